What follows belongs to an exercise in optimizing a design on an open flow for small area and a short achievable clock period; a production flow would make more cautious choices.
In this exercise RTL edits were held to simulation tests only and were not proved equivalent to the original.
The runs stand in the order in which they began. Some may have run side by side, so a run need not build on the results above it, and the first need not be the original design.
Not every run is shown, and edits may drop behaviour that the tests do not exercise.
Power and IR drop assume default switching activity.

==> design.v <==
module Compare_and_Swap #(
    parameter BIT_WIDTH = 8
    )
(
    input  [BIT_WIDTH-1:0] a,
    input  [BIT_WIDTH-1:0] b,
    output [BIT_WIDTH-1:0] big,
    output [BIT_WIDTH-1:0] sme
 );
wire [7:0] g0 = b & ~a;
wire [7:0] l0 = a & ~b;
wire [3:0] g1, l1;
wire [1:0] g2, l2;
genvar k;
generate
  for (k = 0; k < 4; k = k + 1) begin : t1
    assign g1[k] = g0[2*k+1] | (~l0[2*k+1] & g0[2*k]);
    assign l1[k] = l0[2*k+1] | (~g0[2*k+1] & l0[2*k]);
  end
  for (k = 0; k < 2; k = k + 1) begin : t2
    assign g2[k] = g1[2*k+1] | (~l1[2*k+1] & g1[2*k]);
    assign l2[k] = l1[2*k+1] | (~g1[2*k+1] & l1[2*k]);
  end
endgenerate
wire a_lt_b = g2[1] | (~l2[1] & g2[0]);
assign big = a_lt_b ? b : a;
assign sme = a_lt_b ? a : b;
endmodule
module OE_Sort #(
    parameter BIT_WIDTH = 8,
    parameter N = 16
    )
(
    input clk,
    input rst,
    input in_valid,
    input [BIT_WIDTH*N-1:0] list,
    output out_valid,
    output [BIT_WIDTH*N-1:0] sorted_list
    );
reg [3:0] valid_pipe;
always @(posedge clk)
    if (rst) valid_pipe <= 4'b0;
    else valid_pipe <= {valid_pipe[2:0], in_valid};
assign out_valid = valid_pipe[3];
wire [7:0] l1_0, l1_13;
Compare_and_Swap #(.BIT_WIDTH(8)) cs_1_0_13 (.a(list[7:0]), .b(list[111:104]), .big(l1_0), .sme(l1_13));
wire [7:0] l1_1, l1_12;
Compare_and_Swap #(.BIT_WIDTH(8)) cs_1_1_12 (.a(list[15:8]), .b(list[103:96]), .big(l1_1), .sme(l1_12));
wire [7:0] l1_2, l1_15;
Compare_and_Swap #(.BIT_WIDTH(8)) cs_1_2_15 (.a(list[23:16]), .b(list[127:120]), .big(l1_2), .sme(l1_15));
wire [7:0] l1_3, l1_14;
Compare_and_Swap #(.BIT_WIDTH(8)) cs_1_3_14 (.a(list[31:24]), .b(list[119:112]), .big(l1_3), .sme(l1_14));
wire [7:0] l1_4, l1_8;
Compare_and_Swap #(.BIT_WIDTH(8)) cs_1_4_8 (.a(list[39:32]), .b(list[71:64]), .big(l1_4), .sme(l1_8));
wire [7:0] l1_5, l1_6;
Compare_and_Swap #(.BIT_WIDTH(8)) cs_1_5_6 (.a(list[47:40]), .b(list[55:48]), .big(l1_5), .sme(l1_6));
wire [7:0] l1_7, l1_11;
Compare_and_Swap #(.BIT_WIDTH(8)) cs_1_7_11 (.a(list[63:56]), .b(list[95:88]), .big(l1_7), .sme(l1_11));
wire [7:0] l1_9, l1_10;
Compare_and_Swap #(.BIT_WIDTH(8)) cs_1_9_10 (.a(list[79:72]), .b(list[87:80]), .big(l1_9), .sme(l1_10));
wire [7:0] l2_0, l2_5;
Compare_and_Swap #(.BIT_WIDTH(8)) cs_2_0_5 (.a(l1_0), .b(l1_5), .big(l2_0), .sme(l2_5));
wire [7:0] l2_1, l2_7;
Compare_and_Swap #(.BIT_WIDTH(8)) cs_2_1_7 (.a(l1_1), .b(l1_7), .big(l2_1), .sme(l2_7));
wire [7:0] l2_2, l2_9;
Compare_and_Swap #(.BIT_WIDTH(8)) cs_2_2_9 (.a(l1_2), .b(l1_9), .big(l2_2), .sme(l2_9));
wire [7:0] l2_3, l2_4;
Compare_and_Swap #(.BIT_WIDTH(8)) cs_2_3_4 (.a(l1_3), .b(l1_4), .big(l2_3), .sme(l2_4));
wire [7:0] l2_6, l2_13;
Compare_and_Swap #(.BIT_WIDTH(8)) cs_2_6_13 (.a(l1_6), .b(l1_13), .big(l2_6), .sme(l2_13));
wire [7:0] l2_8, l2_14;
Compare_and_Swap #(.BIT_WIDTH(8)) cs_2_8_14 (.a(l1_8), .b(l1_14), .big(l2_8), .sme(l2_14));
wire [7:0] l2_10, l2_15;
Compare_and_Swap #(.BIT_WIDTH(8)) cs_2_10_15 (.a(l1_10), .b(l1_15), .big(l2_10), .sme(l2_15));
wire [7:0] l2_11, l2_12;
Compare_and_Swap #(.BIT_WIDTH(8)) cs_2_11_12 (.a(l1_11), .b(l1_12), .big(l2_11), .sme(l2_12));
reg [7:0] r2_0;
always @(posedge clk) r2_0 <= l2_0;
reg [7:0] r2_1;
always @(posedge clk) r2_1 <= l2_1;
reg [7:0] r2_2;
always @(posedge clk) r2_2 <= l2_2;
reg [7:0] r2_3;
always @(posedge clk) r2_3 <= l2_3;
reg [7:0] r2_4;
always @(posedge clk) r2_4 <= l2_4;
reg [7:0] r2_5;
always @(posedge clk) r2_5 <= l2_5;
reg [7:0] r2_6;
always @(posedge clk) r2_6 <= l2_6;
reg [7:0] r2_7;
always @(posedge clk) r2_7 <= l2_7;
reg [7:0] r2_8;
always @(posedge clk) r2_8 <= l2_8;
reg [7:0] r2_9;
always @(posedge clk) r2_9 <= l2_9;
reg [7:0] r2_10;
always @(posedge clk) r2_10 <= l2_10;
reg [7:0] r2_11;
always @(posedge clk) r2_11 <= l2_11;
reg [7:0] r2_12;
always @(posedge clk) r2_12 <= l2_12;
reg [7:0] r2_13;
always @(posedge clk) r2_13 <= l2_13;
reg [7:0] r2_14;
always @(posedge clk) r2_14 <= l2_14;
reg [7:0] r2_15;
always @(posedge clk) r2_15 <= l2_15;
wire [7:0] l3_0, l3_1;
Compare_and_Swap #(.BIT_WIDTH(8)) cs_3_0_1 (.a(r2_0), .b(r2_1), .big(l3_0), .sme(l3_1));
wire [7:0] l3_2, l3_3;
Compare_and_Swap #(.BIT_WIDTH(8)) cs_3_2_3 (.a(r2_2), .b(r2_3), .big(l3_2), .sme(l3_3));
wire [7:0] l3_4, l3_5;
Compare_and_Swap #(.BIT_WIDTH(8)) cs_3_4_5 (.a(r2_4), .b(r2_5), .big(l3_4), .sme(l3_5));
wire [7:0] l3_6, l3_8;
Compare_and_Swap #(.BIT_WIDTH(8)) cs_3_6_8 (.a(r2_6), .b(r2_8), .big(l3_6), .sme(l3_8));
wire [7:0] l3_7, l3_9;
Compare_and_Swap #(.BIT_WIDTH(8)) cs_3_7_9 (.a(r2_7), .b(r2_9), .big(l3_7), .sme(l3_9));
wire [7:0] l3_10, l3_11;
Compare_and_Swap #(.BIT_WIDTH(8)) cs_3_10_11 (.a(r2_10), .b(r2_11), .big(l3_10), .sme(l3_11));
wire [7:0] l3_12, l3_13;
Compare_and_Swap #(.BIT_WIDTH(8)) cs_3_12_13 (.a(r2_12), .b(r2_13), .big(l3_12), .sme(l3_13));
wire [7:0] l3_14, l3_15;
Compare_and_Swap #(.BIT_WIDTH(8)) cs_3_14_15 (.a(r2_14), .b(r2_15), .big(l3_14), .sme(l3_15));
wire [7:0] l4_0, l4_2;
Compare_and_Swap #(.BIT_WIDTH(8)) cs_4_0_2 (.a(l3_0), .b(l3_2), .big(l4_0), .sme(l4_2));
wire [7:0] l4_1, l4_3;
Compare_and_Swap #(.BIT_WIDTH(8)) cs_4_1_3 (.a(l3_1), .b(l3_3), .big(l4_1), .sme(l4_3));
wire [7:0] l4_4, l4_10;
Compare_and_Swap #(.BIT_WIDTH(8)) cs_4_4_10 (.a(l3_4), .b(l3_10), .big(l4_4), .sme(l4_10));
wire [7:0] l4_5, l4_11;
Compare_and_Swap #(.BIT_WIDTH(8)) cs_4_5_11 (.a(l3_5), .b(l3_11), .big(l4_5), .sme(l4_11));
wire [7:0] l4_6, l4_7;
Compare_and_Swap #(.BIT_WIDTH(8)) cs_4_6_7 (.a(l3_6), .b(l3_7), .big(l4_6), .sme(l4_7));
wire [7:0] l4_8, l4_9;
Compare_and_Swap #(.BIT_WIDTH(8)) cs_4_8_9 (.a(l3_8), .b(l3_9), .big(l4_8), .sme(l4_9));
wire [7:0] l4_12, l4_14;
Compare_and_Swap #(.BIT_WIDTH(8)) cs_4_12_14 (.a(l3_12), .b(l3_14), .big(l4_12), .sme(l4_14));
wire [7:0] l4_13, l4_15;
Compare_and_Swap #(.BIT_WIDTH(8)) cs_4_13_15 (.a(l3_13), .b(l3_15), .big(l4_13), .sme(l4_15));
reg [7:0] r4_0;
always @(posedge clk) r4_0 <= l4_0;
reg [7:0] r4_1;
always @(posedge clk) r4_1 <= l4_1;
reg [7:0] r4_2;
always @(posedge clk) r4_2 <= l4_2;
reg [7:0] r4_3;
always @(posedge clk) r4_3 <= l4_3;
reg [7:0] r4_4;
always @(posedge clk) r4_4 <= l4_4;
reg [7:0] r4_5;
always @(posedge clk) r4_5 <= l4_5;
reg [7:0] r4_6;
always @(posedge clk) r4_6 <= l4_6;
reg [7:0] r4_7;
always @(posedge clk) r4_7 <= l4_7;
reg [7:0] r4_8;
always @(posedge clk) r4_8 <= l4_8;
reg [7:0] r4_9;
always @(posedge clk) r4_9 <= l4_9;
reg [7:0] r4_10;
always @(posedge clk) r4_10 <= l4_10;
reg [7:0] r4_11;
always @(posedge clk) r4_11 <= l4_11;
reg [7:0] r4_12;
always @(posedge clk) r4_12 <= l4_12;
reg [7:0] r4_13;
always @(posedge clk) r4_13 <= l4_13;
reg [7:0] r4_14;
always @(posedge clk) r4_14 <= l4_14;
reg [7:0] r4_15;
always @(posedge clk) r4_15 <= l4_15;
wire [7:0] l5_1, l5_2;
Compare_and_Swap #(.BIT_WIDTH(8)) cs_5_1_2 (.a(r4_1), .b(r4_2), .big(l5_1), .sme(l5_2));
wire [7:0] l5_3, l5_12;
Compare_and_Swap #(.BIT_WIDTH(8)) cs_5_3_12 (.a(r4_3), .b(r4_12), .big(l5_3), .sme(l5_12));
wire [7:0] l5_4, l5_6;
Compare_and_Swap #(.BIT_WIDTH(8)) cs_5_4_6 (.a(r4_4), .b(r4_6), .big(l5_4), .sme(l5_6));
wire [7:0] l5_5, l5_7;
Compare_and_Swap #(.BIT_WIDTH(8)) cs_5_5_7 (.a(r4_5), .b(r4_7), .big(l5_5), .sme(l5_7));
wire [7:0] l5_8, l5_10;
Compare_and_Swap #(.BIT_WIDTH(8)) cs_5_8_10 (.a(r4_8), .b(r4_10), .big(l5_8), .sme(l5_10));
wire [7:0] l5_9, l5_11;
Compare_and_Swap #(.BIT_WIDTH(8)) cs_5_9_11 (.a(r4_9), .b(r4_11), .big(l5_9), .sme(l5_11));
wire [7:0] l5_13, l5_14;
Compare_and_Swap #(.BIT_WIDTH(8)) cs_5_13_14 (.a(r4_13), .b(r4_14), .big(l5_13), .sme(l5_14));
wire [7:0] l6_1, l6_4;
Compare_and_Swap #(.BIT_WIDTH(8)) cs_6_1_4 (.a(l5_1), .b(l5_4), .big(l6_1), .sme(l6_4));
wire [7:0] l6_2, l6_6;
Compare_and_Swap #(.BIT_WIDTH(8)) cs_6_2_6 (.a(l5_2), .b(l5_6), .big(l6_2), .sme(l6_6));
wire [7:0] l6_5, l6_8;
Compare_and_Swap #(.BIT_WIDTH(8)) cs_6_5_8 (.a(l5_5), .b(l5_8), .big(l6_5), .sme(l6_8));
wire [7:0] l6_7, l6_10;
Compare_and_Swap #(.BIT_WIDTH(8)) cs_6_7_10 (.a(l5_7), .b(l5_10), .big(l6_7), .sme(l6_10));
wire [7:0] l6_9, l6_13;
Compare_and_Swap #(.BIT_WIDTH(8)) cs_6_9_13 (.a(l5_9), .b(l5_13), .big(l6_9), .sme(l6_13));
wire [7:0] l6_11, l6_14;
Compare_and_Swap #(.BIT_WIDTH(8)) cs_6_11_14 (.a(l5_11), .b(l5_14), .big(l6_11), .sme(l6_14));
reg [7:0] r6_0;
always @(posedge clk) r6_0 <= r4_0;
reg [7:0] r6_1;
always @(posedge clk) r6_1 <= l6_1;
reg [7:0] r6_2;
always @(posedge clk) r6_2 <= l6_2;
reg [7:0] r6_3;
always @(posedge clk) r6_3 <= l5_3;
reg [7:0] r6_4;
always @(posedge clk) r6_4 <= l6_4;
reg [7:0] r6_5;
always @(posedge clk) r6_5 <= l6_5;
reg [7:0] r6_6;
always @(posedge clk) r6_6 <= l6_6;
reg [7:0] r6_7;
always @(posedge clk) r6_7 <= l6_7;
reg [7:0] r6_8;
always @(posedge clk) r6_8 <= l6_8;
reg [7:0] r6_9;
always @(posedge clk) r6_9 <= l6_9;
reg [7:0] r6_10;
always @(posedge clk) r6_10 <= l6_10;
reg [7:0] r6_11;
always @(posedge clk) r6_11 <= l6_11;
reg [7:0] r6_12;
always @(posedge clk) r6_12 <= l5_12;
reg [7:0] r6_13;
always @(posedge clk) r6_13 <= l6_13;
reg [7:0] r6_14;
always @(posedge clk) r6_14 <= l6_14;
reg [7:0] r6_15;
always @(posedge clk) r6_15 <= r4_15;
wire [7:0] l7_2, l7_4;
Compare_and_Swap #(.BIT_WIDTH(8)) cs_7_2_4 (.a(r6_2), .b(r6_4), .big(l7_2), .sme(l7_4));
wire [7:0] l7_3, l7_6;
Compare_and_Swap #(.BIT_WIDTH(8)) cs_7_3_6 (.a(r6_3), .b(r6_6), .big(l7_3), .sme(l7_6));
wire [7:0] l7_9, l7_12;
Compare_and_Swap #(.BIT_WIDTH(8)) cs_7_9_12 (.a(r6_9), .b(r6_12), .big(l7_9), .sme(l7_12));
wire [7:0] l7_11, l7_13;
Compare_and_Swap #(.BIT_WIDTH(8)) cs_7_11_13 (.a(r6_11), .b(r6_13), .big(l7_11), .sme(l7_13));
wire [7:0] l8_3, l8_5;
Compare_and_Swap #(.BIT_WIDTH(8)) cs_8_3_5 (.a(l7_3), .b(r6_5), .big(l8_3), .sme(l8_5));
wire [7:0] l8_6, l8_8;
Compare_and_Swap #(.BIT_WIDTH(8)) cs_8_6_8 (.a(l7_6), .b(r6_8), .big(l8_6), .sme(l8_8));
wire [7:0] l8_7, l8_9;
Compare_and_Swap #(.BIT_WIDTH(8)) cs_8_7_9 (.a(r6_7), .b(l7_9), .big(l8_7), .sme(l8_9));
wire [7:0] l8_10, l8_12;
Compare_and_Swap #(.BIT_WIDTH(8)) cs_8_10_12 (.a(r6_10), .b(l7_12), .big(l8_10), .sme(l8_12));
reg [7:0] r8_0;
always @(posedge clk) r8_0 <= r6_0;
reg [7:0] r8_1;
always @(posedge clk) r8_1 <= r6_1;
reg [7:0] r8_2;
always @(posedge clk) r8_2 <= l7_2;
reg [7:0] r8_3;
always @(posedge clk) r8_3 <= l8_3;
reg [7:0] r8_4;
always @(posedge clk) r8_4 <= l7_4;
reg [7:0] r8_5;
always @(posedge clk) r8_5 <= l8_5;
reg [7:0] r8_6;
always @(posedge clk) r8_6 <= l8_6;
reg [7:0] r8_7;
always @(posedge clk) r8_7 <= l8_7;
reg [7:0] r8_8;
always @(posedge clk) r8_8 <= l8_8;
reg [7:0] r8_9;
always @(posedge clk) r8_9 <= l8_9;
reg [7:0] r8_10;
always @(posedge clk) r8_10 <= l8_10;
reg [7:0] r8_11;
always @(posedge clk) r8_11 <= l7_11;
reg [7:0] r8_12;
always @(posedge clk) r8_12 <= l8_12;
reg [7:0] r8_13;
always @(posedge clk) r8_13 <= l7_13;
reg [7:0] r8_14;
always @(posedge clk) r8_14 <= r6_14;
reg [7:0] r8_15;
always @(posedge clk) r8_15 <= r6_15;
wire [7:0] l9_3, l9_4;
Compare_and_Swap #(.BIT_WIDTH(8)) cs_9_3_4 (.a(r8_3), .b(r8_4), .big(l9_3), .sme(l9_4));
wire [7:0] l9_5, l9_6;
Compare_and_Swap #(.BIT_WIDTH(8)) cs_9_5_6 (.a(r8_5), .b(r8_6), .big(l9_5), .sme(l9_6));
wire [7:0] l9_7, l9_8;
Compare_and_Swap #(.BIT_WIDTH(8)) cs_9_7_8 (.a(r8_7), .b(r8_8), .big(l9_7), .sme(l9_8));
wire [7:0] l9_9, l9_10;
Compare_and_Swap #(.BIT_WIDTH(8)) cs_9_9_10 (.a(r8_9), .b(r8_10), .big(l9_9), .sme(l9_10));
wire [7:0] l9_11, l9_12;
Compare_and_Swap #(.BIT_WIDTH(8)) cs_9_11_12 (.a(r8_11), .b(r8_12), .big(l9_11), .sme(l9_12));
wire [7:0] l10_6, l10_7;
Compare_and_Swap #(.BIT_WIDTH(8)) cs_10_6_7 (.a(l9_6), .b(l9_7), .big(l10_6), .sme(l10_7));
wire [7:0] l10_8, l10_9;
Compare_and_Swap #(.BIT_WIDTH(8)) cs_10_8_9 (.a(l9_8), .b(l9_9), .big(l10_8), .sme(l10_9));
assign sorted_list[7:0] = r8_0;
assign sorted_list[15:8] = r8_1;
assign sorted_list[23:16] = r8_2;
assign sorted_list[31:24] = l9_3;
assign sorted_list[39:32] = l9_4;
assign sorted_list[47:40] = l9_5;
assign sorted_list[55:48] = l10_6;
assign sorted_list[63:56] = l10_7;
assign sorted_list[71:64] = l10_8;
assign sorted_list[79:72] = l10_9;
assign sorted_list[87:80] = l9_10;
assign sorted_list[95:88] = l9_11;
assign sorted_list[103:96] = l9_12;
assign sorted_list[111:104] = r8_13;
assign sorted_list[119:112] = r8_14;
assign sorted_list[127:120] = r8_15;
endmodule
==> run.sh <==
#!/bin/bash
# synth_recipe.tcl (not shown) runs the flow's synth.tcl, then flattens the netlist and writes it again
# the make line also repeats each setting of config.mk as NAME=value (left out here)
make -C /OpenROAD-flow-scripts/flow DESIGN_CONFIG=/design/flow/config.mk WORK_HOME=/design/flow/orfs CLKGATE_MAP_FILE= SYNTH_SCRIPT=/design/flow/synth_recipe.tcl finish
==> config.mk <==
export PLATFORM = sky130hd
export DESIGN_NAME = OE_Sort
export DESIGN_NICKNAME = OE_Sort
export VERILOG_FILES = /design/flow/design.v
export SDC_FILE = /design/flow/constraint.sdc
export NUM_CORES = 4
export LEC_CHECK = 0
export ABC_AREA = 1
export CAP_MARGIN = 20
export CORE_MARGIN = 2
export CORE_UTILIZATION = 40
export SLEW_MARGIN = 20
==> constraint.sdc <==
create_clock -name core_clock -period 2.5 [get_ports {clk}]
set_input_delay 0.5000 -clock core_clock [delete_from_list [all_inputs] [get_ports {clk}]]
set_output_delay 0.5000 -clock core_clock [all_outputs]
set_load 0.01 [all_outputs]
==> impl_metrics.csv, run 1 <==
group,metric,value,unit
flow_run,maxCapViolations,0,
floorplan,io-pin-count,260,
finish,final_cell_mix,"nand2_1 (2644), nand3_1 (888), inv_1 (767)",
finish,drive_gt1_frac,0.227,
sta,skew,0.0249,ns
critical_path,worst_r2r_path_depth,17,
floorplan,core_area,85500,um2
hold_path,hold_depth,0,
clock_tree,clockBufferDepth,3,
sta,setup_slack,-0.878,ns
clock_tree,htreeDepth,2,
critical_path,crit_type,"flop to output port",
floorplan,die_h,298,um
synth,ys_warn_count,1,
critical_path,startpoint_type,"flop",
routing,drt_pass1_iterations,6,
finish,finalNetCount,7215,
hold_path,min_path_type,"flop to flop",
clock_tree,cts_buffers,53,
synth,synth-seq-cells,516,
floorplan,dieArea,89000,um2
sta,fin_crit_sh,1.35,
finish,syn2layout_area_growth,37.8,%
synth,syn_nets,6261,
critical_path,critPathMaxFanout,8,
sta,setup_violations,77,
synth,synth_area,34600,um2
sta,drv_slew,0,
status,so.violations,"setup timing",
finish,mostFrequentLayoutCell,"nand2_1",
clock_tree,cts_tree,"done",
place,dp_hpwl,88500,um
sta,period_minus_slack,3.38,ns
global_routing,first_global_vias,35700,
sta,max_slew_margin,0.535,
clock_tree,clkTransAtPathRegs,0.06,ns
place,numPortBuffers,259,
routing,viasPerCell,4.79,
hold_path,hold-path-endpoint,"r8_15[4]$_DFF_P_",
routing,wire_per_inst,13.5,um
critical_path,ff2ff_setup_slack,0.14,ns
clock_tree,cts_sinks,516,
sta,worst_hold_slack,0.325,ns
synth,ys_seq_area_frac,0.298,
critical_path,reg2reg_from,"r2_6[7]$_DFF_P_",
clock_tree,hold_buffers,0,
finish,num_antenna_cells,0,
routing,wirelength,112000,um
sta,rsz0062_at_grt,"yes",
global_routing,grt-ovfl-total,0,
clock_tree,ctsRootBufferMaster,"clkbuf_16",
routing,drc_errors,0,
critical_path,cp.arrival,2.88,ns
sta,hold_viol,0,
status,status,"finished with violations",
sta,tightest_slew,0.695,ns
hold_path,min_from,"r6_15[4]$_DFF_P_",
floorplan,fp.dieW,298,um
sta,fmax,0.296,GHz
critical_path,timing.rr.end,"r4_9[4]$_DFF_P_",
synth,syn_avg_cell_area,5.65,um2
routing,first_iter_violations,2677,
floorplan,start_util,0.405,
synth,ys_types,37,
global_routing,grt_max_degree,26,
floorplan,num_rows,107,
critical_path,worst_ep_required_time,2.00,ns
global_routing,grt_pass1_wl,176000,um
synth,synth_cells,6130,
clock_tree,insertion_delay,0.61,ns
critical_path,cp-end-kind,"output port",
place,gp_congestion,0.968,
global_routing,antenna_found_initial,0,
global_routing,grt_usage,0.238,
routing,vias,39600,
routing,ant_nets,0,
==> cells by family after synthesis <==
family,after synthesis,synth area share
multiplexers,3,0.000867
flip-flops,516,0.298
AO/OA/AOI/OAI,456,0.0729
AND/OR/NAND/NOR,4110,0.498
buffers and inverters,1045,0.130
==> synthesized netlist by cell type <==
cell type,count,area share
nor2_1,195,0.021
o21a_4,2,0.00087
o21ai_0,191,0.028
o2111ai_1,5,0.0013
inv_1,798,0.086
nand4_1,48,0.0087
a21oi_2,4,0.0010
o21a_2,6,0.0015
mux2i_1,3,0.00087
or2_1,9,0.0016
nand2_2,66,0.012
dfxtp_1,516,0.30
o21a_1,27,0.0059
nand2_1,2818,0.31
buf_2,123,0.018
a21oi_1,106,0.015
nor2_4,6,0.0019
nand3_4,1,0.00051
inv_2,25,0.0027
a21boi_0,1,0.00022
nand3_1,913,0.13
o21ai_2,9,0.0023
o211ai_1,14,0.0030
buf_4,49,0.011
nor2_8,2,0.0012
nand2_4,27,0.0088
clkbuf_1,16,0.0017
nand3b_1,3,0.00065
buf_6,34,0.011
nor3_1,4,0.00058
nand2_8,1,0.00058
o22ai_1,5,0.00090
nor2_2,15,0.0027
o21ai_1,73,0.011
and2_1,2,0.00036
o31ai_1,4,0.00087
a31oi_1,9,0.0016
==> timing repair <==
item,in CTS,in global routing
setup endpoints to repair,86,494
cloned,11,15
pin swaps,52,119
buffers inserted,48,55
gates resized for setup,569,498
==> layout make-up <==
class / count / area (um2)
Fill cell: 8391 / 37800
Multi-Input combinational cell: 4582 / 21600
Sequential cell: 516 / 10500
Timing Repair Buffer: 1108 / 9430
Inverter: 823 / 3100
Clock buffer: 73 / 1460
Tap cell: 1144 / 1430
Clock inverter: 27 / 308
==> through the flow <==
stage / cells / setup WS, ns / cell area [um2] / TNS, ns / utilization
2_1_floorplan: 6130 / 0.0237 / 34600 / 0 / -
3_3_place_gp: 8053 / -0.553 / 43100 / -74.82 / 0.504
3_5_place_dp: 8053 / -0.621 / 43100 / -79.42 / 0.504
4_1_cts: 8211 / -0.817 / 45600 / -31.94 / 0.533
5_1_grt: 8273 / -1.06 / 47800 / -46.14 / 0.558
6_report: 8273 / -0.878 / 47800 / -35.05 / 0.558
==> critical path: stages, from the launching register on <==
cell and delay, ns:
dfxtp_2 0.33, inv_2 0.06, nand2_2 0.06, nand2_2 0.08, nand2_4 0.07, a21oi_4 0.22, nand2_8 0.12, buf_8 0.17
nand3_4 0.07, nand4_1 0.22, nand2_4 0.16, buf_4 0.12, o21a_4 0.14, buf_12 0.12, nand2_8 0.08, nand2_2 0.07
nand2_1 0.04, buf_2 0.13
==> metal layers <==
metal	part of all wire	GRT usage	up-vias
li1	-	-	21000
met1	0.44	0.298	17600
met2	0.48	0.426	864
met3	0.036	0.0211	189
met4	0.036	0.0803	0
met5	0	0	-
==> how the worst max path moves through the flow <==
| stage | start | endpoint | cells after the start |
|---|---|---|---|
| floorplan | r8_7[7]$_DFF_P_ | sorted_list[70] | 20 |
| global placement | r8_9[7]$_DFF_P_ | sorted_list[71] | 18 |
| detailed placement | r8_7[7]$_DFF_P_ | sorted_list[55] | 18 |
| CTS | r8_7[7]$_DFF_P_ | sorted_list[55] | 20 |
| global route | r8_7[7]$_DFF_P_ | sorted_list[54] | 19 |
| finish | r8_7[7]$_DFF_P_ | sorted_list[48] | 17 |
Power of run 1 is left out: the tool's default activity adds up to more than one toggle a clock period on the data nets, which glitch-free logic cannot reach.
==> inputs of run 2 (changes only) <==
==> design.v (replaced) <==
module Compare_and_Swap #(
    parameter BIT_WIDTH = 8
    )
(
    input  [BIT_WIDTH-1:0] a,
    input  [BIT_WIDTH-1:0] b,
    output [BIT_WIDTH-1:0] big,
    output [BIT_WIDTH-1:0] sme
 );
wire [7:0] g0 = b & ~a;
wire [7:0] l0 = a & ~b;
wire [3:0] g1, l1;
wire [1:0] g2, l2;
genvar k;
generate
  for (k = 0; k < 4; k = k + 1) begin : t1
    assign g1[k] = g0[2*k+1] | (~l0[2*k+1] & g0[2*k]);
    assign l1[k] = l0[2*k+1] | (~g0[2*k+1] & l0[2*k]);
  end
  for (k = 0; k < 2; k = k + 1) begin : t2
    assign g2[k] = g1[2*k+1] | (~l1[2*k+1] & g1[2*k]);
    assign l2[k] = l1[2*k+1] | (~g1[2*k+1] & l1[2*k]);
  end
endgenerate
wire a_lt_b = g2[1] | (~l2[1] & g2[0]);
assign big = a_lt_b ? b : a;
assign sme = a_lt_b ? a : b;
endmodule
module OE_Sort #(
    parameter BIT_WIDTH = 8,
    parameter N = 16
    )
(
    input clk,
    input rst,
    input in_valid,
    input [BIT_WIDTH*N-1:0] list,
    output out_valid,
    output [BIT_WIDTH*N-1:0] sorted_list
    );
reg [4:0] valid_pipe;
always @(posedge clk)
    if (rst) valid_pipe <= 5'b0;
    else valid_pipe <= {valid_pipe[3:0], in_valid};
assign out_valid = valid_pipe[4];
wire [7:0] l1_0, l1_13;
Compare_and_Swap #(.BIT_WIDTH(8)) cs_1_0_13 (.a(list[7:0]), .b(list[111:104]), .big(l1_0), .sme(l1_13));
wire [7:0] l1_1, l1_12;
Compare_and_Swap #(.BIT_WIDTH(8)) cs_1_1_12 (.a(list[15:8]), .b(list[103:96]), .big(l1_1), .sme(l1_12));
wire [7:0] l1_2, l1_15;
Compare_and_Swap #(.BIT_WIDTH(8)) cs_1_2_15 (.a(list[23:16]), .b(list[127:120]), .big(l1_2), .sme(l1_15));
wire [7:0] l1_3, l1_14;
Compare_and_Swap #(.BIT_WIDTH(8)) cs_1_3_14 (.a(list[31:24]), .b(list[119:112]), .big(l1_3), .sme(l1_14));
wire [7:0] l1_4, l1_8;
Compare_and_Swap #(.BIT_WIDTH(8)) cs_1_4_8 (.a(list[39:32]), .b(list[71:64]), .big(l1_4), .sme(l1_8));
wire [7:0] l1_5, l1_6;
Compare_and_Swap #(.BIT_WIDTH(8)) cs_1_5_6 (.a(list[47:40]), .b(list[55:48]), .big(l1_5), .sme(l1_6));
wire [7:0] l1_7, l1_11;
Compare_and_Swap #(.BIT_WIDTH(8)) cs_1_7_11 (.a(list[63:56]), .b(list[95:88]), .big(l1_7), .sme(l1_11));
wire [7:0] l1_9, l1_10;
Compare_and_Swap #(.BIT_WIDTH(8)) cs_1_9_10 (.a(list[79:72]), .b(list[87:80]), .big(l1_9), .sme(l1_10));
reg [7:0] r1_0;
always @(posedge clk) r1_0 <= l1_0;
reg [7:0] r1_1;
always @(posedge clk) r1_1 <= l1_1;
reg [7:0] r1_2;
always @(posedge clk) r1_2 <= l1_2;
reg [7:0] r1_3;
always @(posedge clk) r1_3 <= l1_3;
reg [7:0] r1_4;
always @(posedge clk) r1_4 <= l1_4;
reg [7:0] r1_5;
always @(posedge clk) r1_5 <= l1_5;
reg [7:0] r1_6;
always @(posedge clk) r1_6 <= l1_6;
reg [7:0] r1_7;
always @(posedge clk) r1_7 <= l1_7;
reg [7:0] r1_8;
always @(posedge clk) r1_8 <= l1_8;
reg [7:0] r1_9;
always @(posedge clk) r1_9 <= l1_9;
reg [7:0] r1_10;
always @(posedge clk) r1_10 <= l1_10;
reg [7:0] r1_11;
always @(posedge clk) r1_11 <= l1_11;
reg [7:0] r1_12;
always @(posedge clk) r1_12 <= l1_12;
reg [7:0] r1_13;
always @(posedge clk) r1_13 <= l1_13;
reg [7:0] r1_14;
always @(posedge clk) r1_14 <= l1_14;
reg [7:0] r1_15;
always @(posedge clk) r1_15 <= l1_15;
wire [7:0] l2_0, l2_5;
Compare_and_Swap #(.BIT_WIDTH(8)) cs_2_0_5 (.a(r1_0), .b(r1_5), .big(l2_0), .sme(l2_5));
wire [7:0] l2_1, l2_7;
Compare_and_Swap #(.BIT_WIDTH(8)) cs_2_1_7 (.a(r1_1), .b(r1_7), .big(l2_1), .sme(l2_7));
wire [7:0] l2_2, l2_9;
Compare_and_Swap #(.BIT_WIDTH(8)) cs_2_2_9 (.a(r1_2), .b(r1_9), .big(l2_2), .sme(l2_9));
wire [7:0] l2_3, l2_4;
Compare_and_Swap #(.BIT_WIDTH(8)) cs_2_3_4 (.a(r1_3), .b(r1_4), .big(l2_3), .sme(l2_4));
wire [7:0] l2_6, l2_13;
Compare_and_Swap #(.BIT_WIDTH(8)) cs_2_6_13 (.a(r1_6), .b(r1_13), .big(l2_6), .sme(l2_13));
wire [7:0] l2_8, l2_14;
Compare_and_Swap #(.BIT_WIDTH(8)) cs_2_8_14 (.a(r1_8), .b(r1_14), .big(l2_8), .sme(l2_14));
wire [7:0] l2_10, l2_15;
Compare_and_Swap #(.BIT_WIDTH(8)) cs_2_10_15 (.a(r1_10), .b(r1_15), .big(l2_10), .sme(l2_15));
wire [7:0] l2_11, l2_12;
Compare_and_Swap #(.BIT_WIDTH(8)) cs_2_11_12 (.a(r1_11), .b(r1_12), .big(l2_11), .sme(l2_12));
wire [7:0] l3_0, l3_1;
Compare_and_Swap #(.BIT_WIDTH(8)) cs_3_0_1 (.a(l2_0), .b(l2_1), .big(l3_0), .sme(l3_1));
wire [7:0] l3_2, l3_3;
Compare_and_Swap #(.BIT_WIDTH(8)) cs_3_2_3 (.a(l2_2), .b(l2_3), .big(l3_2), .sme(l3_3));
wire [7:0] l3_4, l3_5;
Compare_and_Swap #(.BIT_WIDTH(8)) cs_3_4_5 (.a(l2_4), .b(l2_5), .big(l3_4), .sme(l3_5));
wire [7:0] l3_6, l3_8;
Compare_and_Swap #(.BIT_WIDTH(8)) cs_3_6_8 (.a(l2_6), .b(l2_8), .big(l3_6), .sme(l3_8));
wire [7:0] l3_7, l3_9;
Compare_and_Swap #(.BIT_WIDTH(8)) cs_3_7_9 (.a(l2_7), .b(l2_9), .big(l3_7), .sme(l3_9));
wire [7:0] l3_10, l3_11;
Compare_and_Swap #(.BIT_WIDTH(8)) cs_3_10_11 (.a(l2_10), .b(l2_11), .big(l3_10), .sme(l3_11));
wire [7:0] l3_12, l3_13;
Compare_and_Swap #(.BIT_WIDTH(8)) cs_3_12_13 (.a(l2_12), .b(l2_13), .big(l3_12), .sme(l3_13));
wire [7:0] l3_14, l3_15;
Compare_and_Swap #(.BIT_WIDTH(8)) cs_3_14_15 (.a(l2_14), .b(l2_15), .big(l3_14), .sme(l3_15));
reg [7:0] r3_0;
always @(posedge clk) r3_0 <= l3_0;
reg [7:0] r3_1;
always @(posedge clk) r3_1 <= l3_1;
reg [7:0] r3_2;
always @(posedge clk) r3_2 <= l3_2;
reg [7:0] r3_3;
always @(posedge clk) r3_3 <= l3_3;
reg [7:0] r3_4;
always @(posedge clk) r3_4 <= l3_4;
reg [7:0] r3_5;
always @(posedge clk) r3_5 <= l3_5;
reg [7:0] r3_6;
always @(posedge clk) r3_6 <= l3_6;
reg [7:0] r3_7;
always @(posedge clk) r3_7 <= l3_7;
reg [7:0] r3_8;
always @(posedge clk) r3_8 <= l3_8;
reg [7:0] r3_9;
always @(posedge clk) r3_9 <= l3_9;
reg [7:0] r3_10;
always @(posedge clk) r3_10 <= l3_10;
reg [7:0] r3_11;
always @(posedge clk) r3_11 <= l3_11;
reg [7:0] r3_12;
always @(posedge clk) r3_12 <= l3_12;
reg [7:0] r3_13;
always @(posedge clk) r3_13 <= l3_13;
reg [7:0] r3_14;
always @(posedge clk) r3_14 <= l3_14;
reg [7:0] r3_15;
always @(posedge clk) r3_15 <= l3_15;
wire [7:0] l4_0, l4_2;
Compare_and_Swap #(.BIT_WIDTH(8)) cs_4_0_2 (.a(r3_0), .b(r3_2), .big(l4_0), .sme(l4_2));
wire [7:0] l4_1, l4_3;
Compare_and_Swap #(.BIT_WIDTH(8)) cs_4_1_3 (.a(r3_1), .b(r3_3), .big(l4_1), .sme(l4_3));
wire [7:0] l4_4, l4_10;
Compare_and_Swap #(.BIT_WIDTH(8)) cs_4_4_10 (.a(r3_4), .b(r3_10), .big(l4_4), .sme(l4_10));
wire [7:0] l4_5, l4_11;
Compare_and_Swap #(.BIT_WIDTH(8)) cs_4_5_11 (.a(r3_5), .b(r3_11), .big(l4_5), .sme(l4_11));
wire [7:0] l4_6, l4_7;
Compare_and_Swap #(.BIT_WIDTH(8)) cs_4_6_7 (.a(r3_6), .b(r3_7), .big(l4_6), .sme(l4_7));
wire [7:0] l4_8, l4_9;
Compare_and_Swap #(.BIT_WIDTH(8)) cs_4_8_9 (.a(r3_8), .b(r3_9), .big(l4_8), .sme(l4_9));
wire [7:0] l4_12, l4_14;
Compare_and_Swap #(.BIT_WIDTH(8)) cs_4_12_14 (.a(r3_12), .b(r3_14), .big(l4_12), .sme(l4_14));
wire [7:0] l4_13, l4_15;
Compare_and_Swap #(.BIT_WIDTH(8)) cs_4_13_15 (.a(r3_13), .b(r3_15), .big(l4_13), .sme(l4_15));
wire [7:0] l5_1, l5_2;
Compare_and_Swap #(.BIT_WIDTH(8)) cs_5_1_2 (.a(l4_1), .b(l4_2), .big(l5_1), .sme(l5_2));
wire [7:0] l5_3, l5_12;
Compare_and_Swap #(.BIT_WIDTH(8)) cs_5_3_12 (.a(l4_3), .b(l4_12), .big(l5_3), .sme(l5_12));
wire [7:0] l5_4, l5_6;
Compare_and_Swap #(.BIT_WIDTH(8)) cs_5_4_6 (.a(l4_4), .b(l4_6), .big(l5_4), .sme(l5_6));
wire [7:0] l5_5, l5_7;
Compare_and_Swap #(.BIT_WIDTH(8)) cs_5_5_7 (.a(l4_5), .b(l4_7), .big(l5_5), .sme(l5_7));
wire [7:0] l5_8, l5_10;
Compare_and_Swap #(.BIT_WIDTH(8)) cs_5_8_10 (.a(l4_8), .b(l4_10), .big(l5_8), .sme(l5_10));
wire [7:0] l5_9, l5_11;
Compare_and_Swap #(.BIT_WIDTH(8)) cs_5_9_11 (.a(l4_9), .b(l4_11), .big(l5_9), .sme(l5_11));
wire [7:0] l5_13, l5_14;
Compare_and_Swap #(.BIT_WIDTH(8)) cs_5_13_14 (.a(l4_13), .b(l4_14), .big(l5_13), .sme(l5_14));
reg [7:0] r5_0;
always @(posedge clk) r5_0 <= l4_0;
reg [7:0] r5_1;
always @(posedge clk) r5_1 <= l5_1;
reg [7:0] r5_2;
always @(posedge clk) r5_2 <= l5_2;
reg [7:0] r5_3;
always @(posedge clk) r5_3 <= l5_3;
reg [7:0] r5_4;
always @(posedge clk) r5_4 <= l5_4;
reg [7:0] r5_5;
always @(posedge clk) r5_5 <= l5_5;
reg [7:0] r5_6;
always @(posedge clk) r5_6 <= l5_6;
reg [7:0] r5_7;
always @(posedge clk) r5_7 <= l5_7;
reg [7:0] r5_8;
always @(posedge clk) r5_8 <= l5_8;
reg [7:0] r5_9;
always @(posedge clk) r5_9 <= l5_9;
reg [7:0] r5_10;
always @(posedge clk) r5_10 <= l5_10;
reg [7:0] r5_11;
always @(posedge clk) r5_11 <= l5_11;
reg [7:0] r5_12;
always @(posedge clk) r5_12 <= l5_12;
reg [7:0] r5_13;
always @(posedge clk) r5_13 <= l5_13;
reg [7:0] r5_14;
always @(posedge clk) r5_14 <= l5_14;
reg [7:0] r5_15;
always @(posedge clk) r5_15 <= l4_15;
wire [7:0] l6_1, l6_4;
Compare_and_Swap #(.BIT_WIDTH(8)) cs_6_1_4 (.a(r5_1), .b(r5_4), .big(l6_1), .sme(l6_4));
wire [7:0] l6_2, l6_6;
Compare_and_Swap #(.BIT_WIDTH(8)) cs_6_2_6 (.a(r5_2), .b(r5_6), .big(l6_2), .sme(l6_6));
wire [7:0] l6_5, l6_8;
Compare_and_Swap #(.BIT_WIDTH(8)) cs_6_5_8 (.a(r5_5), .b(r5_8), .big(l6_5), .sme(l6_8));
wire [7:0] l6_7, l6_10;
Compare_and_Swap #(.BIT_WIDTH(8)) cs_6_7_10 (.a(r5_7), .b(r5_10), .big(l6_7), .sme(l6_10));
wire [7:0] l6_9, l6_13;
Compare_and_Swap #(.BIT_WIDTH(8)) cs_6_9_13 (.a(r5_9), .b(r5_13), .big(l6_9), .sme(l6_13));
wire [7:0] l6_11, l6_14;
Compare_and_Swap #(.BIT_WIDTH(8)) cs_6_11_14 (.a(r5_11), .b(r5_14), .big(l6_11), .sme(l6_14));
wire [7:0] l7_2, l7_4;
Compare_and_Swap #(.BIT_WIDTH(8)) cs_7_2_4 (.a(l6_2), .b(l6_4), .big(l7_2), .sme(l7_4));
wire [7:0] l7_3, l7_6;
Compare_and_Swap #(.BIT_WIDTH(8)) cs_7_3_6 (.a(r5_3), .b(l6_6), .big(l7_3), .sme(l7_6));
wire [7:0] l7_9, l7_12;
Compare_and_Swap #(.BIT_WIDTH(8)) cs_7_9_12 (.a(l6_9), .b(r5_12), .big(l7_9), .sme(l7_12));
wire [7:0] l7_11, l7_13;
Compare_and_Swap #(.BIT_WIDTH(8)) cs_7_11_13 (.a(l6_11), .b(l6_13), .big(l7_11), .sme(l7_13));
reg [7:0] r7_0;
always @(posedge clk) r7_0 <= r5_0;
reg [7:0] r7_1;
always @(posedge clk) r7_1 <= l6_1;
reg [7:0] r7_2;
always @(posedge clk) r7_2 <= l7_2;
reg [7:0] r7_3;
always @(posedge clk) r7_3 <= l7_3;
reg [7:0] r7_4;
always @(posedge clk) r7_4 <= l7_4;
reg [7:0] r7_5;
always @(posedge clk) r7_5 <= l6_5;
reg [7:0] r7_6;
always @(posedge clk) r7_6 <= l7_6;
reg [7:0] r7_7;
always @(posedge clk) r7_7 <= l6_7;
reg [7:0] r7_8;
always @(posedge clk) r7_8 <= l6_8;
reg [7:0] r7_9;
always @(posedge clk) r7_9 <= l7_9;
reg [7:0] r7_10;
always @(posedge clk) r7_10 <= l6_10;
reg [7:0] r7_11;
always @(posedge clk) r7_11 <= l7_11;
reg [7:0] r7_12;
always @(posedge clk) r7_12 <= l7_12;
reg [7:0] r7_13;
always @(posedge clk) r7_13 <= l7_13;
reg [7:0] r7_14;
always @(posedge clk) r7_14 <= l6_14;
reg [7:0] r7_15;
always @(posedge clk) r7_15 <= r5_15;
wire [7:0] l8_3, l8_5;
Compare_and_Swap #(.BIT_WIDTH(8)) cs_8_3_5 (.a(r7_3), .b(r7_5), .big(l8_3), .sme(l8_5));
wire [7:0] l8_6, l8_8;
Compare_and_Swap #(.BIT_WIDTH(8)) cs_8_6_8 (.a(r7_6), .b(r7_8), .big(l8_6), .sme(l8_8));
wire [7:0] l8_7, l8_9;
Compare_and_Swap #(.BIT_WIDTH(8)) cs_8_7_9 (.a(r7_7), .b(r7_9), .big(l8_7), .sme(l8_9));
wire [7:0] l8_10, l8_12;
Compare_and_Swap #(.BIT_WIDTH(8)) cs_8_10_12 (.a(r7_10), .b(r7_12), .big(l8_10), .sme(l8_12));
wire [7:0] l9_3, l9_4;
Compare_and_Swap #(.BIT_WIDTH(8)) cs_9_3_4 (.a(l8_3), .b(r7_4), .big(l9_3), .sme(l9_4));
wire [7:0] l9_5, l9_6;
Compare_and_Swap #(.BIT_WIDTH(8)) cs_9_5_6 (.a(l8_5), .b(l8_6), .big(l9_5), .sme(l9_6));
wire [7:0] l9_7, l9_8;
Compare_and_Swap #(.BIT_WIDTH(8)) cs_9_7_8 (.a(l8_7), .b(l8_8), .big(l9_7), .sme(l9_8));
wire [7:0] l9_9, l9_10;
Compare_and_Swap #(.BIT_WIDTH(8)) cs_9_9_10 (.a(l8_9), .b(l8_10), .big(l9_9), .sme(l9_10));
wire [7:0] l9_11, l9_12;
Compare_and_Swap #(.BIT_WIDTH(8)) cs_9_11_12 (.a(r7_11), .b(l8_12), .big(l9_11), .sme(l9_12));
reg [7:0] r9_0;
always @(posedge clk) r9_0 <= r7_0;
reg [7:0] r9_1;
always @(posedge clk) r9_1 <= r7_1;
reg [7:0] r9_2;
always @(posedge clk) r9_2 <= r7_2;
reg [7:0] r9_3;
always @(posedge clk) r9_3 <= l9_3;
reg [7:0] r9_4;
always @(posedge clk) r9_4 <= l9_4;
reg [7:0] r9_5;
always @(posedge clk) r9_5 <= l9_5;
reg [7:0] r9_6;
always @(posedge clk) r9_6 <= l9_6;
reg [7:0] r9_7;
always @(posedge clk) r9_7 <= l9_7;
reg [7:0] r9_8;
always @(posedge clk) r9_8 <= l9_8;
reg [7:0] r9_9;
always @(posedge clk) r9_9 <= l9_9;
reg [7:0] r9_10;
always @(posedge clk) r9_10 <= l9_10;
reg [7:0] r9_11;
always @(posedge clk) r9_11 <= l9_11;
reg [7:0] r9_12;
always @(posedge clk) r9_12 <= l9_12;
reg [7:0] r9_13;
always @(posedge clk) r9_13 <= r7_13;
reg [7:0] r9_14;
always @(posedge clk) r9_14 <= r7_14;
reg [7:0] r9_15;
always @(posedge clk) r9_15 <= r7_15;
wire [7:0] l10_6, l10_7;
Compare_and_Swap #(.BIT_WIDTH(8)) cs_10_6_7 (.a(r9_6), .b(r9_7), .big(l10_6), .sme(l10_7));
wire [7:0] l10_8, l10_9;
Compare_and_Swap #(.BIT_WIDTH(8)) cs_10_8_9 (.a(r9_8), .b(r9_9), .big(l10_8), .sme(l10_9));
assign sorted_list[7:0] = r9_0;
assign sorted_list[15:8] = r9_1;
assign sorted_list[23:16] = r9_2;
assign sorted_list[31:24] = r9_3;
assign sorted_list[39:32] = r9_4;
assign sorted_list[47:40] = r9_5;
assign sorted_list[55:48] = l10_6;
assign sorted_list[63:56] = l10_7;
assign sorted_list[71:64] = l10_8;
assign sorted_list[79:72] = l10_9;
assign sorted_list[87:80] = r9_10;
assign sorted_list[95:88] = r9_11;
assign sorted_list[103:96] = r9_12;
assign sorted_list[111:104] = r9_13;
assign sorted_list[119:112] = r9_14;
assign sorted_list[127:120] = r9_15;
endmodule
==> run 2 against run 1 <==
The layout still fails its checks (setup timing). Critical path depth down 5. Synthesized cell count down 1.8%. Sequential share of layout area is 6.2 points higher. Sequential cell count up 129. Core utilization is 4.6 points lower. Clock-buffer cell count grew 16. Via count is 5.6% lower. Largest cell class unchanged. Highest routed layer unchanged.
==> impl_metrics.csv, run 2 <==
group,metric,value,unit
hold_path,hold-path-endpoint,"r9_14[5]$_DFF_P_",
sta,period_minus_slack,2.86,ns
clock_tree,ctsRootBufferMaster,"clkbuf_16",
critical_path,startpoint_type,"flop",
global_routing,grt_pass1_wl,171000,um
synth,synth_area,36600,um2
sta,hold_viol,0,
critical_path,worst_ep_required_time,2.00,ns
clock_tree,clockBufferDepth,3,
place,dp_hpwl,86800,um
floorplan,dieArea,93900,um2
critical_path,worst_r2r_path_depth,18,
floorplan,fp.dieW,306,um
finish,num_antenna_cells,0,
sta,rsz0062_at_grt,"yes",
clock_tree,cts_tree,"done",
synth,synth-seq-cells,645,
finish,syn2layout_area_growth,26.3,%
synth,ys_seq_area_frac,0.353,
floorplan,start_util,0.405,
critical_path,critical-path-top-delay-family,"buffers and inverters",
synth,ys_types,43,
sta,drv_slew,0,
finish,finalNetCount,6682,
synth,synthTopCellsByArea,"dfxtp_1 (35%), nand2_1 (26%), nand3_1 (11%)",
synth,syn_avg_cell_area,6.08,um2
clock_tree,insertion_delay,0.64,ns
sta,setup_violations,26,
sta,skew,0.0280,ns
sta,fmax,0.349,GHz
synth,ys_warn_count,1,
clock_tree,clkTransAtPathRegs,0.06,ns
routing,wire_per_inst,14.0,um
synth,yosysMostFrequentCell,"nand2_1",
routing,wirelength,109000,um
synth,syn_nets,6149,
routing,drc_errors,0,
place,numPortBuffers,259,
global_routing,antenna_found_initial,0,
critical_path,cp_slowest_cell,"dfxtp_1",
critical_path,crit_path_max_incr_delay,0.37,ns
critical_path,cp-end-kind,"output port",
place,gp_congestion,0.918,
floorplan,core_area,90300,um2
status,status,"finished with violations",
finish,design_area,46200,um2
place,dpl-instance-area,41500,um2
synth,synth.top_cell.area_share,0.353,
routing,ant_nets,0,
finish,mostFrequentLayoutCell,"nand2_1",
critical_path,timing.rr.end,"r3_7[3]$_DFF_P_",
hold_path,min_from,"r7_14[5]$_DFF_P_",
clock_tree,hold_buffers,0,
critical_path,reg2reg_from,"r1_7[7]$_DFF_P_",
synth,synth_edf_count,0,
clock_tree,cts_sinks,645,
routing,first_iter_violations,2370,
routing,viasPerCell,4.80,
critical_path,critPathMaxFanout,6,
sta,fin_crit_sh,1.15,
sta,max_slew_margin,0.581,
sta,tightest_slew,0.625,ns
clock_tree,htreeDepth,3,
critical_path,crit_path_cell_trace,"inv_1, o211ai_1, o2111ai_1, o211ai_1, nand2_1, o211ai_1, buf_4, buf_6, buf_6, nand2_2, o21ai_1, buf_2",
hold_path,min_path_type,"flop to flop",
synth,synth_cells,6018,
critical_path,critPathMostFrequentCell,"o211ai_1",
synth,synth_top_flop_cell,"dfxtp_1",
critical_path,cp.arrival,2.36,ns
sta,setup_slack,-0.364,ns
synth,yosys.area.top_type,"dfxtp_1",
finish,final_cell_mix,"nand2_1 (2475), inv_1 (804), nand3_1 (777)",
synth,synthTopCellsByCount,"nand2_1 (2570), inv_1 (819), nand3_1 (789)",
critical_path,ff2ff_setup_slack,0.06,ns
hold_path,hold_depth,0,
global_routing,grt_max_degree,29,
sta,worst_hold_slack,0.317,ns
global_routing,first_global_vias,33100,
critical_path,crit_buf_inv,5,
status,so.violations,"setup timing",
clock_tree,cts_buffers,72,
routing,vias,37400,
finish,final.fill_count,9182,
floorplan,die_h,306,um
floorplan,io-pin-count,260,
flow_run,maxCapViolations,0,
finish,drive_gt1_frac,0.150,
routing,drt_pass1_iterations,6,
synth,ys_async_sr_fraction,0,
place,dp_slack,-0.0484,ns
global_routing,grt_usage,0.225,
critical_path,crit_type,"flop to output port",
floorplan,num_rows,110,
global_routing,grt-ovfl-total,0,
run 2: worst max path at each step:
stage                          from                to  slack, ns  cells past startpoint
CTS                 r9_9[5]$_DFF_P_   sorted_list[65]      -0.32                     11
global placement           list[23]  r1_15[5]$_DFF_P_      -0.11                     10
floorplan           r3_6[5]$_DFF_P_   r5_4[2]$_DFF_P_       0.49                     16
finish              r9_9[2]$_DFF_P_   sorted_list[74]      -0.36                     12
detailed placement         list[23]  r1_15[5]$_DFF_P_      -0.05                     10
global route        r9_9[2]$_DFF_P_   sorted_list[74]      -0.52                     12
run 2: layer usage:
layer | part of all wire | track usage | vias up
met5 | 0 | 0 | -
met4 | 0.036 | 0.0869 | 0
met2 | 0.48 | 0.390 | 887
met1 | 0.44 | 0.284 | 16500
met3 | 0.044 | 0.0260 | 145
li1 | - | - | 19800
run 2: final cells by class:
| class | count | area (um2) | area share |
|---|---|---|---|
| clock buffers | 89 | 2010 | 0.0435 |
| inverters | 843 | 3170 | 0.0687 |
| well taps | 1176 | 1470 | 0.0318 |
| flip-flops and latches | 645 | 13000 | 0.281 |
| multi-input cells | 4340 | 20300 | 0.439 |
| clock inverters | 43 | 504 | 0.0109 |
| repair buffers | 649 | 5770 | 0.125 |
run 2: metrics by stage:
step	utilization	cells	setup TNS [ns]
floorplan	-	6018	0
global placement	0.460	7537	-0.145
detailed placement	0.460	7537	-0.121
CTS	0.490	7691	-5.43
global route	0.512	7785	-9.86
finish	0.512	7785	-5.05
run 2: cell families after synthesis:
family,after synthesis,synth area share
simple gates,3747,0.433
mux,5,0.00137
buf+inv,1048,0.125
flops,645,0.353
compound gates,573,0.0871
run 2: timing repair:
action,CTS,global route
cloned,3,16
buffers inserted,19,79
setup endpoints to repair,30,414
pin swaps,9,80
gates resized for setup,209,344
Power of run 2 is left out for the same reason.
==> inputs of run 3 (changes only) <==
==> design.v (replaced) <==
module Compare_and_Swap #(
    parameter BIT_WIDTH = 8
    )
(
    input  [BIT_WIDTH-1:0] a,
    input  [BIT_WIDTH-1:0] b,
    output a_lt_b
 );
wire [7:0] g0 = b & ~a;
wire [7:0] l0 = a & ~b;
wire [3:0] g1, l1;
wire [1:0] g2, l2;
genvar k;
generate
  for (k = 0; k < 4; k = k + 1) begin : t1
    assign g1[k] = g0[2*k+1] | (~l0[2*k+1] & g0[2*k]);
    assign l1[k] = l0[2*k+1] | (~g0[2*k+1] & l0[2*k]);
  end
  for (k = 0; k < 2; k = k + 1) begin : t2
    assign g2[k] = g1[2*k+1] | (~l1[2*k+1] & g1[2*k]);
    assign l2[k] = l1[2*k+1] | (~g1[2*k+1] & l1[2*k]);
  end
endgenerate
assign a_lt_b = g2[1] | (~l2[1] & g2[0]);
endmodule
module OE_Sort #(
    parameter BIT_WIDTH = 8,
    parameter N = 16
    )
(
    input clk,
    input rst,
    input in_valid,
    input [BIT_WIDTH*N-1:0] list,
    output out_valid,
    output [BIT_WIDTH*N-1:0] sorted_list
    );
reg [9:0] valid_pipe;
always @(posedge clk)
    if (rst) valid_pipe <= 10'b0;
    else valid_pipe <= {valid_pipe[8:0], in_valid};
assign out_valid = valid_pipe[9];
wire lt_0_0_13;
Compare_and_Swap #(.BIT_WIDTH(8)) cmp_0 (.a(list[7:0]), .b(list[111:104]), .a_lt_b(lt_0_0_13));
wire [7:0] x0_0 = lt_0_0_13 ? list[111:104] : list[7:0];
wire [7:0] x0_13 = lt_0_0_13 ? list[7:0] : list[111:104];
wire lt_1_1_12;
Compare_and_Swap #(.BIT_WIDTH(8)) cmp_1 (.a(list[15:8]), .b(list[103:96]), .a_lt_b(lt_1_1_12));
wire [7:0] x1_1 = lt_1_1_12 ? list[103:96] : list[15:8];
wire [7:0] x1_12 = lt_1_1_12 ? list[15:8] : list[103:96];
wire lt_2_2_15;
Compare_and_Swap #(.BIT_WIDTH(8)) cmp_2 (.a(list[23:16]), .b(list[127:120]), .a_lt_b(lt_2_2_15));
wire [7:0] x2_2 = lt_2_2_15 ? list[127:120] : list[23:16];
wire [7:0] x2_15 = lt_2_2_15 ? list[23:16] : list[127:120];
wire lt_3_3_14;
Compare_and_Swap #(.BIT_WIDTH(8)) cmp_3 (.a(list[31:24]), .b(list[119:112]), .a_lt_b(lt_3_3_14));
wire [7:0] x3_3 = lt_3_3_14 ? list[119:112] : list[31:24];
wire [7:0] x3_14 = lt_3_3_14 ? list[31:24] : list[119:112];
wire lt_4_4_8;
Compare_and_Swap #(.BIT_WIDTH(8)) cmp_4 (.a(list[39:32]), .b(list[71:64]), .a_lt_b(lt_4_4_8));
wire [7:0] x4_4 = lt_4_4_8 ? list[71:64] : list[39:32];
wire [7:0] x4_8 = lt_4_4_8 ? list[39:32] : list[71:64];
wire lt_5_5_6;
Compare_and_Swap #(.BIT_WIDTH(8)) cmp_5 (.a(list[47:40]), .b(list[55:48]), .a_lt_b(lt_5_5_6));
wire [7:0] x5_5 = lt_5_5_6 ? list[55:48] : list[47:40];
wire [7:0] x5_6 = lt_5_5_6 ? list[47:40] : list[55:48];
wire lt_6_7_11;
Compare_and_Swap #(.BIT_WIDTH(8)) cmp_6 (.a(list[63:56]), .b(list[95:88]), .a_lt_b(lt_6_7_11));
wire [7:0] x6_7 = lt_6_7_11 ? list[95:88] : list[63:56];
wire [7:0] x6_11 = lt_6_7_11 ? list[63:56] : list[95:88];
wire lt_7_9_10;
Compare_and_Swap #(.BIT_WIDTH(8)) cmp_7 (.a(list[79:72]), .b(list[87:80]), .a_lt_b(lt_7_9_10));
wire [7:0] x7_9 = lt_7_9_10 ? list[87:80] : list[79:72];
wire [7:0] x7_10 = lt_7_9_10 ? list[79:72] : list[87:80];
reg [7:0] q0_s1;
always @(posedge clk) q0_s1 <= x0_0;
reg [7:0] q5_s1;
always @(posedge clk) q5_s1 <= x5_5;
wire lt_8_0_5;
Compare_and_Swap #(.BIT_WIDTH(8)) cmp_8 (.a(q0_s1), .b(q5_s1), .a_lt_b(lt_8_0_5));
wire [7:0] x8_0 = lt_8_0_5 ? q5_s1 : q0_s1;
wire [7:0] x8_5 = lt_8_0_5 ? q0_s1 : q5_s1;
reg [7:0] q1_s1;
always @(posedge clk) q1_s1 <= x1_1;
reg [7:0] q7_s1;
always @(posedge clk) q7_s1 <= x6_7;
wire lt_9_1_7;
Compare_and_Swap #(.BIT_WIDTH(8)) cmp_9 (.a(q1_s1), .b(q7_s1), .a_lt_b(lt_9_1_7));
wire [7:0] x9_1 = lt_9_1_7 ? q7_s1 : q1_s1;
wire [7:0] x9_7 = lt_9_1_7 ? q1_s1 : q7_s1;
reg [7:0] q2_s1;
always @(posedge clk) q2_s1 <= x2_2;
reg [7:0] q9_s1;
always @(posedge clk) q9_s1 <= x7_9;
wire lt_10_2_9;
Compare_and_Swap #(.BIT_WIDTH(8)) cmp_10 (.a(q2_s1), .b(q9_s1), .a_lt_b(lt_10_2_9));
wire [7:0] x10_2 = lt_10_2_9 ? q9_s1 : q2_s1;
wire [7:0] x10_9 = lt_10_2_9 ? q2_s1 : q9_s1;
reg [7:0] q3_s1;
always @(posedge clk) q3_s1 <= x3_3;
reg [7:0] q4_s1;
always @(posedge clk) q4_s1 <= x4_4;
wire lt_11_3_4;
Compare_and_Swap #(.BIT_WIDTH(8)) cmp_11 (.a(q3_s1), .b(q4_s1), .a_lt_b(lt_11_3_4));
wire [7:0] x11_3 = lt_11_3_4 ? q4_s1 : q3_s1;
wire [7:0] x11_4 = lt_11_3_4 ? q3_s1 : q4_s1;
reg [7:0] q6_s1;
always @(posedge clk) q6_s1 <= x5_6;
reg [7:0] q13_s1;
always @(posedge clk) q13_s1 <= x0_13;
wire lt_12_6_13;
Compare_and_Swap #(.BIT_WIDTH(8)) cmp_12 (.a(q6_s1), .b(q13_s1), .a_lt_b(lt_12_6_13));
wire [7:0] x12_6 = lt_12_6_13 ? q13_s1 : q6_s1;
wire [7:0] x12_13 = lt_12_6_13 ? q6_s1 : q13_s1;
reg [7:0] q8_s1;
always @(posedge clk) q8_s1 <= x4_8;
reg [7:0] q14_s1;
always @(posedge clk) q14_s1 <= x3_14;
wire lt_13_8_14;
Compare_and_Swap #(.BIT_WIDTH(8)) cmp_13 (.a(q8_s1), .b(q14_s1), .a_lt_b(lt_13_8_14));
wire [7:0] x13_8 = lt_13_8_14 ? q14_s1 : q8_s1;
wire [7:0] x13_14 = lt_13_8_14 ? q8_s1 : q14_s1;
reg [7:0] q10_s1;
always @(posedge clk) q10_s1 <= x7_10;
reg [7:0] q15_s1;
always @(posedge clk) q15_s1 <= x2_15;
wire lt_14_10_15;
Compare_and_Swap #(.BIT_WIDTH(8)) cmp_14 (.a(q10_s1), .b(q15_s1), .a_lt_b(lt_14_10_15));
wire [7:0] x14_10 = lt_14_10_15 ? q15_s1 : q10_s1;
wire [7:0] x14_15 = lt_14_10_15 ? q10_s1 : q15_s1;
reg [7:0] q11_s1;
always @(posedge clk) q11_s1 <= x6_11;
reg [7:0] q12_s1;
always @(posedge clk) q12_s1 <= x1_12;
wire lt_15_11_12;
Compare_and_Swap #(.BIT_WIDTH(8)) cmp_15 (.a(q11_s1), .b(q12_s1), .a_lt_b(lt_15_11_12));
wire [7:0] x15_11 = lt_15_11_12 ? q12_s1 : q11_s1;
wire [7:0] x15_12 = lt_15_11_12 ? q11_s1 : q12_s1;
reg [7:0] q0_s2;
always @(posedge clk) q0_s2 <= x8_0;
reg [7:0] q1_s2;
always @(posedge clk) q1_s2 <= x9_1;
wire lt_16_0_1;
Compare_and_Swap #(.BIT_WIDTH(8)) cmp_16 (.a(q0_s2), .b(q1_s2), .a_lt_b(lt_16_0_1));
wire [7:0] x16_0 = lt_16_0_1 ? q1_s2 : q0_s2;
wire [7:0] x16_1 = lt_16_0_1 ? q0_s2 : q1_s2;
reg [7:0] q2_s2;
always @(posedge clk) q2_s2 <= x10_2;
reg [7:0] q3_s2;
always @(posedge clk) q3_s2 <= x11_3;
wire lt_17_2_3;
Compare_and_Swap #(.BIT_WIDTH(8)) cmp_17 (.a(q2_s2), .b(q3_s2), .a_lt_b(lt_17_2_3));
wire [7:0] x17_2 = lt_17_2_3 ? q3_s2 : q2_s2;
wire [7:0] x17_3 = lt_17_2_3 ? q2_s2 : q3_s2;
reg [7:0] q4_s2;
always @(posedge clk) q4_s2 <= x11_4;
reg [7:0] q5_s2;
always @(posedge clk) q5_s2 <= x8_5;
wire lt_18_4_5;
Compare_and_Swap #(.BIT_WIDTH(8)) cmp_18 (.a(q4_s2), .b(q5_s2), .a_lt_b(lt_18_4_5));
wire [7:0] x18_4 = lt_18_4_5 ? q5_s2 : q4_s2;
wire [7:0] x18_5 = lt_18_4_5 ? q4_s2 : q5_s2;
reg [7:0] q6_s2;
always @(posedge clk) q6_s2 <= x12_6;
reg [7:0] q8_s2;
always @(posedge clk) q8_s2 <= x13_8;
wire lt_19_6_8;
Compare_and_Swap #(.BIT_WIDTH(8)) cmp_19 (.a(q6_s2), .b(q8_s2), .a_lt_b(lt_19_6_8));
wire [7:0] x19_6 = lt_19_6_8 ? q8_s2 : q6_s2;
wire [7:0] x19_8 = lt_19_6_8 ? q6_s2 : q8_s2;
reg [7:0] q7_s2;
always @(posedge clk) q7_s2 <= x9_7;
reg [7:0] q9_s2;
always @(posedge clk) q9_s2 <= x10_9;
wire lt_20_7_9;
Compare_and_Swap #(.BIT_WIDTH(8)) cmp_20 (.a(q7_s2), .b(q9_s2), .a_lt_b(lt_20_7_9));
wire [7:0] x20_7 = lt_20_7_9 ? q9_s2 : q7_s2;
wire [7:0] x20_9 = lt_20_7_9 ? q7_s2 : q9_s2;
reg [7:0] q10_s2;
always @(posedge clk) q10_s2 <= x14_10;
reg [7:0] q11_s2;
always @(posedge clk) q11_s2 <= x15_11;
wire lt_21_10_11;
Compare_and_Swap #(.BIT_WIDTH(8)) cmp_21 (.a(q10_s2), .b(q11_s2), .a_lt_b(lt_21_10_11));
wire [7:0] x21_10 = lt_21_10_11 ? q11_s2 : q10_s2;
wire [7:0] x21_11 = lt_21_10_11 ? q10_s2 : q11_s2;
reg [7:0] q12_s2;
always @(posedge clk) q12_s2 <= x15_12;
reg [7:0] q13_s2;
always @(posedge clk) q13_s2 <= x12_13;
wire lt_22_12_13;
Compare_and_Swap #(.BIT_WIDTH(8)) cmp_22 (.a(q12_s2), .b(q13_s2), .a_lt_b(lt_22_12_13));
wire [7:0] x22_12 = lt_22_12_13 ? q13_s2 : q12_s2;
wire [7:0] x22_13 = lt_22_12_13 ? q12_s2 : q13_s2;
reg [7:0] q14_s2;
always @(posedge clk) q14_s2 <= x13_14;
reg [7:0] q15_s2;
always @(posedge clk) q15_s2 <= x14_15;
wire lt_23_14_15;
Compare_and_Swap #(.BIT_WIDTH(8)) cmp_23 (.a(q14_s2), .b(q15_s2), .a_lt_b(lt_23_14_15));
wire [7:0] x23_14 = lt_23_14_15 ? q15_s2 : q14_s2;
wire [7:0] x23_15 = lt_23_14_15 ? q14_s2 : q15_s2;
reg [7:0] q0_s3;
always @(posedge clk) q0_s3 <= x16_0;
reg [7:0] q2_s3;
always @(posedge clk) q2_s3 <= x17_2;
wire lt_24_0_2;
Compare_and_Swap #(.BIT_WIDTH(8)) cmp_24 (.a(q0_s3), .b(q2_s3), .a_lt_b(lt_24_0_2));
wire [7:0] x24_0 = lt_24_0_2 ? q2_s3 : q0_s3;
wire [7:0] x24_2 = lt_24_0_2 ? q0_s3 : q2_s3;
reg [7:0] q1_s3;
always @(posedge clk) q1_s3 <= x16_1;
reg [7:0] q3_s3;
always @(posedge clk) q3_s3 <= x17_3;
wire lt_25_1_3;
Compare_and_Swap #(.BIT_WIDTH(8)) cmp_25 (.a(q1_s3), .b(q3_s3), .a_lt_b(lt_25_1_3));
wire [7:0] x25_1 = lt_25_1_3 ? q3_s3 : q1_s3;
wire [7:0] x25_3 = lt_25_1_3 ? q1_s3 : q3_s3;
reg [7:0] q4_s3;
always @(posedge clk) q4_s3 <= x18_4;
reg [7:0] q10_s3;
always @(posedge clk) q10_s3 <= x21_10;
wire lt_26_4_10;
Compare_and_Swap #(.BIT_WIDTH(8)) cmp_26 (.a(q4_s3), .b(q10_s3), .a_lt_b(lt_26_4_10));
wire [7:0] x26_4 = lt_26_4_10 ? q10_s3 : q4_s3;
wire [7:0] x26_10 = lt_26_4_10 ? q4_s3 : q10_s3;
reg [7:0] q5_s3;
always @(posedge clk) q5_s3 <= x18_5;
reg [7:0] q11_s3;
always @(posedge clk) q11_s3 <= x21_11;
wire lt_27_5_11;
Compare_and_Swap #(.BIT_WIDTH(8)) cmp_27 (.a(q5_s3), .b(q11_s3), .a_lt_b(lt_27_5_11));
wire [7:0] x27_5 = lt_27_5_11 ? q11_s3 : q5_s3;
wire [7:0] x27_11 = lt_27_5_11 ? q5_s3 : q11_s3;
reg [7:0] q6_s3;
always @(posedge clk) q6_s3 <= x19_6;
reg [7:0] q7_s3;
always @(posedge clk) q7_s3 <= x20_7;
wire lt_28_6_7;
Compare_and_Swap #(.BIT_WIDTH(8)) cmp_28 (.a(q6_s3), .b(q7_s3), .a_lt_b(lt_28_6_7));
wire [7:0] x28_6 = lt_28_6_7 ? q7_s3 : q6_s3;
wire [7:0] x28_7 = lt_28_6_7 ? q6_s3 : q7_s3;
reg [7:0] q8_s3;
always @(posedge clk) q8_s3 <= x19_8;
reg [7:0] q9_s3;
always @(posedge clk) q9_s3 <= x20_9;
wire lt_29_8_9;
Compare_and_Swap #(.BIT_WIDTH(8)) cmp_29 (.a(q8_s3), .b(q9_s3), .a_lt_b(lt_29_8_9));
wire [7:0] x29_8 = lt_29_8_9 ? q9_s3 : q8_s3;
wire [7:0] x29_9 = lt_29_8_9 ? q8_s3 : q9_s3;
reg [7:0] q12_s3;
always @(posedge clk) q12_s3 <= x22_12;
reg [7:0] q14_s3;
always @(posedge clk) q14_s3 <= x23_14;
wire lt_30_12_14;
Compare_and_Swap #(.BIT_WIDTH(8)) cmp_30 (.a(q12_s3), .b(q14_s3), .a_lt_b(lt_30_12_14));
wire [7:0] x30_12 = lt_30_12_14 ? q14_s3 : q12_s3;
wire [7:0] x30_14 = lt_30_12_14 ? q12_s3 : q14_s3;
reg [7:0] q13_s3;
always @(posedge clk) q13_s3 <= x22_13;
reg [7:0] q15_s3;
always @(posedge clk) q15_s3 <= x23_15;
wire lt_31_13_15;
Compare_and_Swap #(.BIT_WIDTH(8)) cmp_31 (.a(q13_s3), .b(q15_s3), .a_lt_b(lt_31_13_15));
wire [7:0] x31_13 = lt_31_13_15 ? q15_s3 : q13_s3;
wire [7:0] x31_15 = lt_31_13_15 ? q13_s3 : q15_s3;
reg [7:0] q1_s4;
always @(posedge clk) q1_s4 <= x25_1;
reg [7:0] q2_s4;
always @(posedge clk) q2_s4 <= x24_2;
wire lt_32_1_2;
Compare_and_Swap #(.BIT_WIDTH(8)) cmp_32 (.a(q1_s4), .b(q2_s4), .a_lt_b(lt_32_1_2));
wire [7:0] x32_1 = lt_32_1_2 ? q2_s4 : q1_s4;
wire [7:0] x32_2 = lt_32_1_2 ? q1_s4 : q2_s4;
reg [7:0] q3_s4;
always @(posedge clk) q3_s4 <= x25_3;
reg [7:0] q12_s4;
always @(posedge clk) q12_s4 <= x30_12;
wire lt_33_3_12;
Compare_and_Swap #(.BIT_WIDTH(8)) cmp_33 (.a(q3_s4), .b(q12_s4), .a_lt_b(lt_33_3_12));
wire [7:0] x33_3 = lt_33_3_12 ? q12_s4 : q3_s4;
wire [7:0] x33_12 = lt_33_3_12 ? q3_s4 : q12_s4;
reg [7:0] q4_s4;
always @(posedge clk) q4_s4 <= x26_4;
reg [7:0] q6_s4;
always @(posedge clk) q6_s4 <= x28_6;
wire lt_34_4_6;
Compare_and_Swap #(.BIT_WIDTH(8)) cmp_34 (.a(q4_s4), .b(q6_s4), .a_lt_b(lt_34_4_6));
wire [7:0] x34_4 = lt_34_4_6 ? q6_s4 : q4_s4;
wire [7:0] x34_6 = lt_34_4_6 ? q4_s4 : q6_s4;
reg [7:0] q5_s4;
always @(posedge clk) q5_s4 <= x27_5;
reg [7:0] q7_s4;
always @(posedge clk) q7_s4 <= x28_7;
wire lt_35_5_7;
Compare_and_Swap #(.BIT_WIDTH(8)) cmp_35 (.a(q5_s4), .b(q7_s4), .a_lt_b(lt_35_5_7));
wire [7:0] x35_5 = lt_35_5_7 ? q7_s4 : q5_s4;
wire [7:0] x35_7 = lt_35_5_7 ? q5_s4 : q7_s4;
reg [7:0] q8_s4;
always @(posedge clk) q8_s4 <= x29_8;
reg [7:0] q10_s4;
always @(posedge clk) q10_s4 <= x26_10;
wire lt_36_8_10;
Compare_and_Swap #(.BIT_WIDTH(8)) cmp_36 (.a(q8_s4), .b(q10_s4), .a_lt_b(lt_36_8_10));
wire [7:0] x36_8 = lt_36_8_10 ? q10_s4 : q8_s4;
wire [7:0] x36_10 = lt_36_8_10 ? q8_s4 : q10_s4;
reg [7:0] q9_s4;
always @(posedge clk) q9_s4 <= x29_9;
reg [7:0] q11_s4;
always @(posedge clk) q11_s4 <= x27_11;
wire lt_37_9_11;
Compare_and_Swap #(.BIT_WIDTH(8)) cmp_37 (.a(q9_s4), .b(q11_s4), .a_lt_b(lt_37_9_11));
wire [7:0] x37_9 = lt_37_9_11 ? q11_s4 : q9_s4;
wire [7:0] x37_11 = lt_37_9_11 ? q9_s4 : q11_s4;
reg [7:0] q13_s4;
always @(posedge clk) q13_s4 <= x31_13;
reg [7:0] q14_s4;
always @(posedge clk) q14_s4 <= x30_14;
wire lt_38_13_14;
Compare_and_Swap #(.BIT_WIDTH(8)) cmp_38 (.a(q13_s4), .b(q14_s4), .a_lt_b(lt_38_13_14));
wire [7:0] x38_13 = lt_38_13_14 ? q14_s4 : q13_s4;
wire [7:0] x38_14 = lt_38_13_14 ? q13_s4 : q14_s4;
reg [7:0] q1_s5;
always @(posedge clk) q1_s5 <= x32_1;
reg [7:0] q4_s5;
always @(posedge clk) q4_s5 <= x34_4;
wire lt_39_1_4;
Compare_and_Swap #(.BIT_WIDTH(8)) cmp_39 (.a(q1_s5), .b(q4_s5), .a_lt_b(lt_39_1_4));
wire [7:0] x39_1 = lt_39_1_4 ? q4_s5 : q1_s5;
wire [7:0] x39_4 = lt_39_1_4 ? q1_s5 : q4_s5;
reg [7:0] q2_s5;
always @(posedge clk) q2_s5 <= x32_2;
reg [7:0] q6_s5;
always @(posedge clk) q6_s5 <= x34_6;
wire lt_40_2_6;
Compare_and_Swap #(.BIT_WIDTH(8)) cmp_40 (.a(q2_s5), .b(q6_s5), .a_lt_b(lt_40_2_6));
wire [7:0] x40_2 = lt_40_2_6 ? q6_s5 : q2_s5;
wire [7:0] x40_6 = lt_40_2_6 ? q2_s5 : q6_s5;
reg [7:0] q5_s5;
always @(posedge clk) q5_s5 <= x35_5;
reg [7:0] q8_s5;
always @(posedge clk) q8_s5 <= x36_8;
wire lt_41_5_8;
Compare_and_Swap #(.BIT_WIDTH(8)) cmp_41 (.a(q5_s5), .b(q8_s5), .a_lt_b(lt_41_5_8));
wire [7:0] x41_5 = lt_41_5_8 ? q8_s5 : q5_s5;
wire [7:0] x41_8 = lt_41_5_8 ? q5_s5 : q8_s5;
reg [7:0] q7_s5;
always @(posedge clk) q7_s5 <= x35_7;
reg [7:0] q10_s5;
always @(posedge clk) q10_s5 <= x36_10;
wire lt_42_7_10;
Compare_and_Swap #(.BIT_WIDTH(8)) cmp_42 (.a(q7_s5), .b(q10_s5), .a_lt_b(lt_42_7_10));
wire [7:0] x42_7 = lt_42_7_10 ? q10_s5 : q7_s5;
wire [7:0] x42_10 = lt_42_7_10 ? q7_s5 : q10_s5;
reg [7:0] q9_s5;
always @(posedge clk) q9_s5 <= x37_9;
reg [7:0] q13_s5;
always @(posedge clk) q13_s5 <= x38_13;
wire lt_43_9_13;
Compare_and_Swap #(.BIT_WIDTH(8)) cmp_43 (.a(q9_s5), .b(q13_s5), .a_lt_b(lt_43_9_13));
wire [7:0] x43_9 = lt_43_9_13 ? q13_s5 : q9_s5;
wire [7:0] x43_13 = lt_43_9_13 ? q9_s5 : q13_s5;
reg [7:0] q11_s5;
always @(posedge clk) q11_s5 <= x37_11;
reg [7:0] q14_s5;
always @(posedge clk) q14_s5 <= x38_14;
wire lt_44_11_14;
Compare_and_Swap #(.BIT_WIDTH(8)) cmp_44 (.a(q11_s5), .b(q14_s5), .a_lt_b(lt_44_11_14));
wire [7:0] x44_11 = lt_44_11_14 ? q14_s5 : q11_s5;
wire [7:0] x44_14 = lt_44_11_14 ? q11_s5 : q14_s5;
reg [7:0] q2_s6;
always @(posedge clk) q2_s6 <= x40_2;
reg [7:0] q4_s6;
always @(posedge clk) q4_s6 <= x39_4;
wire lt_45_2_4;
Compare_and_Swap #(.BIT_WIDTH(8)) cmp_45 (.a(q2_s6), .b(q4_s6), .a_lt_b(lt_45_2_4));
wire [7:0] x45_2 = lt_45_2_4 ? q4_s6 : q2_s6;
wire [7:0] x45_4 = lt_45_2_4 ? q2_s6 : q4_s6;
reg [7:0] q3_s5;
always @(posedge clk) q3_s5 <= x33_3;
reg [7:0] q3_s6;
always @(posedge clk) q3_s6 <= q3_s5;
reg [7:0] q6_s6;
always @(posedge clk) q6_s6 <= x40_6;
wire lt_46_3_6;
Compare_and_Swap #(.BIT_WIDTH(8)) cmp_46 (.a(q3_s6), .b(q6_s6), .a_lt_b(lt_46_3_6));
wire [7:0] x46_3 = lt_46_3_6 ? q6_s6 : q3_s6;
wire [7:0] x46_6 = lt_46_3_6 ? q3_s6 : q6_s6;
reg [7:0] q9_s6;
always @(posedge clk) q9_s6 <= x43_9;
reg [7:0] q12_s5;
always @(posedge clk) q12_s5 <= x33_12;
reg [7:0] q12_s6;
always @(posedge clk) q12_s6 <= q12_s5;
wire lt_47_9_12;
Compare_and_Swap #(.BIT_WIDTH(8)) cmp_47 (.a(q9_s6), .b(q12_s6), .a_lt_b(lt_47_9_12));
wire [7:0] x47_9 = lt_47_9_12 ? q12_s6 : q9_s6;
wire [7:0] x47_12 = lt_47_9_12 ? q9_s6 : q12_s6;
reg [7:0] q11_s6;
always @(posedge clk) q11_s6 <= x44_11;
reg [7:0] q13_s6;
always @(posedge clk) q13_s6 <= x43_13;
wire lt_48_11_13;
Compare_and_Swap #(.BIT_WIDTH(8)) cmp_48 (.a(q11_s6), .b(q13_s6), .a_lt_b(lt_48_11_13));
wire [7:0] x48_11 = lt_48_11_13 ? q13_s6 : q11_s6;
wire [7:0] x48_13 = lt_48_11_13 ? q11_s6 : q13_s6;
reg [7:0] q3_s7;
always @(posedge clk) q3_s7 <= x46_3;
reg [7:0] q5_s6;
always @(posedge clk) q5_s6 <= x41_5;
reg [7:0] q5_s7;
always @(posedge clk) q5_s7 <= q5_s6;
wire lt_49_3_5;
Compare_and_Swap #(.BIT_WIDTH(8)) cmp_49 (.a(q3_s7), .b(q5_s7), .a_lt_b(lt_49_3_5));
wire [7:0] x49_3 = lt_49_3_5 ? q5_s7 : q3_s7;
wire [7:0] x49_5 = lt_49_3_5 ? q3_s7 : q5_s7;
reg [7:0] q6_s7;
always @(posedge clk) q6_s7 <= x46_6;
reg [7:0] q8_s6;
always @(posedge clk) q8_s6 <= x41_8;
reg [7:0] q8_s7;
always @(posedge clk) q8_s7 <= q8_s6;
wire lt_50_6_8;
Compare_and_Swap #(.BIT_WIDTH(8)) cmp_50 (.a(q6_s7), .b(q8_s7), .a_lt_b(lt_50_6_8));
wire [7:0] x50_6 = lt_50_6_8 ? q8_s7 : q6_s7;
wire [7:0] x50_8 = lt_50_6_8 ? q6_s7 : q8_s7;
reg [7:0] q7_s6;
always @(posedge clk) q7_s6 <= x42_7;
reg [7:0] q7_s7;
always @(posedge clk) q7_s7 <= q7_s6;
reg [7:0] q9_s7;
always @(posedge clk) q9_s7 <= x47_9;
wire lt_51_7_9;
Compare_and_Swap #(.BIT_WIDTH(8)) cmp_51 (.a(q7_s7), .b(q9_s7), .a_lt_b(lt_51_7_9));
wire [7:0] x51_7 = lt_51_7_9 ? q9_s7 : q7_s7;
wire [7:0] x51_9 = lt_51_7_9 ? q7_s7 : q9_s7;
reg [7:0] q10_s6;
always @(posedge clk) q10_s6 <= x42_10;
reg [7:0] q10_s7;
always @(posedge clk) q10_s7 <= q10_s6;
reg [7:0] q12_s7;
always @(posedge clk) q12_s7 <= x47_12;
wire lt_52_10_12;
Compare_and_Swap #(.BIT_WIDTH(8)) cmp_52 (.a(q10_s7), .b(q12_s7), .a_lt_b(lt_52_10_12));
wire [7:0] x52_10 = lt_52_10_12 ? q12_s7 : q10_s7;
wire [7:0] x52_12 = lt_52_10_12 ? q10_s7 : q12_s7;
reg [7:0] q3_s8;
always @(posedge clk) q3_s8 <= x49_3;
reg [7:0] q4_s7;
always @(posedge clk) q4_s7 <= x45_4;
reg [7:0] q4_s8;
always @(posedge clk) q4_s8 <= q4_s7;
wire lt_53_3_4;
Compare_and_Swap #(.BIT_WIDTH(8)) cmp_53 (.a(q3_s8), .b(q4_s8), .a_lt_b(lt_53_3_4));
wire [7:0] x53_3 = lt_53_3_4 ? q4_s8 : q3_s8;
wire [7:0] x53_4 = lt_53_3_4 ? q3_s8 : q4_s8;
reg [7:0] q5_s8;
always @(posedge clk) q5_s8 <= x49_5;
reg [7:0] q6_s8;
always @(posedge clk) q6_s8 <= x50_6;
wire lt_54_5_6;
Compare_and_Swap #(.BIT_WIDTH(8)) cmp_54 (.a(q5_s8), .b(q6_s8), .a_lt_b(lt_54_5_6));
wire [7:0] x54_5 = lt_54_5_6 ? q6_s8 : q5_s8;
wire [7:0] x54_6 = lt_54_5_6 ? q5_s8 : q6_s8;
reg [7:0] q7_s8;
always @(posedge clk) q7_s8 <= x51_7;
reg [7:0] q8_s8;
always @(posedge clk) q8_s8 <= x50_8;
wire lt_55_7_8;
Compare_and_Swap #(.BIT_WIDTH(8)) cmp_55 (.a(q7_s8), .b(q8_s8), .a_lt_b(lt_55_7_8));
wire [7:0] x55_7 = lt_55_7_8 ? q8_s8 : q7_s8;
wire [7:0] x55_8 = lt_55_7_8 ? q7_s8 : q8_s8;
reg [7:0] q9_s8;
always @(posedge clk) q9_s8 <= x51_9;
reg [7:0] q10_s8;
always @(posedge clk) q10_s8 <= x52_10;
wire lt_56_9_10;
Compare_and_Swap #(.BIT_WIDTH(8)) cmp_56 (.a(q9_s8), .b(q10_s8), .a_lt_b(lt_56_9_10));
wire [7:0] x56_9 = lt_56_9_10 ? q10_s8 : q9_s8;
wire [7:0] x56_10 = lt_56_9_10 ? q9_s8 : q10_s8;
reg [7:0] q11_s7;
always @(posedge clk) q11_s7 <= x48_11;
reg [7:0] q11_s8;
always @(posedge clk) q11_s8 <= q11_s7;
reg [7:0] q12_s8;
always @(posedge clk) q12_s8 <= x52_12;
wire lt_57_11_12;
Compare_and_Swap #(.BIT_WIDTH(8)) cmp_57 (.a(q11_s8), .b(q12_s8), .a_lt_b(lt_57_11_12));
wire [7:0] x57_11 = lt_57_11_12 ? q12_s8 : q11_s8;
wire [7:0] x57_12 = lt_57_11_12 ? q11_s8 : q12_s8;
reg [7:0] q6_s9;
always @(posedge clk) q6_s9 <= x54_6;
reg [7:0] q7_s9;
always @(posedge clk) q7_s9 <= x55_7;
wire lt_58_6_7;
Compare_and_Swap #(.BIT_WIDTH(8)) cmp_58 (.a(q6_s9), .b(q7_s9), .a_lt_b(lt_58_6_7));
wire [7:0] x58_6 = lt_58_6_7 ? q7_s9 : q6_s9;
wire [7:0] x58_7 = lt_58_6_7 ? q6_s9 : q7_s9;
reg [7:0] q8_s9;
always @(posedge clk) q8_s9 <= x55_8;
reg [7:0] q9_s9;
always @(posedge clk) q9_s9 <= x56_9;
wire lt_59_8_9;
Compare_and_Swap #(.BIT_WIDTH(8)) cmp_59 (.a(q8_s9), .b(q9_s9), .a_lt_b(lt_59_8_9));
wire [7:0] x59_8 = lt_59_8_9 ? q9_s9 : q8_s9;
wire [7:0] x59_9 = lt_59_8_9 ? q8_s9 : q9_s9;
reg [7:0] q0_s4;
always @(posedge clk) q0_s4 <= x24_0;
reg [7:0] q0_s5;
always @(posedge clk) q0_s5 <= q0_s4;
reg [7:0] q0_s6;
always @(posedge clk) q0_s6 <= q0_s5;
reg [7:0] q0_s7;
always @(posedge clk) q0_s7 <= q0_s6;
reg [7:0] q0_s8;
always @(posedge clk) q0_s8 <= q0_s7;
reg [7:0] q0_s9;
always @(posedge clk) q0_s9 <= q0_s8;
reg [7:0] q0_s10;
always @(posedge clk) q0_s10 <= q0_s9;
assign sorted_list[7:0] = q0_s10;
reg [7:0] q1_s6;
always @(posedge clk) q1_s6 <= x39_1;
reg [7:0] q1_s7;
always @(posedge clk) q1_s7 <= q1_s6;
reg [7:0] q1_s8;
always @(posedge clk) q1_s8 <= q1_s7;
reg [7:0] q1_s9;
always @(posedge clk) q1_s9 <= q1_s8;
reg [7:0] q1_s10;
always @(posedge clk) q1_s10 <= q1_s9;
assign sorted_list[15:8] = q1_s10;
reg [7:0] q2_s7;
always @(posedge clk) q2_s7 <= x45_2;
reg [7:0] q2_s8;
always @(posedge clk) q2_s8 <= q2_s7;
reg [7:0] q2_s9;
always @(posedge clk) q2_s9 <= q2_s8;
reg [7:0] q2_s10;
always @(posedge clk) q2_s10 <= q2_s9;
assign sorted_list[23:16] = q2_s10;
reg [7:0] q3_s9;
always @(posedge clk) q3_s9 <= x53_3;
reg [7:0] q3_s10;
always @(posedge clk) q3_s10 <= q3_s9;
assign sorted_list[31:24] = q3_s10;
reg [7:0] q4_s9;
always @(posedge clk) q4_s9 <= x53_4;
reg [7:0] q4_s10;
always @(posedge clk) q4_s10 <= q4_s9;
assign sorted_list[39:32] = q4_s10;
reg [7:0] q5_s9;
always @(posedge clk) q5_s9 <= x54_5;
reg [7:0] q5_s10;
always @(posedge clk) q5_s10 <= q5_s9;
assign sorted_list[47:40] = q5_s10;
reg [7:0] q6_s10;
always @(posedge clk) q6_s10 <= x58_6;
assign sorted_list[55:48] = q6_s10;
reg [7:0] q7_s10;
always @(posedge clk) q7_s10 <= x58_7;
assign sorted_list[63:56] = q7_s10;
reg [7:0] q8_s10;
always @(posedge clk) q8_s10 <= x59_8;
assign sorted_list[71:64] = q8_s10;
reg [7:0] q9_s10;
always @(posedge clk) q9_s10 <= x59_9;
assign sorted_list[79:72] = q9_s10;
reg [7:0] q10_s9;
always @(posedge clk) q10_s9 <= x56_10;
reg [7:0] q10_s10;
always @(posedge clk) q10_s10 <= q10_s9;
assign sorted_list[87:80] = q10_s10;
reg [7:0] q11_s9;
always @(posedge clk) q11_s9 <= x57_11;
reg [7:0] q11_s10;
always @(posedge clk) q11_s10 <= q11_s9;
assign sorted_list[95:88] = q11_s10;
reg [7:0] q12_s9;
always @(posedge clk) q12_s9 <= x57_12;
reg [7:0] q12_s10;
always @(posedge clk) q12_s10 <= q12_s9;
assign sorted_list[103:96] = q12_s10;
reg [7:0] q13_s7;
always @(posedge clk) q13_s7 <= x48_13;
reg [7:0] q13_s8;
always @(posedge clk) q13_s8 <= q13_s7;
reg [7:0] q13_s9;
always @(posedge clk) q13_s9 <= q13_s8;
reg [7:0] q13_s10;
always @(posedge clk) q13_s10 <= q13_s9;
assign sorted_list[111:104] = q13_s10;
reg [7:0] q14_s6;
always @(posedge clk) q14_s6 <= x44_14;
reg [7:0] q14_s7;
always @(posedge clk) q14_s7 <= q14_s6;
reg [7:0] q14_s8;
always @(posedge clk) q14_s8 <= q14_s7;
reg [7:0] q14_s9;
always @(posedge clk) q14_s9 <= q14_s8;
reg [7:0] q14_s10;
always @(posedge clk) q14_s10 <= q14_s9;
assign sorted_list[119:112] = q14_s10;
reg [7:0] q15_s4;
always @(posedge clk) q15_s4 <= x31_15;
reg [7:0] q15_s5;
always @(posedge clk) q15_s5 <= q15_s4;
reg [7:0] q15_s6;
always @(posedge clk) q15_s6 <= q15_s5;
reg [7:0] q15_s7;
always @(posedge clk) q15_s7 <= q15_s6;
reg [7:0] q15_s8;
always @(posedge clk) q15_s8 <= q15_s7;
reg [7:0] q15_s9;
always @(posedge clk) q15_s9 <= q15_s8;
reg [7:0] q15_s10;
always @(posedge clk) q15_s10 <= q15_s9;
assign sorted_list[127:120] = q15_s10;
endmodule
--- a/config.mk
+++ b/config.mk
@@ -9,4 +9,4 @@
 export CAP_MARGIN = 20
 export CORE_MARGIN = 2
-export CORE_UTILIZATION = 40
+export CORE_UTILIZATION = 55
 export SLEW_MARGIN = 20
==> run 3 against run 2 <==
Now clean on timing, DRC and antenna. Critical endpoint is now sorted_list[49]. Worst setup slack improved by 0.77 ns. Sequential share of layout area increased by 17 points. Highest routed layer unchanged. Routed wire length increased by 3.6%. First-iteration DRC count increased by 11%. Global-route usage increased by 1.2 points.
==> impl_metrics.csv, run 3 <==
group,metric,value,unit
status,status,"finished clean",
floorplan,die_h,309,um
synth,ys_warn_count,1,
hold_path,hold_depth,3,
sta,setup_violations,0,
finish,drive_gt1_frac,0.0558,
floorplan,io-pin-count,260,
sta,tightest_slew,0.380,ns
routing,drc_errors,0,
critical_path,cp.arrival,1.60,ns
synth,synth_top_family_by_area,"simple AND/OR/NAND/NOR gates",
place,dp_hpwl,85400,um
synth,synth_top_flop_cell,"dfxtp_1",
routing,wl_met2,52500,um
synth,synth.mux.area_fraction,0,
synth,synth_xor_area_frac,0,
routing,ant_nets,0,
critical_path,crit_path_cell_trace,"clkdlybuf4s50_1",
synth,synth-seq-cells,1290,
critical_path,crit_type,"flop to output port",
routing,first_iter_violations,2623,
routing,routed.top_layer,"met4",
finish,finalNetCount,7298,
sta,skew,0.0237,ns
floorplan,core_area,92100,um2
clock_tree,clockBufferDepth,3,
clock_tree,cts_setup_buffers,0,
floorplan,fp.dieW,309,um
floorplan,dieArea,95700,um2
critical_path,cp_slowest_cell,"clkdlybuf4s50_1",
global_routing,grt_pass1_wl,183000,um
critical_path,worst_ep_required_time,2.00,ns
critical_path,critical-path-top-delay-family,"buffers and inverters",
sta,period_minus_slack,2.10,ns
routing,met1_length,51200,um
clock_tree,cts_buffers,131,
place,numPortBuffers,259,
floorplan,num_rows,111,
synth,synth_area,51300,um2
critical_path,crit_path_max_incr_delay,0.58,ns
critical_path,startpoint_type,"flop",
synth,synth_cells,7011,
global_routing,grt-ovfl-total,0,
synth,synthAdderAreaFrac,0,
place,dp_slack,0.337,ns
synth,synth.top_cell.area_share,0.504,
critical_path,critPathMaxFanout,1,
clock_tree,insertion_delay,0.74,ns
finish,largest_register,"valid_pipe",
clock_tree,clkTransAtPathRegs,0.06,ns
sta,hold_viol,0,
sta,drv_slew,0,
synth,ys_types,14,
sta,fin_setup_tns,0,ns
global_routing,grt_max_degree,18,
finish,mostFrequentLayoutCell,"nand2_1",
routing,drt_pass1_iterations,8,
synth,syn_avg_cell_area,7.31,um2
synth,synth_compound_area_frac,0.0278,
routing,wirelength,113000,um
critical_path,cp-end-kind,"output port",
sta,rsz0062_at_grt,"no",
clock_tree,htreeDepth,4,
synth,yosys.area.top_type,"dfxtp_1",
synth,synthTopCellsByCount,"nand2_1 (3120), dfxtp_1 (1290), nand3_1 (1080)",
synth,synth-simple-area-share,0.371,
global_routing,first_global_vias,36400,
routing,viasPerCell,4.85,
critical_path,worstSetupPathDepth,1,
finish,final_cell_mix,"nand2_1 (3120), dfxtp_1 (1290), nand3_1 (1080)",
finish,syn2layout_area_growth,12.8,%
clock_tree,cts.repair.resized,0,
finish,largest_reg_flops,10,
synth,ys_async_sr_fraction,0,
synth,ys_seq_area_frac,0.504,
clock_tree,cts_sinks,1290,
critical_path,crit_buf_inv,1,
sta,fmax,0.477,GHz
synth,syn_nets,7142,
hold_path,min_path_type,"input port to flop",
global_routing,grt_usage,0.236,
synth,synthTopCellsByArea,"dfxtp_1 (50%), nand2_1 (23%), nand3_1 (11%)",
sta,setup_slack,0.404,ns
routing,wire_per_inst,13.3,um
clock_tree,hold_buffers,0,
routing,met3_length,4740,um
synth,synth_edf_count,0,
floorplan,start_util,0.557,
sta,max_slew_margin,0.746,
flow_run,maxCapViolations,0,
critical_path,worst_r2r_path_depth,8,
clock_tree,cts_tree,"done",
global_routing,antenna_found_initial,1,
synth,yosysMostFrequentCell,"nand2_1",
place,gp_congestion,0.882,
clock_tree,ctsRootBufferMaster,"clkbuf_16",
routing,vias,41300,
sta,fin_crit_sh,0.839,
run 3: routing by layer:
layer	track usage	up-vias
li1	-	22000
met1	0.302	18200
met2	0.398	922
met3	0.0348	209
met4	0.100	0
met5	0	-
run 3: final timing paths:
check	from	to	slack, ns
min reg2reg	q15_s6[0]$_DFF_P_	q15_s7[0]$_DFF_P_	0.31
min	in_valid	valid_pipe[0]$_SDFF_PP0_	0.29
max reg2reg	q1_s1[5]$_DFF_P_	q1_s2[5]$_DFF_P_	0.66
max	q6_s10[1]$_DFF_P_	sorted_list[49]	0.40
run 3: cell families after synthesis:
family,count (synthesis)
compound gates,240
buf+inv,971
flops,1290
simple gates,4510
run 3: area by class of cell:
type                       instances  area, um2
inverter                         730       2740
fill                            8182      34200
multi-input combinational       4750      20500
clock buffer                     168       3680
sequential                      1290      25800
tap                             1243       1560
timing repair buffer             264       2630
antenna                            7       17.5
clock inverter                    68        933
run 3: per-stage QoR:
stage	std cells	area [um2]	hold WS (ns)	utilization
after floorplan	7011	51300	0.310	-
after global placement	8277	53200	0.309	0.578
after detailed placement	8277	53200	0.312	0.578
after CTS	8513	57800	0.239	0.628
after global routing	8514	57800	0.264	0.628
final	8520	57800	0.293	0.628
Power of run 3 is not shown: the default activity estimate is doubtful for this run.
==> inputs of run 4 (changes only) <==
==> design.v (replaced) <==
module Compare_and_Swap #(
    parameter BIT_WIDTH = 8
    )
(
    input  [BIT_WIDTH-1:0] a,
    input  [BIT_WIDTH-1:0] b,
    output a_lt_b
 );
wire [7:0] g0 = b & ~a;
wire [7:0] l0 = a & ~b;
wire [3:0] g1, l1;
wire [1:0] g2, l2;
genvar k;
generate
  for (k = 0; k < 4; k = k + 1) begin : t1
    assign g1[k] = g0[2*k+1] | (~l0[2*k+1] & g0[2*k]);
    assign l1[k] = l0[2*k+1] | (~g0[2*k+1] & l0[2*k]);
  end
  for (k = 0; k < 2; k = k + 1) begin : t2
    assign g2[k] = g1[2*k+1] | (~l1[2*k+1] & g1[2*k]);
    assign l2[k] = l1[2*k+1] | (~g1[2*k+1] & l1[2*k]);
  end
endgenerate
assign a_lt_b = g2[1] | (~l2[1] & g2[0]);
endmodule
module OE_Sort #(
    parameter BIT_WIDTH = 8,
    parameter N = 16
    )
(
    input clk,
    input rst,
    input in_valid,
    input [BIT_WIDTH*N-1:0] list,
    output out_valid,
    output [BIT_WIDTH*N-1:0] sorted_list
    );
reg [5:0] valid_pipe;
always @(posedge clk)
    if (rst) valid_pipe <= 6'b0;
    else valid_pipe <= {valid_pipe[4:0], in_valid};
assign out_valid = valid_pipe[5];
wire lt_0_0_13;
Compare_and_Swap #(.BIT_WIDTH(8)) cmp_0 (.a(list[7:0]), .b(list[111:104]), .a_lt_b(lt_0_0_13));
wire [7:0] x0_0 = lt_0_0_13 ? list[111:104] : list[7:0];
wire [7:0] x0_13 = lt_0_0_13 ? list[7:0] : list[111:104];
wire lt_1_1_12;
Compare_and_Swap #(.BIT_WIDTH(8)) cmp_1 (.a(list[15:8]), .b(list[103:96]), .a_lt_b(lt_1_1_12));
wire [7:0] x1_1 = lt_1_1_12 ? list[103:96] : list[15:8];
wire [7:0] x1_12 = lt_1_1_12 ? list[15:8] : list[103:96];
wire lt_2_2_15;
Compare_and_Swap #(.BIT_WIDTH(8)) cmp_2 (.a(list[23:16]), .b(list[127:120]), .a_lt_b(lt_2_2_15));
wire [7:0] x2_2 = lt_2_2_15 ? list[127:120] : list[23:16];
wire [7:0] x2_15 = lt_2_2_15 ? list[23:16] : list[127:120];
wire lt_3_3_14;
Compare_and_Swap #(.BIT_WIDTH(8)) cmp_3 (.a(list[31:24]), .b(list[119:112]), .a_lt_b(lt_3_3_14));
wire [7:0] x3_3 = lt_3_3_14 ? list[119:112] : list[31:24];
wire [7:0] x3_14 = lt_3_3_14 ? list[31:24] : list[119:112];
wire lt_4_4_8;
Compare_and_Swap #(.BIT_WIDTH(8)) cmp_4 (.a(list[39:32]), .b(list[71:64]), .a_lt_b(lt_4_4_8));
wire [7:0] x4_4 = lt_4_4_8 ? list[71:64] : list[39:32];
wire [7:0] x4_8 = lt_4_4_8 ? list[39:32] : list[71:64];
wire lt_5_5_6;
Compare_and_Swap #(.BIT_WIDTH(8)) cmp_5 (.a(list[47:40]), .b(list[55:48]), .a_lt_b(lt_5_5_6));
wire [7:0] x5_5 = lt_5_5_6 ? list[55:48] : list[47:40];
wire [7:0] x5_6 = lt_5_5_6 ? list[47:40] : list[55:48];
wire lt_6_7_11;
Compare_and_Swap #(.BIT_WIDTH(8)) cmp_6 (.a(list[63:56]), .b(list[95:88]), .a_lt_b(lt_6_7_11));
wire [7:0] x6_7 = lt_6_7_11 ? list[95:88] : list[63:56];
wire [7:0] x6_11 = lt_6_7_11 ? list[63:56] : list[95:88];
wire lt_7_9_10;
Compare_and_Swap #(.BIT_WIDTH(8)) cmp_7 (.a(list[79:72]), .b(list[87:80]), .a_lt_b(lt_7_9_10));
wire [7:0] x7_9 = lt_7_9_10 ? list[87:80] : list[79:72];
wire [7:0] x7_10 = lt_7_9_10 ? list[79:72] : list[87:80];
wire lt_8_0_5;
Compare_and_Swap #(.BIT_WIDTH(8)) cmp_8 (.a(x0_0), .b(x5_5), .a_lt_b(lt_8_0_5));
wire [7:0] x8_0 = lt_8_0_5 ? x5_5 : x0_0;
wire [7:0] x8_5 = lt_8_0_5 ? x0_0 : x5_5;
wire lt_9_1_7;
Compare_and_Swap #(.BIT_WIDTH(8)) cmp_9 (.a(x1_1), .b(x6_7), .a_lt_b(lt_9_1_7));
wire [7:0] x9_1 = lt_9_1_7 ? x6_7 : x1_1;
wire [7:0] x9_7 = lt_9_1_7 ? x1_1 : x6_7;
wire lt_10_2_9;
Compare_and_Swap #(.BIT_WIDTH(8)) cmp_10 (.a(x2_2), .b(x7_9), .a_lt_b(lt_10_2_9));
wire [7:0] x10_2 = lt_10_2_9 ? x7_9 : x2_2;
wire [7:0] x10_9 = lt_10_2_9 ? x2_2 : x7_9;
wire lt_11_3_4;
Compare_and_Swap #(.BIT_WIDTH(8)) cmp_11 (.a(x3_3), .b(x4_4), .a_lt_b(lt_11_3_4));
wire [7:0] x11_3 = lt_11_3_4 ? x4_4 : x3_3;
wire [7:0] x11_4 = lt_11_3_4 ? x3_3 : x4_4;
wire lt_12_6_13;
Compare_and_Swap #(.BIT_WIDTH(8)) cmp_12 (.a(x5_6), .b(x0_13), .a_lt_b(lt_12_6_13));
wire [7:0] x12_6 = lt_12_6_13 ? x0_13 : x5_6;
wire [7:0] x12_13 = lt_12_6_13 ? x5_6 : x0_13;
wire lt_13_8_14;
Compare_and_Swap #(.BIT_WIDTH(8)) cmp_13 (.a(x4_8), .b(x3_14), .a_lt_b(lt_13_8_14));
wire [7:0] x13_8 = lt_13_8_14 ? x3_14 : x4_8;
wire [7:0] x13_14 = lt_13_8_14 ? x4_8 : x3_14;
wire lt_14_10_15;
Compare_and_Swap #(.BIT_WIDTH(8)) cmp_14 (.a(x7_10), .b(x2_15), .a_lt_b(lt_14_10_15));
wire [7:0] x14_10 = lt_14_10_15 ? x2_15 : x7_10;
wire [7:0] x14_15 = lt_14_10_15 ? x7_10 : x2_15;
wire lt_15_11_12;
Compare_and_Swap #(.BIT_WIDTH(8)) cmp_15 (.a(x6_11), .b(x1_12), .a_lt_b(lt_15_11_12));
wire [7:0] x15_11 = lt_15_11_12 ? x1_12 : x6_11;
wire [7:0] x15_12 = lt_15_11_12 ? x6_11 : x1_12;
reg [7:0] q0_s1;
always @(posedge clk) q0_s1 <= x8_0;
reg [7:0] q1_s1;
always @(posedge clk) q1_s1 <= x9_1;
wire lt_16_0_1;
Compare_and_Swap #(.BIT_WIDTH(8)) cmp_16 (.a(q0_s1), .b(q1_s1), .a_lt_b(lt_16_0_1));
wire [7:0] x16_0 = lt_16_0_1 ? q1_s1 : q0_s1;
wire [7:0] x16_1 = lt_16_0_1 ? q0_s1 : q1_s1;
reg [7:0] q2_s1;
always @(posedge clk) q2_s1 <= x10_2;
reg [7:0] q3_s1;
always @(posedge clk) q3_s1 <= x11_3;
wire lt_17_2_3;
Compare_and_Swap #(.BIT_WIDTH(8)) cmp_17 (.a(q2_s1), .b(q3_s1), .a_lt_b(lt_17_2_3));
wire [7:0] x17_2 = lt_17_2_3 ? q3_s1 : q2_s1;
wire [7:0] x17_3 = lt_17_2_3 ? q2_s1 : q3_s1;
reg [7:0] q4_s1;
always @(posedge clk) q4_s1 <= x11_4;
reg [7:0] q5_s1;
always @(posedge clk) q5_s1 <= x8_5;
wire lt_18_4_5;
Compare_and_Swap #(.BIT_WIDTH(8)) cmp_18 (.a(q4_s1), .b(q5_s1), .a_lt_b(lt_18_4_5));
wire [7:0] x18_4 = lt_18_4_5 ? q5_s1 : q4_s1;
wire [7:0] x18_5 = lt_18_4_5 ? q4_s1 : q5_s1;
reg [7:0] q6_s1;
always @(posedge clk) q6_s1 <= x12_6;
reg [7:0] q8_s1;
always @(posedge clk) q8_s1 <= x13_8;
wire lt_19_6_8;
Compare_and_Swap #(.BIT_WIDTH(8)) cmp_19 (.a(q6_s1), .b(q8_s1), .a_lt_b(lt_19_6_8));
wire [7:0] x19_6 = lt_19_6_8 ? q8_s1 : q6_s1;
wire [7:0] x19_8 = lt_19_6_8 ? q6_s1 : q8_s1;
reg [7:0] q7_s1;
always @(posedge clk) q7_s1 <= x9_7;
reg [7:0] q9_s1;
always @(posedge clk) q9_s1 <= x10_9;
wire lt_20_7_9;
Compare_and_Swap #(.BIT_WIDTH(8)) cmp_20 (.a(q7_s1), .b(q9_s1), .a_lt_b(lt_20_7_9));
wire [7:0] x20_7 = lt_20_7_9 ? q9_s1 : q7_s1;
wire [7:0] x20_9 = lt_20_7_9 ? q7_s1 : q9_s1;
reg [7:0] q10_s1;
always @(posedge clk) q10_s1 <= x14_10;
reg [7:0] q11_s1;
always @(posedge clk) q11_s1 <= x15_11;
wire lt_21_10_11;
Compare_and_Swap #(.BIT_WIDTH(8)) cmp_21 (.a(q10_s1), .b(q11_s1), .a_lt_b(lt_21_10_11));
wire [7:0] x21_10 = lt_21_10_11 ? q11_s1 : q10_s1;
wire [7:0] x21_11 = lt_21_10_11 ? q10_s1 : q11_s1;
reg [7:0] q12_s1;
always @(posedge clk) q12_s1 <= x15_12;
reg [7:0] q13_s1;
always @(posedge clk) q13_s1 <= x12_13;
wire lt_22_12_13;
Compare_and_Swap #(.BIT_WIDTH(8)) cmp_22 (.a(q12_s1), .b(q13_s1), .a_lt_b(lt_22_12_13));
wire [7:0] x22_12 = lt_22_12_13 ? q13_s1 : q12_s1;
wire [7:0] x22_13 = lt_22_12_13 ? q12_s1 : q13_s1;
reg [7:0] q14_s1;
always @(posedge clk) q14_s1 <= x13_14;
reg [7:0] q15_s1;
always @(posedge clk) q15_s1 <= x14_15;
wire lt_23_14_15;
Compare_and_Swap #(.BIT_WIDTH(8)) cmp_23 (.a(q14_s1), .b(q15_s1), .a_lt_b(lt_23_14_15));
wire [7:0] x23_14 = lt_23_14_15 ? q15_s1 : q14_s1;
wire [7:0] x23_15 = lt_23_14_15 ? q14_s1 : q15_s1;
wire lt_24_0_2;
Compare_and_Swap #(.BIT_WIDTH(8)) cmp_24 (.a(x16_0), .b(x17_2), .a_lt_b(lt_24_0_2));
reg [7:0] q0_s2;
always @(posedge clk) q0_s2 <= x16_0;
reg [7:0] q2_s2;
always @(posedge clk) q2_s2 <= x17_2;
reg lt_24_0_2_s2;
always @(posedge clk) lt_24_0_2_s2 <= lt_24_0_2;
wire [7:0] x24_0 = lt_24_0_2_s2 ? q2_s2 : q0_s2;
wire [7:0] x24_2 = lt_24_0_2_s2 ? q0_s2 : q2_s2;
wire lt_25_1_3;
Compare_and_Swap #(.BIT_WIDTH(8)) cmp_25 (.a(x16_1), .b(x17_3), .a_lt_b(lt_25_1_3));
reg [7:0] q1_s2;
always @(posedge clk) q1_s2 <= x16_1;
reg [7:0] q3_s2;
always @(posedge clk) q3_s2 <= x17_3;
reg lt_25_1_3_s2;
always @(posedge clk) lt_25_1_3_s2 <= lt_25_1_3;
wire [7:0] x25_1 = lt_25_1_3_s2 ? q3_s2 : q1_s2;
wire [7:0] x25_3 = lt_25_1_3_s2 ? q1_s2 : q3_s2;
wire lt_26_4_10;
Compare_and_Swap #(.BIT_WIDTH(8)) cmp_26 (.a(x18_4), .b(x21_10), .a_lt_b(lt_26_4_10));
reg [7:0] q4_s2;
always @(posedge clk) q4_s2 <= x18_4;
reg [7:0] q10_s2;
always @(posedge clk) q10_s2 <= x21_10;
reg lt_26_4_10_s2;
always @(posedge clk) lt_26_4_10_s2 <= lt_26_4_10;
wire [7:0] x26_4 = lt_26_4_10_s2 ? q10_s2 : q4_s2;
wire [7:0] x26_10 = lt_26_4_10_s2 ? q4_s2 : q10_s2;
wire lt_27_5_11;
Compare_and_Swap #(.BIT_WIDTH(8)) cmp_27 (.a(x18_5), .b(x21_11), .a_lt_b(lt_27_5_11));
reg [7:0] q5_s2;
always @(posedge clk) q5_s2 <= x18_5;
reg [7:0] q11_s2;
always @(posedge clk) q11_s2 <= x21_11;
reg lt_27_5_11_s2;
always @(posedge clk) lt_27_5_11_s2 <= lt_27_5_11;
wire [7:0] x27_5 = lt_27_5_11_s2 ? q11_s2 : q5_s2;
wire [7:0] x27_11 = lt_27_5_11_s2 ? q5_s2 : q11_s2;
wire lt_28_6_7;
Compare_and_Swap #(.BIT_WIDTH(8)) cmp_28 (.a(x19_6), .b(x20_7), .a_lt_b(lt_28_6_7));
reg [7:0] q6_s2;
always @(posedge clk) q6_s2 <= x19_6;
reg [7:0] q7_s2;
always @(posedge clk) q7_s2 <= x20_7;
reg lt_28_6_7_s2;
always @(posedge clk) lt_28_6_7_s2 <= lt_28_6_7;
wire [7:0] x28_6 = lt_28_6_7_s2 ? q7_s2 : q6_s2;
wire [7:0] x28_7 = lt_28_6_7_s2 ? q6_s2 : q7_s2;
wire lt_29_8_9;
Compare_and_Swap #(.BIT_WIDTH(8)) cmp_29 (.a(x19_8), .b(x20_9), .a_lt_b(lt_29_8_9));
reg [7:0] q8_s2;
always @(posedge clk) q8_s2 <= x19_8;
reg [7:0] q9_s2;
always @(posedge clk) q9_s2 <= x20_9;
reg lt_29_8_9_s2;
always @(posedge clk) lt_29_8_9_s2 <= lt_29_8_9;
wire [7:0] x29_8 = lt_29_8_9_s2 ? q9_s2 : q8_s2;
wire [7:0] x29_9 = lt_29_8_9_s2 ? q8_s2 : q9_s2;
wire lt_30_12_14;
Compare_and_Swap #(.BIT_WIDTH(8)) cmp_30 (.a(x22_12), .b(x23_14), .a_lt_b(lt_30_12_14));
reg [7:0] q12_s2;
always @(posedge clk) q12_s2 <= x22_12;
reg [7:0] q14_s2;
always @(posedge clk) q14_s2 <= x23_14;
reg lt_30_12_14_s2;
always @(posedge clk) lt_30_12_14_s2 <= lt_30_12_14;
wire [7:0] x30_12 = lt_30_12_14_s2 ? q14_s2 : q12_s2;
wire [7:0] x30_14 = lt_30_12_14_s2 ? q12_s2 : q14_s2;
wire lt_31_13_15;
Compare_and_Swap #(.BIT_WIDTH(8)) cmp_31 (.a(x22_13), .b(x23_15), .a_lt_b(lt_31_13_15));
reg [7:0] q13_s2;
always @(posedge clk) q13_s2 <= x22_13;
reg [7:0] q15_s2;
always @(posedge clk) q15_s2 <= x23_15;
reg lt_31_13_15_s2;
always @(posedge clk) lt_31_13_15_s2 <= lt_31_13_15;
wire [7:0] x31_13 = lt_31_13_15_s2 ? q15_s2 : q13_s2;
wire [7:0] x31_15 = lt_31_13_15_s2 ? q13_s2 : q15_s2;
wire lt_32_1_2;
Compare_and_Swap #(.BIT_WIDTH(8)) cmp_32 (.a(x25_1), .b(x24_2), .a_lt_b(lt_32_1_2));
wire [7:0] x32_1 = lt_32_1_2 ? x24_2 : x25_1;
wire [7:0] x32_2 = lt_32_1_2 ? x25_1 : x24_2;
wire lt_33_3_12;
Compare_and_Swap #(.BIT_WIDTH(8)) cmp_33 (.a(x25_3), .b(x30_12), .a_lt_b(lt_33_3_12));
wire [7:0] x33_3 = lt_33_3_12 ? x30_12 : x25_3;
wire [7:0] x33_12 = lt_33_3_12 ? x25_3 : x30_12;
wire lt_34_4_6;
Compare_and_Swap #(.BIT_WIDTH(8)) cmp_34 (.a(x26_4), .b(x28_6), .a_lt_b(lt_34_4_6));
wire [7:0] x34_4 = lt_34_4_6 ? x28_6 : x26_4;
wire [7:0] x34_6 = lt_34_4_6 ? x26_4 : x28_6;
wire lt_35_5_7;
Compare_and_Swap #(.BIT_WIDTH(8)) cmp_35 (.a(x27_5), .b(x28_7), .a_lt_b(lt_35_5_7));
wire [7:0] x35_5 = lt_35_5_7 ? x28_7 : x27_5;
wire [7:0] x35_7 = lt_35_5_7 ? x27_5 : x28_7;
wire lt_36_8_10;
Compare_and_Swap #(.BIT_WIDTH(8)) cmp_36 (.a(x29_8), .b(x26_10), .a_lt_b(lt_36_8_10));
wire [7:0] x36_8 = lt_36_8_10 ? x26_10 : x29_8;
wire [7:0] x36_10 = lt_36_8_10 ? x29_8 : x26_10;
wire lt_37_9_11;
Compare_and_Swap #(.BIT_WIDTH(8)) cmp_37 (.a(x29_9), .b(x27_11), .a_lt_b(lt_37_9_11));
wire [7:0] x37_9 = lt_37_9_11 ? x27_11 : x29_9;
wire [7:0] x37_11 = lt_37_9_11 ? x29_9 : x27_11;
wire lt_38_13_14;
Compare_and_Swap #(.BIT_WIDTH(8)) cmp_38 (.a(x31_13), .b(x30_14), .a_lt_b(lt_38_13_14));
wire [7:0] x38_13 = lt_38_13_14 ? x30_14 : x31_13;
wire [7:0] x38_14 = lt_38_13_14 ? x31_13 : x30_14;
reg [7:0] q1_s3;
always @(posedge clk) q1_s3 <= x32_1;
reg [7:0] q4_s3;
always @(posedge clk) q4_s3 <= x34_4;
wire lt_39_1_4;
Compare_and_Swap #(.BIT_WIDTH(8)) cmp_39 (.a(q1_s3), .b(q4_s3), .a_lt_b(lt_39_1_4));
wire [7:0] x39_1 = lt_39_1_4 ? q4_s3 : q1_s3;
wire [7:0] x39_4 = lt_39_1_4 ? q1_s3 : q4_s3;
reg [7:0] q2_s3;
always @(posedge clk) q2_s3 <= x32_2;
reg [7:0] q6_s3;
always @(posedge clk) q6_s3 <= x34_6;
wire lt_40_2_6;
Compare_and_Swap #(.BIT_WIDTH(8)) cmp_40 (.a(q2_s3), .b(q6_s3), .a_lt_b(lt_40_2_6));
wire [7:0] x40_2 = lt_40_2_6 ? q6_s3 : q2_s3;
wire [7:0] x40_6 = lt_40_2_6 ? q2_s3 : q6_s3;
reg [7:0] q5_s3;
always @(posedge clk) q5_s3 <= x35_5;
reg [7:0] q8_s3;
always @(posedge clk) q8_s3 <= x36_8;
wire lt_41_5_8;
Compare_and_Swap #(.BIT_WIDTH(8)) cmp_41 (.a(q5_s3), .b(q8_s3), .a_lt_b(lt_41_5_8));
wire [7:0] x41_5 = lt_41_5_8 ? q8_s3 : q5_s3;
wire [7:0] x41_8 = lt_41_5_8 ? q5_s3 : q8_s3;
reg [7:0] q7_s3;
always @(posedge clk) q7_s3 <= x35_7;
reg [7:0] q10_s3;
always @(posedge clk) q10_s3 <= x36_10;
wire lt_42_7_10;
Compare_and_Swap #(.BIT_WIDTH(8)) cmp_42 (.a(q7_s3), .b(q10_s3), .a_lt_b(lt_42_7_10));
wire [7:0] x42_7 = lt_42_7_10 ? q10_s3 : q7_s3;
wire [7:0] x42_10 = lt_42_7_10 ? q7_s3 : q10_s3;
reg [7:0] q9_s3;
always @(posedge clk) q9_s3 <= x37_9;
reg [7:0] q13_s3;
always @(posedge clk) q13_s3 <= x38_13;
wire lt_43_9_13;
Compare_and_Swap #(.BIT_WIDTH(8)) cmp_43 (.a(q9_s3), .b(q13_s3), .a_lt_b(lt_43_9_13));
wire [7:0] x43_9 = lt_43_9_13 ? q13_s3 : q9_s3;
wire [7:0] x43_13 = lt_43_9_13 ? q9_s3 : q13_s3;
reg [7:0] q11_s3;
always @(posedge clk) q11_s3 <= x37_11;
reg [7:0] q14_s3;
always @(posedge clk) q14_s3 <= x38_14;
wire lt_44_11_14;
Compare_and_Swap #(.BIT_WIDTH(8)) cmp_44 (.a(q11_s3), .b(q14_s3), .a_lt_b(lt_44_11_14));
wire [7:0] x44_11 = lt_44_11_14 ? q14_s3 : q11_s3;
wire [7:0] x44_14 = lt_44_11_14 ? q11_s3 : q14_s3;
wire lt_45_2_4;
Compare_and_Swap #(.BIT_WIDTH(8)) cmp_45 (.a(x40_2), .b(x39_4), .a_lt_b(lt_45_2_4));
reg [7:0] q2_s4;
always @(posedge clk) q2_s4 <= x40_2;
reg [7:0] q4_s4;
always @(posedge clk) q4_s4 <= x39_4;
reg lt_45_2_4_s4;
always @(posedge clk) lt_45_2_4_s4 <= lt_45_2_4;
wire [7:0] x45_2 = lt_45_2_4_s4 ? q4_s4 : q2_s4;
wire [7:0] x45_4 = lt_45_2_4_s4 ? q2_s4 : q4_s4;
reg [7:0] q3_s3;
always @(posedge clk) q3_s3 <= x33_3;
wire lt_46_3_6;
Compare_and_Swap #(.BIT_WIDTH(8)) cmp_46 (.a(q3_s3), .b(x40_6), .a_lt_b(lt_46_3_6));
reg [7:0] q3_s4;
always @(posedge clk) q3_s4 <= q3_s3;
reg [7:0] q6_s4;
always @(posedge clk) q6_s4 <= x40_6;
reg lt_46_3_6_s4;
always @(posedge clk) lt_46_3_6_s4 <= lt_46_3_6;
wire [7:0] x46_3 = lt_46_3_6_s4 ? q6_s4 : q3_s4;
wire [7:0] x46_6 = lt_46_3_6_s4 ? q3_s4 : q6_s4;
reg [7:0] q12_s3;
always @(posedge clk) q12_s3 <= x33_12;
wire lt_47_9_12;
Compare_and_Swap #(.BIT_WIDTH(8)) cmp_47 (.a(x43_9), .b(q12_s3), .a_lt_b(lt_47_9_12));
reg [7:0] q9_s4;
always @(posedge clk) q9_s4 <= x43_9;
reg [7:0] q12_s4;
always @(posedge clk) q12_s4 <= q12_s3;
reg lt_47_9_12_s4;
always @(posedge clk) lt_47_9_12_s4 <= lt_47_9_12;
wire [7:0] x47_9 = lt_47_9_12_s4 ? q12_s4 : q9_s4;
wire [7:0] x47_12 = lt_47_9_12_s4 ? q9_s4 : q12_s4;
wire lt_48_11_13;
Compare_and_Swap #(.BIT_WIDTH(8)) cmp_48 (.a(x44_11), .b(x43_13), .a_lt_b(lt_48_11_13));
reg [7:0] q11_s4;
always @(posedge clk) q11_s4 <= x44_11;
reg [7:0] q13_s4;
always @(posedge clk) q13_s4 <= x43_13;
reg lt_48_11_13_s4;
always @(posedge clk) lt_48_11_13_s4 <= lt_48_11_13;
wire [7:0] x48_11 = lt_48_11_13_s4 ? q13_s4 : q11_s4;
wire [7:0] x48_13 = lt_48_11_13_s4 ? q11_s4 : q13_s4;
reg [7:0] q5_s4;
always @(posedge clk) q5_s4 <= x41_5;
wire lt_49_3_5;
Compare_and_Swap #(.BIT_WIDTH(8)) cmp_49 (.a(x46_3), .b(q5_s4), .a_lt_b(lt_49_3_5));
wire [7:0] x49_3 = lt_49_3_5 ? q5_s4 : x46_3;
wire [7:0] x49_5 = lt_49_3_5 ? x46_3 : q5_s4;
reg [7:0] q8_s4;
always @(posedge clk) q8_s4 <= x41_8;
wire lt_50_6_8;
Compare_and_Swap #(.BIT_WIDTH(8)) cmp_50 (.a(x46_6), .b(q8_s4), .a_lt_b(lt_50_6_8));
wire [7:0] x50_6 = lt_50_6_8 ? q8_s4 : x46_6;
wire [7:0] x50_8 = lt_50_6_8 ? x46_6 : q8_s4;
reg [7:0] q7_s4;
always @(posedge clk) q7_s4 <= x42_7;
wire lt_51_7_9;
Compare_and_Swap #(.BIT_WIDTH(8)) cmp_51 (.a(q7_s4), .b(x47_9), .a_lt_b(lt_51_7_9));
wire [7:0] x51_7 = lt_51_7_9 ? x47_9 : q7_s4;
wire [7:0] x51_9 = lt_51_7_9 ? q7_s4 : x47_9;
reg [7:0] q10_s4;
always @(posedge clk) q10_s4 <= x42_10;
wire lt_52_10_12;
Compare_and_Swap #(.BIT_WIDTH(8)) cmp_52 (.a(q10_s4), .b(x47_12), .a_lt_b(lt_52_10_12));
wire [7:0] x52_10 = lt_52_10_12 ? x47_12 : q10_s4;
wire [7:0] x52_12 = lt_52_10_12 ? q10_s4 : x47_12;
reg [7:0] q3_s5;
always @(posedge clk) q3_s5 <= x49_3;
reg [7:0] q4_s5;
always @(posedge clk) q4_s5 <= x45_4;
wire lt_53_3_4;
Compare_and_Swap #(.BIT_WIDTH(8)) cmp_53 (.a(q3_s5), .b(q4_s5), .a_lt_b(lt_53_3_4));
wire [7:0] x53_3 = lt_53_3_4 ? q4_s5 : q3_s5;
wire [7:0] x53_4 = lt_53_3_4 ? q3_s5 : q4_s5;
reg [7:0] q5_s5;
always @(posedge clk) q5_s5 <= x49_5;
reg [7:0] q6_s5;
always @(posedge clk) q6_s5 <= x50_6;
wire lt_54_5_6;
Compare_and_Swap #(.BIT_WIDTH(8)) cmp_54 (.a(q5_s5), .b(q6_s5), .a_lt_b(lt_54_5_6));
wire [7:0] x54_5 = lt_54_5_6 ? q6_s5 : q5_s5;
wire [7:0] x54_6 = lt_54_5_6 ? q5_s5 : q6_s5;
reg [7:0] q7_s5;
always @(posedge clk) q7_s5 <= x51_7;
reg [7:0] q8_s5;
always @(posedge clk) q8_s5 <= x50_8;
wire lt_55_7_8;
Compare_and_Swap #(.BIT_WIDTH(8)) cmp_55 (.a(q7_s5), .b(q8_s5), .a_lt_b(lt_55_7_8));
wire [7:0] x55_7 = lt_55_7_8 ? q8_s5 : q7_s5;
wire [7:0] x55_8 = lt_55_7_8 ? q7_s5 : q8_s5;
reg [7:0] q9_s5;
always @(posedge clk) q9_s5 <= x51_9;
reg [7:0] q10_s5;
always @(posedge clk) q10_s5 <= x52_10;
wire lt_56_9_10;
Compare_and_Swap #(.BIT_WIDTH(8)) cmp_56 (.a(q9_s5), .b(q10_s5), .a_lt_b(lt_56_9_10));
wire [7:0] x56_9 = lt_56_9_10 ? q10_s5 : q9_s5;
wire [7:0] x56_10 = lt_56_9_10 ? q9_s5 : q10_s5;
reg [7:0] q11_s5;
always @(posedge clk) q11_s5 <= x48_11;
reg [7:0] q12_s5;
always @(posedge clk) q12_s5 <= x52_12;
wire lt_57_11_12;
Compare_and_Swap #(.BIT_WIDTH(8)) cmp_57 (.a(q11_s5), .b(q12_s5), .a_lt_b(lt_57_11_12));
wire [7:0] x57_11 = lt_57_11_12 ? q12_s5 : q11_s5;
wire [7:0] x57_12 = lt_57_11_12 ? q11_s5 : q12_s5;
wire lt_58_6_7;
Compare_and_Swap #(.BIT_WIDTH(8)) cmp_58 (.a(x54_6), .b(x55_7), .a_lt_b(lt_58_6_7));
reg [7:0] q6_s6;
always @(posedge clk) q6_s6 <= x54_6;
reg [7:0] q7_s6;
always @(posedge clk) q7_s6 <= x55_7;
reg lt_58_6_7_s6;
always @(posedge clk) lt_58_6_7_s6 <= lt_58_6_7;
wire [7:0] x58_6 = lt_58_6_7_s6 ? q7_s6 : q6_s6;
wire [7:0] x58_7 = lt_58_6_7_s6 ? q6_s6 : q7_s6;
wire lt_59_8_9;
Compare_and_Swap #(.BIT_WIDTH(8)) cmp_59 (.a(x55_8), .b(x56_9), .a_lt_b(lt_59_8_9));
reg [7:0] q8_s6;
always @(posedge clk) q8_s6 <= x55_8;
reg [7:0] q9_s6;
always @(posedge clk) q9_s6 <= x56_9;
reg lt_59_8_9_s6;
always @(posedge clk) lt_59_8_9_s6 <= lt_59_8_9;
wire [7:0] x59_8 = lt_59_8_9_s6 ? q9_s6 : q8_s6;
wire [7:0] x59_9 = lt_59_8_9_s6 ? q8_s6 : q9_s6;
reg [7:0] q0_s3;
always @(posedge clk) q0_s3 <= x24_0;
reg [7:0] q0_s4;
always @(posedge clk) q0_s4 <= q0_s3;
reg [7:0] q0_s5;
always @(posedge clk) q0_s5 <= q0_s4;
reg [7:0] q0_s6;
always @(posedge clk) q0_s6 <= q0_s5;
assign sorted_list[7:0] = q0_s6;
reg [7:0] q1_s4;
always @(posedge clk) q1_s4 <= x39_1;
reg [7:0] q1_s5;
always @(posedge clk) q1_s5 <= q1_s4;
reg [7:0] q1_s6;
always @(posedge clk) q1_s6 <= q1_s5;
assign sorted_list[15:8] = q1_s6;
reg [7:0] q2_s5;
always @(posedge clk) q2_s5 <= x45_2;
reg [7:0] q2_s6;
always @(posedge clk) q2_s6 <= q2_s5;
assign sorted_list[23:16] = q2_s6;
reg [7:0] q3_s6;
always @(posedge clk) q3_s6 <= x53_3;
assign sorted_list[31:24] = q3_s6;
reg [7:0] q4_s6;
always @(posedge clk) q4_s6 <= x53_4;
assign sorted_list[39:32] = q4_s6;
reg [7:0] q5_s6;
always @(posedge clk) q5_s6 <= x54_5;
assign sorted_list[47:40] = q5_s6;
assign sorted_list[55:48] = x58_6;
assign sorted_list[63:56] = x58_7;
assign sorted_list[71:64] = x59_8;
assign sorted_list[79:72] = x59_9;
reg [7:0] q10_s6;
always @(posedge clk) q10_s6 <= x56_10;
assign sorted_list[87:80] = q10_s6;
reg [7:0] q11_s6;
always @(posedge clk) q11_s6 <= x57_11;
assign sorted_list[95:88] = q11_s6;
reg [7:0] q12_s6;
always @(posedge clk) q12_s6 <= x57_12;
assign sorted_list[103:96] = q12_s6;
reg [7:0] q13_s5;
always @(posedge clk) q13_s5 <= x48_13;
reg [7:0] q13_s6;
always @(posedge clk) q13_s6 <= q13_s5;
assign sorted_list[111:104] = q13_s6;
reg [7:0] q14_s4;
always @(posedge clk) q14_s4 <= x44_14;
reg [7:0] q14_s5;
always @(posedge clk) q14_s5 <= q14_s4;
reg [7:0] q14_s6;
always @(posedge clk) q14_s6 <= q14_s5;
assign sorted_list[119:112] = q14_s6;
reg [7:0] q15_s3;
always @(posedge clk) q15_s3 <= x31_15;
reg [7:0] q15_s4;
always @(posedge clk) q15_s4 <= q15_s3;
reg [7:0] q15_s5;
always @(posedge clk) q15_s5 <= q15_s4;
reg [7:0] q15_s6;
always @(posedge clk) q15_s6 <= q15_s5;
assign sorted_list[127:120] = q15_s6;
endmodule
==> run 4 against run 3 <==
Critical path depth increased by 3. First-iteration DRC count decreased by 11%. Core utilization increased by 6.5 points. Hold slack improved by 0.024 ns.
==> impl_metrics.csv, run 4 <==
group,metric,value,unit
status,status,"finished clean",
critical_path,timing.rr.end,"lt_28_6_7_s2$_DFF_P_",
sta,hold_viol,0,
critical_path,crit_path_cell_trace,"buf_6, nor2_1, a21oi_1, clkdlybuf4s50_1",
global_routing,grt_max_degree,33,
routing,wire_per_inst,13.1,um
global_routing,grt_pass1_wl,152000,um
floorplan,core_area,67000,um2
sta,setup_slack,0.123,ns
synth,synth-seq-cells,788,
floorplan,dieArea,69700,um2
routing,ant_nets,0,
synth,synth_area,37200,um2
finish,num_antenna_cells,0,
finish,finalNetCount,6503,
sta,rsz0062_at_grt,"yes",
floorplan,io-pin-count,260,
critical_path,cp-end-kind,"output port",
synth,synthTopCellsByCount,"nand2_1 (1944), inv_1 (879), dfxtp_1 (788)",
floorplan,fp.dieW,264,um
synth,synth.top_cell.area_share,0.424,
critical_path,startpoint_type,"flop",
synth,synthTopCellsByArea,"dfxtp_1 (42%), nand2_1 (20%), inv_1 (8.9%)",
synth,yosys.area.top_type,"dfxtp_1",
clock_tree,ctsRootBufferMaster,"clkbuf_16",
routing,wirelength,95500,um
routing,first_iter_violations,2323,
critical_path,ff2ff_setup_slack,0.20,ns
sta,skew,0.0215,ns
global_routing,first_global_vias,30900,
floorplan,num_rows,95,
routing,vias,35500,
clock_tree,clkTransAtPathRegs,0.07,ns
clock_tree,clockBufferDepth,3,
place,gp_congestion,0.987,
finish,drive_gt1_frac,0.115,
clock_tree,cts_sinks,788,
synth,synth_cells,5720,
synth,ys_types,47,
clock_tree,cts_tree,"done",
synth,ys_warn_count,1,
critical_path,crit_path_max_incr_delay,0.55,ns
routing,drc_errors,0,
finish,final_cell_mix,"nand2_1 (1934), inv_1 (879), dfxtp_1 (783)",
finish,mostFrequentLayoutCell,"nand2_1",
hold_path,min_from,"q1_s4[7]$_DFF_P_",
critical_path,critPathMaxFanout,32,
sta,drv_slew,0,
place,dp_hpwl,77100,um
sta,tightest_slew,0.877,ns
synth,yosysMostFrequentCell,"nand2_1",
place,numPortBuffers,259,
hold_path,hold-path-endpoint,"q1_s5[7]$_DFF_P_",
global_routing,grt_usage,0.267,
global_routing,grt-ovfl-total,0,
sta,period_minus_slack,2.38,ns
sta,max_slew_margin,0.414,
critical_path,worst_ep_required_time,2.00,ns
synth,syn_avg_cell_area,6.50,um2
sta,setup_violations,0,
floorplan,start_util,0.554,
routing,viasPerCell,4.87,
sta,fmax,0.421,GHz
place,dp_slack,-0.480,ns
clock_tree,hold_buffers,0,
critical_path,reg2reg_from,"q7_s1[7]$_DFF_P_",
synth,ys_seq_area_frac,0.424,
clock_tree,cts_buffers,74,
finish,final_util,0.693,
hold_path,hold_depth,0,
critical_path,crit_type,"flop to output port",
flow_run,maxCapViolations,0,
critical_path,worst_r2r_path_depth,15,
global_routing,antenna_found_initial,0,
synth,syn_nets,5851,
hold_path,min_path_type,"flop to flop",
routing,drt_pass1_iterations,7,
sta,fin_crit_sh,0.951,
critical_path,cp_slowest_cell,"clkdlybuf4s50_1",
clock_tree,insertion_delay,0.62,ns
sta,fin_setup_tns,0,ns
synth,synth_edf_count,0,
synth,ys_async_sr_fraction,0,
finish,syn2layout_area_growth,25.0,%
clock_tree,htreeDepth,3,
critical_path,cp.arrival,1.88,ns
floorplan,die_h,264,um
synth,synth_top_flop_cell,"dfxtp_1",
[run 4: how the worst max path moves through the flow]
stage          cells after the start                 start                      to  slack (ns)
3_5_place_dp                      17             list[103]       q12_s1[1]$_DFF_P_       -0.48
2_1_floorplan                     18              list[23]       q15_s1[2]$_DFF_P_        0.33
5_1_grt                           14     q11_s3[7]$_DFF_P_  lt_48_11_13_s4$_DFF_P_       -0.07
3_3_place_gp                      19              list[19]        q2_s1[1]$_DFF_P_       -0.43
4_1_cts                            4  lt_59_8_9_s6$_DFF_P_         sorted_list[78]        0.04
6_report                           4  lt_59_8_9_s6$_DFF_P_         sorted_list[78]        0.12
[run 4: metrics by stage]
step / hold WS (ns) / cell area, um2 / instances
after floorplan: 0.310 / 37200 / 5720
after global placement: 0.310 / 43700 / 7162
after detailed placement: 0.312 / 43700 / 7162
after CTS: 0.319 / 46300 / 7296
after global routing: 0.324 / 46500 / 7303
final: 0.317 / 46500 / 7303
[run 4: cells by family after synthesis]
group,after synthesis,share of synthesized area
simple gates,2879,0.315
buf+inv,1080,0.118
compound gates,968,0.141
fa+ha+maj,2,0.000539
mux,3,0.000808
flops,788,0.424
[run 4: critical path, delay by kind of cell, from the launching register on]
kind	cells	cell delay, ns
compound gates	1	0.13
buf+inv	2	0.75
simple gates	1	0.06
flops	1	0.32
[run 4: cell type report]
class                      count  area [um2]
fill                        5946       20600
multi-input combinational   3854       17100
sequential                   788       15800
timing repair buffer         762        6540
inverter                     892        3350
clock buffer                  92        2010
tap                          873        1090
clock inverter                42         554
[run 4: metal layers]
metal	global-route usage	wire, um	up-vias
met5	0	0	-
met2	0.456	44500	843
met3	0.0259	3730	201
met4	0.129	4480	0
met1	0.338	42900	15300
li1	-	-	19200
[run 4: what timing repair did]
action,CTS,global route
setup endpoints to repair,0,135
resized for setup,0,54
buffers inserted,0,5
Power of run 4 is not shown: the default activity estimate is doubtful for this run.
==> inputs of run 5 (changes only) <==
==> design.v: back to that of run 3 <==
--- a/config.mk
+++ b/config.mk
@@ -10,3 +10,4 @@
 export CORE_MARGIN = 2
 export CORE_UTILIZATION = 55
+export SETUP_SLACK_MARGIN = 0.8
 export SLEW_MARGIN = 20
==> run 5 against run 4 <==
Still clean. First-iteration DRC count is 13% higher. Core utilization is 6.5 points lower. Critical path depth is 3 lower. Non-clock buffer count is 490 lower. Worst setup slack better by 0.71 ns. Hold slack worse by 0.022 ns. Via count is 16% higher. Routed wire length is 19% higher. Die area is 37% higher. Sequential share of layout area is 11 points higher. Critical path type unchanged. Highest routed layer unchanged.
==> impl_metrics.csv, run 5 <==
group,metric,value,unit
routing,viasPerCell,4.85,
sta,fmax,0.599,GHz
clock_tree,hold_buffers,0,
sta,hold_viol,0,
clock_tree,cts_buffers,131,
clock_tree,cts_sinks,1290,
synth,ys_async_sr_fraction,0,
finish,finalNetCount,7306,
synth,synth.top_cell.area_share,0.504,
routing,first_iter_violations,2631,
global_routing,grt-ovfl-total,0,
floorplan,io-pin-count,260,
sta,fin_crit_sh,0.667,
sta,setup_violations,0,
synth,synth-seq-cells,1290,
routing,ant_nets,0,
place,dp_slack,0.337,ns
routing,wirelength,114000,um
critical_path,critical-path-top-delay-family,"flip-flops",
synth,synth_cells,7011,
sta,drv_slew,0,
place,dp_hpwl,85400,um
sta,tightest_slew,0.367,ns
critical_path,cp-end-kind,"output port",
synth,yosys.area.top_type,"dfxtp_1",
routing,drc_errors,0,
routing,drt_pass1_iterations,8,
finish,largest_register,"valid_pipe",
clock_tree,ctsRootBufferMaster,"clkbuf_16",
synth,synthTopCellsByCount,"nand2_1 (3120), dfxtp_1 (1290), nand3_1 (1080)",
finish,mostFrequentLayoutCell,"nand2_1",
synth,synth_area,51300,um2
synth,ys_warn_count,1,
critical_path,crit_type,"flop to output port",
clock_tree,insertion_delay,0.74,ns
clock_tree,clkTransAtPathRegs,0.06,ns
critical_path,startpoint_type,"flop",
place,gp_congestion,0.882,
critical_path,worst_ep_required_time,2.00,ns
place,place_inst,8277,
floorplan,num_rows,111,
critical_path,cp.arrival,1.17,ns
place,numPortBuffers,259,
floorplan,start_util,0.557,
synth,syn_nets,7142,
global_routing,grt_max_degree,18,
hold_path,min_path_type,"input port to flop",
finish,final-instance-count-excl-fill,8524,
sta,setup_slack,0.832,ns
global_routing,grt_usage,0.236,
synth,ys_seq_area_frac,0.504,
routing,vias,41300,
clock_tree,clockBufferDepth,3,
synth,syn_avg_cell_area,7.31,um2
floorplan,fp.dieW,309,um
floorplan,core_area,92100,um2
global_routing,grt_pass1_wl,183000,um
synth,ys_types,14,
critical_path,crit_path_max_incr_delay,0.33,ns
sta,skew,0.0231,ns
synth,synth_top_flop_cell,"dfxtp_1",
synth,synth_edf_count,0,
finish,final_util,0.628,
global_routing,antenna_found_initial,1,
critical_path,cp_slowest_cell,"dfxtp_2",
routing,wire_per_inst,13.3,um
critical_path,critPathMaxFanout,1,
floorplan,die_h,309,um
flow_run,maxCapViolations,0,
finish,largest_reg_flops,10,
floorplan,dieArea,95700,um2
status,status,"finished clean",
synth,synthTopCellsByArea,"dfxtp_1 (50%), nand2_1 (23%), nand3_1 (11%)",
sta,period_minus_slack,1.67,ns
synth,yosysMostFrequentCell,"nand2_1",
clock_tree,cts_tree,"done",
sta,fin_setup_tns,0,ns
sta,max_slew_margin,0.755,
sta,rsz0062_at_grt,"yes",
critical_path,crit_path_cell_trace,"buf_6",
finish,syn2layout_area_growth,12.8,%
finish,drive_gt1_frac,0.0837,
global_routing,first_global_vias,36400,
critical_path,crit_buf_inv,1,
clock_tree,htreeDepth,4,
finish,final_cell_mix,"nand2_1 (3109), dfxtp_1 (1237), nand3_1 (1080)",
run 5: cell count changes after synthesis, moves of 79 or more:
cell / change
o21ai_0: -425
nand2_1: +1176
a21oi_1: -134
nor2_1: -257
buf_6: +96
buf_4: +100
nand3_1: +653
inv_1: -149
clkbuf_1: -79
dfxtp_1: +502
run 5: cells by family after synthesis:
kind of cell	count (synthesis)	synth area share
DFF	1290	0.504
and+or+nand+nor	4510	0.371
buffers and inverters	971	0.0974
AOI/OAI and AO/OA	240	0.0278
run 5: per-stage QoR:
stage / instance area (um2) / hold WS [ns]
3_5_place_dp: 53200 / 0.312
2_1_floorplan: 51300 / 0.310
4_1_cts: 57400 / 0.239
3_3_place_gp: 53200 / 0.309
5_1_grt: 57800 / 0.264
6_report: 57800 / 0.295
run 5: what timing repair did:
item	4_1_cts	5_1_grt
setup buffers	2	6
setup endpoints to repair	152	225
pin swaps	1	1
hold endpoints to repair	0	0
gates resized for setup	565	99
run 5: per-layer routing:
metal,global-route usage,vias up,share of wire
met2,0.398,894,0.47
li1,-,22000,-
met4,0.103,0,0.038
met3,0.0348,204,0.043
met1,0.302,18200,0.45
met5,0,-,0
run 5: path summary, 6_finish.rpt:
| kind | endpoint | start | depth (start not counted) | slack, ns |
|---|---|---|---|---|
| hold / removal | valid_pipe[0]$_SDFF_PP0_ | in_valid | 3 | 0.29 |
| setup reg to reg | q13_s2[4]$_DFF_P_ | q13_s1[6]$_DFF_P_ | 8 | 0.89 |
| setup / recovery | sorted_list[4] | q0_s10[4]$_DFF_P_ | 1 | 0.83 |
| hold reg to reg | q15_s7[0]$_DFF_P_ | q15_s6[0]$_DFF_P_ | 0 | 0.31 |
run 5: final cells by class:
| cell class | count | area, um2 |
|---|---|---|
| clock buffer | 168 | 3680 |
| inverter | 730 | 2740 |
| tap | 1243 | 1560 |
| fill | 8190 | 34200 |
| sequential | 1290 | 25900 |
| clock inverter | 68 | 933 |
| timing repair buffer | 272 | 2310 |
| antenna | 3 | 7.51 |
| multi-input combinational | 4750 | 20700 |
Power of run 5 is not shown: the default activity estimate is doubtful for this run.
==> inputs of run 6 (changes only) <==
==> design.v: back to that of run 4 <==
==> flow/run.sh (new file) <==
#!/bin/bash
# The standard layout (standard.sh, ORFS from synthesis to finish), except that
# buffer_ports gives every input and output port a sky130_fd_sc_hd__buf_2 instead of the
# delay buffer (clkdlybuf4s50_1) it picks by default. Each ORFS step keeps its own log under
# orfs/logs/; make's full output goes to standard.log here.
set -euo pipefail
export BUFFER_PORTS_ARGS="-buffer_cell sky130_fd_sc_hd__buf_2"
bash standard.sh finish > standard.log 2>&1
==> standard.sh (new file) <==
#!/bin/bash
# synth_recipe.tcl (not shown) runs the flow's synth.tcl, then flattens the netlist and writes it again
# the make line also repeats each setting of config.mk as NAME=value (left out here)
make -C /OpenROAD-flow-scripts/flow DESIGN_CONFIG=/design/flow/config.mk WORK_HOME=/design/flow/orfs CLKGATE_MAP_FILE= SYNTH_SCRIPT=/design/flow/synth_recipe.tcl "${@:-finish}"
--- a/config.mk
+++ b/config.mk
@@ -10,4 +10,3 @@
 export CORE_MARGIN = 2
 export CORE_UTILIZATION = 55
-export SETUP_SLACK_MARGIN = 0.8
 export SLEW_MARGIN = 20
removed: run.sh
==> run 6 against run 5 <==
Core utilization grew 3.2 points. Worst setup slack lost 0.67 ns. Register-to-register slack lost 0.73 ns. Largest cell class is now multi-input gates. Still clean on timing, DRC and antenna. Hold slack lost 0.20 ns. Via count shrank 15%. Sequential share of layout area shrank 9.1 points. Area after synthesis shrank 28%. Sequential cell count shrank 502. Die area shrank 27%. Routed wire length shrank 16%. Fmax shrank 29%. Non-clock buffer count grew 349.
==> impl_metrics.csv, run 6 <==
group,metric,value,unit
synth,yosysMostFrequentCell,"nand2_1",
clock_tree,clockBufferDepth,3,
synth,synth_cells,5720,
sta,period_minus_slack,2.34,ns
clock_tree,hold_buffers,0,
synth,ys_warn_count,1,
finish,mostFrequentLayoutCell,"nand2_1",
routing,drc_errors,0,
floorplan,fp.dieW,264,um
synth,ys_async_sr_fraction,0,
finish,num_antenna_cells,0,
critical_path,cp-end-kind,"flop",
global_routing,first_global_vias,30800,
place,place_inst,7026,
synth,synth.top_cell.area_share,0.424,
routing,viasPerCell,4.90,
floorplan,num_rows,95,
synth,ys_seq_area_frac,0.424,
routing,wirelength,95100,um
floorplan,core_area,67000,um2
sta,drv_slew,0,
routing,first_iter_violations,2583,
finish,multi_input_area,17000,um2
sta,setup_violations,0,
clock_tree,insertion_delay,0.62,ns
synth,synth_edf_count,0,
sta,max_slew_margin,0.362,
global_routing,grt_max_degree,33,
synth,yosys.area.top_type,"dfxtp_1",
synth,synth_top_flop_cell,"dfxtp_1",
synth,syn_avg_cell_area,6.50,um2
clock_tree,htreeDepth,3,
critical_path,worst_ep_required_time,3.00,ns
synth,synthTopCellsByArea,"dfxtp_1 (42%), nand2_1 (20%), inv_1 (8.9%)",
sta,hold_viol,0,
finish,final.fill_count,6092,
clock_tree,ctsRootBufferMaster,"clkbuf_16",
floorplan,dieArea,69700,um2
synth,ys_types,47,
sta,skew,0.0186,ns
global_routing,grt-ovfl-total,0,
clock_tree,clkTransAtPathRegs,0.06,ns
place,dp_hpwl,76800,um
synth,syn_nets,5851,
clock_tree,cts_tree,"done",
clock_tree,cts_buffers,78,
critical_path,ff2ff_setup_slack,0.16,ns
critical_path,crit_path_max_incr_delay,0.33,ns
critical_path,cp_slowest_cell,"dfxtp_1",
critical_path,crit_type,"flop to flop",
global_routing,grt_usage,0.267,
flow_run,maxCapViolations,0,
finish,syn2layout_area_growth,19.0,%
finish,final_cell_mix,"nand2_1 (1941), inv_1 (877), dfxtp_1 (780)",
global_routing,grt_pass1_wl,153000,um
finish,drive_gt1_frac,0.135,
synth,synth-seq-cells,788,
sta,setup_slack,0.160,ns
routing,drt_pass1_iterations,6,
finish,finalNetCount,6364,
hold_path,min_path_type,"input port to flop",
place,numPortBuffers,259,
synth,synth_area,37200,um2
place,gp_congestion,0.970,
clock_tree,cts.repair.resized,0,
global_routing,antenna_found_initial,0,
routing,ant_nets,0,
finish,regArea,15800,um2
routing,wire_per_inst,13.3,um
place,dp_slack,-0.0575,ns
synth,synthTopCellsByCount,"nand2_1 (1944), inv_1 (879), dfxtp_1 (788)",
critical_path,critPathMaxFanout,32,
clock_tree,cts_setup_buffers,0,
critical_path,critPathMostFrequentCell,"o21ai_0",
finish,final-instance-count-excl-fill,7167,
sta,fmax,0.427,GHz
critical_path,crit_path_cell_trace,"buf_12, o21ai_0, inv_1, o22ai_1, o21ai_0, a211oi_1, o21ai_0, nand2_1, clkinv_1, o21ai_0",
floorplan,io-pin-count,260,
critical_path,cp.arrival,2.84,ns
critical_path,startpoint_type,"flop",
status,status,"finished clean",
floorplan,start_util,0.554,
sta,tightest_slew,0.952,ns
sta,fin_crit_sh,0.936,
routing,vias,35100,
floorplan,die_h,264,um
clock_tree,cts_sinks,788,
-- run 6: cell count changes in the layout (fill, tap and decap cells not counted), moves of 67 or more --
cell	delta
clkdlybuf4s50_1	-130
o21ai_1	+67
inv_1	+147
dfxtp_1	-457
o21ai_0	+414
buf_2	+172
nand2_1	-1168
a21oi_1	+134
nand3_1	-653
buf_4	+326
nor2_1	+257
-- run 6: final cells by class --
cell class | instances | area share
clock buffer | 102 | 0.0487
clock inverter | 39 | 0.0119
inverter | 892 | 0.0757
multi-input combinational | 3852 | 0.385
sequential | 788 | 0.357
tap | 873 | 0.0247
timing repair buffer | 621 | 0.0973
-- run 6: final timing paths --
| check | from | to | cells past startpoint |
|---|---|---|---|
| setup / recovery | lt_29_8_9_s2$_DFF_P_ | q10_s3[3]$_DFF_P_ | 10 |
| hold reg to reg | q0_s5[6]$_DFF_P_ | q0_s6[6]$_DFF_P_ | 0 |
| setup reg to reg | lt_29_8_9_s2$_DFF_P_ | q10_s3[3]$_DFF_P_ | 10 |
| hold / removal | in_valid | valid_pipe[0]$_SDFF_PP0_ | 3 |
-- run 6: cell families after synthesis --
| group | count (synthesis) | synth area share |
|---|---|---|
| simple gates | 2879 | 0.315 |
| buf+inv | 1080 | 0.118 |
| compound gates | 968 | 0.141 |
| flops | 788 | 0.424 |
| mux | 3 | 0.000808 |
| fa+ha+maj | 2 | 0.000539 |
-- run 6: critical path: cells and delay by family (launching register included) --
family	cells	cell delay [ns]
compound gates	6	1.18
buf+inv	3	0.51
flops	1	0.33
simple gates	1	0.20
-- run 6: per-stage QoR --
step	util	instance area [um2]	TNS, ns	hold slack, ns
global placement	0.619	41500	-0.919	0.310
floorplan	-	37200	0	0.310
detailed placement	0.619	41500	-0.998	0.312
global route	0.660	44200	-0.00371	0.0962
finish	0.660	44200	0	0.0948
CTS	0.659	44200	0	0.0577
-- run 6: metal layers --
layer	track usage	vias up	part of all wire
li1	-	18900	-
met1	0.338	15300	0.45
met2	0.469	781	0.48
met3	0.0337	143	0.041
met4	0.0920	0	0.031
met5	0	-	0
Power of run 6 is not shown: the default activity estimate is doubtful for this run.
==> inputs of run 7 (changes only) <==
==> design.v: back to that of run 3 <==
--- a/config.mk
+++ b/config.mk
@@ -10,3 +10,6 @@
 export CORE_MARGIN = 2
 export CORE_UTILIZATION = 55
+export CTS_CLUSTER_DIAMETER = 80
+export CTS_CLUSTER_SIZE = 30
+export SETUP_SLACK_MARGIN = 0.8
 export SLEW_MARGIN = 20
==> run 7 against run 6 <==
Register-to-register slack better by 0.75 ns. Fmax rose by 41%. Still clean on timing, DRC and antenna. Critical path depth is 9 lower. Critical path type is now flop to output port.
==> impl_metrics.csv, run 7 <==
group,metric,value,unit
synth,synth_area,51300,um2
floorplan,io-pin-count,260,
clock_tree,cts_buffers,53,
place,dp_slack,0.682,ns
critical_path,crit_path_max_incr_delay,0.35,ns
routing,vias,40300,
synth,ys_types,14,
synth,syn_nets,7142,
routing,first_iter_violations,2641,
synth,syn_avg_cell_area,7.31,um2
synth,ys_warn_count,1,
place,dpl-instance-area,51900,um2
clock_tree,insertion_delay,0.69,ns
sta,tightest_slew,0.394,ns
sta,skew,0.0300,ns
place,gp_congestion,0.877,
sta,hold_viol,0,
routing,viasPerCell,4.82,
sta,setup_violations,0,
critical_path,cp_slowest_cell,"dfxtp_2",
synth,synth_top_flop_cell,"dfxtp_1",
routing,wirelength,113000,um
routing,ant_nets,0,
clock_tree,clockBufferDepth,3,
place,dp_hpwl,85900,um
critical_path,critical-path-top-delay-family,"flip-flops",
flow_run,maxCapViolations,0,
critical_path,cp.arrival,1.15,ns
synth,synth-seq-cells,1290,
synth,yosys.area.top_type,"dfxtp_1",
sta,fin_setup_tns,0,ns
global_routing,grt_max_degree,31,
place,numPortBuffers,259,
sta,rsz0062_at_grt,"yes",
finish,largest_reg_flops,10,
finish,final.fill_count,8533,
finish,syn2layout_area_growth,6.21,%
critical_path,worst_ep_required_time,2.00,ns
synth,synthTopCellsByCount,"nand2_1 (3120), dfxtp_1 (1290), nand3_1 (1080)",
synth,ys_async_sr_fraction,0,
routing,wire_per_inst,13.5,um
floorplan,dieArea,95700,um2
finish,drive_gt1_frac,0.0816,
finish,design_area,54500,um2
hold_path,min_path_type,"input port to flop",
global_routing,antenna_found_initial,0,
clock_tree,cts_tree,"done",
sta,fmax,0.604,GHz
global_routing,grt_usage,0.235,
floorplan,die_h,309,um
floorplan,num_rows,111,
synth,synth_edf_count,0,
global_routing,grt_pass1_wl,183000,um
critical_path,crit_path_cell_trace,"buf_6",
synth,yosysMostFrequentCell,"nand2_1",
clock_tree,cts_sinks,1290,
critical_path,critPathMaxFanout,1,
finish,num_antenna_cells,0,
synth,ys_seq_area_frac,0.504,
synth,synth.top_cell.area_share,0.504,
sta,setup_slack,0.845,ns
critical_path,cp-end-kind,"output port",
floorplan,start_util,0.557,
sta,fin_crit_sh,0.662,
clock_tree,clkTransAtPathRegs,0.10,ns
finish,final_util,0.591,
finish,mostFrequentLayoutCell,"nand2_1",
critical_path,crit_type,"flop to output port",
sta,drv_slew,0,
synth,synth_cells,7011,
global_routing,first_global_vias,35200,
floorplan,core_area,92100,um2
finish,largest_register,"valid_pipe",
global_routing,grt-ovfl-total,0,
finish,final_cell_mix,"nand2_1 (3120), dfxtp_1 (1223), nand3_1 (1080)",
routing,drc_errors,0,
sta,period_minus_slack,1.65,ns
status,status,"finished clean",
finish,finalNetCount,7239,
critical_path,crit_buf_inv,1,
clock_tree,htreeDepth,2,
critical_path,startpoint_type,"flop",
sta,max_slew_margin,0.737,
clock_tree,ctsRootBufferMaster,"clkbuf_16",
routing,drt_pass1_iterations,7,
synth,synthTopCellsByArea,"dfxtp_1 (50%), nand2_1 (23%), nand3_1 (11%)",
floorplan,fp.dieW,309,um
-- run 7: cell types whose count changed in the layout (fill, tap and decap cells not counted), moves of 69 or more --
cell	before	now
a21oi_1	192	60
buf_4	339	2
dfxtp_1	780	1223
inv_1	877	730
nand2_1	1941	3120
nand2_4	14	83
nand3_1	427	1080
nor2_1	387	130
o21ai_0	534	120
-- run 7: logic make-up (layout without fill, tap and decap cells) --
kind of cell,after synthesis,after routing,share of synthesized area
simple gates,4510,4510,0.371
flops,1290,1290,0.504
buf+inv,971,1090,0.0974
compound gates,240,240,0.0278
-- run 7: metal layers --
| layer | track usage | wire, um |
|---|---|---|
| met3 | 0.0262 | 3880 |
| met1 | 0.314 | 52400 |
| met5 | 0 | 0 |
| met4 | 0.0733 | 3680 |
| met2 | 0.399 | 52900 |
-- run 7: metrics by stage --
stage | std cells | hold WS (ns)
finish | 8373 | 0.0446
global route | 8373 | 0.0206
CTS | 8373 | 0.0000916
detailed placement | 8272 | 0.312
global placement | 8272 | 0.310
floorplan | 7011 | 0.310
-- run 7: path summary, 6_finish.rpt --
path | startpoint | endpoint | slack (ns) | depth (start not counted)
setup / recovery | q6_s10[1]$_DFF_P_ | sorted_list[49] | 0.85 | 1
hold / removal | list[21] | q15_s1[5]$_DFF_P_ | 0.04 | 3
setup reg to reg | q4_s1[7]$_DFF_P_ | q3_s2[1]$_DFF_P_ | 0.91 | 8
hold reg to reg | q0_s7[0]$_DFF_P_ | q0_s8[0]$_DFF_P_ | 0.33 | 0
-- run 7: final cells by class --
cell class / instances / area [um2] / area share
Tap cell: 1243 / 1560 / 0.0286
Clock inverter: 19 / 298 / 0.00547
Timing Repair Buffer: 283 / 1790 / 0.0328
Clock buffer: 58 / 1380 / 0.0253
Multi-Input combinational cell: 4750 / 20800 / 0.382
Sequential cell: 1290 / 25900 / 0.476
Inverter: 730 / 2740 / 0.0503
-- run 7: worst reg2reg max path: stages (launching register included) --
cell and delay, ns:
dfxtp_1 0.46, nand2_1 0.10, nand2_1 0.07, nand2_1 0.07, a21oi_1 0.24, nand2_4 0.18
nand2_4 0.19, nand2_1 0.07, nand2_1 0.15
-- run 7: timing repair --
item	4_1_cts	5_1_grt
pin swaps	1	1
hold buffers	22	0
endpoints found under the hold margin	22	0
gates resized for setup	22	145
endpoints found under the setup margin	47	269
setup buffers	2	0
Power of run 7 is not shown: the default activity estimate is doubtful for this run.
==> inputs of run 8 (changes only) <==
--- a/design.v
+++ b/design.v
@@ -7,20 +7,16 @@
     output a_lt_b
  );
-wire [7:0] g0 = b & ~a;
-wire [7:0] l0 = a & ~b;
-wire [3:0] g1, l1;
-wire [1:0] g2, l2;
+wire [7:0] G = b & ~a;
+wire [7:0] P = b | ~a;
+wire [3:0] g2, p2;
+wire [4:0] c;
+assign c[0] = 1'b0;
 genvar k;
-generate
-  for (k = 0; k < 4; k = k + 1) begin : t1
-    assign g1[k] = g0[2*k+1] | (~l0[2*k+1] & g0[2*k]);
-    assign l1[k] = l0[2*k+1] | (~g0[2*k+1] & l0[2*k]);
-  end
-  for (k = 0; k < 2; k = k + 1) begin : t2
-    assign g2[k] = g1[2*k+1] | (~l1[2*k+1] & g1[2*k]);
-    assign l2[k] = l1[2*k+1] | (~g1[2*k+1] & l1[2*k]);
-  end
-endgenerate
-assign a_lt_b = g2[1] | (~l2[1] & g2[0]);
+generate for (k = 0; k < 4; k = k + 1) begin : t
+  assign g2[k] = G[2*k+1] | (P[2*k+1] & G[2*k]);
+  assign p2[k] = P[2*k+1] & P[2*k];
+  assign c[k+1] = g2[k] | (p2[k] & c[k]);
+end endgenerate
+assign a_lt_b = c[4];
 endmodule
 module OE_Sort #(
==> run 8 against run 7 <==
Still clean. Core utilization rose by 1.0 points. Largest cell class unchanged. Critical path type unchanged. First-iteration DRC count down 12%. Sequential share of layout area rose by 2.7 points.
==> impl_metrics.csv, run 8 <==
group,metric,value,unit
finish,final.fill_count,7892,
global_routing,grt_max_degree,31,
critical_path,critical-path-top-delay-family,"flip-flops",
synth,ys_types,18,
floorplan,die_h,298,um
clock_tree,cts_buffers,52,
finish,final_util,0.602,
global_routing,met1_usage,0.294,
routing,vias,36200,
global_routing,antenna_found_initial,1,
finish,final_cell_mix,"nand2_1 (2280), dfxtp_1 (1276), inv_1 (850)",
floorplan,dieArea,88900,um2
synth,synth_edf_count,0,
critical_path,startpoint_type,"flop",
power_and_ir_drop,total_leakage_power,0.0271,uW
critical_path,crit_path_cell_trace,"buf_2",
floorplan,start_util,0.557,
floorplan,num_rows,107,
clock_tree,insertion_delay,0.65,ns
place,gp_congestion,0.919,
global_routing,grt_use_met3,0.0214,
routing,first_iter_violations,2323,
finish,design_area,51400,um2
power_and_ir_drop,irDropWorstVdd,726,uV
place,dpl-instance-area,49400,um2
clock_tree,hold_buffers,0,
hold_path,min_from,"in_valid",
finish,largest_register,"valid_pipe",
place,dp_hpwl,80400,um
finish,mostFrequentLayoutCell,"nand2_1",
routing,ant_nets,0,
critical_path,crit_buf_inv,1,
global_routing,gr-usage-met2,0.398,
synth,synth-seq-cells,1290,
clock_tree,clockBufferDepth,3,
synth,synthTopCellsByArea,"dfxtp_1 (54%), nand2_1 (18%), nand3_1 (8.8%)",
synth,synth_area,47600,um2
synth,ys_warn_count,1,
synth,ys_async_sr_fraction,0,
synth,synth_cells,6171,
sta,fmax,0.607,GHz
sta,hold_viol,0,
synth,synth_top_flop_cell,"dfxtp_1",
critical_path,crit_path_max_incr_delay,0.36,ns
global_routing,grt_busiest_layer,"met2",
global_routing,grt-ovfl-total,0,
finish,finalNetCount,6493,
global_routing,grt_pass1_wl,165000,um
synth,yosys.area.top_type,"dfxtp_1",
critical_path,worst_ep_required_time,2.00,ns
sta,drv_slew,0,
critical_path,reg2reg_from,"q14_s1[7]$_DFF_P_",
critical_path,cp-end-kind,"output port",
sta,fin_crit_sh,0.659,
clock_tree,htreeDepth,2,
floorplan,fp.dieW,298,um
synth,synthTopCellsByCount,"nand2_1 (2280), dfxtp_1 (1290), inv_1 (850)",
power_and_ir_drop,powerDensity,1350,nW/um2
sta,rsz0062_at_grt,"no",
synth,syn_nets,6302,
critical_path,critical_path.startpoint,"q2_s10[6]$_DFF_P_",
sta,setup_violations,0,
floorplan,io-pin-count,260,
sta,period_minus_slack,1.65,ns
synth,ys_seq_area_frac,0.543,
sta,tightest_slew,0.636,ns
clock_tree,cts_tree,"done",
finish,drive_gt1_frac,0.111,
critical_path,cp_slowest_cell,"dfxtp_1",
routing,wire_per_inst,13.7,um
global_routing,grt_usage,0.226,
hold_path,min_path_type,"input port to flop",
critical_path,cp.arrival,1.15,ns
synth,syn_avg_cell_area,7.71,um2
floorplan,core_area,85400,um2
routing,viasPerCell,4.80,
critical_path,critPathMaxFanout,1,
routing,drt_pass1_iterations,7,
sta,skew,0.0228,ns
synth,synth.top_cell.area_share,0.543,
sta,fin_setup_tns,0,ns
sta,worst_hold_slack,0.0482,ns
critical_path,crit_type,"flop to output port",
flow_run,maxCapViolations,0,
synth,yosysMostFrequentCell,"nand2_1",
finish,syn2layout_area_growth,7.98,%
routing,drc_errors,0,
clock_tree,ctsRootBufferMaster,"clkbuf_16",
power_and_ir_drop,total_power,69600,uW
routing,wirelength,103000,um
sta,max_slew_margin,0.576,
status,status,"finished clean",
finish,largest_reg_flops,10,
clock_tree,cts_sinks,1290,
clock_tree,clkTransAtPathRegs,0.10,ns
place,numPortBuffers,259,
global_routing,first_global_vias,31700,
[run 8: path summary, 6_finish.rpt]
kind,to,slack (ns),depth (start not counted)
worst min-delay path,valid_pipe[0]$_SDFF_PP0_,0.05,3
worst max register to register,q14_s2[2]$_DFF_P_,0.87,6
worst max-delay path,sorted_list[22],0.85,1
worst min register to register,q13_s10[7]$_DFF_P_,0.33,0
[run 8: cells by family after synthesis]
logic type,synth area share
buffers and inverters,0.0939
AO/OA/AOI/OAI,0.0520
flip-flops,0.543
AND/OR/NAND/NOR,0.311
[run 8: routing by layer]
| layer | part of all wire | wire [um] |
|---|---|---|
| met1 | 0.45 | 46700 |
| met2 | 0.49 | 50100 |
| met3 | 0.031 | 3240 |
| met4 | 0.029 | 3020 |
| met5 | 0 | 0 |
[run 8: final cells by class]
type	instances	area (um2)	area share
Multi-Input combinational cell	3851	17600	0.342
Clock buffer	58	1400	0.0272
Inverter	850	3190	0.0621
Clock inverter	16	191	0.00372
Antenna cell	2	5.00	0.0000974
Sequential cell	1290	25800	0.503
Timing Repair Buffer	317	1740	0.0339
Tap cell	1144	1430	0.0278
[run 8: timing repair]
| action | in CTS | in global routing |
|---|---|---|
| cloned | 0 | 1 |
| setup buffers | 0 | 5 |
| resized for setup | 2 | 69 |
| pin swaps | 0 | 2 |
| endpoints found under the setup margin | 6 | 383 |
[run 8: metrics by stage]
stage / cells / worst slack (ns)
CTS: 7520 / 0.802
global placement: 7446 / 0.624
floorplan: 6171 / 1.12
detailed placement: 7446 / 0.583
finish: 7528 / 0.853
global route: 7527 / 0.781
[run 8: power by group]
group          switching [uW]  internal (uW)
clock                    6040           4220
sequential               5830          28300
combinational           16500           8800
total                   28300          41300
==> inputs of run 9 (changes only) <==
==> flow/run.sh (replaced) <==
#!/bin/bash
# The standard layout (standard.sh, ORFS from synthesis to finish), except that
# buffer_ports gives every input and output port a sky130_fd_sc_hd__buf_1 instead of the
# delay buffer (clkdlybuf4s50_1) it picks by default. Each ORFS step keeps its own log under
# orfs/logs/; make's full output goes to standard.log here.
set -euo pipefail
export BUFFER_PORTS_ARGS="-buffer_cell sky130_fd_sc_hd__buf_1"
bash standard.sh finish > standard.log 2>&1
--- a/config.mk
+++ b/config.mk
@@ -9,5 +9,5 @@
 export CAP_MARGIN = 20
 export CORE_MARGIN = 2
-export CORE_UTILIZATION = 55
+export CORE_UTILIZATION = 65
 export CTS_CLUSTER_DIAMETER = 80
 export CTS_CLUSTER_SIZE = 30
==> run 9 against run 8 <==
Still clean. Combinational power is 2% lower. Die area is 15% lower. Via count is 1.2% higher. Hold slack better by 0.0033 ns. Routed wire length is 3.6% lower. Clock skew is 0.0035 ns lower. Non-clock buffer count is 5 lower. Critical path type unchanged. Largest cell class unchanged.
==> impl_metrics.csv, run 9 <==
group,metric,value,unit
status,status,"finished clean",
finish,finalNetCount,6489,
critical_path,worst_ep_required_time,2.00,ns
sta,tightest_slew,0.627,ns
finish,final_cell_mix,"nand2_1 (2280), dfxtp_1 (1279), inv_1 (850)",
sta,hold_viol,0,
clock_tree,clkTransAtPathRegs,0.10,ns
power_and_ir_drop,irDropWorstVdd,980,uV
place,gp_congestion,0.947,
critical_path,crit_path_cell_trace,"buf_1",
synth,syn_avg_cell_area,7.71,um2
critical_path,crit_type,"flop to output port",
critical_path,cp_slowest_cell,"dfxtp_1",
finish,design_area,50700,um2
clock_tree,insertion_delay,0.65,ns
global_routing,antenna_found_initial,0,
global_routing,met1_usage,0.329,
critical_path,cp-end-kind,"output port",
critical_path,timing.rr.end,"q5_s3[0]$_DFF_P_",
global_routing,grt_usage,0.257,
floorplan,die_h,275,um
synth,yosysMostFrequentCell,"nand2_1",
synth,synthTopCellsByCount,"nand2_1 (2280), dfxtp_1 (1290), inv_1 (850)",
place,numPortBuffers,259,
critical_path,crit_path_max_incr_delay,0.35,ns
global_routing,first_global_vias,31400,
synth,synthTopCellsByArea,"dfxtp_1 (54%), nand2_1 (18%), nand3_1 (8.8%)",
routing,wirelength,99300,um
synth,synth_edf_count,0,
critical_path,reg2reg_from,"q4_s2[7]$_DFF_P_",
critical_path,crit_buf_inv,1,
routing,drt_pass1_iterations,6,
floorplan,num_rows,99,
synth,yosys.area.top_type,"dfxtp_1",
finish,largest_reg_flops,10,
sta,max_slew_margin,0.582,
clock_tree,ctsRootBufferMaster,"clkbuf_16",
clock_tree,hold_buffers,0,
synth,ys_types,18,
routing,viasPerCell,4.99,
sta,rsz0062_at_grt,"no",
place,dpl-instance-area,48900,um2
power_and_ir_drop,powerDensity,1360,nW/um2
floorplan,fp.dieW,275,um
clock_tree,cts_sinks,1290,
critical_path,critPathMaxFanout,1,
power_and_ir_drop,total_leakage_power,0.0262,uW
routing,wire_per_inst,13.5,um
finish,drive_gt1_frac,0.0697,
critical_path,critical-path-top-delay-family,"flip-flops",
routing,first_iter_violations,2359,
critical_path,worst_r2r_path_depth,7,
synth,syn_nets,6302,
synth,ys_async_sr_fraction,0,
synth,synth_cells,6171,
finish,largest_register,"valid_pipe",
finish,final-instance-count-excl-fill,7332,
place,place_inst,7257,
clock_tree,htreeDepth,2,
finish,final_util,0.697,
routing,vias,36600,
sta,fin_setup_tns,0,ns
floorplan,io-pin-count,260,
sta,period_minus_slack,1.63,ns
routing,drc_errors,0,
sta,skew,0.0193,ns
sta,fin_crit_sh,0.653,
floorplan,dieArea,75400,um2
clock_tree,clockBufferDepth,3,
hold_path,hold_depth,3,
sta,drv_slew,0,
sta,fmax,0.613,GHz
global_routing,gr-usage-met2,0.451,
clock_tree,cts_tree,"done",
floorplan,start_util,0.655,
flow_run,maxCapViolations,0,
hold_path,min_from,"in_valid",
sta,worst_hold_slack,0.0516,ns
routing,ant_nets,0,
global_routing,grt_use_met3,0.0248,
synth,synth_top_flop_cell,"dfxtp_1",
finish,mostFrequentLayoutCell,"nand2_1",
finish,syn2layout_area_growth,6.48,%
hold_path,min_path_type,"input port to flop",
sta,setup_violations,0,
floorplan,core_area,72700,um2
synth,synth.top_cell.area_share,0.543,
critical_path,startpoint_type,"flop",
hold_path,hold-path-endpoint,"valid_pipe[0]$_SDFF_PP0_",
synth,synth-seq-cells,1290,
clock_tree,cts_buffers,50,
synth,ys_warn_count,1,
global_routing,grt_max_degree,31,
synth,synth_area,47600,um2
global_routing,grt_busiest_layer,"met2",
place,dp_hpwl,76600,um
critical_path,cp.arrival,1.13,ns
synth,ys_seq_area_frac,0.543,
critical_path,ff2ff_setup_slack,0.87,ns
global_routing,grt_pass1_wl,157000,um
global_routing,grt-ovfl-total,0,
run 9: cell counts after synthesis:
Identical to the previous run, type by type.
run 9: kinds of logic after synthesis:
family	share of synthesized area
flops	0.543
buf+inv	0.0939
simple gates	0.311
compound gates	0.0520
run 9: how the worst max path moves through the flow:
stage,slack (ns),end,start,depth (start not counted)
2_1_floorplan,1.12,q0_s1[4]$_DFF_P_,list[7],7
3_3_place_gp,0.64,q6_s1[6]$_DFF_P_,list[47],8
3_5_place_dp,0.56,q10_s1[0]$_DFF_P_,list[79],8
4_1_cts,0.80,sorted_list[96],q12_s10[0]$_DFF_P_,1
5_1_grt,0.79,q5_s6[0]$_DFF_P_,q5_s5[3]$_DFF_P_,11
6_report,0.87,sorted_list[15],q1_s10[7]$_DFF_P_,1
run 9: report_power, final:
part           switching (uW)  internal, uW  total, uW
Sequential               5810         28300      34100
Combinational           16400          8500      24900
Clock                    5850          3930       9780
run 9: layout make-up:
| type | count | area (um2) |
|---|---|---|
| sequential | 1290 | 25800 |
| fill | 6095 | 22000 |
| multi-input combinational | 3854 | 17600 |
| inverter | 850 | 3190 |
| timing repair buffer | 312 | 1380 |
| clock buffer | 54 | 1310 |
| tap | 959 | 1200 |
| clock inverter | 12 | 131 |
| antenna | 1 | 2.50 |
run 9: worst reg2reg max path, delay by kind of cell, from the launching register on:
family / cells / cell delay, ns
compound gates: 1 / 0.36
flops: 1 / 0.35
buf+inv: 1 / 0.11
simple gates: 5 / 0.70
run 9: metal layers:
metal / routed length (um) / vias to the layer above / share of wire
met5: 0 / - / 0
met4: 3830 / 0 / 0.039
met3: 3750 / 161 / 0.038
met2: 48200 / 770 / 0.49
met1: 43600 / 16300 / 0.44
li1: - / 19400 / -
run 9: what timing repair did:
action / in CTS / in global routing
gates cloned: 0 / 4
setup endpoints to repair: 8 / 380
hold endpoints to repair: 0 / 0
pin swaps: 0 / 5
gates resized for setup: 6 / 74
buffers inserted: 0 / 4
run 9: through the flow:
| step | setup WS (ns) | total power, uW |
|---|---|---|
| floorplan | 1.12 | 52900 |
| global placement | 0.640 | 58100 |
| detailed placement | 0.561 | 58700 |
| CTS | 0.801 | 68300 |
| global route | 0.793 | 74300 |
| finish | 0.868 | 68800 |
==> inputs of run 10 (changes only) <==
==> run.sh (new file) <==
#!/bin/bash
# synth_recipe.tcl (not shown) runs the flow's synth.tcl, then flattens the netlist and writes it again
# the make line also repeats each setting of config.mk as NAME=value (left out here)
make -C /OpenROAD-flow-scripts/flow DESIGN_CONFIG=/design/flow/config.mk WORK_HOME=/design/flow/orfs CLKGATE_MAP_FILE= SYNTH_SCRIPT=/design/flow/synth_recipe.tcl finish
removed: flow/run.sh
removed: standard.sh
==> run 10 against run 9 <==
Still clean. Via count is 1.1% higher. Core utilization is 1.5 points higher. Clock skew is 0.0051 ns higher. Register-to-register slack worse by 0.05 ns. Die area stayed put. First-iteration DRC count is 8.7% higher. Global-route usage is 0.93 points higher. Cell count is 0.20% higher. Largest cell class unchanged.
==> impl_metrics.csv, run 10 <==
group,metric,value,unit
synth,yosys.area.top_type,"dfxtp_1",
synth,synth_top_flop_cell,"dfxtp_1",
floorplan,core_area,72700,um2
global_routing,first_global_vias,32500,
synth,synth-seq-cells,1290,
finish,design_area,51700,um2
clock_tree,clkTransAtPathRegs,0.11,ns
critical_path,cp_slowest_cell,"a211oi_1",
synth,synth.top_cell.area_share,0.543,
routing,drc_errors,0,
floorplan,num_rows,99,
place,dpl-instance-area,50600,um2
synth,ys_seq_area_frac,0.543,
sta,period_minus_slack,1.68,ns
routing,first_iter_violations,2565,
power_and_ir_drop,intPower,40900,uW
routing,wire_per_inst,13.9,um
sta,fin_setup_tns,0,ns
power_and_ir_drop,power_frac_comb,0.368,
power_and_ir_drop,power.switching,28400,uW
sta,tightest_slew,0.478,ns
clock_tree,cts_sinks,1290,
global_routing,grt_usage,0.266,
status,status,"finished clean",
synth,synthTopCellsByArea,"dfxtp_1 (54%), nand2_1 (18%), nand3_1 (8.8%)",
critical_path,crit_path_max_incr_delay,0.44,ns
clock_tree,insertion_delay,0.65,ns
clock_tree,clockBufferDepth,3,
place,dp_hpwl,78000,um
flow_run,maxCapViolations,0,
finish,final.fill_count,5952,
critical_path,worst_ep_required_time,3.07,ns
critical_path,crit_path_cell_trace,"inv_1, nor2_2, a211oi_1, nand2_4, nand2_4, nand2_1, nand2_1",
finish,mostFrequentLayoutCell,"nand2_1",
power_and_ir_drop,powerDensity,1340,nW/um2
routing,wl_met2,49400,um
finish,largest_register,"valid_pipe",
critical_path,critical-path-top-delay-family,"simple AND/OR/NAND/NOR gates",
sta,drv_slew,0,
routing,wirelength,102000,um
routing,drt_pass1_iterations,6,
finish,final_cell_mix,"nand2_1 (2280), dfxtp_1 (1265), inv_1 (850)",
synth,ys_warn_count,1,
finish,syn2layout_area_growth,8.70,%
synth,ys_async_sr_fraction,0,
power_and_ir_drop,total_leakage_power,0.0271,uW
sta,fin_crit_sh,0.672,
routing,met3_length,4380,um
finish,largest_reg_flops,10,
global_routing,grt-ovfl-total,0,
clock_tree,cts_buffers,50,
floorplan,die_h,275,um
clock_tree,cts_tree,"done",
floorplan,start_util,0.655,
sta,setup_violations,0,
finish,drive_gt1_frac,0.0928,
synth,ys_types,18,
critical_path,critPathMaxFanout,15,
synth,syn_nets,6302,
critical_path,crit_buf_inv,1,
hold_path,min_path_type,"flop to flop",
critical_path,startpoint_type,"flop",
sta,fmax,0.595,GHz
synth,synth_area,47600,um2
critical_path,cp.arrival,2.25,ns
critical_path,crit_type,"flop to flop",
clock_tree,htreeDepth,2,
power_and_ir_drop,clkPwrFrac,0.140,
global_routing,grt_pass1_wl,163000,um
power_and_ir_drop,total_power,69300,uW
synth,syn_avg_cell_area,7.71,um2
floorplan,dieArea,75400,um2
routing,met1_length,44000,um
floorplan,io-pin-count,260,
global_routing,grt_max_degree,31,
routing,ant_nets,0,
place,gp_congestion,0.953,
power_and_ir_drop,irDropWorstVdd,930,uV
clock_tree,hold_buffers,0,
sta,max_slew_margin,0.680,
critical_path,cp-end-kind,"flop",
sta,skew,0.0244,ns
routing,vias,37000,
power_and_ir_drop,seq_power_share,0.492,
place,numPortBuffers,259,
synth,yosysMostFrequentCell,"nand2_1",
routing,routed.top_layer,"met4",
floorplan,fp.dieW,275,um
finish,finalNetCount,6506,
power_and_ir_drop,p_sw_frac,0.409,
synth,synthTopCellsByCount,"nand2_1 (2280), dfxtp_1 (1290), inv_1 (850)",
sta,hold_viol,0,
synth,synth_cells,6171,
global_routing,antenna_found_initial,1,
routing,viasPerCell,5.03,
finish,multi_input_area,17600,um2
finish,regArea,25900,um2
sta,rsz0062_at_grt,"no",
synth,synth_edf_count,0,
clock_tree,ctsRootBufferMaster,"clkbuf_16",
run 10: changes by cell type in the layout (fill, tap and decap cells not counted), moves of 2 or more:
cell             delta
buf_1             -248
clkbuf_2            -7
nand2_4             -3
dfxtp_2            +14
buf_4              +16
clkinv_2            +2
nand2_2             +3
dfxtp_1            -14
clkdlybuf4s50_1   +130
clkinvlp_4          -2
buf_2             +126
run 10: power by group through the flow:
| stage | combinational [uW] | sequential [uW] | clock [uW] |
|---|---|---|---|
| after floorplan | 20400 | 32500 | 0 |
| after global placement | 24800 | 34300 | 0 |
| after CTS | 24800 | 34000 | 9930 |
| after detailed placement | 25300 | 34500 | 0 |
| after global routing | 29300 | 34900 | 10700 |
| final | 25500 | 34100 | 9700 |
run 10: what timing repair did:
action / in CTS / in global routing
gates resized for setup: 514 / 82
buffers inserted: 0 / 11
cloned: 0 / 4
pin swaps: 0 / 5
endpoints found under the setup margin: 151 / 390
run 10: area by class of cell:
cell class / instances / area share
clock inverters: 11 / 0.00206
inverters: 850 / 0.0617
multi-input cells: 3854 / 0.340
flip-flops and latches: 1290 / 0.500
clock buffers: 53 / 0.0252
repair buffers: 329 / 0.0477
diodes: 1 / 0.0000484
well taps: 959 / 0.0232
run 10: path summary, 6_finish.rpt:
path | depth (start not counted) | slack [ns] | to | from
hold / removal | 0 | 0.32 | q1_s9[7]$_DFF_P_ | q1_s8[7]$_DFF_P_
setup / recovery | 7 | 0.82 | q3_s3[5]$_DFF_P_ | q2_s2[7]$_DFF_P_
hold reg to reg | 0 | 0.32 | q1_s9[7]$_DFF_P_ | q1_s8[7]$_DFF_P_
setup reg to reg | 7 | 0.82 | q3_s3[5]$_DFF_P_ | q2_s2[7]$_DFF_P_
run 10: cells by family after synthesis:
logic type / Yosys count / share of synthesized area
DFF: 1290 / 0.543
AOI/OAI and AO/OA: 360 / 0.0520
and+or+nand+nor: 3490 / 0.311
buffers and inverters: 1031 / 0.0939
run 10: routing by layer:
metal  vias to the layer above  global-route usage
met2                       950               0.465
li1                      19400                   -
met1                     16400               0.338
met3                       202              0.0243
met5                         -                   0
met4                         0               0.113
run 10: metrics by stage:
stage,hold slack (ns),utilization,cells,setup slack [ns]
final,0.316,0.712,7347,0.819
after global placement,0.310,0.695,7267,0.121
after CTS,0.308,0.708,7331,0.719
after detailed placement,0.312,0.695,7267,0.122
after global routing,0.328,0.712,7347,0.727
after floorplan,0.310,-,6171,1.12
==> inputs of run 11 (changes only) <==
==> design.v (replaced) <==
module Compare_and_Swap #(
    parameter BIT_WIDTH = 8
    )
(
    input  [BIT_WIDTH-1:0] a,
    input  [BIT_WIDTH-1:0] b,
    output a_lt_b
 );
wire [7:0] G = b & ~a;
wire [7:0] P = b | ~a;
wire [3:0] g2, p2;
wire [4:0] c;
assign c[0] = 1'b0;
genvar k;
generate for (k = 0; k < 4; k = k + 1) begin : t
  assign g2[k] = G[2*k+1] | (P[2*k+1] & G[2*k]);
  assign p2[k] = P[2*k+1] & P[2*k];
  assign c[k+1] = g2[k] | (p2[k] & c[k]);
end endgenerate
assign a_lt_b = c[4];
endmodule
module OE_Sort #(
    parameter BIT_WIDTH = 8,
    parameter N = 16
    )
(
    input clk,
    input rst,
    input in_valid,
    input [BIT_WIDTH*N-1:0] list,
    output out_valid,
    output [BIT_WIDTH*N-1:0] sorted_list
    );
reg [8:0] valid_pipe;
always @(posedge clk)
    if (rst) valid_pipe <= 9'b0;
    else valid_pipe <= {valid_pipe[7:0], in_valid};
assign out_valid = valid_pipe[8];
wire lt_0_0_13;
Compare_and_Swap #(.BIT_WIDTH(8)) cmp_0 (.a(list[7:0]), .b(list[111:104]), .a_lt_b(lt_0_0_13));
wire [7:0] x0_0 = lt_0_0_13 ? list[111:104] : list[7:0];
wire [7:0] x0_13 = lt_0_0_13 ? list[7:0] : list[111:104];
wire lt_1_1_12;
Compare_and_Swap #(.BIT_WIDTH(8)) cmp_1 (.a(list[15:8]), .b(list[103:96]), .a_lt_b(lt_1_1_12));
wire [7:0] x1_1 = lt_1_1_12 ? list[103:96] : list[15:8];
wire [7:0] x1_12 = lt_1_1_12 ? list[15:8] : list[103:96];
wire lt_2_2_15;
Compare_and_Swap #(.BIT_WIDTH(8)) cmp_2 (.a(list[23:16]), .b(list[127:120]), .a_lt_b(lt_2_2_15));
wire [7:0] x2_2 = lt_2_2_15 ? list[127:120] : list[23:16];
wire [7:0] x2_15 = lt_2_2_15 ? list[23:16] : list[127:120];
wire lt_3_3_14;
Compare_and_Swap #(.BIT_WIDTH(8)) cmp_3 (.a(list[31:24]), .b(list[119:112]), .a_lt_b(lt_3_3_14));
wire [7:0] x3_3 = lt_3_3_14 ? list[119:112] : list[31:24];
wire [7:0] x3_14 = lt_3_3_14 ? list[31:24] : list[119:112];
wire lt_4_4_8;
Compare_and_Swap #(.BIT_WIDTH(8)) cmp_4 (.a(list[39:32]), .b(list[71:64]), .a_lt_b(lt_4_4_8));
wire [7:0] x4_4 = lt_4_4_8 ? list[71:64] : list[39:32];
wire [7:0] x4_8 = lt_4_4_8 ? list[39:32] : list[71:64];
wire lt_5_5_6;
Compare_and_Swap #(.BIT_WIDTH(8)) cmp_5 (.a(list[47:40]), .b(list[55:48]), .a_lt_b(lt_5_5_6));
wire [7:0] x5_5 = lt_5_5_6 ? list[55:48] : list[47:40];
wire [7:0] x5_6 = lt_5_5_6 ? list[47:40] : list[55:48];
wire lt_6_7_11;
Compare_and_Swap #(.BIT_WIDTH(8)) cmp_6 (.a(list[63:56]), .b(list[95:88]), .a_lt_b(lt_6_7_11));
wire [7:0] x6_7 = lt_6_7_11 ? list[95:88] : list[63:56];
wire [7:0] x6_11 = lt_6_7_11 ? list[63:56] : list[95:88];
wire lt_7_9_10;
Compare_and_Swap #(.BIT_WIDTH(8)) cmp_7 (.a(list[79:72]), .b(list[87:80]), .a_lt_b(lt_7_9_10));
wire [7:0] x7_9 = lt_7_9_10 ? list[87:80] : list[79:72];
wire [7:0] x7_10 = lt_7_9_10 ? list[79:72] : list[87:80];
reg [7:0] q0_s1;
always @(posedge clk) q0_s1 <= x0_0;
reg [7:0] q5_s1;
always @(posedge clk) q5_s1 <= x5_5;
wire lt_8_0_5;
Compare_and_Swap #(.BIT_WIDTH(8)) cmp_8 (.a(q0_s1), .b(q5_s1), .a_lt_b(lt_8_0_5));
wire [7:0] x8_0 = lt_8_0_5 ? q5_s1 : q0_s1;
wire [7:0] x8_5 = lt_8_0_5 ? q0_s1 : q5_s1;
reg [7:0] q1_s1;
always @(posedge clk) q1_s1 <= x1_1;
reg [7:0] q7_s1;
always @(posedge clk) q7_s1 <= x6_7;
wire lt_9_1_7;
Compare_and_Swap #(.BIT_WIDTH(8)) cmp_9 (.a(q1_s1), .b(q7_s1), .a_lt_b(lt_9_1_7));
wire [7:0] x9_1 = lt_9_1_7 ? q7_s1 : q1_s1;
wire [7:0] x9_7 = lt_9_1_7 ? q1_s1 : q7_s1;
reg [7:0] q2_s1;
always @(posedge clk) q2_s1 <= x2_2;
reg [7:0] q9_s1;
always @(posedge clk) q9_s1 <= x7_9;
wire lt_10_2_9;
Compare_and_Swap #(.BIT_WIDTH(8)) cmp_10 (.a(q2_s1), .b(q9_s1), .a_lt_b(lt_10_2_9));
wire [7:0] x10_2 = lt_10_2_9 ? q9_s1 : q2_s1;
wire [7:0] x10_9 = lt_10_2_9 ? q2_s1 : q9_s1;
reg [7:0] q3_s1;
always @(posedge clk) q3_s1 <= x3_3;
reg [7:0] q4_s1;
always @(posedge clk) q4_s1 <= x4_4;
wire lt_11_3_4;
Compare_and_Swap #(.BIT_WIDTH(8)) cmp_11 (.a(q3_s1), .b(q4_s1), .a_lt_b(lt_11_3_4));
wire [7:0] x11_3 = lt_11_3_4 ? q4_s1 : q3_s1;
wire [7:0] x11_4 = lt_11_3_4 ? q3_s1 : q4_s1;
reg [7:0] q6_s1;
always @(posedge clk) q6_s1 <= x5_6;
reg [7:0] q13_s1;
always @(posedge clk) q13_s1 <= x0_13;
wire lt_12_6_13;
Compare_and_Swap #(.BIT_WIDTH(8)) cmp_12 (.a(q6_s1), .b(q13_s1), .a_lt_b(lt_12_6_13));
wire [7:0] x12_6 = lt_12_6_13 ? q13_s1 : q6_s1;
wire [7:0] x12_13 = lt_12_6_13 ? q6_s1 : q13_s1;
reg [7:0] q8_s1;
always @(posedge clk) q8_s1 <= x4_8;
reg [7:0] q14_s1;
always @(posedge clk) q14_s1 <= x3_14;
wire lt_13_8_14;
Compare_and_Swap #(.BIT_WIDTH(8)) cmp_13 (.a(q8_s1), .b(q14_s1), .a_lt_b(lt_13_8_14));
wire [7:0] x13_8 = lt_13_8_14 ? q14_s1 : q8_s1;
wire [7:0] x13_14 = lt_13_8_14 ? q8_s1 : q14_s1;
reg [7:0] q10_s1;
always @(posedge clk) q10_s1 <= x7_10;
reg [7:0] q15_s1;
always @(posedge clk) q15_s1 <= x2_15;
wire lt_14_10_15;
Compare_and_Swap #(.BIT_WIDTH(8)) cmp_14 (.a(q10_s1), .b(q15_s1), .a_lt_b(lt_14_10_15));
wire [7:0] x14_10 = lt_14_10_15 ? q15_s1 : q10_s1;
wire [7:0] x14_15 = lt_14_10_15 ? q10_s1 : q15_s1;
reg [7:0] q11_s1;
always @(posedge clk) q11_s1 <= x6_11;
reg [7:0] q12_s1;
always @(posedge clk) q12_s1 <= x1_12;
wire lt_15_11_12;
Compare_and_Swap #(.BIT_WIDTH(8)) cmp_15 (.a(q11_s1), .b(q12_s1), .a_lt_b(lt_15_11_12));
wire [7:0] x15_11 = lt_15_11_12 ? q12_s1 : q11_s1;
wire [7:0] x15_12 = lt_15_11_12 ? q11_s1 : q12_s1;
reg [7:0] q0_s2;
always @(posedge clk) q0_s2 <= x8_0;
reg [7:0] q1_s2;
always @(posedge clk) q1_s2 <= x9_1;
wire lt_16_0_1;
Compare_and_Swap #(.BIT_WIDTH(8)) cmp_16 (.a(q0_s2), .b(q1_s2), .a_lt_b(lt_16_0_1));
wire [7:0] x16_0 = lt_16_0_1 ? q1_s2 : q0_s2;
wire [7:0] x16_1 = lt_16_0_1 ? q0_s2 : q1_s2;
reg [7:0] q2_s2;
always @(posedge clk) q2_s2 <= x10_2;
reg [7:0] q3_s2;
always @(posedge clk) q3_s2 <= x11_3;
wire lt_17_2_3;
Compare_and_Swap #(.BIT_WIDTH(8)) cmp_17 (.a(q2_s2), .b(q3_s2), .a_lt_b(lt_17_2_3));
wire [7:0] x17_2 = lt_17_2_3 ? q3_s2 : q2_s2;
wire [7:0] x17_3 = lt_17_2_3 ? q2_s2 : q3_s2;
reg [7:0] q4_s2;
always @(posedge clk) q4_s2 <= x11_4;
reg [7:0] q5_s2;
always @(posedge clk) q5_s2 <= x8_5;
wire lt_18_4_5;
Compare_and_Swap #(.BIT_WIDTH(8)) cmp_18 (.a(q4_s2), .b(q5_s2), .a_lt_b(lt_18_4_5));
wire [7:0] x18_4 = lt_18_4_5 ? q5_s2 : q4_s2;
wire [7:0] x18_5 = lt_18_4_5 ? q4_s2 : q5_s2;
reg [7:0] q6_s2;
always @(posedge clk) q6_s2 <= x12_6;
reg [7:0] q8_s2;
always @(posedge clk) q8_s2 <= x13_8;
wire lt_19_6_8;
Compare_and_Swap #(.BIT_WIDTH(8)) cmp_19 (.a(q6_s2), .b(q8_s2), .a_lt_b(lt_19_6_8));
wire [7:0] x19_6 = lt_19_6_8 ? q8_s2 : q6_s2;
wire [7:0] x19_8 = lt_19_6_8 ? q6_s2 : q8_s2;
reg [7:0] q7_s2;
always @(posedge clk) q7_s2 <= x9_7;
reg [7:0] q9_s2;
always @(posedge clk) q9_s2 <= x10_9;
wire lt_20_7_9;
Compare_and_Swap #(.BIT_WIDTH(8)) cmp_20 (.a(q7_s2), .b(q9_s2), .a_lt_b(lt_20_7_9));
wire [7:0] x20_7 = lt_20_7_9 ? q9_s2 : q7_s2;
wire [7:0] x20_9 = lt_20_7_9 ? q7_s2 : q9_s2;
reg [7:0] q10_s2;
always @(posedge clk) q10_s2 <= x14_10;
reg [7:0] q11_s2;
always @(posedge clk) q11_s2 <= x15_11;
wire lt_21_10_11;
Compare_and_Swap #(.BIT_WIDTH(8)) cmp_21 (.a(q10_s2), .b(q11_s2), .a_lt_b(lt_21_10_11));
wire [7:0] x21_10 = lt_21_10_11 ? q11_s2 : q10_s2;
wire [7:0] x21_11 = lt_21_10_11 ? q10_s2 : q11_s2;
reg [7:0] q12_s2;
always @(posedge clk) q12_s2 <= x15_12;
reg [7:0] q13_s2;
always @(posedge clk) q13_s2 <= x12_13;
wire lt_22_12_13;
Compare_and_Swap #(.BIT_WIDTH(8)) cmp_22 (.a(q12_s2), .b(q13_s2), .a_lt_b(lt_22_12_13));
wire [7:0] x22_12 = lt_22_12_13 ? q13_s2 : q12_s2;
wire [7:0] x22_13 = lt_22_12_13 ? q12_s2 : q13_s2;
reg [7:0] q14_s2;
always @(posedge clk) q14_s2 <= x13_14;
reg [7:0] q15_s2;
always @(posedge clk) q15_s2 <= x14_15;
wire lt_23_14_15;
Compare_and_Swap #(.BIT_WIDTH(8)) cmp_23 (.a(q14_s2), .b(q15_s2), .a_lt_b(lt_23_14_15));
wire [7:0] x23_14 = lt_23_14_15 ? q15_s2 : q14_s2;
wire [7:0] x23_15 = lt_23_14_15 ? q14_s2 : q15_s2;
reg [7:0] q0_s3;
always @(posedge clk) q0_s3 <= x16_0;
reg [7:0] q2_s3;
always @(posedge clk) q2_s3 <= x17_2;
wire lt_24_0_2;
Compare_and_Swap #(.BIT_WIDTH(8)) cmp_24 (.a(q0_s3), .b(q2_s3), .a_lt_b(lt_24_0_2));
wire [7:0] x24_0 = lt_24_0_2 ? q2_s3 : q0_s3;
wire [7:0] x24_2 = lt_24_0_2 ? q0_s3 : q2_s3;
reg [7:0] q1_s3;
always @(posedge clk) q1_s3 <= x16_1;
reg [7:0] q3_s3;
always @(posedge clk) q3_s3 <= x17_3;
wire lt_25_1_3;
Compare_and_Swap #(.BIT_WIDTH(8)) cmp_25 (.a(q1_s3), .b(q3_s3), .a_lt_b(lt_25_1_3));
wire [7:0] x25_1 = lt_25_1_3 ? q3_s3 : q1_s3;
wire [7:0] x25_3 = lt_25_1_3 ? q1_s3 : q3_s3;
reg [7:0] q4_s3;
always @(posedge clk) q4_s3 <= x18_4;
reg [7:0] q10_s3;
always @(posedge clk) q10_s3 <= x21_10;
wire lt_26_4_10;
Compare_and_Swap #(.BIT_WIDTH(8)) cmp_26 (.a(q4_s3), .b(q10_s3), .a_lt_b(lt_26_4_10));
wire [7:0] x26_4 = lt_26_4_10 ? q10_s3 : q4_s3;
wire [7:0] x26_10 = lt_26_4_10 ? q4_s3 : q10_s3;
reg [7:0] q5_s3;
always @(posedge clk) q5_s3 <= x18_5;
reg [7:0] q11_s3;
always @(posedge clk) q11_s3 <= x21_11;
wire lt_27_5_11;
Compare_and_Swap #(.BIT_WIDTH(8)) cmp_27 (.a(q5_s3), .b(q11_s3), .a_lt_b(lt_27_5_11));
wire [7:0] x27_5 = lt_27_5_11 ? q11_s3 : q5_s3;
wire [7:0] x27_11 = lt_27_5_11 ? q5_s3 : q11_s3;
reg [7:0] q6_s3;
always @(posedge clk) q6_s3 <= x19_6;
reg [7:0] q7_s3;
always @(posedge clk) q7_s3 <= x20_7;
wire lt_28_6_7;
Compare_and_Swap #(.BIT_WIDTH(8)) cmp_28 (.a(q6_s3), .b(q7_s3), .a_lt_b(lt_28_6_7));
wire [7:0] x28_6 = lt_28_6_7 ? q7_s3 : q6_s3;
wire [7:0] x28_7 = lt_28_6_7 ? q6_s3 : q7_s3;
reg [7:0] q8_s3;
always @(posedge clk) q8_s3 <= x19_8;
reg [7:0] q9_s3;
always @(posedge clk) q9_s3 <= x20_9;
wire lt_29_8_9;
Compare_and_Swap #(.BIT_WIDTH(8)) cmp_29 (.a(q8_s3), .b(q9_s3), .a_lt_b(lt_29_8_9));
wire [7:0] x29_8 = lt_29_8_9 ? q9_s3 : q8_s3;
wire [7:0] x29_9 = lt_29_8_9 ? q8_s3 : q9_s3;
reg [7:0] q12_s3;
always @(posedge clk) q12_s3 <= x22_12;
reg [7:0] q14_s3;
always @(posedge clk) q14_s3 <= x23_14;
wire lt_30_12_14;
Compare_and_Swap #(.BIT_WIDTH(8)) cmp_30 (.a(q12_s3), .b(q14_s3), .a_lt_b(lt_30_12_14));
wire [7:0] x30_12 = lt_30_12_14 ? q14_s3 : q12_s3;
wire [7:0] x30_14 = lt_30_12_14 ? q12_s3 : q14_s3;
reg [7:0] q13_s3;
always @(posedge clk) q13_s3 <= x22_13;
reg [7:0] q15_s3;
always @(posedge clk) q15_s3 <= x23_15;
wire lt_31_13_15;
Compare_and_Swap #(.BIT_WIDTH(8)) cmp_31 (.a(q13_s3), .b(q15_s3), .a_lt_b(lt_31_13_15));
wire [7:0] x31_13 = lt_31_13_15 ? q15_s3 : q13_s3;
wire [7:0] x31_15 = lt_31_13_15 ? q13_s3 : q15_s3;
reg [7:0] q1_s4;
always @(posedge clk) q1_s4 <= x25_1;
reg [7:0] q6_s4;
always @(posedge clk) q6_s4 <= x28_6;
wire lt_32_1_6;
Compare_and_Swap #(.BIT_WIDTH(8)) cmp_32 (.a(q1_s4), .b(q6_s4), .a_lt_b(lt_32_1_6));
wire [7:0] x32_1 = lt_32_1_6 ? q6_s4 : q1_s4;
wire [7:0] x32_6 = lt_32_1_6 ? q1_s4 : q6_s4;
reg [7:0] q2_s4;
always @(posedge clk) q2_s4 <= x24_2;
reg [7:0] q4_s4;
always @(posedge clk) q4_s4 <= x26_4;
wire lt_33_2_4;
Compare_and_Swap #(.BIT_WIDTH(8)) cmp_33 (.a(q2_s4), .b(q4_s4), .a_lt_b(lt_33_2_4));
wire [7:0] x33_2 = lt_33_2_4 ? q4_s4 : q2_s4;
wire [7:0] x33_4 = lt_33_2_4 ? q2_s4 : q4_s4;
reg [7:0] q3_s4;
always @(posedge clk) q3_s4 <= x25_3;
reg [7:0] q5_s4;
always @(posedge clk) q5_s4 <= x27_5;
wire lt_34_3_5;
Compare_and_Swap #(.BIT_WIDTH(8)) cmp_34 (.a(q3_s4), .b(q5_s4), .a_lt_b(lt_34_3_5));
wire [7:0] x34_3 = lt_34_3_5 ? q5_s4 : q3_s4;
wire [7:0] x34_5 = lt_34_3_5 ? q3_s4 : q5_s4;
reg [7:0] q7_s4;
always @(posedge clk) q7_s4 <= x28_7;
reg [7:0] q8_s4;
always @(posedge clk) q8_s4 <= x29_8;
wire lt_35_7_8;
Compare_and_Swap #(.BIT_WIDTH(8)) cmp_35 (.a(q7_s4), .b(q8_s4), .a_lt_b(lt_35_7_8));
wire [7:0] x35_7 = lt_35_7_8 ? q8_s4 : q7_s4;
wire [7:0] x35_8 = lt_35_7_8 ? q7_s4 : q8_s4;
reg [7:0] q9_s4;
always @(posedge clk) q9_s4 <= x29_9;
reg [7:0] q13_s4;
always @(posedge clk) q13_s4 <= x31_13;
wire lt_36_9_13;
Compare_and_Swap #(.BIT_WIDTH(8)) cmp_36 (.a(q9_s4), .b(q13_s4), .a_lt_b(lt_36_9_13));
wire [7:0] x36_9 = lt_36_9_13 ? q13_s4 : q9_s4;
wire [7:0] x36_13 = lt_36_9_13 ? q9_s4 : q13_s4;
reg [7:0] q10_s4;
always @(posedge clk) q10_s4 <= x26_10;
reg [7:0] q12_s4;
always @(posedge clk) q12_s4 <= x30_12;
wire lt_37_10_12;
Compare_and_Swap #(.BIT_WIDTH(8)) cmp_37 (.a(q10_s4), .b(q12_s4), .a_lt_b(lt_37_10_12));
wire [7:0] x37_10 = lt_37_10_12 ? q12_s4 : q10_s4;
wire [7:0] x37_12 = lt_37_10_12 ? q10_s4 : q12_s4;
reg [7:0] q11_s4;
always @(posedge clk) q11_s4 <= x27_11;
reg [7:0] q14_s4;
always @(posedge clk) q14_s4 <= x30_14;
wire lt_38_11_14;
Compare_and_Swap #(.BIT_WIDTH(8)) cmp_38 (.a(q11_s4), .b(q14_s4), .a_lt_b(lt_38_11_14));
wire [7:0] x38_11 = lt_38_11_14 ? q14_s4 : q11_s4;
wire [7:0] x38_14 = lt_38_11_14 ? q11_s4 : q14_s4;
reg [7:0] q1_s5;
always @(posedge clk) q1_s5 <= x32_1;
reg [7:0] q2_s5;
always @(posedge clk) q2_s5 <= x33_2;
wire lt_39_1_2;
Compare_and_Swap #(.BIT_WIDTH(8)) cmp_39 (.a(q1_s5), .b(q2_s5), .a_lt_b(lt_39_1_2));
wire [7:0] x39_1 = lt_39_1_2 ? q2_s5 : q1_s5;
wire [7:0] x39_2 = lt_39_1_2 ? q1_s5 : q2_s5;
reg [7:0] q3_s5;
always @(posedge clk) q3_s5 <= x34_3;
reg [7:0] q12_s5;
always @(posedge clk) q12_s5 <= x37_12;
wire lt_40_3_12;
Compare_and_Swap #(.BIT_WIDTH(8)) cmp_40 (.a(q3_s5), .b(q12_s5), .a_lt_b(lt_40_3_12));
wire [7:0] x40_3 = lt_40_3_12 ? q12_s5 : q3_s5;
wire [7:0] x40_12 = lt_40_3_12 ? q3_s5 : q12_s5;
reg [7:0] q4_s5;
always @(posedge clk) q4_s5 <= x33_4;
reg [7:0] q6_s5;
always @(posedge clk) q6_s5 <= x32_6;
wire lt_41_4_6;
Compare_and_Swap #(.BIT_WIDTH(8)) cmp_41 (.a(q4_s5), .b(q6_s5), .a_lt_b(lt_41_4_6));
wire [7:0] x41_4 = lt_41_4_6 ? q6_s5 : q4_s5;
wire [7:0] x41_6 = lt_41_4_6 ? q4_s5 : q6_s5;
reg [7:0] q5_s5;
always @(posedge clk) q5_s5 <= x34_5;
reg [7:0] q7_s5;
always @(posedge clk) q7_s5 <= x35_7;
wire lt_42_5_7;
Compare_and_Swap #(.BIT_WIDTH(8)) cmp_42 (.a(q5_s5), .b(q7_s5), .a_lt_b(lt_42_5_7));
wire [7:0] x42_5 = lt_42_5_7 ? q7_s5 : q5_s5;
wire [7:0] x42_7 = lt_42_5_7 ? q5_s5 : q7_s5;
reg [7:0] q8_s5;
always @(posedge clk) q8_s5 <= x35_8;
reg [7:0] q10_s5;
always @(posedge clk) q10_s5 <= x37_10;
wire lt_43_8_10;
Compare_and_Swap #(.BIT_WIDTH(8)) cmp_43 (.a(q8_s5), .b(q10_s5), .a_lt_b(lt_43_8_10));
wire [7:0] x43_8 = lt_43_8_10 ? q10_s5 : q8_s5;
wire [7:0] x43_10 = lt_43_8_10 ? q8_s5 : q10_s5;
reg [7:0] q9_s5;
always @(posedge clk) q9_s5 <= x36_9;
reg [7:0] q11_s5;
always @(posedge clk) q11_s5 <= x38_11;
wire lt_44_9_11;
Compare_and_Swap #(.BIT_WIDTH(8)) cmp_44 (.a(q9_s5), .b(q11_s5), .a_lt_b(lt_44_9_11));
wire [7:0] x44_9 = lt_44_9_11 ? q11_s5 : q9_s5;
wire [7:0] x44_11 = lt_44_9_11 ? q9_s5 : q11_s5;
reg [7:0] q13_s5;
always @(posedge clk) q13_s5 <= x36_13;
reg [7:0] q14_s5;
always @(posedge clk) q14_s5 <= x38_14;
wire lt_45_13_14;
Compare_and_Swap #(.BIT_WIDTH(8)) cmp_45 (.a(q13_s5), .b(q14_s5), .a_lt_b(lt_45_13_14));
wire [7:0] x45_13 = lt_45_13_14 ? q14_s5 : q13_s5;
wire [7:0] x45_14 = lt_45_13_14 ? q13_s5 : q14_s5;
reg [7:0] q3_s6;
always @(posedge clk) q3_s6 <= x40_3;
reg [7:0] q8_s6;
always @(posedge clk) q8_s6 <= x43_8;
wire lt_46_3_8;
Compare_and_Swap #(.BIT_WIDTH(8)) cmp_46 (.a(q3_s6), .b(q8_s6), .a_lt_b(lt_46_3_8));
wire [7:0] x46_3 = lt_46_3_8 ? q8_s6 : q3_s6;
wire [7:0] x46_8 = lt_46_3_8 ? q3_s6 : q8_s6;
reg [7:0] q5_s6;
always @(posedge clk) q5_s6 <= x42_5;
reg [7:0] q6_s6;
always @(posedge clk) q6_s6 <= x41_6;
wire lt_47_5_6;
Compare_and_Swap #(.BIT_WIDTH(8)) cmp_47 (.a(q5_s6), .b(q6_s6), .a_lt_b(lt_47_5_6));
wire [7:0] x47_5 = lt_47_5_6 ? q6_s6 : q5_s6;
wire [7:0] x47_6 = lt_47_5_6 ? q5_s6 : q6_s6;
reg [7:0] q7_s6;
always @(posedge clk) q7_s6 <= x42_7;
reg [7:0] q10_s6;
always @(posedge clk) q10_s6 <= x43_10;
wire lt_48_7_10;
Compare_and_Swap #(.BIT_WIDTH(8)) cmp_48 (.a(q7_s6), .b(q10_s6), .a_lt_b(lt_48_7_10));
wire [7:0] x48_7 = lt_48_7_10 ? q10_s6 : q7_s6;
wire [7:0] x48_10 = lt_48_7_10 ? q7_s6 : q10_s6;
reg [7:0] q9_s6;
always @(posedge clk) q9_s6 <= x44_9;
reg [7:0] q12_s6;
always @(posedge clk) q12_s6 <= x40_12;
wire lt_49_9_12;
Compare_and_Swap #(.BIT_WIDTH(8)) cmp_49 (.a(q9_s6), .b(q12_s6), .a_lt_b(lt_49_9_12));
wire [7:0] x49_9 = lt_49_9_12 ? q12_s6 : q9_s6;
wire [7:0] x49_12 = lt_49_9_12 ? q9_s6 : q12_s6;
reg [7:0] q2_s6;
always @(posedge clk) q2_s6 <= x39_2;
reg [7:0] q2_s7;
always @(posedge clk) q2_s7 <= q2_s6;
reg [7:0] q4_s6;
always @(posedge clk) q4_s6 <= x41_4;
reg [7:0] q4_s7;
always @(posedge clk) q4_s7 <= q4_s6;
wire lt_50_2_4;
Compare_and_Swap #(.BIT_WIDTH(8)) cmp_50 (.a(q2_s7), .b(q4_s7), .a_lt_b(lt_50_2_4));
wire [7:0] x50_2 = lt_50_2_4 ? q4_s7 : q2_s7;
wire [7:0] x50_4 = lt_50_2_4 ? q2_s7 : q4_s7;
reg [7:0] q3_s7;
always @(posedge clk) q3_s7 <= x46_3;
reg [7:0] q5_s7;
always @(posedge clk) q5_s7 <= x47_5;
wire lt_51_3_5;
Compare_and_Swap #(.BIT_WIDTH(8)) cmp_51 (.a(q3_s7), .b(q5_s7), .a_lt_b(lt_51_3_5));
wire [7:0] x51_3 = lt_51_3_5 ? q5_s7 : q3_s7;
wire [7:0] x51_5 = lt_51_3_5 ? q3_s7 : q5_s7;
reg [7:0] q6_s7;
always @(posedge clk) q6_s7 <= x47_6;
reg [7:0] q8_s7;
always @(posedge clk) q8_s7 <= x46_8;
wire lt_52_6_8;
Compare_and_Swap #(.BIT_WIDTH(8)) cmp_52 (.a(q6_s7), .b(q8_s7), .a_lt_b(lt_52_6_8));
wire [7:0] x52_6 = lt_52_6_8 ? q8_s7 : q6_s7;
wire [7:0] x52_8 = lt_52_6_8 ? q6_s7 : q8_s7;
reg [7:0] q7_s7;
always @(posedge clk) q7_s7 <= x48_7;
reg [7:0] q9_s7;
always @(posedge clk) q9_s7 <= x49_9;
wire lt_53_7_9;
Compare_and_Swap #(.BIT_WIDTH(8)) cmp_53 (.a(q7_s7), .b(q9_s7), .a_lt_b(lt_53_7_9));
wire [7:0] x53_7 = lt_53_7_9 ? q9_s7 : q7_s7;
wire [7:0] x53_9 = lt_53_7_9 ? q7_s7 : q9_s7;
reg [7:0] q10_s7;
always @(posedge clk) q10_s7 <= x48_10;
reg [7:0] q12_s7;
always @(posedge clk) q12_s7 <= x49_12;
wire lt_54_10_12;
Compare_and_Swap #(.BIT_WIDTH(8)) cmp_54 (.a(q10_s7), .b(q12_s7), .a_lt_b(lt_54_10_12));
wire [7:0] x54_10 = lt_54_10_12 ? q12_s7 : q10_s7;
wire [7:0] x54_12 = lt_54_10_12 ? q10_s7 : q12_s7;
reg [7:0] q11_s6;
always @(posedge clk) q11_s6 <= x44_11;
reg [7:0] q11_s7;
always @(posedge clk) q11_s7 <= q11_s6;
reg [7:0] q13_s6;
always @(posedge clk) q13_s6 <= x45_13;
reg [7:0] q13_s7;
always @(posedge clk) q13_s7 <= q13_s6;
wire lt_55_11_13;
Compare_and_Swap #(.BIT_WIDTH(8)) cmp_55 (.a(q11_s7), .b(q13_s7), .a_lt_b(lt_55_11_13));
wire [7:0] x55_11 = lt_55_11_13 ? q13_s7 : q11_s7;
wire [7:0] x55_13 = lt_55_11_13 ? q11_s7 : q13_s7;
reg [7:0] q3_s8;
always @(posedge clk) q3_s8 <= x51_3;
reg [7:0] q4_s8;
always @(posedge clk) q4_s8 <= x50_4;
wire lt_56_3_4;
Compare_and_Swap #(.BIT_WIDTH(8)) cmp_56 (.a(q3_s8), .b(q4_s8), .a_lt_b(lt_56_3_4));
wire [7:0] x56_3 = lt_56_3_4 ? q4_s8 : q3_s8;
wire [7:0] x56_4 = lt_56_3_4 ? q3_s8 : q4_s8;
reg [7:0] q5_s8;
always @(posedge clk) q5_s8 <= x51_5;
reg [7:0] q6_s8;
always @(posedge clk) q6_s8 <= x52_6;
wire lt_57_5_6;
Compare_and_Swap #(.BIT_WIDTH(8)) cmp_57 (.a(q5_s8), .b(q6_s8), .a_lt_b(lt_57_5_6));
wire [7:0] x57_5 = lt_57_5_6 ? q6_s8 : q5_s8;
wire [7:0] x57_6 = lt_57_5_6 ? q5_s8 : q6_s8;
reg [7:0] q7_s8;
always @(posedge clk) q7_s8 <= x53_7;
reg [7:0] q8_s8;
always @(posedge clk) q8_s8 <= x52_8;
wire lt_58_7_8;
Compare_and_Swap #(.BIT_WIDTH(8)) cmp_58 (.a(q7_s8), .b(q8_s8), .a_lt_b(lt_58_7_8));
wire [7:0] x58_7 = lt_58_7_8 ? q8_s8 : q7_s8;
wire [7:0] x58_8 = lt_58_7_8 ? q7_s8 : q8_s8;
reg [7:0] q9_s8;
always @(posedge clk) q9_s8 <= x53_9;
reg [7:0] q10_s8;
always @(posedge clk) q10_s8 <= x54_10;
wire lt_59_9_10;
Compare_and_Swap #(.BIT_WIDTH(8)) cmp_59 (.a(q9_s8), .b(q10_s8), .a_lt_b(lt_59_9_10));
wire [7:0] x59_9 = lt_59_9_10 ? q10_s8 : q9_s8;
wire [7:0] x59_10 = lt_59_9_10 ? q9_s8 : q10_s8;
reg [7:0] q11_s8;
always @(posedge clk) q11_s8 <= x55_11;
reg [7:0] q12_s8;
always @(posedge clk) q12_s8 <= x54_12;
wire lt_60_11_12;
Compare_and_Swap #(.BIT_WIDTH(8)) cmp_60 (.a(q11_s8), .b(q12_s8), .a_lt_b(lt_60_11_12));
wire [7:0] x60_11 = lt_60_11_12 ? q12_s8 : q11_s8;
wire [7:0] x60_12 = lt_60_11_12 ? q11_s8 : q12_s8;
reg [7:0] q0_s4;
always @(posedge clk) q0_s4 <= x24_0;
reg [7:0] q0_s5;
always @(posedge clk) q0_s5 <= q0_s4;
reg [7:0] q0_s6;
always @(posedge clk) q0_s6 <= q0_s5;
reg [7:0] q0_s7;
always @(posedge clk) q0_s7 <= q0_s6;
reg [7:0] q0_s8;
always @(posedge clk) q0_s8 <= q0_s7;
reg [7:0] q0_s9;
always @(posedge clk) q0_s9 <= q0_s8;
assign sorted_list[7:0] = q0_s9;
reg [7:0] q1_s6;
always @(posedge clk) q1_s6 <= x39_1;
reg [7:0] q1_s7;
always @(posedge clk) q1_s7 <= q1_s6;
reg [7:0] q1_s8;
always @(posedge clk) q1_s8 <= q1_s7;
reg [7:0] q1_s9;
always @(posedge clk) q1_s9 <= q1_s8;
assign sorted_list[15:8] = q1_s9;
reg [7:0] q2_s8;
always @(posedge clk) q2_s8 <= x50_2;
reg [7:0] q2_s9;
always @(posedge clk) q2_s9 <= q2_s8;
assign sorted_list[23:16] = q2_s9;
reg [7:0] q3_s9;
always @(posedge clk) q3_s9 <= x56_3;
assign sorted_list[31:24] = q3_s9;
reg [7:0] q4_s9;
always @(posedge clk) q4_s9 <= x56_4;
assign sorted_list[39:32] = q4_s9;
reg [7:0] q5_s9;
always @(posedge clk) q5_s9 <= x57_5;
assign sorted_list[47:40] = q5_s9;
reg [7:0] q6_s9;
always @(posedge clk) q6_s9 <= x57_6;
assign sorted_list[55:48] = q6_s9;
reg [7:0] q7_s9;
always @(posedge clk) q7_s9 <= x58_7;
assign sorted_list[63:56] = q7_s9;
reg [7:0] q8_s9;
always @(posedge clk) q8_s9 <= x58_8;
assign sorted_list[71:64] = q8_s9;
reg [7:0] q9_s9;
always @(posedge clk) q9_s9 <= x59_9;
assign sorted_list[79:72] = q9_s9;
reg [7:0] q10_s9;
always @(posedge clk) q10_s9 <= x59_10;
assign sorted_list[87:80] = q10_s9;
reg [7:0] q11_s9;
always @(posedge clk) q11_s9 <= x60_11;
assign sorted_list[95:88] = q11_s9;
reg [7:0] q12_s9;
always @(posedge clk) q12_s9 <= x60_12;
assign sorted_list[103:96] = q12_s9;
reg [7:0] q13_s8;
always @(posedge clk) q13_s8 <= x55_13;
reg [7:0] q13_s9;
always @(posedge clk) q13_s9 <= q13_s8;
assign sorted_list[111:104] = q13_s9;
reg [7:0] q14_s6;
always @(posedge clk) q14_s6 <= x45_14;
reg [7:0] q14_s7;
always @(posedge clk) q14_s7 <= q14_s6;
reg [7:0] q14_s8;
always @(posedge clk) q14_s8 <= q14_s7;
reg [7:0] q14_s9;
always @(posedge clk) q14_s9 <= q14_s8;
assign sorted_list[119:112] = q14_s9;
reg [7:0] q15_s4;
always @(posedge clk) q15_s4 <= x31_15;
reg [7:0] q15_s5;
always @(posedge clk) q15_s5 <= q15_s4;
reg [7:0] q15_s6;
always @(posedge clk) q15_s6 <= q15_s5;
reg [7:0] q15_s7;
always @(posedge clk) q15_s7 <= q15_s6;
reg [7:0] q15_s8;
always @(posedge clk) q15_s8 <= q15_s7;
reg [7:0] q15_s9;
always @(posedge clk) q15_s9 <= q15_s8;
assign sorted_list[127:120] = q15_s9;
endmodule
==> flow/run.sh (new file) <==
#!/bin/bash
# The standard layout (standard.sh, ORFS from synthesis to finish), except that
# buffer_ports gives every input and output port a sky130_fd_sc_hd__buf_1 instead of the
# delay buffer (clkdlybuf4s50_1) it picks by default. Each ORFS step keeps its own log under
# orfs/logs/; make's full output goes to standard.log here.
set -euo pipefail
export BUFFER_PORTS_ARGS="-buffer_cell sky130_fd_sc_hd__buf_1"
bash standard.sh finish > standard.log 2>&1
==> standard.sh (new file) <==
#!/bin/bash
# synth_recipe.tcl (not shown) runs the flow's synth.tcl, then flattens the netlist and writes it again
# the make line also repeats each setting of config.mk as NAME=value (left out here)
make -C /OpenROAD-flow-scripts/flow DESIGN_CONFIG=/design/flow/config.mk WORK_HOME=/design/flow/orfs CLKGATE_MAP_FILE= SYNTH_SCRIPT=/design/flow/synth_recipe.tcl "${@:-finish}"
removed: run.sh
==> run 11 against run 10 <==
Still clean on timing, DRC and antenna. Synthesized cell count down 0.81%. Non-clock buffer count down 51. Routed wire length up 0.43%. Largest cell class unchanged.
==> impl_metrics.csv, run 11 <==
group,metric,value,unit
routing,first_iter_violations,2251,
finish,finalNetCount,6401,
power_and_ir_drop,powerDensity,1360,nW/um2
clock_tree,insertion_delay,0.66,ns
floorplan,dieArea,73200,um2
global_routing,grt_usage,0.275,
floorplan,core_area,70100,um2
finish,largest_register,"valid_pipe",
flow_run,maxCapViolations,0,
routing,vias,36500,
sta,worst_hold_slack,0.0444,ns
finish,mostFrequentLayoutCell,"nand2_1",
global_routing,grt_max_degree,31,
floorplan,die_h,271,um
routing,drt_pass1_iterations,5,
clock_tree,ctsRootBufferMaster,"clkbuf_16",
critical_path,critical-path-top-delay-family,"flip-flops",
synth,synthTopCellsByCount,"nand2_1 (2318), dfxtp_1 (1161), nand3_1 (854)",
synth,synth.top_cell.area_share,0.503,
finish,num_antenna_cells,0,
status,status,"finished clean",
synth,yosys.area.top_type,"dfxtp_1",
global_routing,grt_pass1_wl,164000,um
synth,ys_seq_area_frac,0.503,
synth,syn_nets,6252,
critical_path,critPathMaxFanout,1,
floorplan,start_util,0.659,
finish,final_util,0.697,
global_routing,grt-ovfl-total,0,
critical_path,cp-end-kind,"output port",
critical_path,worstSetupPathDepth,1,
power_and_ir_drop,total_leakage_power,0.0251,uW
finish,design_area,48900,um2
power_and_ir_drop,irDropWorstVdd,752,uV
synth,synth_top_flop_cell,"dfxtp_1",
critical_path,crit_path_cell_trace,"buf_1",
synth,yosysMostFrequentCell,"nand2_1",
hold_path,min_path_type,"input port to flop",
sta,fin_crit_sh,0.654,
sta,period_minus_slack,1.63,ns
global_routing,antenna_found_initial,1,
clock_tree,htreeDepth,2,
floorplan,fp.dieW,271,um
critical_path,cp.arrival,1.13,ns
routing,wire_per_inst,14.2,um
global_routing,first_global_vias,32200,
routing,wirelength,103000,um
clock_tree,cts_sinks,1161,
place,dpl-instance-area,47100,um2
floorplan,num_rows,97,
floorplan,io-pin-count,260,
synth,synth_area,46200,um2
critical_path,startpoint_type,"flop",
critical_path,crit_path_max_incr_delay,0.32,ns
clock_tree,cts_buffers,48,
place,gp_congestion,0.963,
critical_path,worst_r2r_path_depth,7,
finish,syn2layout_area_growth,5.82,%
clock_tree,cts_tree,"done",
clock_tree,clkTransAtPathRegs,0.10,ns
synth,synth-seq-cells,1161,
finish,final_cell_mix,"nand2_1 (2318), dfxtp_1 (1150), nand3_1 (854)",
synth,synthTopCellsByArea,"dfxtp_1 (50%), nand2_1 (19%), nand3_1 (9.3%)",
critical_path,ff2ff_setup_slack,0.90,ns
synth,ys_types,24,
routing,ant_nets,0,
finish,drive_gt1_frac,0.0897,
power_and_ir_drop,total_power,66700,uW
synth,ys_async_sr_fraction,0,
place,dp_hpwl,81100,um
sta,rsz0062_at_grt,"no",
critical_path,crit_type,"flop to output port",
synth,synth_edf_count,0,
sta,hold_viol,0,
routing,drc_errors,0,
synth,synth_cells,6121,
critical_path,crit_buf_inv,1,
sta,tightest_slew,0.646,ns
finish,largest_reg_flops,9,
sta,setup_violations,0,
sta,fin_setup_tns,0,ns
sta,drv_slew,0,
sta,skew,0.0375,ns
clock_tree,clockBufferDepth,3,
routing,viasPerCell,5.05,
hold_path,hold_depth,3,
critical_path,cp_slowest_cell,"dfxtp_1",
sta,fmax,0.612,GHz
place,numPortBuffers,259,
critical_path,worst_ep_required_time,2.00,ns
finish,final.fill_count,6062,
synth,syn_avg_cell_area,7.55,um2
sta,max_slew_margin,0.569,
synth,ys_warn_count,1,
[run 11: changes by cell type in the layout (fill, tap and decap cells not counted), sizes merged, moves of 2 or more]
cell / before / now
clkinv: 7 / 45
nand3: 840 / 854
o21ai: 120 / 122
nand2: 2404 / 2445
clkdlybuf4s50: 130 / 0
inv: 854 / 833
buf: 198 / 278
dfxtp: 1290 / 1161
[run 11: power by group]
part	internal (uW)	switching [uW]
sequential	25500	6010
combinational	8680	17200
clock	3840	5500
[run 11: per-stage QoR]
| step | instances | setup slack [ns] |
|---|---|---|
| after detailed placement | 7149 | 0.519 |
| final | 7231 | 0.865 |
| after floorplan | 6121 | 1.15 |
| after CTS | 7220 | 0.813 |
| after global placement | 7149 | 0.590 |
| after global routing | 7231 | 0.785 |
[run 11: layout make-up]
class,instances,area [um2],area share
multi-input cells,3918,18700,0.382
repair buffers,278,1120,0.0228
clock inverters,17,191,0.00392
clock buffers,54,1250,0.0257
inverters,863,3240,0.0663
well taps,940,1180,0.0241
flip-flops and latches,1161,23300,0.476
[run 11: cell families after synthesis]
| kind of cell | count (synthesis) | synth area share |
|---|---|---|
| buffers and inverters | 1047 | 0.0983 |
| DFF | 1161 | 0.503 |
| and+or+nand+nor | 3547 | 0.331 |
| AOI/OAI and AO/OA | 366 | 0.0674 |
[run 11: worst paths after layout]
kind                         start                  endpoint
hold / removal            in_valid  valid_pipe[0]$_SDFF_PP0_
setup / recovery  q9_s9[6]$_DFF_P_           sorted_list[78]
hold reg to reg   q0_s8[2]$_DFF_P_          q0_s9[2]$_DFF_P_
setup reg to reg  q3_s4[7]$_DFF_P_          q5_s5[5]$_DFF_P_
[run 11: tightest hold or removal path, delay by kind of cell]
family / cells / cell delay [ns]
buf+inv: 2 / 0.11
simple gates: 1 / 0.03
[run 11: repair_timing]
| item | in CTS | in global routing |
|---|---|---|
| cloned | 0 | 5 |
| hold buffers | 0 | 0 |
| endpoints found under the setup margin | 3 | 284 |
| pin swaps | 0 | 5 |
| setup buffers | 0 | 6 |
| resized for setup | 2 | 50 |
[run 11: per-layer routing]
layer	vias up	global-route usage	part of all wire
met5	-	0	0
met4	0	0.141	0.057
met3	202	0.0279	0.038
met2	835	0.484	0.49
met1	16300	0.335	0.42
li1	19200	-	-
==> inputs of run 12 (changes only) <==
==> run.sh (new file) <==
#!/bin/bash
# synth_recipe.tcl (not shown) runs the flow's synth.tcl, then flattens the netlist and writes it again
# the make line also repeats each setting of config.mk as NAME=value (left out here)
make -C /OpenROAD-flow-scripts/flow DESIGN_CONFIG=/design/flow/config.mk WORK_HOME=/design/flow/orfs CLKGATE_MAP_FILE= SYNTH_SCRIPT=/design/flow/synth_recipe.tcl finish
removed: flow/run.sh
removed: standard.sh
==> run 12 against run 11 <==
Critical path depth grew 6. Fmax shrank 2.7%. Sequential power is essentially flat. Die area is the same. Critical path type is now flop to flop. Largest cell class unchanged.
==> impl_metrics.csv, run 12 <==
group,metric,value,unit
floorplan,num_rows,97,
synth,synthTopCellsByCount,"nand2_1 (2318), dfxtp_1 (1161), nand3_1 (854)",
sta,drv_slew,0,
place,gp_congestion,0.965,
sta,period_minus_slack,1.68,ns
critical_path,worst_ep_required_time,3.03,ns
synth,yosysMostFrequentCell,"nand2_1",
finish,final.fill_count,5868,
clock_tree,insertion_delay,0.64,ns
sta,skew,0.0224,ns
synth,synth_edf_count,0,
synth,ys_warn_count,1,
hold_path,hold-path-endpoint,"q15_s5[4]$_DFF_P_",
routing,drt_pass1_iterations,9,
global_routing,grt_pass1_wl,167000,um
clock_tree,ctsRootBufferMaster,"clkbuf_16",
global_routing,grt-ovfl-total,0,
power_and_ir_drop,power.switching,28900,uW
sta,fmax,0.595,GHz
power_and_ir_drop,power_frac_comb,0.396,
clock_tree,clkTransAtPathRegs,0.11,ns
critical_path,critPathMaxFanout,14,
synth,synth-seq-cells,1161,
sta,rsz0062_at_grt,"yes",
routing,wirelength,105000,um
critical_path,crit_buf_inv,2,
synth,ys_async_sr_fraction,0,
global_routing,first_global_vias,32800,
floorplan,die_h,271,um
finish,largest_register,"valid_pipe",
floorplan,io-pin-count,260,
clock_tree,htreeDepth,2,
critical_path,reg2reg_from,"q0_s3[7]$_DFF_P_",
sta,worst_hold_slack,0.330,ns
critical_path,crit_path_cell_trace,"inv_2, nor2_2, nor3_1, a21oi_2, buf_4, nand3_1, nand2_1",
critical_path,crit_path_max_incr_delay,0.51,ns
clock_tree,cts_buffers,47,
routing,first_iter_violations,2375,
synth,synth_cells,6121,
place,dpl-instance-area,48800,um2
global_routing,grt_max_degree,31,
synth,synthTopCellsByArea,"dfxtp_1 (50%), nand2_1 (19%), nand3_1 (9.3%)",
hold_path,min_from,"q15_s4[4]$_DFF_P_",
hold_path,min_path_type,"flop to flop",
synth,syn_nets,6252,
critical_path,timing.rr.end,"q0_s4[6]$_DFF_P_",
finish,finalNetCount,6409,
hold_path,hold_depth,0,
finish,design_area,50100,um2
routing,wire_per_inst,14.5,um
floorplan,start_util,0.659,
finish,final_util,0.714,
sta,fin_setup_tns,0,ns
routing,viasPerCell,5.10,
power_and_ir_drop,seq_power_share,0.466,
critical_path,worst_r2r_path_depth,7,
synth,ys_types,24,
finish,final_cell_mix,"nand2_1 (2317), dfxtp_1 (1114), nand3_1 (854)",
clock_tree,cts_tree,"done",
place,dp_hpwl,81800,um
synth,yosys.area.top_type,"dfxtp_1",
routing,vias,36900,
critical_path,cp-end-kind,"flop",
power_and_ir_drop,p_sw_frac,0.429,
critical_path,cp.arrival,2.21,ns
routing,drc_errors,0,
power_and_ir_drop,clkPwrFrac,0.137,
critical_path,crit_type,"flop to flop",
sta,setup_violations,0,
critical_path,ff2ff_setup_slack,0.82,ns
clock_tree,cts_sinks,1161,
power_and_ir_drop,intPower,38500,uW
floorplan,fp.dieW,271,um
finish,syn2layout_area_growth,8.39,%
routing,ant_nets,0,
sta,tightest_slew,0.450,ns
synth,syn_avg_cell_area,7.55,um2
power_and_ir_drop,powerDensity,1350,nW/um2
status,status,"finished clean",
power_and_ir_drop,total_leakage_power,0.0260,uW
synth,synth.top_cell.area_share,0.503,
place,numPortBuffers,259,
sta,hold_viol,0,
flow_run,maxCapViolations,0,
finish,mostFrequentLayoutCell,"nand2_1",
critical_path,cp_slowest_cell,"dfxtp_1",
floorplan,dieArea,73200,um2
floorplan,core_area,70100,um2
global_routing,grt_usage,0.279,
global_routing,antenna_found_initial,0,
finish,largest_reg_flops,9,
finish,drive_gt1_frac,0.117,
synth,synth_area,46200,um2
synth,ys_seq_area_frac,0.503,
synth,synth_top_flop_cell,"dfxtp_1",
power_and_ir_drop,total_power,67400,uW
sta,max_slew_margin,0.699,
sta,fin_crit_sh,0.672,
clock_tree,clockBufferDepth,3,
critical_path,critical-path-top-delay-family,"simple AND/OR/NAND/NOR gates",
critical_path,startpoint_type,"flop",
power_and_ir_drop,irDropWorstVdd,620,uV
[run 12: power groups by stage]
stage	clock network (uW)	logic, uW	registers, uW
3_5_place_dp	0	26500	31700
5_1_grt	10100	30400	32100
6_report	9250	26700	31400
3_3_place_gp	0	25900	31600
4_1_cts	9450	26200	31300
2_1_floorplan	0	21400	29700
[run 12: routing by layer]
metal / vias to the layer above / routed length [um] / GRT usage
met1: 16600 / 43000 / 0.334
li1: 19200 / - / -
met2: 926 / 51300 / 0.494
met4: 0 / 6140 / 0.149
met5: - / 0 / 0
met3: 236 / 4280 / 0.0291
[run 12: cell type report]
type	instances	area (um2)	share of cell area
Clock inverter	13	170	0.00340
Tap cell	940	1180	0.0235
Antenna cell	5	12.5	0.000250
Timing Repair Buffer	290	2280	0.0455
Sequential cell	1161	23300	0.465
Multi-Input combinational cell	3915	18700	0.373
Inverter	863	3240	0.0647
Clock buffer	50	1230	0.0246
[run 12: cell families (layout without fill, tap and decap cells)]
| kind of cell | after synthesis | count (layout) | synth area share |
|---|---|---|---|
| simple gates | 3547 | 3549 | 0.331 |
| flops | 1161 | 1161 | 0.503 |
| buf+inv | 1047 | 1216 | 0.0983 |
| compound gates | 366 | 366 | 0.0674 |
| other cells | 0 | 5 | 0 |
[run 12: worst max path at each step]
| stage | from | depth (start not counted) | slack (ns) | endpoint |
|---|---|---|---|---|
| 2_1_floorplan | list[79] | 7 | 1.15 | q10_s1[0]$_DFF_P_ |
| 3_3_place_gp | list[3] | 12 | 0.37 | q0_s1[2]$_DFF_P_ |
| 3_5_place_dp | list[19] | 12 | 0.32 | q2_s1[5]$_DFF_P_ |
| 4_1_cts | q2_s9[0]$_DFF_P_ | 1 | 0.80 | sorted_list[16] |
| 5_1_grt | q6_s2[7]$_DFF_P_ | 7 | 0.78 | q6_s3[6]$_DFF_P_ |
| 6_report | q0_s3[7]$_DFF_P_ | 7 | 0.82 | q0_s4[6]$_DFF_P_ |
[run 12: what timing repair did]
| item | CTS | global route |
|---|---|---|
| setup endpoints to repair | 157 | 352 |
| pin swaps | 0 | 2 |
| hold buffers | 0 | 0 |
| setup buffers | 0 | 17 |
| resized for setup | 450 | 122 |
| gates cloned | 0 | 2 |
[run 12: worst reg2reg max path, stage by stage, from the launching register on]
cell and delay [ns]:
dfxtp_1 0.51, inv_2 0.09, nor2_2 0.12, nor3_1 0.07, a21oi_2 0.19, buf_4 0.23
nand3_1 0.09, nand2_1 0.27
[run 12: metrics by stage]
stage | cells | worst slack (ns)
after floorplan | 6121 | 1.15
after global placement | 7150 | 0.372
after detailed placement | 7150 | 0.323
after CTS | 7213 | 0.800
after global routing | 7232 | 0.777
final | 7237 | 0.820
==> inputs of run 13 (changes only) <==
==> flow/run.sh (new file) <==
#!/bin/bash
# The standard layout (standard.sh, ORFS from synthesis to finish), except that
# buffer_ports gives every input and output port a sky130_fd_sc_hd__buf_1 instead of the
# delay buffer (clkdlybuf4s50_1) it picks by default. Each ORFS step keeps its own log under
# orfs/logs/; make's full output goes to standard.log here.
set -euo pipefail
export BUFFER_PORTS_ARGS="-buffer_cell sky130_fd_sc_hd__buf_1"
bash standard.sh finish > standard.log 2>&1
==> standard.sh (new file) <==
#!/bin/bash
# synth_recipe.tcl (not shown) runs the flow's synth.tcl, then flattens the netlist and writes it again
# the make line also repeats each setting of config.mk as NAME=value (left out here)
make -C /OpenROAD-flow-scripts/flow DESIGN_CONFIG=/design/flow/config.mk WORK_HOME=/design/flow/orfs CLKGATE_MAP_FILE= SYNTH_SCRIPT=/design/flow/synth_recipe.tcl "${@:-finish}"
--- a/config.mk
+++ b/config.mk
@@ -12,4 +12,4 @@
 export CTS_CLUSTER_DIAMETER = 80
 export CTS_CLUSTER_SIZE = 30
-export SETUP_SLACK_MARGIN = 0.8
+export SETUP_SLACK_MARGIN = 1.0
 export SLEW_MARGIN = 20
removed: run.sh
==> run 13 against run 12 <==
Still clean on timing, DRC and antenna. Hold slack got worse by 0.29 ns. Clock skew rose by 0.017 ns. Area after synthesis did not move. Non-clock buffer count rose by 184. Sequential cell count did not move. Sequential power rose by 1%. Clock-buffer cell count rose by 4. Routed wire length rose by 3.9%. Worst setup slack improved by 0.065 ns. Sequential share of layout area fell by 1.3 points. Total power rose by 7.2%. Critical endpoint is now sorted_list[102]. Largest cell class unchanged. Largest power group unchanged.
==> impl_metrics.csv, run 13 <==
group,metric,value,unit
status,status,"finished clean",
place,dp_hpwl,81100,um
place,numPortBuffers,259,
critical_path,ff2ff_setup_slack,1.00,ns
synth,yosys.area.top_type,"dfxtp_1",
synth,syn_avg_cell_area,7.55,um2
routing,drc_errors,0,
synth,synthTopCellsByCount,"nand2_1 (2318), dfxtp_1 (1161), nand3_1 (854)",
finish,largest_reg_flops,9,
floorplan,die_h,271,um
routing,wire_per_inst,14.6,um
routing,vias,38000,
sta,drv_slew,0,
critical_path,critical_path.startpoint,"q12_s9[6]$_DFF_P_",
finish,design_area,51900,um2
floorplan,fp.dieW,271,um
critical_path,crit_type,"flop to output port",
power_and_ir_drop,powerDensity,1390,nW/um2
synth,ys_seq_area_frac,0.503,
critical_path,critical-path-top-delay-family,"flip-flops",
sta,tightest_slew,0.644,ns
critical_path,crit_buf_inv,1,
clock_tree,htreeDepth,2,
floorplan,core_area,70100,um2
power_and_ir_drop,total_power,72300,uW
power_and_ir_drop,power_frac_comb,0.430,
finish,mostFrequentLayoutCell,"nand2_1",
clock_tree,cts_buffers,48,
critical_path,cp-end-kind,"output port",
place,dpl-instance-area,47100,um2
global_routing,grt_usage,0.279,
critical_path,reg2reg_from,"q1_s2[6]$_DFF_P_",
synth,ys_async_sr_fraction,0,
critical_path,cp_slowest_cell,"dfxtp_1",
sta,rsz0062_at_grt,"yes",
place,place_inst,7149,
floorplan,io-pin-count,260,
clock_tree,cts_sinks,1161,
sta,fmax,0.619,GHz
critical_path,timing.rr.end,"q1_s3[1]$_DFF_P_",
clock_tree,hold_buffers,0,
clock_tree,cts_tree,"done",
power_and_ir_drop,clkPwrFrac,0.130,
routing,first_iter_violations,2556,
hold_path,min_path_type,"input port to flop",
sta,max_slew_margin,0.571,
synth,syn_nets,6252,
power_and_ir_drop,seq_power_share,0.441,
synth,synth_top_flop_cell,"dfxtp_1",
floorplan,dieArea,73200,um2
critical_path,crit_path_max_incr_delay,0.33,ns
routing,drt_pass1_iterations,10,
sta,hold_viol,0,
critical_path,worstSetupPathDepth,1,
critical_path,worst_r2r_path_depth,6,
synth,synth_area,46200,um2
sta,fin_crit_sh,0.646,
flow_run,maxCapViolations,0,
global_routing,first_global_vias,32800,
synth,synth_edf_count,0,
synth,synth-seq-cells,1161,
place,gp_congestion,0.963,
global_routing,grt_pass1_wl,166000,um
sta,skew,0.0389,ns
finish,final.fill_count,5581,
finish,final_cell_mix,"nand2_1 (2284), dfxtp_1 (969), nand3_1 (854)",
clock_tree,insertion_delay,0.66,ns
global_routing,grt-ovfl-total,0,
finish,num_antenna_cells,0,
finish,largest_register,"valid_pipe",
critical_path,crit_path_cell_trace,"buf_2",
finish,syn2layout_area_growth,12.4,%
finish,drive_gt1_frac,0.174,
clock_tree,ctsRootBufferMaster,"clkbuf_16",
power_and_ir_drop,total_leakage_power,0.0269,uW
global_routing,grt_max_degree,31,
power_and_ir_drop,intPower,41500,uW
synth,synth_cells,6121,
sta,setup_violations,0,
floorplan,num_rows,97,
synth,synthTopCellsByArea,"dfxtp_1 (50%), nand2_1 (19%), nand3_1 (9.3%)",
power_and_ir_drop,power.switching,30800,uW
synth,ys_warn_count,1,
power_and_ir_drop,irDropWorstVdd,868,uV
finish,finalNetCount,6613,
power_and_ir_drop,p_sw_frac,0.426,
routing,viasPerCell,5.11,
global_routing,antenna_found_initial,0,
finish,final-instance-count-excl-fill,7443,
clock_tree,clkTransAtPathRegs,0.10,ns
synth,ys_types,24,
clock_tree,clockBufferDepth,3,
sta,fin_setup_tns,0,ns
sta,period_minus_slack,1.61,ns
critical_path,cp.arrival,1.11,ns
critical_path,worst_ep_required_time,2.00,ns
critical_path,startpoint_type,"flop",
routing,ant_nets,0,
floorplan,start_util,0.659,
synth,synth.top_cell.area_share,0.503,
critical_path,critPathMaxFanout,1,
routing,wirelength,109000,um
synth,yosysMostFrequentCell,"nand2_1",
critical_path,endpoint,"sorted_list[102]",
## run 13: cell counts after synthesis
No cell type changed its count.
## run 13: power by group through the flow
| stage | Clock (uW) | Sequential, uW | Combinational (uW) |
|---|---|---|---|
| after global placement | 0 | 31700 | 24800 |
| after global routing | 10200 | 32500 | 34800 |
| after CTS | 9560 | 31400 | 26700 |
| final | 9370 | 31800 | 31100 |
| after detailed placement | 0 | 31800 | 25300 |
| after floorplan | 0 | 29700 | 21400 |
## run 13: cell type report
| class | instances | area, um2 | share of cell area |
|---|---|---|---|
| timing repair buffer | 474 | 3160 | 0.0609 |
| multi-input combinational | 3934 | 19400 | 0.374 |
| clock inverter | 17 | 191 | 0.00369 |
| clock buffer | 54 | 1250 | 0.0242 |
| sequential | 1161 | 23500 | 0.453 |
| inverter | 863 | 3240 | 0.0624 |
| tap | 940 | 1180 | 0.0226 |
## run 13: repair_timing
action                     in CTS  in global routing
setup buffers                  47                155
setup endpoints to repair     458                844
cloned                          2                 19
pin swaps                       3                  8
gates resized for setup       252                295
## run 13: worst min path at each step
| stage | start | to | slack, ns | cells after the start |
|---|---|---|---|---|
| 2_1_floorplan | q0_s4[0]$_DFF_P_ | q0_s5[0]$_DFF_P_ | 0.31 | 0 |
| 3_3_place_gp | q1_s6[5]$_DFF_P_ | q1_s7[5]$_DFF_P_ | 0.31 | 0 |
| 3_5_place_dp | q0_s7[3]$_DFF_P_ | q0_s8[3]$_DFF_P_ | 0.31 | 0 |
| 4_1_cts | in_valid | valid_pipe[0]$_SDFF_PP0_ | 0.006 | 3 |
| 5_1_grt | in_valid | valid_pipe[0]$_SDFF_PP0_ | 0.05 | 3 |
| 6_report | in_valid | valid_pipe[0]$_SDFF_PP0_ | 0.04 | 3 |
## run 13: cells by family after synthesis
group / Yosys count / synth area share
flip-flops: 1161 / 0.503
buffers and inverters: 1047 / 0.0983
AO/OA/AOI/OAI: 366 / 0.0674
AND/OR/NAND/NOR: 3547 / 0.331
## run 13: per-layer routing
layer / vias up / wire [um] / GRT usage
li1: 19700 / - / -
met1: 17100 / 44500 / 0.338
met2: 1044 / 53300 / 0.493
met3: 237 / 4520 / 0.0267
met4: 0 / 6460 / 0.146
met5: - / 0 / 0
## run 13: through the flow
stage	setup WS, ns	utilization	hold slack, ns
CTS	0.863	0.707	0.00591
finish	0.885	0.740	0.0415
global route	0.849	0.740	0.0511
detailed placement	0.519	0.672	0.312
floorplan	1.15	-	0.310
global placement	0.590	0.672	0.310
==> inputs of run 14 (changes only) <==
--- a/config.mk
+++ b/config.mk
@@ -9,7 +9,7 @@
 export CAP_MARGIN = 20
 export CORE_MARGIN = 2
-export CORE_UTILIZATION = 65
+export CORE_UTILIZATION = 80
 export CTS_CLUSTER_DIAMETER = 80
 export CTS_CLUSTER_SIZE = 30
-export SETUP_SLACK_MARGIN = 1.0
+export SETUP_SLACK_MARGIN = 0.8
 export SLEW_MARGIN = 20
==> run 14 against run 13 <==
Worst setup slack lost 0.11 ns. Largest cell class unchanged. Sequential cell count is the same. Clock skew shrank 0.0082 ns. Still clean on timing, DRC and antenna. Critical endpoint is now q13_s4[2]$_DFF_P_. Global-route usage grew 9.5 points. Hold slack lost 0.0053 ns.
==> impl_metrics.csv, run 14 <==
group,metric,value,unit
status,status,"finished clean",
finish,multi_input_area,18700,um2
sta,hold_viol,0,
critical_path,cp-end-kind,"flop",
routing,viasPerCell,5.60,
sta,setup_violations,0,
flow_run,maxCapViolations,0,
clock_tree,cts_buffers,46,
critical_path,startpoint_type,"flop",
finish,finalNetCount,6421,
critical_path,cp.arrival,2.30,ns
routing,drt_pass1_iterations,7,
finish,regArea,23300,um2
clock_tree,clkTransAtPathRegs,0.11,ns
place,dp_hpwl,84700,um
power_and_ir_drop,total_leakage_power,0.0253,uW
finish,largest_register,"valid_pipe",
hold_path,min_from,"in_valid",
synth,syn_avg_cell_area,7.55,um2
synth,syn_nets,6252,
routing,ant_nets,0,
sta,rsz0062_at_grt,"no",
hold_path,hold_depth,3,
sta,max_slew_margin,0.580,
floorplan,num_rows,88,
critical_path,critical_path.startpoint,"q15_s3[2]$_DFF_P_",
sta,skew,0.0307,ns
place,numPortBuffers,259,
power_and_ir_drop,powerDensity,1410,nW/um2
routing,first_iter_violations,3426,
hold_path,min_path_type,"input port to flop",
routing,wirelength,116000,um
clock_tree,ctsRootBufferMaster,"clkbuf_16",
floorplan,start_util,0.805,
critical_path,worst_ep_required_time,3.08,ns
floorplan,fp.dieW,244,um
routing,wire_per_inst,16.4,um
global_routing,antenna_found_initial,2,
sta,period_minus_slack,1.72,ns
finish,final.fill_count,3364,
synth,synth_top_flop_cell,"dfxtp_1",
critical_path,worst_r2r_path_depth,12,
critical_path,critPathMaxFanout,16,
synth,ys_warn_count,1,
floorplan,dieArea,59700,um2
floorplan,core_area,57400,um2
synth,yosys.area.top_type,"dfxtp_1",
place,gp_congestion,1.03,
global_routing,grt_usage,0.375,
floorplan,die_h,244,um
finish,design_area,48900,um2
power_and_ir_drop,irDropWorstVdd,881,uV
synth,ys_seq_area_frac,0.503,
synth,synthTopCellsByCount,"nand2_1 (2318), dfxtp_1 (1161), nand3_1 (854)",
routing,drc_errors,0,
finish,drive_gt1_frac,0.0927,
clock_tree,htreeDepth,2,
place,dpl-instance-area,46900,um2
routing,vias,39600,
synth,ys_async_sr_fraction,0,
synth,synth-seq-cells,1161,
clock_tree,cts_sinks,1161,
critical_path,crit_type,"flop to flop",
sta,drv_slew,0,
power_and_ir_drop,total_power,68700,uW
clock_tree,clockBufferDepth,3,
global_routing,grt_max_degree,31,
synth,synth.top_cell.area_share,0.503,
sta,tightest_slew,0.630,ns
finish,final_cell_mix,"nand2_1 (2317), dfxtp_1 (1152), nand3_1 (854)",
synth,synthTopCellsByArea,"dfxtp_1 (50%), nand2_1 (19%), nand3_1 (9.3%)",
finish,largest_reg_flops,9,
sta,fin_setup_tns,0,ns
global_routing,grt-ovfl-total,0,
synth,synth_cells,6121,
sta,fmax,0.581,GHz
global_routing,grt_pass1_wl,180000,um
finish,mostFrequentLayoutCell,"nand2_1",
sta,fin_crit_sh,0.689,
clock_tree,insertion_delay,0.64,ns
synth,ys_types,24,
synth,synth_area,46200,um2
floorplan,io-pin-count,260,
synth,synth_edf_count,0,
synth,yosysMostFrequentCell,"nand2_1",
clock_tree,cts_tree,"done",
finish,syn2layout_area_growth,5.74,%
critical_path,reg2reg_from,"q15_s3[2]$_DFF_P_",
global_routing,first_global_vias,36100,
sta,worst_hold_slack,0.0362,ns
## run 14: changes by cell type in the layout (fill, tap and decap cells not counted), moves of 33 or more
cell     before   now
dfxtp_1     969  1152
dfxtp_2     183     9
buf_4       198    40
buf_1       130   253
buf_2        88     2
buf_6        47     0
nand2_1    2284  2317
## run 14: worst paths after layout
check                                  end  slack, ns
setup / recovery         q13_s4[2]$_DFF_P_       0.78
hold / removal    valid_pipe[0]$_SDFF_PP0_       0.04
setup reg to reg         q13_s4[2]$_DFF_P_       0.78
hold reg to reg           q0_s9[6]$_DFF_P_       0.33
## run 14: metal layers
layer	up-vias	GRT usage	routed length (um)
met4	4	0.265	9520
met2	1923	0.658	56500
met1	17900	0.421	42000
met3	521	0.0515	7670
li1	19300	-	-
met5	-	0	21
## run 14: through the flow
step	utilization	std cells	setup WS, ns
5_1_grt	0.852	7068	0.653
2_1_floorplan	-	6121	1.15
3_5_place_dp	0.818	6973	0.532
4_1_cts	0.842	7036	0.800
3_3_place_gp	0.818	6973	0.592
6_report	0.852	7070	0.777
## run 14: cells by family after synthesis
group / Yosys count / synth area share
buffers and inverters: 1047 / 0.0983
and+or+nand+nor: 3547 / 0.331
DFF: 1161 / 0.503
AOI/OAI and AO/OA: 366 / 0.0674
## run 14: where the power goes
part,total [uW],internal [uW],switching (uW)
clock,9210,3740,5470
combinational,27500,8900,18600
sequential,31900,25500,6470
## run 14: what timing repair did
item / 4_1_cts / 5_1_grt
setup endpoints to repair: 30 / 399
endpoints found under the hold margin: 0 / 0
cloned: 2 / 3
gates resized for setup: 5 / 72
pin swaps: 2 / 3
setup buffers: 0 / 29
hold buffers: 0 / 0
## run 14: cell type report
type / instances / area share
antenna: 2 / 0.000102
clock buffer: 50 / 0.0247
clock inverter: 11 / 0.00289
inverter: 863 / 0.0663
multi-input combinational: 3918 / 0.384
sequential: 1161 / 0.476
tap: 765 / 0.0196
timing repair buffer: 300 / 0.0266
## run 14: worst max-delay path: stages, from the launching register on
cell and delay [ns]:
dfxtp_1 0.47, inv_1 0.10, nand2_1 0.07, nand2_1 0.05, inv_1 0.13, nand2_1 0.10
nand2_1 0.07, nand2_1 0.04, nand2_1 0.10, nand2_4 0.16, nand2_4 0.17, nand2_1 0.11
nand2_1 0.10
==> inputs of run 15 (changes only) <==
--- a/design.v
+++ b/design.v
@@ -70,35 +70,35 @@
 wire [7:0] x7_10 = lt_7_9_10 ? list[79:72] : list[87:80];
 reg [7:0] q0_s1;
-always @(posedge clk) q0_s1 <= x0_0;
+always @(posedge clk) q0_s1 <= ~x0_0;
 reg [7:0] q5_s1;
-always @(posedge clk) q5_s1 <= x5_5;
+always @(posedge clk) q5_s1 <= ~x5_5;
 wire lt_8_0_5;
-Compare_and_Swap #(.BIT_WIDTH(8)) cmp_8 (.a(q0_s1), .b(q5_s1), .a_lt_b(lt_8_0_5));
-wire [7:0] x8_0 = lt_8_0_5 ? q5_s1 : q0_s1;
-wire [7:0] x8_5 = lt_8_0_5 ? q0_s1 : q5_s1;
+Compare_and_Swap #(.BIT_WIDTH(8)) cmp_8 (.a(~q0_s1), .b(~q5_s1), .a_lt_b(lt_8_0_5));
+wire [7:0] x8_0 = lt_8_0_5 ? ~q5_s1 : ~q0_s1;
+wire [7:0] x8_5 = lt_8_0_5 ? ~q0_s1 : ~q5_s1;
 reg [7:0] q1_s1;
-always @(posedge clk) q1_s1 <= x1_1;
+always @(posedge clk) q1_s1 <= ~x1_1;
 reg [7:0] q7_s1;
-always @(posedge clk) q7_s1 <= x6_7;
+always @(posedge clk) q7_s1 <= ~x6_7;
 wire lt_9_1_7;
-Compare_and_Swap #(.BIT_WIDTH(8)) cmp_9 (.a(q1_s1), .b(q7_s1), .a_lt_b(lt_9_1_7));
-wire [7:0] x9_1 = lt_9_1_7 ? q7_s1 : q1_s1;
-wire [7:0] x9_7 = lt_9_1_7 ? q1_s1 : q7_s1;
+Compare_and_Swap #(.BIT_WIDTH(8)) cmp_9 (.a(~q1_s1), .b(~q7_s1), .a_lt_b(lt_9_1_7));
+wire [7:0] x9_1 = lt_9_1_7 ? ~q7_s1 : ~q1_s1;
+wire [7:0] x9_7 = lt_9_1_7 ? ~q1_s1 : ~q7_s1;
 reg [7:0] q2_s1;
-always @(posedge clk) q2_s1 <= x2_2;
+always @(posedge clk) q2_s1 <= ~x2_2;
 reg [7:0] q9_s1;
-always @(posedge clk) q9_s1 <= x7_9;
+always @(posedge clk) q9_s1 <= ~x7_9;
 wire lt_10_2_9;
-Compare_and_Swap #(.BIT_WIDTH(8)) cmp_10 (.a(q2_s1), .b(q9_s1), .a_lt_b(lt_10_2_9));
-wire [7:0] x10_2 = lt_10_2_9 ? q9_s1 : q2_s1;
-wire [7:0] x10_9 = lt_10_2_9 ? q2_s1 : q9_s1;
+Compare_and_Swap #(.BIT_WIDTH(8)) cmp_10 (.a(~q2_s1), .b(~q9_s1), .a_lt_b(lt_10_2_9));
+wire [7:0] x10_2 = lt_10_2_9 ? ~q9_s1 : ~q2_s1;
+wire [7:0] x10_9 = lt_10_2_9 ? ~q2_s1 : ~q9_s1;
 reg [7:0] q3_s1;
-always @(posedge clk) q3_s1 <= x3_3;
+always @(posedge clk) q3_s1 <= ~x3_3;
 reg [7:0] q4_s1;
-always @(posedge clk) q4_s1 <= x4_4;
+always @(posedge clk) q4_s1 <= ~x4_4;
 wire lt_11_3_4;
-Compare_and_Swap #(.BIT_WIDTH(8)) cmp_11 (.a(q3_s1), .b(q4_s1), .a_lt_b(lt_11_3_4));
-wire [7:0] x11_3 = lt_11_3_4 ? q4_s1 : q3_s1;
-wire [7:0] x11_4 = lt_11_3_4 ? q3_s1 : q4_s1;
+Compare_and_Swap #(.BIT_WIDTH(8)) cmp_11 (.a(~q3_s1), .b(~q4_s1), .a_lt_b(lt_11_3_4));
+wire [7:0] x11_3 = lt_11_3_4 ? ~q4_s1 : ~q3_s1;
+wire [7:0] x11_4 = lt_11_3_4 ? ~q3_s1 : ~q4_s1;
 reg [7:0] q6_s1;
 always @(posedge clk) q6_s1 <= x5_6;
@@ -134,19 +134,19 @@
 wire [7:0] x15_12 = lt_15_11_12 ? q11_s1 : q12_s1;
 reg [7:0] q0_s2;
-always @(posedge clk) q0_s2 <= x8_0;
+always @(posedge clk) q0_s2 <= ~x8_0;
 reg [7:0] q1_s2;
-always @(posedge clk) q1_s2 <= x9_1;
+always @(posedge clk) q1_s2 <= ~x9_1;
 wire lt_16_0_1;
-Compare_and_Swap #(.BIT_WIDTH(8)) cmp_16 (.a(q0_s2), .b(q1_s2), .a_lt_b(lt_16_0_1));
-wire [7:0] x16_0 = lt_16_0_1 ? q1_s2 : q0_s2;
-wire [7:0] x16_1 = lt_16_0_1 ? q0_s2 : q1_s2;
+Compare_and_Swap #(.BIT_WIDTH(8)) cmp_16 (.a(~q0_s2), .b(~q1_s2), .a_lt_b(lt_16_0_1));
+wire [7:0] x16_0 = lt_16_0_1 ? ~q1_s2 : ~q0_s2;
+wire [7:0] x16_1 = lt_16_0_1 ? ~q0_s2 : ~q1_s2;
 reg [7:0] q2_s2;
-always @(posedge clk) q2_s2 <= x10_2;
+always @(posedge clk) q2_s2 <= ~x10_2;
 reg [7:0] q3_s2;
-always @(posedge clk) q3_s2 <= x11_3;
+always @(posedge clk) q3_s2 <= ~x11_3;
 wire lt_17_2_3;
-Compare_and_Swap #(.BIT_WIDTH(8)) cmp_17 (.a(q2_s2), .b(q3_s2), .a_lt_b(lt_17_2_3));
-wire [7:0] x17_2 = lt_17_2_3 ? q3_s2 : q2_s2;
-wire [7:0] x17_3 = lt_17_2_3 ? q2_s2 : q3_s2;
+Compare_and_Swap #(.BIT_WIDTH(8)) cmp_17 (.a(~q2_s2), .b(~q3_s2), .a_lt_b(lt_17_2_3));
+wire [7:0] x17_2 = lt_17_2_3 ? ~q3_s2 : ~q2_s2;
+wire [7:0] x17_3 = lt_17_2_3 ? ~q2_s2 : ~q3_s2;
 reg [7:0] q4_s2;
 always @(posedge clk) q4_s2 <= x11_4;
@@ -158,11 +158,11 @@
 wire [7:0] x18_5 = lt_18_4_5 ? q4_s2 : q5_s2;
 reg [7:0] q6_s2;
-always @(posedge clk) q6_s2 <= x12_6;
+always @(posedge clk) q6_s2 <= ~x12_6;
 reg [7:0] q8_s2;
-always @(posedge clk) q8_s2 <= x13_8;
+always @(posedge clk) q8_s2 <= ~x13_8;
 wire lt_19_6_8;
-Compare_and_Swap #(.BIT_WIDTH(8)) cmp_19 (.a(q6_s2), .b(q8_s2), .a_lt_b(lt_19_6_8));
-wire [7:0] x19_6 = lt_19_6_8 ? q8_s2 : q6_s2;
-wire [7:0] x19_8 = lt_19_6_8 ? q6_s2 : q8_s2;
+Compare_and_Swap #(.BIT_WIDTH(8)) cmp_19 (.a(~q6_s2), .b(~q8_s2), .a_lt_b(lt_19_6_8));
+wire [7:0] x19_6 = lt_19_6_8 ? ~q8_s2 : ~q6_s2;
+wire [7:0] x19_8 = lt_19_6_8 ? ~q6_s2 : ~q8_s2;
 reg [7:0] q7_s2;
 always @(posedge clk) q7_s2 <= x9_7;
@@ -174,11 +174,11 @@
 wire [7:0] x20_9 = lt_20_7_9 ? q7_s2 : q9_s2;
 reg [7:0] q10_s2;
-always @(posedge clk) q10_s2 <= x14_10;
+always @(posedge clk) q10_s2 <= ~x14_10;
 reg [7:0] q11_s2;
-always @(posedge clk) q11_s2 <= x15_11;
+always @(posedge clk) q11_s2 <= ~x15_11;
 wire lt_21_10_11;
-Compare_and_Swap #(.BIT_WIDTH(8)) cmp_21 (.a(q10_s2), .b(q11_s2), .a_lt_b(lt_21_10_11));
-wire [7:0] x21_10 = lt_21_10_11 ? q11_s2 : q10_s2;
-wire [7:0] x21_11 = lt_21_10_11 ? q10_s2 : q11_s2;
+Compare_and_Swap #(.BIT_WIDTH(8)) cmp_21 (.a(~q10_s2), .b(~q11_s2), .a_lt_b(lt_21_10_11));
+wire [7:0] x21_10 = lt_21_10_11 ? ~q11_s2 : ~q10_s2;
+wire [7:0] x21_11 = lt_21_10_11 ? ~q10_s2 : ~q11_s2;
 reg [7:0] q12_s2;
 always @(posedge clk) q12_s2 <= x15_12;
@@ -198,11 +198,11 @@
 wire [7:0] x23_15 = lt_23_14_15 ? q14_s2 : q15_s2;
 reg [7:0] q0_s3;
-always @(posedge clk) q0_s3 <= x16_0;
+always @(posedge clk) q0_s3 <= ~x16_0;
 reg [7:0] q2_s3;
-always @(posedge clk) q2_s3 <= x17_2;
+always @(posedge clk) q2_s3 <= ~x17_2;
 wire lt_24_0_2;
-Compare_and_Swap #(.BIT_WIDTH(8)) cmp_24 (.a(q0_s3), .b(q2_s3), .a_lt_b(lt_24_0_2));
-wire [7:0] x24_0 = lt_24_0_2 ? q2_s3 : q0_s3;
-wire [7:0] x24_2 = lt_24_0_2 ? q0_s3 : q2_s3;
+Compare_and_Swap #(.BIT_WIDTH(8)) cmp_24 (.a(~q0_s3), .b(~q2_s3), .a_lt_b(lt_24_0_2));
+wire [7:0] x24_0 = lt_24_0_2 ? ~q2_s3 : ~q0_s3;
+wire [7:0] x24_2 = lt_24_0_2 ? ~q0_s3 : ~q2_s3;
 reg [7:0] q1_s3;
 always @(posedge clk) q1_s3 <= x16_1;
@@ -214,11 +214,11 @@
 wire [7:0] x25_3 = lt_25_1_3 ? q1_s3 : q3_s3;
 reg [7:0] q4_s3;
-always @(posedge clk) q4_s3 <= x18_4;
+always @(posedge clk) q4_s3 <= ~x18_4;
 reg [7:0] q10_s3;
-always @(posedge clk) q10_s3 <= x21_10;
+always @(posedge clk) q10_s3 <= ~x21_10;
 wire lt_26_4_10;
-Compare_and_Swap #(.BIT_WIDTH(8)) cmp_26 (.a(q4_s3), .b(q10_s3), .a_lt_b(lt_26_4_10));
-wire [7:0] x26_4 = lt_26_4_10 ? q10_s3 : q4_s3;
-wire [7:0] x26_10 = lt_26_4_10 ? q4_s3 : q10_s3;
+Compare_and_Swap #(.BIT_WIDTH(8)) cmp_26 (.a(~q4_s3), .b(~q10_s3), .a_lt_b(lt_26_4_10));
+wire [7:0] x26_4 = lt_26_4_10 ? ~q10_s3 : ~q4_s3;
+wire [7:0] x26_10 = lt_26_4_10 ? ~q4_s3 : ~q10_s3;
 reg [7:0] q5_s3;
 always @(posedge clk) q5_s3 <= x18_5;
@@ -230,11 +230,11 @@
 wire [7:0] x27_11 = lt_27_5_11 ? q5_s3 : q11_s3;
 reg [7:0] q6_s3;
-always @(posedge clk) q6_s3 <= x19_6;
+always @(posedge clk) q6_s3 <= ~x19_6;
 reg [7:0] q7_s3;
-always @(posedge clk) q7_s3 <= x20_7;
+always @(posedge clk) q7_s3 <= ~x20_7;
 wire lt_28_6_7;
-Compare_and_Swap #(.BIT_WIDTH(8)) cmp_28 (.a(q6_s3), .b(q7_s3), .a_lt_b(lt_28_6_7));
-wire [7:0] x28_6 = lt_28_6_7 ? q7_s3 : q6_s3;
-wire [7:0] x28_7 = lt_28_6_7 ? q6_s3 : q7_s3;
+Compare_and_Swap #(.BIT_WIDTH(8)) cmp_28 (.a(~q6_s3), .b(~q7_s3), .a_lt_b(lt_28_6_7));
+wire [7:0] x28_6 = lt_28_6_7 ? ~q7_s3 : ~q6_s3;
+wire [7:0] x28_7 = lt_28_6_7 ? ~q6_s3 : ~q7_s3;
 reg [7:0] q8_s3;
 always @(posedge clk) q8_s3 <= x19_8;
@@ -246,11 +246,11 @@
 wire [7:0] x29_9 = lt_29_8_9 ? q8_s3 : q9_s3;
 reg [7:0] q12_s3;
-always @(posedge clk) q12_s3 <= x22_12;
+always @(posedge clk) q12_s3 <= ~x22_12;
 reg [7:0] q14_s3;
-always @(posedge clk) q14_s3 <= x23_14;
+always @(posedge clk) q14_s3 <= ~x23_14;
 wire lt_30_12_14;
-Compare_and_Swap #(.BIT_WIDTH(8)) cmp_30 (.a(q12_s3), .b(q14_s3), .a_lt_b(lt_30_12_14));
-wire [7:0] x30_12 = lt_30_12_14 ? q14_s3 : q12_s3;
-wire [7:0] x30_14 = lt_30_12_14 ? q12_s3 : q14_s3;
+Compare_and_Swap #(.BIT_WIDTH(8)) cmp_30 (.a(~q12_s3), .b(~q14_s3), .a_lt_b(lt_30_12_14));
+wire [7:0] x30_12 = lt_30_12_14 ? ~q14_s3 : ~q12_s3;
+wire [7:0] x30_14 = lt_30_12_14 ? ~q12_s3 : ~q14_s3;
 reg [7:0] q13_s3;
 always @(posedge clk) q13_s3 <= x22_13;
@@ -262,51 +262,51 @@
 wire [7:0] x31_15 = lt_31_13_15 ? q13_s3 : q15_s3;
 reg [7:0] q1_s4;
-always @(posedge clk) q1_s4 <= x25_1;
+always @(posedge clk) q1_s4 <= ~x25_1;
 reg [7:0] q6_s4;
-always @(posedge clk) q6_s4 <= x28_6;
+always @(posedge clk) q6_s4 <= ~x28_6;
 wire lt_32_1_6;
-Compare_and_Swap #(.BIT_WIDTH(8)) cmp_32 (.a(q1_s4), .b(q6_s4), .a_lt_b(lt_32_1_6));
-wire [7:0] x32_1 = lt_32_1_6 ? q6_s4 : q1_s4;
-wire [7:0] x32_6 = lt_32_1_6 ? q1_s4 : q6_s4;
+Compare_and_Swap #(.BIT_WIDTH(8)) cmp_32 (.a(~q1_s4), .b(~q6_s4), .a_lt_b(lt_32_1_6));
+wire [7:0] x32_1 = lt_32_1_6 ? ~q6_s4 : ~q1_s4;
+wire [7:0] x32_6 = lt_32_1_6 ? ~q1_s4 : ~q6_s4;
 reg [7:0] q2_s4;
 always @(posedge clk) q2_s4 <= x24_2;
 reg [7:0] q4_s4;
-always @(posedge clk) q4_s4 <= x26_4;
+always @(posedge clk) q4_s4 <= ~x26_4;
 wire lt_33_2_4;
-Compare_and_Swap #(.BIT_WIDTH(8)) cmp_33 (.a(q2_s4), .b(q4_s4), .a_lt_b(lt_33_2_4));
-wire [7:0] x33_2 = lt_33_2_4 ? q4_s4 : q2_s4;
-wire [7:0] x33_4 = lt_33_2_4 ? q2_s4 : q4_s4;
+Compare_and_Swap #(.BIT_WIDTH(8)) cmp_33 (.a(q2_s4), .b(~q4_s4), .a_lt_b(lt_33_2_4));
+wire [7:0] x33_2 = lt_33_2_4 ? ~q4_s4 : q2_s4;
+wire [7:0] x33_4 = lt_33_2_4 ? q2_s4 : ~q4_s4;
 reg [7:0] q3_s4;
 always @(posedge clk) q3_s4 <= x25_3;
 reg [7:0] q5_s4;
-always @(posedge clk) q5_s4 <= x27_5;
+always @(posedge clk) q5_s4 <= ~x27_5;
 wire lt_34_3_5;
-Compare_and_Swap #(.BIT_WIDTH(8)) cmp_34 (.a(q3_s4), .b(q5_s4), .a_lt_b(lt_34_3_5));
-wire [7:0] x34_3 = lt_34_3_5 ? q5_s4 : q3_s4;
-wire [7:0] x34_5 = lt_34_3_5 ? q3_s4 : q5_s4;
+Compare_and_Swap #(.BIT_WIDTH(8)) cmp_34 (.a(q3_s4), .b(~q5_s4), .a_lt_b(lt_34_3_5));
+wire [7:0] x34_3 = lt_34_3_5 ? ~q5_s4 : q3_s4;
+wire [7:0] x34_5 = lt_34_3_5 ? q3_s4 : ~q5_s4;
 reg [7:0] q7_s4;
 always @(posedge clk) q7_s4 <= x28_7;
 reg [7:0] q8_s4;
-always @(posedge clk) q8_s4 <= x29_8;
+always @(posedge clk) q8_s4 <= ~x29_8;
 wire lt_35_7_8;
-Compare_and_Swap #(.BIT_WIDTH(8)) cmp_35 (.a(q7_s4), .b(q8_s4), .a_lt_b(lt_35_7_8));
-wire [7:0] x35_7 = lt_35_7_8 ? q8_s4 : q7_s4;
-wire [7:0] x35_8 = lt_35_7_8 ? q7_s4 : q8_s4;
+Compare_and_Swap #(.BIT_WIDTH(8)) cmp_35 (.a(q7_s4), .b(~q8_s4), .a_lt_b(lt_35_7_8));
+wire [7:0] x35_7 = lt_35_7_8 ? ~q8_s4 : q7_s4;
+wire [7:0] x35_8 = lt_35_7_8 ? q7_s4 : ~q8_s4;
 reg [7:0] q9_s4;
 always @(posedge clk) q9_s4 <= x29_9;
 reg [7:0] q13_s4;
-always @(posedge clk) q13_s4 <= x31_13;
+always @(posedge clk) q13_s4 <= ~x31_13;
 wire lt_36_9_13;
-Compare_and_Swap #(.BIT_WIDTH(8)) cmp_36 (.a(q9_s4), .b(q13_s4), .a_lt_b(lt_36_9_13));
-wire [7:0] x36_9 = lt_36_9_13 ? q13_s4 : q9_s4;
-wire [7:0] x36_13 = lt_36_9_13 ? q9_s4 : q13_s4;
+Compare_and_Swap #(.BIT_WIDTH(8)) cmp_36 (.a(q9_s4), .b(~q13_s4), .a_lt_b(lt_36_9_13));
+wire [7:0] x36_9 = lt_36_9_13 ? ~q13_s4 : q9_s4;
+wire [7:0] x36_13 = lt_36_9_13 ? q9_s4 : ~q13_s4;
 reg [7:0] q10_s4;
 always @(posedge clk) q10_s4 <= x26_10;
 reg [7:0] q12_s4;
-always @(posedge clk) q12_s4 <= x30_12;
+always @(posedge clk) q12_s4 <= ~x30_12;
 wire lt_37_10_12;
-Compare_and_Swap #(.BIT_WIDTH(8)) cmp_37 (.a(q10_s4), .b(q12_s4), .a_lt_b(lt_37_10_12));
-wire [7:0] x37_10 = lt_37_10_12 ? q12_s4 : q10_s4;
-wire [7:0] x37_12 = lt_37_10_12 ? q10_s4 : q12_s4;
+Compare_and_Swap #(.BIT_WIDTH(8)) cmp_37 (.a(q10_s4), .b(~q12_s4), .a_lt_b(lt_37_10_12));
+wire [7:0] x37_10 = lt_37_10_12 ? ~q12_s4 : q10_s4;
+wire [7:0] x37_12 = lt_37_10_12 ? q10_s4 : ~q12_s4;
 reg [7:0] q11_s4;
 always @(posedge clk) q11_s4 <= x27_11;
@@ -318,19 +318,19 @@
 wire [7:0] x38_14 = lt_38_11_14 ? q11_s4 : q14_s4;
 reg [7:0] q1_s5;
-always @(posedge clk) q1_s5 <= x32_1;
+always @(posedge clk) q1_s5 <= ~x32_1;
 reg [7:0] q2_s5;
-always @(posedge clk) q2_s5 <= x33_2;
+always @(posedge clk) q2_s5 <= ~x33_2;
 wire lt_39_1_2;
-Compare_and_Swap #(.BIT_WIDTH(8)) cmp_39 (.a(q1_s5), .b(q2_s5), .a_lt_b(lt_39_1_2));
-wire [7:0] x39_1 = lt_39_1_2 ? q2_s5 : q1_s5;
-wire [7:0] x39_2 = lt_39_1_2 ? q1_s5 : q2_s5;
+Compare_and_Swap #(.BIT_WIDTH(8)) cmp_39 (.a(~q1_s5), .b(~q2_s5), .a_lt_b(lt_39_1_2));
+wire [7:0] x39_1 = lt_39_1_2 ? ~q2_s5 : ~q1_s5;
+wire [7:0] x39_2 = lt_39_1_2 ? ~q1_s5 : ~q2_s5;
 reg [7:0] q3_s5;
-always @(posedge clk) q3_s5 <= x34_3;
+always @(posedge clk) q3_s5 <= ~x34_3;
 reg [7:0] q12_s5;
 always @(posedge clk) q12_s5 <= x37_12;
 wire lt_40_3_12;
-Compare_and_Swap #(.BIT_WIDTH(8)) cmp_40 (.a(q3_s5), .b(q12_s5), .a_lt_b(lt_40_3_12));
-wire [7:0] x40_3 = lt_40_3_12 ? q12_s5 : q3_s5;
-wire [7:0] x40_12 = lt_40_3_12 ? q3_s5 : q12_s5;
+Compare_and_Swap #(.BIT_WIDTH(8)) cmp_40 (.a(~q3_s5), .b(q12_s5), .a_lt_b(lt_40_3_12));
+wire [7:0] x40_3 = lt_40_3_12 ? q12_s5 : ~q3_s5;
+wire [7:0] x40_12 = lt_40_3_12 ? ~q3_s5 : q12_s5;
 reg [7:0] q4_s5;
 always @(posedge clk) q4_s5 <= x33_4;
@@ -344,25 +344,25 @@
 always @(posedge clk) q5_s5 <= x34_5;
 reg [7:0] q7_s5;
-always @(posedge clk) q7_s5 <= x35_7;
+always @(posedge clk) q7_s5 <= ~x35_7;
 wire lt_42_5_7;
-Compare_and_Swap #(.BIT_WIDTH(8)) cmp_42 (.a(q5_s5), .b(q7_s5), .a_lt_b(lt_42_5_7));
-wire [7:0] x42_5 = lt_42_5_7 ? q7_s5 : q5_s5;
-wire [7:0] x42_7 = lt_42_5_7 ? q5_s5 : q7_s5;
+Compare_and_Swap #(.BIT_WIDTH(8)) cmp_42 (.a(q5_s5), .b(~q7_s5), .a_lt_b(lt_42_5_7));
+wire [7:0] x42_5 = lt_42_5_7 ? ~q7_s5 : q5_s5;
+wire [7:0] x42_7 = lt_42_5_7 ? q5_s5 : ~q7_s5;
 reg [7:0] q8_s5;
 always @(posedge clk) q8_s5 <= x35_8;
 reg [7:0] q10_s5;
-always @(posedge clk) q10_s5 <= x37_10;
+always @(posedge clk) q10_s5 <= ~x37_10;
 wire lt_43_8_10;
-Compare_and_Swap #(.BIT_WIDTH(8)) cmp_43 (.a(q8_s5), .b(q10_s5), .a_lt_b(lt_43_8_10));
-wire [7:0] x43_8 = lt_43_8_10 ? q10_s5 : q8_s5;
-wire [7:0] x43_10 = lt_43_8_10 ? q8_s5 : q10_s5;
+Compare_and_Swap #(.BIT_WIDTH(8)) cmp_43 (.a(q8_s5), .b(~q10_s5), .a_lt_b(lt_43_8_10));
+wire [7:0] x43_8 = lt_43_8_10 ? ~q10_s5 : q8_s5;
+wire [7:0] x43_10 = lt_43_8_10 ? q8_s5 : ~q10_s5;
 reg [7:0] q9_s5;
-always @(posedge clk) q9_s5 <= x36_9;
+always @(posedge clk) q9_s5 <= ~x36_9;
 reg [7:0] q11_s5;
-always @(posedge clk) q11_s5 <= x38_11;
+always @(posedge clk) q11_s5 <= ~x38_11;
 wire lt_44_9_11;
-Compare_and_Swap #(.BIT_WIDTH(8)) cmp_44 (.a(q9_s5), .b(q11_s5), .a_lt_b(lt_44_9_11));
-wire [7:0] x44_9 = lt_44_9_11 ? q11_s5 : q9_s5;
-wire [7:0] x44_11 = lt_44_9_11 ? q9_s5 : q11_s5;
+Compare_and_Swap #(.BIT_WIDTH(8)) cmp_44 (.a(~q9_s5), .b(~q11_s5), .a_lt_b(lt_44_9_11));
+wire [7:0] x44_9 = lt_44_9_11 ? ~q11_s5 : ~q9_s5;
+wire [7:0] x44_11 = lt_44_9_11 ? ~q9_s5 : ~q11_s5;
 reg [7:0] q13_s5;
 always @(posedge clk) q13_s5 <= x36_13;
@@ -374,19 +374,19 @@
 wire [7:0] x45_14 = lt_45_13_14 ? q13_s5 : q14_s5;
 reg [7:0] q3_s6;
-always @(posedge clk) q3_s6 <= x40_3;
+always @(posedge clk) q3_s6 <= ~x40_3;
 reg [7:0] q8_s6;
-always @(posedge clk) q8_s6 <= x43_8;
+always @(posedge clk) q8_s6 <= ~x43_8;
 wire lt_46_3_8;
-Compare_and_Swap #(.BIT_WIDTH(8)) cmp_46 (.a(q3_s6), .b(q8_s6), .a_lt_b(lt_46_3_8));
-wire [7:0] x46_3 = lt_46_3_8 ? q8_s6 : q3_s6;
-wire [7:0] x46_8 = lt_46_3_8 ? q3_s6 : q8_s6;
+Compare_and_Swap #(.BIT_WIDTH(8)) cmp_46 (.a(~q3_s6), .b(~q8_s6), .a_lt_b(lt_46_3_8));
+wire [7:0] x46_3 = lt_46_3_8 ? ~q8_s6 : ~q3_s6;
+wire [7:0] x46_8 = lt_46_3_8 ? ~q3_s6 : ~q8_s6;
 reg [7:0] q5_s6;
-always @(posedge clk) q5_s6 <= x42_5;
+always @(posedge clk) q5_s6 <= ~x42_5;
 reg [7:0] q6_s6;
 always @(posedge clk) q6_s6 <= x41_6;
 wire lt_47_5_6;
-Compare_and_Swap #(.BIT_WIDTH(8)) cmp_47 (.a(q5_s6), .b(q6_s6), .a_lt_b(lt_47_5_6));
-wire [7:0] x47_5 = lt_47_5_6 ? q6_s6 : q5_s6;
-wire [7:0] x47_6 = lt_47_5_6 ? q5_s6 : q6_s6;
+Compare_and_Swap #(.BIT_WIDTH(8)) cmp_47 (.a(~q5_s6), .b(q6_s6), .a_lt_b(lt_47_5_6));
+wire [7:0] x47_5 = lt_47_5_6 ? q6_s6 : ~q5_s6;
+wire [7:0] x47_6 = lt_47_5_6 ? ~q5_s6 : q6_s6;
 reg [7:0] q7_s6;
 always @(posedge clk) q7_s6 <= x42_7;
@@ -398,11 +398,11 @@
 wire [7:0] x48_10 = lt_48_7_10 ? q7_s6 : q10_s6;
 reg [7:0] q9_s6;
-always @(posedge clk) q9_s6 <= x44_9;
+always @(posedge clk) q9_s6 <= ~x44_9;
 reg [7:0] q12_s6;
 always @(posedge clk) q12_s6 <= x40_12;
 wire lt_49_9_12;
-Compare_and_Swap #(.BIT_WIDTH(8)) cmp_49 (.a(q9_s6), .b(q12_s6), .a_lt_b(lt_49_9_12));
-wire [7:0] x49_9 = lt_49_9_12 ? q12_s6 : q9_s6;
-wire [7:0] x49_12 = lt_49_9_12 ? q9_s6 : q12_s6;
+Compare_and_Swap #(.BIT_WIDTH(8)) cmp_49 (.a(~q9_s6), .b(q12_s6), .a_lt_b(lt_49_9_12));
+wire [7:0] x49_9 = lt_49_9_12 ? q12_s6 : ~q9_s6;
+wire [7:0] x49_12 = lt_49_9_12 ? ~q9_s6 : q12_s6;
 reg [7:0] q2_s6;
 always @(posedge clk) q2_s6 <= x39_2;
@@ -410,19 +410,19 @@
 always @(posedge clk) q2_s7 <= q2_s6;
 reg [7:0] q4_s6;
-always @(posedge clk) q4_s6 <= x41_4;
+always @(posedge clk) q4_s6 <= ~x41_4;
 reg [7:0] q4_s7;
 always @(posedge clk) q4_s7 <= q4_s6;
 wire lt_50_2_4;
-Compare_and_Swap #(.BIT_WIDTH(8)) cmp_50 (.a(q2_s7), .b(q4_s7), .a_lt_b(lt_50_2_4));
-wire [7:0] x50_2 = lt_50_2_4 ? q4_s7 : q2_s7;
-wire [7:0] x50_4 = lt_50_2_4 ? q2_s7 : q4_s7;
+Compare_and_Swap #(.BIT_WIDTH(8)) cmp_50 (.a(q2_s7), .b(~q4_s7), .a_lt_b(lt_50_2_4));
+wire [7:0] x50_2 = lt_50_2_4 ? ~q4_s7 : q2_s7;
+wire [7:0] x50_4 = lt_50_2_4 ? q2_s7 : ~q4_s7;
 reg [7:0] q3_s7;
-always @(posedge clk) q3_s7 <= x46_3;
+always @(posedge clk) q3_s7 <= ~x46_3;
 reg [7:0] q5_s7;
-always @(posedge clk) q5_s7 <= x47_5;
+always @(posedge clk) q5_s7 <= ~x47_5;
 wire lt_51_3_5;
-Compare_and_Swap #(.BIT_WIDTH(8)) cmp_51 (.a(q3_s7), .b(q5_s7), .a_lt_b(lt_51_3_5));
-wire [7:0] x51_3 = lt_51_3_5 ? q5_s7 : q3_s7;
-wire [7:0] x51_5 = lt_51_3_5 ? q3_s7 : q5_s7;
+Compare_and_Swap #(.BIT_WIDTH(8)) cmp_51 (.a(~q3_s7), .b(~q5_s7), .a_lt_b(lt_51_3_5));
+wire [7:0] x51_3 = lt_51_3_5 ? ~q5_s7 : ~q3_s7;
+wire [7:0] x51_5 = lt_51_3_5 ? ~q3_s7 : ~q5_s7;
 reg [7:0] q6_s7;
 always @(posedge clk) q6_s7 <= x47_6;
@@ -434,11 +434,11 @@
 wire [7:0] x52_8 = lt_52_6_8 ? q6_s7 : q8_s7;
 reg [7:0] q7_s7;
-always @(posedge clk) q7_s7 <= x48_7;
+always @(posedge clk) q7_s7 <= ~x48_7;
 reg [7:0] q9_s7;
-always @(posedge clk) q9_s7 <= x49_9;
+always @(posedge clk) q9_s7 <= ~x49_9;
 wire lt_53_7_9;
-Compare_and_Swap #(.BIT_WIDTH(8)) cmp_53 (.a(q7_s7), .b(q9_s7), .a_lt_b(lt_53_7_9));
-wire [7:0] x53_7 = lt_53_7_9 ? q9_s7 : q7_s7;
-wire [7:0] x53_9 = lt_53_7_9 ? q7_s7 : q9_s7;
+Compare_and_Swap #(.BIT_WIDTH(8)) cmp_53 (.a(~q7_s7), .b(~q9_s7), .a_lt_b(lt_53_7_9));
+wire [7:0] x53_7 = lt_53_7_9 ? ~q9_s7 : ~q7_s7;
+wire [7:0] x53_9 = lt_53_7_9 ? ~q7_s7 : ~q9_s7;
 reg [7:0] q10_s7;
 always @(posedge clk) q10_s7 <= x48_10;
@@ -454,51 +454,51 @@
 always @(posedge clk) q11_s7 <= q11_s6;
 reg [7:0] q13_s6;
-always @(posedge clk) q13_s6 <= x45_13;
+always @(posedge clk) q13_s6 <= ~x45_13;
 reg [7:0] q13_s7;
 always @(posedge clk) q13_s7 <= q13_s6;
 wire lt_55_11_13;
-Compare_and_Swap #(.BIT_WIDTH(8)) cmp_55 (.a(q11_s7), .b(q13_s7), .a_lt_b(lt_55_11_13));
-wire [7:0] x55_11 = lt_55_11_13 ? q13_s7 : q11_s7;
-wire [7:0] x55_13 = lt_55_11_13 ? q11_s7 : q13_s7;
+Compare_and_Swap #(.BIT_WIDTH(8)) cmp_55 (.a(q11_s7), .b(~q13_s7), .a_lt_b(lt_55_11_13));
+wire [7:0] x55_11 = lt_55_11_13 ? ~q13_s7 : q11_s7;
+wire [7:0] x55_13 = lt_55_11_13 ? q11_s7 : ~q13_s7;
 reg [7:0] q3_s8;
-always @(posedge clk) q3_s8 <= x51_3;
+always @(posedge clk) q3_s8 <= ~x51_3;
 reg [7:0] q4_s8;
 always @(posedge clk) q4_s8 <= x50_4;
 wire lt_56_3_4;
-Compare_and_Swap #(.BIT_WIDTH(8)) cmp_56 (.a(q3_s8), .b(q4_s8), .a_lt_b(lt_56_3_4));
-wire [7:0] x56_3 = lt_56_3_4 ? q4_s8 : q3_s8;
-wire [7:0] x56_4 = lt_56_3_4 ? q3_s8 : q4_s8;
+Compare_and_Swap #(.BIT_WIDTH(8)) cmp_56 (.a(~q3_s8), .b(q4_s8), .a_lt_b(lt_56_3_4));
+wire [7:0] x56_3 = lt_56_3_4 ? q4_s8 : ~q3_s8;
+wire [7:0] x56_4 = lt_56_3_4 ? ~q3_s8 : q4_s8;
 reg [7:0] q5_s8;
 always @(posedge clk) q5_s8 <= x51_5;
 reg [7:0] q6_s8;
-always @(posedge clk) q6_s8 <= x52_6;
+always @(posedge clk) q6_s8 <= ~x52_6;
 wire lt_57_5_6;
-Compare_and_Swap #(.BIT_WIDTH(8)) cmp_57 (.a(q5_s8), .b(q6_s8), .a_lt_b(lt_57_5_6));
-wire [7:0] x57_5 = lt_57_5_6 ? q6_s8 : q5_s8;
-wire [7:0] x57_6 = lt_57_5_6 ? q5_s8 : q6_s8;
+Compare_and_Swap #(.BIT_WIDTH(8)) cmp_57 (.a(q5_s8), .b(~q6_s8), .a_lt_b(lt_57_5_6));
+wire [7:0] x57_5 = lt_57_5_6 ? ~q6_s8 : q5_s8;
+wire [7:0] x57_6 = lt_57_5_6 ? q5_s8 : ~q6_s8;
 reg [7:0] q7_s8;
-always @(posedge clk) q7_s8 <= x53_7;
+always @(posedge clk) q7_s8 <= ~x53_7;
 reg [7:0] q8_s8;
 always @(posedge clk) q8_s8 <= x52_8;
 wire lt_58_7_8;
-Compare_and_Swap #(.BIT_WIDTH(8)) cmp_58 (.a(q7_s8), .b(q8_s8), .a_lt_b(lt_58_7_8));
-wire [7:0] x58_7 = lt_58_7_8 ? q8_s8 : q7_s8;
-wire [7:0] x58_8 = lt_58_7_8 ? q7_s8 : q8_s8;
+Compare_and_Swap #(.BIT_WIDTH(8)) cmp_58 (.a(~q7_s8), .b(q8_s8), .a_lt_b(lt_58_7_8));
+wire [7:0] x58_7 = lt_58_7_8 ? q8_s8 : ~q7_s8;
+wire [7:0] x58_8 = lt_58_7_8 ? ~q7_s8 : q8_s8;
 reg [7:0] q9_s8;
 always @(posedge clk) q9_s8 <= x53_9;
 reg [7:0] q10_s8;
-always @(posedge clk) q10_s8 <= x54_10;
+always @(posedge clk) q10_s8 <= ~x54_10;
 wire lt_59_9_10;
-Compare_and_Swap #(.BIT_WIDTH(8)) cmp_59 (.a(q9_s8), .b(q10_s8), .a_lt_b(lt_59_9_10));
-wire [7:0] x59_9 = lt_59_9_10 ? q10_s8 : q9_s8;
-wire [7:0] x59_10 = lt_59_9_10 ? q9_s8 : q10_s8;
+Compare_and_Swap #(.BIT_WIDTH(8)) cmp_59 (.a(q9_s8), .b(~q10_s8), .a_lt_b(lt_59_9_10));
+wire [7:0] x59_9 = lt_59_9_10 ? ~q10_s8 : q9_s8;
+wire [7:0] x59_10 = lt_59_9_10 ? q9_s8 : ~q10_s8;
 reg [7:0] q11_s8;
-always @(posedge clk) q11_s8 <= x55_11;
+always @(posedge clk) q11_s8 <= ~x55_11;
 reg [7:0] q12_s8;
 always @(posedge clk) q12_s8 <= x54_12;
 wire lt_60_11_12;
-Compare_and_Swap #(.BIT_WIDTH(8)) cmp_60 (.a(q11_s8), .b(q12_s8), .a_lt_b(lt_60_11_12));
-wire [7:0] x60_11 = lt_60_11_12 ? q12_s8 : q11_s8;
-wire [7:0] x60_12 = lt_60_11_12 ? q11_s8 : q12_s8;
+Compare_and_Swap #(.BIT_WIDTH(8)) cmp_60 (.a(~q11_s8), .b(q12_s8), .a_lt_b(lt_60_11_12));
+wire [7:0] x60_11 = lt_60_11_12 ? q12_s8 : ~q11_s8;
+wire [7:0] x60_12 = lt_60_11_12 ? ~q11_s8 : q12_s8;
 reg [7:0] q0_s4;
 always @(posedge clk) q0_s4 <= x24_0;
--- a/config.mk
+++ b/config.mk
@@ -9,5 +9,5 @@
 export CAP_MARGIN = 20
 export CORE_MARGIN = 2
-export CORE_UTILIZATION = 80
+export CORE_UTILIZATION = 65
 export CTS_CLUSTER_DIAMETER = 80
 export CTS_CLUSTER_SIZE = 30
==> run 15 against run 14 <==
Area after synthesis fell by 0.74%. Design area fell by 0.57%. Clock skew fell by 0.0018 ns. Fmax rose by 5.8%. Core utilization fell by 16 points. Synthesized cell count rose by 3.8%. Non-clock buffer count fell by 31. Clock-buffer cell count rose by 1. Critical path depth fell by 11. Register-to-register slack improved by 0.12 ns. Routed wire length fell by 13%. Highest routed layer unchanged.
==> impl_metrics.csv, run 15 <==
group,metric,value,unit
status,status,"finished clean",
synth,yosys.area.top_type,"dfxtp_1",
finish,final.fill_count,6100,
critical_path,cp_slowest_cell,"dfxtp_1",
hold_path,min_path_type,"input port to flop",
sta,drv_slew,0,
place,dp_hpwl,77200,um
finish,syn2layout_area_growth,5.92,%
synth,synth_cells,6356,
clock_tree,cts_tree,"done",
synth,ys_types,24,
synth,synth-seq-cells,1161,
sta,setup_violations,0,
sta,tightest_slew,0.652,ns
sta,skew,0.0289,ns
critical_path,cp-end-kind,"output port",
clock_tree,clockBufferDepth,3,
global_routing,grt-ovfl-total,0,
global_routing,grt_pass1_wl,162000,um
synth,syn_avg_cell_area,7.21,um2
clock_tree,cts_buffers,47,
critical_path,ff2ff_setup_slack,0.90,ns
sta,max_slew_margin,0.565,
clock_tree,insertion_delay,0.64,ns
clock_tree,cts_sinks,1161,
floorplan,start_util,0.656,
routing,drt_pass1_iterations,6,
synth,syn_nets,6487,
finish,finalNetCount,6626,
global_routing,first_global_vias,33200,
routing,wire_per_inst,13.4,um
sta,fin_crit_sh,0.651,
floorplan,dieArea,72700,um2
global_routing,grt_max_degree,31,
critical_path,worst_ep_required_time,2.00,ns
routing,drc_errors,0,
floorplan,die_h,270,um
finish,mostFrequentLayoutCell,"nand2_1",
routing,first_iter_violations,3104,
sta,fin_setup_tns,0,ns
floorplan,fp.dieW,270,um
synth,ys_warn_count,1,
flow_run,maxCapViolations,0,
finish,num_antenna_cells,0,
critical_path,crit_buf_inv,1,
synth,synth.top_cell.area_share,0.507,
clock_tree,htreeDepth,2,
sta,fmax,0.614,GHz
routing,vias,37600,
critical_path,critPathMaxFanout,1,
floorplan,core_area,69900,um2
clock_tree,ctsRootBufferMaster,"clkbuf_16",
floorplan,io-pin-count,260,
place,gp_congestion,0.952,
critical_path,worst_r2r_path_depth,5,
finish,final_cell_mix,"nand2_1 (2281), dfxtp_1 (1153), inv_1 (1073)",
clock_tree,clkTransAtPathRegs,0.10,ns
synth,yosysMostFrequentCell,"nand2_1",
place,numPortBuffers,259,
sta,hold_viol,0,
sta,period_minus_slack,1.63,ns
synth,ys_async_sr_fraction,0,
routing,ant_nets,0,
critical_path,crit_path_cell_trace,"buf_1",
synth,synthTopCellsByArea,"dfxtp_1 (51%), nand2_1 (19%), nand3_1 (8.8%)",
synth,synth_edf_count,0,
global_routing,grt_usage,0.268,
critical_path,crit_path_max_incr_delay,0.32,ns
critical_path,startpoint_type,"flop",
critical_path,cp.arrival,1.13,ns
routing,wirelength,100000,um
finish,drive_gt1_frac,0.0407,
synth,ys_seq_area_frac,0.507,
hold_path,hold_depth,3,
critical_path,worstSetupPathDepth,1,
critical_path,crit_type,"flop to output port",
critical_path,critical-path-top-delay-family,"flip-flops",
synth,synthTopCellsByCount,"nand2_1 (2287), dfxtp_1 (1161), inv_1 (1073)",
floorplan,num_rows,97,
finish,largest_register,"valid_pipe",
sta,rsz0062_at_grt,"no",
synth,synth_top_flop_cell,"dfxtp_1",
clock_tree,cts_setup_buffers,0,
synth,synth_area,45900,um2
finish,largest_reg_flops,9,
global_routing,antenna_found_initial,1,
routing,viasPerCell,5.04,
run 15: changes by cell type after synthesis, sizes merged, moves of 48 or more:
cell,delta
or2,-61
o22ai,+126
a211oi,-61
inv,+272
nand3,-48
nor3,-55
nand3b,+48
nor2,+61
a22o,-61
run 15: worst paths after layout:
path               startpoint                       end
max reg2reg  q7_s5[7]$_DFF_P_          q7_s6[3]$_DFF_P_
min reg2reg  q0_s4[3]$_DFF_P_          q0_s5[3]$_DFF_P_
min                  in_valid  valid_pipe[0]$_SDFF_PP0_
max          q9_s9[0]$_DFF_P_           sorted_list[72]
run 15: cells by family (layout without fill, tap and decap cells):
kind of cell | after synthesis | count (layout) | synth area share
flops | 1161 | 1161 | 0.507
compound gates | 445 | 445 | 0.0566
simple gates | 3472 | 3477 | 0.319
buf+inv | 1278 | 1428 | 0.117
run 15: final cells by class:
type	instances	area (um2)	area share
clock buffer	51	1230	0.0254
clock inverter	14	148	0.00304
inverter	1094	4110	0.0845
timing repair buffer	269	1050	0.0216
tap	940	1180	0.0242
multi-input combinational	3922	17600	0.363
sequential	1161	23300	0.479
run 15: timing repair:
| item | CTS | global route |
|---|---|---|
| resized for setup | 5 | 73 |
| hold buffers | 0 | 0 |
| pin swaps | 0 | 5 |
| cloned | 0 | 5 |
| endpoints found under the setup margin | 16 | 460 |
run 15: layer usage:
metal  track usage  up-vias  part of all wire
li1              -    19700                 -
met1         0.340    16700              0.44
met2         0.461      908              0.48
met3        0.0323      191             0.044
met4         0.116        2             0.043
met5             0        -           0.00013
run 15: through the flow:
| step | cell area, um2 | setup slack (ns) | utilization | hold slack (ns) | instances |
|---|---|---|---|---|---|
| floorplan | 45900 | 1.12 | - | 0.310 | 6356 |
| global placement | 46800 | 0.696 | 0.670 | 0.310 | 7381 |
| detailed placement | 46800 | 0.666 | 0.670 | 0.312 | 7381 |
| CTS | 48200 | 0.810 | 0.690 | 0.0139 | 7446 |
| global route | 48600 | 0.798 | 0.695 | 0.0597 | 7451 |
| finish | 48600 | 0.872 | 0.695 | 0.0442 | 7451 |
run 15: tightest hold or removal path, stage by stage:
cell	delay, ns
buf_1	0.07
inv_1	0.04
nor2_1	0.03
Power of run 15 is not shown: the default activity estimate is doubtful for this run.
==> inputs of run 16 (changes only) <==
==> design.v: back to that of run 11 <==
--- a/config.mk
+++ b/config.mk
@@ -12,4 +12,4 @@
 export CTS_CLUSTER_DIAMETER = 80
 export CTS_CLUSTER_SIZE = 30
-export SETUP_SLACK_MARGIN = 0.8
+export SETUP_SLACK_MARGIN = 0.7
 export SLEW_MARGIN = 20
==> run 16 against run 15 <==
Still clean on timing, DRC and antenna. Routed wire length is 2.7% higher. First-iteration DRC count is 29% lower. Register-to-register slack worse by 0.097 ns. Design area is 0.17% higher. Clock skew is 0.0071 ns higher. Critical endpoint is now q11_s3[6]$_DFF_P_. Critical path depth is 8 higher.
==> impl_metrics.csv, run 16 <==
group,metric,value,unit
clock_tree,hold_buffers,0,
synth,synth.top_cell.area_share,0.503,
clock_tree,cts_buffers,48,
sta,drv_slew,0,
flow_run,maxCapViolations,0,
synth,syn_avg_cell_area,7.55,um2
sta,hold_viol,0,
routing,ant_nets,0,
sta,worst_hold_slack,0.0440,ns
sta,setup_violations,0,
floorplan,fp.dieW,271,um
clock_tree,htreeDepth,2,
status,status,"finished clean",
floorplan,num_rows,97,
sta,fmax,0.589,GHz
finish,largest_reg_flops,9,
clock_tree,ctsRootBufferMaster,"clkbuf_16",
routing,viasPerCell,5.05,
place,dp_hpwl,81100,um
synth,synth-simple-area-share,0.331,
finish,syn2layout_area_growth,5.32,%
sta,rsz0062_at_grt,"no",
routing,drc_errors,0,
critical_path,cp.arrival,2.22,ns
synth,synth_top_flop_cell,"dfxtp_1",
finish,final_cell_mix,"nand2_1 (2318), dfxtp_1 (1161), nand3_1 (854)",
synth,ys_async_sr_fraction,0,
finish,largest_register,"valid_pipe",
synth,synthAdderAreaFrac,0,
synth,ys_seq_area_frac,0.503,
sta,tightest_slew,0.645,ns
synth,synth_area,46200,um2
synth,synth.mux.area_fraction,0,
routing,first_iter_violations,2195,
synth,synth_cells,6121,
routing,wire_per_inst,14.2,um
floorplan,start_util,0.659,
hold_path,min_path_type,"input port to flop",
global_routing,grt_usage,0.275,
sta,period_minus_slack,1.70,ns
routing,wirelength,103000,um
critical_path,critPathMaxFanout,15,
synth,ys_warn_count,1,
critical_path,cp-end-kind,"flop",
place,gp_congestion,0.963,
synth,synth_edf_count,0,
floorplan,core_area,70100,um2
synth,synthTopCellsByArea,"dfxtp_1 (50%), nand2_1 (19%), nand3_1 (9.3%)",
synth,synth_compound_area_frac,0.0674,
power_and_ir_drop,irDropWorstVdd,796,uV
finish,mostFrequentLayoutCell,"nand2_1",
finish,drive_gt1_frac,0.0864,
finish,final_util,0.694,
clock_tree,clockBufferDepth,3,
routing,vias,36500,
place,numPortBuffers,259,
global_routing,grt-ovfl-total,0,
floorplan,dieArea,73200,um2
global_routing,first_global_vias,32200,
power_and_ir_drop,clkPwrFrac,0.141,
critical_path,crit_type,"flop to flop",
synth,yosys.area.top_type,"dfxtp_1",
sta,max_slew_margin,0.570,
synth,synth_xor_area_frac,0,
sta,fin_crit_sh,0.679,
critical_path,worst_ep_required_time,3.02,ns
global_routing,antenna_found_initial,1,
routing,drt_pass1_iterations,6,
clock_tree,clkTransAtPathRegs,0.10,ns
power_and_ir_drop,power_frac_comb,0.385,
clock_tree,cts_sinks,1161,
synth,synth_top_family_by_area,"simple AND/OR/NAND/NOR gates",
floorplan,die_h,271,um
critical_path,startpoint_type,"flop",
power_and_ir_drop,powerDensity,1360,nW/um2
sta,skew,0.0360,ns
synth,syn_nets,6252,
power_and_ir_drop,seq_power_share,0.474,
floorplan,io-pin-count,260,
clock_tree,cts_tree,"done",
power_and_ir_drop,p_sw_frac,0.430,
synth,yosysMostFrequentCell,"nand2_1",
global_routing,grt_pass1_wl,164000,um
synth,synth-seq-cells,1161,
finish,finalNetCount,6392,
synth,ys_types,24,
power_and_ir_drop,intPower,37800,uW
power_and_ir_drop,power.switching,28500,uW
sta,fin_setup_tns,0,ns
clock_tree,insertion_delay,0.65,ns
synth,synthTopCellsByCount,"nand2_1 (2318), dfxtp_1 (1161), nand3_1 (854)",
power_and_ir_drop,total_leakage_power,0.0250,uW
global_routing,grt_max_degree,31,
==> run 16: cell count changes after synthesis, moves of 58 or more <==
cell and delta:
a21oi_1 -70, nor2_2 +59, or2_2 +61, buf_2 +58, nor2_1 -120, inv_2 +65
a22o_1 +61, inv_1 -337, o22ai_1 -126
==> run 16: layer usage <==
metal | part of all wire | up-vias | GRT usage
li1 | - | 19200 | -
met1 | 0.42 | 16300 | 0.335
met2 | 0.49 | 818 | 0.484
met3 | 0.037 | 213 | 0.0279
met4 | 0.056 | 0 | 0.140
met5 | 0 | - | 0
==> run 16: worst paths after layout <==
check                          from                  endpoint  slack [ns]  cells after the start
setup / recovery  q10_s2[4]$_DFF_P_         q11_s3[6]$_DFF_P_        0.80                      9
setup reg to reg  q10_s2[4]$_DFF_P_         q11_s3[6]$_DFF_P_        0.80                      9
hold reg to reg    q0_s8[2]$_DFF_P_          q0_s9[2]$_DFF_P_        0.32                      0
hold / removal             in_valid  valid_pipe[0]$_SDFF_PP0_        0.04                      3
==> run 16: logic make-up (layout without fill, tap and decap cells) <==
kind of cell,count (synthesis),count (layout)
AO/OA/AOI/OAI,366,366
buffers and inverters,1047,1207
flip-flops,1161,1161
other,0,1
AND/OR/NAND/NOR,3547,3548
==> run 16: stage by stage <==
stage | total power (uW) | cell area [um2] | instances | worst slack (ns)
finish | 66300 | 48700 | 7223 | 0.803
global route | 71600 | 48700 | 7222 | 0.705
CTS | 66300 | 48600 | 7220 | 0.789
detailed placement | 57100 | 47100 | 7149 | 0.519
global placement | 56500 | 47100 | 7149 | 0.590
floorplan | 51000 | 46200 | 6121 | 1.15
==> run 16: power groups by stage <==
stage               clock (uW)  sequential [uW]  combinational (uW)
finish                    9330            31500               25500
detailed placement           0            31800               25300
global placement             0            31700               24800
global route             10200            32100               29200
CTS                       9560            31400               25400
floorplan                    0            29700               21400
==> run 16: final cells by class <==
class	instances	area, um2
inverters	863	3240
multi-input cells	3914	18500
clock inverters	17	191
diodes	1	2.50
well taps	940	1180
clock buffers	54	1250
fillers	6095	21500
repair buffers	273	1080
flip-flops and latches	1161	23200
==> run 16: worst max-delay path: stages (launching register included) <==
cell	delay [ns]
dfxtp_1	0.48
inv_1	0.10
o22ai_1	0.18
inv_2	0.04
nand2_1	0.06
nand2_1	0.06
nand2_2	0.26
nand2_4	0.19
nand2_1	0.10
nand2_1	0.11
==> run 16: timing repair <==
item	4_1_cts	5_1_grt
setup buffers	0	1
resized for setup	0	10
setup endpoints to repair	0	47
==> inputs of run 17 (changes only) <==
--- a/config.mk
+++ b/config.mk
@@ -12,4 +12,4 @@
 export CTS_CLUSTER_DIAMETER = 80
 export CTS_CLUSTER_SIZE = 30
-export SETUP_SLACK_MARGIN = 0.7
+export SETUP_SLACK_MARGIN = 0.85
 export SLEW_MARGIN = 20
==> run 17 against run 16 <==
Non-clock buffer count rose by 42. Worst setup slack better by 0.071 ns. Register-to-register slack better by 0.07 ns. Core utilization increased by 1.1 points. Still clean on timing, DRC and antenna. Highest routed layer unchanged. Routed wire length is 1.1% higher. Clock-buffer cell count did not move. Cell count up 0.66%. Design area increased by 1.6%. Area after synthesis unchanged. Synthesized cell count stayed put.
==> impl_metrics.csv, run 17 <==
group,metric,value,unit
hold_path,min_path_type,"input port to flop",
global_routing,grt_pass1_wl,164000,um
critical_path,crit_type,"flop to flop",
global_routing,first_global_vias,32200,
synth,ys_async_sr_fraction,0,
floorplan,io-pin-count,260,
critical_path,critPathMaxFanout,7,
power_and_ir_drop,powerDensity,1370,nW/um2
clock_tree,clkTransAtPathRegs,0.11,ns
synth,synth_top_flop_cell,"dfxtp_1",
synth,ys_warn_count,1,
synth,synthTopCellsByCount,"nand2_1 (2318), dfxtp_1 (1161), nand3_1 (854)",
power_and_ir_drop,clkPwrFrac,0.138,
sta,fmax,0.615,GHz
sta,fin_setup_tns,0,ns
synth,synthTopCellsByArea,"dfxtp_1 (50%), nand2_1 (19%), nand3_1 (9.3%)",
place,dp_hpwl,81100,um
clock_tree,cts_buffers,48,
floorplan,fp.dieW,271,um
power_and_ir_drop,power_frac_comb,0.396,
power_and_ir_drop,intPower,38500,uW
finish,largest_reg_flops,9,
sta,tightest_slew,0.639,ns
synth,yosys.area.top_type,"dfxtp_1",
global_routing,antenna_found_initial,1,
clock_tree,cts_tree,"done",
routing,wire_per_inst,14.3,um
global_routing,grt_max_degree,31,
synth,syn_avg_cell_area,7.55,um2
synth,synth_cells,6121,
routing,first_iter_violations,2280,
finish,mostFrequentLayoutCell,"nand2_1",
critical_path,cp-end-kind,"flop",
critical_path,cp.arrival,2.09,ns
routing,viasPerCell,5.05,
routing,ant_nets,0,
power_and_ir_drop,p_sw_frac,0.430,
synth,synth-seq-cells,1161,
sta,setup_slack,0.873,ns
power_and_ir_drop,total_leakage_power,0.0256,uW
global_routing,grt-ovfl-total,0,
routing,drc_errors,0,
finish,largest_register,"valid_pipe",
critical_path,worst_ep_required_time,2.96,ns
clock_tree,insertion_delay,0.66,ns
clock_tree,cts_sinks,1161,
critical_path,startpoint_type,"flop",
power_and_ir_drop,seq_power_share,0.466,
place,dp_slack,0.519,ns
place,numPortBuffers,259,
floorplan,num_rows,97,
synth,ys_seq_area_frac,0.503,
place,gp_congestion,0.963,
global_routing,grt_usage,0.275,
synth,synth.top_cell.area_share,0.503,
power_and_ir_drop,power.switching,29100,uW
floorplan,core_area,70100,um2
synth,synth_area,46200,um2
finish,final_util,0.705,
routing,wirelength,104000,um
finish,num_antenna_cells,0,
routing,vias,36700,
synth,yosysMostFrequentCell,"nand2_1",
sta,hold_viol,0,
finish,drive_gt1_frac,0.106,
clock_tree,htreeDepth,2,
clock_tree,ctsRootBufferMaster,"clkbuf_16",
finish,final_cell_mix,"nand2_1 (2318), dfxtp_1 (1141), nand3_1 (854)",
floorplan,die_h,271,um
clock_tree,hold_buffers,0,
sta,drv_slew,0,
sta,fin_crit_sh,0.651,
sta,skew,0.0378,ns
finish,final.fill_count,5981,
sta,setup_violations,0,
floorplan,dieArea,73200,um2
power_and_ir_drop,irDropWorstVdd,767,uV
synth,synth_edf_count,0,
finish,finalNetCount,6441,
sta,period_minus_slack,1.63,ns
synth,ys_types,24,
flow_run,maxCapViolations,0,
finish,syn2layout_area_growth,7.01,%
sta,max_slew_margin,0.574,
status,status,"finished clean",
sta,rsz0062_at_grt,"no",
clock_tree,clockBufferDepth,3,
floorplan,start_util,0.659,
synth,syn_nets,6252,
routing,drt_pass1_iterations,8,
==> run 17: cell type report <==
cell class	count	area, um2	share of cell area
multi-input combinational	3921	18800	0.381
clock inverter	17	191	0.00387
timing repair buffer	315	1490	0.0301
tap	940	1180	0.0238
clock buffer	54	1250	0.0254
sequential	1161	23300	0.471
inverter	863	3240	0.0655
==> run 17: worst paths after layout <==
path                                       start                  endpoint  slack [ns]  depth (start not counted)
worst min register to register  q0_s8[2]$_DFF_P_          q0_s9[2]$_DFF_P_        0.32                          0
worst max register to register  q9_s3[0]$_DFF_P_          q9_s4[2]$_DFF_P_        0.87                         10
worst min-delay path                    in_valid  valid_pipe[0]$_SDFF_PP0_        0.04                          3
worst max-delay path            q9_s3[0]$_DFF_P_          q9_s4[2]$_DFF_P_        0.87                         10
==> run 17: critical path: stages (launching register included) <==
cell     delay, ns
dfxtp_1       0.43
inv_1         0.06
o21ai_1       0.12
nand2_1       0.07
nand2_1       0.08
nand2_1       0.07
nand2_1       0.11
nand2_4       0.10
buf_4         0.16
nand3_1       0.06
nand2_1       0.18
==> run 17: power by group through the flow <==
stage	Sequential [uW]	Clock, uW	Combinational, uW
floorplan	29700	0	21400
global placement	31700	0	24800
detailed placement	31800	0	25300
CTS	31400	9560	25400
global route	32200	10200	30500
finish	31500	9340	26800
==> run 17: repair_timing <==
item,CTS,global route
endpoints found under the setup margin,38,520
gates resized for setup,29,117
gates cloned,0,8
pin swaps,0,7
buffers inserted,0,43
==> run 17: per-layer routing <==
| metal | global-route usage | vias up | routed length (um) |
|---|---|---|---|
| met2 | 0.484 | 814 | 50900 |
| met3 | 0.0279 | 202 | 3820 |
| met5 | 0 | - | 0 |
| met1 | 0.335 | 16400 | 43400 |
| met4 | 0.141 | 0 | 5740 |
| li1 | - | 19300 | - |
==> run 17: cell families after synthesis <==
group / Yosys count / synth area share
and+or+nand+nor: 3547 / 0.331
buffers and inverters: 1047 / 0.0983
AOI/OAI and AO/OA: 366 / 0.0674
DFF: 1161 / 0.503
==> run 17: per-stage QoR <==
step | area [um2] | total power [uW] | cells | hold WS, ns
final | 49400 | 67600 | 7271 | 0.0387
after global routing | 49400 | 72900 | 7271 | 0.0347
after CTS | 48600 | 66400 | 7220 | 0.00591
after detailed placement | 47100 | 57100 | 7149 | 0.312
after global placement | 47100 | 56500 | 7149 | 0.310
after floorplan | 46200 | 51000 | 6121 | 0.310
==> inputs of run 18 (changes only) <==
--- a/config.mk
+++ b/config.mk
@@ -12,4 +12,4 @@
 export CTS_CLUSTER_DIAMETER = 80
 export CTS_CLUSTER_SIZE = 30
-export SETUP_SLACK_MARGIN = 0.85
+export SETUP_SLACK_MARGIN = 0.9
 export SLEW_MARGIN = 20
==> run 18 against run 17 <==
Clock-buffer cell count unchanged. Register-to-register slack improved by 0.03 ns. Hold slack improved by 0.0045 ns. Highest routed layer unchanged. Sequential power about the same. Critical endpoint is now sorted_list[102].
==> impl_metrics.csv, run 18 <==
group,metric,value,unit
status,status,"finished clean",
place,dp_hpwl,81100,um
place,gp_congestion,0.963,
power_and_ir_drop,irDropWorstVdd,778,uV
synth,synth_top_flop_cell,"dfxtp_1",
critical_path,endpoint,"sorted_list[102]",
critical_path,crit_path_max_incr_delay,0.34,ns
sta,fin_setup_tns,0,ns
power_and_ir_drop,powerDensity,1370,nW/um2
sta,worst_hold_slack,0.0433,ns
floorplan,dieArea,73200,um2
finish,mostFrequentLayoutCell,"nand2_1",
place,dp_slack,0.519,ns
clock_tree,cts_sinks,1161,
clock_tree,ctsRootBufferMaster,"clkbuf_16",
routing,drt_pass1_iterations,9,
sta,rsz0062_at_grt,"yes",
critical_path,worstSetupPathDepth,1,
critical_path,crit_buf_inv,1,
sta,tightest_slew,0.638,ns
sta,period_minus_slack,1.61,ns
synth,synth-seq-cells,1161,
critical_path,critPathMaxFanout,1,
finish,syn2layout_area_growth,8.90,%
synth,syn_nets,6252,
place,numPortBuffers,259,
sta,fin_crit_sh,0.645,
sta,setup_violations,0,
routing,drc_errors,0,
synth,ys_async_sr_fraction,0,
routing,ant_nets,0,
synth,synth_area,46200,um2
routing,first_iter_violations,2421,
power_and_ir_drop,total_leakage_power,0.0262,uW
global_routing,grt_max_degree,31,
critical_path,reg2reg_from,"q9_s3[0]$_DFF_P_",
clock_tree,htreeDepth,2,
routing,wirelength,105000,um
floorplan,fp.dieW,271,um
critical_path,timing.rr.end,"q9_s4[2]$_DFF_P_",
synth,yosys.area.top_type,"dfxtp_1",
critical_path,worst_ep_required_time,2.00,ns
routing,viasPerCell,5.06,
critical_path,critical-path-top-delay-family,"flip-flops",
global_routing,grt-ovfl-total,0,
finish,finalNetCount,6489,
synth,ys_types,24,
critical_path,crit_path_cell_trace,"buf_2",
clock_tree,cts_buffers,48,
routing,wire_per_inst,14.4,um
flow_run,maxCapViolations,0,
floorplan,core_area,70100,um2
critical_path,critical_path.startpoint,"q12_s9[6]$_DFF_P_",
sta,drv_slew,0,
global_routing,antenna_found_initial,0,
synth,synth_cells,6121,
hold_path,min_path_type,"input port to flop",
synth,syn_avg_cell_area,7.55,um2
clock_tree,clockBufferDepth,3,
sta,skew,0.0355,ns
synth,synth_edf_count,0,
clock_tree,hold_buffers,0,
routing,vias,37100,
synth,synthTopCellsByArea,"dfxtp_1 (50%), nand2_1 (19%), nand3_1 (9.3%)",
global_routing,grt_usage,0.277,
critical_path,cp_slowest_cell,"dfxtp_1",
clock_tree,clkTransAtPathRegs,0.10,ns
critical_path,startpoint_type,"flop",
floorplan,num_rows,97,
global_routing,grt_pass1_wl,165000,um
critical_path,ff2ff_setup_slack,0.90,ns
sta,max_slew_margin,0.575,
sta,fmax,0.620,GHz
finish,num_antenna_cells,0,
sta,setup_slack,0.887,ns
critical_path,worst_r2r_path_depth,10,
finish,final_cell_mix,"nand2_1 (2313), dfxtp_1 (1084), nand3_1 (854)",
critical_path,cp-end-kind,"output port",
synth,synthTopCellsByCount,"nand2_1 (2318), dfxtp_1 (1161), nand3_1 (854)",
synth,yosysMostFrequentCell,"nand2_1",
global_routing,first_global_vias,32400,
floorplan,start_util,0.659,
sta,hold_viol,0,
floorplan,die_h,271,um
clock_tree,insertion_delay,0.66,ns
synth,synth.top_cell.area_share,0.503,
clock_tree,cts_tree,"done",
critical_path,cp.arrival,1.11,ns
synth,ys_seq_area_frac,0.503,
floorplan,io-pin-count,260,
finish,drive_gt1_frac,0.134,
critical_path,crit_type,"flop to output port",
finish,largest_register,"valid_pipe",
finish,final_util,0.717,
finish,largest_reg_flops,9,
synth,ys_warn_count,1,
==> run 18: cell families (layout without fill, tap and decap cells) <==
| family | Yosys count | after routing | synth area share |
|---|---|---|---|
| and+or+nand+nor | 3547 | 3556 | 0.331 |
| DFF | 1161 | 1161 | 0.503 |
| buffers and inverters | 1047 | 1296 | 0.0983 |
| AOI/OAI and AO/OA | 366 | 366 | 0.0674 |
==> run 18: final cells by class <==
| cell class | count | area (um2) |
|---|---|---|
| clock buffers | 54 | 1250 |
| clock inverters | 17 | 191 |
| fillers | 5823 | 19800 |
| inverters | 863 | 3240 |
| multi-input cells | 3922 | 18900 |
| flip-flops and latches | 1161 | 23300 |
| well taps | 940 | 1180 |
| repair buffers | 362 | 2160 |
==> run 18: metrics by stage <==
stage | area [um2] | power (uW) | std cells
after floorplan | 46200 | 51000 | 6121
after CTS | 49000 | 66700 | 7223
final | 50300 | 68900 | 7319
after global placement | 47100 | 56500 | 7149
after detailed placement | 47100 | 57100 | 7149
after global routing | 50300 | 74200 | 7319
==> run 18: how the worst min path moves through the flow <==
| stage | slack, ns | depth (start not counted) | start | end |
|---|---|---|---|---|
| after floorplan | 0.31 | 0 | q0_s4[0]$_DFF_P_ | q0_s5[0]$_DFF_P_ |
| after global placement | 0.31 | 0 | q1_s6[5]$_DFF_P_ | q1_s7[5]$_DFF_P_ |
| after detailed placement | 0.31 | 0 | q0_s7[3]$_DFF_P_ | q0_s8[3]$_DFF_P_ |
| after CTS | 0.006 | 3 | in_valid | valid_pipe[0]$_SDFF_PP0_ |
| after global routing | 0.05 | 3 | in_valid | valid_pipe[0]$_SDFF_PP0_ |
| final | 0.04 | 3 | in_valid | valid_pipe[0]$_SDFF_PP0_ |
==> run 18: routing by layer <==
layer | up-vias | track usage | share of wire
met5 | - | 0 | 0
met4 | 0 | 0.141 | 0.057
met3 | 220 | 0.0276 | 0.037
met2 | 927 | 0.488 | 0.49
met1 | 16500 | 0.336 | 0.42
li1 | 19400 | - | -
==> run 18: timing repair <==
item                                    in CTS  in global routing
gates cloned                                 0                  9
pin swaps                                    0                  9
buffers inserted                             3                 87
endpoints found under the setup margin     184                775
gates resized for setup                    180                163
==> run 18: report_power, final <==
group	leakage (uW)	total (uW)	internal (uW)	switching, uW
clock network	0.000709	9350	3840	5510
logic	0.0158	28000	10000	17900
registers	0.00971	31600	25500	6080
==> inputs of run 19 (changes only) <==
==> flow/run.sh (replaced) <==
#!/bin/bash
# The standard layout (standard.sh, ORFS from synthesis to finish), except that
# buffer_ports gives every input and output port a sky130_fd_sc_hd__buf_2 instead of the
# delay buffer (clkdlybuf4s50_1) it picks by default. Each ORFS step keeps its own log under
# orfs/logs/; make's full output goes to standard.log here.
set -euo pipefail
export BUFFER_PORTS_ARGS="-buffer_cell sky130_fd_sc_hd__buf_2"
bash standard.sh finish > standard.log 2>&1
--- a/config.mk
+++ b/config.mk
@@ -12,4 +12,4 @@
 export CTS_CLUSTER_DIAMETER = 80
 export CTS_CLUSTER_SIZE = 30
-export SETUP_SLACK_MARGIN = 0.9
+export SETUP_SLACK_MARGIN = 0.8
 export SLEW_MARGIN = 20
==> run 19 against run 18 <==
Total power shrank 2.7%. Fmax down 3.8%. Register-to-register slack worse by 0.08 ns. Core utilization is 1.5 points lower. Highest routed layer unchanged. Still clean on timing, DRC and antenna. Routed wire length decreased by 2.0%. Largest power group unchanged. Non-clock buffer count decreased by 83. Critical path depth rose by 5. Sequential power barely moved. Clock-buffer cell count decreased by 1. Via count down 1.2%. Critical path type is now flop to flop.
==> impl_metrics.csv, run 19 <==
group,metric,value,unit
global_routing,grt_pass1_wl,164000,um
place,dpl-instance-area,47500,um2
critical_path,worst_ep_required_time,3.08,ns
routing,wirelength,103000,um
clock_tree,cts_sinks,1161,
synth,synth_area,46200,um2
routing,first_iter_violations,2373,
power_and_ir_drop,total_leakage_power,0.0260,uW
clock_tree,cts_tree,"done",
synth,synth.top_cell.area_share,0.503,
finish,largest_reg_flops,9,
synth,syn_nets,6252,
floorplan,start_util,0.659,
critical_path,cp.arrival,2.26,ns
clock_tree,clkTransAtPathRegs,0.10,ns
status,status,"finished clean",
sta,tightest_slew,0.650,ns
synth,ys_async_sr_fraction,0,
floorplan,io-pin-count,260,
power_and_ir_drop,total_power,67100,uW
critical_path,cp-end-kind,"flop",
finish,final_cell_mix,"nand2_1 (2318), dfxtp_1 (1152), nand3_1 (854)",
finish,syn2layout_area_growth,6.62,%
sta,fin_setup_tns,0,ns
synth,synthTopCellsByCount,"nand2_1 (2318), dfxtp_1 (1161), nand3_1 (854)",
sta,fin_crit_sh,0.671,
synth,yosysMostFrequentCell,"nand2_1",
sta,period_minus_slack,1.68,ns
synth,synth-seq-cells,1161,
sta,drv_slew,0,
global_routing,first_global_vias,32100,
routing,drt_pass1_iterations,6,
critical_path,crit_type,"flop to flop",
routing,viasPerCell,5.06,
sta,hold_viol,0,
routing,wire_per_inst,14.3,um
critical_path,ff2ff_setup_slack,0.82,ns
finish,mostFrequentLayoutCell,"nand2_1",
finish,design_area,49300,um2
critical_path,critPathMaxFanout,15,
floorplan,num_rows,97,
floorplan,dieArea,73200,um2
critical_path,cp_slowest_cell,"dfxtp_1",
synth,synth_edf_count,0,
critical_path,startpoint_type,"flop",
power_and_ir_drop,irDropWorstVdd,737,uV
synth,synth_top_flop_cell,"dfxtp_1",
place,dp_hpwl,80800,um
synth,ys_warn_count,1,
clock_tree,insertion_delay,0.64,ns
sta,rsz0062_at_grt,"no",
global_routing,grt_usage,0.276,
critical_path,critPathMostFrequentCell,"nand2_1",
clock_tree,ctsRootBufferMaster,"clkbuf_16",
sta,skew,0.0165,ns
sta,max_slew_margin,0.567,
synth,ys_seq_area_frac,0.503,
critical_path,crit_path_max_incr_delay,0.59,ns
clock_tree,clockBufferDepth,3,
place,numPortBuffers,259,
synth,ys_types,24,
global_routing,antenna_found_initial,0,
routing,vias,36600,
sta,setup_violations,0,
sta,fmax,0.596,GHz
floorplan,core_area,70100,um2
synth,yosys.area.top_type,"dfxtp_1",
critical_path,critical_path.startpoint,"q15_s2[7]$_DFF_P_",
hold_path,min_path_type,"input port to flop",
synth,syn_avg_cell_area,7.55,um2
clock_tree,cts_buffers,48,
finish,finalNetCount,6402,
synth,synthTopCellsByArea,"dfxtp_1 (50%), nand2_1 (19%), nand3_1 (9.3%)",
finish,drive_gt1_frac,0.131,
critical_path,crit_path_cell_trace,"nor2_2, a211oi_1, nand2_2, nand2_4, nand2_1, nand2_1",
synth,synth_cells,6121,
finish,largest_register,"valid_pipe",
floorplan,fp.dieW,271,um
global_routing,grt_max_degree,31,
hold_path,min_from,"in_valid",
place,gp_congestion,0.982,
power_and_ir_drop,powerDensity,1360,nW/um2
critical_path,reg2reg_from,"q15_s2[7]$_DFF_P_",
routing,drc_errors,0,
flow_run,maxCapViolations,0,
global_routing,grt-ovfl-total,0,
floorplan,die_h,271,um
routing,ant_nets,0,
clock_tree,htreeDepth,2,
clock_tree,hold_buffers,0,
==> run 19: cells by family after synthesis <==
kind of cell           share of synthesized area
and+or+nand+nor                            0.331
buffers and inverters                     0.0983
AOI/OAI and AO/OA                         0.0674
DFF                                        0.503
==> run 19: routing by layer <==
metal / share of wire / routed length, um / up-vias / GRT usage
met3: 0.038 / 3920 / 208 / 0.0272
met5: 0 / 0 / - / 0
met4: 0.058 / 5940 / 0 / 0.140
met1: 0.41 / 42700 / 16400 / 0.333
li1: - / - / 19200 / -
met2: 0.49 / 50700 / 821 / 0.491
==> run 19: worst paths after layout <==
kind                                            endpoint  depth (start not counted)
worst max-delay path                   q14_s3[3]$_DFF_P_                          6
worst min-delay path            valid_pipe[0]$_SDFF_PP0_                          3
worst max register to register         q14_s3[3]$_DFF_P_                          6
worst min register to register          q4_s7[2]$_DFF_P_                          0
==> run 19: where the power goes <==
| group | switching, uW | internal [uW] | total [uW] |
|---|---|---|---|
| sequential | 6070 | 25400 | 31500 |
| combinational | 17200 | 8890 | 26100 |
| clock | 5480 | 4020 | 9500 |
==> run 19: area by class of cell <==
class                      instances  area [um2]
fill                            5912       20900
tap                              940        1180
timing repair buffer             279        1450
clock inverter                    18         233
clock buffer                      53        1250
multi-input combinational       3918       18700
antenna                            2        5.00
sequential                      1161       23300
inverter                         863        3240
==> run 19: what timing repair did <==
item	in CTS	in global routing
endpoints found under the hold margin	0	0
endpoints found under the setup margin	6	272
buffers inserted	0	7
resized for setup	3	46
gates cloned	0	5
pin swaps	0	5
==> run 19: critical path, delay by kind of cell, from the launching register on <==
kind	cells	cell delay (ns)
compound gates	1	0.31
flops	1	0.59
simple gates	5	0.73
==> run 19: through the flow <==
| stage | instances | util | hold slack, ns | worst slack, ns |
|---|---|---|---|---|
| 2_1_floorplan | 6121 | - | 0.310 | 1.15 |
| 3_5_place_dp | 7149 | 0.677 | 0.312 | 0.569 |
| 4_1_cts | 7220 | 0.698 | 0.0447 | 0.816 |
| 5_1_grt | 7232 | 0.702 | 0.0650 | 0.803 |
| 6_report | 7234 | 0.702 | 0.0718 | 0.823 |
| 3_3_place_gp | 7149 | 0.677 | 0.310 | 0.637 |
==> inputs of run 20 (changes only) <==
==> flow/run.sh (replaced) <==
#!/bin/bash
# The standard layout (standard.sh, ORFS from synthesis to finish), except that
# buffer_ports gives every input and output port a sky130_fd_sc_hd__buf_1 instead of the
# delay buffer (clkdlybuf4s50_1) it picks by default. Each ORFS step keeps its own log under
# orfs/logs/; make's full output goes to standard.log here.
set -euo pipefail
export BUFFER_PORTS_ARGS="-buffer_cell sky130_fd_sc_hd__buf_1"
bash standard.sh finish > standard.log 2>&1
--- a/config.mk
+++ b/config.mk
@@ -10,6 +10,6 @@
 export CORE_MARGIN = 2
 export CORE_UTILIZATION = 65
-export CTS_CLUSTER_DIAMETER = 80
-export CTS_CLUSTER_SIZE = 30
+export CTS_CLUSTER_DIAMETER = 60
+export CTS_CLUSTER_SIZE = 20
 export SETUP_SLACK_MARGIN = 0.8
 export SLEW_MARGIN = 20
==> run 20 against run 19 <==
Still clean. Hold slack lost 0.016 ns. Via count is 1.0% higher. Sequential power barely moved. Clock power grew 27%. Critical path depth rose by 6. Global-route usage grew 0.32 points. Total power is 3.7% higher. Combinational power about the same. Design area grew 1.1%. Synthesized cell count is the same. Register-to-register slack is essentially flat. Critical path type unchanged. Critical endpoint is now q8_s4[4]$_DFF_P_. Largest cell class unchanged. Highest routed layer unchanged.
==> impl_metrics.csv, run 20 <==
group,metric,value,unit
power_and_ir_drop,intPower,40200,uW
clock_tree,insertion_delay,0.64,ns
clock_tree,htreeDepth,3,
place,dp_slack,0.519,ns
global_routing,grt_usage,0.280,
finish,final_util,0.710,
sta,fin_setup_tns,0,ns
power_and_ir_drop,power.switching,29400,uW
sta,drv_slew,0,
critical_path,reg2reg_from,"q8_s3[3]$_DFF_P_",
finish,design_area,49800,um2
critical_path,startpoint_type,"flop",
clock_tree,cts_buffers,75,
routing,vias,37000,
synth,synth-seq-cells,1161,
floorplan,dieArea,73200,um2
clock_tree,cts_tree,"done",
place,dp_hpwl,81100,um
synth,ys_types,24,
finish,final_cell_mix,"nand2_1 (2318), dfxtp_1 (1155), nand3_1 (854)",
global_routing,grt_pass1_wl,166000,um
synth,synth.top_cell.area_share,0.503,
finish,drive_gt1_frac,0.0957,
synth,synthTopCellsByCount,"nand2_1 (2318), dfxtp_1 (1161), nand3_1 (854)",
place,place_inst,7149,
finish,syn2layout_area_growth,7.76,%
sta,setup_slack,0.819,ns
sta,tightest_slew,0.647,ns
floorplan,die_h,271,um
power_and_ir_drop,power_frac_comb,0.373,
global_routing,grt-ovfl-total,0,
floorplan,fp.dieW,271,um
finish,finalNetCount,6439,
global_routing,antenna_found_initial,1,
synth,synth_area,46200,um2
floorplan,start_util,0.659,
place,gp_congestion,0.963,
hold_path,min_path_type,"input port to flop",
synth,ys_async_sr_fraction,0,
power_and_ir_drop,irDropWorstVdd,708,uV
finish,regArea,23200,um2
critical_path,critical_path.startpoint,"q8_s3[3]$_DFF_P_",
sta,rsz0062_at_grt,"yes",
sta,fin_crit_sh,0.672,
hold_path,min_from,"in_valid",
synth,syn_nets,6252,
power_and_ir_drop,p_sw_frac,0.422,
floorplan,io-pin-count,260,
clock_tree,cts_sinks,1161,
synth,synth_top_flop_cell,"dfxtp_1",
critical_path,cp.arrival,2.20,ns
synth,synthTopCellsByArea,"dfxtp_1 (50%), nand2_1 (19%), nand3_1 (9.3%)",
sta,skew,0.0227,ns
clock_tree,hold_buffers,0,
routing,ant_nets,0,
sta,period_minus_slack,1.68,ns
finish,largest_register,"valid_pipe",
sta,hold_viol,0,
finish,mostFrequentLayoutCell,"nand2_1",
synth,ys_seq_area_frac,0.503,
routing,viasPerCell,5.08,
finish,largest_reg_flops,9,
power_and_ir_drop,seq_power_share,0.453,
synth,ys_warn_count,1,
power_and_ir_drop,powerDensity,1400,nW/um2
clock_tree,ctsRootBufferMaster,"clkbuf_16",
global_routing,first_global_vias,32700,
sta,setup_violations,0,
routing,drt_pass1_iterations,6,
routing,drc_errors,0,
routing,first_iter_violations,2236,
routing,wire_per_inst,14.4,um
critical_path,worst_ep_required_time,3.02,ns
synth,yosysMostFrequentCell,"nand2_1",
synth,synth_cells,6121,
critical_path,crit_type,"flop to flop",
place,numPortBuffers,259,
sta,max_slew_margin,0.569,
finish,final.fill_count,5932,
hold_path,hold_depth,3,
power_and_ir_drop,total_leakage_power,0.0256,uW
floorplan,core_area,70100,um2
clock_tree,clkTransAtPathRegs,0.07,ns
flow_run,maxCapViolations,0,
place,dpl-instance-area,47100,um2
synth,syn_avg_cell_area,7.55,um2
sta,fmax,0.595,GHz
critical_path,critPathMaxFanout,16,
routing,wirelength,105000,um
clock_tree,clockBufferDepth,3,
finish,final-instance-count-excl-fill,7281,
synth,yosys.area.top_type,"dfxtp_1",
critical_path,worst_r2r_path_depth,12,
global_routing,grt_max_degree,21,
floorplan,num_rows,97,
critical_path,cp-end-kind,"flop",
power_and_ir_drop,clkPwrFrac,0.174,
finish,multi_input_area,18600,um2
status,status,"finished clean",
synth,synth_edf_count,0,
-- run 20: cell counts after synthesis --
Identical to the previous run, type by type.
-- run 20: layout make-up --
cell class	instances	area share
antenna	1	0.0000503
multi-input combinational	3918	0.374
sequential	1161	0.467
clock inverter	26	0.00669
timing repair buffer	289	0.0241
tap	940	0.0236
inverter	863	0.0651
clock buffer	83	0.0393
-- run 20: worst max-delay path: stages (launching register included) --
cell and delay [ns]:
dfxtp_1 0.43, inv_1 0.08, nand2_1 0.05, o21ai_0 0.07, inv_1 0.06, nand2_1 0.06
nand2_1 0.07, nand2_1 0.07, nand2_2 0.25, nand2_2 0.17, buf_4 0.18, nand2_1 0.05
nand2_1 0.04
-- run 20: path summary, 6_finish.rpt --
check	end	slack [ns]
max	q8_s4[4]$_DFF_P_	0.82
max reg2reg	q8_s4[4]$_DFF_P_	0.82
min reg2reg	q15_s6[2]$_DFF_P_	0.32
min	valid_pipe[0]$_SDFF_PP0_	0.06
-- run 20: power groups by stage --
stage               Sequential (uW)  Combinational (uW)  Clock (uW)
finish                        31500               25900       12100
global route                  32200               29600       13100
CTS                           31400               25400       12400
detailed placement            31800               25300           0
global placement              31700               24800           0
floorplan                     29700               21400           0
-- run 20: what timing repair did --
action                     4_1_cts  5_1_grt
setup endpoints to repair        7      271
gates resized for setup          2       39
pin swaps                        0        4
cloned                           0        5
buffers inserted                 0       17
-- run 20: logic make-up (layout without fill, tap and decap cells) --
family / Yosys count / count (layout) / synth area share
and+or+nand+nor: 3547 / 3552 / 0.331
DFF: 1161 / 1161 / 0.503
buffers and inverters: 1047 / 1261 / 0.0983
AOI/OAI and AO/OA: 366 / 366 / 0.0674
other: 0 / 1 / 0
-- run 20: routing by layer --
metal / global-route usage / part of all wire
met5: 0 / 0
met1: 0.336 / 0.41
met2: 0.486 / 0.49
met3: 0.0339 / 0.042
met4: 0.155 / 0.058
-- run 20: through the flow --
| step | hold slack [ns] | power, uW |
|---|---|---|
| CTS | 0.0235 | 69200 |
| global route | 0.0474 | 74900 |
| global placement | 0.310 | 56500 |
| floorplan | 0.310 | 51000 |
| detailed placement | 0.312 | 57100 |
| finish | 0.0554 | 69600 |

-- re-timing with driven ports --
Ports are ideal in the flow. The routed layouts listed here were re-timed in OpenROAD.
Step 1, drivers: a clkbuf_16 drives clk and a buf_2 each remaining input, both assumed.
Step 2 also shifts input and output timing later by t, the mid clock arrival at the registers, as if the neighbouring blocks saw the same clock.
Three values: no drivers, after step 1, after step 2; two values: the first two.
| run | t (ns) | slack for setup (ns) | hold slack, ns | cell pins on the clock port's net |
|---|---|---|---|---|
| run 1 | 0.667 | -0.878 / -0.945 / -0.509 | 0.325 / 0.325 / 0.325 | 1 |
| run 2 | 0.694 | -0.364 / -0.435 / -0.012 | 0.317 / 0.317 / 0.317 | 1 |
| run 3 | 0.798 | 0.404 / 0.331 / 0.324 | 0.293 / 0.242 / 0.306 | 1 |
| run 4 | 0.679 | 0.123 / 0.054 / -0.482 | 0.317 / 0.317 / 0.317 | 1 |
| run 5 | 0.796 | 0.832 / 0.759 / 0.323 | 0.295 / 0.243 / 0.306 | 1 |
| run 6 | 0.675 | 0.160 / 0.160 / -0.083 | 0.095 / 0.062 / 0.321 | 1 |
| run 7 | 0.753 | 0.845 / 0.771 / 0.219 | 0.045 / -0.006 / 0.328 | 1 |
| run 8 | 0.711 | 0.853 / 0.784 / 0.567 | 0.048 / 0.000 / 0.332 | 1 |
| run 9 | 0.705 | 0.868 / 0.800 / 0.552 | 0.052 / 0.004 / 0.329 | 1 |
| run 10 | 0.710 | 0.819 / 0.810 / 0.294 | 0.316 / 0.316 / 0.316 | 1 |
| run 11 | 0.706 | 0.865 / 0.796 / 0.495 | 0.044 / 0.007 / 0.321 | 1 |
| run 12 | 0.699 | 0.820 / 0.770 / 0.280 | 0.330 / 0.330 / 0.330 | 1 |
| run 13 | 0.710 | 0.885 / 0.814 / 0.490 | 0.042 / 0.003 / 0.315 | 1 |
| run 14 | 0.696 | 0.777 / 0.768 / 0.490 | 0.036 / -0.009 / 0.333 | 1 |
| run 15 | 0.692 | 0.872 / 0.805 / 0.649 | 0.044 / 0.001 / 0.322 | 1 |
| run 16 | 0.706 | 0.803 / 0.795 / 0.498 | 0.044 / 0.006 / 0.321 | 1 |
| run 17 | 0.708 | 0.873 / 0.817 / 0.490 | 0.039 / 0.002 / 0.322 | 1 |
| run 18 | 0.706 | 0.887 / 0.818 / 0.496 | 0.043 / 0.008 / 0.316 | 1 |
| run 19 | 0.697 | 0.823 / 0.823 / 0.550 | 0.072 / 0.029 / 0.330 | 1 |
| run 20 | 0.700 | 0.819 / 0.792 / 0.513 | 0.055 / 0.019 / 0.324 | 1 |
Met with ideal ports but missed after step 2: setup timing in run 4 and run 6. For run 7, which loses most, drivers alone change the setup slack by -0.074 ns; drivers and shift together by -0.626 ns.
